Source: an optimization exercise on an open RTL-to-GDS flow (aim: small area, a short achievable clock period and few clock cycles per item). Production flows keep margins and buffers that such runs may drop. Where RTL was checked, it was by simulation tests only, not by an equivalence proof against the original. Order is by start time. A run may have started before the one above it ended, and the first run may already hold edits. The series may have gaps, and a smaller design here may also do less where the tests do not look. Function not checked in runs 2 to 7, 11, 18, 26 to 29, 31, 32, 37, 38, 40 and 42: the RTL went through the layout flow alone. No activity file was given, so power comes from the tool's default toggle rates.

File: design/flow/run.sh
#!/bin/bash
# synth_recipe.tcl (not shown) runs the flow's synth.tcl, then flattens the netlist and writes it again
# the make line also repeats each setting of config.mk as NAME=value (left out here)
make -C /OpenROAD-flow-scripts/flow DESIGN_CONFIG=/design/flow/config.mk WORK_HOME=/design/flow/orfs CLKGATE_MAP_FILE= SYNTH_SCRIPT=/design/flow/synth_recipe.tcl finish
File: design/flow/constraint.sdc
create_clock -name core_clock -period 8.5 [get_ports {clock}]
set_input_delay 1.7000 -clock core_clock [delete_from_list [all_inputs] [get_ports {clock}]]
set_output_delay 1.7000 -clock core_clock [all_outputs]
set_load 0.01 [all_outputs]
File: design/flow/design.v
module alu_design(clock,reset,A,B,start_op,op_sel,result,end_op);
	localparam IN_WIDTH = 16;
	localparam OUT_WIDTH = 32;
	localparam OP_WIDTH = 3;
	input logic clock,reset;
	input logic [IN_WIDTH - 1 : 0] A;
	input logic [IN_WIDTH - 1 : 0] B;
	input logic start_op;
	input [OP_WIDTH - 1 : 0] op_sel;
	output logic [OUT_WIDTH - 1 : 0] result;
	output logic end_op;
	logic [OUT_WIDTH - 1 : 0] mul_done1,mul_done2;
	int counter;
	always_ff @(posedge clock or posedge reset)
	begin
		if(reset) begin
			result <= 0;
			end_op <= 0;
			counter <= 0;
			mul_done1 <= 0;
			mul_done2 <= 0;
		end
		else if(start_op) begin
			unique case(op_sel)
				3'b000	:	begin
								result <= 0;
								end_op <= 1;
							end
				3'b001		:	begin
								result <= A + B;
								end_op <= 1;
							end
				3'b010		:	begin
								result <= A - B;
								end_op <= 1;
							end
				3'b011		:	begin
								result <= A ^ B;
								end_op <= 1;
							end
				3'b100		:	begin
								mul_done1 <= A * B;
								mul_done2 <= mul_done1;
								result <= mul_done2;
								if(counter >= 2) begin
									counter <= 0;
									end_op <= 1;
								end
								else begin
									counter <= counter + 1;
									end_op <= 0;
								end
							end
				3'b101		:	begin
								result <= A & B;
								end_op <= 1;
							end
				default	:	begin
								result <= 0;
								end_op <= 0;
							end
			endcase
		end
		else begin
			result <= 0;
			end_op <= 0;
			counter <= 0;
			mul_done1 <= 0;
			mul_done2 <= 0;
		end
	end
endmodule
File: design/flow/config.mk
export PLATFORM = sky130hd
export DESIGN_NAME = alu_design
export DESIGN_NICKNAME = alu_design
export VERILOG_FILES = /design/flow/design.v
export SDC_FILE = /design/flow/constraint.sdc
export NUM_CORES = 4
export LEC_CHECK = 0
export CAP_MARGIN = 20
export CORE_MARGIN = 2
export CORE_UTILIZATION = 40
export SLEW_MARGIN = 20
==> qor.yml, run 1 <==
run_status:
  status: "timing/DRC/antenna clean"
logic_synthesis:
  yosys-top-cells-area: "fa_1 25%, dfrtp_1 20%, ha_1 11%"
  seq_area_frac_synth_pct: 20.2
  avgSynthCellArea_sq_um: 8.62
  synth.ff_latch_count: 129
  synth_cells: 1858
  synth_most_common_cell: "nand2_1"
  synth_top_area_cell: "fa_1"
  synth_warnings: 1
  synth.top_cell.area_share_pct: 24.5
  ys_top_cells_by_count: "292 x nand2_1, 279 x inv_1, 196 x fa_1"
  synth-async-reset-ratio_pct: 100
  ys_types: 73
  synth_edf_count: 0
  ys.flop_type: "dfrtp_1"
  netlist_area_sq_um: 16000
sta:
  post-route-period-util_pct: 93.4
  worst_slew_pin_slew_ps: 910
  rsz0062_at_grt: "false"
  hold_slack_ps: 487
  fmax_mhz: 126
  skew_ps: 9.21
  setup_viol: 0
  setup_tns_ps: 0
  report.final.slew_viol_count: 0
  relSlewSlack_pct: 39.3
  fin_crit_ps: 7940
  hold_violations: 0
  setup_ws_ps: 562
pwr:
  p_per_area_nw_per_um2: 352
  combPwrFrac_pct: 78.3
  p_clk_share_pct: 11.1
  seqPwrFrac_pct: 10.6
  total_power_mw: 6.32
  p_leak_nw: 8.56
  vdd_ir_drop_max_mv: 0.335
  p_int_mw: 2.92
  power_switching_mw: 3.40
  swShare_pct: 53.9
worst_setup_path:
  timing.rr.start: "counter[0]"
  crit_type: "in2reg"
  crit_chain: "clkdlybuf4s50_1, ha_1, fa_1, inv_1, fa_1, fa_1, inv_1, ha_1, fa_1, inv_1, fa_1, inv_1, ha_1, a2111oi_0, a21o_1, a21oi_1, o31ai_1, nand3_1, a32o_1"
  crit_path_max_incr_delay_ps: 680
  worst_r2r_path_depth: 9
  crit_path_start: "A[5]"
  required_ps: 8810
  cpMaxStageDelayCell: "a2111oi_0"
  crit_top_cell: "fa_1"
  cp_max_fo: 10
  endpoint: "mul_done1[29]"
  r2r_slack_ps: 5730
  cp.arrival_ps: 8250
  setup.worst_path.end_class: "flop"
  startpoint_type: "input port"
  rr_endpoint: "counter[29]"
grt:
  first_global_vias: 13700
  grt_max_degree: 74
  track_usage_pct: 22.5
  grt_pass1_wl_um: 73700
  antenna_found_initial: 0
  gr-total-overflow: 0
placed_design:
  place_area_sq_um: 17400
  place_ws_ps: 210
  gp_congestion: 0.877
  dp_cells: 2417
  hpwl_um: 35500
  io_buffers: 70
detailed_routing:
  finalWirelength_um: 44200
  drt_drc_violations_left: 0
  vias_per_cell: 5.34
  drt_iter0_drc: 764
  first_pass_iters: 5
  dr_total_vias: 13100
  ant_nets: 0
  post_drt_wl_per_cell_um: 18.1
layout:
  area_delta_synth_final_pct: 12.3
  fillers: 3963
  drive_gt1_share_pct: 5.51
  final_cell_count_no_fill: 2449
  antenna_cells: 0
  fin_util_pct: 45.4
  nets: 2283
  design_area_sq_um: 18000
clock_network:
  postCtsSetupBuffers: 0
  clockRootBuffer: "clkbuf_16"
  cts_buffer_depth: 2
  path_clk_slew_ps: 60
  cts_resized: 0
  cts_htree_levels: 4
  cts.sinks: 129
  tritoncts: "built"
  cts_hold_buf: 0
  numCtsBuffers: 17
  clk_latency_ps: 420
floorplanning:
  core_area_sq_um: 39600
  io_pins: 71
  dieArea_sq_um: 41600
  row_count: 73
  start_util_pct: 40.4
  fp.dieH_um: 204
  die_w_um: 204
flow_run:
  max-cap-violations: 0
hold_path:
  hold_class: "reg2reg"
cells in the final DEF, fill, tap and decap left out, types with 16 or more instances in the layout:
master,Yosys,final
xnor2_1,27,27
o21ai_0,71,69
clkbuf_16,0,17
dfrtp_1,129,129
clkdlybuf4s50_1,0,69
nand2_1,292,292
a21oi_1,76,76
and2_1,106,106
xor2_1,33,33
ha_1,138,138
a21boi_0,41,41
fa_1,196,196
nor3_1,16,16
nand3_1,47,47
nor2_1,98,97
nand4_1,17,17
inv_1,279,278
buf_4,1,53
and3_1,16,16
critical path: cells and delay by family:
family	cells	cell delay, ps
compound gates	5	1840
fa+ha+maj	8	3720
buf+inv	5	830
simple gates	1	140
power by group through the flow:
stage | sequential (mW) | combinational (mW) | clock, mW
3_3_place_gp | 0.679 | 4.89 | 0
4_1_cts | 0.669 | 4.94 | 0.709
2_1_floorplan | 0.677 | 3.41 | 0
6_report | 0.668 | 4.95 | 0.701
3_5_place_dp | 0.680 | 4.91 | 0
5_1_grt | 0.673 | 5.55 | 0.741
flip-flops by register name, summed over array words and instances (netlist names):
| name | count |
|---|---|
| end_op | 1 |
| mul_done1 | 32 |
| counter | 32 |
| result | 32 |
| mul_done2 | 32 |
logic make-up (layout without fill, tap and decap cells):
kind of cell	count (synthesis)	count (layout)	synth area share (%)
adder cells (fa/ha/maj)	334	334	35.3
buffers and inverters	368	434	8.78
XOR/XNOR	60	60	3.28
multiplexers	21	21	1.36
AO/OA/AOI/OAI	303	303	12.3
flip-flops	129	129	20.2
AND/OR/NAND/NOR	643	643	18.8
worst min path at each step:
stage,depth (start not counted),slack [ps],endpoint,start
6_report,2,490,mul_done1[20],mul_done1[20]
5_1_grt,2,530,mul_done1[16],mul_done1[16]
4_1_cts,2,490,mul_done1[16],mul_done1[16]
3_5_place_dp,2,480,mul_done1[20],mul_done1[20]
3_3_place_gp,2,470,mul_done1[10],mul_done1[10]
2_1_floorplan,2,450,mul_done1[10],mul_done1[10]
area by class of cell:
| class | instances | area [sq um] | share of cell area [%] |
|---|---|---|---|
| inverter | 279 | 1050 | 5.84 |
| sequential | 129 | 3230 | 18.0 |
| clock buffer | 19 | 433 | 2.41 |
| timing repair buffer | 123 | 1090 | 6.08 |
| tap | 525 | 657 | 3.65 |
| multi-input combinational | 1361 | 11400 | 63.3 |
| clock inverter | 13 | 129 | 0.717 |
layer usage:
layer	vias up	global-route usage, %	part of all wire [%]
li1	6082	-	-
met1	6601	29.6	43
met2	331	38.4	49
met3	73	2.61	4.4
met4	0	7.82	3.3
met5	-	0	0
Testbench counts, summed over its fixed seeds: cycles 32,024, items 24,000.
==> run 2: changes to the inputs <==
==> design/flow/design.v (replaced) <==
module alu_design(clock,reset,A,B,start_op,op_sel,result,end_op);
	localparam IN_WIDTH = 16;
	localparam OUT_WIDTH = 32;
	localparam OP_WIDTH = 3;
	input logic clock,reset;
	input logic [IN_WIDTH - 1 : 0] A;
	input logic [IN_WIDTH - 1 : 0] B;
	input logic start_op;
	input [OP_WIDTH - 1 : 0] op_sel;
	output logic [OUT_WIDTH - 1 : 0] result;
	output logic end_op;
	logic [2:0] cnt;           
	wire is_add = (op_sel == 3'b001);
	wire is_sub = (op_sel == 3'b010);
	wire is_mul = (op_sel == 3'b100);
	wire [1:0] dig = B[{cnt, 1'b0} +: 2];
	wire [15:0] hi  = (cnt == 3'd0) ? 16'd0 : result[31:16];
	wire [15:0] x   = is_mul ? hi : (is_sub ? ~B : B);
	wire [15:0] y   = A & {16{~is_mul | dig[0]}};
	wire [16:0] z   = {A, 1'b0} & {17{is_mul & dig[1]}};
	wire [17:0] sum = {2'b00, x} + {2'b00, y} + {1'b0, z} + {17'd0, is_sub};
	logic [31:0] res_d;
	always_comb begin
		case (op_sel)
			3'b001:  res_d = {15'd0, sum[16:0]};
			3'b010:  res_d = {{16{~sum[16]}}, sum[15:0]};
			3'b011:  res_d = {16'd0, A ^ B};
			3'b100:  res_d = {sum, result[15:2]};
			3'b101:  res_d = {16'd0, A & B};
			default: res_d = 32'd0;
		endcase
	end
	always_ff @(posedge clock)
		result <= res_d;
	always_ff @(posedge clock or posedge reset)
	begin
		if (reset) begin
			end_op <= 1'b0;
			cnt    <= 3'd0;
		end
		else if (start_op) begin
			end_op <= ~is_mul | (cnt == 3'd7);
			cnt    <= is_mul ? cnt + 3'd1 : 3'd0;
		end
		else begin
			end_op <= 1'b0;
			cnt    <= 3'd0;
		end
	end
endmodule
==> run 2 against run 1 <==
Effect of this change:
- routed wire length decreased by 75%
- first-iteration DRC count decreased by 75%
- power decreased by 90%
- sequential share of layout area decreased by 1.3 points
- clock-buffer cell count decreased by 13
- register-to-register slack got worse by 1800 ps
- maximum frequency increased by 20%
- worst hold slack improved by 76 ps
- combinational power decreased by 94%
- largest cell class unchanged
==> qor.yml, run 2 <==
clock_network:
  cts_hold_buf: 0  # unchanged
  clockRootBuffer: "clkbuf_8"
  clk_latency_ps: 300  # -120 ps
  cts_resized: 0  # unchanged
  cts.sinks: 36  # -72%
  path_clk_slew_ps: 80  # +20 ps
  cts_buffer_depth: 2  # unchanged
  cts_htree_levels: 2  # -2
  numCtsBuffers: 5  # -12
  postCtsSetupBuffers: 0  # unchanged
  tritoncts: "built"
logic_synthesis:
  synth.top_cell.area_share_pct: 17.8  # -6.7 points
  synth_most_common_cell: "nand2_1"
  synth_edf_count: 0  # unchanged
  synth_top_area_cell: "dfxtp_1"
  synth_warnings: 1  # unchanged
  synth.ff_latch_count: 36  # -72%
  ys.flop_type: "dfxtp_1"
  synth-async-reset-ratio_pct: 11.1  # -89 points
  netlist_area_sq_um: 3600  # -78%
  avgSynthCellArea_sq_um: 8.41  # -2.4%
  ys_types: 53  # -27%
  synth_cells: 428  # -77%
  yosys-top-cells-area: "dfxtp_1 18%, ha_1 12%, fa_1 9.5%"
  seq_area_frac_synth_pct: 20.6  # +0.41 points
  ys_top_cells_by_count: "54 x nand2_1, 44 x inv_1, 35 x ha_1"
detailed_routing:
  finalWirelength_um: 11000  # -75%
  ant_nets: 0  # unchanged
  drt_iter0_drc: 190  # -75%
  post_drt_wl_per_cell_um: 18.4  # +2.1%
  first_pass_iters: 5  # unchanged
  dr_total_vias: 3440  # -74%
  vias_per_cell: 5.77  # +8.0%
  drt_drc_violations_left: 0  # unchanged
layout:
  reg_top3: "result x32, cnt x3, end_op x1"
  drive_gt1_share_pct: 5.94  # +0.43 points
  area_delta_synth_final_pct: 23.7
  largest_reg_flops: 32
  final_cell_mix: "70 x clkdlybuf4s50_1, 54 x nand2_1, 44 x inv_1"
  regMostFlops: "result"
  antenna_cells: 0  # unchanged
  fin_util_pct: 51.1  # +5.7 points
  final_common_cell: "clkdlybuf4s50_1"
  nets: 577  # -75%
worst_setup_path:
  startpoint_type: "input port"
  r2r_slack_ps: 3940  # -1790 ps
  rr_endpoint: "result[31]"
  crit_path_max_incr_delay_ps: 760  # +80 ps
  cp_max_fo: 29  # +19
  worst_r2r_path_depth: 13  # +4
  cpMaxStageDelayCell: "a21oi_2"
  crit_top_cell: "buf_4"
  required_ps: 8650  # -160 ps
  cp.arrival_ps: 6740  # -1510 ps
  timing.rr.start: "cnt[0]"
  crit_type: "in2reg"
  crit_chain: "clkdlybuf4s50_1, buf_4, nand2b_1, buf_4, or2_2, a21oi_2, a22oi_1, fa_1, inv_1, ha_1, a21o_1, and4_1, nor4_4, o21ai_1, nand4_4, o221ai_1"
  critical_path_buf_inv_count: 4  # -1
  setup.worst_path.end_class: "flop"
  worst-path-stages: 16  # -3
  path_delay_family: "simple AND/OR/NAND/NOR gates"
sta:
  skew_ps: 10.2  # +1.02 ps
  rsz0062_at_grt: "false"
  hold_violations: 0  # unchanged
  relSlewSlack_pct: 37.4  # -1.9 points
  post-route-period-util_pct: 77.6  # -16 points
  setup_viol: 0  # unchanged
  fmax_mhz: 152  # +20%
  worst_slew_pin_slew_ps: 937  # +27.1 ps
  setup_tns_ps: 0  # unchanged
  fin_crit_ps: 6600  # -1340 ps
  report.final.slew_viol_count: 0  # unchanged
pwr:
  p_leak_nw: 2.02  # -76%
  p_per_area_nw_per_um2: 149  # -58%
  vdd_ir_drop_max_mv: 0.0807  # -76%
grt:
  gr-total-overflow: 0  # unchanged
  first_global_vias: 3368  # -75%
  grt_pass1_wl_um: 17400  # -76%
  grt_max_degree: 34  # -54%
  track_usage_pct: 22.5  # about the same
  antenna_found_initial: 0  # unchanged
floorplanning:
  io_pins: 71  # unchanged
  die_w_um: 98.9  # -52%
  row_count: 34  # -53%
  start_util_pct: 41.3  # +0.90 points
  dieArea_sq_um: 9780  # -77%
  fp.dieH_um: 98.9  # -52%
  core_area_sq_um: 8720  # -78%
placed_design:
  hpwl_um: 8300  # -77%
  io_buffers: 70  # unchanged
  gp_congestion: 0.862  # -1.8%
run_status:
  status: "timing/DRC/antenna clean"
hold_path:
  hold_path_end: "result[1]"
  holdPathStages: 2  # unchanged
  hold_class: "reg2reg"
  min_from: "result[3]"
flow_run:
  max-cap-violations: 0  # unchanged
==> run 2: metrics by stage <==
stage	hold slack [ps]	std cells	total power, mW	instance area (sq um)	setup WS, ps
final	563	596	0.663	4460	1900
after global routing	587	596	0.707	4460	1630
after CTS	550	596	0.664	4460	1910
after detailed placement	550	588	0.525	4360	1620
after global placement	535	588	0.524	4360	1650
after floorplan	552	428	0.408	3600	3230
==> run 2: logic make-up after synthesis <==
logic type	share of synthesized area (%)
AOI/OAI and AO/OA	22.1
xor gates and xnor gates	5.11
adders and majority gates	21.6
buffers and inverters	7.78
DFF	20.6
muxes	7.51
and+or+nand+nor	15.3
==> run 2: final cells by class <==
class                      count  area [sq um]
multi-input combinational    324          2580
tap                          108           135
timing repair buffer          75           738
clock inverter                 2          10.0
clock buffer                   6          82.6
inverter                      45           169
fill                         854          4270
sequential                    36           741
==> run 2: routing by layer <==
metal  vias to the layer above  global-route usage (%)  wire, um
li1                       1633                       -         -
met1                      1662                    30.5      4910
met2                       130                    37.4      5140
met3                        15                    3.83       763
met4                         0                    5.48       178
met5                         -                       0         0
==> run 2: worst reg2reg max path, stage by stage (launching register included) <==
cell and delay (ps):
dfrtp_1 540, mux4_2 440, nand2_1 70, a21oi_2 710, nand2_1 170, fa_1 600, inv_1 60, ha_1 290
a21o_1 210, and4_1 250, nor4_4 380, o21ai_1 210, nand4_4 290, o221ai_1 200
==> run 2: where the power goes <==
part	switching [mW]	leakage (nW)	internal [mW]
clock network	0.0725	0.0510	0.0650
logic	0.170	1.65	0.148
registers	0.0148	0.318	0.192
==> run 2: how the worst max path moves through the flow <==
stage / startpoint / to / slack (ps)
after CTS: op_sel[1] / result[31] / 1910
after global placement: op_sel[1] / result[31] / 1650
after global routing: op_sel[1] / result[31] / 1630
final: op_sel[1] / result[31] / 1900
after detailed placement: op_sel[1] / result[31] / 1620
after floorplan: op_sel[1] / result[19] / 3230
==> run 3: changes to the inputs <==
--- a/design/flow/config.mk
+++ b/design/flow/config.mk
@@ -6,6 +6,8 @@
 export NUM_CORES = 4
 export LEC_CHECK = 0
+export ABC_CLOCK_PERIOD_IN_PS = 3500
 export CAP_MARGIN = 20
 export CORE_MARGIN = 2
 export CORE_UTILIZATION = 40
+export SETUP_SLACK_MARGIN = 5
 export SLEW_MARGIN = 20
==> run 3 against run 2 <==
Effect of this change:
- power grew 23%
- synthesized cell count is the same
- sequential share of layout area shrank 3.2 points
- die area is the same
- maximum frequency grew 36%
- first-iteration DRC count grew 4.7%
- routed wire length grew 21%
- still clean on timing, DRC and antenna
- final cell count grew 9.9%
- critical path depth grew 2
- combinational power grew about 50%
- critical path type unchanged
==> qor.yml, run 3 <==
clock_network:
  cts_buffer_depth: 2  # unchanged
  cts.sinks: 36  # unchanged
  tritoncts: "built"
  path_clk_slew_ps: 70  # about the same
  clk_latency_ps: 290  # about the same
  cts_htree_levels: 2  # unchanged
  clockRootBuffer: "clkbuf_8"
  numCtsBuffers: 5  # unchanged
logic_synthesis:
  seq_area_frac_synth_pct: 20.6  # unchanged
  synth-adder-area-share_pct: 21.6  # unchanged
  synth_cells: 428  # unchanged
  netlist_area_sq_um: 3600  # unchanged
  synthMuxAreaShare_pct: 7.51  # unchanged
  synth.ff_latch_count: 36  # unchanged
  yosys-top-cells-area: "dfxtp_1 18%, ha_1 12%, fa_1 9.5%"
  synth_most_common_cell: "nand2_1"
  yosys.area_share.simple_pct: 15.3  # unchanged
  ys_types: 53  # unchanged
  synth_top_area_cell: "dfxtp_1"
  synth_top_family_by_area: "compound AO/OA/AOI/OAI gates"
  ys_top_cells_by_count: "54 x nand2_1, 44 x inv_1, 35 x ha_1"
  synth_compound_area_share_pct: 22.1  # unchanged
  synth_edf_count: 0  # unchanged
  synth_warnings: 1  # unchanged
  avgSynthCellArea_sq_um: 8.41  # unchanged
  synth_xor_area_share_pct: 5.11  # unchanged
  ys.flop_type: "dfxtp_1"
  synth.top_cell.area_share_pct: 17.8  # unchanged
  synth-async-reset-ratio_pct: 11.1  # unchanged
sta:
  setup_ws_ps: 3640  # +1740 ps
  setup_tns_ps: 0  # unchanged
  skew_ps: 9.21  # -1.02 ps
  relSlewSlack_pct: 58.0  # +21 points
  fin_crit_ps: 4860  # -1740 ps
  fmax_mhz: 206  # +36%
  post-route-period-util_pct: 57.1  # -20 points
  report.final.slew_viol_count: 0  # unchanged
  rsz0062_at_grt: "true"
  setup_viol: 0  # unchanged
  worst_slew_pin_slew_ps: 629  # -308 ps
  hold_violations: 0  # unchanged
layout:
  area_delta_synth_final_pct: 53.3
  nets: 636  # +10%
  final_common_cell: "clkdlybuf4s50_1"
  reg_top3: "result x32, cnt x3, end_op x1"
  largest_reg_flops: 32  # unchanged
  design_area_sq_um: 5520  # +24%
  fin_util_pct: 63.3  # +12 points
  antenna_cells: 0  # unchanged
  fillers: 710  # -17%
  drive_gt1_share_pct: 33.1  # +27 points
  final_cell_mix: "51 x clkdlybuf4s50_1, 50 x buf_4, 48 x nand2_1"
  regMostFlops: "result"
worst_setup_path:
  worst_r2r_path_depth: 15  # +2
  required_ps: 8710  # +60 ps
  crit_type: "in2reg"
  path_delay_family: "simple AND/OR/NAND/NOR gates"
  crit_chain: "buf_8, buf_12, nand2b_4, or2_4, a21oi_4, buf_12, buf_16, a22oi_2, fa_1, inv_2, ha_4, a21o_1, a31o_4, nor4_4, buf_4, or3_4, nand4_4, o211ai_1"
  cp.arrival_ps: 5070  # -1670 ps
  rr_endpoint: "result[15]"
  setup.worst_path.end_class: "flop"
  crit_path_max_incr_delay_ps: 520  # -240 ps
  r2r_slack_ps: 4520  # +580 ps
  timing.rr.start: "cnt[0]"
  critical_path_buf_inv_count: 6  # +2
  cp_max_fo: 8  # -72%
  startpoint_type: "input port"
  cpMaxStageDelayCell: "fa_1"
  endpoint: "result[16]"
  crit_top_cell: "buf_12"
  crit_path_start: "op_sel[1]"
  worst-path-stages: 18  # +2
grt:
  track_usage_pct: 26.7  # +4.2 points
  grt_max_degree: 21  # -38%
  grt_pass1_wl_um: 20200  # +16%
  antenna_found_initial: 0  # unchanged
  first_global_vias: 3668  # +8.9%
  gr-total-overflow: 0  # unchanged
pwr:
  p_per_area_nw_per_um2: 148  # -0.51%
  total_power_mw: 0.817  # +23%
  p_leak_nw: 2.43  # +21%
  vdd_ir_drop_max_mv: 0.0834  # +3.3%
placed_design:
  gp_congestion: 0.899  # +4.3%
  io_buffers: 70  # unchanged
  hpwl_um: 9020  # +8.7%
  place_area_sq_um: 4450  # +2.0%
  place_ws_ps: 1940  # +327 ps
detailed_routing:
  ant_nets: 0  # unchanged
  post_drt_wl_per_cell_um: 20.3  # +10%
  vias_per_cell: 5.81  # +0.62%
  drt_drc_violations_left: 0  # unchanged
  finalWirelength_um: 13300  # +21%
  dr_total_vias: 3804  # +11%
  drt_iter0_drc: 199  # +4.7%
  first_pass_iters: 5  # unchanged
floorplanning:
  row_count: 34  # unchanged
  start_util_pct: 41.3  # unchanged
  io_pins: 71  # unchanged
  core_area_sq_um: 8720  # unchanged
  die_w_um: 98.9  # unchanged
  fp.dieH_um: 98.9  # unchanged
  dieArea_sq_um: 9780  # unchanged
run_status:
  status: "timing/DRC/antenna clean"
hold_path:
  hold_class: "reg2reg"
flow_run:
  max-cap-violations: 0  # unchanged
-- run 3: cell types whose count changed in the layout (fill, tap and decap cells not counted), sizes merged, moves of 2 or more --
cell	delta
clkinv	-2
clkdlybuf4s50	-19
buf	+75
clkbuf	+2
-- run 3: logic make-up after synthesis --
group           Yosys count
xor+xnor                 21
simple gates            110
fa+ha+maj                52
flops                    36
compound gates          119
buf+inv                  68
mux                      22
-- run 3: what timing repair did --
action / in CTS / in global routing
resized for setup: 164 / 43
hold buffers: 0 / 0
setup endpoints to repair: 32 / 32
setup buffers: 41 / 16
pin swaps: 63 / 44
cloned: 4 / 0
-- run 3: final cells by class --
class	count	area (sq um)	share of cell area (%)
Clock buffer	8	90.1	1.63
Inverter	45	171	3.11
Sequential cell	36	741	13.4
Timing Repair Buffer	132	1280	23.3
Multi-Input combinational cell	326	3100	56.1
Tap cell	108	135	2.45
-- run 3: worst min-delay path by stage --
stage,startpoint,endpoint,cells past startpoint
6_report,result[3],result[1],2
5_1_grt,result[3],result[1],2
4_1_cts,result[3],result[1],2
3_5_place_dp,result[3],result[1],2
3_3_place_gp,result[3],result[1],2
2_1_floorplan,result[3],result[1],2
-- run 3: through the flow --
stage,hold slack [ps],instances
after global placement,547,586
final,562,655
after detailed placement,557,586
after CTS,564,639
after global routing,591,655
after floorplan,552,428
-- run 3: metal layers --
layer / up-vias / GRT usage, % / part of all wire [%]
met2: 151 / 44.2 / 47
met1: 1867 / 37.1 / 45
met4: 0 / 6.43 / 2.6
li1: 1754 / - / -
met5: - / 0 / 0
met3: 32 / 3.48 / 5.4
-- run 3: worst min-delay path, cell delays in order (launching register included) --
cell	delay (ps)
dfxtp_1	320
mux2i_1	120
o21ai_1	70
-- run 3: report_power, final --
group | switching (mW) | internal, mW | leakage [nW]
registers | 0.0166 | 0.192 | 0.318
logic | 0.236 | 0.241 | 2.07
clock network | 0.0650 | 0.0663 | 0.0455
==> run 4: changes to the inputs <==
--- a/design/flow/config.mk
+++ b/design/flow/config.mk
@@ -6,8 +6,8 @@
 export NUM_CORES = 4
 export LEC_CHECK = 0
-export ABC_CLOCK_PERIOD_IN_PS = 3500
+export ABC_CLOCK_PERIOD_IN_PS = 4500
 export CAP_MARGIN = 20
 export CORE_MARGIN = 2
 export CORE_UTILIZATION = 40
-export SETUP_SLACK_MARGIN = 5
+export SETUP_SLACK_MARGIN = 4
 export SLEW_MARGIN = 20
==> run 4 against run 3 <==
Effect of this change:
- register-to-register slack hardly changed
- design area is 1.5% lower
- non-clock buffer count is 8 lower
- largest power group unchanged
==> qor.yml, run 4 <==
sta:
  post-route-period-util_pct: 56.9  # -0.19 points
  fmax_mhz: 207  # +0.33%
  hold_violations: 0  # unchanged
  hold_slack_ps: 565  # +3.64 ps
  report.final.slew_viol_count: 0  # unchanged
  relSlewSlack_pct: 57.7  # -0.34 points
  setup_tns_ps: 0  # unchanged
  skew_ps: 10.4  # +1.19 ps
  worst_slew_pin_slew_ps: 634  # +5.10 ps
  rsz0062_at_grt: "true"
  setup_viol: 0  # unchanged
  fin_crit_ps: 4840  # -16.1 ps
layout:
  final_cell_mix: "51 x clkdlybuf4s50_1, 49 x nand2_1, 44 x buf_4"
  fillers: 747  # +5.2%
  drive_gt1_share_pct: 31.4  # -1.7 points
  fin_util_pct: 62.4  # -0.93 points
  regMostFlops: "result"
  nets: 628  # -1.3%
  final_common_cell: "clkdlybuf4s50_1"
  multi_input_area_sq_um: 3070  # -0.93%
  seqCellArea_sq_um: 741  # unchanged
  largest_reg_flops: 32  # unchanged
  area_delta_synth_final_pct: 51.0
  antenna_cells: 0  # unchanged
  reg_top3: "result x32, cnt x3, end_op x1"
worst_setup_path:
  crit_type: "in2reg"
  crit_path_max_incr_delay_ps: 540  # +20 ps
  critical_path_buf_inv_count: 6  # unchanged
  cpMaxStageDelayCell: "fa_2"
  cp_max_fo: 6  # -2
  path_delay_family: "compound AO/OA/AOI/OAI gates"
  cp.arrival_ps: 5000  # -70 ps
  crit_chain: "buf_8, buf_12, nand2b_4, or2_4, a21oi_4, buf_12, buf_8, a22oi_2, fa_2, inv_2, ha_4, a21o_1, a21oi_2, a21oi_2, buf_4, or3_1, o211ai_1, o211ai_1"
  startpoint_type: "input port"
  worst_r2r_path_depth: 16  # +1
  worst-path-stages: 18  # unchanged
  setup.worst_path.end_class: "flop"
  required_ps: 8660  # -50 ps
floorplanning:
  dieArea_sq_um: 9780  # unchanged
  row_count: 34  # unchanged
  fp.dieH_um: 98.9  # unchanged
  die_w_um: 98.9  # unchanged
  core_area_sq_um: 8720  # unchanged
  io_pins: 71  # unchanged
  start_util_pct: 41.3  # unchanged
placed_design:
  io_buffers: 70  # unchanged
  hpwl_um: 9010  # -0.11%
  gp_congestion: 0.897  # -0.20%
flow_run:
  max-cap-violations: 0  # unchanged
clock_network:
  path_clk_slew_ps: 90  # +20 ps
  cts_buffer_depth: 2  # unchanged
  clk_latency_ps: 290  # about the same
  cts_htree_levels: 2  # unchanged
  tritoncts: "built"
  cts.sinks: 36  # unchanged
  numCtsBuffers: 5  # unchanged
  clockRootBuffer: "clkbuf_8"
detailed_routing:
  drt_drc_violations_left: 0  # unchanged
  drt_iter0_drc: 235  # +18%
  post_drt_wl_per_cell_um: 20.2  # -0.58%
  finalWirelength_um: 13100  # -1.8%
  ant_nets: 0  # unchanged
  vias_per_cell: 5.77  # -0.71%
  first_pass_iters: 5  # unchanged
  dr_total_vias: 3731  # -1.9%
hold_path:
  holdPathStages: 2  # unchanged
  hold_class: "reg2reg"
logic_synthesis:
  avgSynthCellArea_sq_um: 8.41  # unchanged
  netlist_area_sq_um: 3600  # unchanged
  synth_edf_count: 0  # unchanged
  synth_top_area_cell: "dfxtp_1"
  synth_most_common_cell: "nand2_1"
  ys_top_cells_by_count: "54 x nand2_1, 44 x inv_1, 35 x ha_1"
  ys.flop_type: "dfxtp_1"
  seq_area_frac_synth_pct: 20.6  # unchanged
  synth.ff_latch_count: 36  # unchanged
  synth_warnings: 1  # unchanged
  ys_types: 53  # unchanged
  yosys-top-cells-area: "dfxtp_1 18%, ha_1 12%, fa_1 9.5%"
  synth_cells: 428  # unchanged
  synth-async-reset-ratio_pct: 11.1  # unchanged
  synth.top_cell.area_share_pct: 17.8  # unchanged
pwr:
  p_per_area_nw_per_um2: 151  # +2.1%
  total_power_mw: 0.821  # +0.56%
  p_leak_nw: 2.39  # -1.5%
  vdd_ir_drop_max_mv: 0.0712  # -15%
run_status:
  status: "timing/DRC/antenna clean"
grt:
  track_usage_pct: 26.7  # -0.048 points
  first_global_vias: 3679  # +0.30%
  grt_pass1_wl_um: 20400  # +0.86%
  grt_max_degree: 21  # unchanged
  antenna_found_initial: 0  # unchanged
  gr-total-overflow: 0  # unchanged
run 4: cells by family (layout without fill, tap and decap cells):
group | Yosys count | count (layout) | synth area share (%)
AOI/OAI and AO/OA | 119 | 119 | 22.1
and+or+nand+nor | 110 | 112 | 15.3
buffers and inverters | 68 | 177 | 7.78
adders and majority gates | 52 | 52 | 21.6
DFF | 36 | 36 | 20.6
muxes | 22 | 22 | 7.51
xor gates and xnor gates | 21 | 21 | 5.11
run 4: cell type report:
class / instances / share of cell area, %
clock buffers: 5 / 1.27
multi-input cells: 326 / 56.5
well taps: 108 / 2.48
clock inverters: 3 / 0.782
flip-flops and latches: 36 / 13.6
repair buffers: 124 / 22.2
inverters: 45 / 3.20
run 4: path summary, 6_finish.rpt:
kind	slack [ps]	startpoint	end
worst max-delay path	3660	op_sel[1]	result[13]
min in group asynchronous	1580	reset	cnt[2]
max in group asynchronous	6770	reset	cnt[0]
worst min register to register	570	result[3]	result[1]
worst min-delay path	570	result[3]	result[1]
worst max register to register	4510	cnt[0]	result[11]
run 4: stage by stage:
step / setup WS [ps] / instance area, sq um / instances
after CTS: 3670 / 5320 / 640
after global placement: 1900 / 4450 / 586
after floorplan: 3540 / 3740 / 428
after global routing: 3560 / 5440 / 647
after detailed placement: 1830 / 4450 / 586
final: 3660 / 5440 / 647
run 4: timing repair:
item                                    CTS  global route
setup buffers                            43             7
pin swaps                                50            23
resized for setup                       193            15
hold buffers                              0             0
endpoints found under the setup margin   32            29
gates cloned                              3             0
run 4: per-layer routing:
metal | wire length, um | global-route usage (%)
met2 | 6390 | 44.3
met3 | 687 | 2.20
met1 | 5870 | 38.4
met4 | 112 | 4.64
met5 | 0 | 0
run 4: power breakdown:
part	switching, mW	leakage (nW)	internal, mW
sequential	0.0168	0.318	0.192
clock	0.0691	0.0541	0.0869
combinational	0.228	2.02	0.228
total	0.314	2.39	0.507
run 4: tightest hold or removal path: stages, from the launching register on:
cell and delay [ps]:
dfxtp_1 320, mux2i_1 110, o21ai_0 90
==> run 5: changes to the inputs <==
==> design/flow/design.v (replaced) <==
module alu_design(clock,reset,A,B,start_op,op_sel,result,end_op);
	localparam IN_WIDTH = 16;
	localparam OUT_WIDTH = 32;
	localparam OP_WIDTH = 3;
	input logic clock,reset;
	input logic [IN_WIDTH - 1 : 0] A;
	input logic [IN_WIDTH - 1 : 0] B;
	input logic start_op;
	input [OP_WIDTH - 1 : 0] op_sel;
	output logic [OUT_WIDTH - 1 : 0] result;
	output logic end_op;
	logic [1:0] cnt;           
	wire is_mul = op_sel[2] & ~op_sel[0];
	wire is_sub = ~op_sel[2] & op_sel[1] & ~op_sel[0];
	wire [3:0] dig = B[cnt * 4 +: 4];
	wire [15:0] hi = (cnt == 2'd0) ? 16'd0 : result[31:16];
	wire [15:0] x  = is_mul ? hi : (B ^ {16{is_sub}});
	wire [15:0] y  = A & {16{~is_mul | dig[0]}};
	wire [16:0] z  = ({A, 1'b0} & {17{is_mul & dig[1]}});
	wire [16:0] s  = {1'b0, x ^ y} ^ z;
	wire [16:0] c  = ({1'b0, x & y}) | ({1'b0, x ^ y} & z);
	wire [19:0] sum = {3'd0, s} + {2'd0, c, is_sub} + ({20'd0} | ({A, 2'd0} & {18{is_mul & dig[2]}})) + ({20'd0} | ({A, 3'd0} & {19{is_mul & dig[3]}}));
	logic [31:0] res_d;
	always_comb begin
		if (op_sel[2])
			res_d = op_sel[0] ? {16'd0, c[15:0]} : {sum, result[15:4]};
		else if (op_sel[1] & op_sel[0])
			res_d = {16'd0, s[15:0]};
		else if (op_sel[1])
			res_d = {{16{~sum[16]}}, sum[15:0]};
		else if (op_sel[0])
			res_d = {15'd0, sum[16:0]};
		else
			res_d = 32'd0;
	end
	always_ff @(posedge clock)
		result <= res_d;
	always_ff @(posedge clock or posedge reset)
	begin
		if (reset) begin
			end_op <= 1'b0;
			cnt    <= 2'd0;
		end
		else if (start_op) begin
			end_op <= ~is_mul | (cnt == 2'd3);
			cnt    <= (is_mul && cnt != 2'd3) ? cnt + 2'd1 : 2'd0;
		end
		else begin
			end_op <= 1'b0;
			cnt    <= 2'd0;
		end
	end
endmodule
--- a/design/flow/config.mk
+++ b/design/flow/config.mk
@@ -6,8 +6,8 @@
 export NUM_CORES = 4
 export LEC_CHECK = 0
-export ABC_CLOCK_PERIOD_IN_PS = 4500
+export ABC_CLOCK_PERIOD_IN_PS = 3500
 export CAP_MARGIN = 20
 export CORE_MARGIN = 2
 export CORE_UTILIZATION = 40
-export SETUP_SLACK_MARGIN = 4
+export SETUP_SLACK_MARGIN = 5
 export SLEW_MARGIN = 20
==> run 5 against run 4 <==
Effect of this change:
- critical path depth up 1
- still clean on timing, DRC and antenna
- worst hold slack worse by 4.6 ps
- first-iteration DRC count up 4.7%
- synthesized area up 22%
- clock skew down 4.9 ps
- setup slack worse by 1200 ps
- non-clock buffer count up 18
- clock power down 13%
- routed wire length up 19%
- final cell count up 26%
==> qor.yml, run 5 <==
pwr:
  combPwrFrac_pct: 69.5  # +14 points
  p_clk_share_pct: 11.4  # -7.6 points
  p_int_mw: 0.692  # +36%
  power_switching_mw: 0.505  # +61%
  swShare_pct: 42.2  # +3.9 points
  p_per_area_nw_per_um2: 182  # +20%
  seqPwrFrac_pct: 19.2  # -6.2 points
  p_leak_nw: 3.00  # +25%
  vdd_ir_drop_max_mv: 0.0979  # +38%
logic_synthesis:
  synth_warnings: 1  # unchanged
  synth.top_cell.area_share_pct: 20.4  # +2.7 points
  netlist_area_sq_um: 4410  # +22%
  synth_compound_area_share_pct: 19.3  # -2.8 points
  synthMuxAreaShare_pct: 5.03  # -2.5 points
  yosys.area_share.simple_pct: 20.9  # +5.6 points
  yosys-top-cells-area: "fa_1 20%, dfxtp_1 15%, ha_1 7.7%"
  ys_types: 63  # +19%
  synth_edf_count: 0  # unchanged
  synth-async-reset-ratio_pct: 8.57  # -2.5 points
  ys_top_cells_by_count: "71 x nand2_1, 70 x inv_1, 47 x a21oi_1"
  synth_cells: 547  # +28%
  synth_most_common_cell: "nand2_1"
  synth_top_family_by_area: "adder cells"
  synth-adder-area-share_pct: 28.1  # +6.5 points
  avgSynthCellArea_sq_um: 8.05  # -4.3%
  synth_top_area_cell: "fa_1"
  ys.flop_type: "dfxtp_1"
  seq_area_frac_synth_pct: 16.2  # -4.3 points
  synth_xor_area_share_pct: 1.79  # -3.3 points
  synth.ff_latch_count: 35  # -2.8%
worst_setup_path:
  crit_chain: "buf_6, mux4_2, buf_6, or2_4, and2_4, fa_1, fa_1, inv_1, fa_1, inv_2, ha_4, and4_4, nand3_2, a21o_1, and4_4, o41ai_4, buf_4, buf_12, o211ai_2"
  cp_max_fo: 8  # +2
  rr_endpoint: "result[30]"
  r2r_slack_ps: 3340  # -1170 ps
  crit_top_cell: "fa_1"
  required_ps: 8660  # about the same
  worst_r2r_path_depth: 18  # +2
  startpoint_type: "input port"
  setup.worst_path.end_class: "flop"
  crit_path_max_incr_delay_ps: 510  # -30 ps
  cpMaxStageDelayCell: "fa_1"
  crit_type: "in2reg"
  cp.arrival_ps: 6210  # +1210 ps
  timing.rr.start: "cnt[0]"
clock_network:
  cts_buffer_depth: 2  # unchanged
  cts_htree_levels: 2  # unchanged
  clk_latency_ps: 300  # about the same
  tritoncts: "built"
  numCtsBuffers: 5  # unchanged
  path_clk_slew_ps: 70  # -20 ps
  cts.sinks: 35  # -2.8%
  cts_hold_buf: 0  # unchanged
  clockRootBuffer: "clkbuf_8"
sta:
  setup_viol: 0  # unchanged
  setup_tns_ps: 0  # unchanged
  hold_violations: 0  # unchanged
  worst_slew_pin_slew_ps: 676  # +42.0 ps
  relSlewSlack_pct: 54.9  # -2.8 points
  skew_ps: 5.53  # -4.88 ps
  post-route-period-util_pct: 71.2  # +14 points
  fmax_mhz: 165  # -20%
  rsz0062_at_grt: "true"
  fin_crit_ps: 6050  # +1210 ps
  report.final.slew_viol_count: 0  # unchanged
  hold_slack_ps: 561  # -4.58 ps
run_status:
  status: "timing/DRC/antenna clean"
floorplanning:
  row_count: 38  # +12%
  start_util_pct: 40.8  # -0.47 points
  dieArea_sq_um: 11900  # +21%
  fp.dieH_um: 109  # +10%
  io_pins: 71  # unchanged
  core_area_sq_um: 10800  # +24%
  die_w_um: 109  # +10%
detailed_routing:
  vias_per_cell: 5.59  # -3.1%
  first_pass_iters: 5  # unchanged
  drt_drc_violations_left: 0  # unchanged
  drt_iter0_drc: 246  # +4.7%
  post_drt_wl_per_cell_um: 19.1  # -5.2%
  dr_total_vias: 4544  # +22%
  ant_nets: 0  # unchanged
  finalWirelength_um: 15600  # +19%
layout:
  final_cell_mix: "63 x nand2_1, 62 x inv_1, 60 x buf_4"
  largest_reg_flops: 32  # unchanged
  reg_top3: "result x32, cnt x2, end_op x1"
  final_common_cell: "nand2_1"
  nets: 782  # +25%
  antenna_cells: 0  # unchanged
  drive_gt1_share_pct: 32.2  # +0.89 points
  area_delta_synth_final_pct: 49.4
  regMostFlops: "result"
placed_design:
  io_buffers: 70  # unchanged
  hpwl_um: 11300  # +25%
  gp_congestion: 0.835  # -6.9%
hold_path:
  hold_path_end: "result[1]"
  min_from: "result[5]"
  hold_class: "reg2reg"
  holdPathStages: 2  # unchanged
grt:
  track_usage_pct: 26.7  # +0.060 points
  grt_max_degree: 30  # +43%
  grt_pass1_wl_um: 23600  # +16%
  gr-total-overflow: 0  # unchanged
  antenna_found_initial: 0  # unchanged
  first_global_vias: 4361  # +19%
flow_run:
  max-cap-violations: 0  # unchanged
-- run 5: changes by cell type after synthesis, moves of 12 or more --
cell	delta
and3_1	+31
a22oi_1	-13
xnor2_1	-17
nand2_1	+17
inv_1	+26
o21ai_0	+12
a21oi_1	+28
fa_1	+28
nor2_1	+20
-- run 5: cells by family after synthesis --
family | count (synthesis)
multiplexers | 17
buffers and inverters | 97
XOR/XNOR | 9
AND/OR/NAND/NOR | 185
AO/OA/AOI/OAI | 132
adder cells (fa/ha/maj) | 72
flip-flops | 35
-- run 5: metal layers --
| layer | up-vias | part of all wire [%] | global-route usage (%) |
|---|---|---|---|
| met4 | 0 | 4.1 | 12.5 |
| met1 | 2222 | 41 | 34.2 |
| li1 | 2109 | - | - |
| met2 | 169 | 50 | 44.5 |
| met3 | 44 | 5.2 | 3.83 |
| met5 | - | 0 | 0 |
-- run 5: worst max-delay path by stage --
stage,to,cells past startpoint,startpoint
6_report,result[30],19,B[12]
5_1_grt,result[30],19,B[12]
4_1_cts,result[29],18,B[12]
3_5_place_dp,result[18],20,op_sel[2]
3_3_place_gp,result[16],18,op_sel[2]
2_1_floorplan,result[30],17,B[12]
-- run 5: cell type report --
type,count,area [sq um]
Fill cell,942,4210
Multi-Input combinational cell,417,3970
Timing Repair Buffer,142,1340
Sequential cell,35,716
Inverter,71,279
Tap cell,140,175
Clock buffer,8,100
-- run 5: worst max-delay path, delay by kind of cell --
family          cells  cell delay (ps)
mux                 1              480
buf+inv             6              620
fa+ha+maj           4             1790
compound gates      3              630
simple gates        5              970
-- run 5: power by group through the flow --
stage          combinational, mW  clock [mW]  sequential (mW)
2_1_floorplan              0.389           0            0.240
3_3_place_gp               0.610           0            0.233
3_5_place_dp               0.616           0            0.232
4_1_cts                    0.736       0.136            0.229
5_1_grt                    0.895       0.144            0.232
6_report                   0.831       0.136            0.229
-- run 5: through the flow --
step	cell area, sq um	setup slack [ps]	power, mW	cells	utilization (%)
after floorplan	4740	2520	0.629	547	-
after global placement	5450	1070	0.843	733	50.5
after detailed placement	5450	981	0.847	733	50.5
after CTS	6210	2480	1.10	782	57.5
after global routing	6580	2330	1.27	813	61.0
final	6580	2450	1.20	813	61.0
-- run 5: what timing repair did --
action	CTS	global route
gates resized for setup	116	40
pin swaps	50	53
setup buffers	36	31
setup endpoints to repair	32	32
cloned	5	0
==> run 6: changes to the inputs <==
==> design/flow/design.v (replaced) <==
module alu_design(clock,reset,A,B,start_op,op_sel,result,end_op);
	localparam IN_WIDTH = 16;
	localparam OUT_WIDTH = 32;
	localparam OP_WIDTH = 3;
	input logic clock,reset;
	input logic [IN_WIDTH - 1 : 0] A;
	input logic [IN_WIDTH - 1 : 0] B;
	input logic start_op;
	input [OP_WIDTH - 1 : 0] op_sel;
	output logic [OUT_WIDTH - 1 : 0] result;
	output logic end_op;
	logic [2:0] cnt;           
	wire is_mul = op_sel[2] & ~op_sel[0];
	wire is_sub = ~op_sel[2] & op_sel[1] & ~op_sel[0];
	wire [1:0] dig = B[cnt * 2 +: 2];
	wire [15:0] hi = (cnt == 3'd0) ? 16'd0 : result[31:16];
	wire [15:0] x  = is_mul ? hi : (B ^ {16{is_sub}});
	wire [15:0] y  = A & {16{~is_mul | dig[0]}};
	wire [16:0] z  = ({A, 1'b0} & {17{is_mul & dig[1]}});
	wire [16:0] s  = {1'b0, x ^ y} ^ z;
	wire [16:0] c  = ({1'b0, x & y}) | ({1'b0, x ^ y} & z);
	wire [17:0] sum = 18'(s) + 18'({c, is_sub});
	logic [31:0] res_d;
	always_comb begin
		if (op_sel[2])
			res_d = op_sel[0] ? {16'd0, c[15:0]} : {sum, result[15:2]};
		else if (op_sel[1] & op_sel[0])
			res_d = {16'd0, s[15:0]};
		else if (op_sel[1])
			res_d = {{16{~sum[16]}}, sum[15:0]};
		else if (op_sel[0])
			res_d = {15'd0, sum[16:0]};
		else
			res_d = 32'd0;
	end
	always_ff @(posedge clock)
		result <= res_d;
	always_ff @(posedge clock or posedge reset)
	begin
		if (reset) begin
			end_op <= 1'b0;
			cnt    <= 3'd0;
		end
		else if (start_op) begin
			end_op <= ~is_mul | (cnt == 3'd7);
			cnt    <= (is_mul && cnt != 3'd7) ? cnt + 3'd1 : 3'd0;
		end
		else begin
			end_op <= 1'b0;
			cnt    <= 3'd0;
		end
	end
endmodule
==> run 6 against run 5 <==
Effect of this change:
- still clean on timing, DRC and antenna
- first-iteration DRC count rose by 79%
- worst hold slack worse by 7.3 ps
- setup slack better by 1100 ps
- power decreased by 24%
- critical endpoint is now result[15]
==> qor.yml, run 6 <==
run_status:
  status: "timing/DRC/antenna clean"
clock_network:
  clk_latency_ps: 300  # about the same
  cts_htree_levels: 2  # unchanged
  cts.sinks: 36  # +2.9%
  clockRootBuffer: "clkbuf_8"
  cts_hold_buf: 0  # unchanged
  path_clk_slew_ps: 80  # about the same
  numCtsBuffers: 5  # unchanged
  cts_buffer_depth: 2  # unchanged
  tritoncts: "built"
logic_synthesis:
  synth_warnings: 1  # unchanged
  synth_edf_count: 0  # unchanged
  yosys-top-cells-area: "dfxtp_1 19%, fa_1 9.5%, ha_1 7.8%"
  synth_cells: 416  # -24%
  netlist_area_sq_um: 3390  # -23%
  ys_types: 54  # -14%
  synth_top_area_cell: "dfxtp_1"
  seq_area_frac_synth_pct: 21.9  # +5.6 points
  ys.flop_type: "dfxtp_1"
  synth.top_cell.area_share_pct: 18.9  # -1.5 points
  synth-async-reset-ratio_pct: 11.1  # +2.5 points
  synth.ff_latch_count: 36  # +2.9%
  synth_most_common_cell: "nand2_1"
  ys_top_cells_by_count: "43 x nand2_1, 42 x a21oi_1, 36 x inv_1"
  avgSynthCellArea_sq_um: 8.14  # +1.1%
layout:
  area_delta_synth_final_pct: 59.1
  final_common_cell: "buf_4"
  antenna_cells: 0  # unchanged
  final_cell_mix: "54 x buf_4, 51 x clkdlybuf4s50_1, 35 x nand2_1"
  fillers: 678  # -28%
  reg_top3: "result x32, cnt x3, end_op x1"
  drive_gt1_share_pct: 37.7  # +5.5 points
  nets: 612  # -22%
  regMostFlops: "result"
  fin_util_pct: 65.6  # +4.6 points
  largest_reg_flops: 32  # unchanged
sta:
  post-route-period-util_pct: 58.7  # -12 points
  setup_tns_ps: 0  # unchanged
  hold_slack_ps: 553  # -7.32 ps
  skew_ps: 6.51  # +0.983 ps
  worst_slew_pin_slew_ps: 525  # -151 ps
  fin_crit_ps: 4990  # -1060 ps
  setup_viol: 0  # unchanged
  rsz0062_at_grt: "true"
  setup_ws_ps: 3510  # +1060 ps
  fmax_mhz: 200  # +21%
  report.final.slew_viol_count: 0  # unchanged
  relSlewSlack_pct: 65.0  # +10 points
  hold_violations: 0  # unchanged
placed_design:
  gp_congestion: 0.968  # +16%
  place_ws_ps: 2070  # +1090 ps
  hpwl_um: 8220  # -27%
  io_buffers: 70  # unchanged
grt:
  gr-usage-met1_pct: 37.1  # +2.9 points
  track_usage_pct: 28.5  # +1.8 points
  antenna_found_initial: 0  # unchanged
  grt_util_met3_pct: 5.09  # +1.3 points
  first_global_vias: 3623  # -17%
  busiest_layer: "met2"
  grt_max_degree: 29  # -3.3%
  gr-total-overflow: 0  # unchanged
  grt_pass1_wl_um: 19500  # -18%
  met2_usage_pct: 47.5  # +3.1 points
pwr:
  vdd_ir_drop_max_mv: 0.0987  # +0.90%
  p_leak_nw: 2.34  # -22%
  p_per_area_nw_per_um2: 169  # -6.9%
detailed_routing:
  ant_nets: 0  # unchanged
  first_pass_iters: 6  # +1
  drt_drc_violations_left: 0  # unchanged
  drt_iter0_drc: 440  # +79%
  finalWirelength_um: 13300  # -14%
  vias_per_cell: 5.80  # +3.8%
  dr_total_vias: 3731  # -18%
  post_drt_wl_per_cell_um: 20.7  # +8.1%
worst_setup_path:
  path_delay_family: "compound AO/OA/AOI/OAI gates"
  setup.worst_path.end_class: "flop"
  crit_top_cell: "a21oi_2"
  crit_chain: "buf_8, mux4_2, nor2b_4, a211o_4, nand2_2, fa_2, inv_1, ha_1, a21oi_2, nor2b_2, a311o_1, a21oi_4, buf_4, o21ai_2, xnor2_2, a21oi_2"
  crit_type: "in2reg"
  cp_max_fo: 8  # unchanged
  cpMaxStageDelayCell: "mux4_2"
  critical_path_buf_inv_count: 3  # -3
  cp.arrival_ps: 5220  # -990 ps
  crit_path_max_incr_delay_ps: 470  # -40 ps
  required_ps: 8730  # +70 ps
  startpoint_type: "input port"
floorplanning:
  row_count: 33  # -13%
  core_area_sq_um: 8220  # -24%
  io_pins: 71  # unchanged
  die_w_um: 96.0  # -12%
  dieArea_sq_um: 9220  # -22%
  start_util_pct: 41.2  # +0.40 points
  fp.dieH_um: 96.0  # -12%
hold_path:
  hold_class: "reg2reg"
flow_run:
  max-cap-violations: 0  # unchanged
==> run 6: what timing repair did <==
action / in CTS / in global routing
cloned: 6 / 3
pin swaps: 44 / 39
gates resized for setup: 137 / 56
setup buffers: 38 / 17
endpoints found under the setup margin: 32 / 32
==> run 6: metal layers <==
layer | vias up | part of all wire (%)
met4 | 0 | 3.0
met3 | 37 | 8.9
met2 | 187 | 49
met5 | - | 0
met1 | 1803 | 39
li1 | 1704 | -
==> run 6: area by class of cell <==
type / count / area [sq um] / area share, %
tap: 105 / 131 / 2.44
clock buffer: 8 / 90.1 / 1.67
inverter: 36 / 139 / 2.58
multi-input combinational: 325 / 2980 / 55.3
sequential: 36 / 741 / 13.7
timing repair buffer: 133 / 1310 / 24.3
==> run 6: worst paths after layout <==
path / from / endpoint / slack (ps) / depth (start not counted)
hold / removal: result[3] / result[1] / 550 / 2
setup / recovery: B[6] / result[15] / 3510 / 16
setup reg to reg: cnt[0] / result[15] / 4260 / 16
hold reg to reg: result[3] / result[1] / 550 / 2
max in group asynchronous: reset / end_op / 6770 / 2
min in group asynchronous: reset / cnt[2] / 1580 / 2
==> run 6: worst reg2reg max path, stage by stage (launching register included) <==
cell	delay, ps
dfrtp_1	550
inv_1	100
ha_1	200
nand2b_1	390
a21oi_1	140
a221o_1	320
fa_2	600
inv_1	60
ha_1	310
a21oi_2	210
nor2b_2	90
a311o_1	410
a21oi_4	230
buf_4	150
o21ai_2	70
xnor2_2	160
a21oi_2	180
==> run 6: power breakdown <==
group | leakage [nW] | internal (mW) | switching, mW | total (mW)
Combinational | 1.97 | 0.285 | 0.271 | 0.555
Sequential | 0.321 | 0.200 | 0.0206 | 0.220
Clock | 0.0455 | 0.0664 | 0.0705 | 0.137
==> run 6: through the flow <==
| stage | power, mW | instance area (sq um) | cells |
|---|---|---|---|
| after floorplan | 0.481 | 3550 | 416 |
| after global placement | 0.623 | 4260 | 571 |
| after detailed placement | 0.623 | 4260 | 571 |
| after CTS | 0.855 | 5060 | 623 |
| after global routing | 0.956 | 5390 | 643 |
| final | 0.913 | 5390 | 643 |
==> run 6: cell families (layout without fill, tap and decap cells) <==
| group | Yosys count | in the layout | share of synthesized area, % |
|---|---|---|---|
| mux | 19 | 19 | 7.09 |
| flops | 36 | 36 | 21.9 |
| simple gates | 117 | 120 | 16.1 |
| fa+ha+maj | 37 | 37 | 17.2 |
| buf+inv | 59 | 177 | 7.72 |
| xor+xnor | 20 | 20 | 5.17 |
| compound gates | 128 | 129 | 24.8 |
==> run 7: changes to the inputs <==
--- a/design/flow/design.v
+++ b/design/flow/design.v
@@ -10,9 +10,10 @@
 	output logic [OUT_WIDTH - 1 : 0] result;
 	output logic end_op;
-	logic [2:0] cnt;           
+	logic [1:0] cnt;           
 	wire is_mul = op_sel[2] & ~op_sel[0];
 	wire is_sub = ~op_sel[2] & op_sel[1] & ~op_sel[0];
-	wire [1:0] dig = B[cnt * 2 +: 2];
-	wire [15:0] hi = (cnt == 3'd0) ? 16'd0 : result[31:16];
+	wire [15:0] src = (cnt == 2'd0) ? B : result[15:0];
+	wire [3:0] dig = src[3:0];
+	wire [15:0] hi = (cnt == 2'd0) ? 16'd0 : result[31:16];
 	wire [15:0] x  = is_mul ? hi : (B ^ {16{is_sub}});
 	wire [15:0] y  = A & {16{~is_mul | dig[0]}};
@@ -20,9 +21,9 @@
 	wire [16:0] s  = {1'b0, x ^ y} ^ z;
 	wire [16:0] c  = ({1'b0, x & y}) | ({1'b0, x ^ y} & z);
-	wire [17:0] sum = 18'(s) + 18'({c, is_sub});
+	wire [19:0] sum = 20'(s) + 20'({c, is_sub}) + ({20'd0} | ({A, 2'd0} & {18{is_mul & dig[2]}})) + ({20'd0} | ({A, 3'd0} & {19{is_mul & dig[3]}}));
 	logic [31:0] res_d;
 	always_comb begin
 		if (op_sel[2])
-			res_d = op_sel[0] ? {16'd0, c[15:0]} : {sum, result[15:2]};
+			res_d = op_sel[0] ? {16'd0, c[15:0]} : {sum, src[15:4]};
 		else if (op_sel[1] & op_sel[0])
 			res_d = {16'd0, s[15:0]};
@@ -40,13 +41,13 @@
 		if (reset) begin
 			end_op <= 1'b0;
-			cnt    <= 3'd0;
+			cnt    <= 2'd0;
 		end
 		else if (start_op) begin
-			end_op <= ~is_mul | (cnt == 3'd7);
-			cnt    <= (is_mul && cnt != 3'd7) ? cnt + 3'd1 : 3'd0;
+			end_op <= ~is_mul | (cnt == 2'd3);
+			cnt    <= (is_mul && cnt != 2'd3) ? cnt + 2'd1 : 2'd0;
 		end
 		else begin
 			end_op <= 1'b0;
-			cnt    <= 3'd0;
+			cnt    <= 2'd0;
 		end
 	end
==> run 7 against run 6 <==
Effect of this change:
- die area increased by 37%
- utilization decreased by 2.5 points
- maximum frequency decreased by 15%
- via count increased by 34%
- register-to-register slack got worse by 960 ps
- combinational power increased by 89%
- flip-flop and latch count decreased by 1
- final cell count increased by 30%
- power increased by 61%
- largest power group unchanged
- highest routed layer unchanged
==> qor.yml, run 7 <==
floorplanning:
  start_util_pct: 41.1  # -0.11 points
  die_w_um: 113  # +17%
  io_pins: 71  # unchanged
  core_area_sq_um: 11500  # +40%
  dieArea_sq_um: 12700  # +37%
  fp.dieH_um: 113  # +17%
  row_count: 39  # +18%
logic_synthesis:
  netlist_area_sq_um: 4710  # +39%
  synth_compound_area_share_pct: 21.2  # -3.6 points
  seq_area_frac_synth_pct: 15.2  # -6.7 points
  synth_warnings: 1  # unchanged
  ys_types: 67  # +24%
  synthMuxAreaShare_pct: 5.73  # -1.4 points
  ys.flop_type: "dfxtp_1"
  yosys.area_share.simple_pct: 19.0  # +2.9 points
  synth.ff_latch_count: 35  # -2.8%
  avgSynthCellArea_sq_um: 8.34  # +2.5%
  synth_most_common_cell: "inv_1"
  synth_cells: 565  # +36%
  synth-async-reset-ratio_pct: 8.57  # -2.5 points
  synth.top_cell.area_share_pct: 19.1  # +0.19 points
  synth_edf_count: 0  # unchanged
  ys_top_cells_by_count: "67 x inv_1, 45 x fa_1, 43 x and2_1"
  synth-adder-area-share_pct: 26.3  # +9.1 points
  synth_top_area_cell: "fa_1"
  synth_top_family_by_area: "adder cells"
  yosys-top-cells-area: "fa_1 19%, dfxtp_1 14%, ha_1 7.2%"
  synth_xor_area_share_pct: 4.09  # -1.1 points
layout:
  area_delta_synth_final_pct: 53.6
  largest_reg_flops: 32  # unchanged
  reg_top3: "result x32, cnt x2, end_op x1"
  seqCellArea_sq_um: 716  # -3.4%
  regMostFlops: "result"
  nets: 804  # +31%
  drive_gt1_share_pct: 31.5  # -6.2 points
  fillers: 910  # +34%
  antenna_cells: 0  # unchanged
  final_cell_count_no_fill: 838  # +30%
  final_common_cell: "clkdlybuf4s50_1"
  multi_input_area_sq_um: 4330  # +45%
  final_cell_mix: "65 x clkdlybuf4s50_1, 61 x inv_1, 57 x buf_4"
pwr:
  total_power_mw: 1.47  # +61%
  p_leak_nw: 3.19  # +37%
  p_per_area_nw_per_um2: 203  # +20%
  vdd_ir_drop_max_mv: 0.112  # +13%
sta:
  relSlewSlack_pct: 46.9  # -18 points
  fin_crit_ps: 5840  # +850 ps
  setup_tns_ps: 0  # unchanged
  worst_slew_pin_slew_ps: 790  # +265 ps
  fmax_mhz: 171  # -15%
  skew_ps: 5.17  # -1.34 ps
  hold_slack_ps: 580  # +26.7 ps
  hold_violations: 0  # unchanged
  rsz0062_at_grt: "true"
  setup_viol: 0  # unchanged
  setup_ws_ps: 2660  # -850 ps
  post-route-period-util_pct: 68.7  # +10 points
  report.final.slew_viol_count: 0  # unchanged
grt:
  antenna_found_initial: 0  # unchanged
  gr-total-overflow: 0  # unchanged
  grt_max_degree: 33  # +14%
  grt_pass1_wl_um: 27500  # +41%
  first_global_vias: 4863  # +34%
  track_usage_pct: 28.1  # -0.48 points
clock_network:
  cts_htree_levels: 2  # unchanged
  tritoncts: "built"
  numCtsBuffers: 5  # unchanged
  clk_latency_ps: 290  # about the same
  clockRootBuffer: "clkbuf_16"
  cts.sinks: 35  # -2.8%
  path_clk_slew_ps: 60  # -20 ps
  cts_buffer_depth: 2  # unchanged
placed_design:
  dp_cells: 755  # +32%
  place_ws_ps: 1360  # -709 ps
  gp_congestion: 0.899  # -7.1%
  hpwl_um: 11400  # +39%
  io_buffers: 70  # unchanged
worst_setup_path:
  cp_max_fo: 5  # -3
  startpoint_type: "input port"
  cp.arrival_ps: 6040  # +820 ps
  required_ps: 8700  # -30 ps
  setup.worst_path.end_class: "flop"
  crit_type: "in2reg"
detailed_routing:
  finalWirelength_um: 18300  # +38%
  vias_per_cell: 5.96  # +2.6%
  drt_iter0_drc: 406  # -7.7%
  ant_nets: 0  # unchanged
  post_drt_wl_per_cell_um: 21.9  # +5.6%
  first_pass_iters: 5  # -1
  dr_total_vias: 4991  # +34%
  drt_drc_violations_left: 0  # unchanged
flow_run:
  max-cap-violations: 0  # unchanged
hold_path:
  hold_class: "reg2reg"
run_status:
  status: "timing/DRC/antenna clean"
## run 7: changes by cell type after synthesis, sizes merged, moves of 7 or more
cell	change
a21o	+11
and2	+29
fa	+29
inv	+31
nand3b	+11
nor3b	+7
o21ai	-10
o31ai	+8
## run 7: logic make-up (layout without fill, tap and decap cells)
| family | after synthesis | in the layout |
|---|---|---|
| flip-flops | 35 | 35 |
| AND/OR/NAND/NOR | 166 | 167 |
| XOR/XNOR | 22 | 22 |
| adder cells (fa/ha/maj) | 72 | 72 |
| buffers and inverters | 101 | 230 |
| AO/OA/AOI/OAI | 144 | 144 |
| multiplexers | 25 | 25 |
## run 7: layout make-up
| cell class | instances | area share (%) |
|---|---|---|
| inverter | 68 | 3.75 |
| sequential | 35 | 9.89 |
| clock inverter | 1 | 0.0691 |
| multi-input combinational | 430 | 59.8 |
| timing repair buffer | 154 | 22.2 |
| clock buffer | 7 | 1.83 |
| tap | 143 | 2.47 |
## run 7: worst max-delay path, cell delays in order
cell      delay, ps
buf_12          100
buf_12          120
nor3_4          230
buf_4           150
buf_6           100
buf_16          120
xor2_2          160
a21oi_2          90
fa_1            570
inv_2            50
fa_1            560
fa_1            460
ha_4            310
o211ai_1        120
a21o_4          240
buf_4           150
a21oi_4         190
buf_6           130
xnor2_2          90
o21bai_1        170
a22oi_1         220
## run 7: power by group
part | total, mW | switching (mW) | internal (mW)
sequential | 0.229 | 0.0266 | 0.203
clock | 0.187 | 0.0788 | 0.109
combinational | 1.05 | 0.532 | 0.518
total | 1.47 | 0.637 | 0.829
## run 7: repair_timing
action	CTS	global route
setup buffers	51	17
setup endpoints to repair	32	32
pin swaps	55	28
hold buffers	0	0
cloned	7	0
endpoints found under the hold margin	0	0
gates resized for setup	129	54
## run 7: path summary, 6_finish.rpt
kind / slack [ps] / from / cells past startpoint / to
max: 2660 / op_sel[0] / 21 / result[10]
min: 580 / cnt[0] / 2 / cnt[0]
max reg2reg: 3300 / cnt[0] / 22 / result[10]
min reg2reg: 580 / cnt[0] / 2 / cnt[0]
max in group asynchronous: 6780 / reset / 2 / cnt[0]
min in group asynchronous: 1590 / reset / 2 / cnt[1]
## run 7: per-layer routing
layer | vias to the layer above | global-route usage, % | share of wire [%]
met5 | - | 0 | 0
met4 | 0 | 10.9 | 3.4
met3 | 57 | 4.70 | 8.8
met2 | 281 | 44.2 | 47
met1 | 2453 | 38.6 | 41
li1 | 2200 | - | -
## run 7: stage by stage
step                      utilization [%]  area [sq um]
after detailed placement             49.3          5650
after floorplan                         -          4870
after global placement               49.3          5650
final                                63.1          7240
after global routing                 63.1          7240
after CTS                            59.9          6870
==> run 8: changes to the inputs <==
==> design/flow/design.v (replaced) <==
module alu_design(clock,reset,A,B,start_op,op_sel,result,end_op);
	localparam IN_WIDTH = 16;
	localparam OUT_WIDTH = 32;
	localparam OP_WIDTH = 3;
	input logic clock,reset;
	input logic [IN_WIDTH - 1 : 0] A;
	input logic [IN_WIDTH - 1 : 0] B;
	input logic start_op;
	input [OP_WIDTH - 1 : 0] op_sel;
	output logic [OUT_WIDTH - 1 : 0] result;
	output logic end_op;
	logic [2:0] cnt;           
	wire is_mul = op_sel[2] & ~op_sel[0];
	wire is_sub = ~op_sel[2] & op_sel[1] & ~op_sel[0];
	wire [15:0] src = (cnt == 3'd0) ? B : result[15:0];
	wire [1:0] dig = src[1:0];
	wire [15:0] hi = (cnt == 3'd0) ? 16'd0 : result[31:16];
	wire [15:0] x  = is_mul ? hi : (B ^ {16{is_sub}});
	wire [15:0] y  = A & {16{~is_mul | dig[0]}};
	wire [16:0] z  = ({A, 1'b0} & {17{is_mul & dig[1]}});
	wire [16:0] s  = {1'b0, x ^ y} ^ z;
	wire [16:0] c  = ({1'b0, x & y}) | ({1'b0, x ^ y} & z);
	wire [17:0] sum = 18'(s) + 18'({c, is_sub});
	logic [31:0] res_d;
	always_comb begin
		if (op_sel[2])
			res_d = op_sel[0] ? {16'd0, c[15:0]} : {sum, src[15:2]};
		else if (op_sel[1] & op_sel[0])
			res_d = {16'd0, s[15:0]};
		else if (op_sel[1])
			res_d = {{16{~sum[16]}}, sum[15:0]};
		else if (op_sel[0])
			res_d = {15'd0, sum[16:0]};
		else
			res_d = 32'd0;
	end
	always_ff @(posedge clock)
		result <= res_d;
	always_ff @(posedge clock or posedge reset)
	begin
		if (reset) begin
			end_op <= 1'b0;
			cnt    <= 3'd0;
		end
		else if (start_op) begin
			end_op <= ~is_mul | (cnt == 3'd7);
			cnt    <= (is_mul && cnt != 3'd7) ? cnt + 3'd1 : 3'd0;
		end
		else begin
			end_op <= 1'b0;
			cnt    <= 3'd0;
		end
	end
endmodule
==> run 8 against run 7 <==
Effect of this change:
- first-iteration DRC count is 48% lower
- flip-flop and latch count is 1 higher
- global-route usage is 1.4 points lower
- sequential share of layout area is 3.9 points higher
- clock power is 32% lower
- maximum frequency is 24% higher
- critical endpoint is now result[31]
- largest power group unchanged
- highest routed layer unchanged
==> qor.yml, run 8 <==
logic_synthesis:
  synth_most_common_cell: "a21oi_1"
  synth_edf_count: 0  # unchanged
  ys_top_cells_by_count: "54 x a21oi_1, 44 x nand2_1, 35 x o21ai_0"
  netlist_area_sq_um: 3420  # -27%
  ys.flop_type: "dfxtp_1"
  avgSynthCellArea_sq_um: 7.81  # -6.4%
  synth.ff_latch_count: 36  # +2.9%
  synth_cells: 438  # -22%
  synth.top_cell.area_share_pct: 18.7  # -0.39 points
  seq_area_frac_synth_pct: 21.6  # +6.5 points
  yosys-top-cells-area: "dfxtp_1 19%, fa_1 9.4%, a21oi_1 7.9%"
  synth_warnings: 1  # unchanged
  ys_types: 49  # -27%
  synth_top_area_cell: "dfxtp_1"
  synth-async-reset-ratio_pct: 11.1  # +2.5 points
worst_setup_path:
  setup.worst_path.end_class: "flop"
  cpMaxStageDelayCell: "fa_1"
  crit_path_max_incr_delay_ps: 600  # +30 ps
  crit_top_cell: "a21oi_1"
  crit_chain: "clkbuf_16, nand2b_4, buf_12, a21oi_1, a21oi_1, o21ai_2, fa_1, inv_1, ha_4, o211a_1, o31ai_4, a31oi_4, o31a_1, o32ai_4, or3_4, o211ai_1"
  cp_max_fo: 14  # +9
  required_ps: 8720  # +20 ps
  startpoint_type: "input port"
  crit_type: "in2reg"
  cp.arrival_ps: 4940  # -1100 ps
layout:
  largest_reg_flops: 32  # unchanged
  antenna_cells: 0  # unchanged
  area_delta_synth_final_pct: 56.6
  final_cell_count_no_fill: 645  # -23%
  design_area_sq_um: 5360  # -26%
  drive_gt1_share_pct: 30.7  # -0.77 points
  nets: 614  # -24%
  reg_top3: "result x32, cnt x3, end_op x1"
  final_common_cell: "clkdlybuf4s50_1"
  fin_util_pct: 64.9  # +1.7 points
  final_cell_mix: "60 x clkdlybuf4s50_1, 42 x a21oi_1, 39 x nand2_1"
  regMostFlops: "result"
clock_network:
  cts_htree_levels: 2  # unchanged
  numCtsBuffers: 5  # unchanged
  path_clk_slew_ps: 80  # +20 ps
  cts_buffer_depth: 2  # unchanged
  clk_latency_ps: 300  # about the same
  cts.sinks: 36  # +2.9%
  clockRootBuffer: "clkbuf_8"
  tritoncts: "built"
grt:
  grt_max_degree: 32  # -3.0%
  gr-total-overflow: 0  # unchanged
  grt_pass1_wl_um: 18900  # -32%
  first_global_vias: 3674  # -24%
  antenna_found_initial: 0  # unchanged
  track_usage_pct: 26.6  # -1.4 points
floorplanning:
  row_count: 33  # -15%
  dieArea_sq_um: 9310  # -27%
  die_w_um: 96.5  # -14%
  start_util_pct: 41.4  # +0.33 points
  io_pins: 71  # unchanged
  core_area_sq_um: 8260  # -28%
  fp.dieH_um: 96.5  # -14%
placed_design:
  dp_cells: 590  # -22%
  gp_congestion: 0.821  # -8.6%
  hpwl_um: 7550  # -34%
  place_area_sq_um: 4230  # -25%
  io_buffers: 70  # unchanged
detailed_routing:
  drt_drc_violations_left: 0  # unchanged
  dr_total_vias: 3686  # -26%
  ant_nets: 0  # unchanged
  drt_iter0_drc: 212  # -48%
  finalWirelength_um: 12500  # -32%
  first_pass_iters: 6  # +1
  post_drt_wl_per_cell_um: 19.3  # -12%
  vias_per_cell: 5.71  # -4.0%
sta:
  setup_viol: 0  # unchanged
  skew_ps: 9.68  # +4.51 ps
  setup_tns_ps: 0  # unchanged
  relSlewSlack_pct: 29.2  # -18 points
  hold_violations: 0  # unchanged
  report.final.slew_viol_count: 0  # unchanged
  rsz0062_at_grt: "true"
  post-route-period-util_pct: 55.5  # -13 points
  hold_slack_ps: 586  # +5.92 ps
  worst_slew_pin_slew_ps: 1050  # +264 ps
  fmax_mhz: 212  # +24%
  fin_crit_ps: 4720  # -1120 ps
run_status:
  status: "timing/DRC/antenna clean"
pwr:
  p_per_area_nw_per_um2: 164  # -19%
  vdd_ir_drop_max_mv: 0.0801  # -28%
  p_leak_nw: 2.20  # -31%
hold_path:
  hold_class: "reg2reg"
flow_run:
  max-cap-violations: 0  # unchanged
==> run 8: layout make-up <==
type / count / area, sq um
Timing Repair Buffer: 119 / 1220
Fill cell: 672 / 2900
Tap cell: 105 / 131
Clock buffer: 7 / 76.3
Multi-Input combinational cell: 346 / 3060
Clock inverter: 1 / 5.00
Sequential cell: 36 / 741
Inverter: 31 / 116
==> run 8: critical path: cells and delay by family <==
family,cells,cell delay [ps]
and+or+nand+nor,2,670
AOI/OAI and AO/OA,9,1260
adders and majority gates,2,910
buffers and inverters,3,380
==> run 8: metal layers <==
metal	global-route usage, %	up-vias	part of all wire [%]
li1	-	1712	-
met1	36.1	1739	43
met2	43.5	202	47
met3	4.42	33	8.0
met4	8.10	0	2.5
met5	0	-	0
==> run 8: stage by stage <==
step,power [mW],setup WS (ps)
after floorplan,0.464,3470
after global placement,0.592,2720
after CTS,0.799,3850
final,0.877,3780
after global routing,0.926,3710
after detailed placement,0.594,2690
==> run 8: path summary, 6_finish.rpt <==
check | to | cells past startpoint | slack (ps) | from
max in group asynchronous | cnt[0] | 2 | 6770 | reset
worst max register to register | result[31] | 17 | 4020 | cnt[0]
worst max-delay path | result[31] | 16 | 3780 | op_sel[0]
min in group asynchronous | end_op | 2 | 1580 | reset
worst min register to register | cnt[0] | 2 | 590 | cnt[0]
worst min-delay path | cnt[0] | 2 | 590 | cnt[0]
==> run 8: what timing repair did <==
| item | 4_1_cts | 5_1_grt |
|---|---|---|
| hold endpoints to repair | 0 | 0 |
| gates resized for setup | 89 | 64 |
| setup endpoints to repair | 32 | 31 |
| setup buffers | 26 | 15 |
| pin swaps | 36 | 53 |
| hold buffers | 0 | 0 |
| gates cloned | 5 | 1 |
==> run 8: power by group <==
group	total [mW]	switching [mW]	internal (mW)
Combinational	0.532	0.258	0.275
Sequential	0.218	0.0190	0.199
Clock	0.127	0.0689	0.0577
Total	0.877	0.346	0.532
==> run 8: kinds of logic after synthesis <==
| group | count (synthesis) | synth area share, % |
|---|---|---|
| mux | 22 | 6.69 |
| simple gates | 130 | 18.6 |
| flops | 36 | 21.6 |
| compound gates | 132 | 23.2 |
| buf+inv | 59 | 7.20 |
| xor+xnor | 22 | 5.63 |
| fa+ha+maj | 37 | 17.0 |
Testbench counts for the RTL of run 8, summed over its fixed seeds: cycles 52,084, items 24,000.
==> run 9: changes to the inputs <==
--- a/design/flow/config.mk
+++ b/design/flow/config.mk
@@ -9,5 +9,5 @@
 export CAP_MARGIN = 20
 export CORE_MARGIN = 2
-export CORE_UTILIZATION = 40
+export CORE_UTILIZATION = 60
 export SETUP_SLACK_MARGIN = 5
 export SLEW_MARGIN = 20
==> run 9 against run 8 <==
Effect of this change:
- the flow now stops in 5_1_grt
- synthesized cell count did not move
- synthesized area unchanged
==> qor.yml, run 9 <==
logic_synthesis:
  netlist_area_sq_um: 3420  # unchanged
  synth.ff_latch_count: 36  # unchanged
  ys_types: 49  # unchanged
  yosys-top-cells-area: "dfxtp_1 19%, fa_1 9.4%, a21oi_1 7.9%"
  synth_cells: 438  # unchanged
  synth.top_cell.area_share_pct: 18.7  # unchanged
  avgSynthCellArea_sq_um: 7.81  # unchanged
  seq_area_frac_synth_pct: 21.6  # unchanged
  ys_top_cells_by_count: "54 x a21oi_1, 44 x nand2_1, 35 x o21ai_0"
  ys.flop_type: "dfxtp_1"
  synth_most_common_cell: "a21oi_1"
  synth_warnings: 1  # unchanged
  synth_top_area_cell: "dfxtp_1"
  synth_edf_count: 0  # unchanged
  synth-async-reset-ratio_pct: 11.1  # unchanged
floorplanning:
  io_pins: 71  # unchanged
  row_count: 27  # -18%
  fp.dieH_um: 79.5  # -18%
  die_w_um: 79.5  # -18%
  start_util_pct: 62.1  # +21 points
run_status:
  failed_stage: "5_1_grt"
  error: "[ERROR DPL-0038] Utilization greater than 100%, impossible to legalize"
  status: "stopped before the end"
clock_network:
  cts.sinks: 36  # unchanged
  numCtsBuffers: 5  # unchanged
  cts_hold_buf: 0  # unchanged
  cts_buffer_depth: 2  # unchanged
  clockRootBuffer: "clkbuf_8"
  cts_htree_levels: 2  # unchanged
placed_design:
  gp_congestion: 0.884  # +7.6%
  hpwl_um: 7110  # -5.8%
  io_buffers: 70  # unchanged
grt:
  grt_max_degree: 45
sta:
  worst-ep-kind: "sequential cell input"
  grt-worst-endpoint: "result[20]$_DFF_P_/D"
-- run 9: per-stage QoR --
stage	worst slack [ps]	area, sq um	hold slack [ps]	instances	utilization [%]
after floorplan	3470	3580	543	438	-
after global placement	2410	4190	568	556	76.1
after detailed placement	2340	4190	574	556	76.1
after CTS	3840	5010	584	607	91.0
-- run 9: worst max path at each step --
stage / startpoint / endpoint / cells after the start
2_1_floorplan: op_sel[1] / result[16] / 17
3_3_place_gp: op_sel[2] / result[16] / 15
3_5_place_dp: op_sel[2] / result[21] / 15
4_1_cts: op_sel[0] / result[23] / 17
-- run 9: power groups by stage --
stage	logic (mW)	registers [mW]	clock network (mW)
4_1_cts	0.464	0.216	0.123
3_5_place_dp	0.373	0.220	0
3_3_place_gp	0.367	0.219	0
2_1_floorplan	0.233	0.231	0
-- run 9: cell families after synthesis --
group                      after synthesis  share of synthesized area (%)
AOI/OAI and AO/OA                      132                           23.2
buffers and inverters                   59                           7.20
DFF                                     36                           21.6
muxes                                   22                           6.69
and+or+nand+nor                        130                           18.6
adders and majority gates               37                           17.0
xor gates and xnor gates                22                           5.63
-- run 9: what timing repair did --
action / in CTS
endpoints found under the setup margin: 32
cloned: 7
pin swaps: 34
buffers inserted: 36
gates resized for setup: 98
==> run 10: changes to the inputs <==
--- a/design/flow/config.mk
+++ b/design/flow/config.mk
@@ -6,8 +6,8 @@
 export NUM_CORES = 4
 export LEC_CHECK = 0
-export ABC_CLOCK_PERIOD_IN_PS = 3500
+export ABC_CLOCK_PERIOD_IN_PS = 5000
 export CAP_MARGIN = 20
 export CORE_MARGIN = 2
-export CORE_UTILIZATION = 60
-export SETUP_SLACK_MARGIN = 5
+export CORE_UTILIZATION = 40
+export SETUP_SLACK_MARGIN = 3
 export SLEW_MARGIN = 20
==> run 10 against run 9 <==
Effect of this change:
- now clean on timing, DRC and antenna
- synthesized area is the same
- synthesized cell count is the same
==> qor.yml, run 10 <==
run_status:
  status: "timing/DRC/antenna clean"
layout:
  area_delta_synth_final_pct: 27.7
  seqCellArea_sq_um: 741
  multi_input_area_sq_um: 2500
  nets: 574
  final_cell_mix: "68 x clkdlybuf4s50_1, 53 x a21oi_1, 43 x nand2_1"
  largest_reg_flops: 32
  regMostFlops: "result"
  drive_gt1_share_pct: 8.80
  final_common_cell: "clkdlybuf4s50_1"
  design_area_sq_um: 4370
  antenna_cells: 0
  fillers: 820
  reg_top3: "result x32, cnt x3, end_op x1"
worst_setup_path:
  cpMaxStageDelayCell: "fa_1"
  path_delay_family: "simple AND/OR/NAND/NOR gates"
  cp_max_fo: 19
  startpoint_type: "input port"
  crit_path_max_incr_delay_ps: 580
  critical_path_buf_inv_count: 3
  required_ps: 8720
  setup.worst_path.end_class: "flop"
  crit_chain: "clkdlybuf4s50_1, buf_6, or2b_4, xnor2_1, a22oi_1, fa_1, inv_1, ha_1, o211a_1, o31ai_4, a31oi_2, nor4_2, o32ai_4, or3_4, o211ai_1"
  crit_type: "in2reg"
  cp.arrival_ps: 5540
logic_synthesis:
  synth_cells: 438  # unchanged
  synth_top_family_by_area: "compound AO/OA/AOI/OAI gates"
  avgSynthCellArea_sq_um: 7.81  # unchanged
  ys.flop_type: "dfxtp_1"
  synthMuxAreaShare_pct: 6.69  # unchanged
  ys_top_cells_by_count: "54 x a21oi_1, 44 x nand2_1, 35 x o21ai_0"
  synth-adder-area-share_pct: 17.0  # unchanged
  yosys-top-cells-area: "dfxtp_1 19%, fa_1 9.4%, a21oi_1 7.9%"
  synth_edf_count: 0  # unchanged
  synth.top_cell.area_share_pct: 18.7  # unchanged
  ys_types: 49  # unchanged
  synth_top_area_cell: "dfxtp_1"
  synth_xor_area_share_pct: 5.63  # unchanged
  netlist_area_sq_um: 3420  # unchanged
  synth_warnings: 1  # unchanged
  seq_area_frac_synth_pct: 21.6  # unchanged
  synth_compound_area_share_pct: 23.2  # unchanged
  synth-async-reset-ratio_pct: 11.1  # unchanged
  synth_most_common_cell: "a21oi_1"
  synth.ff_latch_count: 36  # unchanged
  yosys.area_share.simple_pct: 18.6  # unchanged
clock_network:
  cts.sinks: 36  # unchanged
  path_clk_slew_ps: 80
  cts_hold_buf: 0  # unchanged
  clk_latency_ps: 290
  tritoncts: "built"
  clockRootBuffer: "clkbuf_8"
  numCtsBuffers: 5  # unchanged
  cts_buffer_depth: 2  # unchanged
  cts_htree_levels: 2  # unchanged
hold_path:
  hold_class: "reg2reg"
detailed_routing:
  vias_per_cell: 5.53
  drt_drc_violations_left: 0
  ant_nets: 0
  met2_length_um: 4820
  first_pass_iters: 4
  met3WireLength_um: 581
  finalWirelength_um: 10400
  drt_iter0_drc: 203
  met1_length_um: 4820
  routed.top_layer: "met4"
  post_drt_wl_per_cell_um: 17.1
  dr_total_vias: 3343
flow_run:
  max-cap-violations: 0
sta:
  hold_slack_ps: 579
  hold_violations: 0
  setup_tns_ps: 0
  fin_crit_ps: 5320
  skew_ps: 7.55
  rsz0062_at_grt: "false"
  post-route-period-util_pct: 62.6
  worst_slew_pin_slew_ps: 906
  relSlewSlack_pct: 39.2
  setup_ws_ps: 3180
  report.final.slew_viol_count: 0
  setup_viol: 0
  fmax_mhz: 188
floorplanning:
  dieArea_sq_um: 9310
  io_pins: 71  # unchanged
  row_count: 33  # +22%
  die_w_um: 96.5  # +21%
  core_area_sq_um: 8260
  start_util_pct: 41.4  # -21 points
  fp.dieH_um: 96.5  # +21%
placed_design:
  io_buffers: 70  # unchanged
  place_ws_ps: 2240  # -99.3 ps
  hpwl_um: 7500  # +5.4%
  place_area_sq_um: 4160  # -0.60%
  gp_congestion: 0.872  # -1.3%
pwr:
  vdd_ir_drop_max_mv: 0.0651
  p_leak_nw: 1.85
  p_per_area_nw_per_um2: 166
grt:
  grt_max_degree: 36
  grt_pass1_wl_um: 16500
  antenna_found_initial: 0
  track_usage_pct: 22.9
  gr-total-overflow: 0
  first_global_vias: 3351
[run 10: path summary, 6_finish.rpt]
kind	cells after the start	end	from	slack [ps]
max reg2reg	16	result[31]	cnt[0]	4150
max	15	result[31]	op_sel[1]	3180
min reg2reg	2	cnt[0]	cnt[0]	580
min	2	cnt[0]	cnt[0]	580
max in group asynchronous	2	cnt[2]	reset	6770
min in group asynchronous	2	end_op	reset	1580
[run 10: area by class of cell]
cell class	instances	area share, %
clock buffers	8	2.06
flip-flops and latches	36	17.0
well taps	105	3.01
repair buffers	80	18.0
multi-input cells	345	57.3
inverters	31	2.66
[run 10: timing repair]
action,4_1_cts,5_1_grt
buffers inserted,0,4
gates resized for setup,8,16
cloned,0,2
setup endpoints to repair,24,23
pin swaps,0,4
[run 10: cells by family (layout without fill, tap and decap cells)]
kind of cell,Yosys count,count (layout)
compound gates,132,132
flops,36,36
mux,22,22
fa+ha+maj,37,37
buf+inv,59,119
xor+xnor,22,22
simple gates,130,132
[run 10: worst min-delay path, cell delays in order, from the launching register on]
cell     delay (ps)
dfrtp_1         350
inv_1            60
and3_1          130
[run 10: power breakdown]
| group | leakage [nW] | total [mW] | internal, mW | switching (mW) |
|---|---|---|---|---|
| combinational | 1.48 | 0.374 | 0.178 | 0.196 |
| clock | 0.0455 | 0.133 | 0.0663 | 0.0663 |
| sequential | 0.321 | 0.217 | 0.199 | 0.0179 |
[run 10: per-layer routing]
metal | global-route usage, % | up-vias
met3 | 3.26 | 13
li1 | - | 1626
met1 | 31.4 | 1582
met2 | 37.7 | 122
met5 | 0 | -
met4 | 6.46 | 0
[run 10: through the flow]
step	instances	power [mW]	utilization [%]
floorplan	438	0.447	-
global placement	591	0.578	50.4
detailed placement	591	0.580	50.4
CTS	599	0.716	51.7
global route	605	0.775	52.9
finish	605	0.724	52.9
==> run 11: changes to the inputs <==
==> design/flow/design.v (replaced) <==
module alu_design(clock,reset,A,B,start_op,op_sel,result,end_op);
	localparam IN_WIDTH = 16;
	localparam OUT_WIDTH = 32;
	localparam OP_WIDTH = 3;
	input logic clock,reset;
	input logic [IN_WIDTH - 1 : 0] A;
	input logic [IN_WIDTH - 1 : 0] B;
	input logic start_op;
	input [OP_WIDTH - 1 : 0] op_sel;
	output logic [OUT_WIDTH - 1 : 0] result;
	output logic end_op;
	logic [1:0] cnt;           
	logic       bp;            
	wire is_mul = op_sel[2] & ~op_sel[0];
	wire is_sub = ~op_sel[2] & op_sel[1] & ~op_sel[0];
	wire first  = (cnt == 2'd0);
	wire last   = (cnt == 2'd3);
	wire [15:0] src = first ? B : result[15:0];
	wire        bm1 = ~first & bp;
	wire one0 = src[0] ^ bm1;
	wire two0 = (src[1] & ~src[0] & ~bm1) | (~src[1] & src[0] & bm1);
	wire one1 = src[2] ^ src[1];
	wire two1 = (src[3] & ~src[2] & ~src[1]) | (~src[3] & src[2] & src[1]);
	wire one0_e = ~is_mul | one0;
	wire two0_e = is_mul & two0;
	wire neg0_e = is_mul & src[1];
	wire one1_e = is_mul & one1;
	wire two1_e = is_mul & two1;
	wire neg1_e = is_mul & src[3];
	wire [16:0] mag0 = ({1'b0, A} & {17{one0_e}}) | ({A, 1'b0} & {17{two0_e}});
	wire [16:0] mag1 = ({1'b0, A} & {17{one1_e}}) | ({A, 1'b0} & {17{two1_e}});
	wire [19:0] row0 = {{3{neg0_e}}, mag0 ^ {17{neg0_e}}};
	wire [19:0] row1 = {neg1_e, mag1 ^ {17{neg1_e}}, 2'b00};
	wire [15:0] hi = first ? 16'd0 : result[31:16];
	wire [19:0] x  = is_mul ? {{4{hi[15]}}, hi} : {4'd0, B ^ {16{is_sub}}};
	wire        fix = is_mul & last & src[3];
	wire [19:0] w  = {A & {16{fix}}, 1'b0, neg1_e, 1'b0, is_mul ? neg0_e : is_sub};
	wire [19:0] s   = x ^ row0 ^ row1;
	wire [19:0] c   = (x & row0) | (x & row1) | (row0 & row1);
	wire [19:0] sum = s + {c[18:0], 1'b0} + w;
	logic [31:0] res_d;
	always_comb begin
		if (op_sel[2])
			res_d = op_sel[0] ? {16'd0, c[15:0]} : {sum, src[15:4]};
		else if (op_sel[1] & op_sel[0])
			res_d = {16'd0, s[15:0]};
		else if (op_sel[1])
			res_d = {{16{~sum[16]}}, sum[15:0]};
		else if (op_sel[0])
			res_d = {15'd0, sum[16:0]};
		else
			res_d = 32'd0;
	end
	always_ff @(posedge clock) begin
		result <= res_d;
		bp     <= src[3];
	end
	always_ff @(posedge clock or posedge reset)
	begin
		if (reset) begin
			end_op <= 1'b0;
			cnt    <= 2'd0;
		end
		else if (start_op) begin
			end_op <= ~is_mul | last;
			cnt    <= is_mul ? cnt + 2'd1 : 2'd0;
		end
		else begin
			end_op <= 1'b0;
			cnt    <= 2'd0;
		end
	end
endmodule
--- a/design/flow/config.mk
+++ b/design/flow/config.mk
@@ -6,8 +6,8 @@
 export NUM_CORES = 4
 export LEC_CHECK = 0
-export ABC_CLOCK_PERIOD_IN_PS = 5000
+export ABC_CLOCK_PERIOD_IN_PS = 3500
 export CAP_MARGIN = 20
 export CORE_MARGIN = 2
 export CORE_UTILIZATION = 40
-export SETUP_SLACK_MARGIN = 3
+export SETUP_SLACK_MARGIN = 5
 export SLEW_MARGIN = 20
==> run 11 against run 10 <==
Effect of this change:
- still clean on timing, DRC and antenna
- synthesized area grew 35%
- design area grew 65%
- register-to-register slack lost 1000 ps
- power grew 130%
- clock power grew 48%
- via count grew 52%
- combinational power grew to 3.3 times the previous value
- highest routed layer unchanged
==> qor.yml, run 11 <==
run_status:
  status: "timing/DRC/antenna clean"
worst_setup_path:
  crit_path_start: "B[2]"
  timing.rr.start: "cnt[0]"
  cp.arrival_ps: 6040  # +500 ps
  endpoint: "result[17]"
  rr_endpoint: "result[17]"
  setup.worst_path.end_class: "flop"
  crit_type: "in2reg"
  startpoint_type: "input port"
  r2r_slack_ps: 3120  # -1030 ps
  worst_r2r_path_depth: 21  # +5
  cp_max_fo: 8  # -11
  required_ps: 8740  # +20 ps
layout:
  antenna_cells: 0  # unchanged
  final_cell_mix: "63 x clkdlybuf4s50_1, 54 x buf_4, 49 x inv_1"
  final_common_cell: "clkdlybuf4s50_1"
  reg_top3: "result x32, cnt x2"
  largest_reg_flops: 32  # unchanged
  final_cell_count_no_fill: 842  # +39%
  area_delta_synth_final_pct: 56.0
  regMostFlops: "result"
  nets: 796  # +39%
  drive_gt1_share_pct: 36.2  # +27 points
clock_network:
  cts_htree_levels: 2  # unchanged
  tritoncts: "built"
  cts_hold_buf: 0  # unchanged
  clockRootBuffer: "clkbuf_16"
  numCtsBuffers: 5  # unchanged
  path_clk_slew_ps: 60  # -20 ps
  clk_latency_ps: 290  # about the same
  cts.sinks: 36  # unchanged
  cts_buffer_depth: 2  # unchanged
logic_synthesis:
  synth-adder-area-share_pct: 21.7  # +4.7 points
  ys_types: 58  # +18%
  synth_edf_count: 0  # unchanged
  yosys.area_share.simple_pct: 12.5  # -6.1 points
  ys.flop_type: "dfxtp_1"
  synth_most_common_cell: "inv_1"
  ys_top_cells_by_count: "63 x inv_1, 62 x nand2_1, 55 x a21oi_1"
  avgSynthCellArea_sq_um: 8.06  # +3.1%
  seq_area_frac_synth_pct: 15.9  # -5.8 points
  synth.ff_latch_count: 36  # unchanged
  synth-async-reset-ratio_pct: 8.33  # -2.8 points
  synth.top_cell.area_share_pct: 14.7  # -4.0 points
  synthMuxAreaShare_pct: 5.67  # -1.0 points
  synth_xor_area_share_pct: 10.8  # +5.1 points
  synth_compound_area_share_pct: 24.1  # +0.96 points
  synth_top_area_cell: "fa_1"
  yosys-top-cells-area: "fa_1 15%, dfxtp_1 14%, xnor2_1 8.7%"
  synth_cells: 575  # +31%
  netlist_area_sq_um: 4630  # +35%
  synth_warnings: 1  # unchanged
  synth_top_family_by_area: "compound AO/OA/AOI/OAI gates"
sta:
  fmax_mhz: 172  # -8.4%
  setup_viol: 0  # unchanged
  fin_crit_ps: 5810  # +487 ps
  setup_ws_ps: 2690  # -487 ps
  post-route-period-util_pct: 68.3  # +5.7 points
  rsz0062_at_grt: "true"
  skew_ps: 9.83  # +2.28 ps
  hold_violations: 0  # unchanged
  report.final.slew_viol_count: 0  # unchanged
  setup_tns_ps: 0  # unchanged
  worst_slew_pin_slew_ps: 927  # +21.6 ps
  relSlewSlack_pct: 38.2  # -1.0 points
pwr:
  p_per_area_nw_per_um2: 233  # +40%
  p_int_mw: 0.939  # +110%
  seqPwrFrac_pct: 15.6  # -14 points
  swShare_pct: 44.1  # +5.4 points
  vdd_ir_drop_max_mv: 0.168  # +160%
  p_leak_nw: 3.11  # +68%
  power_switching_mw: 0.742  # +160%
  p_clk_share_pct: 11.7  # -6.6 points
  total_power_mw: 1.68  # +130%
  combPwrFrac_pct: 72.7  # +21 points
grt:
  antenna_found_initial: 0  # unchanged
  first_global_vias: 5190  # +55%
  gr-total-overflow: 0  # unchanged
  track_usage_pct: 29.2  # +6.3 points
  grt_pass1_wl_um: 28400  # +71%
  grt_max_degree: 51  # +42%
placed_design:
  gp_congestion: 0.933  # +6.9%
  place_ws_ps: 1050  # -1180 ps
  hpwl_um: 12000  # +60%
  io_buffers: 70  # unchanged
  dp_cells: 761  # +29%
detailed_routing:
  first_pass_iters: 6  # +2
  dr_total_vias: 5073  # +52%
  finalWirelength_um: 18600  # +79%
  vias_per_cell: 6.02  # +9.0%
  post_drt_wl_per_cell_um: 22.1  # +29%
  drt_drc_violations_left: 0  # unchanged
  ant_nets: 0  # unchanged
  drt_iter0_drc: 594  # +190%
floorplanning:
  start_util_pct: 40.8  # -0.69 points
  core_area_sq_um: 11400  # +38%
  dieArea_sq_um: 12500  # +34%
  die_w_um: 112  # +16%
  row_count: 39  # +18%
  fp.dieH_um: 112  # +16%
  io_pins: 71  # unchanged
hold_path:
  hold_class: "reg2reg"
flow_run:
  max-cap-violations: 0  # unchanged
-- run 11: kinds of logic after synthesis --
group,Yosys count
compound gates,168
xor+xnor,57
fa+ha+maj,60
buf+inv,97
flops,36
mux,25
simple gates,132
-- run 11: cell type report --
cell class,count,area [sq um]
tap,143,179
multi-input combinational,443,4420
sequential,36,736
fill,933,4140
inverter,63,236
timing repair buffer,149,1510
clock buffer,8,146
-- run 11: per-layer routing --
metal	share of wire, %	wire length (um)	global-route usage, %
met1	39	7330	37.4
met2	47	8710	46.5
met3	8.7	1610	6.10
met4	5.1	950	14.8
met5	0	0	0
-- run 11: timing repair --
| action | CTS | global route |
|---|---|---|
| gates resized for setup | 139 | 62 |
| pin swaps | 73 | 65 |
| gates cloned | 3 | 0 |
| endpoints found under the setup margin | 32 | 32 |
| buffers inserted | 55 | 15 |
-- run 11: through the flow --
stage / utilization (%) / cell area, sq um / hold WS, ps
detailed placement: 49.6 / 5640 / 577
global placement: 49.6 / 5640 / 558
floorplan: - / 4970 / 543
finish: 63.6 / 7230 / 586
global route: 63.6 / 7230 / 608
CTS: 59.9 / 6810 / 588
-- run 11: worst min-delay path by stage --
stage	start	endpoint	depth (start not counted)
floorplan	cnt[0]	cnt[0]	2
global placement	cnt[0]	cnt[0]	2
detailed placement	cnt[0]	cnt[0]	2
CTS	cnt[0]	cnt[0]	2
global route	cnt[0]	cnt[0]	2
finish	cnt[0]	cnt[0]	2
-- run 11: power groups by stage --
stage / Combinational (mW) / Sequential [mW] / Clock [mW]
floorplan: 0.543 / 0.275 / 0
global placement: 0.822 / 0.264 / 0
detailed placement: 0.824 / 0.265 / 0
CTS: 1.04 / 0.262 / 0.200
global route: 1.29 / 0.267 / 0.205
finish: 1.22 / 0.263 / 0.197
-- run 11: critical path, cell delays in order --
cell and delay, ps:
buf_8 100, or3b_4 400, a31oi_4 220, and2_4 220, buf_12 130, a22oi_2 90, xnor2_2 170, fa_1 550
inv_2 50, fa_1 490, inv_2 50, ha_4 270, nand2_2 60, o31a_1 370, o41ai_2 330, xor2_1 150
buf_4 160, or3_4 440, nand2_2 100
==> run 12: changes to the inputs <==
==> design/flow/design.v (replaced) <==
module alu_design(clock,reset,A,B,start_op,op_sel,result,end_op);
	localparam IN_WIDTH = 16;
	localparam OUT_WIDTH = 32;
	localparam OP_WIDTH = 3;
	input logic clock,reset;
	input logic [IN_WIDTH - 1 : 0] A;
	input logic [IN_WIDTH - 1 : 0] B;
	input logic start_op;
	input [OP_WIDTH - 1 : 0] op_sel;
	output logic [OUT_WIDTH - 1 : 0] result;
	output logic end_op;
	logic [2:0] cnt;           
	wire is_mul = op_sel[2] & ~op_sel[0];
	wire is_sub = ~op_sel[2] & op_sel[1] & ~op_sel[0];
	wire [15:0] src = (cnt == 3'd0) ? B : result[15:0];
	wire [1:0] dig = src[1:0];
	wire [15:0] hi = (cnt == 3'd0) ? 16'd0 : result[31:16];
	wire [15:0] x  = is_mul ? hi : (B ^ {16{is_sub}});
	wire [15:0] y  = A & {16{~is_mul | dig[0]}};
	wire [16:0] z  = ({A, 1'b0} & {17{is_mul & dig[1]}});
	wire [16:0] s  = {1'b0, x ^ y} ^ z;
	wire [16:0] c  = ({1'b0, x & y}) | ({1'b0, x ^ y} & z);
	wire [17:0] sum = 18'(s) + 18'({c, is_sub});
	logic [31:0] res_d;
	always_comb begin
		if (op_sel[2])
			res_d = op_sel[0] ? {16'd0, c[15:0]} : {sum, src[15:2]};
		else if (op_sel[1] & op_sel[0])
			res_d = {16'd0, s[15:0]};
		else if (op_sel[1])
			res_d = {{16{~sum[16]}}, sum[15:0]};
		else if (op_sel[0])
			res_d = {15'd0, sum[16:0]};
		else
			res_d = 32'd0;
	end
	always_ff @(posedge clock)
		result <= res_d;
	always_ff @(posedge clock or posedge reset)
	begin
		if (reset) begin
			end_op <= 1'b0;
			cnt    <= 3'd0;
		end
		else if (start_op) begin
			end_op <= ~is_mul | (cnt == 3'd7);
			cnt    <= (is_mul && cnt != 3'd7) ? cnt + 3'd1 : 3'd0;
		end
		else begin
			end_op <= 1'b0;
			cnt    <= 3'd0;
		end
	end
endmodule
--- a/design/flow/config.mk
+++ b/design/flow/config.mk
@@ -6,8 +6,8 @@
 export NUM_CORES = 4
 export LEC_CHECK = 0
-export ABC_CLOCK_PERIOD_IN_PS = 3500
+export ABC_CLOCK_PERIOD_IN_PS = 5000
 export CAP_MARGIN = 20
 export CORE_MARGIN = 2
 export CORE_UTILIZATION = 40
-export SETUP_SLACK_MARGIN = 5
+export SETUP_SLACK_MARGIN = 2
 export SLEW_MARGIN = 20
==> run 12 against run 11 <==
Effect of this change:
- critical path depth down 6
- setup slack got worse by 260 ps
- die area shrank 25%
- maximum frequency decreased by 4.3%
- non-clock buffer count decreased by 73
- synthesized area decreased by 26%
- sequential power is 17% lower
- global-route usage decreased by 6.3 points
- design area fell by 41%
- combinational power down about 70%
- routed wire length decreased by 46%
- clock power decreased by 34%
- critical endpoint is now result[29]
- highest routed layer unchanged
==> qor.yml, run 12 <==
sta:
  relSlewSlack_pct: 40.0  # +1.8 points
  setup_ws_ps: 2430  # -260 ps
  setup_tns_ps: 0  # unchanged
  hold_slack_ps: 579  # -6.66 ps
  worst_slew_pin_slew_ps: 894  # -33.8 ps
  skew_ps: 10.1  # +0.277 ps
  report.final.slew_viol_count: 0  # unchanged
  hold_violations: 0  # unchanged
  rsz0062_at_grt: "false"
  setup_viol: 0  # unchanged
  fin_crit_ps: 6070  # +260 ps
  post-route-period-util_pct: 71.4  # +3.1 points
  fmax_mhz: 165  # -4.3%
pwr:
  vdd_ir_drop_max_mv: 0.0644  # -62%
  total_power_mw: 0.712  # -58%
  combPwrFrac_pct: 51.0  # -22 points
  p_int_mw: 0.438  # -53%
  power_switching_mw: 0.274  # -63%
  swShare_pct: 38.5  # -5.6 points
  p_clk_share_pct: 18.5  # +6.8 points
  p_per_area_nw_per_um2: 167  # -28%
  p_leak_nw: 1.80  # -42%
  seqPwrFrac_pct: 30.6  # +15 points
worst_setup_path:
  timing.rr.start: "cnt[0]"
  crit_path_start: "op_sel[2]"
  crit_type: "in2reg"
  crit_chain: "clkdlybuf4s50_1, nor2b_1, nand2_1, and2_1, fa_1, ha_1, a21o_2, a21oi_1, o21ai_0, a211oi_1, o21ai_0, xnor2_1, o21ai_0"
  setup.worst_path.end_class: "flop"
  crit_top_cell: "o21ai_0"
  cp_max_fo: 17  # +9
  r2r_slack_ps: 3830  # +710 ps
  required_ps: 8670  # -70 ps
  endpoint: "result[29]"
  crit_path_max_incr_delay_ps: 870  # +320 ps
  worst_r2r_path_depth: 16  # -24%
  startpoint_type: "input port"
  rr_endpoint: "result[29]"
  cp.arrival_ps: 6230  # +190 ps
  cpMaxStageDelayCell: "clkdlybuf4s50_1"
layout:
  reg_top3: "result x32, cnt x3, end_op x1"
  antenna_cells: 0  # unchanged
  design_area_sq_um: 4250  # -41%
  multi_input_area_sq_um: 2430  # -45%
  regMostFlops: "result"
  area_delta_synth_final_pct: 24.3
  drive_gt1_share_pct: 5.67  # -31 points
  nets: 568  # -29%
  fin_util_pct: 51.5  # -12 points
  final_cell_mix: "69 x clkdlybuf4s50_1, 54 x a21oi_1, 44 x nand2_1"
  fillers: 830  # -11%
  largest_reg_flops: 32  # unchanged
  seqCellArea_sq_um: 741  # +0.68%
  final_common_cell: "clkdlybuf4s50_1"
  final_cell_count_no_fill: 599  # -29%
logic_synthesis:
  ys_types: 49  # -16%
  synth_cells: 438  # -24%
  netlist_area_sq_um: 3420  # -26%
  synth-async-reset-ratio_pct: 11.1  # +2.8 points
  ys_top_cells_by_count: "54 x a21oi_1, 44 x nand2_1, 35 x o21ai_0"
  synth.ff_latch_count: 36  # unchanged
  ys.flop_type: "dfxtp_1"
  synth_warnings: 1  # unchanged
  yosys-top-cells-area: "dfxtp_1 19%, fa_1 9.4%, a21oi_1 7.9%"
  synth_edf_count: 0  # unchanged
  synth.top_cell.area_share_pct: 18.7  # +4.0 points
  seq_area_frac_synth_pct: 21.6  # +5.8 points
  avgSynthCellArea_sq_um: 7.81  # -3.0%
  synth_top_area_cell: "dfxtp_1"
  synth_most_common_cell: "a21oi_1"
hold_path:
  hold_class: "reg2reg"
grt:
  grt_max_degree: 36  # -29%
  antenna_found_initial: 0  # unchanged
  first_global_vias: 3352  # -35%
  gr-total-overflow: 0  # unchanged
  grt_pass1_wl_um: 16500  # -42%
  track_usage_pct: 22.9  # -6.3 points
detailed_routing:
  ant_nets: 0  # unchanged
  met2_length_um: 4780  # -45%
  met3WireLength_um: 526  # -67%
  post_drt_wl_per_cell_um: 16.9  # -23%
  dr_total_vias: 3296  # -35%
  drt_iter0_drc: 158  # -73%
  routed.top_layer: "met4"
  finalWirelength_um: 10100  # -46%
  vias_per_cell: 5.50  # -8.7%
  met1_length_um: 4690  # -36%
  drt_drc_violations_left: 0  # unchanged
  first_pass_iters: 5  # -1
flow_run:
  max-cap-violations: 0  # unchanged
clock_network:
  path_clk_slew_ps: 70  # about the same
  cts_buffer_depth: 2  # unchanged
  numCtsBuffers: 5  # unchanged
  clk_latency_ps: 290  # about the same
  cts_hold_buf: 0  # unchanged
  postCtsSetupBuffers: 0  # -100%
  cts_resized: 0  # -100%
  cts.sinks: 36  # unchanged
  tritoncts: "built"
  clockRootBuffer: "clkbuf_8"
  cts_htree_levels: 2  # unchanged
placed_design:
  place_ws_ps: 2240  # +1180 ps
  dp_cells: 591  # -22%
  hpwl_um: 7500  # -38%
  gp_congestion: 0.872  # -6.5%
  io_buffers: 70  # unchanged
  place_area_sq_um: 4160  # -26%
floorplanning:
  start_util_pct: 41.4  # +0.69 points
  io_pins: 71  # unchanged
  fp.dieH_um: 96.5  # -14%
  row_count: 33  # -15%
  dieArea_sq_um: 9310  # -25%
  die_w_um: 96.5  # -14%
  core_area_sq_um: 8260  # -27%
run_status:
  status: "timing/DRC/antenna clean"
[run 12: changes by cell type after synthesis, sizes merged, moves of 6 or more]
cell	previous run	this run
xnor2	46	12
inv	63	31
a22oi	35	5
nand2	64	44
fa	34	16
a221oi	14	0
nor2b	5	15
and2	6	15
nor3	1	7
o21ai	29	35
[run 12: power by group through the flow]
| stage | clock (mW) | sequential [mW] | combinational [mW] |
|---|---|---|---|
| floorplan | 0 | 0.231 | 0.216 |
| global placement | 0 | 0.222 | 0.357 |
| detailed placement | 0 | 0.221 | 0.358 |
| CTS | 0.135 | 0.218 | 0.362 |
| global route | 0.143 | 0.221 | 0.401 |
| finish | 0.131 | 0.218 | 0.363 |
[run 12: cells by family (layout without fill, tap and decap cells)]
| logic type | after synthesis | after routing | synth area share [%] |
|---|---|---|---|
| AO/OA/AOI/OAI | 132 | 132 | 23.2 |
| XOR/XNOR | 22 | 22 | 5.63 |
| adder cells (fa/ha/maj) | 37 | 37 | 17.0 |
| buffers and inverters | 59 | 115 | 7.20 |
| flip-flops | 36 | 36 | 21.6 |
| multiplexers | 22 | 22 | 6.69 |
| AND/OR/NAND/NOR | 130 | 130 | 18.6 |
[run 12: layer usage]
metal / global-route usage (%) / vias to the layer above
li1: - / 1611
met3: 3.26 / 15
met5: 0 / -
met4: 6.46 / 0
met2: 37.7 / 105
met1: 31.3 / 1565
[run 12: final cells by class]
class	instances	share of cell area, %
multi-input combinational	343	57.2
sequential	36	17.4
timing repair buffer	76	17.4
tap	105	3.09
inverter	31	2.74
clock buffer	8	2.12
[run 12: worst min-delay path by stage]
stage	depth (start not counted)	start	to
after floorplan	2	cnt[0]	cnt[0]
after global placement	2	cnt[0]	cnt[0]
after detailed placement	2	cnt[0]	cnt[0]
after CTS	2	cnt[0]	cnt[0]
after global routing	2	cnt[0]	cnt[0]
final	2	cnt[0]	cnt[0]
[run 12: critical path: cells and delay by family]
kind	cells	cell delay, ps
simple gates	3	1180
buf+inv	1	870
xor+xnor	1	220
fa+ha+maj	2	880
compound gates	6	1360
Testbench counts for the RTL of run 12, summed over its fixed seeds: cycles 52,084, items 24,000.
==> run 13: changes to the inputs <==
--- a/design/flow/config.mk
+++ b/design/flow/config.mk
@@ -6,8 +6,8 @@
 export NUM_CORES = 4
 export LEC_CHECK = 0
-export ABC_CLOCK_PERIOD_IN_PS = 5000
+export ABC_CLOCK_PERIOD_IN_PS = 3500
 export CAP_MARGIN = 20
 export CORE_MARGIN = 2
 export CORE_UTILIZATION = 40
-export SETUP_SLACK_MARGIN = 2
+export SETUP_SLACK_MARGIN = 3
 export SLEW_MARGIN = 20
==> run 13 against run 12 <==
Effect of this change:
- critical endpoint is now result[31]
- largest power group unchanged
- critical path type unchanged
- die area is the same
- routed wire length is 2.4% higher
- synthesized area is the same
==> qor.yml, run 13 <==
run_status:
  status: "timing/DRC/antenna clean"
logic_synthesis:
  seq_area_frac_synth_pct: 21.6  # unchanged
  synth.top_cell.area_share_pct: 18.7  # unchanged
  ys_types: 49  # unchanged
  synth_top_area_cell: "dfxtp_1"
  synth-async-reset-ratio_pct: 11.1  # unchanged
  synth_compound_area_share_pct: 23.2  # unchanged
  ys.flop_type: "dfxtp_1"
  synth_most_common_cell: "a21oi_1"
  synth-adder-area-share_pct: 17.0  # unchanged
  synth_cells: 438  # unchanged
  netlist_area_sq_um: 3420  # unchanged
  synth_edf_count: 0  # unchanged
  synth_top_family_by_area: "compound AO/OA/AOI/OAI gates"
  synth_warnings: 1  # unchanged
  yosys.area_share.simple_pct: 18.6  # unchanged
  avgSynthCellArea_sq_um: 7.81  # unchanged
  ys_top_cells_by_count: "54 x a21oi_1, 44 x nand2_1, 35 x o21ai_0"
  synthMuxAreaShare_pct: 6.69  # unchanged
  synth_xor_area_share_pct: 5.63  # unchanged
  synth.ff_latch_count: 36  # unchanged
  yosys-top-cells-area: "dfxtp_1 19%, fa_1 9.4%, a21oi_1 7.9%"
grt:
  first_global_vias: 3351  # -0.030%
  grt_max_degree: 36  # unchanged
  antenna_found_initial: 0  # unchanged
  gr-total-overflow: 0  # unchanged
  grt_pass1_wl_um: 16500  # about the same
  track_usage_pct: 22.9  # about the same
layout:
  reg_top3: "result x32, cnt x3, end_op x1"
  drive_gt1_share_pct: 8.80  # +3.1 points
  final_common_cell: "clkdlybuf4s50_1"
  regMostFlops: "result"
  final_cell_count_no_fill: 605  # +1.0%
  antenna_cells: 0  # unchanged
  nets: 574  # +1.1%
  design_area_sq_um: 4370  # +2.7%
  area_delta_synth_final_pct: 27.7
  fillers: 820  # -1.2%
  final_cell_mix: "68 x clkdlybuf4s50_1, 53 x a21oi_1, 43 x nand2_1"
  largest_reg_flops: 32  # unchanged
worst_setup_path:
  worst_r2r_path_depth: 16  # unchanged
  crit_chain: "clkdlybuf4s50_1, buf_6, or2b_4, xnor2_1, a22oi_1, fa_1, inv_1, ha_1, o211a_1, o31ai_4, a31oi_2, nor4_2, o32ai_4, or3_4, o211ai_1"
  setup.worst_path.end_class: "flop"
  cp.arrival_ps: 5540  # -690 ps
  startpoint_type: "input port"
  crit_path_max_incr_delay_ps: 580  # -290 ps
  cp_max_fo: 19  # +2
  required_ps: 8720  # +50 ps
  crit_type: "in2reg"
  cpMaxStageDelayCell: "fa_1"
detailed_routing:
  vias_per_cell: 5.53  # +0.42%
  finalWirelength_um: 10400  # +2.4%
  first_pass_iters: 4  # -1
  post_drt_wl_per_cell_um: 17.1  # +1.4%
  dr_total_vias: 3343  # +1.4%
  drt_drc_violations_left: 0  # unchanged
  drt_iter0_drc: 203  # +28%
  ant_nets: 0  # unchanged
sta:
  post-route-period-util_pct: 62.6  # -8.8 points
  report.final.slew_viol_count: 0  # unchanged
  setup_viol: 0  # unchanged
  rsz0062_at_grt: "false"
  worst_slew_pin_slew_ps: 906  # +12.2 ps
  fin_crit_ps: 5320  # -747 ps
  hold_violations: 0  # unchanged
  fmax_mhz: 188  # +14%
  relSlewSlack_pct: 39.2  # -0.82 points
  setup_tns_ps: 0  # unchanged
  skew_ps: 7.55  # -2.56 ps
clock_network:
  numCtsBuffers: 5  # unchanged
  path_clk_slew_ps: 80  # about the same
  tritoncts: "built"
  cts_htree_levels: 2  # unchanged
  clockRootBuffer: "clkbuf_8"
  clk_latency_ps: 290  # about the same
  cts.sinks: 36  # unchanged
  cts_buffer_depth: 2  # unchanged
placed_design:
  place_area_sq_um: 4160  # unchanged
  hpwl_um: 7500  # unchanged
  io_buffers: 70  # unchanged
  dp_cells: 591  # unchanged
  gp_congestion: 0.872  # unchanged
pwr:
  p_leak_nw: 1.85  # +2.4%
  power_switching_mw: 0.280  # +2.2%
  combPwrFrac_pct: 51.7  # +0.7 points
  swShare_pct: 38.7  # +0.19 points
  p_int_mw: 0.444  # +1.4%
  p_clk_share_pct: 18.3  # -0.2 points
  seqPwrFrac_pct: 30.0  # -0.6 points
  p_per_area_nw_per_um2: 166  # -0.99%
  vdd_ir_drop_max_mv: 0.0651  # +1.1%
floorplanning:
  io_pins: 71  # unchanged
  dieArea_sq_um: 9310  # unchanged
  die_w_um: 96.5  # unchanged
  row_count: 33  # unchanged
  fp.dieH_um: 96.5  # unchanged
  core_area_sq_um: 8260  # unchanged
  start_util_pct: 41.4  # unchanged
flow_run:
  max-cap-violations: 0  # unchanged
hold_path:
  hold_class: "reg2reg"
  holdPathStages: 2  # unchanged
run 13: cell counts after synthesis:
No cell type changed its count.
run 13: worst paths after layout:
check | from | end | slack (ps)
hold reg to reg | cnt[0] | cnt[0] | 580
max in group asynchronous | reset | cnt[2] | 6770
setup reg to reg | cnt[0] | result[31] | 4150
setup / recovery | op_sel[1] | result[31] | 3180
hold / removal | cnt[0] | cnt[0] | 580
min in group asynchronous | reset | end_op | 1580
run 13: kinds of logic after synthesis:
group                    count (synthesis)
XOR/XNOR                                22
multiplexers                            22
adder cells (fa/ha/maj)                 37
AO/OA/AOI/OAI                          132
flip-flops                              36
AND/OR/NAND/NOR                        130
buffers and inverters                   59
run 13: power by group through the flow:
stage,Combinational [mW],Sequential [mW],Clock [mW]
finish,0.374,0.217,0.133
CTS,0.363,0.218,0.135
detailed placement,0.358,0.221,0
floorplan,0.216,0.231,0
global route,0.412,0.221,0.143
global placement,0.357,0.222,0
run 13: cell type report:
type                    instances  area, sq um  area share, %
multi-input cells             345         2500           57.3
flip-flops and latches         36          741           17.0
repair buffers                 80          786           18.0
well taps                     105          131           3.01
inverters                      31          116           2.66
clock buffers                   8         90.1           2.06
run 13: what timing repair did:
item                                    CTS  global route
cloned                                    0             2
endpoints found under the setup margin   24            23
hold buffers                              0             0
setup buffers                             0             4
resized for setup                         8            16
pin swaps                                 0             4
run 13: per-layer routing:
layer  up-vias  wire (um)  track usage [%]
met5         -          0                0
met3        13        581             3.26
met1      1582       4820             31.4
li1       1626          -                -
met2       122       4820             37.7
met4         0        151             6.46
run 13: through the flow:
stage          power, mW  hold WS (ps)  setup slack [ps]  util [%]
3_5_place_dp       0.580           577              2240      50.4
4_1_cts            0.716           583              3010      51.7
5_1_grt            0.775           641              2990      52.9
2_1_floorplan      0.447           543              3150         -
3_3_place_gp       0.578           565              2330      50.4
6_report           0.724           579              3180      52.9
run 13: worst max-delay path: cells and delay by family:
kind | cells | cell delay [ps]
xor+xnor | 1 | 170
simple gates | 3 | 1130
fa+ha+maj | 2 | 930
buf+inv | 3 | 720
compound gates | 6 | 860
==> run 14: changes to the inputs <==
--- a/design/flow/config.mk
+++ b/design/flow/config.mk
@@ -6,8 +6,8 @@
 export NUM_CORES = 4
 export LEC_CHECK = 0
-export ABC_CLOCK_PERIOD_IN_PS = 3500
+export ABC_CLOCK_PERIOD_IN_PS = 4500
 export CAP_MARGIN = 20
 export CORE_MARGIN = 2
 export CORE_UTILIZATION = 40
-export SETUP_SLACK_MARGIN = 3
+export SETUP_SLACK_MARGIN = 4
 export SLEW_MARGIN = 20
==> run 14 against run 13 <==
Effect of this change:
- largest power group unchanged
- register-to-register slack better by 140 ps
- setup slack better by 590 ps
- power up 15%
- critical path type unchanged
- sequential power about the same
- clock power up 8%
- utilization up 8.7 points
- non-clock buffer count up 29
- critical path depth down 1
- still clean
==> qor.yml, run 14 <==
placed_design:
  io_buffers: 70  # unchanged
  hpwl_um: 7230  # -3.5%
  place_area_sq_um: 4230  # +1.6%
  gp_congestion: 0.882  # +1.1%
worst_setup_path:
  required_ps: 8720  # about the same
  setup.worst_path.end_class: "flop"
  startpoint_type: "input port"
  crit_type: "in2reg"
  cp.arrival_ps: 4940  # -600 ps
  cp_max_fo: 8  # -11
  r2r_slack_ps: 4290  # +140 ps
  timing.rr.start: "cnt[0]"
  worst_r2r_path_depth: 18  # +2
  rr_endpoint: "result[16]"
logic_synthesis:
  ys_types: 49  # unchanged
  seq_area_frac_synth_pct: 21.6  # unchanged
  synth_edf_count: 0  # unchanged
  avgSynthCellArea_sq_um: 7.81  # unchanged
  ys.flop_type: "dfxtp_1"
  synth.ff_latch_count: 36  # unchanged
  synth.top_cell.area_share_pct: 18.7  # unchanged
  synth_top_area_cell: "dfxtp_1"
  ys_top_cells_by_count: "54 x a21oi_1, 44 x nand2_1, 35 x o21ai_0"
  synth_cells: 438  # unchanged
  netlist_area_sq_um: 3420  # unchanged
  synth-async-reset-ratio_pct: 11.1  # unchanged
  synth_most_common_cell: "a21oi_1"
  yosys-top-cells-area: "dfxtp_1 19%, fa_1 9.4%, a21oi_1 7.9%"
  synth_warnings: 1  # unchanged
layout:
  reg_top3: "result x32, cnt x3, end_op x1"
  regMostFlops: "result"
  final_cell_mix: "62 x clkdlybuf4s50_1, 45 x a21oi_1, 42 x nand2_1"
  area_delta_synth_final_pct: 48.6
  nets: 604  # +5.2%
  drive_gt1_share_pct: 23.8  # +15 points
  fillers: 715  # -13%
  design_area_sq_um: 5080  # +16%
  antenna_cells: 0  # unchanged
  final_common_cell: "clkdlybuf4s50_1"
  largest_reg_flops: 32  # unchanged
clock_network:
  cts.sinks: 36  # unchanged
  tritoncts: "built"
  clk_latency_ps: 290  # about the same
  cts_htree_levels: 2  # unchanged
  cts_buffer_depth: 2  # unchanged
  cts_hold_buf: 0  # unchanged
  numCtsBuffers: 5  # unchanged
  path_clk_slew_ps: 80  # about the same
  clockRootBuffer: "clkbuf_8"
sta:
  post-route-period-util_pct: 55.6  # -7.0 points
  rsz0062_at_grt: "true"
  setup_viol: 0  # unchanged
  fin_crit_ps: 4730  # -592 ps
  report.final.slew_viol_count: 0  # unchanged
  skew_ps: 5.26  # -2.28 ps
  worst_slew_pin_slew_ps: 980  # +74.6 ps
  hold_violations: 0  # unchanged
  setup_tns_ps: 0  # unchanged
  relSlewSlack_pct: 34.2  # -5.0 points
  fmax_mhz: 212  # +13%
pwr:
  vdd_ir_drop_max_mv: 0.0894  # +37%
  power_switching_mw: 0.325  # +16%
  swShare_pct: 38.9  # +0.16 points
  p_clk_share_pct: 17.1  # -1.2 points
  p_leak_nw: 2.14  # +16%
  seqPwrFrac_pct: 26.1  # -3.9 points
  p_per_area_nw_per_um2: 164  # -0.89%
  p_int_mw: 0.510  # +15%
  combPwrFrac_pct: 56.9  # +5.2 points
grt:
  gr-total-overflow: 0  # unchanged
  antenna_found_initial: 0  # unchanged
  first_global_vias: 3699  # +10%
  grt_max_degree: 49  # +36%
  track_usage_pct: 26.4  # +3.5 points
  grt_pass1_wl_um: 18700  # +13%
detailed_routing:
  post_drt_wl_per_cell_um: 18.9  # +11%
  dr_total_vias: 3647  # +9.1%
  drt_iter0_drc: 204  # +0.49%
  vias_per_cell: 5.74  # +3.9%
  finalWirelength_um: 12000  # +16%
  first_pass_iters: 4  # unchanged
  drt_drc_violations_left: 0  # unchanged
  ant_nets: 0  # unchanged
floorplanning:
  die_w_um: 96.5  # unchanged
  start_util_pct: 41.4  # unchanged
  core_area_sq_um: 8260  # unchanged
  dieArea_sq_um: 9310  # unchanged
  row_count: 33  # unchanged
  io_pins: 71  # unchanged
  fp.dieH_um: 96.5  # unchanged
run_status:
  status: "timing/DRC/antenna clean"
hold_path:
  hold_class: "reg2reg"
  min_from: "cnt[0]"
  holdPathStages: 2  # unchanged
  hold_path_end: "cnt[0]"
flow_run:
  max-cap-violations: 0  # unchanged
## run 14: cell counts after synthesis
Identical to the previous run, type by type.
## run 14: metrics by stage
stage	cells	hold slack, ps	setup WS, ps	utilization (%)	power (mW)
final	635	586	3770	61.6	0.835
after global routing	635	617	3680	61.6	0.882
after CTS	631	594	3820	60.1	0.796
after detailed placement	590	579	2590	51.2	0.589
after global placement	590	571	2720	51.2	0.590
after floorplan	438	543	3470	-	0.460
## run 14: worst max path at each step
stage | depth (start not counted) | to | startpoint
floorplan | 17 | result[16] | op_sel[1]
CTS | 17 | result[16] | op_sel[0]
global route | 14 | result[16] | op_sel[0]
finish | 14 | result[16] | op_sel[0]
detailed placement | 13 | result[16] | op_sel[2]
global placement | 13 | result[31] | op_sel[2]
## run 14: cell families (layout without fill, tap and decap cells)
group | Yosys count | in the layout | share of synthesized area, %
buffers and inverters | 59 | 148 | 7.20
xor gates and xnor gates | 22 | 22 | 5.63
and+or+nand+nor | 130 | 133 | 18.6
muxes | 22 | 22 | 6.69
adders and majority gates | 37 | 37 | 17.0
DFF | 36 | 36 | 21.6
AOI/OAI and AO/OA | 132 | 132 | 23.2
## run 14: critical path, cell delays in order
cell,delay (ps)
buf_16,110
buf_12,130
or2b_4,320
a211oi_2,250
nor3_2,70
fa_1,580
ha_4,240
o21a_1,170
o211ai_1,270
a31oi_4,70
nor4_4,270
o32ai_4,150
or3_4,490
o211ai_1,110
## run 14: power by group through the flow
stage / registers [mW] / logic (mW) / clock network [mW]
2_1_floorplan: 0.231 / 0.229 / 0
3_3_place_gp: 0.220 / 0.370 / 0
3_5_place_dp: 0.220 / 0.369 / 0
4_1_cts: 0.217 / 0.435 / 0.145
5_1_grt: 0.220 / 0.510 / 0.152
6_report: 0.218 / 0.475 / 0.143
## run 14: area by class of cell
cell class	count	area, sq um	area share, %
Multi-Input combinational cell	346	2830	55.7
Timing Repair Buffer	109	1160	22.9
Sequential cell	36	741	14.6
Tap cell	105	131	2.58
Inverter	31	116	2.29
Clock buffer	8	100	1.97
## run 14: per-layer routing
layer  GRT usage, %  part of all wire (%)  vias to the layer above
met5              0                     0                        -
met4           10.2                   2.6                        0
met3           2.79                   7.5                       30
met2           44.2                    48                      176
met1           34.9                    42                     1749
li1               -                     -                     1692
## run 14: repair_timing
item                                    CTS  global route
endpoints found under the setup margin   31            24
gates cloned                              6             0
pin swaps                                29            25
gates resized for setup                  84            27
buffers inserted                         27             4
==> run 15: changes to the inputs <==
--- a/design/flow/config.mk
+++ b/design/flow/config.mk
@@ -6,8 +6,8 @@
 export NUM_CORES = 4
 export LEC_CHECK = 0
-export ABC_CLOCK_PERIOD_IN_PS = 4500
+export ABC_AREA = 1
 export CAP_MARGIN = 20
 export CORE_MARGIN = 2
 export CORE_UTILIZATION = 40
-export SETUP_SLACK_MARGIN = 4
+export SETUP_SLACK_MARGIN = 3
 export SLEW_MARGIN = 20
==> run 15 against run 14 <==
Effect of this change:
- still clean on timing, DRC and antenna
- setup slack worse by 550 ps
- utilization shrank 9.1 points
- combinational power is 13% lower
- flip-flop and latch count unchanged
- sequential power is essentially flat
- die area increased by 4.8%
- register-to-register slack worse by 730 ps
- routed wire length increased by 5.2%
- non-clock buffer count decreased by 26
- largest power group unchanged
==> qor.yml, run 15 <==
layout:
  regMostFlops: "result"
  design_area_sq_um: 4580  # -10%
  area_delta_synth_final_pct: 27.4
  seqCellArea_sq_um: 741  # unchanged
  largest_reg_flops: 32  # unchanged
  multi_input_area_sq_um: 2430  # -14%
  nets: 734  # +22%
  reg_top3: "result x32, cnt x3, end_op x1"
  final_cell_mix: "215 x nand2_1, 88 x inv_1, 68 x clkdlybuf4s50_1"
  final_common_cell: "nand2_1"
  drive_gt1_share_pct: 6.36  # -17 points
  antenna_cells: 0  # unchanged
  fillers: 889  # +24%
worst_setup_path:
  startpoint_type: "input port"
  setup.worst_path.end_class: "flop"
  r2r_slack_ps: 3560  # -730 ps
  cpMaxStageDelayCell: "fa_1"
  required_ps: 8680  # -40 ps
  crit_chain: "clkdlybuf4s50_1, inv_1, nor2_1, inv_1, nor2_4, clkinvlp_4, buf_4, nand2_1, a32oi_1, fa_1, inv_1, ha_1, or2_1, nand3_1, nand2_1, or2_2, nand3_1, nand2_1, nand2_1, nand2_1"
  crit_top_cell: "nand2_1"
  crit_type: "in2reg"
  cp_max_fo: 9  # +1
  crit_path_max_incr_delay_ps: 580  # about the same
  cp.arrival_ps: 5460  # +520 ps
logic_synthesis:
  synth_top_area_cell: "nand2_1"
  synth-async-reset-ratio_pct: 11.1  # unchanged
  synth_warnings: 1  # unchanged
  ys.flop_type: "dfxtp_1"
  seq_area_frac_synth_pct: 20.6  # -1.0 points
  yosys-top-cells-area: "nand2_1 22%, dfxtp_1 18%, inv_1 9.3%"
  synth_cells: 587  # +34%
  avgSynthCellArea_sq_um: 6.12  # -22%
  synth_most_common_cell: "nand2_1"
  ys_types: 40  # -18%
  netlist_area_sq_um: 3590  # +5.0%
  ys_top_cells_by_count: "215 x nand2_1, 89 x inv_1, 45 x nor2_1"
  synth.top_cell.area_share_pct: 22.5  # +3.7 points
  synth_edf_count: 0  # unchanged
  synth.ff_latch_count: 36  # unchanged
clock_network:
  numCtsBuffers: 5  # unchanged
  clk_latency_ps: 290  # about the same
  cts_buffer_depth: 2  # unchanged
  cts_htree_levels: 2  # unchanged
  clockRootBuffer: "clkbuf_8"
  tritoncts: "built"
  cts.sinks: 36  # unchanged
  path_clk_slew_ps: 80  # about the same
  cts_hold_buf: 0  # unchanged
sta:
  hold_violations: 0  # unchanged
  setup_tns_ps: 0  # unchanged
  post-route-period-util_pct: 62.1  # +6.5 points
  report.final.slew_viol_count: 0  # unchanged
  setup_viol: 0  # unchanged
  fmax_mhz: 189  # -10%
  relSlewSlack_pct: 32.5  # -1.6 points
  hold_slack_ps: 456  # -129 ps
  rsz0062_at_grt: "false"
  fin_crit_ps: 5280  # +551 ps
  skew_ps: 5.00  # -0.262 ps
  worst_slew_pin_slew_ps: 1010  # +30.4 ps
run_status:
  status: "timing/DRC/antenna clean"
floorplanning:
  start_util_pct: 41.2  # -0.25 points
  fp.dieH_um: 98.8  # +2.4%
  die_w_um: 98.8  # +2.4%
  row_count: 34  # +3.0%
  dieArea_sq_um: 9750  # +4.8%
  io_pins: 71  # unchanged
  core_area_sq_um: 8720  # +5.6%
detailed_routing:
  drt_iter0_drc: 280  # +37%
  first_pass_iters: 5  # +1
  post_drt_wl_per_cell_um: 16.5  # -13%
  vias_per_cell: 5.17  # -10%
  ant_nets: 0  # unchanged
  finalWirelength_um: 12700  # +5.2%
  drt_drc_violations_left: 0  # unchanged
  dr_total_vias: 3970  # +8.9%
flow_run:
  max-cap-violations: 0  # unchanged
pwr:
  vdd_ir_drop_max_mv: 0.0689  # -23%
  p_per_area_nw_per_um2: 171  # +4.2%
  p_leak_nw: 2.45  # +14%
grt:
  first_global_vias: 3724  # +0.68%
  antenna_found_initial: 0  # unchanged
  grt_util_met3_pct: 5.53  # +2.7 points
  track_usage_pct: 25.8  # -0.60 points
  grt_pass1_wl_um: 19600  # +4.5%
  busiest_layer: "met2"
  met2_usage_pct: 39.3  # -4.9 points
  gr-total-overflow: 0  # unchanged
  grt_max_degree: 33  # -33%
  gr-usage-met1_pct: 37.3  # +2.3 points
hold_path:
  hold_class: "reg2reg"
placed_design:
  hpwl_um: 10100  # +40%
  place_area_sq_um: 4350  # +2.8%
  io_buffers: 70  # unchanged
  gp_congestion: 0.940  # +6.6%
==> run 15: logic make-up after synthesis <==
group | count (synthesis) | share of synthesized area (%)
AND/OR/NAND/NOR | 320 | 37.1
adder cells (fa/ha/maj) | 37 | 16.2
AO/OA/AOI/OAI | 79 | 12.8
XOR/XNOR | 4 | 0.975
buffers and inverters | 111 | 12.2
flip-flops | 36 | 20.6
==> run 15: power breakdown <==
part / internal [mW] / total [mW] / switching [mW]
Clock: 0.0869 / 0.155 / 0.0682
Combinational: 0.168 / 0.411 / 0.243
Sequential: 0.199 / 0.217 / 0.0175
Total: 0.454 / 0.783 / 0.329
==> run 15: cell type report <==
class,count,share of cell area (%)
multi-input combinational,441,53.1
tap,108,2.95
sequential,36,16.2
clock buffer,5,1.50
clock inverter,3,0.930
inverter,92,7.74
timing repair buffer,83,17.6
==> run 15: path summary, 6_finish.rpt <==
check	endpoint	from	cells after the start
max	result[7]	op_sel[1]	20
min	cnt[0]	cnt[0]	1
max reg2reg	result[30]	cnt[0]	19
min reg2reg	cnt[0]	cnt[0]	1
max in group asynchronous	cnt[0]	reset	2
min in group asynchronous	end_op	reset	2
==> run 15: worst max-delay path, delay by kind of cell <==
kind	cells	cell delay [ps]
and+or+nand+nor	11	1570
AOI/OAI and AO/OA	1	80
buffers and inverters	6	1160
adders and majority gates	2	950
==> run 15: repair_timing <==
action	4_1_cts	5_1_grt
endpoints found under the setup margin	29	29
pin swaps	1	2
gates resized for setup	2	6
setup buffers	0	11
cloned	1	0
==> run 15: metal layers <==
metal	vias to the layer above	part of all wire, %	wire length (um)
li1	1981	-	-
met1	1807	47	6010
met2	169	43	5420
met3	13	8.2	1040
met4	0	1.5	194
met5	-	0	0
==> run 15: stage by stage <==
stage | cells | util [%] | total power [mW] | setup WS, ps
floorplan | 587 | - | 0.460 | 4000
global placement | 748 | 49.9 | 0.621 | 2510
detailed placement | 748 | 49.9 | 0.620 | 2440
CTS | 757 | 51.3 | 0.776 | 3000
global route | 768 | 52.5 | 0.835 | 2990
finish | 768 | 52.5 | 0.783 | 3220
==> run 16: changes to the inputs <==
--- a/design/flow/config.mk
+++ b/design/flow/config.mk
@@ -6,8 +6,7 @@
 export NUM_CORES = 4
 export LEC_CHECK = 0
-export ABC_AREA = 1
 export CAP_MARGIN = 20
 export CORE_MARGIN = 2
 export CORE_UTILIZATION = 40
-export SETUP_SLACK_MARGIN = 3
+export SETUP_SLACK_MARGIN = 3.5
 export SLEW_MARGIN = 20
==> run 16 against run 15 <==
Effect of this change:
- first-iteration DRC count is 17% lower
- critical endpoint is now result[28]
- combinational power about the same
- largest power group unchanged
- via count down 11%
- non-clock buffer count is 10 higher
- flip-flop and latch count unchanged
- utilization increased by 4.5 points
- worst hold slack better by 120 ps
- critical path depth is 7 lower
- synthesized cell count is 25% lower
==> qor.yml, run 16 <==
pwr:
  vdd_ir_drop_max_mv: 0.0771  # +12%
  total_power_mw: 0.758  # -3.2%
  swShare_pct: 38.4  # -3.6 points
  p_clk_share_pct: 17.6  # -2.2 points
  p_int_mw: 0.467  # +2.8%
  p_leak_nw: 1.99  # -19%
  power_switching_mw: 0.291  # -11%
  p_per_area_nw_per_um2: 161  # -5.9%
  seqPwrFrac_pct: 28.6  # +0.9 points
  combPwrFrac_pct: 53.8  # +1.3 points
clock_network:
  clk_latency_ps: 300  # about the same
  cts_htree_levels: 2  # unchanged
  cts.sinks: 36  # unchanged
  numCtsBuffers: 5  # unchanged
  tritoncts: "built"
  cts_buffer_depth: 2  # unchanged
  clockRootBuffer: "clkbuf_8"
  path_clk_slew_ps: 80  # about the same
  cts_hold_buf: 0  # unchanged
detailed_routing:
  first_pass_iters: 5  # unchanged
  finalWirelength_um: 11600  # -8.6%
  drt_drc_violations_left: 0  # unchanged
  vias_per_cell: 5.71  # +10%
  dr_total_vias: 3524  # -11%
  post_drt_wl_per_cell_um: 18.7  # +14%
  ant_nets: 0  # unchanged
  drt_iter0_drc: 232  # -17%
floorplanning:
  fp.dieH_um: 96.5  # -2.3%
  row_count: 33  # -2.9%
  core_area_sq_um: 8260  # -5.3%
  io_pins: 71  # unchanged
  start_util_pct: 41.4  # +0.25 points
  dieArea_sq_um: 9310  # -4.5%
  die_w_um: 96.5  # -2.3%
logic_synthesis:
  ys_types: 49  # +23%
  seq_area_frac_synth_pct: 21.6  # +1.0 points
  avgSynthCellArea_sq_um: 7.81  # +28%
  synth.top_cell.area_share_pct: 18.7  # -3.7 points
  synth.ff_latch_count: 36  # unchanged
  synth_edf_count: 0  # unchanged
  yosys-top-cells-area: "dfxtp_1 19%, fa_1 9.4%, a21oi_1 7.9%"
  synth-async-reset-ratio_pct: 11.1  # unchanged
  ys.flop_type: "dfxtp_1"
  synth_cells: 438  # -25%
  synth_warnings: 1  # unchanged
  netlist_area_sq_um: 3420  # -4.7%
  synth_top_area_cell: "dfxtp_1"
  synth_most_common_cell: "a21oi_1"
  ys_top_cells_by_count: "54 x a21oi_1, 44 x nand2_1, 35 x o21ai_0"
sta:
  setup_ws_ps: 3570  # +345 ps
  relSlewSlack_pct: 37.6  # +5.0 points
  fin_crit_ps: 4930  # -345 ps
  post-route-period-util_pct: 58.0  # -4.1 points
  hold_slack_ps: 580  # +124 ps
  skew_ps: 5.44  # +0.435 ps
  hold_violations: 0  # unchanged
  report.final.slew_viol_count: 0  # unchanged
  fmax_mhz: 203  # +7.0%
  worst_slew_pin_slew_ps: 930  # -80.9 ps
  setup_tns_ps: 0  # unchanged
  rsz0062_at_grt: "false"
  setup_viol: 0  # unchanged
placed_design:
  hpwl_um: 7350  # -28%
  dp_cells: 590  # -21%
  io_buffers: 70  # unchanged
  gp_congestion: 0.841  # -11%
  place_area_sq_um: 4210  # -3.2%
  place_ws_ps: 2210  # -235 ps
flow_run:
  max-cap-violations: 0  # unchanged
layout:
  final_cell_mix: "66 x clkdlybuf4s50_1, 52 x a21oi_1, 43 x nand2_1"
  area_delta_synth_final_pct: 37.6
  antenna_cells: 0  # unchanged
  reg_top3: "result x32, cnt x3, end_op x1"
  largest_reg_flops: 32  # unchanged
  final_common_cell: "clkdlybuf4s50_1"
  fin_util_pct: 57.0  # +4.5 points
  fillers: 778  # -12%
  design_area_sq_um: 4710  # +2.9%
  drive_gt1_share_pct: 14.6  # +8.3 points
  regMostFlops: "result"
  nets: 586  # -20%
  final_cell_count_no_fill: 617  # -20%
grt:
  gr-total-overflow: 0  # unchanged
  grt_max_degree: 31  # -6.1%
  first_global_vias: 3341  # -10%
  antenna_found_initial: 0  # unchanged
  grt_pass1_wl_um: 17200  # -12%
  track_usage_pct: 24.3  # -1.5 points
worst_setup_path:
  crit_type: "in2reg"
  cp_max_fo: 8  # -1
  startpoint_type: "input port"
  worst_r2r_path_depth: 17  # -2
  cp.arrival_ps: 5110  # -350 ps
  required_ps: 8680  # about the same
  setup.worst_path.end_class: "flop"
hold_path:
  hold_class: "reg2reg"
  holdPathStages: 2  # +1
run_status:
  status: "timing/DRC/antenna clean"
==> run 16: cell types whose count changed after synthesis, sizes merged, moves of 15 or more <==
cell / before / now
a21oi: 32 / 54
clkbuf: 6 / 21
inv: 92 / 31
mux2i: 0 / 15
nand2: 220 / 44
nand3: 33 / 2
nor2: 50 / 32
nor2b: 0 / 15
==> run 16: area by class of cell <==
cell class / count / area [sq um] / share of cell area [%]
Multi-Input combinational cell: 344 / 2610 / 55.5
Timing Repair Buffer: 93 / 1020 / 21.6
Sequential cell: 36 / 741 / 15.7
Tap cell: 105 / 131 / 2.79
Inverter: 31 / 116 / 2.47
Clock buffer: 8 / 90.1 / 1.91
==> run 16: kinds of logic (layout without fill, tap and decap cells) <==
| family | after synthesis | after routing | share of synthesized area (%) |
|---|---|---|---|
| AOI/OAI and AO/OA | 132 | 132 | 23.2 |
| and+or+nand+nor | 130 | 131 | 18.6 |
| buffers and inverters | 59 | 132 | 7.20 |
| adders and majority gates | 37 | 37 | 17.0 |
| DFF | 36 | 36 | 21.6 |
| xor gates and xnor gates | 22 | 22 | 5.63 |
| muxes | 22 | 22 | 6.69 |
==> run 16: final timing paths <==
check	from	end	slack, ps
max	B[0]	result[28]	3570
min	cnt[0]	cnt[0]	580
max reg2reg	cnt[0]	result[28]	4290
min reg2reg	cnt[0]	cnt[0]	580
max in group asynchronous	reset	cnt[1]	6780
min in group asynchronous	reset	end_op	1570
==> run 16: critical path, stage by stage <==
cell             delay (ps)
clkdlybuf4s50_1         460
mux2i_2                 250
nand2_4                 150
and2_1                  200
fa_1                    530
ha_2                    320
o21a_1                  190
o211ai_1                270
a31oi_4                  70
o31a_1                  330
o32ai_2                 280
or3_4                   270
o21ai_0                 110
==> run 16: repair_timing <==
action	CTS	global route
setup buffers	6	7
resized for setup	35	28
setup endpoints to repair	30	22
pin swaps	2	8
hold endpoints to repair	0	0
gates cloned	4	2
==> run 16: power by group through the flow <==
stage	clock network [mW]	registers, mW	logic (mW)
after floorplan	0	0.231	0.225
after global placement	0	0.220	0.363
after detailed placement	0	0.220	0.364
after CTS	0.136	0.217	0.385
after global routing	0.143	0.220	0.446
final	0.134	0.217	0.408
==> run 16: metal layers <==
layer / GRT usage (%) / vias up / part of all wire [%]
met5: 0 / - / 0
met4: 7.04 / 0 / 1.7
met3: 3.10 / 15 / 5.8
met2: 40.1 / 149 / 46
met1: 33.3 / 1701 / 46
li1: - / 1659 / -
==> run 17: changes to the inputs <==
==> design/flow/flow/run.sh (new file) <==
#!/bin/bash
# The standard layout, with the port buffers made from the smallest
# buffer cell instead of the flow's default choice.
set -euo pipefail
bash standard.sh BUFFER_PORTS_ARGS="-buffer_cell sky130_fd_sc_hd__buf_1" finish > standard_flow.log 2>&1
==> design/flow/standard.sh (new file) <==
#!/bin/bash
# synth_recipe.tcl (not shown) runs the flow's synth.tcl, then flattens the netlist and writes it again
# the make line also repeats each setting of config.mk as NAME=value (left out here)
make -C /OpenROAD-flow-scripts/flow DESIGN_CONFIG=/design/flow/config.mk WORK_HOME=/design/flow/orfs CLKGATE_MAP_FILE= SYNTH_SCRIPT=/design/flow/synth_recipe.tcl "${@:-finish}"
--- a/design/flow/config.mk
+++ b/design/flow/config.mk
@@ -9,4 +9,4 @@
 export CORE_MARGIN = 2
 export CORE_UTILIZATION = 40
-export SETUP_SLACK_MARGIN = 3.5
+export SETUP_SLACK_MARGIN = 3
 export SLEW_MARGIN = 20
removed: design/flow/run.sh
==> run 17 against run 16 <==
Effect of this change:
- routed wire length decreased by 15%
- via count decreased by 6.0%
- final cell count decreased by 3.1%
- clock power about the same
- global-route usage decreased by 2.4 points
- utilization decreased by 10 points
- maximum frequency decreased by 6.5%
- flip-flop and latch count unchanged
- synthesized area unchanged
- non-clock buffer count decreased by 18
- critical endpoint is now result[27]
==> qor.yml, run 17 <==
detailed_routing:
  post_drt_wl_per_cell_um: 16.5  # -12%
  met1_length_um: 4450  # -17%
  first_pass_iters: 5  # unchanged
  routed.top_layer: "met4"
  drt_iter0_drc: 123  # -47%
  vias_per_cell: 5.54  # -3.0%
  met3WireLength_um: 472  # -29%
  finalWirelength_um: 9870  # -15%
  ant_nets: 0  # unchanged
  dr_total_vias: 3312  # -6.0%
  drt_drc_violations_left: 0  # unchanged
  met2_length_um: 4660  # -13%
layout:
  largest_reg_flops: 32  # unchanged
  reg_top3: "result x32, cnt x3, end_op x1"
  seqCellArea_sq_um: 741  # unchanged
  multi_input_area_sq_um: 2460  # -5.7%
  antenna_cells: 0  # unchanged
  final_common_cell: "buf_1"
  regMostFlops: "result"
  drive_gt1_share_pct: 6.90  # -7.8 points
  fillers: 837  # +7.6%
  area_delta_synth_final_pct: 12.4
  final_cell_mix: "68 x buf_1, 54 x a21oi_1, 43 x nand2_1"
  nets: 567  # -3.2%
pwr:
  combPwrFrac_pct: 47.6  # -6.2 points
  seqPwrFrac_pct: 32.5  # +3.9 points
  p_int_mw: 0.391  # -16%
  p_clk_share_pct: 19.9  # +2.3 points
  swShare_pct: 41.0  # +2.6 points
  vdd_ir_drop_max_mv: 0.0785  # +1.8%
  total_power_mw: 0.663  # -13%
  power_switching_mw: 0.272  # -6.6%
  p_per_area_nw_per_um2: 172  # +7.1%
  p_leak_nw: 1.63  # -18%
grt:
  track_usage_pct: 22.0  # -2.4 points
  grt_max_degree: 34  # +9.7%
  grt_pass1_wl_um: 15900  # -7.2%
  gr-total-overflow: 0  # unchanged
  first_global_vias: 3262  # -2.4%
  antenna_found_initial: 0  # unchanged
logic_synthesis:
  synth.ff_latch_count: 36  # unchanged
  avgSynthCellArea_sq_um: 7.81  # unchanged
  ys.flop_type: "dfxtp_1"
  ys_types: 49  # unchanged
  synth_top_area_cell: "dfxtp_1"
  synth_most_common_cell: "a21oi_1"
  synth_cells: 438  # unchanged
  synth_warnings: 1  # unchanged
  seq_area_frac_synth_pct: 21.6  # unchanged
  synth.top_cell.area_share_pct: 18.7  # unchanged
  synth_edf_count: 0  # unchanged
  netlist_area_sq_um: 3420  # unchanged
  yosys-top-cells-area: "dfxtp_1 19%, fa_1 9.4%, a21oi_1 7.9%"
  ys_top_cells_by_count: "54 x a21oi_1, 44 x nand2_1, 35 x o21ai_0"
  synth-async-reset-ratio_pct: 11.1  # unchanged
worst_setup_path:
  cpMaxStageDelayCell: "fa_1"
  crit_chain: "clkbuf_4, nand2b_1, buf_4, a21oi_1, a21oi_1, o21ai_0, fa_1, inv_1, ha_1, o211a_1, o31ai_4, a31oi_2, o31a_1, o32ai_2, or3_4, o21ai_0"
  startpoint_type: "input port"
  cp.arrival_ps: 5430  # +320 ps
  setup.worst_path.end_class: "flop"
  critical_path_buf_inv_count: 3  # +2
  crit_path_max_incr_delay_ps: 580  # +50 ps
  cp_max_fo: 30  # +22
  path_delay_family: "compound AO/OA/AOI/OAI gates"
  required_ps: 8650  # -30 ps
  crit_type: "in2reg"
sta:
  fin_crit_ps: 5280  # +345 ps
  report.final.slew_viol_count: 0  # unchanged
  worst_slew_pin_slew_ps: 801  # -128 ps
  setup_viol: 0  # unchanged
  fmax_mhz: 189  # -6.5%
  hold_violations: 0  # unchanged
  rsz0062_at_grt: "false"
  relSlewSlack_pct: 46.2  # +8.6 points
  setup_tns_ps: 0  # unchanged
  skew_ps: 5.86  # +0.423 ps
  post-route-period-util_pct: 62.1  # +4.1 points
placed_design:
  hpwl_um: 7150  # -2.8%
  io_buffers: 70  # unchanged
  gp_congestion: 0.912  # +8.5%
clock_network:
  cts_buffer_depth: 2  # unchanged
  tritoncts: "built"
  cts_hold_buf: 0  # unchanged
  numCtsBuffers: 5  # unchanged
  clockRootBuffer: "clkbuf_8"
  cts.sinks: 36  # unchanged
  clk_latency_ps: 290  # about the same
  path_clk_slew_ps: 80  # about the same
  cts_htree_levels: 2  # unchanged
floorplanning:
  die_w_um: 96.5  # unchanged
  core_area_sq_um: 8260  # unchanged
  row_count: 33  # unchanged
  fp.dieH_um: 96.5  # unchanged
  start_util_pct: 41.4  # unchanged
  io_pins: 71  # unchanged
  dieArea_sq_um: 9310  # unchanged
hold_path:
  hold_class: "reg2reg"
run_status:
  status: "timing/DRC/antenna clean"
flow_run:
  max-cap-violations: 0  # unchanged
run 17: logic make-up (layout without fill, tap and decap cells):
family / Yosys count / in the layout / share of synthesized area, %
DFF: 36 / 36 / 21.6
AOI/OAI and AO/OA: 132 / 132 / 23.2
and+or+nand+nor: 130 / 130 / 18.6
adders and majority gates: 37 / 37 / 17.0
muxes: 22 / 22 / 6.69
xor gates and xnor gates: 22 / 22 / 5.63
buffers and inverters: 59 / 114 / 7.20
run 17: metrics by stage:
step,util (%),instances,hold WS (ps),instance area (sq um),setup WS [ps]
finish,46.6,598,590,3850,3220
global route,46.6,598,612,3850,2990
CTS,46.2,598,595,3820,3020
detailed placement,45.1,590,585,3730,2410
global placement,45.1,590,559,3730,2470
floorplan,-,438,543,3420,3150
run 17: final cells by class:
class / instances / share of cell area, %
tap: 105 / 3.42
inverter: 31 / 3.03
timing repair buffer: 75 / 7.94
clock buffer: 8 / 2.34
sequential: 36 / 19.3
multi-input combinational: 343 / 64.0
run 17: worst paths after layout:
check / start / to / slack [ps] / depth (start not counted)
max in group asynchronous: reset / cnt[0] / 7100 / 2
hold / removal: cnt[0] / cnt[0] / 590 / 2
min in group asynchronous: reset / cnt[1] / 1250 / 2
hold reg to reg: cnt[0] / cnt[0] / 590 / 2
setup reg to reg: cnt[0] / result[27] / 4090 / 16
setup / recovery: op_sel[0] / result[27] / 3220 / 16
run 17: power groups by stage:
stage | Clock [mW] | Sequential [mW] | Combinational, mW
after floorplan | 0 | 0.231 | 0.216
after global routing | 0.141 | 0.219 | 0.354
after CTS | 0.136 | 0.216 | 0.313
final | 0.132 | 0.216 | 0.316
after global placement | 0 | 0.219 | 0.309
after detailed placement | 0 | 0.219 | 0.309
run 17: per-layer routing:
layer | vias to the layer above | global-route usage [%]
met5 | - | 0
met4 | 0 | 9.15
met3 | 24 | 2.79
met2 | 106 | 36.1
met1 | 1571 | 29.1
li1 | 1611 | -
run 17: worst min-delay path: stages, from the launching register on:
cell and delay, ps:
dfrtp_1 350, inv_1 60, and3_1 140
run 17: repair_timing:
action / in CTS / in global routing
gates resized for setup: 1 / 9
setup endpoints to repair: 19 / 23
setup buffers: 0 / 0
==> run 18: changes to the inputs <==
--- a/design/flow/design.v
+++ b/design/flow/design.v
@@ -16,7 +16,7 @@
 	wire [1:0] dig = src[1:0];
 	wire [15:0] hi = (cnt == 3'd0) ? 16'd0 : result[31:16];
-	wire [15:0] x  = is_mul ? hi : (B ^ {16{is_sub}});
-	wire [15:0] y  = A & {16{~is_mul | dig[0]}};
-	wire [16:0] z  = ({A, 1'b0} & {17{is_mul & dig[1]}});
+	wire [15:0] x  = op_sel[2] ? hi : (B ^ {16{op_sel[1] & ~op_sel[0]}});
+	wire [15:0] y  = A & {16{~op_sel[2] | dig[0]}};
+	wire [16:0] z  = ({A, 1'b0} & {17{op_sel[2] & dig[1]}});
 	wire [16:0] s  = {1'b0, x ^ y} ^ z;
 	wire [16:0] c  = ({1'b0, x & y}) | ({1'b0, x ^ y} & z);
@@ -25,5 +25,5 @@
 	always_comb begin
 		if (op_sel[2])
-			res_d = op_sel[0] ? {16'd0, c[15:0]} : {sum, src[15:2]};
+			res_d = op_sel[0] ? {16'd0, A & B} : {sum, src[15:2]};
 		else if (op_sel[1] & op_sel[0])
 			res_d = {16'd0, s[15:0]};
==> run 18 against run 17 <==
Effect of this change:
- largest power group unchanged
- routed wire length rose by 9.7%
- still clean
- register-to-register slack got worse by 150 ps
- worst hold slack got worse by 6.2 ps
- largest cell class unchanged
- design area rose by 5.2%
- highest routed layer unchanged
- global-route usage rose by 0.13 points
- power rose by 5.5%
- final cell count rose by 5.0%
- setup slack improved by 150 ps
==> qor.yml, run 18 <==
run_status:
  status: "timing/DRC/antenna clean"
logic_synthesis:
  synth_top_area_cell: "dfxtp_1"
  seq_area_frac_synth_pct: 20.8  # -0.87 points
  yosys-top-cells-area: "dfxtp_1 18%, fa_1 9.0%, ha_1 7.4%"
  ys.flop_type: "dfxtp_1"
  synth.top_cell.area_share_pct: 18.0  # -0.76 points
  synth_edf_count: 0  # unchanged
  synth_most_common_cell: "nand2_1"
  synth_warnings: 1  # unchanged
  ys_types: 57  # +16%
  avgSynthCellArea_sq_um: 7.72  # -1.2%
  synth-async-reset-ratio_pct: 11.1  # unchanged
  synth.ff_latch_count: 36  # unchanged
  synth_cells: 462  # +5.5%
  ys_top_cells_by_count: "43 x nand2_1, 35 x inv_1, 33 x nor2_1"
  netlist_area_sq_um: 3570  # +4.2%
sta:
  fmax_mhz: 195  # +2.9%
  report.final.slew_viol_count: 0  # unchanged
  setup_viol: 0  # unchanged
  relSlewSlack_pct: 42.6  # -3.6 points
  post-route-period-util_pct: 60.3  # -1.8 points
  fin_crit_ps: 5130  # -149 ps
  setup_tns_ps: 0  # unchanged
  worst_slew_pin_slew_ps: 861  # +59.6 ps
  rsz0062_at_grt: "false"
  hold_violations: 0  # unchanged
  skew_ps: 8.47  # +2.61 ps
floorplanning:
  core_area_sq_um: 8680  # +5.1%
  fp.dieH_um: 98.4  # +2.0%
  dieArea_sq_um: 9690  # +4.0%
  row_count: 34  # +3.0%
  start_util_pct: 41.1  # -0.35 points
  die_w_um: 98.4  # +2.0%
  io_pins: 71  # unchanged
detailed_routing:
  vias_per_cell: 5.75  # +3.9%
  ant_nets: 0  # unchanged
  dr_total_vias: 3614  # +9.1%
  post_drt_wl_per_cell_um: 17.2  # +4.5%
  first_pass_iters: 5  # unchanged
  finalWirelength_um: 10800  # +9.7%
  drt_iter0_drc: 198  # +61%
  drt_drc_violations_left: 0  # unchanged
grt:
  grt_max_degree: 70  # +110%
  gr-total-overflow: 0  # unchanged
  first_global_vias: 3452  # +5.8%
  antenna_found_initial: 0  # unchanged
  track_usage_pct: 22.1  # +0.13 points
  grt_pass1_wl_um: 17400  # +9.0%
layout:
  multi_input_area_sq_um: 2570  # +4.4%
  nets: 594  # +4.8%
  reg_top3: "result x32, cnt x3, end_op x1"
  fillers: 909  # +8.6%
  regMostFlops: "result"
  area_delta_synth_final_pct: 13.4
  drive_gt1_share_pct: 7.12  # +0.22 points
  seqCellArea_sq_um: 741  # unchanged
  final_cell_mix: "67 x buf_1, 42 x nand2_1, 35 x inv_1"
  final_common_cell: "buf_1"
  largest_reg_flops: 32  # unchanged
  antenna_cells: 0  # unchanged
worst_setup_path:
  setup.worst_path.end_class: "flop"
  worst-path-stages: 14  # -2
  cpMaxStageDelayCell: "fa_1"
  crit_type: "in2reg"
  crit_path_start: "op_sel[0]"
  endpoint: "result[26]"
  rr_endpoint: "result[13]"
  cp.arrival_ps: 5270  # -160 ps
  worst_r2r_path_depth: 15  # -1
  startpoint_type: "input port"
  required_ps: 8640  # about the same
  path_delay_family: "compound AO/OA/AOI/OAI gates"
  cp_max_fo: 48  # +60%
  crit_path_max_incr_delay_ps: 480  # -100 ps
  timing.rr.start: "cnt[0]"
  critical_path_buf_inv_count: 2  # -1
  r2r_slack_ps: 3940  # -150 ps
  crit_chain: "clkbuf_4, nor2b_4, buf_4, xnor2_1, nor2_1, a31oi_1, fa_1, fa_1, nand2b_1, a21oi_1, o21a_1, a31oi_1, xor2_1, o22ai_1"
clock_network:
  tritoncts: "built"
  numCtsBuffers: 5  # unchanged
  cts_htree_levels: 2  # unchanged
  clk_latency_ps: 300  # about the same
  cts_buffer_depth: 2  # unchanged
  clockRootBuffer: "clkbuf_8"
  cts.sinks: 36  # unchanged
  path_clk_slew_ps: 80  # about the same
  cts_hold_buf: 0  # unchanged
placed_design:
  gp_congestion: 0.889  # -2.5%
  io_buffers: 70  # unchanged
  hpwl_um: 7780  # +8.9%
flow_run:
  max-cap-violations: 0  # unchanged
pwr:
  p_per_area_nw_per_um2: 173  # +0.28%
  vdd_ir_drop_max_mv: 0.0696  # -11%
  total_power_mw: 0.699  # +5.5%
  p_leak_nw: 1.70  # +4.4%
hold_path:
  hold_class: "reg2reg"
run 18: cell types whose count changed after synthesis, sizes merged, moves of 5 or more:
cell and change:
a21oi -29, nand3 +23, a31oi +21, o22ai +12, nor2b -11, xnor2 +11, mux2 -6, o21ai -6
a211oi -5, and3 +5, xor2 -5
run 18: worst min-delay path by stage:
stage                     startpoint  endpoint  slack, ps  cells past startpoint
after floorplan               cnt[0]    cnt[0]        540                      2
after global placement        cnt[0]    cnt[0]        560                      2
after detailed placement      cnt[0]    cnt[0]        580                      2
after CTS                     cnt[0]    cnt[0]        590                      2
after global routing          cnt[0]    cnt[0]        610                      2
final                         cnt[0]    cnt[0]        580                      2
run 18: cell type report:
| cell class | count | share of cell area (%) |
|---|---|---|
| Multi-Input combinational cell | 360 | 63.5 |
| Sequential cell | 36 | 18.3 |
| Timing Repair Buffer | 81 | 9.09 |
| Tap cell | 108 | 3.34 |
| Inverter | 35 | 3.25 |
| Clock buffer | 8 | 2.47 |
run 18: kinds of logic (layout without fill, tap and decap cells):
family | count (synthesis) | in the layout | share of synthesized area [%]
buf+inv | 66 | 124 | 7.51
flops | 36 | 36 | 20.8
mux | 18 | 18 | 5.09
compound gates | 127 | 127 | 22.6
fa+ha+maj | 37 | 37 | 16.4
simple gates | 150 | 150 | 20.2
xor+xnor | 28 | 28 | 7.40
run 18: tightest hold or removal path: stages (launching register included):
cell and delay, ps:
dfrtp_1 360, inv_1 60, and3_1 130
run 18: per-layer routing:
| metal | routed length, um | vias to the layer above | share of wire (%) | track usage (%) |
|---|---|---|---|---|
| met2 | 5170 | 128 | 48 | 36.7 |
| met3 | 623 | 22 | 5.8 | 3.26 |
| met1 | 4820 | 1723 | 45 | 29.5 |
| met5 | 0 | - | 0 | 0 |
| li1 | - | 1741 | - | - |
| met4 | 217 | 0 | 2.0 | 7.38 |
run 18: through the flow:
step | util (%) | area, sq um | cells | hold slack [ps] | setup slack [ps]
final | 46.6 | 4050 | 628 | 584 | 3370
after global routing | 46.6 | 4050 | 628 | 614 | 3070
after CTS | 45.7 | 3970 | 620 | 589 | 3140
after detailed placement | 44.4 | 3860 | 612 | 579 | 2370
after global placement | 44.4 | 3850 | 612 | 565 | 2490
after floorplan | - | 3570 | 462 | 543 | 3540
run 18: repair_timing:
| action | in CTS | in global routing |
|---|---|---|
| setup endpoints to repair | 27 | 18 |
| resized for setup | 4 | 1 |
| buffers inserted | 0 | 7 |
| gates cloned | 0 | 0 |
| pin swaps | 0 | 1 |
run 18: where the power goes:
part | leakage, nW | switching [mW] | internal, mW | total, mW
registers | 0.321 | 0.0150 | 0.197 | 0.212
logic | 1.33 | 0.208 | 0.136 | 0.344
clock network | 0.0515 | 0.0696 | 0.0742 | 0.144
==> run 19: changes to the inputs <==
--- a/design/flow/design.v
+++ b/design/flow/design.v
@@ -16,7 +16,7 @@
 	wire [1:0] dig = src[1:0];
 	wire [15:0] hi = (cnt == 3'd0) ? 16'd0 : result[31:16];
-	wire [15:0] x  = op_sel[2] ? hi : (B ^ {16{op_sel[1] & ~op_sel[0]}});
+	wire [15:0] x  = hi;
 	wire [15:0] y  = A & {16{~op_sel[2] | dig[0]}};
-	wire [16:0] z  = ({A, 1'b0} & {17{op_sel[2] & dig[1]}});
+	wire [16:0] z  = op_sel[2] ? {A & {16{dig[1]}}, 1'b0} : {1'b0, B ^ {16{op_sel[1] & ~op_sel[0]}}};
 	wire [16:0] s  = {1'b0, x ^ y} ^ z;
 	wire [16:0] c  = ({1'b0, x & y}) | ({1'b0, x ^ y} & z);
==> run 19 against run 18 <==
Effect of this change:
- still clean
- sequential power barely moved
- final cell count fell by 7.3%
- sequential share of layout area rose by 0.98 points
- first-iteration DRC count fell by 9.1%
- synthesized area fell by 4.2%
- worst hold slack improved by 6.3 ps
- synthesized cell count fell by 9.1%
- clock skew fell by 6.2 ps
- die area fell by 4.0%
- critical endpoint is now result[16]
- highest routed layer unchanged
==> qor.yml, run 19 <==
clock_network:
  numCtsBuffers: 5  # unchanged
  cts.sinks: 36  # unchanged
  clockRootBuffer: "clkbuf_8"
  cts_buffer_depth: 2  # unchanged
  clk_latency_ps: 300  # about the same
  path_clk_slew_ps: 80  # about the same
  cts_htree_levels: 2  # unchanged
  cts_hold_buf: 0  # unchanged
  tritoncts: "built"
layout:
  regMostFlops: "result"
  reg_top3: "result x32, cnt x3, end_op x1"
  antenna_cells: 0  # unchanged
  final_cell_mix: "67 x buf_1, 41 x o21ai_0, 39 x a21oi_1"
  area_delta_synth_final_pct: 12.4
  final_cell_count_no_fill: 582  # -7.3%
  drive_gt1_share_pct: 6.92  # -0.20 points
  final_common_cell: "buf_1"
  largest_reg_flops: 32  # unchanged
  nets: 551  # -7.2%
sta:
  skew_ps: 2.30  # -6.17 ps
  worst_slew_pin_slew_ps: 754  # -107 ps
  report.final.slew_viol_count: 0  # unchanged
  relSlewSlack_pct: 49.7  # +7.2 points
  hold_violations: 0  # unchanged
  rsz0062_at_grt: "false"
  fin_crit_ps: 5260  # +131 ps
  post-route-period-util_pct: 61.9  # +1.5 points
  fmax_mhz: 190  # -2.5%
  setup_tns_ps: 0  # unchanged
  setup_viol: 0  # unchanged
flow_run:
  max-cap-violations: 0  # unchanged
floorplanning:
  start_util_pct: 41.4  # +0.27 points
  die_w_um: 96.4  # -2.0%
  fp.dieH_um: 96.4  # -2.0%
  dieArea_sq_um: 9290  # -4.0%
  row_count: 33  # -2.9%
  core_area_sq_um: 8260  # -4.8%
  io_pins: 71  # unchanged
logic_synthesis:
  ys_types: 52  # -8.8%
  seq_area_frac_synth_pct: 21.7  # +0.91 points
  avgSynthCellArea_sq_um: 8.13  # +5.4%
  ys_top_cells_by_count: "41 x o21ai_0, 39 x a21oi_1, 39 x nand2_1"
  synth.top_cell.area_share_pct: 18.8  # +0.79 points
  yosys-top-cells-area: "dfxtp_1 19%, fa_1 10%, ha_1 7.3%"
  synth_edf_count: 0  # unchanged
  synth_warnings: 1  # unchanged
  ys.flop_type: "dfxtp_1"
  synth-async-reset-ratio_pct: 11.1  # unchanged
  synth_top_area_cell: "dfxtp_1"
  synth.ff_latch_count: 36  # unchanged
  synth_most_common_cell: "o21ai_0"
  netlist_area_sq_um: 3420  # -4.2%
  synth_cells: 420  # -9.1%
worst_setup_path:
  crit_path_max_incr_delay_ps: 480  # about the same
  critical_path_buf_inv_count: 2  # unchanged
  cpMaxStageDelayCell: "fa_1"
  startpoint_type: "input port"
  crit_path_start: "op_sel[0]"
  cp.arrival_ps: 5410  # +140 ps
  crit_chain: "clkbuf_4, nand2b_1, xnor2_1, nand2b_1, fa_1, inv_1, ha_1, fa_1, a211oi_2, o211a_1, a2bb2oi_2, o21bai_4, mux2i_4, o221ai_1"
  cp_max_fo: 43  # -10%
  timing.rr.start: "cnt[0]"
  required_ps: 8650  # about the same
  path_delay_family: "adder cells"
  setup.worst_path.end_class: "flop"
  crit_type: "in2reg"
detailed_routing:
  first_pass_iters: 4  # -1
  drt_iter0_drc: 180  # -9.1%
  post_drt_wl_per_cell_um: 16.8  # -2.6%
  dr_total_vias: 3205  # -11%
  drt_drc_violations_left: 0  # unchanged
  vias_per_cell: 5.51  # -4.3%
  finalWirelength_um: 9770  # -9.8%
  ant_nets: 0  # unchanged
hold_path:
  min_from: "cnt[0]"
  hold_class: "reg2reg"
grt:
  grt_max_degree: 58  # -17%
  gr-total-overflow: 0  # unchanged
  antenna_found_initial: 0  # unchanged
  track_usage_pct: 21.9  # -0.20 points
  grt_pass1_wl_um: 15700  # -9.3%
  first_global_vias: 3169  # -8.2%
placed_design:
  io_buffers: 70  # unchanged
  gp_congestion: 0.914  # +2.7%
  dp_cells: 573  # -6.4%
  hpwl_um: 7140  # -8.3%
run_status:
  status: "timing/DRC/antenna clean"
pwr:
  p_per_area_nw_per_um2: 169  # -2.1%
  p_leak_nw: 1.60  # -5.9%
  vdd_ir_drop_max_mv: 0.0552  # -21%
==> run 19: cell types whose count changed after synthesis, sizes merged, moves of 5 or more <==
cell	before	now
a31oi	23	6
a21oi	25	39
nand3	25	11
o21ai	29	42
o22ai	17	4
inv	35	23
nor2	33	23
and2	12	18
clkbuf	22	17
o211ai	4	9
o31ai	5	0
==> run 19: what timing repair did <==
item	4_1_cts	5_1_grt
setup buffers	1	0
setup endpoints to repair	19	16
gates resized for setup	3	2
==> run 19: path summary, 6_finish.rpt <==
| path | end | slack, ps | cells after the start |
|---|---|---|---|
| min in group asynchronous | cnt[1] | 1250 | 2 |
| max in group asynchronous | cnt[2] | 7080 | 2 |
| setup reg to reg | result[16] | 4000 | 17 |
| hold reg to reg | cnt[0] | 590 | 2 |
| setup / recovery | result[16] | 3240 | 14 |
| hold / removal | cnt[0] | 590 | 2 |
==> run 19: metrics by stage <==
| stage | instance area [sq um] | setup WS (ps) | hold slack [ps] | utilization, % | total power, mW |
|---|---|---|---|---|---|
| 2_1_floorplan | 3420 | 3610 | 543 | - | 0.434 |
| 3_3_place_gp | 3710 | 2590 | 567 | 45.0 | 0.515 |
| 3_5_place_dp | 3710 | 2420 | 577 | 45.0 | 0.515 |
| 4_1_cts | 3830 | 3190 | 594 | 46.4 | 0.655 |
| 5_1_grt | 3840 | 3040 | 646 | 46.5 | 0.701 |
| 6_report | 3840 | 3240 | 590 | 46.5 | 0.650 |
==> run 19: power breakdown <==
group          switching (mW)  total [mW]  internal, mW
Sequential             0.0170       0.214         0.197
Clock                  0.0695       0.134        0.0649
Combinational           0.182       0.301         0.119
Total                   0.268       0.650         0.381
==> run 19: worst reg2reg max path: stages, from the launching register on <==
cell and delay [ps]:
dfrtp_1 360, inv_1 60, ha_1 190, nand2b_1 110
buf_4 410, mux2i_1 240, nor2b_1 60, buf_4 200
nand2_1 90, o21ai_0 100, fa_1 520, fa_1 520
a211oi_2 290, o211a_1 220, a2bb2oi_2 220, o21bai_4 100
mux2i_4 480, o221ai_1 220
==> run 19: kinds of logic (layout without fill, tap and decap cells) <==
| kind of cell | Yosys count | after routing | synth area share [%] |
|---|---|---|---|
| AND/OR/NAND/NOR | 118 | 118 | 16.7 |
| buffers and inverters | 49 | 106 | 6.41 |
| adder cells (fa/ha/maj) | 37 | 37 | 17.3 |
| multiplexers | 17 | 17 | 5.35 |
| AO/OA/AOI/OAI | 131 | 131 | 24.4 |
| XOR/XNOR | 32 | 32 | 8.21 |
| flip-flops | 36 | 36 | 21.7 |
==> run 19: final cells by class <==
cell class | count | area (sq um)
inverter | 23 | 86.3
timing repair buffer | 75 | 323
clock buffer | 6 | 82.6
clock inverter | 2 | 10.0
fill | 832 | 4420
multi-input combinational | 335 | 2470
sequential | 36 | 741
tap | 105 | 131
==> run 19: layer usage <==
metal	up-vias	wire length (um)	track usage, %
met1	1535	4510	30.5
met2	80	4610	35.4
met3	10	514	3.18
met4	0	138	6.10
met5	-	0	0
li1	1580	-	-
Testbench counts for the RTL of run 19, summed over its fixed seeds: cycles 52,084, items 24,000.
==> run 20: changes to the inputs <==
--- a/design/flow/design.v
+++ b/design/flow/design.v
@@ -16,7 +16,7 @@
 	wire [1:0] dig = src[1:0];
 	wire [15:0] hi = (cnt == 3'd0) ? 16'd0 : result[31:16];
-	wire [15:0] x  = hi;
-	wire [15:0] y  = A & {16{~op_sel[2] | dig[0]}};
-	wire [16:0] z  = op_sel[2] ? {A & {16{dig[1]}}, 1'b0} : {1'b0, B ^ {16{op_sel[1] & ~op_sel[0]}}};
+	wire [15:0] x  = is_mul ? hi : (B ^ {16{is_sub}});
+	wire [15:0] y  = A & {16{~is_mul | dig[0]}};
+	wire [16:0] z  = ({A, 1'b0} & {17{is_mul & dig[1]}});
 	wire [16:0] s  = {1'b0, x ^ y} ^ z;
 	wire [16:0] c  = ({1'b0, x & y}) | ({1'b0, x ^ y} & z);
@@ -25,5 +25,5 @@
 	always_comb begin
 		if (op_sel[2])
-			res_d = op_sel[0] ? {16'd0, A & B} : {sum, src[15:2]};
+			res_d = op_sel[0] ? {16'd0, c[15:0]} : {sum, src[15:2]};
 		else if (op_sel[1] & op_sel[0])
 			res_d = {16'd0, s[15:0]};
==> design/flow/flow/run.sh (replaced) <==
#!/bin/bash
# The standard layout, with the port buffers made from the smallest
# buffer cell, and adders left to ABC instead of the full/half-adder cells.
set -euo pipefail
bash standard.sh BUFFER_PORTS_ARGS="-buffer_cell sky130_fd_sc_hd__buf_1" ADDER_MAP_FILE= finish > standard_flow.log 2>&1
==> run 20 against run 19 <==
Effect of this change:
- still clean on timing, DRC and antenna
- via count is 40% higher
- routed wire length rose by 45%
- flip-flop and latch count unchanged
- clock skew grew 11 ps
- critical endpoint is now result[10]
==> qor.yml, run 20 <==
pwr:
  vdd_ir_drop_max_mv: 0.0649  # +18%
  p_leak_nw: 1.66  # +4.2%
  p_per_area_nw_per_um2: 164  # -2.9%
worst_setup_path:
  crit_chain: "buf_6, buf_8, nor2b_2, a221o_1, a311oi_1, xnor2_1, a211oi_2, o21ai_1, a2111o_1, a31o_2, maj3_2, maj3_2, xor2_1, o21bai_1, nand3_1"
  path_delay_family: "compound AO/OA/AOI/OAI gates"
  crit_top_cell: "maj3_2"
  crit_type: "in2reg"
  timing.rr.start: "cnt[0]"
  critical_path_buf_inv_count: 2  # unchanged
  startpoint_type: "input port"
  cp.arrival_ps: 5470  # +60 ps
  cp_max_fo: 32  # -26%
  worst_r2r_path_depth: 13  # -4
  cpMaxStageDelayCell: "a2111o_1"
  setup.worst_path.end_class: "flop"
  required_ps: 8690  # +40 ps
  rr_endpoint: "result[10]"
  crit_path_max_incr_delay_ps: 490  # about the same
  r2r_slack_ps: 4120  # +120 ps
placed_design:
  hpwl_um: 10400  # +46%
  gp_congestion: 0.988  # +8.1%
  io_buffers: 70  # unchanged
sta:
  fmax_mhz: 189  # -0.32%
  fin_crit_ps: 5280  # +16.8 ps
  worst_slew_pin_slew_ps: 806  # +52.5 ps
  hold_slack_ps: 617  # +27.2 ps
  setup_tns_ps: 0  # unchanged
  skew_ps: 13.7  # +11.4 ps
  post-route-period-util_pct: 62.1  # +0.20 points
  setup_viol: 0  # unchanged
  report.final.slew_viol_count: 0  # unchanged
  relSlewSlack_pct: 45.8  # -4.0 points
  hold_violations: 0  # unchanged
  rsz0062_at_grt: "true"
detailed_routing:
  ant_nets: 0  # unchanged
  drt_iter0_drc: 447  # +150%
  drt_drc_violations_left: 0  # unchanged
  vias_per_cell: 6.02  # +9.3%
  post_drt_wl_per_cell_um: 19.1  # +14%
  dr_total_vias: 4474  # +40%
  finalWirelength_um: 14200  # +45%
  first_pass_iters: 5  # +1
grt:
  busiest_layer: "met2"
  antenna_found_initial: 0  # unchanged
  grt_util_met3_pct: 3.12  # -0.062 points
  gr-total-overflow: 0  # unchanged
  first_global_vias: 4236  # +34%
  track_usage_pct: 27.3  # +5.5 points
  met2_usage_pct: 46.8  # +11 points
  grt_max_degree: 41  # -29%
  gr-usage-met1_pct: 35.2  # +4.7 points
  grt_pass1_wl_um: 22200  # +41%
logic_synthesis:
  synth_edf_count: 0  # unchanged
  netlist_area_sq_um: 3900  # +14%
  yosys-top-cells-area: "dfxtp_1 16%, nand2_1 9.9%, a21oi_1 6.9%"
  synth.ff_latch_count: 36  # unchanged
  ys_types: 69  # +33%
  synthMuxAreaShare_pct: 2.56  # -2.8 points
  synth_most_common_cell: "nand2_1"
  synth-async-reset-ratio_pct: 11.1  # unchanged
  synth_xor_area_share_pct: 12.0  # +3.8 points
  synth_cells: 562  # +34%
  seq_area_frac_synth_pct: 19.0  # -2.7 points
  ys.flop_type: "dfxtp_1"
  synth.top_cell.area_share_pct: 16.4  # -2.3 points
  synth_top_area_cell: "dfxtp_1"
  ys_top_cells_by_count: "103 x nand2_1, 54 x a21oi_1, 48 x nor2_1"
  synth_top_family_by_area: "compound AO/OA/AOI/OAI gates"
  avgSynthCellArea_sq_um: 6.94  # -15%
  synth_compound_area_share_pct: 32.9  # +8.5 points
  yosys.area_share.simple_pct: 24.5  # +7.8 points
  synth-adder-area-share_pct: 3.40  # -14 points
  synth_warnings: 1  # unchanged
layout:
  largest_reg_flops: 32  # unchanged
  final_common_cell: "nand2_1"
  nets: 647  # +17%
  regMostFlops: "result"
  final_cell_mix: "102 x nand2_1, 67 x buf_1, 54 x a21oi_1"
  drive_gt1_share_pct: 8.20  # +1.3 points
  antenna_cells: 0  # unchanged
  reg_top3: "result x32, cnt x3, end_op x1"
  area_delta_synth_final_pct: 12.6
clock_network:
  path_clk_slew_ps: 90  # about the same
  cts_buffer_depth: 2  # unchanged
  cts_hold_buf: 0  # unchanged
  clk_latency_ps: 300  # about the same
  clockRootBuffer: "clkbuf_8"
  cts.sinks: 36  # unchanged
  numCtsBuffers: 5  # unchanged
  cts_htree_levels: 2  # unchanged
  tritoncts: "built"
floorplanning:
  dieArea_sq_um: 10600  # +14%
  core_area_sq_um: 9640  # +17%
  fp.dieH_um: 103  # +6.6%
  io_pins: 71  # unchanged
  start_util_pct: 40.5  # -0.88 points
  row_count: 36  # +9.1%
  die_w_um: 103  # +6.6%
hold_path:
  hold_class: "reg2reg"
  holdPathStages: 4  # +2
  hold_path_end: "result[3]"
  min_from: "result[5]"
run_status:
  status: "timing/DRC/antenna clean"
flow_run:
  max-cap-violations: 0  # unchanged
==> run 20: what timing repair did <==
action                     in CTS  in global routing
buffers inserted                0                  3
cloned                          0                  0
setup endpoints to repair      23                 23
resized for setup               7                 13
==> run 20: final cells by class <==
type                            count  area [sq um]
Fill cell                        1080          5250
Multi-Input combinational cell    477          2970
Sequential cell                    36           741
Timing Repair Buffer               80           369
Tap cell                          133           166
Clock buffer                        5          68.8
Clock inverter                      3          41.3
Inverter                            9          33.8
==> run 20: worst reg2reg max path, cell delays in order, from the launching register on <==
cell and delay (ps):
dfrtp_1 550, or3_1 430, buf_4 270, a311o_1 420, o21ai_0 200, xor2_2 350
o21ai_1 150, a2111o_1 490, a31o_2 280, maj3_2 330, maj3_2 320, xor2_1 240
o21bai_1 160, nand3_1 90
==> run 20: cells by family after synthesis <==
family | Yosys count
adder cells (fa/ha/maj) | 13
AO/OA/AOI/OAI | 194
buffers and inverters | 49
flip-flops | 36
multiplexers | 10
AND/OR/NAND/NOR | 209
XOR/XNOR | 51
==> run 20: worst max-delay path by stage <==
stage | from | cells past startpoint | endpoint | slack [ps]
final | op_sel[0] | 15 | result[10] | 3220
after global routing | op_sel[0] | 15 | result[12] | 3000
after CTS | op_sel[2] | 14 | result[10] | 3000
after detailed placement | op_sel[0] | 15 | result[31] | 2280
after global placement | op_sel[0] | 15 | result[16] | 2360
after floorplan | B[0] | 15 | result[10] | 3520
==> run 20: through the flow <==
stage          setup slack [ps]  power (mW)  utilization [%]  cell area [sq um]  cells
2_1_floorplan              3520       0.456                -               3900    562
3_3_place_gp               2360       0.552             43.6               4200    732
3_5_place_dp               2280       0.554             43.6               4200    732
4_1_cts                    3000       0.712             44.9               4330    740
5_1_grt                    3000       0.765             45.6               4390    743
6_report                   3220       0.722             45.6               4390    743
==> run 20: report_power, final <==
group | internal (mW) | switching, mW | leakage [nW]
Sequential | 0.197 | 0.0248 | 0.321
Combinational | 0.125 | 0.217 | 1.29
Clock | 0.0872 | 0.0707 | 0.0585
==> run 20: metal layers <==
layer,share of wire [%],up-vias,wire (um)
met3,6.3,38,896
met4,3.4,0,482
met1,42,2105,5960
met2,48,206,6870
li1,-,2125,-
met5,0,-,0
Testbench counts for the RTL of run 20, summed over its fixed seeds: cycles 52,084, items 24,000.
==> run 21: changes to the inputs <==
==> design/flow/flow/run.sh (replaced) <==
#!/bin/bash
# The standard layout, with the port buffers made from the smallest
# buffer cell instead of the flow's default choice.
set -euo pipefail
bash standard.sh BUFFER_PORTS_ARGS="-buffer_cell sky130_fd_sc_hd__buf_1" finish > standard_flow.log 2>&1
--- a/design/flow/config.mk
+++ b/design/flow/config.mk
@@ -6,4 +6,5 @@
 export NUM_CORES = 4
 export LEC_CHECK = 0
+export ABC_AREA = 1
 export CAP_MARGIN = 20
 export CORE_MARGIN = 2
==> run 21 against run 20 <==
Effect of this change:
- global-route usage shrank 1.7 points
- critical endpoint is now result[17]
- final cell count grew 2.4%
- clock-buffer cell count grew 2
- maximum frequency is essentially flat
- utilization grew 0.75 points
- setup slack gained 4.5 ps
- clock skew shrank 6.6 ps
- highest routed layer unchanged
- flip-flop and latch count is the same
- non-clock buffer count shrank 5
- clock power shrank 17%
- worst hold slack lost 160 ps
- synthesized area shrank 8.0%
==> qor.yml, run 21 <==
floorplanning:
  start_util_pct: 41.2  # +0.71 points
  dieArea_sq_um: 9750  # -7.7%
  io_pins: 71  # unchanged
  row_count: 34  # -5.6%
  fp.dieH_um: 98.8  # -3.9%
  die_w_um: 98.8  # -3.9%
  core_area_sq_um: 8720  # -9.5%
sta:
  fmax_mhz: 190  # about the same
  hold_slack_ps: 460  # -157 ps
  rsz0062_at_grt: "false"
  relSlewSlack_pct: 35.7  # -10 points
  fin_crit_ps: 5270  # -4.49 ps
  hold_violations: 0  # unchanged
  worst_slew_pin_slew_ps: 963  # +157 ps
  skew_ps: 7.08  # -6.62 ps
  setup_tns_ps: 0  # unchanged
  setup_viol: 0  # unchanged
  report.final.slew_viol_count: 0  # unchanged
  post-route-period-util_pct: 62.0  # about the same
detailed_routing:
  post_drt_wl_per_cell_um: 16.4  # -14%
  ant_nets: 0  # unchanged
  vias_per_cell: 5.35  # -11%
  dr_total_vias: 4068  # -9.1%
  finalWirelength_um: 12500  # -12%
  drt_drc_violations_left: 0  # unchanged
  first_pass_iters: 5  # unchanged
  drt_iter0_drc: 308  # -31%
grt:
  track_usage_pct: 25.6  # -1.7 points
  gr-total-overflow: 0  # unchanged
  first_global_vias: 3637  # -14%
  antenna_found_initial: 0  # unchanged
  grt_pass1_wl_um: 19500  # -12%
  grt_max_degree: 32  # -22%
clock_network:
  tritoncts: "built"
  cts_buffer_depth: 2  # unchanged
  cts_htree_levels: 2  # unchanged
  cts_resized: 0  # -7
  clockRootBuffer: "clkbuf_8"
  cts.sinks: 36  # unchanged
  numCtsBuffers: 5  # unchanged
  clk_latency_ps: 290  # about the same
  path_clk_slew_ps: 80  # about the same
  cts_hold_buf: 0  # unchanged
logic_synthesis:
  synth.top_cell.area_share_pct: 22.5  # +6.1 points
  netlist_area_sq_um: 3590  # -8.0%
  ys.flop_type: "dfxtp_1"
  seq_area_frac_synth_pct: 20.6  # +1.6 points
  synth-async-reset-ratio_pct: 11.1  # unchanged
  synth_edf_count: 0  # unchanged
  synth_most_common_cell: "nand2_1"
  synth_top_area_cell: "nand2_1"
  synth_warnings: 1  # unchanged
  yosys-top-cells-area: "nand2_1 22%, dfxtp_1 18%, inv_1 9.3%"
  synth.ff_latch_count: 36  # unchanged
  synth_cells: 587  # +4.4%
  ys_types: 40  # -42%
  ys_top_cells_by_count: "215 x nand2_1, 89 x inv_1, 45 x nor2_1"
  avgSynthCellArea_sq_um: 6.12  # -12%
layout:
  area_delta_synth_final_pct: 12.5  # about the same
  multi_input_area_sq_um: 2420  # -18%
  drive_gt1_share_pct: 4.59  # -3.6 points
  final_common_cell: "nand2_1"
  design_area_sq_um: 4040  # -8.0%
  final_cell_mix: "215 x nand2_1, 89 x inv_1, 70 x buf_1"
  nets: 727  # +12%
  fillers: 976  # -9.6%
  fin_util_pct: 46.3  # +0.75 points
  reg_top3: "result x32, cnt x3, end_op x1"
  largest_reg_flops: 32  # unchanged
  antenna_cells: 0  # unchanged
  seqCellArea_sq_um: 741  # unchanged
  regMostFlops: "result"
pwr:
  p_per_area_nw_per_um2: 175  # +6.4%
  total_power_mw: 0.707  # -2.1%
  vdd_ir_drop_max_mv: 0.0616  # -5.1%
  p_leak_nw: 2.20  # +32%
worst_setup_path:
  critical_path_buf_inv_count: 4  # +2
  startpoint_type: "input port"
  crit_chain: "buf_1, inv_2, nor2_4, nor2_1, inv_1, o211ai_1, fa_1, fa_1, inv_1, nand3_1, nand3_2, nand2_1, nand2_1, nand2_1, nand3b_1, nand2_2, nand2_4, o21ai_0"
  timing.rr.start: "cnt[0]"
  path_delay_family: "simple AND/OR/NAND/NOR gates"
  required_ps: 8660  # -30 ps
  cp.arrival_ps: 5430  # -40 ps
  rr_endpoint: "result[17]"
  crit_type: "in2reg"
  crit_path_max_incr_delay_ps: 500  # about the same
  cpMaxStageDelayCell: "fa_1"
  cp_max_fo: 19  # -41%
  setup.worst_path.end_class: "flop"
  crit_top_cell: "nand2_1"
  worst_r2r_path_depth: 23  # +10
  r2r_slack_ps: 3960  # -160 ps
placed_design:
  hpwl_um: 9780  # -6.4%
  io_buffers: 70  # unchanged
  place_area_sq_um: 3900  # -7.1%
  gp_congestion: 0.967  # -2.1%
flow_run:
  max-cap-violations: 0  # unchanged
hold_path:
  hold_path_end: "cnt[0]"
  hold_class: "reg2reg"
  min_from: "cnt[0]"
  holdPathStages: 1  # -3
run_status:
  status: "timing/DRC/antenna clean"
==> run 21: cell types whose count changed after synthesis, sizes merged, moves of 21 or more <==
| cell | change |
|---|---|
| ha | +21 |
| nand2 | +115 |
| a21oi | -23 |
| xor2 | -24 |
| o21ai | -25 |
| inv | +84 |
| xnor2 | -23 |
==> run 21: area by class of cell <==
| cell class | instances | share of cell area (%) |
|---|---|---|
| multi-input cells | 442 | 60.0 |
| clock buffers | 7 | 2.14 |
| well taps | 108 | 3.34 |
| inverters | 92 | 8.55 |
| flip-flops and latches | 36 | 18.3 |
| clock inverters | 1 | 0.186 |
| repair buffers | 75 | 7.43 |
==> run 21: where the power goes <==
| group | switching (mW) | internal, mW | total (mW) | leakage [nW] |
|---|---|---|---|---|
| clock | 0.0649 | 0.0659 | 0.131 | 0.0445 |
| combinational | 0.241 | 0.118 | 0.360 | 1.83 |
| sequential | 0.0166 | 0.199 | 0.216 | 0.320 |
| total | 0.323 | 0.384 | 0.707 | 2.20 |
==> run 21: what timing repair did <==
action                     CTS  global route
hold endpoints to repair     0             0
buffers inserted             0             4
setup endpoints to repair   28            28
pin swaps                    1             3
cloned                       1             1
==> run 21: worst max path at each step <==
stage,cells past startpoint,end,startpoint,slack [ps]
6_report,18,result[17],op_sel[2],3230
5_1_grt,18,result[18],op_sel[2],3040
4_1_cts,20,result[17],op_sel[2],3020
3_5_place_dp,20,result[17],op_sel[2],2340
3_3_place_gp,20,result[26],op_sel[2],2440
2_1_floorplan,20,result[20],op_sel[0],4000
==> run 21: through the flow <==
step / cells / setup WS [ps]
5_1_grt: 761 / 3040
4_1_cts: 756 / 3020
3_5_place_dp: 747 / 2340
3_3_place_gp: 747 / 2440
6_report: 761 / 3230
2_1_floorplan: 587 / 4000
==> run 21: logic make-up after synthesis <==
group                    share of synthesized area, %
adder cells (fa/ha/maj)                          16.2
XOR/XNOR                                        0.975
buffers and inverters                            12.2
flip-flops                                       20.6
AO/OA/AOI/OAI                                    12.8
AND/OR/NAND/NOR                                  37.1
==> run 21: metal layers <==
layer / vias to the layer above / track usage [%] / wire (um)
met5: - / 0 / 0
met3: 22 / 2.41 / 943
li1: 1971 / - / -
met2: 195 / 38.8 / 5460
met1: 1880 / 38.9 / 5800
met4: 0 / 7.06 / 311
==> run 22: changes to the inputs <==
--- a/design/flow/config.mk
+++ b/design/flow/config.mk
@@ -6,8 +6,7 @@
 export NUM_CORES = 4
 export LEC_CHECK = 0
-export ABC_AREA = 1
 export CAP_MARGIN = 20
 export CORE_MARGIN = 2
-export CORE_UTILIZATION = 40
+export CORE_UTILIZATION = 75
 export SETUP_SLACK_MARGIN = 3
 export SLEW_MARGIN = 20
==> run 22 against run 21 <==
Effect of this change:
- still clean
- routed wire length fell by 22%
- register-to-register slack improved by 20 ps
- critical path depth shrank 4
- final cell count shrank 28%
- via count fell by 13%
- largest cell class unchanged
- largest power group unchanged
==> qor.yml, run 22 <==
run_status:
  status: "timing/DRC/antenna clean"
floorplanning:
  row_count: 24  # -29%
  core_area_sq_um: 4380  # -50%
  io_pins: 71  # unchanged
  dieArea_sq_um: 5120  # -48%
  start_util_pct: 78.1  # +37 points
  die_w_um: 71.5  # -28%
  fp.dieH_um: 71.5  # -28%
hold_path:
  holdPathStages: 2  # +1
  min_from: "cnt[0]"
  hold_path_end: "cnt[0]"
  hold_class: "reg2reg"
clock_network:
  clk_latency_ps: 300  # about the same
  numCtsBuffers: 5  # unchanged
  tritoncts: "built"
  clockRootBuffer: "clkbuf_8"
  cts.sinks: 36  # unchanged
  cts_htree_levels: 2  # unchanged
  cts_hold_buf: 0  # unchanged
  cts_buffer_depth: 2  # unchanged
  path_clk_slew_ps: 80  # about the same
detailed_routing:
  post_drt_wl_per_cell_um: 17.8  # +8.5%
  vias_per_cell: 6.49  # +21%
  finalWirelength_um: 9730  # -22%
  drt_drc_violations_left: 0  # unchanged
  drt_iter0_drc: 408  # +32%
  ant_nets: 0  # unchanged
  dr_total_vias: 3537  # -13%
  first_pass_iters: 5  # unchanged
layout:
  fin_util_pct: 86.2  # +40 points
  largest_reg_flops: 32  # unchanged
  final_cell_mix: "68 x buf_1, 54 x a21oi_1, 43 x nand2_1"
  regMostFlops: "result"
  drive_gt1_share_pct: 6.69  # +2.1 points
  reg_top3: "result x32, cnt x3, end_op x1"
  antenna_cells: 0  # unchanged
  final_common_cell: "buf_1"
  area_delta_synth_final_pct: 10.5
  nets: 567  # -22%
logic_synthesis:
  synth.top_cell.area_share_pct: 18.7  # -3.7 points
  ys_types: 49  # +23%
  synth_top_area_cell: "dfxtp_1"
  seq_area_frac_synth_pct: 21.6  # +1.0 points
  yosys-top-cells-area: "dfxtp_1 19%, fa_1 9.4%, a21oi_1 7.9%"
  synth_most_common_cell: "a21oi_1"
  synth_cells: 438  # -25%
  synth.ff_latch_count: 36  # unchanged
  ys.flop_type: "dfxtp_1"
  netlist_area_sq_um: 3420  # -4.7%
  avgSynthCellArea_sq_um: 7.81  # +28%
  synth_warnings: 1  # unchanged
  ys_top_cells_by_count: "54 x a21oi_1, 44 x nand2_1, 35 x o21ai_0"
  synth_edf_count: 0  # unchanged
  synth-async-reset-ratio_pct: 11.1  # unchanged
worst_setup_path:
  required_ps: 8660  # about the same
  cpMaxStageDelayCell: "fa_1"
  crit_path_max_incr_delay_ps: 580  # +80 ps
  r2r_slack_ps: 3980  # +20 ps
  crit_type: "in2reg"
  worst_r2r_path_depth: 17  # -26%
  setup.worst_path.end_class: "flop"
  cp.arrival_ps: 5570  # +140 ps
  timing.rr.start: "cnt[0]"
  startpoint_type: "input port"
  critical_path_buf_inv_count: 2  # -2
  path_delay_family: "compound AO/OA/AOI/OAI gates"
  cp_max_fo: 22  # +3
  rr_endpoint: "result[27]"
  crit_chain: "buf_2, nor2b_2, and2_2, a22oi_1, fa_1, inv_1, ha_1, o211a_1, o31ai_4, a31oi_1, o31a_1, o32ai_2, or3_4, o21ai_0"
pwr:
  total_power_mw: 0.677  # -4.1%
  p_leak_nw: 1.63  # -26%
  seqPwrFrac_pct: 31.8  # +1.2 points
  swShare_pct: 41.0  # -4.7 points
  vdd_ir_drop_max_mv: 0.127  # +110%
  combPwrFrac_pct: 47.5  # -3.4 points
  p_int_mw: 0.400  # +4.1%
  power_switching_mw: 0.278  # -14%
  p_per_area_nw_per_um2: 179  # +2.5%
  p_clk_share_pct: 20.7  # +2.2 points
sta:
  relSlewSlack_pct: 38.4  # +2.7 points
  rsz0062_at_grt: "false"
  setup_tns_ps: 0  # unchanged
  report.final.slew_viol_count: 0  # unchanged
  post-route-period-util_pct: 63.6  # +1.6 points
  skew_ps: 4.73  # -2.34 ps
  hold_violations: 0  # unchanged
  fmax_mhz: 185  # -2.5%
  fin_crit_ps: 5410  # +134 ps
  worst_slew_pin_slew_ps: 917  # -46.0 ps
  setup_viol: 0  # unchanged
flow_run:
  max-cap-violations: 0  # unchanged
grt:
  antenna_found_initial: 0  # unchanged
  track_usage_pct: 38.8  # +13 points
  first_global_vias: 3431  # -5.7%
  grt_max_degree: 33  # +3.1%
  grt_pass1_wl_um: 15800  # -19%
  gr-total-overflow: 0  # unchanged
placed_design:
  io_buffers: 70  # unchanged
  gp_congestion: 0.902  # -6.7%
  hpwl_um: 6810  # -30%
-- run 22: changes by cell type in the layout (fill, tap and decap cells not counted), sizes merged, moves of 6 or more --
| cell | change |
|---|---|
| nand2 | -176 |
| a21o | +6 |
| mux2i | +15 |
| o21ai | +11 |
| nor2b | +15 |
| nor2 | -20 |
| a21oi | +22 |
| xnor2 | +10 |
| xor2 | +8 |
| nand3 | -31 |
| mux2 | +7 |
| inv | -61 |
| and2 | +13 |
-- run 22: per-layer routing --
layer  vias to the layer above  track usage [%]  wire [um]
met5                         -                0          0
met4                         0             14.0        234
met3                        34             5.63        973
met2                       256             67.3       4780
met1                      1632             49.3       3740
li1                       1615                -          -
-- run 22: worst max-delay path by stage --
| stage | startpoint | endpoint | slack [ps] | depth (start not counted) |
|---|---|---|---|---|
| after floorplan | op_sel[1] | result[16] | 3150 | 17 |
| after global placement | op_sel[0] | result[27] | 2720 | 14 |
| after detailed placement | op_sel[0] | result[27] | 2550 | 14 |
| after CTS | op_sel[2] | result[27] | 3070 | 14 |
| after global routing | op_sel[2] | result[19] | 3010 | 14 |
| final | op_sel[2] | result[27] | 3090 | 14 |
-- run 22: power by group through the flow --
stage / logic (mW) / registers, mW / clock network, mW
3_3_place_gp: 0.299 / 0.218 / 0
3_5_place_dp: 0.309 / 0.219 / 0
6_report: 0.322 / 0.215 / 0.140
5_1_grt: 0.353 / 0.218 / 0.143
4_1_cts: 0.313 / 0.215 / 0.138
2_1_floorplan: 0.216 / 0.231 / 0
-- run 22: timing repair --
item,CTS,global route
endpoints found under the hold margin,0,0
setup endpoints to repair,16,21
buffers inserted,0,0
resized for setup,3,6
-- run 22: cell families (layout without fill, tap and decap cells) --
kind of cell / after synthesis / in the layout / share of synthesized area (%)
xor+xnor: 22 / 22 / 5.63
flops: 36 / 36 / 21.6
buf+inv: 59 / 114 / 7.20
compound gates: 132 / 132 / 23.2
fa+ha+maj: 37 / 37 / 17.0
mux: 22 / 22 / 6.69
simple gates: 130 / 130 / 18.6
-- run 22: cell type report --
cell class,count,area [sq um]
inverters,31,116
flip-flops and latches,36,741
repair buffers,75,307
multi-input cells,343,2450
well taps,52,65.1
clock buffers,8,100
fillers,282,604
-- run 22: metrics by stage --
step / worst slack, ps / std cells / instance area [sq um] / hold slack [ps]
6_report: 3090 / 545 / 3780 / 593
5_1_grt: 3010 / 545 / 3780 / 626
4_1_cts: 3070 / 545 / 3770 / 596
3_5_place_dp: 2550 / 537 / 3660 / 584
3_3_place_gp: 2720 / 537 / 3660 / 566
2_1_floorplan: 3150 / 438 / 3420 / 543
-- run 22: worst min-delay path, cell delays in order, from the launching register on --
cell     delay [ps]
dfrtp_1         360
inv_1            60
and3_1          140
==> run 23: changes to the inputs <==
--- a/design/flow/config.mk
+++ b/design/flow/config.mk
@@ -8,5 +8,5 @@
 export CAP_MARGIN = 20
 export CORE_MARGIN = 2
-export CORE_UTILIZATION = 75
+export CORE_UTILIZATION = 60
 export SETUP_SLACK_MARGIN = 3
 export SLEW_MARGIN = 20
==> run 23 against run 22 <==
Effect of this change:
- still clean
- critical path depth stayed put
- sequential share of layout area shrank 0.33 points
- maximum frequency rose by 1.9%
- non-clock buffer count up 4
- register-to-register slack got worse by 70 ps
- combinational power about the same
- clock power is 6% lower
- synthesized area did not move
- sequential power hardly changed
- largest power group unchanged
==> qor.yml, run 23 <==
floorplanning:
  fp.dieH_um: 79.5  # +11%
  core_area_sq_um: 5510  # +26%
  row_count: 27  # +13%
  dieArea_sq_um: 6320  # +24%
  io_pins: 71  # unchanged
  start_util_pct: 62.1  # -16 points
  die_w_um: 79.5  # +11%
logic_synthesis:
  synth.top_cell.area_share_pct: 18.7  # unchanged
  seq_area_frac_synth_pct: 21.6  # unchanged
  netlist_area_sq_um: 3420  # unchanged
  synth-async-reset-ratio_pct: 11.1  # unchanged
  synth_cells: 438  # unchanged
  avgSynthCellArea_sq_um: 7.81  # unchanged
  synth_edf_count: 0  # unchanged
  synth_top_area_cell: "dfxtp_1"
  yosys-top-cells-area: "dfxtp_1 19%, fa_1 9.4%, a21oi_1 7.9%"
  ys_types: 49  # unchanged
  ys.flop_type: "dfxtp_1"
  ys_top_cells_by_count: "54 x a21oi_1, 44 x nand2_1, 35 x o21ai_0"
  synth.ff_latch_count: 36  # unchanged
  synth_warnings: 1  # unchanged
  synth_most_common_cell: "a21oi_1"
detailed_routing:
  vias_per_cell: 5.95  # -8.3%
  post_drt_wl_per_cell_um: 16.9  # -5.3%
  first_pass_iters: 4  # -1
  drt_drc_violations_left: 0  # unchanged
  drt_iter0_drc: 255  # -38%
  finalWirelength_um: 9620  # -1.1%
  ant_nets: 0  # unchanged
  dr_total_vias: 3385  # -4.3%
clock_network:
  cts_hold_buf: 0  # unchanged
  path_clk_slew_ps: 80  # about the same
  clockRootBuffer: "clkbuf_8"
  numCtsBuffers: 5  # unchanged
  cts_buffer_depth: 2  # unchanged
  cts.sinks: 36  # unchanged
  cts_htree_levels: 2  # unchanged
  clk_latency_ps: 290  # about the same
  tritoncts: "built"
worst_setup_path:
  r2r_slack_ps: 3910  # -70 ps
  cpMaxStageDelayCell: "fa_1"
  path_delay_family: "adder cells"
  cp.arrival_ps: 5460  # -110 ps
  setup.worst_path.end_class: "flop"
  worst-path-stages: 14  # unchanged
  rr_endpoint: "result[26]"
  crit_path_max_incr_delay_ps: 510  # -70 ps
  endpoint: "result[10]"
  startpoint_type: "input port"
  crit_chain: "clkbuf_4, buf_6, or2b_4, mux2_2, o21ai_0, fa_1, fa_1, nor2b_4, o31ai_4, and2_1, o21ai_0, a31oi_1, xor2_1, o221ai_1"
  cp_max_fo: 27  # +23%
  crit_type: "in2reg"
  required_ps: 8650  # about the same
  timing.rr.start: "cnt[0]"
  crit_path_start: "op_sel[0]"
  worst_r2r_path_depth: 15  # -2
  critical_path_buf_inv_count: 2  # unchanged
placed_design:
  hpwl_um: 7070  # +4.0%
  io_buffers: 70  # unchanged
  gp_congestion: 0.894  # -0.92%
  place_ws_ps: 2470  # -81.4 ps
grt:
  track_usage_pct: 31.1  # -7.8 points
  grt_pass1_wl_um: 15400  # -2.8%
  antenna_found_initial: 0  # unchanged
  grt_max_degree: 34  # +3.0%
  first_global_vias: 3212  # -6.4%
  gr-total-overflow: 0  # unchanged
sta:
  post-route-period-util_pct: 62.4  # -1.2 points
  fin_crit_ps: 5310  # -101 ps
  rsz0062_at_grt: "false"
  report.final.slew_viol_count: 0  # unchanged
  worst_slew_pin_slew_ps: 788  # -129 ps
  skew_ps: 6.96  # +2.22 ps
  relSlewSlack_pct: 47.1  # +8.6 points
  hold_slack_ps: 592  # -0.547 ps
  setup_tns_ps: 0  # unchanged
  setup_ws_ps: 3190  # +101 ps
  setup_viol: 0  # unchanged
  hold_violations: 0  # unchanged
  fmax_mhz: 188  # +1.9%
pwr:
  power_switching_mw: 0.276  # -0.68%
  p_clk_share_pct: 19.7  # -1.0 points
  p_int_mw: 0.392  # -1.9%
  p_per_area_nw_per_um2: 174  # -3.1%
  p_leak_nw: 1.65  # +1.3%
  seqPwrFrac_pct: 32.4  # +0.6 points
  vdd_ir_drop_max_mv: 0.126  # -0.55%
  swShare_pct: 41.3  # +0.31 points
  combPwrFrac_pct: 47.9  # +0.4 points
layout:
  seqCellArea_sq_um: 741  # unchanged
  multi_input_area_sq_um: 2460  # +0.46%
  drive_gt1_share_pct: 8.05  # +1.4 points
  antenna_cells: 0  # unchanged
  area_delta_synth_final_pct: 12.4
  final_common_cell: "buf_1"
  regMostFlops: "result"
  final_cell_mix: "68 x buf_1, 54 x a21oi_1, 43 x nand2_1"
  nets: 571  # +0.71%
  reg_top3: "result x32, cnt x3, end_op x1"
  fin_util_pct: 69.8  # -16 points
  fillers: 501  # +78%
  largest_reg_flops: 32  # unchanged
run_status:
  status: "timing/DRC/antenna clean"
flow_run:
  max-cap-violations: 0  # unchanged
hold_path:
  hold_class: "reg2reg"
  holdPathStages: 2  # unchanged
run 23: logic make-up (layout without fill, tap and decap cells):
group / after synthesis / count (layout) / synth area share, %
fa+ha+maj: 37 / 37 / 17.0
flops: 36 / 36 / 21.6
xor+xnor: 22 / 22 / 5.63
simple gates: 130 / 130 / 18.6
mux: 22 / 22 / 6.69
compound gates: 132 / 132 / 23.2
buf+inv: 59 / 118 / 7.20
run 23: layout make-up:
class | count | share of cell area [%]
clock buffer | 6 | 2.15
clock inverter | 2 | 0.260
inverter | 31 | 3.03
multi-input combinational | 343 | 64.0
sequential | 36 | 19.3
tap | 72 | 2.34
timing repair buffer | 79 | 8.92
run 23: stage by stage:
stage | total power [mW] | cells | area, sq um
after floorplan | 0.447 | 438 | 3420
after CTS | 0.660 | 565 | 3800
final | 0.668 | 569 | 3840
after global routing | 0.712 | 569 | 3840
after detailed placement | 0.529 | 557 | 3690
after global placement | 0.523 | 557 | 3680
run 23: routing by layer:
layer / vias to the layer above / wire, um / track usage, %
li1: 1621 / - / -
met1: 1617 / 4280 / 42.1
met2: 137 / 4660 / 52.6
met3: 10 / 591 / 3.28
met4: 0 / 84 / 8.28
met5: - / 0 / 0
run 23: worst min-delay path: stages, from the launching register on:
cell and delay (ps):
dfrtp_1 360, inv_1 60, and3_1 140
run 23: worst min-delay path by stage:
stage                start      to  slack, ps
finish              cnt[0]  cnt[0]        590
global route        cnt[0]  cnt[0]        600
CTS                 cnt[0]  cnt[0]        590
detailed placement  cnt[0]  cnt[0]        580
global placement    cnt[0]  cnt[0]        570
floorplan           cnt[0]  cnt[0]        540
run 23: power by group through the flow:
stage | Sequential [mW] | Clock (mW) | Combinational [mW]
floorplan | 0.231 | 0 | 0.216
global placement | 0.218 | 0 | 0.305
detailed placement | 0.220 | 0 | 0.309
CTS | 0.216 | 0.131 | 0.313
global route | 0.219 | 0.138 | 0.355
finish | 0.217 | 0.131 | 0.320
run 23: what timing repair did:
action,CTS,global route
endpoints found under the setup margin,21,17
buffers inserted,0,4
resized for setup,6,4
==> run 24: changes to the inputs <==
--- a/design/flow/design.v
+++ b/design/flow/design.v
@@ -16,7 +16,7 @@
 	wire [1:0] dig = src[1:0];
 	wire [15:0] hi = (cnt == 3'd0) ? 16'd0 : result[31:16];
-	wire [15:0] x  = is_mul ? hi : (B ^ {16{is_sub}});
-	wire [15:0] y  = A & {16{~is_mul | dig[0]}};
-	wire [16:0] z  = ({A, 1'b0} & {17{is_mul & dig[1]}});
+	wire [15:0] x  = hi;
+	wire [15:0] y  = A & {16{~op_sel[2] | dig[0]}};
+	wire [16:0] z  = op_sel[2] ? {A & {16{dig[1]}}, 1'b0} : {1'b0, B ^ {16{op_sel[1] & ~op_sel[0]}}};
 	wire [16:0] s  = {1'b0, x ^ y} ^ z;
 	wire [16:0] c  = ({1'b0, x & y}) | ({1'b0, x ^ y} & z);
@@ -25,5 +25,5 @@
 	always_comb begin
 		if (op_sel[2])
-			res_d = op_sel[0] ? {16'd0, c[15:0]} : {sum, src[15:2]};
+			res_d = op_sel[0] ? {16'd0, A & B} : {sum, src[15:2]};
 		else if (op_sel[1] & op_sel[0])
 			res_d = {16'd0, s[15:0]};
--- a/design/flow/config.mk
+++ b/design/flow/config.mk
@@ -8,5 +8,5 @@
 export CAP_MARGIN = 20
 export CORE_MARGIN = 2
-export CORE_UTILIZATION = 60
-export SETUP_SLACK_MARGIN = 3
+export CORE_UTILIZATION = 40
+export SETUP_SLACK_MARGIN = 4
 export SLEW_MARGIN = 20
==> run 24 against run 23 <==
Effect of this change:
- clock power is 9.9% higher
- power is 14% higher
- routed wire length is 19% higher
- register-to-register slack better by 380 ps
- setup slack better by 760 ps
- via count is 1.6% higher
- utilization is 14 points lower
- die area is 47% higher
- sequential power is 2% lower
- global-route usage is 6.2 points lower
- clock-buffer cell count is 2 higher
- final cell count is 7.6% higher
- largest cell class unchanged
==> qor.yml, run 24 <==
logic_synthesis:
  synth_edf_count: 0  # unchanged
  yosys-top-cells-area: "dfxtp_1 19%, fa_1 10%, ha_1 7.3%"
  synth_cells: 420  # -4.1%
  ys_top_cells_by_count: "41 x o21ai_0, 39 x a21oi_1, 39 x nand2_1"
  synth_warnings: 1  # unchanged
  synthMuxAreaShare_pct: 5.35  # -1.3 points
  synth-async-reset-ratio_pct: 11.1  # unchanged
  synth_top_area_cell: "dfxtp_1"
  netlist_area_sq_um: 3420  # -0.18%
  synth_most_common_cell: "o21ai_0"
  synth.ff_latch_count: 36  # unchanged
  synth_top_family_by_area: "compound AO/OA/AOI/OAI gates"
  avgSynthCellArea_sq_um: 8.13  # +4.1%
  synth.top_cell.area_share_pct: 18.8  # +0.034 points
  synth_xor_area_share_pct: 8.21  # +2.6 points
  ys.flop_type: "dfxtp_1"
  ys_types: 52  # +6.1%
  synth-adder-area-share_pct: 17.3  # +0.25 points
  yosys.area_share.simple_pct: 16.7  # -1.9 points
  seq_area_frac_synth_pct: 21.7  # +0.040 points
  synth_compound_area_share_pct: 24.4  # +1.2 points
detailed_routing:
  drt_iter0_drc: 220  # -14%
  vias_per_cell: 5.62  # -5.5%
  first_pass_iters: 4  # unchanged
  post_drt_wl_per_cell_um: 18.7  # +11%
  finalWirelength_um: 11400  # +19%
  ant_nets: 0  # unchanged
  dr_total_vias: 3440  # +1.6%
  drt_drc_violations_left: 0  # unchanged
floorplanning:
  die_w_um: 96.4  # +21%
  row_count: 33  # +22%
  fp.dieH_um: 96.4  # +21%
  core_area_sq_um: 8260  # +50%
  dieArea_sq_um: 9290  # +47%
  io_pins: 71  # unchanged
  start_util_pct: 41.4  # -21 points
sta:
  report.final.slew_viol_count: 0  # unchanged
  post-route-period-util_pct: 53.5  # -8.9 points
  fin_crit_ps: 4550  # -756 ps
  skew_ps: 15.8  # +8.83 ps
  setup_tns_ps: 0  # unchanged
  setup_viol: 0  # unchanged
  hold_slack_ps: 603  # +10.3 ps
  fmax_mhz: 220  # +17%
  worst_slew_pin_slew_ps: 911  # +122 ps
  rsz0062_at_grt: "true"
  hold_violations: 0  # unchanged
  relSlewSlack_pct: 39.3  # -7.8 points
placed_design:
  io_buffers: 70  # unchanged
  hpwl_um: 7140  # +0.96%
  place_area_sq_um: 3730  # +1.1%
  gp_congestion: 0.862  # -3.6%
  dp_cells: 574  # +3.1%
worst_setup_path:
  crit_type: "in2reg"
  crit_path_max_incr_delay_ps: 610  # +100 ps
  cpMaxStageDelayCell: "fa_2"
  startpoint_type: "input port"
  crit_top_cell: "buf_4"
  required_ps: 8690  # +40 ps
  setup.worst_path.end_class: "flop"
  cp.arrival_ps: 4740  # -720 ps
  cp_max_fo: 5  # -81%
  crit_chain: "clkbuf_16, buf_12, nor2b_4, buf_6, xnor2_2, o21ai_2, fa_2, ha_4, a211oi_4, o211ai_1, a221oi_2, buf_4, buf_4, xor2_4, a21oi_1"
clock_network:
  clockRootBuffer: "clkbuf_8"
  clk_latency_ps: 320  # +30 ps
  path_clk_slew_ps: 90  # about the same
  cts.sinks: 36  # unchanged
  numCtsBuffers: 5  # unchanged
  cts_htree_levels: 2  # unchanged
  cts_hold_buf: 0  # unchanged
  cts_buffer_depth: 2  # unchanged
  tritoncts: "built"
layout:
  final_cell_mix: "65 x buf_1, 38 x nand2_1, 36 x a21oi_1"
  antenna_cells: 0  # unchanged
  drive_gt1_share_pct: 19.7  # +12 points
  largest_reg_flops: 32  # unchanged
  regMostFlops: "result"
  final_common_cell: "buf_1"
  design_area_sq_um: 4580  # +19%
  area_delta_synth_final_pct: 34.0
  reg_top3: "result x32, cnt x3, end_op x1"
  nets: 581  # +1.8%
  final_cell_count_no_fill: 612  # +7.6%
flow_run:
  max-cap-violations: 0  # unchanged
pwr:
  combPwrFrac_pct: 53.2  # +5.3 points
  vdd_ir_drop_max_mv: 0.0981  # -22%
  p_clk_share_pct: 18.9  # -0.8 points
  p_int_mw: 0.453  # +16%
  seqPwrFrac_pct: 28.0  # -4.4 points
  power_switching_mw: 0.308  # +12%
  p_leak_nw: 1.86  # +13%
  swShare_pct: 40.5  # -0.87 points
  p_per_area_nw_per_um2: 166  # -4.3%
grt:
  track_usage_pct: 24.9  # -6.2 points
  grt_pass1_wl_um: 17300  # +13%
  gr-total-overflow: 0  # unchanged
  met2_usage_pct: 41.3  # -11 points
  antenna_found_initial: 0  # unchanged
  grt_util_met3_pct: 3.10  # -0.18 points
  gr-usage-met1_pct: 33.8  # -8.3 points
  busiest_layer: "met2"
  first_global_vias: 3388  # +5.5%
  grt_max_degree: 33  # -2.9%
hold_path:
  hold_class: "reg2reg"
run_status:
  status: "timing/DRC/antenna clean"
[run 24: cell types whose count changed in the layout (fill, tap and decap cells not counted), moves of 10 or more]
cell / delta
a21oi_1: -18
buf_4: +15
ha_1: -15
ha_4: +11
nor2b_1: -10
o21ai_0: -14
o21ai_1: +16
[run 24: kinds of logic (layout without fill, tap and decap cells)]
| kind of cell | Yosys count | count (layout) |
|---|---|---|
| buffers and inverters | 49 | 136 |
| AO/OA/AOI/OAI | 131 | 131 |
| AND/OR/NAND/NOR | 118 | 118 |
| flip-flops | 36 | 36 |
| multiplexers | 17 | 17 |
| XOR/XNOR | 32 | 32 |
| adder cells (fa/ha/maj) | 37 | 37 |
[run 24: per-layer routing]
| metal | share of wire (%) | wire (um) |
|---|---|---|
| met5 | 0 | 0 |
| met1 | 42 | 4850 |
| met3 | 8.0 | 915 |
| met4 | 1.9 | 223 |
| met2 | 48 | 5460 |
[run 24: timing repair]
item                                    in CTS  in global routing
pin swaps                                   10                 18
endpoints found under the setup margin      31                 24
cloned                                       5                  0
buffers inserted                            18                  7
gates resized for setup                     67                 30
[run 24: stage by stage]
step	setup WS (ps)	util, %	total power, mW
after detailed placement	2560	45.2	0.516
after global routing	3810	55.4	0.806
after CTS	3940	52.8	0.714
after global placement	2740	45.2	0.514
final	3950	55.4	0.761
after floorplan	3920	-	0.437
[run 24: final timing paths]
kind                       slack (ps)         end  cells past startpoint       from
setup / recovery                 3950  result[13]                     15  op_sel[0]
hold reg to reg                   600      cnt[0]                      2     cnt[0]
hold / removal                    600      cnt[0]                      2     cnt[0]
max in group asynchronous        7130      cnt[0]                      2      reset
min in group asynchronous        1220      cnt[2]                      2      reset
setup reg to reg                 4290  result[13]                     16     cnt[0]
[run 24: worst max-delay path, delay by kind of cell]
family | cells | cell delay [ps]
AOI/OAI and AO/OA | 5 | 1040
adders and majority gates | 2 | 840
buffers and inverters | 5 | 710
xor gates and xnor gates | 2 | 290
and+or+nand+nor | 1 | 150
[run 24: area by class of cell]
cell class | count | area (sq um)
multi-input combinational | 335 | 2810
inverter | 23 | 86.3
sequential | 36 | 741
clock buffer | 8 | 100
tap | 105 | 131
timing repair buffer | 105 | 712
fill | 775 | 3680
[run 24: power groups by stage]
stage / combinational [mW] / sequential (mW) / clock (mW)
after global routing: 0.440 / 0.216 / 0.150
after floorplan: 0.210 / 0.227 / 0
after global placement: 0.298 / 0.216 / 0
after detailed placement: 0.300 / 0.216 / 0
after CTS: 0.356 / 0.213 / 0.145
final: 0.404 / 0.213 / 0.144
Testbench counts for the RTL of run 24, summed over its fixed seeds: cycles 52,084, items 24,000.
==> run 25: changes to the inputs <==
--- a/design/flow/config.mk
+++ b/design/flow/config.mk
@@ -9,4 +9,4 @@
 export CORE_MARGIN = 2
 export CORE_UTILIZATION = 40
-export SETUP_SLACK_MARGIN = 4
+export SETUP_SLACK_MARGIN = 3.5
 export SLEW_MARGIN = 20
==> run 25 against run 24 <==
Effect of this change:
- critical path depth did not move
- utilization fell by 7.7 points
- combinational power fell by 23%
- largest power group unchanged
- critical path type unchanged
- via count fell by 5.0%
==> qor.yml, run 25 <==
worst_setup_path:
  startpoint_type: "input port"
  path_delay_family: "compound AO/OA/AOI/OAI gates"
  rr_endpoint: "result[27]"
  setup.worst_path.end_class: "flop"
  worst_r2r_path_depth: 18  # +2
  required_ps: 8650  # -40 ps
  cpMaxStageDelayCell: "fa_2"
  critical_path_buf_inv_count: 4  # -1
  cp_max_fo: 29  # +24
  crit_path_max_incr_delay_ps: 520  # -90 ps
  crit_chain: "clkbuf_2, buf_12, nor2b_1, buf_6, nand2_1, o21ai_0, fa_2, fa_2, a211oi_2, o211a_1, a2bb2oi_2, o21bai_4, mux2i_4, buf_4, o21ai_0"
  crit_type: "in2reg"
  r2r_slack_ps: 4190  # -100 ps
  cp.arrival_ps: 5010  # +270 ps
  timing.rr.start: "cnt[0]"
logic_synthesis:
  ys_types: 52  # unchanged
  synth_top_family_by_area: "compound AO/OA/AOI/OAI gates"
  synth-async-reset-ratio_pct: 11.1  # unchanged
  ys_top_cells_by_count: "41 x o21ai_0, 39 x a21oi_1, 39 x nand2_1"
  synth-adder-area-share_pct: 17.3  # unchanged
  synth.top_cell.area_share_pct: 18.8  # unchanged
  yosys-top-cells-area: "dfxtp_1 19%, fa_1 10%, ha_1 7.3%"
  netlist_area_sq_um: 3420  # unchanged
  seq_area_frac_synth_pct: 21.7  # unchanged
  synth_most_common_cell: "o21ai_0"
  synth_xor_area_share_pct: 8.21  # unchanged
  ys.flop_type: "dfxtp_1"
  yosys.area_share.simple_pct: 16.7  # unchanged
  synth_warnings: 1  # unchanged
  synth_edf_count: 0  # unchanged
  avgSynthCellArea_sq_um: 8.13  # unchanged
  synth.ff_latch_count: 36  # unchanged
  synthMuxAreaShare_pct: 5.35  # unchanged
  synth_cells: 420  # unchanged
  synth_top_area_cell: "dfxtp_1"
  synth_compound_area_share_pct: 24.4  # unchanged
detailed_routing:
  drt_drc_violations_left: 0  # unchanged
  vias_per_cell: 5.59  # -0.58%
  dr_total_vias: 3269  # -5.0%
  drt_iter0_drc: 179  # -19%
  first_pass_iters: 4  # unchanged
  finalWirelength_um: 10200  # -11%
  post_drt_wl_per_cell_um: 17.4  # -7.0%
  ant_nets: 0  # unchanged
placed_design:
  place_area_sq_um: 3710  # -0.44%
  hpwl_um: 7140  # about the same
  io_buffers: 70  # unchanged
  place_ws_ps: 2420  # -145 ps
  dp_cells: 573  # -0.17%
  gp_congestion: 0.914  # +6.0%
clock_network:
  clk_latency_ps: 300  # -20 ps
  cts.sinks: 36  # unchanged
  numCtsBuffers: 5  # unchanged
  path_clk_slew_ps: 80  # about the same
  cts_buffer_depth: 2  # unchanged
  clockRootBuffer: "clkbuf_8"
  cts_htree_levels: 2  # unchanged
  tritoncts: "built"
  cts_hold_buf: 0  # unchanged
sta:
  fin_crit_ps: 4860  # +308 ps
  worst_slew_pin_slew_ps: 743  # -168 ps
  setup_viol: 0  # unchanged
  hold_violations: 0  # unchanged
  hold_slack_ps: 589  # -13.6 ps
  report.final.slew_viol_count: 0  # unchanged
  skew_ps: 2.92  # -12.9 ps
  fmax_mhz: 206  # -6.3%
  setup_tns_ps: 0  # unchanged
  setup_ws_ps: 3640  # -308 ps
  rsz0062_at_grt: "false"
  post-route-period-util_pct: 57.2  # +3.6 points
  relSlewSlack_pct: 50.5  # +11 points
grt:
  grt_pass1_wl_um: 15800  # -9.0%
  met2_usage_pct: 35.7  # -5.6 points
  grt_max_degree: 58  # +76%
  gr-total-overflow: 0  # unchanged
  track_usage_pct: 21.9  # -2.9 points
  first_global_vias: 3199  # -5.6%
  gr-usage-met1_pct: 30.4  # -3.4 points
  busiest_layer: "met2"
  antenna_found_initial: 0  # unchanged
  grt_util_met3_pct: 3.18  # +0.078 points
layout:
  nets: 554  # -4.6%
  final_cell_mix: "67 x buf_1, 41 x o21ai_0, 38 x a21oi_1, 38 x nand2_1, 32 x dfxtp_1"
  final_cell_count_no_fill: 585  # -4.4%
  antenna_cells: 0  # unchanged
  largest_reg_flops: 32  # unchanged
  regMostFlops: "result"
  area_delta_synth_final_pct: 15.5
  design_area_sq_um: 3940  # -14%
  drive_gt1_share_pct: 8.75  # -11 points
  final_common_cell: "buf_1"
  reg_top3: "result x32, cnt x3, end_op x1"
  fin_util_pct: 47.8  # -7.7 points
floorplanning:
  fp.dieH_um: 96.4  # unchanged
  core_area_sq_um: 8260  # unchanged
  start_util_pct: 41.4  # unchanged
  io_pins: 71  # unchanged
  dieArea_sq_um: 9290  # unchanged
  row_count: 33  # unchanged
  die_w_um: 96.4  # unchanged
hold_path:
  hold_path_end: "cnt[0]"
  holdPathStages: 2  # unchanged
  min_from: "cnt[0]"
  hold_class: "reg2reg"
pwr:
  total_power_mw: 0.661  # -13%
  vdd_ir_drop_max_mv: 0.0555  # -43%
  p_leak_nw: 1.64  # -12%
  p_per_area_nw_per_um2: 167  # +0.75%
flow_run:
  max-cap-violations: 0  # unchanged
run_status:
  status: "timing/DRC/antenna clean"
run 25: cell count changes in the layout (fill, tap and decap cells not counted), moves of 3 or more:
| cell | previous run | this run |
|---|---|---|
| ha_4 | 11 | 0 |
| xnor2_2 | 3 | 0 |
| buf_4 | 22 | 3 |
| xnor2_1 | 20 | 23 |
| o21ai_2 | 5 | 1 |
| ha_2 | 3 | 0 |
| o21ai_0 | 21 | 41 |
| o21ai_1 | 16 | 0 |
| ha_1 | 6 | 20 |
| bufbuf_16 | 4 | 0 |
| buf_6 | 8 | 1 |
run 25: what timing repair did:
item | CTS | global route
setup endpoints to repair | 27 | 18
pin swaps | 0 | 1
setup buffers | 3 | 0
gates cloned | 0 | 1
gates resized for setup | 8 | 9
run 25: cell families (layout without fill, tap and decap cells):
logic type | Yosys count | in the layout
buf+inv | 49 | 109
flops | 36 | 36
xor+xnor | 32 | 32
simple gates | 118 | 118
fa+ha+maj | 37 | 37
mux | 17 | 17
compound gates | 131 | 131
run 25: where the power goes:
| part | total [mW] | switching (mW) | internal (mW) |
|---|---|---|---|
| Combinational | 0.312 | 0.187 | 0.125 |
| Clock | 0.135 | 0.0698 | 0.0649 |
| Sequential | 0.214 | 0.0169 | 0.197 |
| Total | 0.661 | 0.273 | 0.387 |
run 25: area by class of cell:
cell class                 count  area, sq um
fill                         831         4310
multi-input combinational    335         2500
sequential                    36          741
timing repair buffer          78          397
tap                          105          131
inverter                      23         86.3
clock buffer                   6         82.6
clock inverter                 2         10.0
run 25: worst max path at each step:
stage / startpoint / end / cells after the start
floorplan: op_sel[1] / result[26] / 14
global placement: op_sel[0] / result[16] / 15
detailed placement: op_sel[0] / result[16] / 15
CTS: op_sel[2] / result[12] / 13
global route: op_sel[0] / result[28] / 15
finish: op_sel[2] / result[27] / 15
run 25: worst register-to-register path: cells and delay by family (launching register included):
| kind | cells | cell delay (ps) |
|---|---|---|
| adders and majority gates | 3 | 1150 |
| AOI/OAI and AO/OA | 6 | 1060 |
| buffers and inverters | 4 | 880 |
| DFF | 1 | 360 |
| muxes | 2 | 360 |
| and+or+nand+nor | 3 | 350 |
run 25: metal layers:
metal | share of wire, % | vias up | wire, um
li1 | - | 1583 | -
met1 | 46 | 1574 | 4670
met2 | 47 | 99 | 4800
met3 | 5.3 | 13 | 543
met4 | 1.6 | 0 | 166
met5 | 0 | - | 0
==> run 26: changes to the inputs <==
==> design/flow/design.v (replaced) <==
module alu_design(clock,reset,A,B,start_op,op_sel,result,end_op);
	localparam IN_WIDTH = 16;
	localparam OUT_WIDTH = 32;
	localparam OP_WIDTH = 3;
	input logic clock,reset;
	input logic [IN_WIDTH - 1 : 0] A;
	input logic [IN_WIDTH - 1 : 0] B;
	input logic start_op;
	input [OP_WIDTH - 1 : 0] op_sel;
	output logic [OUT_WIDTH - 1 : 0] result;
	output logic end_op;
	logic [2:0]  cnt;          
	logic [31:0] acc;          
	logic        neg;          
	wire is_mul = op_sel[2] & ~op_sel[0];
	wire is_sub = ~op_sel[2] & op_sel[1] & ~op_sel[0];
	wire first  = (cnt == 3'd0);
	wire [15:0] src = first ? B : acc[15:0];
	wire [1:0]  dig = src[1:0];
	wire [15:0] x   = first ? 16'd0 : acc[31:16];
	wire [15:0] y   = A & {16{~op_sel[2] | dig[0]}};
	wire [16:0] z   = op_sel[2] ? {A & {16{dig[1]}}, 1'b0}
	                            : {1'b0, B ^ {16{op_sel[1] & ~op_sel[0]}}};
	wire [16:0] s   = {1'b0, x ^ y} ^ z;
	wire [16:0] c   = {1'b0, x & y} | ({1'b0, x ^ y} & z);
	wire [17:0] sum = 18'(s) + 18'({c, is_sub});
	logic [31:0] acc_d;
	always_comb begin
		if (op_sel[2])
			acc_d = op_sel[0] ? {16'd0, A & B} : {sum, src[15:2]};
		else if (op_sel[1] & op_sel[0])
			acc_d = {16'd0, s[15:0]};
		else if (op_sel[1])
			acc_d = {15'd0, ~sum[16], sum[15:0]};
		else if (op_sel[0])
			acc_d = {15'd0, sum[16:0]};
		else
			acc_d = 32'd0;
	end
	always_ff @(posedge clock) begin
		acc <= acc_d;
		neg <= is_sub & ~sum[16];
	end
	assign result = {acc[31:17] | {15{neg}}, acc[16:0]};
	always_ff @(posedge clock or posedge reset)
	begin
		if (reset) begin
			end_op <= 1'b0;
			cnt    <= 3'd0;
		end
		else if (start_op) begin
			end_op <= ~is_mul | (cnt == 3'd7);
			cnt    <= (is_mul && cnt != 3'd7) ? cnt + 3'd1 : 3'd0;
		end
		else begin
			end_op <= 1'b0;
			cnt    <= 3'd0;
		end
	end
endmodule
==> run 26 against run 25 <==
Effect of this change:
- routed wire length up 0.89%
- global-route usage down 1.6 points
- combinational power about the same
- worst hold slack worse by 11 ps
- via count up 3.4%
- final cell count up 5.8%
- die area up 4.3%
- first-iteration DRC count up 15%
- setup slack better by 65 ps
- clock-buffer cell count unchanged
- critical path depth up 2
- still clean
- sequential share of layout area up 0.071 points
==> qor.yml, run 26 <==
sta:
  setup_ws_ps: 3710  # +64.8 ps
  fin_crit_ps: 4790  # -64.8 ps
  setup_tns_ps: 0  # unchanged
  relSlewSlack_pct: 46.6  # -3.9 points
  setup_viol: 0  # unchanged
  worst_slew_pin_slew_ps: 801  # +58.8 ps
  fmax_mhz: 209  # +1.4%
  rsz0062_at_grt: "false"
  report.final.slew_viol_count: 0  # unchanged
  hold_violations: 0  # unchanged
  skew_ps: 3.78  # +0.865 ps
  post-route-period-util_pct: 56.4  # -0.76 points
detailed_routing:
  dr_total_vias: 3380  # +3.4%
  drt_drc_violations_left: 0  # unchanged
  ant_nets: 0  # unchanged
  post_drt_wl_per_cell_um: 16.6  # -4.6%
  drt_iter0_drc: 206  # +15%
  finalWirelength_um: 10300  # +0.89%
  first_pass_iters: 5  # +1
  vias_per_cell: 5.46  # -2.3%
worst_setup_path:
  crit_type: "in2reg"
  cp.arrival_ps: 4980  # -30 ps
  startpoint_type: "input port"
  setup.worst_path.end_class: "flop"
  required_ps: 8690  # +40 ps
  cp_max_fo: 38  # +31%
pwr:
  total_power_mw: 0.689  # +4.4%
  combPwrFrac_pct: 45.0  # -2.2 points
  vdd_ir_drop_max_mv: 0.0711  # +28%
  swShare_pct: 39.5  # -1.9 points
  p_clk_share_pct: 24.6  # +4.2 points
  seqPwrFrac_pct: 30.4  # -2.0 points
  p_leak_nw: 1.76  # +7.5%
  p_int_mw: 0.417  # +7.7%
  p_per_area_nw_per_um2: 171  # +2.0%
  power_switching_mw: 0.272  # -0.38%
floorplanning:
  dieArea_sq_um: 9690  # +4.3%
  fp.dieH_um: 98.5  # +2.1%
  row_count: 34  # +3.0%
  die_w_um: 98.5  # +2.1%
  core_area_sq_um: 8680  # +5.1%
  start_util_pct: 41.1  # -0.24 points
  io_pins: 71  # unchanged
logic_synthesis:
  ys_types: 48  # -7.7%
  synth.top_cell.area_share_pct: 18.5  # -0.24 points
  yosys-top-cells-area: "dfxtp_1 19%, fa_1 9.5%, ha_1 7.0%"
  synth_top_area_cell: "dfxtp_1"
  synth.ff_latch_count: 37  # +2.8%
  synth_edf_count: 0  # unchanged
  netlist_area_sq_um: 3570  # +4.5%
  ys_top_cells_by_count: "46 x nor2_1, 44 x nand2_1, 40 x a21oi_1"
  seq_area_frac_synth_pct: 21.3  # -0.37 points
  synth_warnings: 1  # unchanged
  ys.flop_type: "dfxtp_1"
  synth-async-reset-ratio_pct: 10.8  # -0.30 points
  synth_most_common_cell: "nor2_1"
  synth_cells: 466  # +11%
  avgSynthCellArea_sq_um: 7.66  # -5.8%
grt:
  grt_util_met3_pct: 2.84  # -0.34 points
  first_global_vias: 3094  # -3.3%
  gr-total-overflow: 0  # unchanged
  gr-usage-met1_pct: 30.4  # about the same
  busiest_layer: "met1"
  grt_max_degree: 59  # +1.7%
  antenna_found_initial: 0  # unchanged
  met2_usage_pct: 30.4  # -5.4 points
  track_usage_pct: 20.3  # -1.6 points
  grt_pass1_wl_um: 15900  # +0.53%
layout:
  reg_top3: "acc x32, cnt x3"
  fillers: 882  # +6.1%
  nets: 585  # +5.6%
  largest_reg_flops: 32  # unchanged
  final_common_cell: "buf_1"
  area_delta_synth_final_pct: 13.1
  seqCellArea_sq_um: 761  # +2.7%
  multi_input_area_sq_um: 2490  # -0.25%
  regMostFlops: "acc"
  final_cell_mix: "69 x buf_1, 46 x nor2_1, 43 x nand2_1"
  drive_gt1_share_pct: 10.2  # +1.4 points
  antenna_cells: 0  # unchanged
hold_path:
  hold_class: "reg2reg"
placed_design:
  hpwl_um: 7680  # +7.6%
  io_buffers: 70  # unchanged
  gp_congestion: 0.932  # +2.0%
  place_ws_ps: 2620  # +204 ps
clock_network:
  clockRootBuffer: "clkbuf_8"
  cts.sinks: 37  # +2.8%
  cts_htree_levels: 2  # unchanged
  cts_buffer_depth: 2  # unchanged
  numCtsBuffers: 5  # unchanged
  cts_hold_buf: 0  # unchanged
  tritoncts: "built"
  clk_latency_ps: 300  # about the same
  path_clk_slew_ps: 80  # about the same
run_status:
  status: "timing/DRC/antenna clean"
flow_run:
  max-cap-violations: 0  # unchanged
==> run 26: cell count changes in the layout (fill, tap and decap cells not counted), sizes merged, moves of 4 or more <==
cell | before | now
nor2 | 23 | 47
or2 | 0 | 17
inv | 23 | 31
o21ai | 42 | 20
nand4 | 0 | 4
and2 | 18 | 12
xor2 | 9 | 2
buf | 74 | 80
nand2 | 39 | 44
==> run 26: path summary, 6_finish.rpt <==
| check | end | slack (ps) | from | depth (start not counted) |
|---|---|---|---|---|
| worst max register to register | acc[16] | 4140 | cnt[0] | 19 |
| min in group asynchronous | end_op | 1240 | reset | 2 |
| worst min register to register | cnt[0] | 580 | cnt[0] | 2 |
| worst min-delay path | cnt[0] | 580 | cnt[0] | 2 |
| max in group asynchronous | cnt[0] | 7110 | reset | 2 |
| worst max-delay path | acc[16] | 3710 | op_sel[0] | 17 |
==> run 26: metal layers <==
metal | up-vias | wire [um] | part of all wire (%)
li1 | 1648 | - | -
met1 | 1568 | 4770 | 46
met2 | 149 | 4580 | 45
met3 | 15 | 737 | 7.2
met4 | 0 | 184 | 1.8
met5 | - | 0 | 0
==> run 26: cell families (layout without fill, tap and decap cells) <==
kind of cell	count (synthesis)	count (layout)	share of synthesized area, %
mux	16	16	4.49
compound gates	105	105	18.1
fa+ha+maj	37	37	16.5
buf+inv	76	121	10.0
xor+xnor	27	27	6.63
flops	37	37	21.3
simple gates	168	168	22.9
==> run 26: stage by stage <==
step,hold WS (ps),util [%],std cells,area (sq um)
2_1_floorplan,543,-,466,3570
3_3_place_gp,557,43.2,602,3750
3_5_place_dp,566,43.2,602,3750
4_1_cts,585,45.4,614,3940
5_1_grt,602,46.5,619,4040
6_report,578,46.5,619,4040
==> run 26: area by class of cell <==
| type | instances | share of cell area (%) |
|---|---|---|
| sequential | 37 | 18.9 |
| timing repair buffer | 82 | 10.2 |
| inverter | 31 | 2.88 |
| clock buffer | 6 | 2.05 |
| multi-input combinational | 353 | 61.7 |
| tap | 108 | 3.35 |
| clock inverter | 2 | 0.930 |
==> run 26: worst max-delay path, cell delays in order <==
cell and delay (ps):
buf_1 80, buf_6 190, nor2b_4 260, buf_12 180, xnor2_1 120, nor2_1 60, a21oi_1 230, fa_1 490
inv_1 80, ha_1 270, a21oi_1 190, o21ai_1 130, and3_1 200, a21oi_1 140, o221ai_2 130, and2_4 180
or3_1 330
==> run 26: power by group through the flow <==
stage	clock network [mW]	registers, mW	logic [mW]
6_report	0.170	0.209	0.310
5_1_grt	0.177	0.212	0.340
4_1_cts	0.170	0.209	0.298
3_5_place_dp	0	0.213	0.292
3_3_place_gp	0	0.213	0.291
2_1_floorplan	0	0.208	0.231
==> run 26: what timing repair did <==
action	CTS	global route
endpoints found under the setup margin	26	7
gates resized for setup	7	7
setup buffers	4	4
gates cloned	0	1
pin swaps	0	3
==> run 27: changes to the inputs <==
==> design/flow/design.v (replaced) <==
module alu_design(clock,reset,A,B,start_op,op_sel,result,end_op);
	localparam IN_WIDTH = 16;
	localparam OUT_WIDTH = 32;
	localparam OP_WIDTH = 3;
	input logic clock,reset;
	input logic [IN_WIDTH - 1 : 0] A;
	input logic [IN_WIDTH - 1 : 0] B;
	input logic start_op;
	input [OP_WIDTH - 1 : 0] op_sel;
	output logic [OUT_WIDTH - 1 : 0] result;
	output logic end_op;
	logic [2:0] cnt;           
	wire is_mul = op_sel[2] & ~op_sel[0];
	wire is_sub = ~op_sel[2] & op_sel[1] & ~op_sel[0];
	wire [15:0] src = (cnt == 3'd0) ? B : result[15:0];
	wire [1:0] dig = src[1:0];
	wire [15:0] hi = (cnt == 3'd0) ? 16'd0 : result[31:16];
	wire [15:0] x  = hi;
	wire [15:0] y  = A & {16{~op_sel[2] | dig[0]}};
	wire [16:0] z  = op_sel[2] ? {A & {16{dig[1]}}, 1'b0} : {1'b0, B ^ {16{op_sel[1] & ~op_sel[0]}}};
	wire [16:0] s  = {1'b0, x ^ y} ^ z;
	wire [16:0] c  = ({1'b0, x & y}) | ({1'b0, x ^ y} & z);
	function [17:0] bk_add;
		input [17:0] a;
		input [17:0] b;
		input ci;
		reg [17:0] p, g, gg, pp;
		integer l, j;
		begin
			p  = a ^ b;
			g  = a & b;
			gg = g;
			pp = p;
			gg[0] = g[0] | (p[0] & ci);
			for (l = 1; l < 18; l = l * 2)
				for (j = 2 * l - 1; j < 18; j = j + 2 * l) begin
					gg[j] = gg[j] | (pp[j] & gg[j - l]);
					pp[j] = pp[j] & pp[j - l];
				end
			for (l = 8; l >= 1; l = l / 2)
				for (j = 3 * l - 1; j < 18; j = j + 2 * l) begin
					gg[j] = gg[j] | (pp[j] & gg[j - l]);
					pp[j] = pp[j] & pp[j - l];
				end
			bk_add = p ^ {gg[16:0], ci};
		end
	endfunction
	wire [17:0] sum = bk_add(18'(s), 18'(c) << 1, is_sub);
	logic [31:0] res_d;
	always_comb begin
		if (op_sel[2])
			res_d = op_sel[0] ? {16'd0, A & B} : {sum, src[15:2]};
		else if (op_sel[1] & op_sel[0])
			res_d = {16'd0, s[15:0]};
		else if (op_sel[1])
			res_d = {{16{~sum[16]}}, sum[15:0]};
		else if (op_sel[0])
			res_d = {15'd0, sum[16:0]};
		else
			res_d = 32'd0;
	end
	always_ff @(posedge clock)
		result <= res_d;
	always_ff @(posedge clock or posedge reset)
	begin
		if (reset) begin
			end_op <= 1'b0;
			cnt    <= 3'd0;
		end
		else if (start_op) begin
			end_op <= ~is_mul | (cnt == 3'd7);
			cnt    <= (is_mul && cnt != 3'd7) ? cnt + 3'd1 : 3'd0;
		end
		else begin
			end_op <= 1'b0;
			cnt    <= 3'd0;
		end
	end
endmodule
==> run 27 against run 26 <==
Effect of this change:
- still clean
- clock power shrank 7%
- worst hold slack lost 1.2 ps
- global-route usage grew 3.4 points
- combinational power grew 16%
- maximum frequency shrank 5.3%
- critical endpoint is now result[14]
- largest cell class unchanged
==> qor.yml, run 27 <==
sta:
  rsz0062_at_grt: "true"
  report.final.slew_viol_count: 0  # unchanged
  setup_ws_ps: 3440  # -268 ps
  setup_viol: 0  # unchanged
  skew_ps: 8.00  # +4.22 ps
  setup_tns_ps: 0  # unchanged
  hold_violations: 0  # unchanged
  fmax_mhz: 198  # -5.3%
  relSlewSlack_pct: 55.1  # +8.5 points
  fin_crit_ps: 5060  # +268 ps
  post-route-period-util_pct: 59.5  # +3.2 points
  worst_slew_pin_slew_ps: 670  # -132 ps
logic_synthesis:
  synth_warnings: 1  # unchanged
  ys_types: 33  # -31%
  avgSynthCellArea_sq_um: 8.33  # +8.7%
  synth_most_common_cell: "nand2_1"
  netlist_area_sq_um: 3210  # -10%
  synth.top_cell.area_share_pct: 20.0  # +1.5 points
  synth_edf_count: 0  # unchanged
  ys_top_cells_by_count: "39 x nand2_1, 36 x inv_1, 32 x dfxtp_1"
  ys.flop_type: "dfxtp_1"
  yosys-top-cells-area: "dfxtp_1 20%, fa_1 16%, ha_1 7.0%"
  synth.ff_latch_count: 36  # -2.7%
  synth_cells: 385  # -17%
  synth_top_area_cell: "dfxtp_1"
  synth-async-reset-ratio_pct: 11.1  # +0.30 points
  seq_area_frac_synth_pct: 23.1  # +1.8 points
layout:
  nets: 557  # -4.8%
  multi_input_area_sq_um: 2510  # +0.90%
  final_common_cell: "buf_1"
  regMostFlops: "result"
  drive_gt1_share_pct: 19.7  # +9.5 points
  final_cell_mix: "66 x buf_1, 37 x nand2_1, 32 x dfxtp_1"
  antenna_cells: 0  # unchanged
  design_area_sq_um: 4320  # +6.9%
  fillers: 694  # -21%
  area_delta_synth_final_pct: 34.6
  reg_top3: "result x32, cnt x3, end_op x1"
  largest_reg_flops: 32  # unchanged
  seqCellArea_sq_um: 741  # -2.6%
worst_setup_path:
  cp_max_fo: 6  # -84%
  required_ps: 8670  # -20 ps
  crit_chain: "clkbuf_16, buf_12, nor2b_4, buf_6, buf_4, buf_4, xnor2_1, nor2_1, a21oi_2, fa_1, inv_2, ha_4, o211ai_1, buf_4, a211oi_4, buf_6, o41ai_4, fa_2, mux2i_1, a211oi_1, a21oi_1"
  startpoint_type: "input port"
  endpoint: "result[14]"
  cp.arrival_ps: 5230  # +250 ps
  crit_type: "in2reg"
  crit_path_max_incr_delay_ps: 610  # +120 ps
  crit_path_start: "op_sel[0]"
  worst_r2r_path_depth: 20  # +1
  timing.rr.start: "cnt[0]"
  setup.worst_path.end_class: "flop"
  r2r_slack_ps: 3840  # -300 ps
  rr_endpoint: "result[14]"
  crit_top_cell: "buf_4"
  cpMaxStageDelayCell: "fa_2"
detailed_routing:
  drt_drc_violations_left: 0  # unchanged
  drt_iter0_drc: 194  # -5.8%
  vias_per_cell: 5.39  # -1.3%
  dr_total_vias: 3119  # -7.7%
  post_drt_wl_per_cell_um: 17.8  # +7.5%
  ant_nets: 0  # unchanged
  first_pass_iters: 4  # -1
  finalWirelength_um: 10300  # +0.55%
pwr:
  p_int_mw: 0.447  # +7.1%
  swShare_pct: 38.6  # -0.86 points
  vdd_ir_drop_max_mv: 0.0953  # +34%
  power_switching_mw: 0.281  # +3.3%
  seqPwrFrac_pct: 29.0  # -1.4 points
  total_power_mw: 0.728  # +5.6%
  p_per_area_nw_per_um2: 169  # -1.3%
  p_clk_share_pct: 21.7  # -2.9 points
  p_leak_nw: 1.78  # +0.98%
  combPwrFrac_pct: 49.3  # +4.3 points
flow_run:
  max-cap-violations: 0  # unchanged
floorplanning:
  core_area_sq_um: 7730  # -11%
  die_w_um: 93.5  # -5.0%
  fp.dieH_um: 93.5  # -5.0%
  io_pins: 71  # unchanged
  row_count: 32  # -5.9%
  start_util_pct: 41.5  # +0.36 points
  dieArea_sq_um: 8750  # -9.8%
clock_network:
  clockRootBuffer: "clkbuf_8"
  cts.sinks: 36  # -2.7%
  cts_htree_levels: 2  # unchanged
  clk_latency_ps: 300  # about the same
  path_clk_slew_ps: 80  # about the same
  tritoncts: "built"
  cts_buffer_depth: 2  # unchanged
  numCtsBuffers: 5  # unchanged
grt:
  antenna_found_initial: 0  # unchanged
  first_global_vias: 3128  # +1.1%
  grt_pass1_wl_um: 15900  # unchanged
  gr-total-overflow: 0  # unchanged
  grt_max_degree: 30  # -49%
  track_usage_pct: 23.8  # +3.4 points
placed_design:
  place_area_sq_um: 3580  # -4.6%
  io_buffers: 70  # unchanged
  place_ws_ps: 2110  # -512 ps
  hpwl_um: 6710  # -13%
  gp_congestion: 0.849  # -8.8%
hold_path:
  hold_class: "reg2reg"
run_status:
  status: "timing/DRC/antenna clean"
run 27: cell count changes in the layout (fill, tap and decap cells not counted), moves of 12 or more:
| cell | previous run | this run |
|---|---|---|
| nor2_1 | 46 | 25 |
| buf_4 | 7 | 24 |
| o21ai_1 | 2 | 14 |
| a21oi_1 | 40 | 21 |
| or2_2 | 17 | 0 |
run 27: cell families after synthesis:
group | Yosys count | share of synthesized area (%)
AOI/OAI and AO/OA | 102 | 19.4
xor gates and xnor gates | 24 | 6.79
adders and majority gates | 43 | 22.6
buffers and inverters | 59 | 7.73
DFF | 36 | 23.1
muxes | 20 | 6.25
and+or+nand+nor | 101 | 14.1
run 27: power groups by stage:
stage	combinational [mW]	clock, mW	sequential [mW]
floorplan	0.188	0	0.224
global placement	0.275	0	0.214
detailed placement	0.276	0	0.214
CTS	0.308	0.159	0.211
global route	0.392	0.166	0.214
finish	0.359	0.158	0.211
run 27: worst min path at each step:
stage / startpoint / to / slack (ps) / cells after the start
floorplan: cnt[0] / cnt[0] / 540 / 2
detailed placement: cnt[0] / cnt[0] / 580 / 2
global route: cnt[0] / cnt[0] / 640 / 2
CTS: cnt[0] / cnt[0] / 590 / 2
global placement: cnt[0] / cnt[0] / 570 / 2
finish: cnt[0] / cnt[0] / 580 / 2
run 27: layout make-up:
class | count | share of cell area (%)
sequential | 36 | 17.2
clock buffer | 6 | 1.68
timing repair buffer | 106 | 16.0
inverter | 36 | 3.13
tap | 102 | 2.96
clock inverter | 2 | 0.812
multi-input combinational | 291 | 58.2
run 27: metal layers:
metal	wire [um]	vias to the layer above	track usage, %
met4	204	0	7.48
li1	-	1487	-
met1	4460	1508	31.5
met5	0	-	0
met3	706	18	4.11
met2	4960	106	39.4
run 27: repair_timing:
item	in CTS	in global routing
endpoints found under the hold margin	0	0
endpoints found under the setup margin	30	23
pin swaps	13	20
gates cloned	3	0
gates resized for setup	35	37
hold buffers	0	0
buffers inserted	11	17
run 27: through the flow:
| step | cells | utilization [%] | hold WS (ps) |
|---|---|---|---|
| floorplan | 385 | - | 543 |
| global placement | 540 | 46.3 | 569 |
| detailed placement | 540 | 46.3 | 575 |
| CTS | 562 | 51.6 | 586 |
| global route | 579 | 55.8 | 644 |
| finish | 579 | 55.8 | 576 |
run 27: critical path: cells and delay by family:
family                   cells  cell delay (ps)
adder cells (fa/ha/maj)      3             1480
buffers and inverters        8              990
AO/OA/AOI/OAI                6              640
AND/OR/NAND/NOR              2              270
multiplexers                 1               80
XOR/XNOR                     1               60
==> run 28: changes to the inputs <==
--- a/design/flow/config.mk
+++ b/design/flow/config.mk
@@ -9,4 +9,4 @@
 export CORE_MARGIN = 2
 export CORE_UTILIZATION = 40
-export SETUP_SLACK_MARGIN = 3.5
+export SETUP_SLACK_MARGIN = 3
 export SLEW_MARGIN = 20
==> run 28 against run 27 <==
Effect of this change:
- still clean on timing, DRC and antenna
- global-route usage fell by 2.9 points
- sequential power barely moved
- first-iteration DRC count fell by 41%
- utilization fell by 7.3 points
- via count fell by 5.7%
- maximum frequency fell by 4.8%
- routed wire length fell by 14%
- critical endpoint is now result[12]
- largest power group unchanged
==> qor.yml, run 28 <==
grt:
  grt_pass1_wl_um: 14200  # -11%
  antenna_found_initial: 0  # unchanged
  first_global_vias: 2894  # -7.5%
  gr-total-overflow: 0  # unchanged
  track_usage_pct: 20.8  # -2.9 points
  grt_max_degree: 54  # +80%
floorplanning:
  dieArea_sq_um: 8750  # unchanged
  fp.dieH_um: 93.5  # unchanged
  die_w_um: 93.5  # unchanged
  core_area_sq_um: 7730  # unchanged
  start_util_pct: 41.5  # unchanged
  row_count: 32  # unchanged
  io_pins: 71  # unchanged
sta:
  worst_slew_pin_slew_ps: 674  # +4.38 ps
  hold_violations: 0  # unchanged
  rsz0062_at_grt: "false"
  post-route-period-util_pct: 62.6  # +3.0 points
  setup_tns_ps: 0  # unchanged
  report.final.slew_viol_count: 0  # unchanged
  skew_ps: 5.81  # -2.19 ps
  fmax_mhz: 188  # -4.8%
  fin_crit_ps: 5320  # +256 ps
  setup_viol: 0  # unchanged
  relSlewSlack_pct: 54.8  # -0.29 points
clock_network:
  path_clk_slew_ps: 80  # about the same
  tritoncts: "built"
  cts_buffer_depth: 2  # unchanged
  numCtsBuffers: 5  # unchanged
  cts_htree_levels: 2  # unchanged
  clk_latency_ps: 300  # about the same
  cts.sinks: 36  # unchanged
  clockRootBuffer: "clkbuf_8"
detailed_routing:
  drt_iter0_drc: 114  # -41%
  first_pass_iters: 4  # unchanged
  ant_nets: 0  # unchanged
  post_drt_wl_per_cell_um: 16.1  # -9.8%
  finalWirelength_um: 8870  # -14%
  dr_total_vias: 2940  # -5.7%
  vias_per_cell: 5.34  # -0.95%
  drt_drc_violations_left: 0  # unchanged
layout:
  largest_reg_flops: 32  # unchanged
  drive_gt1_share_pct: 6.46  # -13 points
  fin_util_pct: 48.6  # -7.3 points
  final_cell_mix: "67 x buf_1, 37 x nand2_1, 36 x inv_1"
  nets: 529  # -5.0%
  final_common_cell: "buf_1"
  antenna_cells: 0  # unchanged
  area_delta_synth_final_pct: 17.1
  reg_top3: "result x32, cnt x3, end_op x1"
  regMostFlops: "result"
logic_synthesis:
  seq_area_frac_synth_pct: 23.1  # unchanged
  yosys-top-cells-area: "dfxtp_1 20%, fa_1 16%, ha_1 7.0%"
  ys_top_cells_by_count: "39 x nand2_1, 36 x inv_1, 32 x dfxtp_1"
  synth.ff_latch_count: 36  # unchanged
  synth_most_common_cell: "nand2_1"
  synth_edf_count: 0  # unchanged
  netlist_area_sq_um: 3210  # unchanged
  synth_warnings: 1  # unchanged
  synth_cells: 385  # unchanged
  synth.top_cell.area_share_pct: 20.0  # unchanged
  ys_types: 33  # unchanged
  avgSynthCellArea_sq_um: 8.33  # unchanged
  synth_top_area_cell: "dfxtp_1"
  ys.flop_type: "dfxtp_1"
  synth-async-reset-ratio_pct: 11.1  # unchanged
worst_setup_path:
  cp_max_fo: 12  # +6
  timing.rr.start: "cnt[0]"
  required_ps: 8680  # about the same
  cp.arrival_ps: 5500  # +270 ps
  rr_endpoint: "result[12]"
  startpoint_type: "input port"
  setup.worst_path.end_class: "flop"
  r2r_slack_ps: 3630  # -210 ps
  worst_r2r_path_depth: 19  # -5.0%
  endpoint: "result[12]"
  crit_type: "in2reg"
  crit_path_start: "op_sel[1]"
pwr:
  p_per_area_nw_per_um2: 173  # +2.6%
  p_leak_nw: 1.56  # -13%
  vdd_ir_drop_max_mv: 0.0631  # -34%
hold_path:
  min_from: "cnt[0]"
  hold_class: "reg2reg"
placed_design:
  hpwl_um: 6540  # -2.5%
  gp_congestion: 0.822  # -3.2%
  io_buffers: 70  # unchanged
run_status:
  status: "timing/DRC/antenna clean"
flow_run:
  max-cap-violations: 0  # unchanged
-- run 28: final cells by class --
class | count | area [sq um]
clock inverter | 3 | 42.5
inverter | 36 | 135
sequential | 36 | 741
multi-input combinational | 290 | 2280
fill | 789 | 3980
clock buffer | 5 | 68.8
tap | 102 | 128
timing repair buffer | 79 | 362
-- run 28: layer usage --
metal,track usage [%],up-vias,part of all wire (%)
met3,3.87,6,4.9
met4,3.68,0,0.64
met2,36.4,76,48
met5,0,-,0
li1,-,1429,-
met1,27.1,1429,46
-- run 28: power breakdown --
part	total [mW]	internal, mW	switching (mW)
Clock	0.158	0.0869	0.0711
Combinational	0.281	0.115	0.165
Sequential	0.210	0.196	0.0147
-- run 28: cell families after synthesis --
kind of cell,count (synthesis),synth area share [%]
AO/OA/AOI/OAI,102,19.4
XOR/XNOR,24,6.79
adder cells (fa/ha/maj),43,22.6
buffers and inverters,59,7.73
flip-flops,36,23.1
multiplexers,20,6.25
AND/OR/NAND/NOR,101,14.1
-- run 28: timing repair --
item,CTS,global route
pin swaps,0,1
resized for setup,6,10
setup buffers,2,2
hold buffers,0,0
endpoints found under the setup margin,27,20
-- run 28: worst min path at each step --
| stage | cells past startpoint | endpoint | slack (ps) |
|---|---|---|---|
| after global routing | 2 | cnt[0] | 650 |
| after floorplan | 2 | cnt[0] | 540 |
| after global placement | 2 | cnt[0] | 560 |
| final | 2 | cnt[0] | 610 |
| after detailed placement | 2 | cnt[0] | 580 |
| after CTS | 2 | cnt[0] | 600 |
-- run 28: through the flow --
step,power (mW),setup WS [ps],instance area (sq um),hold WS (ps),std cells
after floorplan,0.403,3050,3210,543,385
after global placement,0.480,2160,3530,561,539
after detailed placement,0.483,1990,3530,584,539
after CTS,0.648,3040,3690,599,549
after global routing,0.695,3000,3750,653,551
final,0.649,3180,3750,606,551
-- run 28: critical path, stage by stage --
cell      delay [ps]
clkbuf_4         220
nor2b_4          250
xnor2_1          130
nor2_1            80
fa_1             580
ha_1             150
inv_1             50
fa_1             470
nand2b_1         180
a21o_1           210
a211oi_4         270
nor2_1           110
fa_1             630
mux2i_1          120
a211oi_2         290
a21oi_1           60
==> run 29: changes to the inputs <==
--- a/design/flow/design.v
+++ b/design/flow/design.v
@@ -21,9 +21,9 @@
 	wire [16:0] s  = {1'b0, x ^ y} ^ z;
 	wire [16:0] c  = ({1'b0, x & y}) | ({1'b0, x ^ y} & z);
-	function [17:0] bk_add;
+	function [17:0] sk_add;
 		input [17:0] a;
 		input [17:0] b;
 		input ci;
-		reg [17:0] p, g, gg, pp;
+		reg [17:0] p, g, gg, pp, ng, np;
 		integer l, j;
 		begin
@@ -33,18 +33,19 @@
 			pp = p;
 			gg[0] = g[0] | (p[0] & ci);
-			for (l = 1; l < 18; l = l * 2)
-				for (j = 2 * l - 1; j < 18; j = j + 2 * l) begin
-					gg[j] = gg[j] | (pp[j] & gg[j - l]);
-					pp[j] = pp[j] & pp[j - l];
-				end
-			for (l = 8; l >= 1; l = l / 2)
-				for (j = 3 * l - 1; j < 18; j = j + 2 * l) begin
-					gg[j] = gg[j] | (pp[j] & gg[j - l]);
-					pp[j] = pp[j] & pp[j - l];
-				end
-			bk_add = p ^ {gg[16:0], ci};
+			for (l = 1; l < 18; l = l * 2) begin
+				ng = gg;
+				np = pp;
+				for (j = 0; j < 18; j = j + 1)
+					if ((j / l) % 2 == 1) begin
+						ng[j] = gg[j] | (pp[j] & gg[(j / l) * l - 1]);
+						np[j] = pp[j] & pp[(j / l) * l - 1];
+					end
+				gg = ng;
+				pp = np;
+			end
+			sk_add = p ^ {gg[16:0], ci};
 		end
 	endfunction
-	wire [17:0] sum = bk_add(18'(s), 18'(c) << 1, is_sub);
+	wire [17:0] sum = sk_add(18'(s), 18'(c) << 1, is_sub);
 	logic [31:0] res_d;
 	always_comb begin
--- a/design/flow/config.mk
+++ b/design/flow/config.mk
@@ -9,4 +9,4 @@
 export CORE_MARGIN = 2
 export CORE_UTILIZATION = 40
-export SETUP_SLACK_MARGIN = 3
+export SETUP_SLACK_MARGIN = 3.5
 export SLEW_MARGIN = 20
==> run 29 against run 28 <==
Effect of this change:
- combinational power rose by 35%
- synthesized area rose by 0.74%
- largest cell class unchanged
- flip-flop and latch count did not move
- worst hold slack got worse by 20 ps
- non-clock buffer count rose by 32
- maximum frequency rose by 2.2%
- still clean on timing, DRC and antenna
- clock-buffer cell count rose by 1
==> qor.yml, run 29 <==
run_status:
  status: "timing/DRC/antenna clean"
clock_network:
  tritoncts: "built"
  cts.sinks: 36  # unchanged
  clk_latency_ps: 310  # about the same
  cts_htree_levels: 2  # unchanged
  path_clk_slew_ps: 80  # about the same
  numCtsBuffers: 5  # unchanged
  cts_hold_buf: 0  # unchanged
  cts_buffer_depth: 2  # unchanged
  clockRootBuffer: "clkbuf_8"
layout:
  multi_input_area_sq_um: 2560  # +12%
  final_cell_mix: "67 x buf_1, 35 x nand2_1, 32 x dfxtp_1"
  seqCellArea_sq_um: 741  # unchanged
  reg_top3: "result x32, cnt x3, end_op x1"
  area_delta_synth_final_pct: 35.7
  regMostFlops: "result"
  fillers: 724  # -8.2%
  design_area_sq_um: 4380  # +17%
  drive_gt1_share_pct: 22.2  # +16 points
  final_common_cell: "buf_1"
  largest_reg_flops: 32  # unchanged
  nets: 563  # +6.4%
  antenna_cells: 0  # unchanged
pwr:
  p_leak_nw: 1.81  # +16%
  p_clk_share_pct: 18.7  # -5.6 points
  swShare_pct: 40.5  # +1.8 points
  p_int_mw: 0.433  # +8.7%
  seqPwrFrac_pct: 29.0  # -3.4 points
  vdd_ir_drop_max_mv: 0.0750  # +19%
  total_power_mw: 0.726  # +12%
  p_per_area_nw_per_um2: 166  # -4.2%
  power_switching_mw: 0.294  # +17%
  combPwrFrac_pct: 52.3  # +9.1 points
logic_synthesis:
  avgSynthCellArea_sq_um: 8.26  # -0.80%
  ys.flop_type: "dfxtp_1"
  yosys-top-cells-area: "dfxtp_1 20%, fa_1 13%, ha_1 7.0%"
  synth.ff_latch_count: 36  # unchanged
  synth_cells: 391  # +1.6%
  synth-async-reset-ratio_pct: 11.1  # unchanged
  synth_top_area_cell: "dfxtp_1"
  ys_top_cells_by_count: "38 x nand2_1, 32 x dfxtp_1, 30 x nor2_1"
  seq_area_frac_synth_pct: 22.9  # -0.17 points
  synth_edf_count: 0  # unchanged
  synth_warnings: 1  # unchanged
  netlist_area_sq_um: 3230  # +0.74%
  ys_types: 50  # +52%
  synth_most_common_cell: "nand2_1"
  synth.top_cell.area_share_pct: 19.8  # -0.15 points
sta:
  setup_tns_ps: 0  # unchanged
  report.final.slew_viol_count: 0  # unchanged
  hold_violations: 0  # unchanged
  fmax_mhz: 192  # +2.2%
  fin_crit_ps: 5200  # -117 ps
  post-route-period-util_pct: 61.2  # -1.4 points
  rsz0062_at_grt: "true"
  setup_ws_ps: 3300  # +117 ps
  setup_viol: 0  # unchanged
  worst_slew_pin_slew_ps: 846  # +172 ps
  skew_ps: 9.64  # +3.83 ps
  relSlewSlack_pct: 43.6  # -11 points
detailed_routing:
  dr_total_vias: 3326  # +13%
  first_pass_iters: 5  # +1
  post_drt_wl_per_cell_um: 18.9  # +17%
  ant_nets: 0  # unchanged
  vias_per_cell: 5.65  # +5.8%
  finalWirelength_um: 11100  # +25%
  drt_drc_violations_left: 0  # unchanged
  drt_iter0_drc: 153  # +34%
placed_design:
  place_ws_ps: 2060  # +65.8 ps
  gp_congestion: 0.819  # -0.39%
  io_buffers: 70  # unchanged
  hpwl_um: 6580  # +0.57%
  place_area_sq_um: 3610  # +2.1%
worst_setup_path:
  crit_type: "in2reg"
  setup.worst_path.end_class: "flop"
  timing.rr.start: "cnt[0]"
  crit_path_max_incr_delay_ps: 580  # -50 ps
  r2r_slack_ps: 3700  # +70 ps
  required_ps: 8690  # about the same
  endpoint: "result[31]"
  crit_path_start: "op_sel[0]"
  cpMaxStageDelayCell: "fa_2"
  startpoint_type: "input port"
  worst_r2r_path_depth: 20  # +1
  crit_chain: "clkbuf_16, buf_12, nor2b_4, buf_6, buf_4, nor2b_2, ha_2, inv_2, fa_2, nand2b_4, a211oi_4, o21ai_2, a21boi_2, o21a_2, nor2_4, fa_2, buf_6, nand2_8, o21ai_0"
  rr_endpoint: "result[31]"
  cp_max_fo: 8  # -4
  cp.arrival_ps: 5390  # -110 ps
floorplanning:
  core_area_sq_um: 7770  # +0.52%
  dieArea_sq_um: 8810  # +0.71%
  fp.dieH_um: 93.9  # +0.35%
  row_count: 32  # unchanged
  io_pins: 71  # unchanged
  start_util_pct: 41.6  # +0.092 points
  die_w_um: 93.9  # +0.35%
grt:
  gr-total-overflow: 0  # unchanged
  met2_usage_pct: 42.2  # +5.8 points
  grt_max_degree: 33  # -39%
  grt_util_met3_pct: 4.82  # +0.95 points
  gr-usage-met1_pct: 33.9  # +6.8 points
  track_usage_pct: 25.6  # +4.8 points
  first_global_vias: 3396  # +17%
  antenna_found_initial: 0  # unchanged
  grt_pass1_wl_um: 17400  # +23%
  busiest_layer: "met2"
hold_path:
  hold_class: "reg2reg"
flow_run:
  max-cap-violations: 0  # unchanged
[run 29: metrics by stage]
step	hold slack, ps	util, %	std cells
CTS	598	54.1	581
global route	613	56.4	589
global placement	560	46.4	545
finish	586	56.4	589
floorplan	543	-	391
detailed placement	583	46.4	545
[run 29: layer usage]
metal	part of all wire (%)	wire, um	vias up
met5	0	0	-
met4	1.3	146	0
met3	7.0	784	16
met2	49	5430	138
met1	43	4770	1638
li1	-	-	1534
[run 29: layout make-up]
class	instances	area share (%)
clock buffers	6	1.88
clock inverters	2	0.228
inverters	25	2.14
multi-input cells	307	58.3
flip-flops and latches	36	16.9
well taps	102	2.91
repair buffers	111	17.6
[run 29: repair_timing]
item	4_1_cts	5_1_grt
gates resized for setup	41	32
cloned	7	0
pin swaps	22	12
setup endpoints to repair	27	19
endpoints found under the hold margin	0	0
setup buffers	21	8
[run 29: logic make-up (layout without fill, tap and decap cells)]
kind of cell	after synthesis	in the layout	share of synthesized area [%]
DFF	36	36	22.9
AOI/OAI and AO/OA	109	109	21.7
buffers and inverters	49	144	6.04
and+or+nand+nor	115	116	16.9
muxes	18	18	5.73
xor gates and xnor gates	25	25	6.78
adders and majority gates	39	39	20.0
[run 29: worst max-delay path: cells and delay by family]
family	cells	cell delay [ps]
fa+ha+maj	3	1240
simple gates	5	890
compound gates	5	830
buf+inv	6	700
[run 29: how the worst min path moves through the flow]
stage                start      to  slack (ps)  cells after the start
floorplan           cnt[0]  cnt[0]         540                      2
global placement    cnt[0]  cnt[0]         560                      2
detailed placement  cnt[0]  cnt[0]         580                      2
CTS                 cnt[0]  cnt[0]         600                      2
global route        cnt[0]  cnt[0]         610                      2
finish              cnt[0]  cnt[0]         590                      2
[run 29: power by group through the flow]
stage          Combinational (mW)  Clock (mW)  Sequential (mW)
2_1_floorplan               0.197           0            0.225
3_3_place_gp                0.282           0            0.214
3_5_place_dp                0.283           0            0.215
4_1_cts                     0.334       0.136            0.211
5_1_grt                     0.411       0.144            0.214
6_report                    0.380       0.136            0.211
==> run 30: changes to the inputs <==
--- a/design/flow/design.v
+++ b/design/flow/design.v
@@ -21,31 +21,5 @@
 	wire [16:0] s  = {1'b0, x ^ y} ^ z;
 	wire [16:0] c  = ({1'b0, x & y}) | ({1'b0, x ^ y} & z);
-	function [17:0] sk_add;
-		input [17:0] a;
-		input [17:0] b;
-		input ci;
-		reg [17:0] p, g, gg, pp, ng, np;
-		integer l, j;
-		begin
-			p  = a ^ b;
-			g  = a & b;
-			gg = g;
-			pp = p;
-			gg[0] = g[0] | (p[0] & ci);
-			for (l = 1; l < 18; l = l * 2) begin
-				ng = gg;
-				np = pp;
-				for (j = 0; j < 18; j = j + 1)
-					if ((j / l) % 2 == 1) begin
-						ng[j] = gg[j] | (pp[j] & gg[(j / l) * l - 1]);
-						np[j] = pp[j] & pp[(j / l) * l - 1];
-					end
-				gg = ng;
-				pp = np;
-			end
-			sk_add = p ^ {gg[16:0], ci};
-		end
-	endfunction
-	wire [17:0] sum = sk_add(18'(s), 18'(c) << 1, is_sub);
+	wire [17:0] sum = 18'(s) + 18'({c, is_sub});
 	logic [31:0] res_d;
 	always_comb begin
--- a/design/flow/config.mk
+++ b/design/flow/config.mk
@@ -9,4 +9,4 @@
 export CORE_MARGIN = 2
 export CORE_UTILIZATION = 40
-export SETUP_SLACK_MARGIN = 3.5
+export SETUP_SLACK_MARGIN = 3.75
 export SLEW_MARGIN = 20
==> run 30 against run 29 <==
Effect of this change:
- synthesized area rose by 5.8%
- worst hold slack better by 2.1 ps
- utilization is 6.3 points lower
- sequential share of layout area increased by 0.98 points
- non-clock buffer count is 23 lower
- first-iteration DRC count is 37% higher
- power shrank 5.1%
- critical path type unchanged
- flip-flop and latch count did not move
- clock-buffer cell count rose by 2
- setup slack better by 560 ps
- clock power about the same
- sequential power about the same
==> qor.yml, run 30 <==
flow_run:
  max-cap-violations: 0  # unchanged
grt:
  grt_util_met3_pct: 3.49  # -1.3 points
  gr-total-overflow: 0  # unchanged
  met2_usage_pct: 36.7  # -5.5 points
  first_global_vias: 3229  # -4.9%
  grt_pass1_wl_um: 16000  # -8.0%
  gr-usage-met1_pct: 31.0  # -2.9 points
  grt_max_degree: 44  # +33%
  antenna_found_initial: 0  # unchanged
  busiest_layer: "met2"
  track_usage_pct: 22.4  # -3.3 points
worst_setup_path:
  crit_chain: "clkbuf_2, buf_12, nor2b_4, clkbuf_4, nand2_1, o21ai_0, fa_1, ha_1, o211ai_2, o211a_1, a2bb2oi_4, o21bai_4, mux2i_4, buf_6, o21ai_0"
  crit_path_max_incr_delay_ps: 490  # -90 ps
  cp_max_fo: 15  # +7
  startpoint_type: "input port"
  critical_path_buf_inv_count: 4  # -2
  setup.worst_path.end_class: "flop"
  path_delay_family: "compound AO/OA/AOI/OAI gates"
  crit_top_cell: "o21ai_0"
  required_ps: 8650  # -40 ps
  crit_type: "in2reg"
  cpMaxStageDelayCell: "fa_1"
  cp.arrival_ps: 4790  # -600 ps
layout:
  final_cell_mix: "67 x buf_1, 38 x a21oi_1, 38 x nand2_1"
  reg_top3: "result x32, cnt x3, end_op x1"
  drive_gt1_share_pct: 12.7  # -9.5 points
  antenna_cells: 0  # unchanged
  area_delta_synth_final_pct: 21.3
  regMostFlops: "result"
  final_cell_count_no_fill: 595  # +1.0%
  nets: 564  # +0.18%
  largest_reg_flops: 32  # unchanged
  final_common_cell: "buf_1"
  design_area_sq_um: 4140  # -5.5%
detailed_routing:
  ant_nets: 0  # unchanged
  vias_per_cell: 5.57  # -1.3%
  dr_total_vias: 3317  # -0.27%
  first_pass_iters: 6  # +1
  drt_drc_violations_left: 0  # unchanged
  finalWirelength_um: 10400  # -6.7%
  drt_iter0_drc: 209  # +37%
  post_drt_wl_per_cell_um: 17.4  # -7.7%
logic_synthesis:
  netlist_area_sq_um: 3420  # +5.8%
  yosys-top-cells-area: "dfxtp_1 19%, fa_1 10%, ha_1 7.3%"
  synth_cells: 420  # +7.4%
  avgSynthCellArea_sq_um: 8.13  # -1.5%
  synth_top_area_cell: "dfxtp_1"
  seq_area_frac_synth_pct: 21.7  # -1.3 points
  ys_top_cells_by_count: "41 x o21ai_0, 39 x a21oi_1, 39 x nand2_1"
  ys.flop_type: "dfxtp_1"
  synth.top_cell.area_share_pct: 18.8  # -1.1 points
  synth-async-reset-ratio_pct: 11.1  # unchanged
  synth_edf_count: 0  # unchanged
  ys_types: 52  # +4.0%
  synth_warnings: 1  # unchanged
  synth.ff_latch_count: 36  # unchanged
  synth_most_common_cell: "o21ai_0"
sta:
  setup_tns_ps: 0  # unchanged
  hold_violations: 0  # unchanged
  post-route-period-util_pct: 54.6  # -6.6 points
  fmax_mhz: 216  # +12%
  fin_crit_ps: 4640  # -563 ps
  report.final.slew_viol_count: 0  # unchanged
  skew_ps: 6.33  # -3.31 ps
  worst_slew_pin_slew_ps: 768  # -77.6 ps
  rsz0062_at_grt: "false"
  relSlewSlack_pct: 48.8  # +5.2 points
  setup_viol: 0  # unchanged
placed_design:
  place_area_sq_um: 3710  # +2.9%
  hpwl_um: 7220  # +9.7%
  io_buffers: 70  # unchanged
  gp_congestion: 0.874  # +6.8%
  dp_cells: 573  # +5.1%
pwr:
  total_power_mw: 0.690  # -5.1%
  vdd_ir_drop_max_mv: 0.0686  # -8.4%
  p_per_area_nw_per_um2: 166  # +0.43%
  p_leak_nw: 1.70  # -5.9%
clock_network:
  clk_latency_ps: 300  # about the same
  cts_hold_buf: 0  # unchanged
  cts_htree_levels: 2  # unchanged
  tritoncts: "built"
  clockRootBuffer: "clkbuf_8"
  cts.sinks: 36  # unchanged
  numCtsBuffers: 5  # unchanged
  cts_buffer_depth: 2  # unchanged
  path_clk_slew_ps: 80  # about the same
floorplanning:
  core_area_sq_um: 8260  # +6.3%
  dieArea_sq_um: 9290  # +5.5%
  die_w_um: 96.4  # +2.7%
  start_util_pct: 41.4  # -0.21 points
  row_count: 33  # +3.1%
  io_pins: 71  # unchanged
  fp.dieH_um: 96.4  # +2.7%
hold_path:
  hold_class: "reg2reg"
run_status:
  status: "timing/DRC/antenna clean"
run 30: cell types whose count changed in the layout (fill, tap and decap cells not counted), moves of 5 or more:
cell / change
o21ai_0: +24
a21oi_1: +18
buf_4: -15
o21ai_1: -13
xor2_1: +8
a21oi_2: -6
buf_6: -6
nor2_1: -5
run 30: worst reg2reg max path, stage by stage (launching register included):
cell	delay (ps)
dfrtp_1	360
inv_1	60
ha_1	200
nand2b_2	280
buf_4	370
mux2i_1	320
nand2_4	100
buf_4	190
and2_1	180
fa_1	490
ha_1	440
and2_2	230
o211ai_2	130
a2bb2oi_4	170
o21bai_4	170
mux2i_4	290
buf_6	160
o21ai_0	90
run 30: cells by family (layout without fill, tap and decap cells):
group	count (synthesis)	count (layout)	synth area share, %
flops	36	36	21.7
buf+inv	49	119	6.41
simple gates	118	118	16.7
mux	17	17	5.35
compound gates	131	131	24.4
fa+ha+maj	37	37	17.3
xor+xnor	32	32	8.21
run 30: cell type report:
cell class | instances | area (sq um)
multi-input cells | 335 | 2590
fillers | 841 | 4120
clock buffers | 8 | 90.1
repair buffers | 88 | 502
inverters | 23 | 86.3
flip-flops and latches | 36 | 741
well taps | 105 | 131
run 30: what timing repair did:
| item | 4_1_cts | 5_1_grt |
|---|---|---|
| gates cloned | 1 | 2 |
| setup endpoints to repair | 31 | 24 |
| resized for setup | 14 | 33 |
| buffers inserted | 4 | 7 |
| pin swaps | 0 | 7 |
run 30: path summary, 6_finish.rpt:
check,startpoint,to,slack (ps),depth (start not counted)
max reg2reg,cnt[0],result[27],4130,17
min,cnt[0],cnt[0],590,2
max in group asynchronous,reset,cnt[2],7120,2
min in group asynchronous,reset,cnt[0],1240,2
min reg2reg,cnt[0],cnt[0],590,2
max,op_sel[2],result[27],3860,15
run 30: routing by layer:
layer,vias to the layer above,part of all wire (%),routed length (um)
met5,-,0,0
met4,0,1.3,132
met3,15,4.8,494
met2,112,47,4870
met1,1589,47,4880
li1,1601,-,-
run 30: report_power, final:
part / total, mW / internal [mW] / switching (mW)
Combinational: 0.340 / 0.143 / 0.197
Clock: 0.137 / 0.0664 / 0.0702
Sequential: 0.213 / 0.197 / 0.0156
Total: 0.690 / 0.407 / 0.282
run 30: stage by stage:
stage | utilization [%] | setup slack, ps | hold slack (ps)
2_1_floorplan | - | 3760 | 543
3_3_place_gp | 45.0 | 2610 | 567
3_5_place_dp | 45.0 | 2440 | 572
4_1_cts | 47.6 | 3760 | 587
5_1_grt | 50.2 | 3740 | 607
6_report | 50.2 | 3860 | 588
Testbench counts for the RTL of run 30, summed over its fixed seeds: cycles 52,084, items 24,000.
==> run 31: changes to the inputs <==
==> design/flow/design.v (replaced) <==
module alu_design(clock,reset,A,B,start_op,op_sel,result,end_op);
	localparam IN_WIDTH = 16;
	localparam OUT_WIDTH = 32;
	localparam OP_WIDTH = 3;
	input logic clock,reset;
	input logic [IN_WIDTH - 1 : 0] A;
	input logic [IN_WIDTH - 1 : 0] B;
	input logic start_op;
	input [OP_WIDTH - 1 : 0] op_sel;
	output logic [OUT_WIDTH - 1 : 0] result;
	output logic end_op;
	logic [2:0]  cnt;          
	logic [31:0] acc;          
	logic        neg;          
	wire is_mul = op_sel[2] & ~op_sel[0];
	wire is_sub = ~op_sel[2] & op_sel[1] & ~op_sel[0];
	wire first  = (cnt == 3'd0);
	wire [15:0] src = first ? B : acc[15:0];
	wire [1:0]  dig = src[1:0];
	wire [15:0] x   = first ? 16'd0 : acc[31:16];
	wire [15:0] y   = A & {16{~op_sel[2] | dig[0]}};
	wire [16:0] z   = op_sel[2] ? {A & {16{dig[1]}}, 1'b0}
	                            : {1'b0, B ^ {16{op_sel[1] & ~op_sel[0]}}};
	wire [16:0] s   = {1'b0, x ^ y} ^ z;
	wire [16:0] c   = {1'b0, x & y} | ({1'b0, x ^ y} & z);
	wire [17:0] sum = 18'(s) + 18'({c, is_sub});
	logic [31:0] acc_d;
	always_comb begin
		if (op_sel[2])
			acc_d = op_sel[0] ? {16'd0, A & B} : {sum, src[15:2]};
		else if (op_sel[1] & op_sel[0])
			acc_d = {16'd0, s[15:0]};
		else if (op_sel[1])
			acc_d = {15'd0, ~sum[16], sum[15:0]};
		else if (op_sel[0])
			acc_d = {15'd0, sum[16:0]};
		else
			acc_d = 32'd0;
	end
	always_ff @(posedge clock) begin
		acc <= acc_d;
		neg <= is_sub & ~sum[16];
	end
	assign result = {acc[31:17] | {15{neg}}, acc[16:0]};
	always_ff @(posedge clock or posedge reset)
	begin
		if (reset) begin
			end_op <= 1'b0;
			cnt    <= 3'd0;
		end
		else if (start_op) begin
			end_op <= ~is_mul | (cnt == 3'd7);
			cnt    <= (is_mul && cnt != 3'd7) ? cnt + 3'd1 : 3'd0;
		end
		else begin
			end_op <= 1'b0;
			cnt    <= 3'd0;
		end
	end
endmodule
==> run 31 against run 30 <==
Effect of this change:
- still clean
- clock power rose by 22%
- maximum frequency fell by 2.1%
- non-clock buffer count increased by 10
- sequential share of layout area down 0.73 points
- clock skew hardly changed
- die area up 4.3%
- routed wire length rose by 7.4%
- first-iteration DRC count fell by 11%
- synthesized area up 4.5%
- critical path depth up 2
- setup slack worse by 98 ps
- critical path type unchanged
- largest cell class unchanged
- highest routed layer unchanged
==> qor.yml, run 31 <==
run_status:
  status: "timing/DRC/antenna clean"
clock_network:
  cts_buffer_depth: 2  # unchanged
  numCtsBuffers: 5  # unchanged
  cts_hold_buf: 0  # unchanged
  cts.sinks: 37  # +2.8%
  cts_htree_levels: 2  # unchanged
  clk_latency_ps: 300  # about the same
  tritoncts: "built"
  clockRootBuffer: "clkbuf_8"
  path_clk_slew_ps: 80  # about the same
placed_design:
  dp_cells: 602  # +5.1%
  place_ws_ps: 2400  # -41.0 ps
  gp_congestion: 0.954  # +9.1%
  io_buffers: 70  # unchanged
  hpwl_um: 7830  # +8.5%
grt:
  antenna_found_initial: 0  # unchanged
  first_global_vias: 3197  # -0.99%
  track_usage_pct: 21.2  # -1.2 points
  gr-usage-met1_pct: 31.9  # +0.83 points
  gr-total-overflow: 0  # unchanged
  grt_max_degree: 39  # -11%
  grt_util_met3_pct: 2.84  # -0.65 points
  busiest_layer: "met2"
  met2_usage_pct: 32.4  # -4.3 points
  grt_pass1_wl_um: 16600  # +3.3%
pwr:
  p_leak_nw: 1.89  # +11%
  p_per_area_nw_per_um2: 167  # about the same
  vdd_ir_drop_max_mv: 0.0749  # +9.2%
layout:
  reg_top3: "acc x32, cnt x3"
  area_delta_synth_final_pct: 24.3
  final_cell_count_no_fill: 635  # +6.7%
  fin_util_pct: 51.1  # +0.96 points
  final_common_cell: "buf_1"
  nets: 601  # +6.6%
  largest_reg_flops: 32  # unchanged
  drive_gt1_share_pct: 19.2  # +6.5 points
  antenna_cells: 0  # unchanged
  final_cell_mix: "66 x buf_1, 45 x nor2_1, 42 x nand2_1"
  regMostFlops: "acc"
logic_synthesis:
  synth-adder-area-share_pct: 16.5  # -0.74 points
  synth_most_common_cell: "nor2_1"
  synth.ff_latch_count: 37  # +2.8%
  synth_compound_area_share_pct: 18.1  # -6.2 points
  yosys-top-cells-area: "dfxtp_1 19%, fa_1 9.5%, ha_1 7.0%"
  ys_types: 48  # -7.7%
  synth_cells: 466  # +11%
  synth_xor_area_share_pct: 6.63  # -1.6 points
  synth_top_area_cell: "dfxtp_1"
  ys_top_cells_by_count: "46 x nor2_1, 44 x nand2_1, 40 x a21oi_1"
  synth-async-reset-ratio_pct: 10.8  # -0.30 points
  synth.top_cell.area_share_pct: 18.5  # -0.24 points
  synth_top_family_by_area: "simple AND/OR/NAND/NOR gates"
  ys.flop_type: "dfxtp_1"
  synth_edf_count: 0  # unchanged
  synth_warnings: 1  # unchanged
  synthMuxAreaShare_pct: 4.49  # -0.86 points
  yosys.area_share.simple_pct: 22.9  # +6.2 points
  seq_area_frac_synth_pct: 21.3  # -0.37 points
  netlist_area_sq_um: 3570  # +4.5%
  avgSynthCellArea_sq_um: 7.66  # -5.8%
sta:
  setup_viol: 0  # unchanged
  relSlewSlack_pct: 42.3  # -6.4 points
  fmax_mhz: 211  # -2.1%
  post-route-period-util_pct: 55.7  # +1.2 points
  hold_violations: 0  # unchanged
  rsz0062_at_grt: "true"
  report.final.slew_viol_count: 0  # unchanged
  hold_slack_ps: 582  # -5.96 ps
  fin_crit_ps: 4730  # +97.8 ps
  worst_slew_pin_slew_ps: 865  # +96.5 ps
  skew_ps: 6.75  # +0.419 ps
  setup_ws_ps: 3770  # -97.8 ps
  setup_tns_ps: 0  # unchanged
worst_setup_path:
  crit_chain: "buf_8, buf_12, nor2b_4, buf_12, xnor2_4, nor2_2, fa_1, ha_2, inv_2, fa_2, nand2b_4, a21oi_4, o211ai_1, a21oi_2, o221ai_4, and2_4, or3_1"
  cp_max_fo: 5  # -10
  crit_top_cell: "buf_12"
  crit_path_max_incr_delay_ps: 540  # +50 ps
  cpMaxStageDelayCell: "fa_1"
  required_ps: 8680  # +30 ps
  path_delay_family: "adder cells"
  startpoint_type: "input port"
  crit_type: "in2reg"
  setup.worst_path.end_class: "flop"
  r2r_slack_ps: 4160  # +30 ps
  critical_path_buf_inv_count: 4  # unchanged
  cp.arrival_ps: 4910  # +120 ps
detailed_routing:
  dr_total_vias: 3540  # +6.7%
  post_drt_wl_per_cell_um: 17.6  # +0.64%
  first_pass_iters: 5  # -1
  ant_nets: 0  # unchanged
  drt_iter0_drc: 185  # -11%
  vias_per_cell: 5.57  # about the same
  finalWirelength_um: 11100  # +7.4%
  drt_drc_violations_left: 0  # unchanged
floorplanning:
  core_area_sq_um: 8680  # +5.1%
  row_count: 34  # +3.0%
  io_pins: 71  # unchanged
  dieArea_sq_um: 9690  # +4.3%
  start_util_pct: 41.1  # -0.24 points
  die_w_um: 98.5  # +2.1%
  fp.dieH_um: 98.5  # +2.1%
hold_path:
  hold_class: "reg2reg"
flow_run:
  max-cap-violations: 0  # unchanged
[run 31: logic make-up after synthesis]
| kind of cell | Yosys count |
|---|---|
| AND/OR/NAND/NOR | 168 |
| AO/OA/AOI/OAI | 105 |
| buffers and inverters | 76 |
| adder cells (fa/ha/maj) | 37 |
| flip-flops | 37 |
| XOR/XNOR | 27 |
| multiplexers | 16 |
[run 31: cell type report]
type / instances / area [sq um]
well taps: 108 / 135
fillers: 856 / 4240
clock buffers: 6 / 82.6
inverters: 31 / 116
repair buffers: 98 / 611
multi-input cells: 353 / 2690
flip-flops and latches: 37 / 761
clock inverters: 2 / 37.5
[run 31: path summary, 6_finish.rpt]
| check | depth (start not counted) | startpoint | to |
|---|---|---|---|
| min reg2reg | 2 | cnt[0] | cnt[0] |
| max | 17 | op_sel[0] | acc[16] |
| min in group asynchronous | 2 | reset | end_op |
| max in group asynchronous | 2 | reset | cnt[1] |
| min | 2 | cnt[0] | cnt[0] |
| max reg2reg | 19 | cnt[0] | acc[16] |
[run 31: per-layer routing]
layer | vias to the layer above | part of all wire [%]
met1 | 1669 | 45
met3 | 17 | 7.4
met4 | 0 | 1.8
met5 | - | 0
li1 | 1677 | -
met2 | 177 | 46
[run 31: where the power goes]
group / leakage, nW / total, mW / internal [mW] / switching [mW]
registers: 0.328 / 0.210 / 0.197 / 0.0137
logic: 1.51 / 0.362 / 0.157 / 0.205
clock network: 0.0574 / 0.167 / 0.0955 / 0.0715
[run 31: worst reg2reg max path: stages (launching register included)]
cell and delay (ps):
dfrtp_1 360, inv_1 60, ha_1 180, nand2b_1 60, buf_4 410, mux2i_1 380, nor2b_4 90, buf_4 160
nand2_1 70, o21ai_1 100, fa_1 540, inv_1 80, fa_2 390, nand2b_4 170, a21oi_4 180, o211ai_1 160
a21oi_2 210, o221ai_4 140, and2_4 170, or3_1 300
[run 31: metrics by stage]
step,power (mW),area [sq um]
3_3_place_gp,0.509,3770
5_1_grt,0.781,4440
4_1_cts,0.690,4050
6_report,0.739,4440
3_5_place_dp,0.510,3770
2_1_floorplan,0.442,3600
[run 31: repair_timing]
action / in CTS / in global routing
pin swaps: 1 / 21
endpoints found under the setup margin: 32 / 16
buffers inserted: 6 / 16
gates resized for setup: 15 / 53
gates cloned: 1 / 2
==> run 32: changes to the inputs <==
==> design/flow/design.v (replaced) <==
module alu_design(clock,reset,A,B,start_op,op_sel,result,end_op);
	localparam IN_WIDTH = 16;
	localparam OUT_WIDTH = 32;
	localparam OP_WIDTH = 3;
	input logic clock,reset;
	input logic [IN_WIDTH - 1 : 0] A;
	input logic [IN_WIDTH - 1 : 0] B;
	input logic start_op;
	input [OP_WIDTH - 1 : 0] op_sel;
	output logic [OUT_WIDTH - 1 : 0] result;
	output logic end_op;
	logic [2:0] cnt;           
	wire is_mul = op_sel[2] & ~op_sel[0];
	wire is_sub = ~op_sel[2] & op_sel[1] & ~op_sel[0];
	wire [15:0] src = (cnt == 3'd0) ? B : result[15:0];
	wire [1:0] dig = src[1:0];
	wire [15:0] hi = (cnt == 3'd0) ? 16'd0 : result[31:16];
	wire        sub = op_sel[1] & ~op_sel[0];
	wire [15:0] x  = hi | (~B & {16{sub}});
	wire [15:0] y  = A & {16{~op_sel[2] | dig[0]}};
	wire [16:0] z  = op_sel[2] ? {A & {16{dig[1]}}, 1'b0} : {1'b0, B & {16{~sub}}};
	wire [16:0] s  = {1'b0, x ^ y} ^ z;
	wire [16:0] c  = ({1'b0, x & y}) | ({1'b0, x ^ y} & z);
	wire [17:0] sum = 18'(s) + 18'({c, is_sub});
	logic [31:0] res_d;
	always_comb begin
		if (op_sel[2])
			res_d = op_sel[0] ? {16'd0, A & B} : {sum, src[15:2]};
		else if (op_sel[1] & op_sel[0])
			res_d = {16'd0, s[15:0]};
		else if (op_sel[1])
			res_d = {{16{~sum[16]}}, sum[15:0]};
		else if (op_sel[0])
			res_d = {15'd0, sum[16:0]};
		else
			res_d = 32'd0;
	end
	always_ff @(posedge clock)
		result <= res_d;
	always_ff @(posedge clock or posedge reset)
	begin
		if (reset) begin
			end_op <= 1'b0;
			cnt    <= 3'd0;
		end
		else if (start_op) begin
			end_op <= ~is_mul | (cnt == 3'd7);
			cnt    <= (is_mul && cnt != 3'd7) ? cnt + 3'd1 : 3'd0;
		end
		else begin
			end_op <= 1'b0;
			cnt    <= 3'd0;
		end
	end
endmodule
--- a/design/flow/config.mk
+++ b/design/flow/config.mk
@@ -9,4 +9,4 @@
 export CORE_MARGIN = 2
 export CORE_UTILIZATION = 40
-export SETUP_SLACK_MARGIN = 3.75
+export SETUP_SLACK_MARGIN = 3.5
 export SLEW_MARGIN = 20
==> run 32 against run 31 <==
Effect of this change:
- synthesized cell count shrank 10%
- global-route usage increased by 1.7 points
- largest power group unchanged
- power fell by 0.68%
- die area is 5.5% lower
- largest cell class unchanged
- flip-flop and latch count decreased by 1
- maximum frequency fell by 3.5%
==> qor.yml, run 32 <==
run_status:
  status: "timing/DRC/antenna clean"
floorplanning:
  dieArea_sq_um: 9160  # -5.5%
  fp.dieH_um: 95.7  # -2.8%
  die_w_um: 95.7  # -2.8%
  io_pins: 71  # unchanged
  start_util_pct: 41.1  # about the same
  row_count: 33  # -2.9%
  core_area_sq_um: 8180  # -5.8%
logic_synthesis:
  synth.top_cell.area_share_pct: 19.0  # +0.53 points
  synth_edf_count: 0  # unchanged
  synth_top_area_cell: "dfxtp_1"
  synth_cells: 419  # -10%
  netlist_area_sq_um: 3360  # -5.8%
  synth.ff_latch_count: 36  # -2.7%
  ys_types: 50  # +4.2%
  ys_top_cells_by_count: "34 x a21oi_1, 34 x nand2_1, 32 x dfxtp_1"
  yosys-top-cells-area: "dfxtp_1 19%, fa_1 10%, ha_1 7.4%"
  synth_warnings: 1  # unchanged
  synth-async-reset-ratio_pct: 11.1  # +0.30 points
  avgSynthCellArea_sq_um: 8.03  # +4.8%
  ys.flop_type: "dfxtp_1"
  seq_area_frac_synth_pct: 22.0  # +0.71 points
sta:
  setup_viol: 0  # unchanged
  skew_ps: 11.1  # +4.34 ps
  relSlewSlack_pct: 33.8  # -8.5 points
  rsz0062_at_grt: "false"
  report.final.slew_viol_count: 0  # unchanged
  worst_slew_pin_slew_ps: 986  # +121 ps
  hold_slack_ps: 583  # +1.47 ps
  fmax_mhz: 204  # -3.5%
  fin_crit_ps: 4910  # +173 ps
  setup_tns_ps: 0  # unchanged
  hold_violations: 0  # unchanged
  post-route-period-util_pct: 57.7  # +2.0 points
detailed_routing:
  drt_iter0_drc: 250  # +35%
  dr_total_vias: 3498  # -1.2%
  post_drt_wl_per_cell_um: 18.7  # +6.8%
  drt_drc_violations_left: 0  # unchanged
  finalWirelength_um: 11200  # +0.20%
  first_pass_iters: 5  # unchanged
  vias_per_cell: 5.87  # +5.3%
  ant_nets: 0  # unchanged
worst_setup_path:
  worst_r2r_path_depth: 17  # -2
  cp.arrival_ps: 5110  # +200 ps
  startpoint_type: "input port"
  cpMaxStageDelayCell: "fa_2"
  crit_type: "in2reg"
  setup.worst_path.end_class: "flop"
  crit_chain: "buf_2, buf_12, nor2b_4, buf_6, a22o_1, fa_2, fa_2, a21o_1, a311oi_4, nor4_2, nor3_4, buf_4, mux2i_1, nor3_1"
  crit_path_max_incr_delay_ps: 480  # -60 ps
  required_ps: 8700  # +20 ps
  cp_max_fo: 11  # +6
  crit_top_cell: "fa_2"
placed_design:
  hpwl_um: 7510  # -4.1%
  gp_congestion: 0.909  # -4.7%
  dp_cells: 572  # -5.0%
  place_area_sq_um: 3700  # -1.9%
  io_buffers: 70  # unchanged
layout:
  drive_gt1_share_pct: 9.37  # -9.8 points
  regMostFlops: "result"
  final_cell_mix: "67 x buf_1, 33 x nand2_1, 33 x a21oi_1"
  area_delta_synth_final_pct: 20.5
  nets: 565  # -6.0%
  largest_reg_flops: 32  # unchanged
  final_common_cell: "buf_1"
  design_area_sq_um: 4050  # -8.6%
  final_cell_count_no_fill: 596  # -6.1%
  antenna_cells: 0  # unchanged
  reg_top3: "result x32, cnt x3, end_op x1"
pwr:
  p_leak_nw: 1.77  # -6.8%
  p_per_area_nw_per_um2: 181  # +8.7%
  vdd_ir_drop_max_mv: 0.0723  # -3.5%
  total_power_mw: 0.734  # -0.68%
clock_network:
  clockRootBuffer: "clkbuf_8"
  numCtsBuffers: 5  # unchanged
  cts_htree_levels: 2  # unchanged
  cts_buffer_depth: 2  # unchanged
  tritoncts: "built"
  path_clk_slew_ps: 80  # about the same
  cts.sinks: 36  # -2.7%
  clk_latency_ps: 300  # about the same
  cts_hold_buf: 0  # unchanged
grt:
  grt_pass1_wl_um: 16100  # -2.8%
  antenna_found_initial: 0  # unchanged
  gr-total-overflow: 0  # unchanged
  grt_max_degree: 45  # +15%
  first_global_vias: 3223  # +0.81%
  track_usage_pct: 22.9  # +1.7 points
flow_run:
  max-cap-violations: 0  # unchanged
hold_path:
  holdPathStages: 2  # unchanged
  hold_class: "reg2reg"
## run 32: cell types whose count changed after synthesis, sizes merged, moves of 7 or more
| cell | previous run | this run |
|---|---|---|
| buf | 28 | 3 |
| nor2 | 47 | 26 |
| xnor2 | 25 | 9 |
| or2 | 17 | 2 |
| nand2 | 44 | 34 |
| o21ai | 20 | 30 |
| a22o | 0 | 9 |
| o22ai | 6 | 15 |
| inv | 31 | 23 |
| a21oi | 41 | 34 |
| a22oi | 0 | 7 |
## run 32: power breakdown
part	leakage [nW]	switching (mW)	internal, mW	total, mW
registers	0.321	0.0179	0.201	0.219
clock network	0.0422	0.0693	0.0578	0.127
logic	1.40	0.229	0.159	0.388
total	1.77	0.316	0.418	0.734
## run 32: cell families (layout without fill, tap and decap cells)
family                     count (synthesis)  after routing  synth area share [%]
AOI/OAI and AO/OA                        138            138                  26.2
xor gates and xnor gates                  17             17                  4.65
adders and majority gates                 37             37                  17.6
buffers and inverters                     49            121                  5.69
DFF                                       36             36                  22.0
muxes                                     19             19                  5.65
and+or+nand+nor                          123            123                  18.3
## run 32: metal layers
| layer | vias to the layer above | part of all wire (%) | global-route usage [%] |
|---|---|---|---|
| li1 | 1651 | - | - |
| met1 | 1715 | 44 | 30.3 |
| met2 | 110 | 48 | 37.7 |
| met3 | 22 | 4.7 | 3.13 |
| met4 | 0 | 2.7 | 9.52 |
| met5 | - | 0 | 0 |
## run 32: what timing repair did
action,CTS,global route
setup buffers,4,8
endpoints found under the setup margin,29,21
pin swaps,1,6
cloned,0,4
gates resized for setup,8,20
## run 32: final cells by class
cell class / instances / area [sq um]
Clock buffer: 7 / 76.3
Tap cell: 105 / 131
Fill cell: 818 / 4120
Sequential cell: 36 / 741
Clock inverter: 1 / 5.00
Timing Repair Buffer: 90 / 509
Inverter: 23 / 86.3
Multi-Input combinational cell: 334 / 2500
## run 32: path summary, 6_finish.rpt
kind | startpoint | end | slack, ps
setup / recovery | op_sel[2] | result[16] | 3590
hold / removal | cnt[0] | cnt[0] | 580
max in group asynchronous | reset | cnt[0] | 7110
hold reg to reg | cnt[0] | cnt[0] | 580
setup reg to reg | cnt[0] | result[16] | 3980
min in group asynchronous | reset | cnt[2] | 1240
## run 32: metrics by stage
stage,utilization (%),worst slack (ps)
6_report,49.6,3590
5_1_grt,49.6,3480
4_1_cts,47.1,3500
3_5_place_dp,45.2,2070
3_3_place_gp,45.2,2220
2_1_floorplan,-,3510
## run 32: worst max-delay path, delay by kind of cell
family                   cells  cell delay (ps)
AND/OR/NAND/NOR              4              910
adder cells (fa/ha/maj)      2              890
AO/OA/AOI/OAI                3              790
buffers and inverters        4              750
multiplexers                 1               60
==> run 33: changes to the inputs <==
--- a/design/flow/design.v
+++ b/design/flow/design.v
@@ -16,8 +16,7 @@
 	wire [1:0] dig = src[1:0];
 	wire [15:0] hi = (cnt == 3'd0) ? 16'd0 : result[31:16];
-	wire        sub = op_sel[1] & ~op_sel[0];
-	wire [15:0] x  = hi | (~B & {16{sub}});
+	wire [15:0] x  = hi;
 	wire [15:0] y  = A & {16{~op_sel[2] | dig[0]}};
-	wire [16:0] z  = op_sel[2] ? {A & {16{dig[1]}}, 1'b0} : {1'b0, B & {16{~sub}}};
+	wire [16:0] z  = op_sel[2] ? {A & {16{dig[1]}}, 1'b0} : {1'b0, B ^ {16{op_sel[1] & ~op_sel[0]}}};
 	wire [16:0] s  = {1'b0, x ^ y} ^ z;
 	wire [16:0] c  = ({1'b0, x & y}) | ({1'b0, x ^ y} & z);
--- a/design/flow/config.mk
+++ b/design/flow/config.mk
@@ -9,4 +9,5 @@
 export CORE_MARGIN = 2
 export CORE_UTILIZATION = 40
+export PLACE_DENSITY = 0.8
 export SETUP_SLACK_MARGIN = 3.5
 export SLEW_MARGIN = 20
==> run 33 against run 32 <==
Effect of this change:
- still clean
- utilization is 1.5 points lower
- final cell count shrank 1.5%
- clock power increased by 23%
- via count is 4.7% lower
- largest cell class unchanged
- highest routed layer unchanged
==> qor.yml, run 33 <==
run_status:
  status: "timing/DRC/antenna clean"
logic_synthesis:
  synth_compound_area_share_pct: 24.4  # -1.8 points
  yosys-top-cells-area: "dfxtp_1 19%, fa_1 10%, ha_1 7.3%"
  synth_most_common_cell: "o21ai_0"
  synth-async-reset-ratio_pct: 11.1  # unchanged
  synth_edf_count: 0  # unchanged
  seq_area_frac_synth_pct: 21.7  # -0.34 points
  ys_top_cells_by_count: "41 x o21ai_0, 39 x a21oi_1, 39 x nand2_1"
  synth_top_area_cell: "dfxtp_1"
  synth_cells: 420  # +0.24%
  synth-adder-area-share_pct: 17.3  # -0.27 points
  netlist_area_sq_um: 3420  # +1.6%
  ys_types: 52  # +4.0%
  synth_xor_area_share_pct: 8.21  # +3.6 points
  avgSynthCellArea_sq_um: 8.13  # +1.3%
  synth_top_family_by_area: "compound AO/OA/AOI/OAI gates"
  synth_warnings: 1  # unchanged
  ys.flop_type: "dfxtp_1"
  synthMuxAreaShare_pct: 5.35  # -0.31 points
  synth.ff_latch_count: 36  # unchanged
  yosys.area_share.simple_pct: 16.7  # -1.6 points
  synth.top_cell.area_share_pct: 18.8  # -0.29 points
layout:
  final_cell_mix: "67 x buf_1, 41 x o21ai_0, 38 x a21oi_1, 38 x nand2_1, 32 x dfxtp_1"
  antenna_cells: 0  # unchanged
  seqCellArea_sq_um: 741  # unchanged
  reg_top3: "result x32, cnt x3, end_op x1"
  regMostFlops: "result"
  fillers: 782  # -4.4%
  drive_gt1_share_pct: 8.71  # -0.65 points
  nets: 556  # -1.6%
  design_area_sq_um: 3970  # -2.0%
  area_delta_synth_final_pct: 16.3
  multi_input_area_sq_um: 2500  # unchanged
  largest_reg_flops: 32  # unchanged
  final_common_cell: "buf_1"
clock_network:
  numCtsBuffers: 5  # unchanged
  cts_buffer_depth: 2  # unchanged
  clk_latency_ps: 300  # about the same
  cts_htree_levels: 2  # unchanged
  cts.sinks: 36  # unchanged
  clockRootBuffer: "clkbuf_8"
  path_clk_slew_ps: 80  # about the same
  cts_hold_buf: 0  # unchanged
  tritoncts: "built"
sta:
  fin_crit_ps: 4870  # -36.6 ps
  relSlewSlack_pct: 40.5  # +6.7 points
  worst_slew_pin_slew_ps: 893  # -93.1 ps
  report.final.slew_viol_count: 0  # unchanged
  skew_ps: 13.6  # +2.52 ps
  rsz0062_at_grt: "false"
  setup_viol: 0  # unchanged
  fmax_mhz: 205  # +0.75%
  post-route-period-util_pct: 57.3  # -0.43 points
  setup_tns_ps: 0  # unchanged
  hold_violations: 0  # unchanged
detailed_routing:
  drt_drc_violations_left: 0  # unchanged
  dr_total_vias: 3333  # -4.7%
  finalWirelength_um: 10100  # -9.8%
  vias_per_cell: 5.68  # -3.3%
  first_pass_iters: 7  # +2
  drt_iter0_drc: 354  # +42%
  ant_nets: 0  # unchanged
  post_drt_wl_per_cell_um: 17.2  # -8.4%
floorplanning:
  io_pins: 71  # unchanged
  core_area_sq_um: 8260  # +1.0%
  die_w_um: 96.4  # +0.75%
  fp.dieH_um: 96.4  # +0.75%
  dieArea_sq_um: 9290  # +1.5%
  row_count: 33  # unchanged
  start_util_pct: 41.4  # +0.22 points
grt:
  antenna_found_initial: 0  # unchanged
  grt_pass1_wl_um: 15300  # -4.7%
  gr-usage-met1_pct: 27.1  # -3.2 points
  busiest_layer: "met2"
  grt_max_degree: 58  # +29%
  gr-total-overflow: 0  # unchanged
  track_usage_pct: 21.2  # -1.7 points
  grt_util_met3_pct: 2.09  # -1.0 points
  met2_usage_pct: 37.7  # about the same
  first_global_vias: 3142  # -2.5%
pwr:
  p_leak_nw: 1.66  # -6.3%
  p_per_area_nw_per_um2: 173  # -4.2%
  total_power_mw: 0.689  # -6.2%
  vdd_ir_drop_max_mv: 0.0790  # +9.4%
worst_setup_path:
  cp.arrival_ps: 5020  # -90 ps
  crit_type: "in2reg"
  cp_max_fo: 22  # +11
  worst_r2r_path_depth: 17  # unchanged
  r2r_slack_ps: 3930  # -50 ps
  required_ps: 8640  # -60 ps
  setup.worst_path.end_class: "flop"
  startpoint_type: "input port"
placed_design:
  place_area_sq_um: 3710  # +0.37%
  gp_congestion: 0.933  # +2.7%
  io_buffers: 70  # unchanged
  hpwl_um: 7230  # -3.7%
flow_run:
  max-cap-violations: 0  # unchanged
hold_path:
  holdPathStages: 2  # unchanged
  hold_class: "reg2reg"
==> run 33: cell count changes after synthesis, sizes merged, moves of 6 or more <==
cell    previous run  this run
xnor2              9        23
o21ai             30        42
o22ai             15         4
a22o               9         0
a22oi              7         0
and2              12        18
clkbuf            23        17
==> run 33: worst max-delay path, stage by stage <==
cell and delay, ps:
clkbuf_2 140, buf_12 180, nand2b_2 230, xnor2_1 150, nand2b_1 80, fa_1 480, inv_1 60, ha_1 250
fa_2 390, a211oi_2 310, o211a_1 250, a2bb2oi_4 210, o21bai_4 90, mux2i_4 200, buf_4 210, o21ai_0 100
==> run 33: cell type report <==
class / count / area share (%)
well taps: 105 / 3.31
clock inverters: 2 / 0.882
flip-flops and latches: 36 / 18.7
repair buffers: 80 / 10.1
inverters: 23 / 2.17
multi-input cells: 335 / 63.1
clock buffers: 6 / 1.83
==> run 33: timing repair <==
item | in CTS | in global routing
pin swaps | 0 | 1
setup buffers | 5 | 0
endpoints found under the hold margin | 0 | 0
setup endpoints to repair | 28 | 21
gates resized for setup | 4 | 16
gates cloned | 0 | 1
==> run 33: worst paths after layout <==
path | from | endpoint
setup / recovery | op_sel[0] | result[20]
hold / removal | cnt[0] | cnt[0]
setup reg to reg | cnt[0] | result[20]
hold reg to reg | cnt[0] | cnt[0]
max in group asynchronous | reset | cnt[2]
min in group asynchronous | reset | end_op
==> run 33: metrics by stage <==
step	setup slack [ps]	hold slack (ps)	util, %	std cells
finish	3630	579	48.1	587
global route	3500	605	48.1	587
CTS	3510	585	47.0	586
detailed placement	2450	575	44.9	573
global placement	2580	566	44.9	573
floorplan	3610	543	-	420
==> run 33: kinds of logic (layout without fill, tap and decap cells) <==
logic type	after synthesis	in the layout
AOI/OAI and AO/OA	131	131
xor gates and xnor gates	32	32
adders and majority gates	37	37
buffers and inverters	49	111
DFF	36	36
muxes	17	17
and+or+nand+nor	118	118
==> run 33: routing by layer <==
layer | part of all wire [%] | routed length, um
met2 | 50 | 5010
met5 | 0 | 0
met1 | 42 | 4180
met4 | 2.5 | 255
met3 | 6.2 | 623
==> run 33: where the power goes <==
part           switching, mW  leakage, nW  internal [mW]
Clock                 0.0692       0.0552         0.0872
Sequential            0.0174        0.321          0.197
Combinational          0.191         1.28          0.127
Testbench counts for the RTL of run 33, summed over its fixed seeds: cycles 52,084, items 24,000.
==> run 34: changes to the inputs <==
--- a/design/flow/config.mk
+++ b/design/flow/config.mk
@@ -9,5 +9,5 @@
 export CORE_MARGIN = 2
 export CORE_UTILIZATION = 40
-export PLACE_DENSITY = 0.8
+export PLACE_DENSITY = 0.45
 export SETUP_SLACK_MARGIN = 3.5
 export SLEW_MARGIN = 20
==> run 34 against run 33 <==
Effect of this change:
- design area grew 0.66%
- clock-buffer cell count is the same
- routed wire length grew 7.1%
- clock skew shrank 6.3 ps
- sequential share of layout area shrank 0.12 points
- setup slack gained 66 ps
- flip-flop and latch count is the same
- critical path type unchanged
==> qor.yml, run 34 <==
layout:
  regMostFlops: "result"
  multi_input_area_sq_um: 2520  # +0.50%
  final_common_cell: "buf_1"
  seqCellArea_sq_um: 741  # unchanged
  drive_gt1_share_pct: 8.71  # unchanged
  final_cell_mix: "67 x buf_1, 39 x a21oi_1, 39 x o21ai_0"
  fillers: 869  # +11%
  area_delta_synth_final_pct: 17.0
  antenna_cells: 0  # unchanged
  largest_reg_flops: 32  # unchanged
  nets: 557  # +0.18%
  reg_top3: "result x32, cnt x3, end_op x1"
logic_synthesis:
  synth.ff_latch_count: 36  # unchanged
  synth_edf_count: 0  # unchanged
  synth_most_common_cell: "o21ai_0"
  avgSynthCellArea_sq_um: 8.13  # unchanged
  yosys.area_share.simple_pct: 16.7  # unchanged
  synth_warnings: 1  # unchanged
  yosys-top-cells-area: "dfxtp_1 19%, fa_1 10%, ha_1 7.3%"
  synthMuxAreaShare_pct: 5.35  # unchanged
  synth_cells: 420  # unchanged
  ys_top_cells_by_count: "41 x o21ai_0, 39 x a21oi_1, 39 x nand2_1"
  synth_compound_area_share_pct: 24.4  # unchanged
  synth_xor_area_share_pct: 8.21  # unchanged
  synth-adder-area-share_pct: 17.3  # unchanged
  ys_types: 52  # unchanged
  netlist_area_sq_um: 3420  # unchanged
  synth_top_area_cell: "dfxtp_1"
  ys.flop_type: "dfxtp_1"
  synth_top_family_by_area: "compound AO/OA/AOI/OAI gates"
  synth.top_cell.area_share_pct: 18.8  # unchanged
  seq_area_frac_synth_pct: 21.7  # unchanged
  synth-async-reset-ratio_pct: 11.1  # unchanged
sta:
  skew_ps: 7.32  # -6.29 ps
  setup_viol: 0  # unchanged
  hold_violations: 0  # unchanged
  relSlewSlack_pct: 43.3  # +2.8 points
  setup_tns_ps: 0  # unchanged
  post-route-period-util_pct: 56.5  # -0.77 points
  hold_slack_ps: 588  # +8.30 ps
  worst_slew_pin_slew_ps: 850  # -42.7 ps
  fmax_mhz: 208  # +1.4%
  rsz0062_at_grt: "false"
  fin_crit_ps: 4810  # -65.5 ps
  report.final.slew_viol_count: 0  # unchanged
clock_network:
  cts.sinks: 36  # unchanged
  cts_hold_buf: 0  # unchanged
  cts_htree_levels: 2  # unchanged
  cts_buffer_depth: 2  # unchanged
  clk_latency_ps: 290  # about the same
  tritoncts: "built"
  path_clk_slew_ps: 70  # about the same
  clockRootBuffer: "clkbuf_8"
  numCtsBuffers: 5  # unchanged
worst_setup_path:
  required_ps: 8640  # about the same
  startpoint_type: "input port"
  cp.arrival_ps: 4950  # -70 ps
  setup.worst_path.end_class: "flop"
  worst_r2r_path_depth: 19  # +2
  cp_max_fo: 22  # unchanged
  crit_type: "in2reg"
placed_design:
  io_buffers: 70  # unchanged
  gp_congestion: 0.878  # -5.9%
  hpwl_um: 7490  # +3.5%
pwr:
  vdd_ir_drop_max_mv: 0.0909  # +15%
  p_leak_nw: 1.66  # about the same
  total_power_mw: 0.658  # -4.5%
  p_per_area_nw_per_um2: 165  # -5.1%
floorplanning:
  dieArea_sq_um: 9290  # unchanged
  io_pins: 71  # unchanged
  fp.dieH_um: 96.4  # unchanged
  die_w_um: 96.4  # unchanged
  start_util_pct: 41.4  # unchanged
  row_count: 33  # unchanged
  core_area_sq_um: 8260  # unchanged
detailed_routing:
  post_drt_wl_per_cell_um: 18.4  # +7.1%
  dr_total_vias: 3238  # -2.9%
  finalWirelength_um: 10800  # +7.1%
  drt_iter0_drc: 152  # -57%
  ant_nets: 0  # unchanged
  drt_drc_violations_left: 0  # unchanged
  first_pass_iters: 5  # -2
  vias_per_cell: 5.52  # -2.9%
run_status:
  status: "timing/DRC/antenna clean"
flow_run:
  max-cap-violations: 0  # unchanged
grt:
  grt_max_degree: 58  # unchanged
  first_global_vias: 3150  # +0.25%
  gr-total-overflow: 0  # unchanged
  grt_pass1_wl_um: 16100  # +5.1%
  antenna_found_initial: 0  # unchanged
  track_usage_pct: 22.8  # +1.6 points
hold_path:
  hold_class: "reg2reg"
  holdPathStages: 2  # unchanged
[run 34: area by class of cell]
cell class	instances	area share, %
Sequential cell	36	18.5
Clock inverter	1	0.125
Tap cell	105	3.29
Timing Repair Buffer	81	11.1
Multi-Input combinational cell	335	63.0
Clock buffer	6	1.82
Inverter	23	2.16
[run 34: per-stage QoR]
step / instances / area (sq um) / setup slack, ps / util (%)
final: 587 / 4000 / 3690 / 48.4
after CTS: 583 / 3850 / 3520 / 46.6
after detailed placement: 574 / 3720 / 2560 / 45.0
after global routing: 587 / 4000 / 3500 / 48.4
after floorplan: 420 / 3420 / 3610 / -
after global placement: 574 / 3720 / 2680 / 45.0
[run 34: repair_timing]
item                                   CTS  global route
pin swaps                                0             3
setup buffers                            2             2
endpoints found under the hold margin    0             0
cloned                                   0             2
setup endpoints to repair               26            20
resized for setup                        9            16
[run 34: worst paths after layout]
| kind | slack [ps] | endpoint | from |
|---|---|---|---|
| min in group asynchronous | 1250 | cnt[2] | reset |
| worst min-delay path | 590 | cnt[0] | cnt[0] |
| worst max register to register | 4210 | result[16] | cnt[0] |
| worst min register to register | 590 | cnt[0] | cnt[0] |
| max in group asynchronous | 7100 | cnt[0] | reset |
| worst max-delay path | 3690 | result[16] | op_sel[0] |
[run 34: cell families (layout without fill, tap and decap cells)]
| logic type | count (synthesis) | after routing |
|---|---|---|
| adder cells (fa/ha/maj) | 37 | 37 |
| multiplexers | 17 | 17 |
| AO/OA/AOI/OAI | 131 | 131 |
| XOR/XNOR | 32 | 32 |
| buffers and inverters | 49 | 111 |
| AND/OR/NAND/NOR | 118 | 118 |
| flip-flops | 36 | 36 |
[run 34: report_power, final]
group / switching (mW) / internal (mW) / total, mW
Sequential: 0.0146 / 0.197 / 0.212
Combinational: 0.194 / 0.130 / 0.324
Clock: 0.0656 / 0.0559 / 0.122
[run 34: worst max-delay path, cell delays in order]
cell and delay (ps):
clkbuf_2 140, buf_12 170, nor2b_2 160, buf_12 190, xnor2_1 130, o21ai_1 100
fa_1 550, fa_2 460, a211oi_4 290, o211a_1 260, a2bb2oi_4 200, o21bai_4 90
mux2i_4 180, buf_4 180, o221ai_1 110
[run 34: per-layer routing]
layer  GRT usage, %  vias up  routed length [um]
li1               -     1586                   -
met1           31.8     1548                5140
met2           38.2       98                4910
met3           2.79        6                 673
met4           4.34        0                  65
met5              0        -                   0
==> run 35: changes to the inputs <==
==> design/flow/flow/run.sh (replaced) <==
#!/bin/bash
# The standard layout, with the port buffers made from the smallest
# buffer cell, and the buffers from synthesis removed before placement so
# the resizer buffers the design afresh.
set -euo pipefail
bash standard.sh BUFFER_PORTS_ARGS="-buffer_cell sky130_fd_sc_hd__buf_1" REMOVE_ABC_BUFFERS=1 finish > standard_flow.log 2>&1
--- a/design/flow/config.mk
+++ b/design/flow/config.mk
@@ -9,5 +9,4 @@
 export CORE_MARGIN = 2
 export CORE_UTILIZATION = 40
-export PLACE_DENSITY = 0.45
-export SETUP_SLACK_MARGIN = 3.5
+export SETUP_SLACK_MARGIN = 4
 export SLEW_MARGIN = 20
==> run 35 against run 34 <==
Effect of this change:
- still clean on timing, DRC and antenna
- routed wire length rose by 5.7%
- die area unchanged
- clock-buffer cell count up 2
- non-clock buffer count up 31
- synthesized cell count unchanged
- flip-flop and latch count did not move
- sequential share of layout area shrank 2.4 points
- final cell count increased by 5.6%
- power rose by 15%
- largest power group unchanged
==> qor.yml, run 35 <==
logic_synthesis:
  synth-async-reset-ratio_pct: 11.1  # unchanged
  synth_most_common_cell: "o21ai_0"
  synth_edf_count: 0  # unchanged
  synth.top_cell.area_share_pct: 18.8  # unchanged
  ys_types: 52  # unchanged
  synth_top_area_cell: "dfxtp_1"
  synth.ff_latch_count: 36  # unchanged
  netlist_area_sq_um: 3420  # unchanged
  ys.flop_type: "dfxtp_1"
  synth_cells: 420  # unchanged
  ys_top_cells_by_count: "41 x o21ai_0, 39 x a21oi_1, 39 x nand2_1"
  synth_warnings: 1  # unchanged
  seq_area_frac_synth_pct: 21.7  # unchanged
  yosys-top-cells-area: "dfxtp_1 19%, fa_1 10%, ha_1 7.3%"
  avgSynthCellArea_sq_um: 8.13  # unchanged
floorplanning:
  io_pins: 71  # unchanged
  core_area_sq_um: 8260  # unchanged
  start_util_pct: 41.4  # unchanged
  row_count: 33  # unchanged
  die_w_um: 96.4  # unchanged
  dieArea_sq_um: 9290  # unchanged
  fp.dieH_um: 96.4  # unchanged
layout:
  drive_gt1_share_pct: 21.2  # +12 points
  final_common_cell: "buf_1"
  final_cell_mix: "66 x buf_1, 37 x nand2_1, 34 x a21oi_1"
  area_delta_synth_final_pct: 34.1
  fillers: 761  # -12%
  nets: 589  # +5.7%
  regMostFlops: "result"
  largest_reg_flops: 32  # unchanged
  reg_top3: "result x32, cnt x3, end_op x1"
  antenna_cells: 0  # unchanged
clock_network:
  clockRootBuffer: "clkbuf_8"
  clk_latency_ps: 300  # about the same
  cts_htree_levels: 2  # unchanged
  tritoncts: "built"
  numCtsBuffers: 5  # unchanged
  cts_hold_buf: 0  # unchanged
  cts_buffer_depth: 2  # unchanged
  cts.sinks: 36  # unchanged
  path_clk_slew_ps: 80  # about the same
pwr:
  swShare_pct: 40.2  # -1.5 points
  p_clk_share_pct: 19.1  # +0.6 points
  combPwrFrac_pct: 52.8  # +3.5 points
  p_int_mw: 0.453  # +18%
  vdd_ir_drop_max_mv: 0.0772  # -15%
  power_switching_mw: 0.305  # +11%
  seqPwrFrac_pct: 28.1  # -4.1 points
  p_leak_nw: 1.88  # +14%
  p_per_area_nw_per_um2: 166  # +0.60%
hold_path:
  min_from: "cnt[0]"
  hold_class: "reg2reg"
placed_design:
  io_buffers: 70  # unchanged
  gp_congestion: 0.858  # -2.3%
  hpwl_um: 6890  # -8.0%
detailed_routing:
  post_drt_wl_per_cell_um: 18.4  # about the same
  ant_nets: 0  # unchanged
  drt_drc_violations_left: 0  # unchanged
  first_pass_iters: 4  # -1
  vias_per_cell: 5.64  # +2.2%
  finalWirelength_um: 11400  # +5.7%
  drt_iter0_drc: 196  # +29%
  dr_total_vias: 3495  # +7.9%
worst_setup_path:
  required_ps: 8660  # +20 ps
  startpoint_type: "input port"
  cp_max_fo: 8  # -64%
  crit_path_start: "op_sel[1]"
  timing.rr.start: "cnt[0]"
  crit_type: "in2reg"
  setup.worst_path.end_class: "flop"
  cp.arrival_ps: 4740  # -210 ps
run_status:
  status: "timing/DRC/antenna clean"
sta:
  worst_slew_pin_slew_ps: 808  # -42.2 ps
  setup_tns_ps: 0  # unchanged
  skew_ps: 9.37  # +2.04 ps
  hold_slack_ps: 599  # +10.9 ps
  fmax_mhz: 218  # +4.9%
  post-route-period-util_pct: 53.9  # -2.7 points
  hold_violations: 0  # unchanged
  setup_viol: 0  # unchanged
  relSlewSlack_pct: 46.1  # +2.8 points
  rsz0062_at_grt: "true"
  report.final.slew_viol_count: 0  # unchanged
  fin_crit_ps: 4580  # -226 ps
flow_run:
  max-cap-violations: 0  # unchanged
grt:
  antenna_found_initial: 0  # unchanged
  grt_max_degree: 56  # -3.4%
  track_usage_pct: 24.6  # +1.8 points
  grt_pass1_wl_um: 17200  # +6.6%
  first_global_vias: 3279  # +4.1%
  gr-total-overflow: 0  # unchanged
[run 35: cell counts after synthesis]
Identical to the previous run, type by type.
[run 35: logic make-up after synthesis]
family	Yosys count	synth area share [%]
xor gates and xnor gates	32	8.21
and+or+nand+nor	118	16.7
muxes	17	5.35
DFF	36	21.7
adders and majority gates	37	17.3
buffers and inverters	49	6.41
AOI/OAI and AO/OA	131	24.4
[run 35: worst max-delay path: stages]
cell and delay (ps):
buf_1 80, buf_6 110, nor2b_4 130, buf_12 140, xnor2_2 140, nor2_2 130
a21oi_2 50, fa_1 560, inv_2 60, ha_4 300, o211ai_4 80, o211a_1 280
a2bb2oi_4 170, o21bai_4 160, mux2i_4 330, buf_6 150, buf_16 110, o21ai_1 50
[run 35: metrics by stage]
stage                     cell area, sq um  setup WS, ps  instances  power, mW  utilization, %
after global placement                3720          2710        574      0.511            45.0
after detailed placement              3720          2610        574      0.512            45.0
final                                 4580          3920        620      0.758            55.5
after floorplan                       3280          3230        394      0.422               -
after CTS                             4370          3950        612      0.712            52.9
after global routing                  4580          3810        620      0.803            55.5
[run 35: timing repair]
item,in CTS,in global routing
cloned,5,0
setup buffers,25,8
pin swaps,7,17
setup endpoints to repair,31,23
hold endpoints to repair,0,0
gates resized for setup,52,37
[run 35: cell type report]
type	count	area, sq um	share of cell area, %
Clock buffer	8	100	2.19
Inverter	23	86.3	1.88
Multi-Input combinational cell	336	2770	60.5
Sequential cell	36	741	16.2
Tap cell	105	131	2.87
Timing Repair Buffer	112	751	16.4
[run 35: power groups by stage]
stage | Clock, mW | Combinational, mW | Sequential [mW]
6_report | 0.145 | 0.400 | 0.213
3_5_place_dp | 0 | 0.296 | 0.216
5_1_grt | 0.152 | 0.434 | 0.216
3_3_place_gp | 0 | 0.296 | 0.216
4_1_cts | 0.148 | 0.351 | 0.213
2_1_floorplan | 0 | 0.195 | 0.227
[run 35: final timing paths]
check	endpoint	slack [ps]	depth (start not counted)
hold reg to reg	cnt[0]	600	2
setup / recovery	result[19]	3920	18
max in group asynchronous	cnt[0]	7120	2
min in group asynchronous	end_op	1240	2
setup reg to reg	result[19]	4220	17
hold / removal	cnt[0]	600	2
[run 35: per-layer routing]
layer | vias up | GRT usage [%] | wire [um]
met5 | - | 0 | 0
met4 | 0 | 6.57 | 230
met3 | 19 | 3.34 | 788
met2 | 144 | 40.5 | 5380
met1 | 1680 | 34.0 | 5010
li1 | 1652 | - | -
==> run 36: changes to the inputs <==
--- a/design/flow/config.mk
+++ b/design/flow/config.mk
@@ -9,4 +9,4 @@
 export CORE_MARGIN = 2
 export CORE_UTILIZATION = 40
-export SETUP_SLACK_MARGIN = 4
+export SETUP_SLACK_MARGIN = 3.5
 export SLEW_MARGIN = 20
==> run 36 against run 35 <==
Effect of this change:
- synthesized cell count stayed put
- utilization fell by 7.4 points
- synthesized area stayed put
- highest routed layer unchanged
==> qor.yml, run 36 <==
hold_path:
  holdPathStages: 2  # unchanged
  hold_path_end: "cnt[0]"
  min_from: "cnt[0]"
  hold_class: "reg2reg"
logic_synthesis:
  synth_cells: 420  # unchanged
  synthMuxAreaShare_pct: 5.35  # unchanged
  synth_top_area_cell: "dfxtp_1"
  synth_most_common_cell: "o21ai_0"
  ys_top_cells_by_count: "41 x o21ai_0, 39 x a21oi_1, 39 x nand2_1"
  synth_compound_area_share_pct: 24.4  # unchanged
  yosys-top-cells-area: "dfxtp_1 19%, fa_1 10%, ha_1 7.3%"
  ys_types: 52  # unchanged
  synth_edf_count: 0  # unchanged
  synth-async-reset-ratio_pct: 11.1  # unchanged
  synth_top_family_by_area: "compound AO/OA/AOI/OAI gates"
  synth.ff_latch_count: 36  # unchanged
  synth-adder-area-share_pct: 17.3  # unchanged
  avgSynthCellArea_sq_um: 8.13  # unchanged
  synth_warnings: 1  # unchanged
  synth_xor_area_share_pct: 8.21  # unchanged
  netlist_area_sq_um: 3420  # unchanged
  seq_area_frac_synth_pct: 21.7  # unchanged
  ys.flop_type: "dfxtp_1"
  synth.top_cell.area_share_pct: 18.8  # unchanged
  yosys.area_share.simple_pct: 16.7  # unchanged
worst_setup_path:
  timing.rr.start: "cnt[0]"
  cpMaxStageDelayCell: "fa_1"
  r2r_slack_ps: 4160  # -60 ps
  crit_top_cell: "buf_12"
  startpoint_type: "input port"
  crit_path_max_incr_delay_ps: 480  # -80 ps
  cp.arrival_ps: 5010  # +270 ps
  required_ps: 8670  # about the same
  worst_r2r_path_depth: 17  # unchanged
  rr_endpoint: "result[21]"
  crit_type: "in2reg"
  crit_chain: "clkbuf_4, buf_12, nand2b_2, xnor2_1, nand2b_1, fa_1, inv_1, ha_1, fa_2, a211oi_2, o211a_1, a2bb2oi_4, o21bai_4, mux2i_4, buf_12, buf_4, o21ai_2"
  setup.worst_path.end_class: "flop"
  cp_max_fo: 21  # +13
clock_network:
  numCtsBuffers: 5  # unchanged
  cts_htree_levels: 2  # unchanged
  path_clk_slew_ps: 80  # about the same
  cts.sinks: 36  # unchanged
  clk_latency_ps: 300  # about the same
  tritoncts: "built"
  clockRootBuffer: "clkbuf_8"
  cts_buffer_depth: 2  # unchanged
placed_design:
  dp_cells: 574  # unchanged
  gp_congestion: 0.858  # unchanged
  hpwl_um: 6890  # unchanged
  io_buffers: 70  # unchanged
detailed_routing:
  dr_total_vias: 3206  # -8.3%
  first_pass_iters: 4  # unchanged
  drt_iter0_drc: 141  # -28%
  ant_nets: 0  # unchanged
  met3WireLength_um: 633  # -20%
  met1_length_um: 4470  # -11%
  finalWirelength_um: 9720  # -15%
  post_drt_wl_per_cell_um: 16.5  # -10%
  met2_length_um: 4440  # -17%
  drt_drc_violations_left: 0  # unchanged
  routed.top_layer: "met4"
  vias_per_cell: 5.44  # -3.4%
sta:
  setup_tns_ps: 0  # unchanged
  report.final.slew_viol_count: 0  # unchanged
  hold_violations: 0  # unchanged
  fmax_mhz: 206  # -5.4%
  post-route-period-util_pct: 57.0  # +3.1 points
  fin_crit_ps: 4840  # +263 ps
  worst_slew_pin_slew_ps: 723  # -84.4 ps
  skew_ps: 9.13  # -0.239 ps
  setup_viol: 0  # unchanged
  rsz0062_at_grt: "false"
  relSlewSlack_pct: 51.8  # +5.6 points
layout:
  largest_reg_flops: 32  # unchanged
  multi_input_area_sq_um: 2490  # -10%
  antenna_cells: 0  # unchanged
  final_cell_mix: "68 x buf_1, 41 x o21ai_0, 39 x a21oi_1"
  fillers: 838  # +10%
  drive_gt1_share_pct: 8.47  # -13 points
  area_delta_synth_final_pct: 16.2
  nets: 558  # -5.3%
  regMostFlops: "result"
  seqCellArea_sq_um: 741  # unchanged
  final_cell_count_no_fill: 589  # -5.0%
  reg_top3: "result x32, cnt x3, end_op x1"
  final_common_cell: "buf_1"
grt:
  antenna_found_initial: 0  # unchanged
  gr-total-overflow: 0  # unchanged
  grt_max_degree: 56  # unchanged
  grt_pass1_wl_um: 15200  # -11%
  first_global_vias: 3030  # -7.6%
  track_usage_pct: 21.4  # -3.2 points
floorplanning:
  die_w_um: 96.4  # unchanged
  io_pins: 71  # unchanged
  core_area_sq_um: 8260  # unchanged
  fp.dieH_um: 96.4  # unchanged
  row_count: 33  # unchanged
  start_util_pct: 41.4  # unchanged
  dieArea_sq_um: 9290  # unchanged
flow_run:
  max-cap-violations: 0  # unchanged
pwr:
  p_per_area_nw_per_um2: 168  # +1.7%
  vdd_ir_drop_max_mv: 0.0694  # -10%
  total_power_mw: 0.668  # -12%
  p_leak_nw: 1.66  # -12%
run_status:
  status: "timing/DRC/antenna clean"
==> run 36: cell counts after synthesis <==
Identical to the previous run, type by type.
==> run 36: metrics by stage <==
| stage | instance area [sq um] | hold slack [ps] | utilization (%) | setup WS (ps) |
|---|---|---|---|---|
| after global placement | 3720 | 560 | 45.0 | 2710 |
| after floorplan | 3280 | 543 | - | 3230 |
| after CTS | 3900 | 609 | 47.2 | 3550 |
| after global routing | 3970 | 619 | 48.1 | 3500 |
| final | 3970 | 599 | 48.1 | 3660 |
| after detailed placement | 3720 | 593 | 45.0 | 2610 |
==> run 36: cells by family after synthesis <==
| family | after synthesis |
|---|---|
| mux | 17 |
| simple gates | 118 |
| xor+xnor | 32 |
| compound gates | 131 |
| buf+inv | 49 |
| flops | 36 |
| fa+ha+maj | 37 |
==> run 36: timing repair <==
item                                    in CTS  in global routing
hold buffers                                 0                  0
cloned                                       0                  1
gates resized for setup                      3                 11
setup buffers                                6                  0
endpoints found under the setup margin      25                 18
pin swaps                                    0                  2
==> run 36: area by class of cell <==
class	count	share of cell area, %
multi-input combinational	335	62.8
clock buffer	8	2.52
sequential	36	18.7
inverter	23	2.18
timing repair buffer	82	10.5
tap	105	3.31
==> run 36: how the worst max path moves through the flow <==
| stage | startpoint | endpoint | slack (ps) | cells past startpoint |
|---|---|---|---|---|
| 2_1_floorplan | op_sel[1] | result[16] | 3230 | 11 |
| 3_3_place_gp | op_sel[1] | result[16] | 2710 | 13 |
| 3_5_place_dp | op_sel[1] | result[16] | 2610 | 13 |
| 4_1_cts | op_sel[0] | result[12] | 3550 | 14 |
| 5_1_grt | op_sel[0] | result[21] | 3500 | 17 |
| 6_report | op_sel[0] | result[21] | 3660 | 17 |
==> run 36: worst max-delay path: cells and delay by family <==
family / cells / cell delay [ps]
adder cells (fa/ha/maj): 3 / 1090
AO/OA/AOI/OAI: 5 / 870
buffers and inverters: 5 / 640
AND/OR/NAND/NOR: 2 / 300
multiplexers: 1 / 220
XOR/XNOR: 1 / 140
==> run 36: where the power goes <==
group          switching (mW)  internal [mW]  total [mW]
Clock                  0.0699         0.0742       0.144
Sequential             0.0148          0.197       0.212
Combinational           0.186          0.126       0.312
==> run 36: routing by layer <==
| metal | vias to the layer above | track usage [%] |
|---|---|---|
| li1 | 1587 | - |
| met1 | 1507 | 30.1 |
| met2 | 101 | 34.1 |
| met3 | 11 | 3.18 |
| met4 | 0 | 6.57 |
| met5 | - | 0 |
==> run 37: changes to the inputs <==
==> design/flow/design.v (replaced) <==
module alu_design(clock,reset,A,B,start_op,op_sel,result,end_op);
	localparam IN_WIDTH = 16;
	localparam OUT_WIDTH = 32;
	localparam OP_WIDTH = 3;
	input logic clock,reset;
	input logic [IN_WIDTH - 1 : 0] A;
	input logic [IN_WIDTH - 1 : 0] B;
	input logic start_op;
	input [OP_WIDTH - 1 : 0] op_sel;
	output logic [OUT_WIDTH - 1 : 0] result;
	output logic end_op;
	logic [1:0] cnt;           
	logic       bp;            
	wire is_mul = op_sel[2] & ~op_sel[0];
	wire is_sub = ~op_sel[2] & op_sel[1] & ~op_sel[0];
	wire first  = (cnt == 2'd0);
	wire last   = (cnt == 2'd3);
	wire [15:0] src = first ? B : result[15:0];
	wire        bm1 = ~first & bp;
	wire one0 = src[0] ^ bm1;
	wire two0 = (src[1] & ~src[0] & ~bm1) | (~src[1] & src[0] & bm1);
	wire one1 = src[2] ^ src[1];
	wire two1 = (src[3] & ~src[2] & ~src[1]) | (~src[3] & src[2] & src[1]);
	wire one0_e = ~is_mul | one0;
	wire two0_e = is_mul & two0;
	wire neg0_e = is_mul & src[1];
	wire one1_e = is_mul & one1;
	wire two1_e = is_mul & two1;
	wire neg1_e = is_mul & src[3];
	wire [16:0] mag0 = ({1'b0, A} & {17{one0_e}}) | ({A, 1'b0} & {17{two0_e}});
	wire [16:0] mag1 = ({1'b0, A} & {17{one1_e}}) | ({A, 1'b0} & {17{two1_e}});
	wire [19:0] row0 = {{3{neg0_e}}, mag0 ^ {17{neg0_e}}};
	wire [19:0] row1 = {neg1_e, mag1 ^ {17{neg1_e}}, 2'b00};
	wire [15:0] hi = first ? 16'd0 : result[31:16];
	wire [19:0] x  = is_mul ? {{4{hi[15]}}, hi} : {4'd0, B ^ {16{is_sub}}};
	wire        fix = is_mul & last & src[3];
	wire [19:0] w  = {A & {16{fix}}, 1'b0, neg1_e, 1'b0, is_mul ? neg0_e : is_sub};
	wire [19:0] s   = x ^ row0 ^ row1;
	wire [19:0] c   = (x & row0) | (x & row1) | (row0 & row1);
	wire [19:0] sum = s + {c[18:0], 1'b0} + w;
	logic [31:0] res_d;
	always_comb begin
		if (op_sel[2])
			res_d = op_sel[0] ? {16'd0, c[15:0]} : {sum, src[15:4]};
		else if (op_sel[1] & op_sel[0])
			res_d = {16'd0, s[15:0]};
		else if (op_sel[1])
			res_d = {{16{~sum[16]}}, sum[15:0]};
		else if (op_sel[0])
			res_d = {15'd0, sum[16:0]};
		else
			res_d = 32'd0;
	end
	always_ff @(posedge clock) begin
		result <= res_d;
		bp     <= src[3];
	end
	always_ff @(posedge clock or posedge reset)
	begin
		if (reset) begin
			end_op <= 1'b0;
			cnt    <= 2'd0;
		end
		else if (start_op) begin
			end_op <= ~is_mul | last;
			cnt    <= is_mul ? cnt + 2'd1 : 2'd0;
		end
		else begin
			end_op <= 1'b0;
			cnt    <= 2'd0;
		end
	end
endmodule
==> design/flow/flow/run.sh (replaced) <==
#!/bin/bash
# The standard layout, with the port buffers made from the smallest
# buffer cell instead of the flow's default choice.
set -euo pipefail
bash standard.sh BUFFER_PORTS_ARGS="-buffer_cell sky130_fd_sc_hd__buf_1" finish > standard_flow.log 2>&1
--- a/design/flow/config.mk
+++ b/design/flow/config.mk
@@ -9,4 +9,4 @@
 export CORE_MARGIN = 2
 export CORE_UTILIZATION = 40
-export SETUP_SLACK_MARGIN = 3.5
+export SETUP_SLACK_MARGIN = 3
 export SLEW_MARGIN = 20
==> run 37 against run 36 <==
Effect of this change:
- still clean on timing, DRC and antenna
- register-to-register slack worse by 910 ps
- routed wire length is 86% higher
- clock power grew 26%
- largest power group unchanged
- combinational power grew to 3.4 times the previous value
==> qor.yml, run 37 <==
run_status:
  status: "timing/DRC/antenna clean"
worst_setup_path:
  rr_endpoint: "result[12]"
  timing.rr.start: "cnt[0]"
  crit_type: "in2reg"
  cp_max_fo: 4  # -81%
  cp.arrival_ps: 6060  # +1050 ps
  setup.worst_path.end_class: "flop"
  r2r_slack_ps: 3250  # -910 ps
  required_ps: 8690  # +20 ps
  worst_r2r_path_depth: 23  # +6
  startpoint_type: "input port"
placed_design:
  gp_congestion: 0.982  # +14%
  dp_cells: 759  # +32%
  hpwl_um: 12300  # +78%
  io_buffers: 70  # unchanged
clock_network:
  path_clk_slew_ps: 60  # -20 ps
  cts_htree_levels: 2  # unchanged
  numCtsBuffers: 5  # unchanged
  clk_latency_ps: 290  # about the same
  cts_hold_buf: 0  # unchanged
  cts_buffer_depth: 2  # unchanged
  cts.sinks: 36  # unchanged
  clockRootBuffer: "clkbuf_16"
  tritoncts: "built"
detailed_routing:
  drt_drc_violations_left: 0  # unchanged
  finalWirelength_um: 18100  # +86%
  dr_total_vias: 4941  # +54%
  drt_iter0_drc: 406  # +190%
  first_pass_iters: 5  # +1
  ant_nets: 0  # unchanged
  vias_per_cell: 5.91  # +8.6%
  post_drt_wl_per_cell_um: 21.7  # +31%
sta:
  hold_violations: 0  # unchanged
  relSlewSlack_pct: 45.0  # -6.8 points
  post-route-period-util_pct: 69.0  # +12 points
  setup_viol: 0  # unchanged
  setup_tns_ps: 0  # unchanged
  fmax_mhz: 170  # -17%
  rsz0062_at_grt: "true"
  worst_slew_pin_slew_ps: 825  # +102 ps
  fin_crit_ps: 5870  # +1020 ps
  report.final.slew_viol_count: 0  # unchanged
  skew_ps: 6.95  # -2.18 ps
logic_synthesis:
  yosys-top-cells-area: "fa_1 15%, dfxtp_1 14%, xnor2_1 8.7%"
  synth_cells: 575  # +37%
  ys_types: 58  # +12%
  ys.flop_type: "dfxtp_1"
  avgSynthCellArea_sq_um: 8.06  # -0.92%
  seq_area_frac_synth_pct: 15.9  # -5.8 points
  synth.top_cell.area_share_pct: 14.7  # -4.1 points
  synth_most_common_cell: "inv_1"
  synth-async-reset-ratio_pct: 8.33  # -2.8 points
  ys_top_cells_by_count: "63 x inv_1, 62 x nand2_1, 55 x a21oi_1"
  synth_edf_count: 0  # unchanged
  synth_top_area_cell: "fa_1"
  synth_warnings: 1  # unchanged
  netlist_area_sq_um: 4630  # +36%
  synth.ff_latch_count: 36  # unchanged
hold_path:
  hold_class: "reg2reg"
  hold_path_end: "cnt[0]"
  holdPathStages: 2  # unchanged
  min_from: "cnt[0]"
pwr:
  p_per_area_nw_per_um2: 235  # +40%
  vdd_ir_drop_max_mv: 0.152  # +120%
  p_leak_nw: 2.85  # +72%
grt:
  first_global_vias: 4859  # +60%
  grt_pass1_wl_um: 27600  # +82%
  gr-total-overflow: 0  # unchanged
  grt_max_degree: 28  # -50%
  antenna_found_initial: 0  # unchanged
  track_usage_pct: 28.5  # +7.1 points
layout:
  final_cell_count_no_fill: 836  # +42%
  drive_gt1_share_pct: 29.0  # +21 points
  antenna_cells: 0  # unchanged
  reg_top3: "result x32, cnt x2"
  largest_reg_flops: 32  # unchanged
  area_delta_synth_final_pct: 39.2
  final_cell_mix: "64 x buf_1, 53 x buf_4, 50 x inv_1, 50 x nand2_1, 49 x a21oi_1"
  nets: 791  # +42%
  regMostFlops: "result"
  final_common_cell: "buf_1"
floorplanning:
  fp.dieH_um: 112  # +16%
  dieArea_sq_um: 12500  # +34%
  io_pins: 71  # unchanged
  row_count: 39  # +18%
  die_w_um: 112  # +16%
  core_area_sq_um: 11400  # +38%
  start_util_pct: 40.8  # -0.61 points
flow_run:
  max-cap-violations: 0  # unchanged
run 37: worst max path at each step:
| stage | slack, ps | end | from | depth (start not counted) |
|---|---|---|---|---|
| floorplan | 2650 | result[16] | B[2] | 22 |
| global placement | 1550 | result[30] | op_sel[0] | 17 |
| detailed placement | 1440 | result[26] | op_sel[0] | 17 |
| CTS | 2800 | result[16] | B[1] | 17 |
| global route | 2530 | result[16] | B[1] | 19 |
| finish | 2630 | result[12] | B[1] | 20 |
run 37: power breakdown:
part           internal, mW  leakage (nW)  switching [mW]
clock network         0.106        0.0657          0.0747
registers             0.221         0.315          0.0408
logic                 0.484          2.47           0.588
run 37: cells by family (layout without fill, tap and decap cells):
logic type | Yosys count | after routing | synth area share [%]
compound gates | 168 | 168 | 24.1
xor+xnor | 57 | 57 | 10.8
fa+ha+maj | 60 | 60 | 21.7
buf+inv | 97 | 213 | 9.32
flops | 36 | 36 | 15.9
mux | 25 | 25 | 5.67
simple gates | 132 | 134 | 12.5
run 37: repair_timing:
action	CTS	global route
endpoints found under the setup margin	28	24
gates resized for setup	74	45
pin swaps	52	36
cloned	7	0
buffers inserted	47	16
run 37: layer usage:
layer / vias up / share of wire (%) / track usage (%)
li1: 2204 / - / -
met5: - / 0 / 0
met3: 50 / 8.7 / 4.52
met1: 2420 / 41 / 39.0
met2: 267 / 47 / 44.9
met4: 0 / 4.1 / 12.2
run 37: layout make-up:
type / instances / area [sq um]
clock buffer: 5 / 125
clock inverter: 2 / 12.5
fill: 1035 / 4920
inverter: 63 / 236
multi-input combinational: 444 / 4030
sequential: 36 / 736
tap: 143 / 179
timing repair buffer: 143 / 1130
run 37: stage by stage:
step	power, mW	util (%)	setup slack [ps]	hold WS (ps)	cell area (sq um)
floorplan	0.793	-	2650	543	4860
global placement	1.00	44.9	1550	558	5100
detailed placement	1.01	44.9	1440	585	5100
CTS	1.37	54.1	2800	593	6150
global route	1.61	56.7	2530	620	6450
finish	1.52	56.7	2630	582	6450
run 37: worst max-delay path: stages:
cell and delay, ps:
buf_8 100, or3b_4 400, a31oi_4 240, and2_4 250, buf_12 120, a22oi_2 80, xnor2_1 180, fa_1 560
inv_1 70, fa_1 490, inv_2 50, ha_4 280, nand2_2 60, o31a_1 400, buf_4 200, o21ai_4 230
a31oi_1 130, xor2_1 170, buf_4 150, a21oi_1 190
==> run 38: changes to the inputs <==
--- a/design/flow/config.mk
+++ b/design/flow/config.mk
@@ -9,4 +9,4 @@
 export CORE_MARGIN = 2
 export CORE_UTILIZATION = 40
-export SETUP_SLACK_MARGIN = 3
+export SETUP_SLACK_MARGIN = 3.5
 export SLEW_MARGIN = 20
==> run 38 against run 37 <==
Effect of this change:
- synthesized area did not move
- synthesized cell count did not move
- register-to-register slack improved by 30 ps
- non-clock buffer count fell by 12
- utilization fell by 1.1 points
- maximum frequency rose by 2.4%
- flip-flop and latch count did not move
- final cell count fell by 1.3%
- combinational power fell by 4%
- first-iteration DRC count fell by 2.5%
- largest cell class unchanged
- highest routed layer unchanged
==> qor.yml, run 38 <==
run_status:
  status: "timing/DRC/antenna clean"
hold_path:
  hold_class: "reg2reg"
  holdPathStages: 2  # unchanged
grt:
  first_global_vias: 4767  # -1.9%
  grt_max_degree: 55  # +96%
  gr-total-overflow: 0  # unchanged
  antenna_found_initial: 0  # unchanged
  grt_pass1_wl_um: 26400  # -4.4%
  track_usage_pct: 27.3  # -1.3 points
logic_synthesis:
  ys_types: 58  # unchanged
  synth_top_area_cell: "fa_1"
  synth_warnings: 1  # unchanged
  ys_top_cells_by_count: "63 x inv_1, 62 x nand2_1, 55 x a21oi_1"
  synth_top_family_by_area: "compound AO/OA/AOI/OAI gates"
  synth-adder-area-share_pct: 21.7  # unchanged
  avgSynthCellArea_sq_um: 8.06  # unchanged
  synth.top_cell.area_share_pct: 14.7  # unchanged
  yosys.area_share.simple_pct: 12.5  # unchanged
  synth.ff_latch_count: 36  # unchanged
  synth_most_common_cell: "inv_1"
  synth_edf_count: 0  # unchanged
  synth_cells: 575  # unchanged
  synth_xor_area_share_pct: 10.8  # unchanged
  seq_area_frac_synth_pct: 15.9  # unchanged
  netlist_area_sq_um: 4630  # unchanged
  ys.flop_type: "dfxtp_1"
  synth-async-reset-ratio_pct: 8.33  # unchanged
  synth_compound_area_share_pct: 24.1  # unchanged
  synthMuxAreaShare_pct: 5.67  # unchanged
  yosys-top-cells-area: "fa_1 15%, dfxtp_1 14%, xnor2_1 8.7%"
layout:
  nets: 779  # -1.5%
  regMostFlops: "result"
  reg_top3: "result x32, cnt x2"
  fillers: 1041  # +0.58%
  largest_reg_flops: 32  # unchanged
  antenna_cells: 0  # unchanged
  final_common_cell: "buf_1"
  seqCellArea_sq_um: 736  # unchanged
  area_delta_synth_final_pct: 36.4
  final_cell_mix: "64 x buf_1, 55 x inv_1, 52 x nand2_1"
  multi_input_area_sq_um: 4140  # +2.7%
  drive_gt1_share_pct: 28.2  # -0.85 points
sta:
  rsz0062_at_grt: "true"
  worst_slew_pin_slew_ps: 887  # +61.8 ps
  fin_crit_ps: 5730  # -140 ps
  skew_ps: 7.67  # +0.726 ps
  hold_violations: 0  # unchanged
  fmax_mhz: 175  # +2.4%
  relSlewSlack_pct: 40.9  # -4.1 points
  setup_tns_ps: 0  # unchanged
  post-route-period-util_pct: 67.4  # -1.6 points
  report.final.slew_viol_count: 0  # unchanged
  setup_viol: 0  # unchanged
  setup_ws_ps: 2770  # +140 ps
placed_design:
  io_buffers: 70  # unchanged
  hpwl_um: 12100  # -1.2%
  gp_congestion: 0.902  # -8.1%
  place_ws_ps: 1260  # -190 ps
detailed_routing:
  drt_iter0_drc: 396  # -2.5%
  met3WireLength_um: 1290  # -19%
  routed.top_layer: "met4"
  met2_length_um: 8290  # -1.8%
  met1_length_um: 7020  # -4.6%
  drt_drc_violations_left: 0  # unchanged
  vias_per_cell: 5.85  # -1.0%
  ant_nets: 0  # unchanged
  first_pass_iters: 5  # unchanged
  dr_total_vias: 4826  # -2.3%
  post_drt_wl_per_cell_um: 20.9  # -3.7%
  finalWirelength_um: 17200  # -5.0%
clock_network:
  cts_htree_levels: 2  # unchanged
  clk_latency_ps: 290  # about the same
  clockRootBuffer: "clkbuf_16"
  tritoncts: "built"
  numCtsBuffers: 5  # unchanged
  cts_buffer_depth: 2  # unchanged
  cts.sinks: 36  # unchanged
  path_clk_slew_ps: 60  # about the same
pwr:
  vdd_ir_drop_max_mv: 0.120  # -21%
  p_per_area_nw_per_um2: 235  # +0.15%
  p_leak_nw: 2.79  # -2.2%
floorplanning:
  dieArea_sq_um: 12500  # unchanged
  fp.dieH_um: 112  # unchanged
  row_count: 39  # unchanged
  core_area_sq_um: 11400  # unchanged
  start_util_pct: 40.8  # unchanged
  die_w_um: 112  # unchanged
  io_pins: 71  # unchanged
worst_setup_path:
  required_ps: 8710  # +20 ps
  worst_r2r_path_depth: 18  # -22%
  cp.arrival_ps: 5940  # -120 ps
  startpoint_type: "input port"
  setup.worst_path.end_class: "flop"
  crit_type: "in2reg"
  cp_max_fo: 8  # +4
flow_run:
  max-cap-violations: 0  # unchanged
-- run 38: cell counts after synthesis --
No cell type changed its count.
-- run 38: worst max-delay path: stages --
cell      delay [ps]
buf_8            100
or3b_4           400
a31oi_4          230
and2_4           250
a22oi_2          110
xnor2_2          160
fa_1             590
inv_2             50
fa_1             490
inv_1             70
ha_4             270
a21oi_4          180
o21ai_1           90
a221oi_2         320
o41ai_4          150
xor2_2           190
or3_4            440
o211ai_1         130
-- run 38: final timing paths --
| check | startpoint | endpoint | slack [ps] |
|---|---|---|---|
| setup / recovery | B[1] | result[29] | 2770 |
| hold / removal | cnt[0] | cnt[0] | 580 |
| setup reg to reg | cnt[0] | result[29] | 3280 |
| hold reg to reg | cnt[0] | cnt[0] | 580 |
| max in group asynchronous | reset | cnt[1] | 7130 |
| min in group asynchronous | reset | end_op | 1240 |
-- run 38: stage by stage --
stage | instances | area, sq um | power (mW) | hold slack, ps | utilization (%)
2_1_floorplan | 575 | 4920 | 0.809 | 543 | -
3_3_place_gp | 760 | 5160 | 1.01 | 560 | 45.4
3_5_place_dp | 760 | 5160 | 1.01 | 573 | 45.4
4_1_cts | 812 | 6010 | 1.36 | 585 | 52.8
5_1_grt | 825 | 6320 | 1.57 | 617 | 55.6
6_report | 825 | 6320 | 1.49 | 583 | 55.6
-- run 38: report_power, final --
part / internal (mW) / leakage, nW / switching, mW
clock: 0.117 / 0.0712 / 0.0755
sequential: 0.221 / 0.315 / 0.0434
combinational: 0.464 / 2.41 / 0.566
total: 0.802 / 2.79 / 0.685
-- run 38: layer usage --
metal  GRT usage, %  up-vias
met5              0        -
li1               -     2191
met1           35.8     2360
met4           9.96        0
met2           44.9      225
met3           5.06       50
-- run 38: kinds of logic after synthesis --
logic type / Yosys count
compound gates: 168
fa+ha+maj: 60
buf+inv: 97
mux: 25
flops: 36
simple gates: 132
xor+xnor: 57
-- run 38: cell type report --
cell class,count,area share (%)
Sequential cell,36,11.6
Clock buffer,8,2.32
Multi-Input combinational cell,444,65.5
Inverter,63,3.74
Tap cell,143,2.83
Timing Repair Buffer,131,13.9
-- run 38: timing repair --
| item | CTS | global route |
|---|---|---|
| pin swaps | 55 | 36 |
| resized for setup | 70 | 39 |
| setup buffers | 40 | 13 |
| hold buffers | 0 | 0 |
| gates cloned | 4 | 0 |
| endpoints found under the setup margin | 30 | 28 |
==> run 39: changes to the inputs <==
==> design/flow/design.v (replaced) <==
module alu_design(clock,reset,A,B,start_op,op_sel,result,end_op);
	localparam IN_WIDTH = 16;
	localparam OUT_WIDTH = 32;
	localparam OP_WIDTH = 3;
	input logic clock,reset;
	input logic [IN_WIDTH - 1 : 0] A;
	input logic [IN_WIDTH - 1 : 0] B;
	input logic start_op;
	input [OP_WIDTH - 1 : 0] op_sel;
	output logic [OUT_WIDTH - 1 : 0] result;
	output logic end_op;
	logic [2:0] cnt;           
	wire is_mul = op_sel[2] & ~op_sel[0];
	wire is_sub = ~op_sel[2] & op_sel[1] & ~op_sel[0];
	wire [15:0] src = (cnt == 3'd0) ? B : result[15:0];
	wire [1:0] dig = src[1:0];
	wire [15:0] hi = (cnt == 3'd0) ? 16'd0 : result[31:16];
	wire [15:0] x  = hi;
	wire [15:0] y  = A & {16{~op_sel[2] | dig[0]}};
	wire [16:0] z  = op_sel[2] ? {A & {16{dig[1]}}, 1'b0} : {1'b0, B ^ {16{op_sel[1] & ~op_sel[0]}}};
	wire [16:0] s  = {1'b0, x ^ y} ^ z;
	wire [16:0] c  = ({1'b0, x & y}) | ({1'b0, x ^ y} & z);
	wire [17:0] sum = 18'(s) + 18'({c, is_sub});
	logic [31:0] res_d;
	always_comb begin
		if (op_sel[2])
			res_d = op_sel[0] ? {16'd0, A & B} : {sum, src[15:2]};
		else if (op_sel[1] & op_sel[0])
			res_d = {16'd0, s[15:0]};
		else if (op_sel[1])
			res_d = {{16{~sum[16]}}, sum[15:0]};
		else if (op_sel[0])
			res_d = {15'd0, sum[16:0]};
		else
			res_d = 32'd0;
	end
	always_ff @(posedge clock)
		result <= res_d;
	always_ff @(posedge clock or posedge reset)
	begin
		if (reset) begin
			end_op <= 1'b0;
			cnt    <= 3'd0;
		end
		else if (start_op) begin
			end_op <= ~is_mul | (cnt == 3'd7);
			cnt    <= (is_mul && cnt != 3'd7) ? cnt + 3'd1 : 3'd0;
		end
		else begin
			end_op <= 1'b0;
			cnt    <= 3'd0;
		end
	end
endmodule
--- a/design/flow/config.mk
+++ b/design/flow/config.mk
@@ -9,4 +9,4 @@
 export CORE_MARGIN = 2
 export CORE_UTILIZATION = 40
-export SETUP_SLACK_MARGIN = 3.5
+export SETUP_SLACK_MARGIN = 3.6
 export SLEW_MARGIN = 20
==> run 39 against run 38 <==
Effect of this change:
- global-route usage down 5.3 points
- sequential share of layout area up 6.6 points
- routed wire length down 39%
- clock power down about 30%
- design area down 36%
- critical path depth down 3
- first-iteration DRC count down 50%
- still clean
- synthesized area down 26%
- critical endpoint is now result[27]
- via count down 31%
- synthesized cell count down 27%
==> qor.yml, run 39 <==
pwr:
  p_leak_nw: 1.68  # -40%
  vdd_ir_drop_max_mv: 0.0553  # -54%
  p_per_area_nw_per_um2: 166  # -29%
placed_design:
  gp_congestion: 0.914  # +1.3%
  io_buffers: 70  # unchanged
  place_area_sq_um: 3710  # -28%
  hpwl_um: 7140  # -41%
  place_ws_ps: 2420  # +1160 ps
clock_network:
  cts.sinks: 36  # unchanged
  tritoncts: "built"
  cts_htree_levels: 2  # unchanged
  path_clk_slew_ps: 80  # +20 ps
  numCtsBuffers: 5  # unchanged
  clockRootBuffer: "clkbuf_8"
  clk_latency_ps: 300  # about the same
  cts_buffer_depth: 2  # unchanged
  cts_hold_buf: 0  # unchanged
grt:
  grt_pass1_wl_um: 15800  # -40%
  track_usage_pct: 22.0  # -5.3 points
  gr-total-overflow: 0  # unchanged
  antenna_found_initial: 0  # unchanged
  grt_max_degree: 58  # +5.5%
  first_global_vias: 3202  # -33%
logic_synthesis:
  seq_area_frac_synth_pct: 21.7  # +5.8 points
  synth-async-reset-ratio_pct: 11.1  # +2.8 points
  synth_warnings: 1  # unchanged
  synth.ff_latch_count: 36  # unchanged
  ys_top_cells_by_count: "41 x o21ai_0, 39 x a21oi_1, 39 x nand2_1"
  netlist_area_sq_um: 3420  # -26%
  synth_top_area_cell: "dfxtp_1"
  synth_most_common_cell: "o21ai_0"
  synth_edf_count: 0  # unchanged
  yosys-top-cells-area: "dfxtp_1 19%, fa_1 10%, ha_1 7.3%"
  synth.top_cell.area_share_pct: 18.8  # +4.1 points
  ys_types: 52  # -10%
  avgSynthCellArea_sq_um: 8.13  # +0.93%
  synth_cells: 420  # -27%
  ys.flop_type: "dfxtp_1"
layout:
  final_common_cell: "buf_1"
  reg_top3: "result x32, cnt x3, end_op x1"
  regMostFlops: "result"
  drive_gt1_share_pct: 10.5  # -18 points
  fin_util_pct: 49.1  # -6.4 points
  final_cell_mix: "67 x buf_1, 40 x o21ai_0, 38 x a21oi_1, 38 x nand2_1, 32 x dfxtp_1"
  design_area_sq_um: 4060  # -36%
  largest_reg_flops: 32  # unchanged
  area_delta_synth_final_pct: 18.8
  nets: 558  # -28%
  antenna_cells: 0  # unchanged
hold_path:
  holdPathStages: 2  # unchanged
  hold_class: "reg2reg"
floorplanning:
  row_count: 33  # -15%
  io_pins: 71  # unchanged
  fp.dieH_um: 96.4  # -14%
  die_w_um: 96.4  # -14%
  start_util_pct: 41.4  # +0.61 points
  dieArea_sq_um: 9290  # -25%
  core_area_sq_um: 8260  # -27%
sta:
  fin_crit_ps: 4780  # -950 ps
  post-route-period-util_pct: 56.2  # -11 points
  fmax_mhz: 209  # +20%
  worst_slew_pin_slew_ps: 749  # -138 ps
  report.final.slew_viol_count: 0  # unchanged
  relSlewSlack_pct: 50.1  # +9.2 points
  skew_ps: 5.24  # -2.44 ps
  setup_ws_ps: 3720  # +950 ps
  hold_violations: 0  # unchanged
  rsz0062_at_grt: "false"
  setup_tns_ps: 0  # unchanged
  setup_viol: 0  # unchanged
worst_setup_path:
  worst_r2r_path_depth: 19  # +1
  required_ps: 8650  # -60 ps
  cp.arrival_ps: 4920  # -1020 ps
  cp_max_fo: 15  # +7
  crit_type: "in2reg"
  setup.worst_path.end_class: "flop"
  startpoint_type: "input port"
detailed_routing:
  first_pass_iters: 4  # -1
  vias_per_cell: 5.62  # -4.0%
  dr_total_vias: 3308  # -31%
  drt_iter0_drc: 199  # -50%
  drt_drc_violations_left: 0  # unchanged
  post_drt_wl_per_cell_um: 17.8  # -15%
  ant_nets: 0  # unchanged
  finalWirelength_um: 10500  # -39%
run_status:
  status: "timing/DRC/antenna clean"
flow_run:
  max-cap-violations: 0  # unchanged
-- run 39: final timing paths --
kind | slack [ps] | end | start
min in group asynchronous | 1250 | cnt[1] | reset
worst min register to register | 590 | cnt[0] | cnt[0]
worst max-delay path | 3720 | result[27] | op_sel[2]
worst max register to register | 4110 | result[27] | cnt[0]
worst min-delay path | 590 | cnt[0] | cnt[0]
max in group asynchronous | 7090 | cnt[2] | reset
-- run 39: layout make-up --
cell class	instances	area, sq um
multi-input cells	335	2550
flip-flops and latches	36	741
clock buffers	6	82.6
well taps	105	131
clock inverters	2	10.0
inverters	23	86.3
repair buffers	82	459
fillers	811	4200
-- run 39: layer usage --
layer  up-vias  part of all wire, %  global-route usage, %
met1      1585                   45                   30.5
met4         0                  1.6                   6.10
met5         -                    0                      0
met2       114                   47                   35.7
met3        14                  6.4                   3.18
li1       1595                    -                      -
-- run 39: logic make-up after synthesis --
group / Yosys count / share of synthesized area, %
compound gates: 131 / 24.4
xor+xnor: 32 / 8.21
fa+ha+maj: 37 / 17.3
buf+inv: 49 / 6.41
flops: 36 / 21.7
mux: 17 / 5.35
simple gates: 118 / 16.7
-- run 39: critical path, cell delays in order --
cell and delay, ps:
buf_2 190, buf_12 180, nor2b_4 210, buf_6 170
nand2_1 70, o21ai_1 110, fa_2 510, fa_2 430
a211oi_4 300, o211a_1 260, a2bb2oi_4 200, o21bai_4 90
mux2i_4 220, buf_4 190, o21ai_0 90
-- run 39: power breakdown --
group	internal, mW	total [mW]	switching, mW
registers	0.197	0.214	0.0171
clock network	0.0649	0.135	0.0701
logic	0.134	0.326	0.192
-- run 39: metrics by stage --
stage	power [mW]	hold WS (ps)	std cells
floorplan	0.434	543	420
global placement	0.515	567	573
detailed placement	0.515	577	573
CTS	0.659	594	584
global route	0.725	646	589
finish	0.676	591	589
-- run 39: repair_timing --
action / CTS / global route
gates resized for setup: 10 / 20
gates cloned: 0 / 3
pin swaps: 0 / 4
hold endpoints to repair: 0 / 0
endpoints found under the setup margin: 28 / 20
setup buffers: 3 / 2
Testbench counts for the RTL of run 39, summed over its fixed seeds: cycles 52,084, items 24,000.
==> run 40: changes to the inputs <==
==> design/flow/design.v (replaced) <==
module alu_design(clock,reset,A,B,start_op,op_sel,result,end_op);
	localparam IN_WIDTH = 16;
	localparam OUT_WIDTH = 32;
	localparam OP_WIDTH = 3;
	input logic clock,reset;
	input logic [IN_WIDTH - 1 : 0] A;
	input logic [IN_WIDTH - 1 : 0] B;
	input logic start_op;
	input [OP_WIDTH - 1 : 0] op_sel;
	output logic [OUT_WIDTH - 1 : 0] result;
	output logic end_op;
	logic [2:0]  cnt;          
	logic [31:0] acc;          
	logic        neg;          
	wire is_mul = op_sel[2] & ~op_sel[0];
	wire is_sub = ~op_sel[2] & op_sel[1] & ~op_sel[0];
	wire first  = (cnt == 3'd0);
	wire [15:0] src = first ? B : acc[15:0];
	wire [1:0]  dig = src[1:0];
	wire [15:0] x   = first ? 16'd0 : acc[31:16];
	wire [15:0] y   = A & {16{~op_sel[2] | dig[0]}};
	wire [16:0] z   = op_sel[2] ? {A & {16{dig[1]}}, 1'b0}
	                            : {1'b0, B ^ {16{op_sel[1] & ~op_sel[0]}}};
	wire [16:0] s   = {1'b0, x ^ y} ^ z;
	wire [16:0] c   = {1'b0, x & y} | ({1'b0, x ^ y} & z);
	wire [17:0] sum = 18'(s) + 18'({c, is_sub});
	logic [31:0] acc_d;
	always_comb begin
		if (op_sel[2])
			acc_d = op_sel[0] ? {16'd0, A & B} : {sum, src[15:2]};
		else if (op_sel[1] & op_sel[0])
			acc_d = {16'd0, s[15:0]};
		else if (op_sel[1])
			acc_d = {15'd0, ~sum[16], sum[15:0]};
		else if (op_sel[0])
			acc_d = {15'd0, sum[16:0]};
		else
			acc_d = 32'd0;
	end
	always_ff @(posedge clock) begin
		acc <= acc_d;
		neg <= is_sub & ~sum[16];
	end
	assign result = {acc[31:17] | {15{neg}}, acc[16:0]};
	always_ff @(posedge clock or posedge reset)
	begin
		if (reset) begin
			end_op <= 1'b0;
			cnt    <= 3'd0;
		end
		else if (start_op) begin
			end_op <= ~is_mul | (cnt == 3'd7);
			cnt    <= (is_mul && cnt != 3'd7) ? cnt + 3'd1 : 3'd0;
		end
		else begin
			end_op <= 1'b0;
			cnt    <= 3'd0;
		end
	end
endmodule
==> run 40 against run 39 <==
Effect of this change:
- clock power fell by 5%
- flip-flop and latch count rose by 1
- die area rose by 4.3%
- highest routed layer unchanged
==> qor.yml, run 40 <==
layout:
  regMostFlops: "acc"
  reg_top3: "acc x32, cnt x3"
  final_common_cell: "buf_1"
  final_cell_mix: "67 x buf_1, 46 x nor2_1, 42 x nand2_1"
  nets: 597  # +7.0%
  antenna_cells: 0  # unchanged
  drive_gt1_share_pct: 18.2  # +7.6 points
  largest_reg_flops: 32  # unchanged
  fin_util_pct: 49.9  # +0.73 points
  area_delta_synth_final_pct: 21.3
worst_setup_path:
  cpMaxStageDelayCell: "fa_1"
  cp.arrival_ps: 4950  # +30 ps
  setup.worst_path.end_class: "flop"
  crit_path_max_incr_delay_ps: 580  # +70 ps
  cp_max_fo: 7  # -8
  crit_type: "in2reg"
  r2r_slack_ps: 4140  # +30 ps
  startpoint_type: "input port"
  required_ps: 8690  # +40 ps
  crit_chain: "buf_2, buf_12, nor2b_4, buf_12, buf_4, xnor2_1, nor2_1, a21oi_1, fa_1, inv_2, ha_4, o21ai_0, nor2_1, o211ai_1, a21oi_2, o221ai_4, and2_4, or3_1"
clock_network:
  path_clk_slew_ps: 90  # about the same
  clk_latency_ps: 290  # about the same
  cts_buffer_depth: 2  # unchanged
  cts.sinks: 37  # +2.8%
  numCtsBuffers: 5  # unchanged
  cts_htree_levels: 2  # unchanged
  clockRootBuffer: "clkbuf_8"
  tritoncts: "built"
placed_design:
  hpwl_um: 7970  # +12%
  place_ws_ps: 2290  # -130 ps
  gp_congestion: 0.886  # -3.1%
  io_buffers: 70  # unchanged
grt:
  antenna_found_initial: 0  # unchanged
  grt_max_degree: 39  # -33%
  grt_pass1_wl_um: 17300  # +9.6%
  first_global_vias: 3280  # +2.4%
  gr-total-overflow: 0  # unchanged
  track_usage_pct: 22.1  # +0.11 points
logic_synthesis:
  synth_compound_area_share_pct: 18.1  # -6.2 points
  avgSynthCellArea_sq_um: 7.66  # -5.8%
  synth.ff_latch_count: 37  # +2.8%
  synth_xor_area_share_pct: 6.63  # -1.6 points
  ys.flop_type: "dfxtp_1"
  synth_top_family_by_area: "simple AND/OR/NAND/NOR gates"
  synth_top_area_cell: "dfxtp_1"
  synth_most_common_cell: "nor2_1"
  yosys-top-cells-area: "dfxtp_1 19%, fa_1 9.5%, ha_1 7.0%"
  synth_edf_count: 0  # unchanged
  netlist_area_sq_um: 3570  # +4.5%
  synth_cells: 466  # +11%
  synth-async-reset-ratio_pct: 10.8  # -0.30 points
  yosys.area_share.simple_pct: 22.9  # +6.2 points
  seq_area_frac_synth_pct: 21.3  # -0.37 points
  ys_top_cells_by_count: "46 x nor2_1, 44 x nand2_1, 40 x a21oi_1"
  synth-adder-area-share_pct: 16.5  # -0.74 points
  synthMuxAreaShare_pct: 4.49  # -0.86 points
  synth_warnings: 1  # unchanged
  synth.top_cell.area_share_pct: 18.5  # -0.24 points
  ys_types: 48  # -7.7%
detailed_routing:
  drt_drc_violations_left: 0  # unchanged
  post_drt_wl_per_cell_um: 17.6  # -1.2%
  drt_iter0_drc: 334  # +68%
  vias_per_cell: 5.58  # -0.73%
  ant_nets: 0  # unchanged
  finalWirelength_um: 11100  # +5.9%
  dr_total_vias: 3518  # +6.3%
  first_pass_iters: 5  # +1
pwr:
  vdd_ir_drop_max_mv: 0.0584  # +5.6%
  p_per_area_nw_per_um2: 160  # -3.8%
  total_power_mw: 0.693  # +2.6%
  p_leak_nw: 1.84  # +9.6%
sta:
  worst_slew_pin_slew_ps: 914  # +165 ps
  hold_violations: 0  # unchanged
  rsz0062_at_grt: "true"
  post-route-period-util_pct: 56.1  # -0.11 points
  fmax_mhz: 210  # +0.20%
  report.final.slew_viol_count: 0  # unchanged
  setup_viol: 0  # unchanged
  skew_ps: 10.7  # +5.46 ps
  fin_crit_ps: 4770  # -9.51 ps
  setup_tns_ps: 0  # unchanged
  relSlewSlack_pct: 39.0  # -11 points
  setup_ws_ps: 3730  # +9.51 ps
floorplanning:
  fp.dieH_um: 98.5  # +2.1%
  core_area_sq_um: 8680  # +5.1%
  start_util_pct: 41.1  # -0.24 points
  die_w_um: 98.5  # +2.1%
  dieArea_sq_um: 9690  # +4.3%
  io_pins: 71  # unchanged
  row_count: 34  # +3.0%
flow_run:
  max-cap-violations: 0  # unchanged
run_status:
  status: "timing/DRC/antenna clean"
hold_path:
  hold_class: "reg2reg"
## run 40: path summary, 6_finish.rpt
path                           end  depth (start not counted)      start
max                        acc[16]                         18  op_sel[0]
min                         cnt[0]                          2     cnt[0]
max reg2reg                acc[16]                         19     cnt[0]
min reg2reg                 cnt[0]                          2     cnt[0]
max in group asynchronous   cnt[0]                          2      reset
min in group asynchronous   end_op                          2      reset
## run 40: repair_timing
item,4_1_cts,5_1_grt
gates cloned,1,1
setup buffers,7,12
setup endpoints to repair,31,12
hold buffers,0,0
pin swaps,0,14
gates resized for setup,12,49
## run 40: kinds of logic after synthesis
kind of cell,count (synthesis)
buffers and inverters,76
flip-flops,37
XOR/XNOR,27
multiplexers,16
AO/OA/AOI/OAI,105
adder cells (fa/ha/maj),37
AND/OR/NAND/NOR,168
## run 40: layout make-up
class                      instances  area [sq um]
sequential                        37           761
clock inverter                     3          17.5
timing repair buffer              94           552
tap                              108           135
multi-input combinational        353          2680
fill                             844          4350
clock buffer                       5          68.8
inverter                          31           116
## run 40: worst max-delay path: cells and delay by family
kind | cells | cell delay [ps]
and+or+nand+nor | 5 | 990
AOI/OAI and AO/OA | 5 | 720
adders and majority gates | 2 | 860
xor gates and xnor gates | 1 | 60
buffers and inverters | 5 | 610
## run 40: layer usage
metal  vias up  global-route usage (%)  routed length (um)
li1       1669                       -                   -
met1      1693                    32.6                5010
met2       147                    34.7                5170
met3         9                    3.62                 785
met4         0                    3.37                 115
met5         -                       0                   0
## run 40: through the flow
step | instances | hold WS, ps | area (sq um)
2_1_floorplan | 466 | 543 | 3590
3_3_place_gp | 602 | 561 | 3760
3_5_place_dp | 602 | 570 | 3760
4_1_cts | 618 | 586 | 4000
5_1_grt | 631 | 626 | 4330
6_report | 631 | 587 | 4330
## run 40: where the power goes
part | internal, mW | switching, mW
logic | 0.152 | 0.203
clock network | 0.0568 | 0.0710
registers | 0.197 | 0.0137
total | 0.405 | 0.288
==> run 41: changes to the inputs <==
==> design/flow/design.v (replaced) <==
module alu_design(clock,reset,A,B,start_op,op_sel,result,end_op);
	localparam IN_WIDTH = 16;
	localparam OUT_WIDTH = 32;
	localparam OP_WIDTH = 3;
	input logic clock,reset;
	input logic [IN_WIDTH - 1 : 0] A;
	input logic [IN_WIDTH - 1 : 0] B;
	input logic start_op;
	input [OP_WIDTH - 1 : 0] op_sel;
	output logic [OUT_WIDTH - 1 : 0] result;
	output logic end_op;
	logic [2:0] cnt;           
	wire is_mul = op_sel[2] & ~op_sel[0];
	wire is_sub = ~op_sel[2] & op_sel[1] & ~op_sel[0];
	wire [15:0] src = (cnt == 3'd0) ? B : result[15:0];
	wire [1:0] dig = src[1:0];
	wire [15:0] hi = (cnt == 3'd0) ? 16'd0 : result[31:16];
	wire [15:0] x  = is_mul ? hi : (B ^ {16{is_sub}});
	wire [15:0] y  = A & {16{~is_mul | dig[0]}};
	wire [16:0] z  = ({A, 1'b0} & {17{is_mul & dig[1]}});
	wire [16:0] s  = {1'b0, x ^ y} ^ z;
	wire [16:0] c  = ({1'b0, x & y}) | ({1'b0, x ^ y} & z);
	wire [17:0] sum = 18'(s) + 18'({c, is_sub});
	logic [31:0] res_d;
	always_comb begin
		if (op_sel[2])
			res_d = op_sel[0] ? {16'd0, c[15:0]} : {sum, src[15:2]};
		else if (op_sel[1] & op_sel[0])
			res_d = {16'd0, s[15:0]};
		else if (op_sel[1])
			res_d = {{16{~sum[16]}}, sum[15:0]};
		else if (op_sel[0])
			res_d = {15'd0, sum[16:0]};
		else
			res_d = 32'd0;
	end
	always_ff @(posedge clock)
		result <= res_d;
	always_ff @(posedge clock or posedge reset)
	begin
		if (reset) begin
			end_op <= 1'b0;
			cnt    <= 3'd0;
		end
		else if (start_op) begin
			end_op <= ~is_mul | (cnt == 3'd7);
			cnt    <= (is_mul && cnt != 3'd7) ? cnt + 3'd1 : 3'd0;
		end
		else begin
			end_op <= 1'b0;
			cnt    <= 3'd0;
		end
	end
endmodule
--- a/design/flow/config.mk
+++ b/design/flow/config.mk
@@ -9,4 +9,4 @@
 export CORE_MARGIN = 2
 export CORE_UTILIZATION = 40
-export SETUP_SLACK_MARGIN = 3.6
+export SETUP_SLACK_MARGIN = 3.5
 export SLEW_MARGIN = 20
==> run 41 against run 40 <==
Effect of this change:
- highest routed layer unchanged
- critical endpoint is now result[26]
- flip-flop and latch count fell by 1
- via count fell by 3.6%
- first-iteration DRC count fell by 43%
==> qor.yml, run 41 <==
detailed_routing:
  drt_drc_violations_left: 0  # unchanged
  finalWirelength_um: 10500  # -5.3%
  first_pass_iters: 4  # -1
  dr_total_vias: 3393  # -3.6%
  post_drt_wl_per_cell_um: 17.3  # -1.4%
  vias_per_cell: 5.60  # +0.43%
  drt_iter0_drc: 191  # -43%
  ant_nets: 0  # unchanged
placed_design:
  gp_congestion: 0.856  # -3.3%
  dp_cells: 590  # -2.0%
  hpwl_um: 7350  # -7.8%
  io_buffers: 70  # unchanged
  place_area_sq_um: 3780  # +0.57%
logic_synthesis:
  netlist_area_sq_um: 3420  # -4.1%
  avgSynthCellArea_sq_um: 7.81  # +2.0%
  synth.ff_latch_count: 36  # -2.7%
  ys.flop_type: "dfxtp_1"
  ys_types: 49  # +2.1%
  synth_most_common_cell: "a21oi_1"
  seq_area_frac_synth_pct: 21.6  # +0.33 points
  synth_warnings: 1  # unchanged
  ys_top_cells_by_count: "54 x a21oi_1, 44 x nand2_1, 35 x o21ai_0"
  synth_top_area_cell: "dfxtp_1"
  synth.top_cell.area_share_pct: 18.7  # +0.21 points
  synth_cells: 438  # -6.0%
  synth-async-reset-ratio_pct: 11.1  # +0.30 points
  yosys-top-cells-area: "dfxtp_1 19%, fa_1 9.4%, a21oi_1 7.9%"
  synth_edf_count: 0  # unchanged
sta:
  skew_ps: 4.23  # -6.47 ps
  fin_crit_ps: 4900  # +138 ps
  rsz0062_at_grt: "false"
  fmax_mhz: 204  # -2.8%
  setup_viol: 0  # unchanged
  post-route-period-util_pct: 57.7  # +1.6 points
  report.final.slew_viol_count: 0  # unchanged
  relSlewSlack_pct: 38.6  # -0.48 points
  hold_violations: 0  # unchanged
  worst_slew_pin_slew_ps: 915  # +0.693 ps
  setup_tns_ps: 0  # unchanged
  hold_slack_ps: 572  # -14.5 ps
layout:
  largest_reg_flops: 32  # unchanged
  regMostFlops: "result"
  antenna_cells: 0  # unchanged
  final_common_cell: "buf_1"
  drive_gt1_share_pct: 11.4  # -6.8 points
  final_cell_mix: "68 x buf_1, 52 x a21oi_1, 43 x nand2_1"
  area_delta_synth_final_pct: 18.9
  nets: 577  # -3.4%
  design_area_sq_um: 4070  # -6.0%
  fillers: 840  # -0.47%
  reg_top3: "result x32, cnt x3, end_op x1"
  final_cell_count_no_fill: 606  # -4.0%
worst_setup_path:
  r2r_slack_ps: 4010  # -130 ps
  worst_r2r_path_depth: 16  # -3
  cpMaxStageDelayCell: "fa_1"
  critical_path_buf_inv_count: 2  # -3
  crit_path_start: "op_sel[1]"
  cp_max_fo: 8  # +1
  required_ps: 8700  # about the same
  setup.worst_path.end_class: "flop"
  crit_path_max_incr_delay_ps: 510  # -70 ps
  rr_endpoint: "result[26]"
  timing.rr.start: "cnt[0]"
  cp.arrival_ps: 5110  # +160 ps
  path_delay_family: "simple AND/OR/NAND/NOR gates"
  crit_chain: "buf_1, buf_6, or2b_4, mux2_2, o21ai_1, fa_1, fa_1, nor2b_4, o31ai_4, a31oi_4, o31a_1, o32ai_4, or3_4, o21ai_0"
  crit_top_cell: "fa_1"
  endpoint: "result[26]"
  crit_type: "in2reg"
  startpoint_type: "input port"
  worst-path-stages: 14  # -4
floorplanning:
  start_util_pct: 41.4  # +0.32 points
  die_w_um: 96.5  # -2.0%
  fp.dieH_um: 96.5  # -2.0%
  io_pins: 71  # unchanged
  row_count: 33  # -2.9%
  dieArea_sq_um: 9310  # -3.9%
  core_area_sq_um: 8260  # -4.8%
hold_path:
  hold_class: "reg2reg"
grt:
  gr-total-overflow: 0  # unchanged
  antenna_found_initial: 0  # unchanged
  grt_pass1_wl_um: 16900  # -2.3%
  track_usage_pct: 23.6  # +1.5 points
  grt_max_degree: 34  # -13%
  first_global_vias: 3437  # +4.8%
pwr:
  vdd_ir_drop_max_mv: 0.0765  # +31%
  p_per_area_nw_per_um2: 166  # +3.9%
  p_leak_nw: 1.70  # -7.9%
clock_network:
  tritoncts: "built"
  clockRootBuffer: "clkbuf_8"
  numCtsBuffers: 5  # unchanged
  path_clk_slew_ps: 70  # -20 ps
  cts_hold_buf: 0  # unchanged
  clk_latency_ps: 290  # about the same
  cts.sinks: 36  # -2.7%
  cts_htree_levels: 2  # unchanged
  cts_buffer_depth: 2  # unchanged
run_status:
  status: "timing/DRC/antenna clean"
flow_run:
  max-cap-violations: 0  # unchanged
## run 41: cell count changes in the layout (fill, tap and decap cells not counted), sizes merged, moves of 4 or more
cell    before  now
nand2b       8    4
nor2        47   32
a22oi        0    5
buf         90   83
nor2b        4   15
xor2         2   10
a21oi       41   54
o21ai       20   35
xnor2       25   12
nand3       14    2
a31oi        7    2
or2         17    0
mux2         0    7
## run 41: how the worst min path moves through the flow
stage          startpoint      to  slack, ps  cells after the start
6_report           cnt[0]  cnt[0]        570                      2
5_1_grt            cnt[0]  cnt[0]        620                      2
4_1_cts            cnt[0]  cnt[0]        580                      2
3_5_place_dp       cnt[0]  cnt[0]        570                      2
3_3_place_gp       cnt[0]  cnt[0]        560                      2
2_1_floorplan      cnt[0]  cnt[0]        540                      2
## run 41: metal layers
| metal | up-vias | global-route usage [%] | share of wire [%] |
|---|---|---|---|
| met5 | - | 0 | 0 |
| met4 | 0 | 9.62 | 2.3 |
| met3 | 15 | 5.20 | 6.5 |
| met2 | 118 | 39.2 | 47 |
| met1 | 1620 | 29.6 | 44 |
| li1 | 1640 | - | - |
## run 41: kinds of logic (layout without fill, tap and decap cells)
group	after synthesis	count (layout)	share of synthesized area, %
AND/OR/NAND/NOR	130	132	18.6
buffers and inverters	59	120	7.20
adder cells (fa/ha/maj)	37	37	17.0
flip-flops	36	36	21.6
multiplexers	22	22	6.69
XOR/XNOR	22	22	5.63
AO/OA/AOI/OAI	132	132	23.2
## run 41: worst reg2reg max path: stages, from the launching register on
cell and delay [ps]:
dfrtp_1 350, inv_1 50, ha_1 180, nand2b_1 60
buf_4 370, mux2i_1 400, nand2_4 210, and2_1 240
fa_1 480, ha_1 400, o21a_1 200, o211ai_1 280
a31oi_4 80, nor4_4 320, o32ai_4 160, or3_4 490
o21ai_0 130
## run 41: stage by stage
stage          util [%]  power [mW]  worst slack (ps)
2_1_floorplan         -       0.456              3470
3_3_place_gp       45.8       0.535              2470
3_5_place_dp       45.8       0.535              2370
4_1_cts            48.1       0.662              3510
5_1_grt            49.3       0.733              3490
6_report           49.3       0.677              3600
## run 41: where the power goes
part | switching [mW] | internal (mW)
Clock | 0.0616 | 0.0547
Sequential | 0.0166 | 0.199
Combinational | 0.203 | 0.142
Total | 0.281 | 0.396
## run 41: repair_timing
action | 4_1_cts | 5_1_grt
gates cloned | 2 | 0
endpoints found under the setup margin | 29 | 21
gates resized for setup | 17 | 23
pin swaps | 1 | 4
setup buffers | 6 | 2
## run 41: layout make-up
type / instances / area, sq um / area share [%]
Clock buffer: 6 / 72.6 / 1.78
Inverter: 31 / 116 / 2.86
Multi-Input combinational cell: 345 / 2610 / 64.1
Sequential cell: 36 / 741 / 18.2
Tap cell: 105 / 131 / 3.23
Timing Repair Buffer: 83 / 400 / 9.84
Testbench counts for the RTL of run 41, summed over its fixed seeds: cycles 52,084, items 24,000.
==> run 42: changes to the inputs <==
--- a/design/flow/design.v
+++ b/design/flow/design.v
@@ -16,7 +16,8 @@
 	wire [1:0] dig = src[1:0];
 	wire [15:0] hi = (cnt == 3'd0) ? 16'd0 : result[31:16];
-	wire [15:0] x  = is_mul ? hi : (B ^ {16{is_sub}});
-	wire [15:0] y  = A & {16{~is_mul | dig[0]}};
-	wire [16:0] z  = ({A, 1'b0} & {17{is_mul & dig[1]}});
+	wire        sub = op_sel[1] & ~op_sel[0];
+	wire [15:0] x  = hi | (~B & {16{sub}});
+	wire [15:0] y  = A & {16{~op_sel[2] | dig[0]}};
+	wire [16:0] z  = op_sel[2] ? {A & {16{dig[1]}}, 1'b0} : {1'b0, B & {16{~sub}}};
 	wire [16:0] s  = {1'b0, x ^ y} ^ z;
 	wire [16:0] c  = ({1'b0, x & y}) | ({1'b0, x ^ y} & z);
@@ -25,5 +26,5 @@
 	always_comb begin
 		if (op_sel[2])
-			res_d = op_sel[0] ? {16'd0, c[15:0]} : {sum, src[15:2]};
+			res_d = op_sel[0] ? {16'd0, A & B} : {sum, src[15:2]};
 		else if (op_sel[1] & op_sel[0])
 			res_d = {16'd0, s[15:0]};
--- a/design/flow/config.mk
+++ b/design/flow/config.mk
@@ -9,4 +9,4 @@
 export CORE_MARGIN = 2
 export CORE_UTILIZATION = 40
-export SETUP_SLACK_MARGIN = 3.5
+export SETUP_SLACK_MARGIN = 3
 export SLEW_MARGIN = 20
==> run 42 against run 41 <==
Effect of this change:
- largest cell class unchanged
- utilization fell by 2.2 points
- largest power group unchanged
- sequential share of layout area up 1.0 points
- non-clock buffer count down 5
- still clean
- critical path type unchanged
==> qor.yml, run 42 <==
run_status:
  status: "timing/DRC/antenna clean"
layout:
  drive_gt1_share_pct: 5.85  # -5.5 points
  final_common_cell: "buf_1"
  final_cell_mix: "68 x buf_1, 34 x a21oi_1, 33 x nand2_1"
  nets: 553  # -4.2%
  reg_top3: "result x32, cnt x3, end_op x1"
  multi_input_area_sq_um: 2460  # -5.5%
  largest_reg_flops: 32  # unchanged
  regMostFlops: "result"
  seqCellArea_sq_um: 741  # unchanged
  fillers: 845  # +0.60%
  area_delta_synth_final_pct: 14.5
  antenna_cells: 0  # unchanged
grt:
  track_usage_pct: 23.4  # -0.17 points
  antenna_found_initial: 0  # unchanged
  grt_max_degree: 45  # +32%
  first_global_vias: 3325  # -3.3%
  gr-total-overflow: 0  # unchanged
  grt_pass1_wl_um: 16600  # -1.8%
logic_synthesis:
  seq_area_frac_synth_pct: 22.0  # +0.38 points
  netlist_area_sq_um: 3360  # -1.7%
  synth_edf_count: 0  # unchanged
  avgSynthCellArea_sq_um: 8.03  # +2.7%
  yosys.area_share.simple_pct: 18.3  # -0.34 points
  synth_xor_area_share_pct: 4.65  # -0.98 points
  ys_top_cells_by_count: "34 x a21oi_1, 34 x nand2_1, 32 x dfxtp_1"
  yosys-top-cells-area: "dfxtp_1 19%, fa_1 10%, ha_1 7.4%"
  synth-adder-area-share_pct: 17.6  # +0.52 points
  synth_warnings: 1  # unchanged
  ys_types: 50  # +2.0%
  synth_cells: 419  # -4.3%
  synth_top_family_by_area: "compound AO/OA/AOI/OAI gates"
  synth_top_area_cell: "dfxtp_1"
  ys.flop_type: "dfxtp_1"
  synth.top_cell.area_share_pct: 19.0  # +0.33 points
  synth.ff_latch_count: 36  # unchanged
  synth_compound_area_share_pct: 26.2  # +3.0 points
  synthMuxAreaShare_pct: 5.65  # -1.0 points
  synth-async-reset-ratio_pct: 11.1  # unchanged
floorplanning:
  dieArea_sq_um: 9160  # -1.7%
  start_util_pct: 41.1  # -0.30 points
  io_pins: 71  # unchanged
  core_area_sq_um: 8180  # -1.0%
  row_count: 33  # unchanged
  fp.dieH_um: 95.7  # -0.83%
  die_w_um: 95.7  # -0.83%
clock_network:
  tritoncts: "built"
  cts_buffer_depth: 2  # unchanged
  cts.sinks: 36  # unchanged
  clk_latency_ps: 290  # about the same
  cts_htree_levels: 2  # unchanged
  clockRootBuffer: "clkbuf_8"
  cts_hold_buf: 0  # unchanged
  numCtsBuffers: 5  # unchanged
  path_clk_slew_ps: 80  # about the same
pwr:
  vdd_ir_drop_max_mv: 0.0686  # -10%
  p_per_area_nw_per_um2: 186  # +12%
  p_leak_nw: 1.67  # -1.7%
  total_power_mw: 0.718  # +6.1%
placed_design:
  hpwl_um: 7630  # +3.8%
  gp_congestion: 0.964  # +13%
  io_buffers: 70  # unchanged
sta:
  worst_slew_pin_slew_ps: 1020  # +106 ps
  post-route-period-util_pct: 62.0  # +4.3 points
  setup_tns_ps: 0  # unchanged
  skew_ps: 4.34  # +0.116 ps
  rsz0062_at_grt: "false"
  fin_crit_ps: 5270  # +368 ps
  hold_violations: 0  # unchanged
  relSlewSlack_pct: 31.5  # -7.1 points
  setup_viol: 0  # unchanged
  fmax_mhz: 190  # -7.0%
  report.final.slew_viol_count: 0  # unchanged
detailed_routing:
  ant_nets: 0  # unchanged
  finalWirelength_um: 10400  # -0.86%
  drt_iter0_drc: 225  # +18%
  post_drt_wl_per_cell_um: 17.8  # +2.9%
  drt_drc_violations_left: 0  # unchanged
  first_pass_iters: 5  # +1
  dr_total_vias: 3438  # +1.3%
  vias_per_cell: 5.89  # +5.1%
worst_setup_path:
  required_ps: 8740  # +40 ps
  setup.worst_path.end_class: "flop"
  cp_max_fo: 44  # +36
  crit_type: "in2reg"
  startpoint_type: "input port"
  cp.arrival_ps: 5510  # +400 ps
hold_path:
  hold_class: "reg2reg"
flow_run:
  max-cap-violations: 0  # unchanged
-- run 42: changes by cell type in the layout (fill, tap and decap cells not counted), sizes merged, moves of 6 or more --
cell and change:
a22o +9, nor2b -11, a31oi +6, and3 +6, a21oi -20, mux2 -7, inv -8, buf -7
nor2 -6, nand2 -10, o22ai +10, nand3 +12
-- run 42: report_power, final --
group,internal [mW],leakage (nW),switching [mW]
registers,0.201,0.321,0.0173
clock network,0.0649,0.0510,0.0687
logic,0.145,1.30,0.221
total,0.411,1.67,0.307
-- run 42: final timing paths --
path                            slack, ps      start    endpoint  depth (start not counted)
worst min register to register        590     cnt[0]      cnt[0]                          2
worst min-delay path                  590     cnt[0]      cnt[0]                          2
max in group asynchronous            7100      reset      cnt[2]                          2
worst max-delay path                 3230  op_sel[2]  result[12]                         12
worst max register to register       3830     cnt[0]  result[12]                         15
min in group asynchronous            1250      reset      end_op                          2
-- run 42: kinds of logic (layout without fill, tap and decap cells) --
family	count (synthesis)	after routing
xor+xnor	17	17
buf+inv	49	109
flops	36	36
fa+ha+maj	37	37
simple gates	123	123
compound gates	138	138
mux	19	19
-- run 42: metrics by stage --
step | std cells | util, % | setup WS [ps] | hold WS (ps) | cell area [sq um]
3_3_place_gp | 571 | 45.0 | 1790 | 565 | 3680
3_5_place_dp | 571 | 45.0 | 1590 | 581 | 3680
4_1_cts | 582 | 46.8 | 3010 | 593 | 3820
2_1_floorplan | 419 | - | 3070 | 543 | 3370
6_report | 584 | 47.1 | 3230 | 592 | 3850
5_1_grt | 584 | 47.1 | 3030 | 613 | 3850
-- run 42: area by class of cell --
class	count	area share, %
inverter	23	2.24
clock inverter	2	0.260
sequential	36	19.2
timing repair buffer	78	8.74
clock buffer	6	2.14
multi-input combinational	334	64.0
tap	105	3.41
-- run 42: worst max-delay path, stage by stage --
cell and delay [ps]:
clkbuf_4 460, nor2b_1 210, buf_4 250, a22o_1 190, fa_1 480, fa_1 500
a21o_1 230, a311oi_2 400, o21bai_1 220, a31o_1 300, or4b_1 470, nand3_1 100
-- run 42: what timing repair did --
| item | in CTS | in global routing |
|---|---|---|
| gates cloned | 0 | 0 |
| pin swaps | 1 | 0 |
| setup endpoints to repair | 28 | 20 |
| setup buffers | 3 | 2 |
| gates resized for setup | 7 | 3 |
-- run 42: layer usage --
metal | global-route usage [%] | part of all wire, % | up-vias
met5 | 0 | 0 | -
met4 | 8.21 | 2.3 | 0
met3 | 3.05 | 6.0 | 16
met2 | 40.3 | 49 | 129
met1 | 30.1 | 43 | 1660
li1 | - | - | 1633

[static timing again, ports no longer ideal]
The results above use ideal ports. As a check the final layouts listed here were re-extracted and re-timed, cells and wires unchanged. Step 1 (the two cells are an assumption about what drives the block):
set clk [get_ports {clock}]
set_driving_cell -lib_cell sky130_fd_sc_hd__clkbuf_16 $clk
set_driving_cell -lib_cell sky130_fd_sc_hd__buf_2 [delete_from_list [all_inputs] $clk]
Step 2 adds t to the input delays and takes it off the output delays; t is the mean of the earliest and latest rising clock arrival at the registers after step 1. Input paths then give back, and output paths get back, about the clock's delay inside the block. Slacks: no drivers / after step 1 / after step 2; pairs: no drivers / after step 1.
run | t, ns | setup WS [ns] | worst slew at a driven data input, ns
run 1 | 0.462 | 0.562 / 0.582 / 0.120 | 0.05
run 2 | 0.326 | 1.904 / 1.913 / 1.587 | 0.04
run 3 | 0.320 | 3.644 / 3.634 / 3.314 | 0.05
run 4 | 0.319 | 3.660 / 3.651 / 3.332 | 0.05
run 5 | 0.324 | 2.450 / 2.440 / 2.117 | 0.05
run 6 | 0.326 | 3.510 / 3.484 / 3.158 | 0.09
run 7 | 0.327 | 2.660 / 2.649 / 2.322 | 0.06
run 8 | 0.322 | 3.782 / 3.686 / 3.364 | 0.12
run 10 | 0.320 | 3.181 / 3.188 / 2.868 | 0.04
run 11 | 0.331 | 2.694 / 2.699 / 2.368 | 0.05
run 12 | 0.319 | 2.435 / 2.434 / 2.116 | 0.04
run 13 | 0.320 | 3.181 / 3.188 / 2.868 | 0.04
run 14 | 0.317 | 3.773 / 3.711 / 3.394 | 0.13
run 15 | 0.322 | 3.222 / 3.230 / 2.909 | 0.04
run 16 | 0.324 | 3.567 / 3.572 / 3.248 | 0.05
run 17 | 0.317 | 3.222 / 3.223 / 2.906 | 0.04
run 18 | 0.326 | 3.371 / 3.380 / 3.054 | 0.03
run 19 | 0.324 | 3.239 / 3.242 / 2.918 | 0.04
run 20 | 0.321 | 3.223 / 3.212 / 2.891 | 0.04
run 21 | 0.320 | 3.227 / 3.237 / 2.917 | 0.03
run 22 | 0.321 | 3.093 / 3.097 / 2.776 | 0.04
run 23 | 0.311 | 3.194 / 3.194 / 2.882 | 0.04
run 24 | 0.344 | 3.950 / 3.940 / 3.596 | 0.06
run 25 | 0.325 | 3.642 / 3.638 / 3.314 | 0.04
run 26 | 0.326 | 3.707 / 3.713 / 3.387 | 0.03
run 27 | 0.328 | 3.438 / 3.420 / 3.092 | 0.07
run 28 | 0.325 | 3.182 / 3.189 / 2.864 | 0.03
run 29 | 0.334 | 3.299 / 3.283 / 2.949 | 0.06
run 30 | 0.324 | 3.863 / 3.867 / 3.543 | 0.06
run 31 | 0.324 | 3.765 / 3.753 / 3.429 | 0.05
run 32 | 0.328 | 3.592 / 3.528 / 3.201 | 0.11
run 33 | 0.324 | 3.629 / 3.633 / 3.309 | 0.04
run 34 | 0.323 | 3.694 / 3.707 / 3.384 | 0.04
run 35 | 0.329 | 3.920 / 3.931 / 3.603 | 0.05
run 36 | 0.326 | 3.657 / 3.667 / 3.342 | 0.03
run 37 | 0.322 | 2.634 / 2.631 / 2.309 | 0.05
run 38 | 0.324 | 2.774 / 2.770 / 2.446 | 0.05
run 39 | 0.326 | 3.725 / 3.705 / 3.379 | 0.05
run 40 | 0.318 | 3.734 / 3.716 / 3.398 | 0.05
run 41 | 0.322 | 3.596 / 3.605 / 3.283 | 0.06
run 42 | 0.321 | 3.228 / 3.236 / 2.915 | 0.04
After both steps every run listed still meets setup and hold. For run 1, which loses most, drivers alone change the setup slack by +0.020 ns; drivers and shift together by -0.442 ns.
